Context: an optimization exercise on an open-source flow, tuned for small area. The choices shown serve that exercise and are no tape-out recipe. Where RTL was checked, it was by simulation tests only, not by an equivalence proof against the original. Runs are listed by start time; runs that overlapped did not see each other's results, and the first one shown may already differ from the original design. Some runs may be left out. An edit can pass the tests and still lose a function that they never use. The RTL of runs 2 to 4 and 6 was laid out without a check of its function. The flow treats the clock pin as an ideal source, which a real chip does not have. Power figures rest on the tool's default switching activity, not on a simulated workload.

==> design/flow/design.v <==
module ProcessingElement #(
    parameter FORWARD = 1    
)(
    input wire clk,
    input wire rst,
    input wire enable,
    input wire read_weight,
    input wire read_data,
    input wire forwarding_enable,
    input wire [7:0] data_bus,
    input wire [7:0] weight_bus,
    input wire [7:0] forwarded_input,
    output wire [7:0] forwarded_data,
    output reg [15:0] product_output
);
    reg [7:0] data;
    reg [7:0] weight;
    reg [7:0] forwarded_q;
    always @(posedge clk or posedge rst) begin
        if (rst) begin
            data <= 8'd0;
            weight <= 8'd0;
            product_output <= 16'd0;
        end else if (enable) begin
            if (read_weight) weight <= weight_bus;
            if (read_data) data <= data_bus;
            if (forwarding_enable) data <= forwarded_input;
            product_output <= data * weight;
        end
    end
    generate
        if (FORWARD) begin : g_forward
            always @(posedge clk or posedge rst) begin
                if (rst) forwarded_q <= 8'd0;
                else if (enable) forwarded_q <= data;   
            end
            assign forwarded_data = forwarded_q;
        end else begin : g_no_forward
            assign forwarded_data = 8'd0;
        end
    endgenerate
    (* keep = "true" *) wire [15:0] debug_product_output = product_output;
    (* keep = "true" *) wire [7:0] debug_forwarded_data = forwarded_data;
endmodule
module AccumulatorTree(
    input clk,
    input rst,
    input [15:0] product0, product1, product2, product3, product4, product5, product6, product7, product8, product9, product10, product11,
    input [31:0] partial_sum,   
    output reg [31:0] accumulated_output
);
    reg [31:0] sum0, sum1, sum2, sum3, sum4, sum5;
    reg [31:0] sum6, sum7, sum8;
    always @(posedge clk or posedge rst) begin
        if (rst) begin
            sum0 <= 32'd0;
            sum1 <= 32'd0;
            sum2 <= 32'd0;
            sum3 <= 32'd0;
            sum4 <= 32'd0;
            sum5 <= 32'd0;
            sum6 <= 32'd0;
            sum7 <= 32'd0;
            sum8 <= 32'd0;
            accumulated_output <= 32'd0;
        end else begin
            sum0 <= product0 + product1;
            sum1 <= product2 + product3;
            sum2 <= product4 + product5;
            sum3 <= product6 + product7;
            sum4 <= product8 + product9;
            sum5 <= product10 + product11;
            sum6 <= sum0 + sum1;
            sum7 <= sum2 + sum3;
            sum8 <= sum4 + sum5;
            accumulated_output <= sum6 + sum7 + sum8 + partial_sum;   
        end
    end
endmodule
module PE_Array(
    input clk,
    input [11:0] rst,               
    input [11:0] enable,            
    input [11:0] read_weight,       
    input [11:0] read_data,         
    input [11:0] forwarding_enable, 
    input [7:0] data_bus0,          
    input [7:0] data_bus1,          
    input [7:0] data_bus2,          
    input [7:0] data_bus3,          
    input [7:0] weight_bus,         
    input [31:0] partial_sum,       
    output [31:0] accumulated_output  
);
    wire [15:0] product_outputs[11:0];
    wire [7:0] forwarded_data[11:0];
    genvar i;
    generate
        for (i = 0; i < 12; i = i + 1) begin : pe_block
            ProcessingElement #(.FORWARD(i < 11 ? 1 : 0)) pe(
                .clk(clk),
                .rst(rst[i]),
                .enable(enable[i]),
                .read_weight(read_weight[i]),
                .read_data(read_data[i]),
                .data_bus(data_bus0),  
                .weight_bus(weight_bus),
                .forwarded_input(i == 0 ? 8'd0 : forwarded_data[i-1]),  
                .forwarding_enable(forwarding_enable[i]),
                .forwarded_data(forwarded_data[i]),
                .product_output(product_outputs[i])
            );
        end
    endgenerate
    AccumulatorTree accum_tree(
        .clk(clk),
        .rst(rst[0]),  
        .product0(product_outputs[0]),
        .product1(product_outputs[1]),
        .product2(product_outputs[2]),
        .product3(product_outputs[3]),
        .product4(product_outputs[4]),
        .product5(product_outputs[5]),
        .product6(product_outputs[6]),
        .product7(product_outputs[7]),
        .product8(product_outputs[8]),
        .product9(product_outputs[9]),
        .product10(product_outputs[10]),
        .product11(product_outputs[11]),
        .partial_sum(partial_sum),   
        .accumulated_output(accumulated_output)
    );
endmodule
module PE_Matrix(
    input clk,
    input rst,                 
    input [47:0] enable,       
    input [11:0] read_weight,  
    input [11:0] read_data,    
    input [11:0] forwarding_enable,  
    input [31:0] data_bus,     
    input [31:0] weight_bus,   
    input [127:0] partial_sum,  
    output [127:0] accumulated_output  
);
    genvar i;
    generate
        for (i = 0; i < 4; i = i + 1) begin : pe_array_block
            PE_Array pe_array(
                .clk(clk),
                .rst({12{rst}}),           
                .enable(enable[i*12 +: 12]),
                .read_weight(read_weight),
                .read_data(read_data),
                .forwarding_enable(forwarding_enable),
                .data_bus0(data_bus[7:0]),       
                .data_bus1(data_bus[15:8]),
                .data_bus2(data_bus[23:16]),
                .data_bus3(data_bus[31:24]),
                .weight_bus(weight_bus[i*8+:8]),  
                .partial_sum(partial_sum[i*32+:32]),
                .accumulated_output(accumulated_output[i*32+:32])  
            );
        end
    endgenerate
endmodule
==> design/flow/run.sh <==
#!/bin/bash
# synth_recipe.tcl (not shown) runs the flow's synth.tcl, then flattens the netlist and writes it again
# the make line also repeats each setting of config.mk as NAME=value (left out here)
make -C /OpenROAD-flow-scripts/flow DESIGN_CONFIG=/design/flow/config.mk WORK_HOME=/design/flow/orfs CLKGATE_MAP_FILE= SYNTH_SCRIPT=/design/flow/synth_recipe.tcl finish
==> design/flow/config.mk <==
export PLATFORM = sky130hd
export DESIGN_NAME = PE_Matrix
export DESIGN_NICKNAME = PE_Matrix
export VERILOG_FILES = /design/flow/design.v
export SDC_FILE = /design/flow/constraint.sdc
export NUM_CORES = 4
export LEC_CHECK = 0
export CAP_MARGIN = 20
export CORE_MARGIN = 2
export CORE_UTILIZATION = 40
export PLACE_DENSITY = 0.6
export SLEW_MARGIN = 20
==> design/flow/constraint.sdc <==
create_clock -name core_clock -period 5.0 [get_ports {clk}]
set_input_delay 1.0000 -clock core_clock [delete_from_list [all_inputs] [get_ports {clk}]]
set_output_delay 1.0000 -clock core_clock [all_outputs]
set_load 0.01 [all_outputs]
==> results of run 1 <==
flip-flops by register name, indices dropped and copies added, names as in the netlist:
name                                                   cells
pe_array_block.pe_array.pe_block.pe.forwarded_q          352
pe_array_block.pe_array.accum_tree.sum6                   72
pe_array_block.pe_array.pe_block.pe.product_output       768
pe_array_block.pe_array.accum_tree.sum8                   72
pe_array_block.pe_array.accum_tree.sum4                   68
pe_array_block.pe_array.accum_tree.accumulated_output    128
pe_array_block.pe_array.accum_tree.sum0                   68
pe_array_block.pe_array.accum_tree.sum7                   72
pe_array_block.pe_array.accum_tree.sum5                   68
pe_array_block.pe_array.pe_block.pe.data                 384
pe_array_block.pe_array.accum_tree.sum1                   68
pe_array_block.pe_array.pe_block.pe.weight               384
pe_array_block.pe_array.accum_tree.sum3                   68
pe_array_block.pe_array.accum_tree.sum2                   68
per-stage QoR:
| step | power, mW | hold slack (ns) | instances | util, % |
|---|---|---|---|---|
| after floorplan | 103 | 0.443 | 21800 | - |
| after global placement | 129 | 0.468 | 29500 | 42.7 |
| after detailed placement | 130 | 0.453 | 29500 | 42.7 |
| after CTS | 155 | 0.425 | 30100 | 44.7 |
| after global routing | 168 | 0.491 | 30100 | 44.7 |
| final | 154 | 0.470 | 30100 | 44.7 |
cell type report:
| type | count | share of cell area (%) |
|---|---|---|
| antenna | 25 | 0.0252 |
| clock buffer | 419 | 3.59 |
| clock inverter | 141 | 0.743 |
| inverter | 3040 | 4.59 |
| multi-input combinational | 15600 | 57.8 |
| sequential | 2640 | 26.6 |
| tap | 7452 | 3.75 |
| timing repair buffer | 809 | 2.97 |
power by group through the flow:
stage          Clock [mW]  Combinational (mW)  Sequential (mW)
2_1_floorplan           0                70.1             33.4
4_1_cts              24.8                94.3             36.0
3_3_place_gp            0                92.4             36.2
5_1_grt              25.6                 106             36.7
3_5_place_dp            0                93.3             36.2
6_report             24.2                93.8             35.9
cells in the final DEF (no fill, tap or decap), types with 642 or more instances in the layout:
master / n
ha_1: 2400
a21oi_1: 833
xnor2_1: 778
fa_1: 1908
nand2_1: 1245
inv_1: 3039
nor2_1: 642
o21ai_0: 846
mux2_2: 1185
and2_1: 2449
dfrtp_1: 2635
routing by layer:
layer	wire [um]	up-vias
met4	23000	28
met3	28600	822
li1	-	73700
met1	267000	79600
met5	184	-
met2	283000	2974
worst max-delay path, delay by kind of cell (launching register included):
kind,cells,cell delay [ns]
AND/OR/NAND/NOR,1,0.13
flip-flops,1,0.58
buffers and inverters,3,0.15
AO/OA/AOI/OAI,6,1.57
adder cells (fa/ha/maj),5,2.24
path summary, 6_finish.rpt:
path | start | endpoint | slack, ns | cells past startpoint
worst max-delay path | flop | flop | 0.25 | 15
worst min-delay path | pe_array_block[1].pe_array.accum_tree.sum3[0] | pe_array_block[1].pe_array.accum_tree.sum7[0] | 0.47 | 1
worst max register to register | flop | flop | 0.25 | 15
worst min register to register | pe_array_block[1].pe_array.accum_tree.sum3[0] | pe_array_block[1].pe_array.accum_tree.sum7[0] | 0.47 | 1
max in group asynchronous | rst | pe_array_block[3].pe_array.accum_tree.sum0[16] | 2.95 | 5
min in group asynchronous | rst | asynchronous set/reset pin | 0.56 | 2
repair_timing:
item,4_1_cts,5_1_grt
gates resized for setup,0,12
setup endpoints to repair,0,8
hold buffers,0,0
==> out/metrics.yaml, run 1 <==
run_status:
  status: "no timing/DRC/antenna violations"
floorplanning:
  ios: 406
  die_h_um: 751
  die_area_um2: 564000
  start_util_pct: 40.1
  row_count: 274
  core_um2: 556000
  die_w_um: 751
critical_path:
  start_kind: "flop"
  cp.arrival_ns: 5.64
  crit_fanout: 10
  required_ns: 5.89
  crit_top_cell: "fa_1"
  worstSetupEndpointType: "flop"
  cpPeakStageDelay_ns: 0.58
  path_class: "reg2reg"
  slowest_stage: "dfrtp_1"
  crit_path_cell_trace: "nand2_1, fa_1, fa_1, inv_1, fa_1, inv_1, fa_1, inv_1, ha_1, o21ai_0, a21oi_1, o21ai_1, o21ai_0, a2111oi_0, o21bai_1"
place:
  hpwl_um: 467000
  place_area_um2: 238000
  gp_congestion: 0.885
  place_ws_ns: 0.0500
  io_buffers: 381
global_routing:
  grt_pass1_vias: 163000
  grt_use_total_pct: 21.4
  antenna_found_initial: 88
  busiest_layer: "met2"
  gr-total-overflow: 0
  grtUsageMet3_pct: 2.95
  met2_usage_pct: 35.4
  use_met1_pct: 28.9
  grt_max_degree: 139
  grt_pass1_wl_um: 950000
drt:
  drc_errors: 0
  viasPerCell: 5.22
  drtAntennaViolNets: 0
  drt-pass1-iter-count: 5
  drt-total-wl_um: 602000
  drt_iter0_markers: 8955
  via_count: 157000
  wire_per_inst_um: 20.0
cts:
  cts_made_buffers: 311
  clk_pin_slew_ns: 0.06
  clock_latency_ns: 0.99
  h-tree-depth: 5
  cts_setup_buffers: 0
  root_buffer: "clkbuf_16"
  cts.path.max_buffers: 4
  cts.sinks: 2640
  cts_tree: "yes"
final_layout:
  multi_input_area_um2: 144000
  design_area_um2: 249000
  fillers: 52500
  drive_gt1_share_pct: 10.0
  area_growth_pct: 11.4
  nets: 27000
  seqCellArea_um2: 66100
timing:
  rsz0062_at_grt: "no"
  fmaxAchievable_ghz: 0.210
  finalSetupViolations: 0
  period_share_pct: 95.1
  tns_ns: 0
  finClkSkew_ns: 0.0312
  timing.final.ws_setup_ns: 0.246
  worst_pin_slew_ns: 1.10
  relSlewSlack_pct: 26.6
  hold_viol: 0
  slew_viol_final: 0
  finalCriticalPeriod_ns: 4.75
power:
  p_comb_share_pct: 61.0
  p_clk_share_pct: 15.7
  swShare_pct: 44.7
  pwr-share-seq_pct: 23.3
  p_per_area_nw_per_um2: 619
  p_int_mw: 85.2
  leakage_nw: 124
  ir_drop_uv: 549
  p_switching_mw: 68.8
run:
  drv_cap: 0
synth:
  postSynthAreaPerCell_um2: 10.2
  synth_area_um2: 223000
  synthesis.instances: 21800
  yosys_warnings: 4
worst_hold_path:
  worstHoldPathType: "reg2reg"
--- run 2: outline of the changes from run 1 ---
design/flow/design.v: 166 -> 1814 lines; modules unchanged: 0
  ProcessingElement: edited, 44 -> 31 lines
  FullAdder: new, 4 lines
  AccumulatorTree: edited, 35 -> 1708 lines, shown in part
  PE_Array: edited, 54 -> 41 lines
  PE_Matrix: edited, 33 -> 30 lines
==> module ProcessingElement as of run 2 <==
module ProcessingElement(
    input wire clk,
    input wire rst,
    input wire enable,
    input wire read_weight,
    input wire read_data,
    input wire forwarding_enable,
    input wire [7:0] data_bus,
    input wire [7:0] weight_bus,
    input wire [7:0] forwarded_input,
    output reg [7:0] forwarded_data,
    output reg [7:0] product_weight
);
    reg [7:0] data;
    reg [7:0] weight;
    always @(posedge clk or posedge rst) begin
        if (rst) begin
            data <= 8'd0;
            weight <= 8'd0;
            forwarded_data <= 8'd0;
        end else if (enable) begin
            if (read_weight) weight <= weight_bus;
            if (forwarding_enable) data <= forwarded_input;
            else if (read_data) data <= data_bus;
            forwarded_data <= data;
        end
    end
    always @(posedge clk) begin
        if (enable) product_weight <= weight;
    end
endmodule
==> module FullAdder as of run 2 <==
module FullAdder(input a, input b, input c, output s, output co);
    assign s = a ^ b ^ c;
    assign co = (a & b) | (a & c) | (b & c);
endmodule
==> module AccumulatorTree, changes in run 2, first 24 of 1728 lines <==
@@ -3,31 +3,1704 @@
     input rst,
-    input [15:0] product0, product1, product2, product3, product4, product5, product6, product7, product8, product9, product10, product11,
-    input [31:0] partial_sum,   
+    input [95:0] fwd,    
+    input [95:0] wgt,    
+    input [31:0] partial_sum,
     output reg [31:0] accumulated_output
 );
-    reg [31:0] sum0, sum1, sum2, sum3, sum4, sum5;
-    reg [31:0] sum6, sum7, sum8;
+    reg [53:0] sum_a;
+    reg [19:0] sum_b;
+    wire pp1, pp2, pp3, pp4, pp5, pp6, pp7, pp8, pp9, pp10, pp11, pp12, pp13, pp14, pp15, pp16;
+    wire pp17, pp18, pp19, pp20, pp21, pp22, pp23, pp24, pp25, pp26, pp27, pp28, pp29, pp30, pp31, pp32;
+    wire pp33, pp34, pp35, pp36, pp37, pp38, pp39, pp40, pp41, pp42, pp43, pp44, pp45, pp46, pp47, pp48;
+    wire pp49, pp50, pp51, pp52, pp53, pp54, pp55, pp56, pp57, pp58, pp59, pp60, pp61, pp62, pp63, pp64;
+    wire pp65, pp66, pp67, pp68, pp69, pp70, pp71, pp72, pp73, pp74, pp75, pp76, pp77, pp78, pp79, pp80;
+    wire pp81, pp82, pp83, pp84, pp85, pp86, pp87, pp88, pp89, pp90, pp91, pp92, pp93, pp94, pp95, pp96;
+    wire pp97, pp98, pp99, pp100, pp101, pp102, pp103, pp104, pp105, pp106, pp107, pp108, pp109, pp110, pp111, pp112;
+    wire pp113, pp114, pp115, pp116, pp117, pp118, pp119, pp120, pp121, pp122, pp123, pp124, pp125, pp126, pp127, pp128;
+    wire pp129, pp130, pp131, pp132, pp133, pp134, pp135, pp136, pp137, pp138, pp139, pp140, pp141, pp142, pp143, pp144;
+    wire pp145, pp146, pp147, pp148, pp149, pp150, pp151, pp152, pp153, pp154, pp155, pp156, pp157, pp158, pp159, pp160;
+    wire pp161, pp162, pp163, pp164, pp165, pp166, pp167, pp168, pp169, pp170, pp171, pp172, pp173, pp174, pp175, pp176;
==> module PE_Array as of run 2 <==
module PE_Array(
    input clk,
    input rst,
    input [11:0] enable,
    input [11:0] read_weight,
    input [11:0] read_data,
    input [11:0] forwarding_enable,
    input [7:0] data_bus,
    input [7:0] weight_bus,
    input [31:0] partial_sum,
    output [31:0] accumulated_output
);
    wire [95:0] fwd;
    wire [95:0] wgt;
    genvar i;
    generate
        for (i = 0; i < 12; i = i + 1) begin : pe_block
            ProcessingElement pe(
                .clk(clk),
                .rst(rst),
                .enable(enable[i]),
                .read_weight(read_weight[i]),
                .read_data(read_data[i]),
                .forwarding_enable(forwarding_enable[i]),
                .data_bus(data_bus),
                .weight_bus(weight_bus),
                .forwarded_input(i == 0 ? 8'd0 : fwd[(i-1)*8 +: 8]),
                .forwarded_data(fwd[i*8 +: 8]),
                .product_weight(wgt[i*8 +: 8])
            );
        end
    endgenerate
    AccumulatorTree accum_tree(
        .clk(clk),
        .rst(rst),
        .fwd(fwd),
        .wgt(wgt),
        .partial_sum(partial_sum),
        .accumulated_output(accumulated_output)
    );
endmodule
==> module PE_Matrix as of run 2 <==
module PE_Matrix(
    input clk,
    input rst,                 
    input [47:0] enable,       
    input [11:0] read_weight,  
    input [11:0] read_data,    
    input [11:0] forwarding_enable,  
    input [31:0] data_bus,     
    input [31:0] weight_bus,   
    input [127:0] partial_sum,  
    output [127:0] accumulated_output  
);
    genvar i;
    generate
        for (i = 0; i < 4; i = i + 1) begin : pe_array_block
            PE_Array pe_array(
                .clk(clk),
                .rst(rst),
                .enable(enable[i*12 +: 12]),
                .read_weight(read_weight),
                .read_data(read_data),
                .forwarding_enable(forwarding_enable),
                .data_bus(data_bus[7:0]),
                .weight_bus(weight_bus[i*8 +: 8]),
                .partial_sum(partial_sum[i*32 +: 32]),
                .accumulated_output(accumulated_output[i*32 +: 32])
            );
        end
    endgenerate
endmodule
--- a/design/flow/config.mk
+++ b/design/flow/config.mk
@@ -12 +12,2 @@
 export SLEW_MARGIN = 20
+export SYNTH_HIERARCHICAL = 1
==> run 2 against run 1 <==
- the layout now fails its checks (negative setup slack)
- register-to-register slack got worse by 0.46 ns
- cell area fell by 24%
- core utilization rose by 3.3 points
- sequential cell count fell by 680
- synthesized cell count fell by 47%
- wire length fell by 5.1%
- via count fell by 34%
- fmax fell by 8.8%
- largest cell class unchanged
- global-route usage rose by 7.4 points
- cell count fell by 37%
- critical path depth fell by 5
==> out/metrics.yaml, run 2 <==
synth:
  synthTopCellsByArea: "fa_1, dfrtp_1, and2_1"
  synthesis.instances: 11700
  yosysMostFrequentCell: "and2_1"
  postSynthAreaPerCell_um2: 13.6
  ys_seq_area_share_pct: 32.2
  synth_ff_type: "dfrtp_1"
  ys_types: 49
  synth_top_area_cell: "fa_1"
  ys_seq_elements: 1960
  synth_top_area_share_pct: 37.1
  synth_area_um2: 158000
  synth_edf_count: 384
  yosys_warnings: 8
  ys_async_sr_fraction_pct: 80.4
  netlist_top_cells_count: "and2_1, fa_1, dfrtp_1"
global_routing:
  antenna_found_initial: 63
  grt_pass1_vias: 111000
  grt_use_total_pct: 28.8
  grt_pass1_wl_um: 813000
  gr-total-overflow: 0
  grt_max_degree: 83
critical_path:
  required_ns: 5.85
  path_class: "reg2reg"
  reg2regPathDepth: 10
  cpPeakStageDelay_ns: 0.60
  crit_top_cell: "fa_2"
  path_buf_inv: 0
  crit_fanout: 4
  cp.arrival_ns: 6.06
  critPathTopFamily: "adder cells"
  crit_path_cell_trace: "and2_1, fa_2, fa_1, fa_2, fa_1, fa_2, fa_1, fa_2, fa_2, fa_2"
  path_depth: 10
  worstSetupEndpointType: "flop"
  slowest_stage: "fa_2"
  start_kind: "flop"
cts:
  cts_made_buffers: 226
  cts_tree: "yes"
  cts_hold_buf: 0
  cts.sinks: 1960
  root_buffer: "clkbuf_16"
  clock_latency_ns: 0.96
  cts.path.max_buffers: 4
  h-tree-depth: 4
  clk_pin_slew_ns: 0.07
drt:
  drt-pass1-iter-count: 11
  wirelength_met1_um: 238000
  wl_met3_um: 43600
  via_count: 103000
  drt_iter0_markers: 11100
  viasPerCell: 5.40
  drtAntennaViolNets: 0
  wire_per_inst_um: 30.0
  dr_wl_met2_um: 262000
  drc_errors: 0
  top_layer: "met5"
  drt-total-wl_um: 571000
floorplanning:
  start_util_pct: 40.2
  die_area_um2: 400000
  die_w_um: 633
  ios: 406
  row_count: 230
  die_h_um: 633
  core_um2: 393000
final_layout:
  drive_gt1_share_pct: 27.8
  layout_commonest_cell: "and2_1"
  area_growth_pct: 19.3
  most-common-layout-cells: "and2_1, fa_1, dfrtp_1"
  fillers: 35300
  seqCellArea_um2: 51100
  nets: 17000
  multi_input_area_um2: 106000
timing:
  finalSetupViolations: 32
  period_share_pct: 104
  finalCriticalPeriod_ns: 5.21
  slew_viol_final: 0
  finClkSkew_ns: 0.0556
  fmaxAchievable_ghz: 0.192
  timing.final.ws_setup_ns: -0.214
  rsz0062_at_grt: "yes"
  worst_pin_slew_ns: 1.13
  hold_viol: 0
  tns_ns: -2.94
  relSlewSlack_pct: 24.6
run:
  drv_cap: 0
place:
  io_buffers: 381
  place_ws_ns: -0.406
  gp_congestion: 1.04
  hpwl_um: 462000
run_status:
  failed_checks: "negative setup slack"
  status: "complete, but fails checks"
worst_hold_path:
  worstHoldPathType: "in2async"
-- run 2: cell types whose count changed in the layout (fill, tap and decap cells not counted), moves of 417 or more --
cell and delta:
inv_1 -2256, ha_1 -2171, dfrtp_1 -1154, nand2_1 -1153, buf_4 +916, fa_2 +826
o21ai_0 -798, a21oi_1 -713, xnor2_1 -634, nor2_1 -598, and2_1 +559, mux2_2 -417
-- run 2: cell families after synthesis --
logic type	after synthesis	synth area share, %
compound gates	832	4.46
mux	768	5.47
other cells	4	0.00949
xor+xnor	180	0.997
buf+inv	892	2.46
flops	1960	32.2
simple gates	3856	15.4
fa+ha+maj	3168	39.0
-- run 2: stage by stage --
step                      hold WS (ns)  std cells  utilization [%]  instance area (um^2)
after global routing             0.406      19000             48.0                189000
after detailed placement         0.425      18400             45.0                177000
after CTS                        0.410      19000             47.6                187000
after floorplan                  0.419      11700                -                158000
after global placement           0.422      18400             45.0                177000
final                            0.398      19100             48.0                189000
-- run 2: layout make-up --
cell class	instances	share of cell area, %
Clock inverter	94	0.555
Antenna cell	51	0.0676
Clock buffer	330	3.47
Sequential cell	1960	27.1
Tap cell	5220	3.46
Timing Repair Buffer	1776	7.73
Multi-Input combinational cell	8836	56.0
Inverter	796	1.59
-- run 2: timing repair --
item	4_1_cts	5_1_grt
endpoints found under the setup margin	80	68
pin swaps	285	376
setup buffers	98	38
cloned	0	0
resized for setup	732	391
-- run 2: worst reg2reg max path, stage by stage, from the launching register on --
cell and delay, ns:
edfxtp_1 0.52, and2_1 0.23, fa_2 0.43, fa_1 0.51, fa_2 0.60, fa_1 0.45
fa_2 0.41, fa_1 0.60, fa_2 0.48, fa_2 0.36, fa_2 0.57
-- run 2: per-module statistics from Yosys, one instance, submodules excluded, a selection --
module / cell area (um^2) / cells inside
AccumulatorTree: 9590 / 1139
FullAdder: 20.0 / 1
PE_Array: 3.75 / 1
ProcessingElement: 1270 / 87
-- run 2: worst paths after layout --
check	end	slack (ns)	start
worst max register to register	pe_array_block[2].pe_array.accum_tree.sum_a[35]	-0.21	flop
max in group asynchronous	asynchronous set/reset pin	3.21	rst
min in group core_clock	flop	0.42	flop
worst min-delay path	asynchronous set/reset pin	0.40	rst
worst max-delay path	pe_array_block[2].pe_array.accum_tree.sum_a[35]	-0.21	flop
worst min register to register	flop	0.42	flop
-- run 2: metal layers --
metal / vias up / global-route usage, %
li1: 42300 / -
met1: 55600 / 39.9
met2: 4197 / 45.0
met3: 900 / 4.82
met4: 16 / 11.9
met5: - / 0
Power of run 2 is left out: the tool's default activity adds up to more than one toggle a clock period on the data nets, which glitch-free logic cannot reach.
==> run 3, diff against run 2 <==
--- a/design/flow/design.v
+++ b/design/flow/design.v
@@ -43,3 +43,3 @@
 );
-    reg [53:0] sum_a;
+    reg [69:0] sum_a;
     reg [19:0] sum_b;
@@ -1691,42 +1691,42 @@
     FullAdder fa698 (.a(c2132), .b(c2134), .c(c2136), .s(s2201), .co(c2202));
-    assign s2203 = s2045 ^ s1923;
-    assign c2204 = s2045 & s1923;
-    FullAdder fa699 (.a(c2138), .b(s2049), .c(s2139), .s(s2205), .co(c2206));
-    FullAdder fa700 (.a(c2140), .b(c2142), .c(s2143), .s(s2207), .co(c2208));
-    FullAdder fa701 (.a(c2144), .b(s2147), .c(c2146), .s(s2209), .co(c2210));
-    FullAdder fa702 (.a(c2148), .b(c2150), .c(s2151), .s(s2211), .co(c2212));
-    FullAdder fa703 (.a(c2152), .b(s2155), .c(c2154), .s(s2213), .co(c2214));
-    FullAdder fa704 (.a(c2156), .b(s2159), .c(c2158), .s(s2215), .co(c2216));
-    FullAdder fa705 (.a(c2160), .b(s2163), .c(c2162), .s(s2217), .co(c2218));
-    FullAdder fa706 (.a(c2164), .b(s2167), .c(c2166), .s(s2219), .co(c2220));
-    FullAdder fa707 (.a(c2168), .b(s2171), .c(c2170), .s(s2221), .co(c2222));
-    FullAdder fa708 (.a(c2172), .b(s2175), .c(c2174), .s(s2223), .co(c2224));
-    FullAdder fa709 (.a(c2176), .b(s2179), .c(c2178), .s(s2225), .co(c2226));
-    FullAdder fa710 (.a(c2180), .b(s2183), .c(c2182), .s(s2227), .co(c2228));
-    FullAdder fa711 (.a(s2187), .b(c2184), .c(c2186), .s(s2229), .co(c2230));
-    FullAdder fa712 (.a(s2191), .b(c2188), .c(c2190), .s(s2231), .co(c2232));
-    FullAdder fa713 (.a(s2195), .b(c2192), .c(s2197), .s(s2233), .co(c2234));
-    FullAdder fa714 (.a(s2199), .b(c2196), .c(s2201), .s(s2235), .co(c2236));
-    assign s2237 = sum_a[0] ^ sum_a[1];
-    assign c2238 = sum_a[0] & sum_a[1];
-    FullAdder fa715 (.a(sum_a[3]), .b(sum_a[4]), .c(sum_a[5]), .s(s2239), .co(c2240));
-    FullAdder fa716 (.a(sum_a[6]), .b(sum_a[7]), .c(sum_a[8]), .s(s2241), .co(c2242));
-    FullAdder fa717 (.a(sum_a[10]), .b(sum_a[11]), .c(sum_a[9]), .s(s2243), .co(c2244));
-    FullAdder fa718 (.a(sum_a[12]), .b(sum_a[13]), .c(sum_a[14]), .s(s2245), .co(c2246));
-    FullAdder fa719 (.a(sum_a[15]), .b(sum_a[16]), .c(sum_a[17]), .s(s2247), .co(c2248));
-    FullAdder fa720 (.a(sum_a[18]), .b(sum_a[19]), .c(sum_a[20]), .s(s2249), .co(c2250));
-    FullAdder fa721 (.a(sum_a[21]), .b(sum_a[22]), .c(sum_a[23]), .s(s2251), .co(c2252));
-    FullAdder fa722 (.a(sum_a[24]), .b(sum_a[25]), .c(sum_a[26]), .s(s2253), .co(c2254));
-    FullAdder fa723 (.a(sum_a[27]), .b(sum_a[28]), .c(sum_a[29]), .s(s2255), .co(c2256));
-    FullAdder fa724 (.a(sum_a[30]), .b(sum_a[31]), .c(sum_a[32]), .s(s2257), .co(c2258));
-    FullAdder fa725 (.a(sum_a[33]), .b(sum_a[34]), .c(sum_a[35]), .s(s2259), .co(c2260));
-    FullAdder fa726 (.a(sum_a[36]), .b(sum_a[37]), .c(sum_a[38]), .s(s2261), .co(c2262));
-    FullAdder fa727 (.a(sum_a[39]), .b(sum_a[40]), .c(sum_a[41]), .s(s2263), .co(c2264));
-    FullAdder fa728 (.a(sum_a[42]), .b(sum_a[43]), .c(sum_a[44]), .s(s2265), .co(c2266));
-    FullAdder fa729 (.a(sum_a[45]), .b(sum_a[46]), .c(sum_a[47]), .s(s2267), .co(c2268));
-    FullAdder fa730 (.a(sum_a[48]), .b(sum_a[49]), .c(sum_a[50]), .s(s2269), .co(c2270));
-    FullAdder fa731 (.a(sum_a[51]), .b(sum_a[52]), .c(sum_a[53]), .s(s2271), .co(c2272));
-    wire [53:0] sum_a_d = {c2236, c2202, c2200, c2234, s2235, c2198, c2232, s2233, c2194, s2231, c2230, s2193, s2229, c2228, s2189, s2227, c2226, s2185, s2225, c2224, s2181, s2223, c2222, s2177, s2221, s2173, c2220, s2219, s2169, c2218, s2217, s2165, c2216, s2215, s2161, c2214, s2213, s2157, c2212, s2153, s2211, c2210, s2149, s2209, c2208, s2145, s2207, c2206, s2205, s2141, c2204, s2203, s2137, s2043};
+    assign s2203 = sum_a[0] ^ sum_a[1];
+    assign c2204 = sum_a[0] & sum_a[1];
+    FullAdder fa699 (.a(sum_a[4]), .b(sum_a[5]), .c(sum_a[6]), .s(s2205), .co(c2206));
+    FullAdder fa700 (.a(sum_a[10]), .b(sum_a[11]), .c(sum_a[8]), .s(s2207), .co(c2208));
+    FullAdder fa701 (.a(sum_a[12]), .b(sum_a[13]), .c(sum_a[14]), .s(s2209), .co(c2210));
+    FullAdder fa702 (.a(sum_a[16]), .b(sum_a[17]), .c(sum_a[18]), .s(s2211), .co(c2212));
+    FullAdder fa703 (.a(sum_a[20]), .b(sum_a[21]), .c(sum_a[22]), .s(s2213), .co(c2214));
+    FullAdder fa704 (.a(sum_a[24]), .b(sum_a[25]), .c(sum_a[26]), .s(s2215), .co(c2216));
+    FullAdder fa705 (.a(sum_a[28]), .b(sum_a[29]), .c(sum_a[30]), .s(s2217), .co(c2218));
+    FullAdder fa706 (.a(sum_a[32]), .b(sum_a[33]), .c(sum_a[34]), .s(s2219), .co(c2220));
+    FullAdder fa707 (.a(sum_a[36]), .b(sum_a[37]), .c(sum_a[38]), .s(s2221), .co(c2222));
+    FullAdder fa708 (.a(sum_a[40]), .b(sum_a[41]), .c(sum_a[42]), .s(s2223), .co(c2224));
+    FullAdder fa709 (.a(sum_a[44]), .b(sum_a[45]), .c(sum_a[46]), .s(s2225), .co(c2226));
+    FullAdder fa710 (.a(sum_a[48]), .b(sum_a[49]), .c(sum_a[50]), .s(s2227), .co(c2228));
+    FullAdder fa711 (.a(sum_a[52]), .b(sum_a[53]), .c(sum_a[54]), .s(s2229), .co(c2230));
+    FullAdder fa712 (.a(sum_a[56]), .b(sum_a[57]), .c(sum_a[58]), .s(s2231), .co(c2232));
+    FullAdder fa713 (.a(sum_a[60]), .b(sum_a[61]), .c(sum_a[62]), .s(s2233), .co(c2234));
+    FullAdder fa714 (.a(sum_a[64]), .b(sum_a[65]), .c(sum_a[66]), .s(s2235), .co(c2236));
+    assign s2237 = sum_a[2] ^ sum_a[3];
+    assign c2238 = sum_a[2] & sum_a[3];
+    FullAdder fa715 (.a(sum_a[7]), .b(c2204), .c(s2205), .s(s2239), .co(c2240));
+    FullAdder fa716 (.a(sum_a[9]), .b(c2206), .c(s2207), .s(s2241), .co(c2242));
+    FullAdder fa717 (.a(sum_a[15]), .b(c2208), .c(s2209), .s(s2243), .co(c2244));
+    FullAdder fa718 (.a(sum_a[19]), .b(c2210), .c(s2211), .s(s2245), .co(c2246));
+    FullAdder fa719 (.a(sum_a[23]), .b(c2212), .c(s2213), .s(s2247), .co(c2248));
+    FullAdder fa720 (.a(sum_a[27]), .b(c2214), .c(s2215), .s(s2249), .co(c2250));
+    FullAdder fa721 (.a(sum_a[31]), .b(c2216), .c(s2217), .s(s2251), .co(c2252));
+    FullAdder fa722 (.a(sum_a[35]), .b(c2218), .c(s2219), .s(s2253), .co(c2254));
+    FullAdder fa723 (.a(sum_a[39]), .b(c2220), .c(s2221), .s(s2255), .co(c2256));
+    FullAdder fa724 (.a(sum_a[43]), .b(c2222), .c(s2223), .s(s2257), .co(c2258));
+    FullAdder fa725 (.a(sum_a[47]), .b(c2224), .c(s2225), .s(s2259), .co(c2260));
+    FullAdder fa726 (.a(sum_a[51]), .b(c2226), .c(s2227), .s(s2261), .co(c2262));
+    FullAdder fa727 (.a(sum_a[55]), .b(c2228), .c(s2229), .s(s2263), .co(c2264));
+    FullAdder fa728 (.a(sum_a[59]), .b(c2230), .c(s2231), .s(s2265), .co(c2266));
+    FullAdder fa729 (.a(sum_a[63]), .b(c2232), .c(s2233), .s(s2267), .co(c2268));
+    FullAdder fa730 (.a(sum_a[67]), .b(c2234), .c(s2235), .s(s2269), .co(c2270));
+    FullAdder fa731 (.a(sum_a[68]), .b(sum_a[69]), .c(c2236), .s(s2271), .co(c2272));
+    wire [69:0] sum_a_d = {c2202, c2200, c2198, s2201, c2196, s2199, c2194, s2197, c2192, s2195, s2193, c2190, c2188, s2191, s2189, c2186, c2184, s2187, s2185, c2182, s2183, c2180, s2181, c2178, s2179, c2176, s2177, c2174, s2175, c2172, s2173, c2170, s2171, c2168, s2169, c2166, s2167, c2164, s2165, c2162, s2163, c2160, s2161, c2158, s2159, c2156, s2157, c2154, s2155, c2152, s2153, s2151, c2150, c2148, s2149, c2146, s2147, c2144, s2145, s2143, c2142, c2140, s2141, s2139, s2049, c2138, s2137, s2043, s1923, s2045};
     wire [19:0] row_a = {1'b0, c2272, c2270, c2268, c2266, c2264, c2262, c2260, c2258, c2256, c2254, c2252, c2250, c2248, c2246, c2244, c2242, c2240, c2238, s2237};
-    wire [19:0] row_b = {1'b0, 1'b0, s2271, s2269, s2267, s2265, s2263, s2261, s2259, s2257, s2255, s2253, s2251, s2249, s2247, s2245, s2243, s2241, s2239, sum_a[2]};
+    wire [19:0] row_b = {1'b0, 1'b0, s2271, s2269, s2267, s2265, s2263, s2261, s2259, s2257, s2255, s2253, s2251, s2249, s2247, s2245, s2243, s2241, s2239, s2203};
     always @(posedge clk or posedge rst) begin
==> run 3 against run 2 <==
- still fails the layout checks on negative setup slack
- worst hold slack better by 0.030 ns
- first-iteration DRC count rose by 3.4%
- cell count fell by 0.59%
- sequential cell count is 64 higher
- core utilization is 1.5 points lower
- non-clock buffer count decreased by 407
- via count grew 0.54%
- critical endpoint is now pe_array_block[2].pe_array.accum_tree.sum_a[51]
- largest cell class unchanged
- highest routed layer unchanged
==> out/metrics.yaml, run 3 <==
global_routing:
  antenna_found_initial: 65
  grt_pass1_wl_um: 829000
  grt_pass1_vias: 111000
  grt_use_total_pct: 28.8
  gr-total-overflow: 0
  grt_max_degree: 114
critical_path:
  reg2regPathDepth: 10
  crit_top_cell: "fa_1"
  crit_path_cell_trace: "buf_4, and2_1, fa_1, fa_2, fa_1, fa_1, fa_1, fa_1, fa_1, fa_1"
  cpPeakStageDelay_ns: 0.61
  path_class: "reg2reg"
  crit_fanout: 7
  worstSetupEndpointType: "flop"
  rrSetupSlack_ns: -0.01
  r2r_end: "pe_array_block[2].pe_array.accum_tree.sum_a[51]"
  required_ns: 5.82
  critPathTopFamily: "adder cells"
  cp.arrival_ns: 5.83
  start_kind: "flop"
  slowest_stage: "fa_1"
  path_buf_inv: 1
drt:
  via_count: 104000
  viasPerCell: 5.46
  drt-pass1-iter-count: 10
  drtAntennaViolNets: 0
  wire_per_inst_um: 30.7
  drc_errors: 0
  drt-total-wl_um: 583000
  drt_iter0_markers: 11500
cts:
  cts_hold_buf: 0
  root_buffer: "clkbuf_16"
  clock_latency_ns: 0.97
  cts_made_buffers: 229
  cts_tree: "yes"
  cts.path.max_buffers: 4
  clk_pin_slew_ns: 0.06
  cts.sinks: 2024
  h-tree-depth: 4
final_layout:
  seqCellArea_um2: 52600
  most-common-layout-cells: "and2_1, fa_1, dfrtp_1"
  design_area_um2: 186000
  layout_commonest_cell: "and2_1"
  area_growth_pct: 15.7
  multi_input_area_um2: 104000
  drive_gt1_share_pct: 18.4
  nets: 16900
  fillers: 36200
synth:
  ys_seq_area_share_pct: 32.7
  synth_top_area_cell: "fa_1"
  ys_seq_elements: 2024
  synth_top_area_share_pct: 36.6
  synth_ff_type: "dfrtp_1"
  yosysMostFrequentCell: "and2_1"
  netlist_top_cells_count: "and2_1, fa_1, dfrtp_1"
  synth_edf_count: 384
  ys_types: 57
  postSynthAreaPerCell_um2: 13.4
  ys_async_sr_fraction_pct: 81.0
  synth_area_um2: 161000
  synthesis.instances: 11900
  yosys_warnings: 8
  synthTopCellsByArea: "fa_1, dfrtp_1, and2_1"
place:
  io_buffers: 381
  gp_congestion: 1.04
  place_area_um2: 177000
  hpwl_um: 469000
run:
  drv_cap: 0
floorplanning:
  ios: 406
  die_w_um: 638
  die_h_um: 638
  row_count: 232
  start_util_pct: 40.2
  core_um2: 399000
  die_area_um2: 407000
timing:
  period_share_pct: 100
  relSlewSlack_pct: 23.5
  finalSetupViolations: 4
  hold_viol: 0
  worst_pin_slew_ns: 1.15
  finClkSkew_ns: 0.0383
  timing.final.ws_setup_ns: -0.0103
  finalCriticalPeriod_ns: 5.01
  fmaxAchievable_ghz: 0.200
  tns_ns: -0.0234
  whs_ns: 0.429
  slew_viol_final: 0
worst_hold_path:
  worstHoldPathType: "reg2reg"
  worstHoldPathCells: 0
run_status:
  failed_checks: "negative setup slack"
  status: "complete, but fails checks"
==> run 3: worst max path at each step <==
stage | depth (start not counted) | endpoint
2_1_floorplan | 9 | pe_array_block[0].pe_array.accum_tree.sum_a[43]
3_3_place_gp | 9 | pe_array_block[3].pe_array.accum_tree.sum_a[47]
3_5_place_dp | 9 | pe_array_block[3].pe_array.accum_tree.sum_a[47]
4_1_cts | 9 | pe_array_block[0].pe_array.accum_tree.sum_a[51]
5_1_grt | 10 | pe_array_block[2].pe_array.accum_tree.sum_a[51]
6_report | 10 | pe_array_block[2].pe_array.accum_tree.sum_a[51]
==> run 3: Yosys stat by module (local to each module, per instance), a selection <==
module / area [um^2] / flip-flops and latches / cells inside / copies in the design
FullAdder: 20.0 / 0 / 1 / 2924
PE_Array: 3.75 / 0 / 1 / 4
AccumulatorTree: 10200 / 122 / 1210 / 4
ProcessingElement: 1270 / 32 / 87 / 48
==> run 3: cell type report <==
type / instances / share of cell area [%]
diodes: 24 / 0.0323
clock buffers: 317 / 3.50
clock inverters: 112 / 0.684
inverters: 816 / 1.66
multi-input cells: 9024 / 56.2
flip-flops and latches: 2024 / 28.3
well taps: 5265 / 3.55
repair buffers: 1369 / 6.09
==> run 3: what timing repair did <==
action,in CTS,in global routing
resized for setup,15,100
setup buffers,6,23
pin swaps,0,20
setup endpoints to repair,19,32
==> run 3: metal layers <==
layer  wire (um)  track usage [%]
met1      242000             39.7
met2      265000             44.7
met3       45100             5.27
met4       31000             12.7
met5         179                0
==> run 3: cells by family (layout without fill, tap and decap cells) <==
logic type	after synthesis	in the layout	share of synthesized area (%)
flops	2024	2024	32.7
buf+inv	924	2614	2.50
simple gates	4032	4032	15.5
other cells	4	56	0.00935
fa+ha+maj	3168	3168	38.4
xor+xnor	160	160	0.873
compound gates	864	864	4.58
mux	768	768	5.39
==> run 3: through the flow <==
stage	utilization, %	cells	worst slack [ns]
floorplan	-	12000	0.499
global placement	44.4	18500	-0.0704
detailed placement	44.4	18500	-0.0930
CTS	46.4	18900	0.000356
global route	46.5	18900	-0.0113
finish	46.5	19000	-0.0103
==> run 3: worst reg2reg max path, delay by kind of cell, from the launching register on <==
| family | cells | cell delay, ns |
|---|---|---|
| DFF | 1 | 0.47 |
| and+or+nand+nor | 1 | 0.19 |
| adders and majority gates | 8 | 3.99 |
| buffers and inverters | 1 | 0.23 |
Power of run 3 is left out for the same reason.
==> run 4, diff against run 3 <==
--- a/design/flow/design.v
+++ b/design/flow/design.v
@@ -43,4 +43,4 @@
 );
-    reg [69:0] sum_a;
-    reg [19:0] sum_b;
+    reg [53:0] sum_a;
+    reg [19:0] sum_b_n;
     wire pp1, pp2, pp3, pp4, pp5, pp6, pp7, pp8, pp9, pp10, pp11, pp12, pp13, pp14, pp15, pp16;
@@ -187,770 +187,770 @@
     wire s2257, c2258, s2259, c2260, s2261, c2262, s2263, c2264, s2265, c2266, s2267, c2268, s2269, c2270, s2271, c2272;
-    assign pp1 = fwd[0] & wgt[0];
-    assign pp2 = fwd[0] & wgt[1];
-    assign pp3 = fwd[0] & wgt[2];
-    assign pp4 = fwd[0] & wgt[3];
-    assign pp5 = fwd[0] & wgt[4];
-    assign pp6 = fwd[0] & wgt[5];
-    assign pp7 = fwd[0] & wgt[6];
-    assign pp8 = fwd[0] & wgt[7];
-    assign pp9 = fwd[1] & wgt[0];
-    assign pp10 = fwd[1] & wgt[1];
-    assign pp11 = fwd[1] & wgt[2];
-    assign pp12 = fwd[1] & wgt[3];
-    assign pp13 = fwd[1] & wgt[4];
-    assign pp14 = fwd[1] & wgt[5];
-    assign pp15 = fwd[1] & wgt[6];
-    assign pp16 = fwd[1] & wgt[7];
-    assign pp17 = fwd[2] & wgt[0];
-    assign pp18 = fwd[2] & wgt[1];
-    assign pp19 = fwd[2] & wgt[2];
-    assign pp20 = fwd[2] & wgt[3];
-    assign pp21 = fwd[2] & wgt[4];
-    assign pp22 = fwd[2] & wgt[5];
-    assign pp23 = fwd[2] & wgt[6];
-    assign pp24 = fwd[2] & wgt[7];
-    assign pp25 = fwd[3] & wgt[0];
-    assign pp26 = fwd[3] & wgt[1];
-    assign pp27 = fwd[3] & wgt[2];
-    assign pp28 = fwd[3] & wgt[3];
-    assign pp29 = fwd[3] & wgt[4];
-    assign pp30 = fwd[3] & wgt[5];
-    assign pp31 = fwd[3] & wgt[6];
-    assign pp32 = fwd[3] & wgt[7];
-    assign pp33 = fwd[4] & wgt[0];
-    assign pp34 = fwd[4] & wgt[1];
-    assign pp35 = fwd[4] & wgt[2];
-    assign pp36 = fwd[4] & wgt[3];
-    assign pp37 = fwd[4] & wgt[4];
-    assign pp38 = fwd[4] & wgt[5];
-    assign pp39 = fwd[4] & wgt[6];
-    assign pp40 = fwd[4] & wgt[7];
-    assign pp41 = fwd[5] & wgt[0];
-    assign pp42 = fwd[5] & wgt[1];
-    assign pp43 = fwd[5] & wgt[2];
-    assign pp44 = fwd[5] & wgt[3];
-    assign pp45 = fwd[5] & wgt[4];
-    assign pp46 = fwd[5] & wgt[5];
-    assign pp47 = fwd[5] & wgt[6];
-    assign pp48 = fwd[5] & wgt[7];
-    assign pp49 = fwd[6] & wgt[0];
-    assign pp50 = fwd[6] & wgt[1];
-    assign pp51 = fwd[6] & wgt[2];
-    assign pp52 = fwd[6] & wgt[3];
-    assign pp53 = fwd[6] & wgt[4];
-    assign pp54 = fwd[6] & wgt[5];
-    assign pp55 = fwd[6] & wgt[6];
-    assign pp56 = fwd[6] & wgt[7];
-    assign pp57 = fwd[7] & wgt[0];
-    assign pp58 = fwd[7] & wgt[1];
-    assign pp59 = fwd[7] & wgt[2];
-    assign pp60 = fwd[7] & wgt[3];
-    assign pp61 = fwd[7] & wgt[4];
-    assign pp62 = fwd[7] & wgt[5];
-    assign pp63 = fwd[7] & wgt[6];
-    assign pp64 = fwd[7] & wgt[7];
-    assign pp65 = fwd[8] & wgt[8];
-    assign pp66 = fwd[8] & wgt[9];
-    assign pp67 = fwd[8] & wgt[10];
-    assign pp68 = fwd[8] & wgt[11];
-    assign pp69 = fwd[8] & wgt[12];
-    assign pp70 = fwd[8] & wgt[13];
-    assign pp71 = fwd[8] & wgt[14];
-    assign pp72 = fwd[8] & wgt[15];
-    assign pp73 = fwd[9] & wgt[8];
-    assign pp74 = fwd[9] & wgt[9];
-    assign pp75 = fwd[9] & wgt[10];
-    assign pp76 = fwd[9] & wgt[11];
-    assign pp77 = fwd[9] & wgt[12];
-    assign pp78 = fwd[9] & wgt[13];
-    assign pp79 = fwd[9] & wgt[14];
-    assign pp80 = fwd[9] & wgt[15];
-    assign pp81 = fwd[10] & wgt[8];
-    assign pp82 = fwd[10] & wgt[9];
-    assign pp83 = fwd[10] & wgt[10];
-    assign pp84 = fwd[10] & wgt[11];
-    assign pp85 = fwd[10] & wgt[12];
-    assign pp86 = fwd[10] & wgt[13];
-    assign pp87 = fwd[10] & wgt[14];
-    assign pp88 = fwd[10] & wgt[15];
-    assign pp89 = fwd[11] & wgt[8];
-    assign pp90 = fwd[11] & wgt[9];
-    assign pp91 = fwd[11] & wgt[10];
-    assign pp92 = fwd[11] & wgt[11];
-    assign pp93 = fwd[11] & wgt[12];
-    assign pp94 = fwd[11] & wgt[13];
-    assign pp95 = fwd[11] & wgt[14];
-    assign pp96 = fwd[11] & wgt[15];
-    assign pp97 = fwd[12] & wgt[8];
-    assign pp98 = fwd[12] & wgt[9];
-    assign pp99 = fwd[12] & wgt[10];
-    assign pp100 = fwd[12] & wgt[11];
-    assign pp101 = fwd[12] & wgt[12];
-    assign pp102 = fwd[12] & wgt[13];
-    assign pp103 = fwd[12] & wgt[14];
-    assign pp104 = fwd[12] & wgt[15];
-    assign pp105 = fwd[13] & wgt[8];
-    assign pp106 = fwd[13] & wgt[9];
-    assign pp107 = fwd[13] & wgt[10];
-    assign pp108 = fwd[13] & wgt[11];
-    assign pp109 = fwd[13] & wgt[12];
-    assign pp110 = fwd[13] & wgt[13];
-    assign pp111 = fwd[13] & wgt[14];
-    assign pp112 = fwd[13] & wgt[15];
-    assign pp113 = fwd[14] & wgt[8];
-    assign pp114 = fwd[14] & wgt[9];
-    assign pp115 = fwd[14] & wgt[10];
-    assign pp116 = fwd[14] & wgt[11];
-    assign pp117 = fwd[14] & wgt[12];
-    assign pp118 = fwd[14] & wgt[13];
-    assign pp119 = fwd[14] & wgt[14];
-    assign pp120 = fwd[14] & wgt[15];
-    assign pp121 = fwd[15] & wgt[8];
-    assign pp122 = fwd[15] & wgt[9];
-    assign pp123 = fwd[15] & wgt[10];
-    assign pp124 = fwd[15] & wgt[11];
-    assign pp125 = fwd[15] & wgt[12];
-    assign pp126 = fwd[15] & wgt[13];
-    assign pp127 = fwd[15] & wgt[14];
-    assign pp128 = fwd[15] & wgt[15];
-    assign pp129 = fwd[16] & wgt[16];
-    assign pp130 = fwd[16] & wgt[17];
-    assign pp131 = fwd[16] & wgt[18];
-    assign pp132 = fwd[16] & wgt[19];
-    assign pp133 = fwd[16] & wgt[20];
-    assign pp134 = fwd[16] & wgt[21];
-    assign pp135 = fwd[16] & wgt[22];
-    assign pp136 = fwd[16] & wgt[23];
-    assign pp137 = fwd[17] & wgt[16];
-    assign pp138 = fwd[17] & wgt[17];
-    assign pp139 = fwd[17] & wgt[18];
-    assign pp140 = fwd[17] & wgt[19];
-    assign pp141 = fwd[17] & wgt[20];
-    assign pp142 = fwd[17] & wgt[21];
-    assign pp143 = fwd[17] & wgt[22];
-    assign pp144 = fwd[17] & wgt[23];
-    assign pp145 = fwd[18] & wgt[16];
-    assign pp146 = fwd[18] & wgt[17];
-    assign pp147 = fwd[18] & wgt[18];
-    assign pp148 = fwd[18] & wgt[19];
-    assign pp149 = fwd[18] & wgt[20];
-    assign pp150 = fwd[18] & wgt[21];
-    assign pp151 = fwd[18] & wgt[22];
-    assign pp152 = fwd[18] & wgt[23];
-    assign pp153 = fwd[19] & wgt[16];
-    assign pp154 = fwd[19] & wgt[17];
-    assign pp155 = fwd[19] & wgt[18];
-    assign pp156 = fwd[19] & wgt[19];
-    assign pp157 = fwd[19] & wgt[20];
-    assign pp158 = fwd[19] & wgt[21];
-    assign pp159 = fwd[19] & wgt[22];
-    assign pp160 = fwd[19] & wgt[23];
-    assign pp161 = fwd[20] & wgt[16];
-    assign pp162 = fwd[20] & wgt[17];
-    assign pp163 = fwd[20] & wgt[18];
-    assign pp164 = fwd[20] & wgt[19];
-    assign pp165 = fwd[20] & wgt[20];
-    assign pp166 = fwd[20] & wgt[21];
-    assign pp167 = fwd[20] & wgt[22];
-    assign pp168 = fwd[20] & wgt[23];
-    assign pp169 = fwd[21] & wgt[16];
-    assign pp170 = fwd[21] & wgt[17];
-    assign pp171 = fwd[21] & wgt[18];
-    assign pp172 = fwd[21] & wgt[19];
-    assign pp173 = fwd[21] & wgt[20];
-    assign pp174 = fwd[21] & wgt[21];
-    assign pp175 = fwd[21] & wgt[22];
-    assign pp176 = fwd[21] & wgt[23];
-    assign pp177 = fwd[22] & wgt[16];
-    assign pp178 = fwd[22] & wgt[17];
-    assign pp179 = fwd[22] & wgt[18];
-    assign pp180 = fwd[22] & wgt[19];
-    assign pp181 = fwd[22] & wgt[20];
-    assign pp182 = fwd[22] & wgt[21];
-    assign pp183 = fwd[22] & wgt[22];
-    assign pp184 = fwd[22] & wgt[23];
-    assign pp185 = fwd[23] & wgt[16];
-    assign pp186 = fwd[23] & wgt[17];
-    assign pp187 = fwd[23] & wgt[18];
-    assign pp188 = fwd[23] & wgt[19];
-    assign pp189 = fwd[23] & wgt[20];
-    assign pp190 = fwd[23] & wgt[21];
-    assign pp191 = fwd[23] & wgt[22];
-    assign pp192 = fwd[23] & wgt[23];
-    assign pp193 = fwd[24] & wgt[24];
-    assign pp194 = fwd[24] & wgt[25];
-    assign pp195 = fwd[24] & wgt[26];
-    assign pp196 = fwd[24] & wgt[27];
-    assign pp197 = fwd[24] & wgt[28];
-    assign pp198 = fwd[24] & wgt[29];
-    assign pp199 = fwd[24] & wgt[30];
-    assign pp200 = fwd[24] & wgt[31];
-    assign pp201 = fwd[25] & wgt[24];
-    assign pp202 = fwd[25] & wgt[25];
-    assign pp203 = fwd[25] & wgt[26];
-    assign pp204 = fwd[25] & wgt[27];
-    assign pp205 = fwd[25] & wgt[28];
-    assign pp206 = fwd[25] & wgt[29];
-    assign pp207 = fwd[25] & wgt[30];
-    assign pp208 = fwd[25] & wgt[31];
-    assign pp209 = fwd[26] & wgt[24];
-    assign pp210 = fwd[26] & wgt[25];
-    assign pp211 = fwd[26] & wgt[26];
-    assign pp212 = fwd[26] & wgt[27];
-    assign pp213 = fwd[26] & wgt[28];
-    assign pp214 = fwd[26] & wgt[29];
-    assign pp215 = fwd[26] & wgt[30];
-    assign pp216 = fwd[26] & wgt[31];
-    assign pp217 = fwd[27] & wgt[24];
-    assign pp218 = fwd[27] & wgt[25];
-    assign pp219 = fwd[27] & wgt[26];
-    assign pp220 = fwd[27] & wgt[27];
-    assign pp221 = fwd[27] & wgt[28];
-    assign pp222 = fwd[27] & wgt[29];
-    assign pp223 = fwd[27] & wgt[30];
-    assign pp224 = fwd[27] & wgt[31];
-    assign pp225 = fwd[28] & wgt[24];
-    assign pp226 = fwd[28] & wgt[25];
-    assign pp227 = fwd[28] & wgt[26];
-    assign pp228 = fwd[28] & wgt[27];
-    assign pp229 = fwd[28] & wgt[28];
-    assign pp230 = fwd[28] & wgt[29];
-    assign pp231 = fwd[28] & wgt[30];
-    assign pp232 = fwd[28] & wgt[31];
-    assign pp233 = fwd[29] & wgt[24];
-    assign pp234 = fwd[29] & wgt[25];
-    assign pp235 = fwd[29] & wgt[26];
-    assign pp236 = fwd[29] & wgt[27];
-    assign pp237 = fwd[29] & wgt[28];
-    assign pp238 = fwd[29] & wgt[29];
-    assign pp239 = fwd[29] & wgt[30];
-    assign pp240 = fwd[29] & wgt[31];
-    assign pp241 = fwd[30] & wgt[24];
-    assign pp242 = fwd[30] & wgt[25];
-    assign pp243 = fwd[30] & wgt[26];
-    assign pp244 = fwd[30] & wgt[27];
-    assign pp245 = fwd[30] & wgt[28];
-    assign pp246 = fwd[30] & wgt[29];
-    assign pp247 = fwd[30] & wgt[30];
-    assign pp248 = fwd[30] & wgt[31];
-    assign pp249 = fwd[31] & wgt[24];
-    assign pp250 = fwd[31] & wgt[25];
-    assign pp251 = fwd[31] & wgt[26];
-    assign pp252 = fwd[31] & wgt[27];
-    assign pp253 = fwd[31] & wgt[28];
-    assign pp254 = fwd[31] & wgt[29];
-    assign pp255 = fwd[31] & wgt[30];
-    assign pp256 = fwd[31] & wgt[31];
-    assign pp257 = fwd[32] & wgt[32];
-    assign pp258 = fwd[32] & wgt[33];
-    assign pp259 = fwd[32] & wgt[34];
-    assign pp260 = fwd[32] & wgt[35];
-    assign pp261 = fwd[32] & wgt[36];
-    assign pp262 = fwd[32] & wgt[37];
-    assign pp263 = fwd[32] & wgt[38];
-    assign pp264 = fwd[32] & wgt[39];
-    assign pp265 = fwd[33] & wgt[32];
-    assign pp266 = fwd[33] & wgt[33];
-    assign pp267 = fwd[33] & wgt[34];
-    assign pp268 = fwd[33] & wgt[35];
-    assign pp269 = fwd[33] & wgt[36];
-    assign pp270 = fwd[33] & wgt[37];
-    assign pp271 = fwd[33] & wgt[38];
-    assign pp272 = fwd[33] & wgt[39];
-    assign pp273 = fwd[34] & wgt[32];
-    assign pp274 = fwd[34] & wgt[33];
-    assign pp275 = fwd[34] & wgt[34];
-    assign pp276 = fwd[34] & wgt[35];
-    assign pp277 = fwd[34] & wgt[36];
-    assign pp278 = fwd[34] & wgt[37];
-    assign pp279 = fwd[34] & wgt[38];
-    assign pp280 = fwd[34] & wgt[39];
-    assign pp281 = fwd[35] & wgt[32];
-    assign pp282 = fwd[35] & wgt[33];
-    assign pp283 = fwd[35] & wgt[34];
-    assign pp284 = fwd[35] & wgt[35];
-    assign pp285 = fwd[35] & wgt[36];
-    assign pp286 = fwd[35] & wgt[37];
-    assign pp287 = fwd[35] & wgt[38];
-    assign pp288 = fwd[35] & wgt[39];
-    assign pp289 = fwd[36] & wgt[32];
-    assign pp290 = fwd[36] & wgt[33];
-    assign pp291 = fwd[36] & wgt[34];
-    assign pp292 = fwd[36] & wgt[35];
-    assign pp293 = fwd[36] & wgt[36];
-    assign pp294 = fwd[36] & wgt[37];
-    assign pp295 = fwd[36] & wgt[38];
-    assign pp296 = fwd[36] & wgt[39];
-    assign pp297 = fwd[37] & wgt[32];
-    assign pp298 = fwd[37] & wgt[33];
-    assign pp299 = fwd[37] & wgt[34];
-    assign pp300 = fwd[37] & wgt[35];
-    assign pp301 = fwd[37] & wgt[36];
-    assign pp302 = fwd[37] & wgt[37];
-    assign pp303 = fwd[37] & wgt[38];
-    assign pp304 = fwd[37] & wgt[39];
-    assign pp305 = fwd[38] & wgt[32];
-    assign pp306 = fwd[38] & wgt[33];
-    assign pp307 = fwd[38] & wgt[34];
-    assign pp308 = fwd[38] & wgt[35];
-    assign pp309 = fwd[38] & wgt[36];
-    assign pp310 = fwd[38] & wgt[37];
-    assign pp311 = fwd[38] & wgt[38];
-    assign pp312 = fwd[38] & wgt[39];
-    assign pp313 = fwd[39] & wgt[32];
-    assign pp314 = fwd[39] & wgt[33];
-    assign pp315 = fwd[39] & wgt[34];
-    assign pp316 = fwd[39] & wgt[35];
-    assign pp317 = fwd[39] & wgt[36];
-    assign pp318 = fwd[39] & wgt[37];
-    assign pp319 = fwd[39] & wgt[38];
-    assign pp320 = fwd[39] & wgt[39];
-    assign pp321 = fwd[40] & wgt[40];
-    assign pp322 = fwd[40] & wgt[41];
-    assign pp323 = fwd[40] & wgt[42];
-    assign pp324 = fwd[40] & wgt[43];
-    assign pp325 = fwd[40] & wgt[44];
-    assign pp326 = fwd[40] & wgt[45];
-    assign pp327 = fwd[40] & wgt[46];
-    assign pp328 = fwd[40] & wgt[47];
-    assign pp329 = fwd[41] & wgt[40];
-    assign pp330 = fwd[41] & wgt[41];
-    assign pp331 = fwd[41] & wgt[42];
-    assign pp332 = fwd[41] & wgt[43];
-    assign pp333 = fwd[41] & wgt[44];
-    assign pp334 = fwd[41] & wgt[45];
-    assign pp335 = fwd[41] & wgt[46];
-    assign pp336 = fwd[41] & wgt[47];
-    assign pp337 = fwd[42] & wgt[40];
-    assign pp338 = fwd[42] & wgt[41];
-    assign pp339 = fwd[42] & wgt[42];
-    assign pp340 = fwd[42] & wgt[43];
-    assign pp341 = fwd[42] & wgt[44];
-    assign pp342 = fwd[42] & wgt[45];
-    assign pp343 = fwd[42] & wgt[46];
-    assign pp344 = fwd[42] & wgt[47];
-    assign pp345 = fwd[43] & wgt[40];
-    assign pp346 = fwd[43] & wgt[41];
-    assign pp347 = fwd[43] & wgt[42];
-    assign pp348 = fwd[43] & wgt[43];
-    assign pp349 = fwd[43] & wgt[44];
-    assign pp350 = fwd[43] & wgt[45];
-    assign pp351 = fwd[43] & wgt[46];
-    assign pp352 = fwd[43] & wgt[47];
-    assign pp353 = fwd[44] & wgt[40];
-    assign pp354 = fwd[44] & wgt[41];
-    assign pp355 = fwd[44] & wgt[42];
-    assign pp356 = fwd[44] & wgt[43];
-    assign pp357 = fwd[44] & wgt[44];
-    assign pp358 = fwd[44] & wgt[45];
-    assign pp359 = fwd[44] & wgt[46];
-    assign pp360 = fwd[44] & wgt[47];
-    assign pp361 = fwd[45] & wgt[40];
-    assign pp362 = fwd[45] & wgt[41];
-    assign pp363 = fwd[45] & wgt[42];
-    assign pp364 = fwd[45] & wgt[43];
-    assign pp365 = fwd[45] & wgt[44];
-    assign pp366 = fwd[45] & wgt[45];
-    assign pp367 = fwd[45] & wgt[46];
-    assign pp368 = fwd[45] & wgt[47];
-    assign pp369 = fwd[46] & wgt[40];
-    assign pp370 = fwd[46] & wgt[41];
-    assign pp371 = fwd[46] & wgt[42];
-    assign pp372 = fwd[46] & wgt[43];
-    assign pp373 = fwd[46] & wgt[44];
-    assign pp374 = fwd[46] & wgt[45];
-    assign pp375 = fwd[46] & wgt[46];
-    assign pp376 = fwd[46] & wgt[47];
-    assign pp377 = fwd[47] & wgt[40];
-    assign pp378 = fwd[47] & wgt[41];
-    assign pp379 = fwd[47] & wgt[42];
-    assign pp380 = fwd[47] & wgt[43];
-    assign pp381 = fwd[47] & wgt[44];
-    assign pp382 = fwd[47] & wgt[45];
-    assign pp383 = fwd[47] & wgt[46];
-    assign pp384 = fwd[47] & wgt[47];
-    assign pp385 = fwd[48] & wgt[48];
-    assign pp386 = fwd[48] & wgt[49];
-    assign pp387 = fwd[48] & wgt[50];
-    assign pp388 = fwd[48] & wgt[51];
-    assign pp389 = fwd[48] & wgt[52];
-    assign pp390 = fwd[48] & wgt[53];
-    assign pp391 = fwd[48] & wgt[54];
-    assign pp392 = fwd[48] & wgt[55];
-    assign pp393 = fwd[49] & wgt[48];
-    assign pp394 = fwd[49] & wgt[49];
-    assign pp395 = fwd[49] & wgt[50];
-    assign pp396 = fwd[49] & wgt[51];
-    assign pp397 = fwd[49] & wgt[52];
-    assign pp398 = fwd[49] & wgt[53];
-    assign pp399 = fwd[49] & wgt[54];
-    assign pp400 = fwd[49] & wgt[55];
-    assign pp401 = fwd[50] & wgt[48];
-    assign pp402 = fwd[50] & wgt[49];
-    assign pp403 = fwd[50] & wgt[50];
-    assign pp404 = fwd[50] & wgt[51];
-    assign pp405 = fwd[50] & wgt[52];
-    assign pp406 = fwd[50] & wgt[53];
-    assign pp407 = fwd[50] & wgt[54];
-    assign pp408 = fwd[50] & wgt[55];
-    assign pp409 = fwd[51] & wgt[48];
-    assign pp410 = fwd[51] & wgt[49];
-    assign pp411 = fwd[51] & wgt[50];
-    assign pp412 = fwd[51] & wgt[51];
-    assign pp413 = fwd[51] & wgt[52];
-    assign pp414 = fwd[51] & wgt[53];
-    assign pp415 = fwd[51] & wgt[54];
-    assign pp416 = fwd[51] & wgt[55];
-    assign pp417 = fwd[52] & wgt[48];
-    assign pp418 = fwd[52] & wgt[49];
-    assign pp419 = fwd[52] & wgt[50];
-    assign pp420 = fwd[52] & wgt[51];
-    assign pp421 = fwd[52] & wgt[52];
-    assign pp422 = fwd[52] & wgt[53];
-    assign pp423 = fwd[52] & wgt[54];
-    assign pp424 = fwd[52] & wgt[55];
-    assign pp425 = fwd[53] & wgt[48];
-    assign pp426 = fwd[53] & wgt[49];
-    assign pp427 = fwd[53] & wgt[50];
-    assign pp428 = fwd[53] & wgt[51];
-    assign pp429 = fwd[53] & wgt[52];
-    assign pp430 = fwd[53] & wgt[53];
-    assign pp431 = fwd[53] & wgt[54];
-    assign pp432 = fwd[53] & wgt[55];
-    assign pp433 = fwd[54] & wgt[48];
-    assign pp434 = fwd[54] & wgt[49];
-    assign pp435 = fwd[54] & wgt[50];
-    assign pp436 = fwd[54] & wgt[51];
-    assign pp437 = fwd[54] & wgt[52];
-    assign pp438 = fwd[54] & wgt[53];
-    assign pp439 = fwd[54] & wgt[54];
-    assign pp440 = fwd[54] & wgt[55];
-    assign pp441 = fwd[55] & wgt[48];
-    assign pp442 = fwd[55] & wgt[49];
-    assign pp443 = fwd[55] & wgt[50];
-    assign pp444 = fwd[55] & wgt[51];
-    assign pp445 = fwd[55] & wgt[52];
-    assign pp446 = fwd[55] & wgt[53];
-    assign pp447 = fwd[55] & wgt[54];
-    assign pp448 = fwd[55] & wgt[55];
-    assign pp449 = fwd[56] & wgt[56];
-    assign pp450 = fwd[56] & wgt[57];
-    assign pp451 = fwd[56] & wgt[58];
-    assign pp452 = fwd[56] & wgt[59];
-    assign pp453 = fwd[56] & wgt[60];
-    assign pp454 = fwd[56] & wgt[61];
-    assign pp455 = fwd[56] & wgt[62];
-    assign pp456 = fwd[56] & wgt[63];
-    assign pp457 = fwd[57] & wgt[56];
-    assign pp458 = fwd[57] & wgt[57];
-    assign pp459 = fwd[57] & wgt[58];
-    assign pp460 = fwd[57] & wgt[59];
-    assign pp461 = fwd[57] & wgt[60];
-    assign pp462 = fwd[57] & wgt[61];
-    assign pp463 = fwd[57] & wgt[62];
-    assign pp464 = fwd[57] & wgt[63];
-    assign pp465 = fwd[58] & wgt[56];
-    assign pp466 = fwd[58] & wgt[57];
-    assign pp467 = fwd[58] & wgt[58];
-    assign pp468 = fwd[58] & wgt[59];
-    assign pp469 = fwd[58] & wgt[60];
-    assign pp470 = fwd[58] & wgt[61];
-    assign pp471 = fwd[58] & wgt[62];
-    assign pp472 = fwd[58] & wgt[63];
-    assign pp473 = fwd[59] & wgt[56];
-    assign pp474 = fwd[59] & wgt[57];
-    assign pp475 = fwd[59] & wgt[58];
-    assign pp476 = fwd[59] & wgt[59];
-    assign pp477 = fwd[59] & wgt[60];
-    assign pp478 = fwd[59] & wgt[61];
-    assign pp479 = fwd[59] & wgt[62];
-    assign pp480 = fwd[59] & wgt[63];
-    assign pp481 = fwd[60] & wgt[56];
-    assign pp482 = fwd[60] & wgt[57];
-    assign pp483 = fwd[60] & wgt[58];
-    assign pp484 = fwd[60] & wgt[59];
-    assign pp485 = fwd[60] & wgt[60];
-    assign pp486 = fwd[60] & wgt[61];
-    assign pp487 = fwd[60] & wgt[62];
-    assign pp488 = fwd[60] & wgt[63];
-    assign pp489 = fwd[61] & wgt[56];
-    assign pp490 = fwd[61] & wgt[57];
-    assign pp491 = fwd[61] & wgt[58];
-    assign pp492 = fwd[61] & wgt[59];
-    assign pp493 = fwd[61] & wgt[60];
-    assign pp494 = fwd[61] & wgt[61];
-    assign pp495 = fwd[61] & wgt[62];
-    assign pp496 = fwd[61] & wgt[63];
-    assign pp497 = fwd[62] & wgt[56];
-    assign pp498 = fwd[62] & wgt[57];
-    assign pp499 = fwd[62] & wgt[58];
-    assign pp500 = fwd[62] & wgt[59];
-    assign pp501 = fwd[62] & wgt[60];
-    assign pp502 = fwd[62] & wgt[61];
-    assign pp503 = fwd[62] & wgt[62];
-    assign pp504 = fwd[62] & wgt[63];
-    assign pp505 = fwd[63] & wgt[56];
-    assign pp506 = fwd[63] & wgt[57];
-    assign pp507 = fwd[63] & wgt[58];
-    assign pp508 = fwd[63] & wgt[59];
-    assign pp509 = fwd[63] & wgt[60];
-    assign pp510 = fwd[63] & wgt[61];
-    assign pp511 = fwd[63] & wgt[62];
-    assign pp512 = fwd[63] & wgt[63];
-    assign pp513 = fwd[64] & wgt[64];
-    assign pp514 = fwd[64] & wgt[65];
-    assign pp515 = fwd[64] & wgt[66];
-    assign pp516 = fwd[64] & wgt[67];
-    assign pp517 = fwd[64] & wgt[68];
-    assign pp518 = fwd[64] & wgt[69];
-    assign pp519 = fwd[64] & wgt[70];
-    assign pp520 = fwd[64] & wgt[71];
-    assign pp521 = fwd[65] & wgt[64];
-    assign pp522 = fwd[65] & wgt[65];
-    assign pp523 = fwd[65] & wgt[66];
-    assign pp524 = fwd[65] & wgt[67];
-    assign pp525 = fwd[65] & wgt[68];
-    assign pp526 = fwd[65] & wgt[69];
-    assign pp527 = fwd[65] & wgt[70];
-    assign pp528 = fwd[65] & wgt[71];
-    assign pp529 = fwd[66] & wgt[64];
-    assign pp530 = fwd[66] & wgt[65];
-    assign pp531 = fwd[66] & wgt[66];
-    assign pp532 = fwd[66] & wgt[67];
-    assign pp533 = fwd[66] & wgt[68];
-    assign pp534 = fwd[66] & wgt[69];
-    assign pp535 = fwd[66] & wgt[70];
-    assign pp536 = fwd[66] & wgt[71];
-    assign pp537 = fwd[67] & wgt[64];
-    assign pp538 = fwd[67] & wgt[65];
-    assign pp539 = fwd[67] & wgt[66];
-    assign pp540 = fwd[67] & wgt[67];
-    assign pp541 = fwd[67] & wgt[68];
-    assign pp542 = fwd[67] & wgt[69];
-    assign pp543 = fwd[67] & wgt[70];
-    assign pp544 = fwd[67] & wgt[71];
-    assign pp545 = fwd[68] & wgt[64];
-    assign pp546 = fwd[68] & wgt[65];
-    assign pp547 = fwd[68] & wgt[66];
-    assign pp548 = fwd[68] & wgt[67];
-    assign pp549 = fwd[68] & wgt[68];
-    assign pp550 = fwd[68] & wgt[69];
-    assign pp551 = fwd[68] & wgt[70];
-    assign pp552 = fwd[68] & wgt[71];
-    assign pp553 = fwd[69] & wgt[64];
-    assign pp554 = fwd[69] & wgt[65];
-    assign pp555 = fwd[69] & wgt[66];
-    assign pp556 = fwd[69] & wgt[67];
-    assign pp557 = fwd[69] & wgt[68];
-    assign pp558 = fwd[69] & wgt[69];
-    assign pp559 = fwd[69] & wgt[70];
-    assign pp560 = fwd[69] & wgt[71];
-    assign pp561 = fwd[70] & wgt[64];
-    assign pp562 = fwd[70] & wgt[65];
-    assign pp563 = fwd[70] & wgt[66];
-    assign pp564 = fwd[70] & wgt[67];
-    assign pp565 = fwd[70] & wgt[68];
-    assign pp566 = fwd[70] & wgt[69];
-    assign pp567 = fwd[70] & wgt[70];
-    assign pp568 = fwd[70] & wgt[71];
-    assign pp569 = fwd[71] & wgt[64];
-    assign pp570 = fwd[71] & wgt[65];
-    assign pp571 = fwd[71] & wgt[66];
-    assign pp572 = fwd[71] & wgt[67];
-    assign pp573 = fwd[71] & wgt[68];
-    assign pp574 = fwd[71] & wgt[69];
-    assign pp575 = fwd[71] & wgt[70];
-    assign pp576 = fwd[71] & wgt[71];
-    assign pp577 = fwd[72] & wgt[72];
-    assign pp578 = fwd[72] & wgt[73];
-    assign pp579 = fwd[72] & wgt[74];
-    assign pp580 = fwd[72] & wgt[75];
-    assign pp581 = fwd[72] & wgt[76];
-    assign pp582 = fwd[72] & wgt[77];
-    assign pp583 = fwd[72] & wgt[78];
-    assign pp584 = fwd[72] & wgt[79];
-    assign pp585 = fwd[73] & wgt[72];
-    assign pp586 = fwd[73] & wgt[73];
-    assign pp587 = fwd[73] & wgt[74];
-    assign pp588 = fwd[73] & wgt[75];
-    assign pp589 = fwd[73] & wgt[76];
-    assign pp590 = fwd[73] & wgt[77];
-    assign pp591 = fwd[73] & wgt[78];
-    assign pp592 = fwd[73] & wgt[79];
-    assign pp593 = fwd[74] & wgt[72];
-    assign pp594 = fwd[74] & wgt[73];
-    assign pp595 = fwd[74] & wgt[74];
-    assign pp596 = fwd[74] & wgt[75];
-    assign pp597 = fwd[74] & wgt[76];
-    assign pp598 = fwd[74] & wgt[77];
-    assign pp599 = fwd[74] & wgt[78];
-    assign pp600 = fwd[74] & wgt[79];
-    assign pp601 = fwd[75] & wgt[72];
-    assign pp602 = fwd[75] & wgt[73];
-    assign pp603 = fwd[75] & wgt[74];
-    assign pp604 = fwd[75] & wgt[75];
-    assign pp605 = fwd[75] & wgt[76];
-    assign pp606 = fwd[75] & wgt[77];
-    assign pp607 = fwd[75] & wgt[78];
-    assign pp608 = fwd[75] & wgt[79];
-    assign pp609 = fwd[76] & wgt[72];
-    assign pp610 = fwd[76] & wgt[73];
-    assign pp611 = fwd[76] & wgt[74];
-    assign pp612 = fwd[76] & wgt[75];
-    assign pp613 = fwd[76] & wgt[76];
-    assign pp614 = fwd[76] & wgt[77];
-    assign pp615 = fwd[76] & wgt[78];
-    assign pp616 = fwd[76] & wgt[79];
-    assign pp617 = fwd[77] & wgt[72];
-    assign pp618 = fwd[77] & wgt[73];
-    assign pp619 = fwd[77] & wgt[74];
-    assign pp620 = fwd[77] & wgt[75];
-    assign pp621 = fwd[77] & wgt[76];
-    assign pp622 = fwd[77] & wgt[77];
-    assign pp623 = fwd[77] & wgt[78];
-    assign pp624 = fwd[77] & wgt[79];
-    assign pp625 = fwd[78] & wgt[72];
-    assign pp626 = fwd[78] & wgt[73];
-    assign pp627 = fwd[78] & wgt[74];
-    assign pp628 = fwd[78] & wgt[75];
-    assign pp629 = fwd[78] & wgt[76];
-    assign pp630 = fwd[78] & wgt[77];
-    assign pp631 = fwd[78] & wgt[78];
-    assign pp632 = fwd[78] & wgt[79];
-    assign pp633 = fwd[79] & wgt[72];
-    assign pp634 = fwd[79] & wgt[73];
-    assign pp635 = fwd[79] & wgt[74];
-    assign pp636 = fwd[79] & wgt[75];
-    assign pp637 = fwd[79] & wgt[76];
-    assign pp638 = fwd[79] & wgt[77];
-    assign pp639 = fwd[79] & wgt[78];
-    assign pp640 = fwd[79] & wgt[79];
-    assign pp641 = fwd[80] & wgt[80];
-    assign pp642 = fwd[80] & wgt[81];
-    assign pp643 = fwd[80] & wgt[82];
-    assign pp644 = fwd[80] & wgt[83];
-    assign pp645 = fwd[80] & wgt[84];
-    assign pp646 = fwd[80] & wgt[85];
-    assign pp647 = fwd[80] & wgt[86];
-    assign pp648 = fwd[80] & wgt[87];
-    assign pp649 = fwd[81] & wgt[80];
-    assign pp650 = fwd[81] & wgt[81];
-    assign pp651 = fwd[81] & wgt[82];
-    assign pp652 = fwd[81] & wgt[83];
-    assign pp653 = fwd[81] & wgt[84];
-    assign pp654 = fwd[81] & wgt[85];
-    assign pp655 = fwd[81] & wgt[86];
-    assign pp656 = fwd[81] & wgt[87];
-    assign pp657 = fwd[82] & wgt[80];
-    assign pp658 = fwd[82] & wgt[81];
-    assign pp659 = fwd[82] & wgt[82];
-    assign pp660 = fwd[82] & wgt[83];
-    assign pp661 = fwd[82] & wgt[84];
-    assign pp662 = fwd[82] & wgt[85];
-    assign pp663 = fwd[82] & wgt[86];
-    assign pp664 = fwd[82] & wgt[87];
-    assign pp665 = fwd[83] & wgt[80];
-    assign pp666 = fwd[83] & wgt[81];
-    assign pp667 = fwd[83] & wgt[82];
-    assign pp668 = fwd[83] & wgt[83];
-    assign pp669 = fwd[83] & wgt[84];
-    assign pp670 = fwd[83] & wgt[85];
-    assign pp671 = fwd[83] & wgt[86];
-    assign pp672 = fwd[83] & wgt[87];
-    assign pp673 = fwd[84] & wgt[80];
-    assign pp674 = fwd[84] & wgt[81];
-    assign pp675 = fwd[84] & wgt[82];
-    assign pp676 = fwd[84] & wgt[83];
-    assign pp677 = fwd[84] & wgt[84];
-    assign pp678 = fwd[84] & wgt[85];
-    assign pp679 = fwd[84] & wgt[86];
-    assign pp680 = fwd[84] & wgt[87];
-    assign pp681 = fwd[85] & wgt[80];
-    assign pp682 = fwd[85] & wgt[81];
-    assign pp683 = fwd[85] & wgt[82];
-    assign pp684 = fwd[85] & wgt[83];
-    assign pp685 = fwd[85] & wgt[84];
-    assign pp686 = fwd[85] & wgt[85];
-    assign pp687 = fwd[85] & wgt[86];
-    assign pp688 = fwd[85] & wgt[87];
-    assign pp689 = fwd[86] & wgt[80];
-    assign pp690 = fwd[86] & wgt[81];
-    assign pp691 = fwd[86] & wgt[82];
-    assign pp692 = fwd[86] & wgt[83];
-    assign pp693 = fwd[86] & wgt[84];
-    assign pp694 = fwd[86] & wgt[85];
-    assign pp695 = fwd[86] & wgt[86];
-    assign pp696 = fwd[86] & wgt[87];
-    assign pp697 = fwd[87] & wgt[80];
-    assign pp698 = fwd[87] & wgt[81];
-    assign pp699 = fwd[87] & wgt[82];
-    assign pp700 = fwd[87] & wgt[83];
-    assign pp701 = fwd[87] & wgt[84];
-    assign pp702 = fwd[87] & wgt[85];
-    assign pp703 = fwd[87] & wgt[86];
-    assign pp704 = fwd[87] & wgt[87];
-    assign pp705 = fwd[88] & wgt[88];
-    assign pp706 = fwd[88] & wgt[89];
-    assign pp707 = fwd[88] & wgt[90];
-    assign pp708 = fwd[88] & wgt[91];
-    assign pp709 = fwd[88] & wgt[92];
-    assign pp710 = fwd[88] & wgt[93];
-    assign pp711 = fwd[88] & wgt[94];
-    assign pp712 = fwd[88] & wgt[95];
-    assign pp713 = fwd[89] & wgt[88];
-    assign pp714 = fwd[89] & wgt[89];
-    assign pp715 = fwd[89] & wgt[90];
-    assign pp716 = fwd[89] & wgt[91];
-    assign pp717 = fwd[89] & wgt[92];
-    assign pp718 = fwd[89] & wgt[93];
-    assign pp719 = fwd[89] & wgt[94];
-    assign pp720 = fwd[89] & wgt[95];
-    assign pp721 = fwd[90] & wgt[88];
-    assign pp722 = fwd[90] & wgt[89];
-    assign pp723 = fwd[90] & wgt[90];
-    assign pp724 = fwd[90] & wgt[91];
-    assign pp725 = fwd[90] & wgt[92];
-    assign pp726 = fwd[90] & wgt[93];
-    assign pp727 = fwd[90] & wgt[94];
-    assign pp728 = fwd[90] & wgt[95];
-    assign pp729 = fwd[91] & wgt[88];
-    assign pp730 = fwd[91] & wgt[89];
-    assign pp731 = fwd[91] & wgt[90];
-    assign pp732 = fwd[91] & wgt[91];
-    assign pp733 = fwd[91] & wgt[92];
-    assign pp734 = fwd[91] & wgt[93];
-    assign pp735 = fwd[91] & wgt[94];
-    assign pp736 = fwd[91] & wgt[95];
-    assign pp737 = fwd[92] & wgt[88];
-    assign pp738 = fwd[92] & wgt[89];
-    assign pp739 = fwd[92] & wgt[90];
-    assign pp740 = fwd[92] & wgt[91];
-    assign pp741 = fwd[92] & wgt[92];
-    assign pp742 = fwd[92] & wgt[93];
-    assign pp743 = fwd[92] & wgt[94];
-    assign pp744 = fwd[92] & wgt[95];
-    assign pp745 = fwd[93] & wgt[88];
-    assign pp746 = fwd[93] & wgt[89];
-    assign pp747 = fwd[93] & wgt[90];
-    assign pp748 = fwd[93] & wgt[91];
-    assign pp749 = fwd[93] & wgt[92];
-    assign pp750 = fwd[93] & wgt[93];
-    assign pp751 = fwd[93] & wgt[94];
-    assign pp752 = fwd[93] & wgt[95];
-    assign pp753 = fwd[94] & wgt[88];
-    assign pp754 = fwd[94] & wgt[89];
-    assign pp755 = fwd[94] & wgt[90];
-    assign pp756 = fwd[94] & wgt[91];
-    assign pp757 = fwd[94] & wgt[92];
-    assign pp758 = fwd[94] & wgt[93];
-    assign pp759 = fwd[94] & wgt[94];
-    assign pp760 = fwd[94] & wgt[95];
-    assign pp761 = fwd[95] & wgt[88];
-    assign pp762 = fwd[95] & wgt[89];
-    assign pp763 = fwd[95] & wgt[90];
-    assign pp764 = fwd[95] & wgt[91];
-    assign pp765 = fwd[95] & wgt[92];
-    assign pp766 = fwd[95] & wgt[93];
-    assign pp767 = fwd[95] & wgt[94];
-    assign pp768 = fwd[95] & wgt[95];
+    assign pp1 = ~(fwd[0] & wgt[0]);
+    assign pp2 = ~(fwd[0] & wgt[1]);
+    assign pp3 = ~(fwd[0] & wgt[2]);
+    assign pp4 = ~(fwd[0] & wgt[3]);
+    assign pp5 = ~(fwd[0] & wgt[4]);
+    assign pp6 = ~(fwd[0] & wgt[5]);
+    assign pp7 = ~(fwd[0] & wgt[6]);
+    assign pp8 = ~(fwd[0] & wgt[7]);
+    assign pp9 = ~(fwd[1] & wgt[0]);
+    assign pp10 = ~(fwd[1] & wgt[1]);
+    assign pp11 = ~(fwd[1] & wgt[2]);
+    assign pp12 = ~(fwd[1] & wgt[3]);
+    assign pp13 = ~(fwd[1] & wgt[4]);
+    assign pp14 = ~(fwd[1] & wgt[5]);
+    assign pp15 = ~(fwd[1] & wgt[6]);
+    assign pp16 = ~(fwd[1] & wgt[7]);
+    assign pp17 = ~(fwd[2] & wgt[0]);
+    assign pp18 = ~(fwd[2] & wgt[1]);
+    assign pp19 = ~(fwd[2] & wgt[2]);
+    assign pp20 = ~(fwd[2] & wgt[3]);
+    assign pp21 = ~(fwd[2] & wgt[4]);
+    assign pp22 = ~(fwd[2] & wgt[5]);
+    assign pp23 = ~(fwd[2] & wgt[6]);
+    assign pp24 = ~(fwd[2] & wgt[7]);
+    assign pp25 = ~(fwd[3] & wgt[0]);
+    assign pp26 = ~(fwd[3] & wgt[1]);
+    assign pp27 = ~(fwd[3] & wgt[2]);
+    assign pp28 = ~(fwd[3] & wgt[3]);
+    assign pp29 = ~(fwd[3] & wgt[4]);
+    assign pp30 = ~(fwd[3] & wgt[5]);
+    assign pp31 = ~(fwd[3] & wgt[6]);
+    assign pp32 = ~(fwd[3] & wgt[7]);
+    assign pp33 = ~(fwd[4] & wgt[0]);
+    assign pp34 = ~(fwd[4] & wgt[1]);
+    assign pp35 = ~(fwd[4] & wgt[2]);
+    assign pp36 = ~(fwd[4] & wgt[3]);
+    assign pp37 = ~(fwd[4] & wgt[4]);
+    assign pp38 = ~(fwd[4] & wgt[5]);
+    assign pp39 = ~(fwd[4] & wgt[6]);
+    assign pp40 = ~(fwd[4] & wgt[7]);
+    assign pp41 = ~(fwd[5] & wgt[0]);
+    assign pp42 = ~(fwd[5] & wgt[1]);
+    assign pp43 = ~(fwd[5] & wgt[2]);
+    assign pp44 = ~(fwd[5] & wgt[3]);
+    assign pp45 = ~(fwd[5] & wgt[4]);
+    assign pp46 = ~(fwd[5] & wgt[5]);
+    assign pp47 = ~(fwd[5] & wgt[6]);
+    assign pp48 = ~(fwd[5] & wgt[7]);
+    assign pp49 = ~(fwd[6] & wgt[0]);
+    assign pp50 = ~(fwd[6] & wgt[1]);
+    assign pp51 = ~(fwd[6] & wgt[2]);
+    assign pp52 = ~(fwd[6] & wgt[3]);
+    assign pp53 = ~(fwd[6] & wgt[4]);
+    assign pp54 = ~(fwd[6] & wgt[5]);
+    assign pp55 = ~(fwd[6] & wgt[6]);
+    assign pp56 = ~(fwd[6] & wgt[7]);
+    assign pp57 = ~(fwd[7] & wgt[0]);
+    assign pp58 = ~(fwd[7] & wgt[1]);
+    assign pp59 = ~(fwd[7] & wgt[2]);
+    assign pp60 = ~(fwd[7] & wgt[3]);
+    assign pp61 = ~(fwd[7] & wgt[4]);
+    assign pp62 = ~(fwd[7] & wgt[5]);
+    assign pp63 = ~(fwd[7] & wgt[6]);
+    assign pp64 = ~(fwd[7] & wgt[7]);
+    assign pp65 = ~(fwd[8] & wgt[8]);
+    assign pp66 = ~(fwd[8] & wgt[9]);
+    assign pp67 = ~(fwd[8] & wgt[10]);
+    assign pp68 = ~(fwd[8] & wgt[11]);
+    assign pp69 = ~(fwd[8] & wgt[12]);
+    assign pp70 = ~(fwd[8] & wgt[13]);
+    assign pp71 = ~(fwd[8] & wgt[14]);
+    assign pp72 = ~(fwd[8] & wgt[15]);
+    assign pp73 = ~(fwd[9] & wgt[8]);
+    assign pp74 = ~(fwd[9] & wgt[9]);
+    assign pp75 = ~(fwd[9] & wgt[10]);
+    assign pp76 = ~(fwd[9] & wgt[11]);
+    assign pp77 = ~(fwd[9] & wgt[12]);
+    assign pp78 = ~(fwd[9] & wgt[13]);
+    assign pp79 = ~(fwd[9] & wgt[14]);
+    assign pp80 = ~(fwd[9] & wgt[15]);
+    assign pp81 = ~(fwd[10] & wgt[8]);
+    assign pp82 = ~(fwd[10] & wgt[9]);
+    assign pp83 = ~(fwd[10] & wgt[10]);
+    assign pp84 = ~(fwd[10] & wgt[11]);
+    assign pp85 = ~(fwd[10] & wgt[12]);
+    assign pp86 = ~(fwd[10] & wgt[13]);
+    assign pp87 = ~(fwd[10] & wgt[14]);
+    assign pp88 = ~(fwd[10] & wgt[15]);
+    assign pp89 = ~(fwd[11] & wgt[8]);
+    assign pp90 = ~(fwd[11] & wgt[9]);
+    assign pp91 = ~(fwd[11] & wgt[10]);
+    assign pp92 = ~(fwd[11] & wgt[11]);
+    assign pp93 = ~(fwd[11] & wgt[12]);
+    assign pp94 = ~(fwd[11] & wgt[13]);
+    assign pp95 = ~(fwd[11] & wgt[14]);
+    assign pp96 = ~(fwd[11] & wgt[15]);
+    assign pp97 = ~(fwd[12] & wgt[8]);
+    assign pp98 = ~(fwd[12] & wgt[9]);
+    assign pp99 = ~(fwd[12] & wgt[10]);
+    assign pp100 = ~(fwd[12] & wgt[11]);
+    assign pp101 = ~(fwd[12] & wgt[12]);
+    assign pp102 = ~(fwd[12] & wgt[13]);
+    assign pp103 = ~(fwd[12] & wgt[14]);
+    assign pp104 = ~(fwd[12] & wgt[15]);
+    assign pp105 = ~(fwd[13] & wgt[8]);
+    assign pp106 = ~(fwd[13] & wgt[9]);
+    assign pp107 = ~(fwd[13] & wgt[10]);
+    assign pp108 = ~(fwd[13] & wgt[11]);
+    assign pp109 = ~(fwd[13] & wgt[12]);
+    assign pp110 = ~(fwd[13] & wgt[13]);
+    assign pp111 = ~(fwd[13] & wgt[14]);
+    assign pp112 = ~(fwd[13] & wgt[15]);
+    assign pp113 = ~(fwd[14] & wgt[8]);
+    assign pp114 = ~(fwd[14] & wgt[9]);
+    assign pp115 = ~(fwd[14] & wgt[10]);
+    assign pp116 = ~(fwd[14] & wgt[11]);
+    assign pp117 = ~(fwd[14] & wgt[12]);
+    assign pp118 = ~(fwd[14] & wgt[13]);
+    assign pp119 = ~(fwd[14] & wgt[14]);
+    assign pp120 = ~(fwd[14] & wgt[15]);
+    assign pp121 = ~(fwd[15] & wgt[8]);
+    assign pp122 = ~(fwd[15] & wgt[9]);
+    assign pp123 = ~(fwd[15] & wgt[10]);
+    assign pp124 = ~(fwd[15] & wgt[11]);
+    assign pp125 = ~(fwd[15] & wgt[12]);
+    assign pp126 = ~(fwd[15] & wgt[13]);
+    assign pp127 = ~(fwd[15] & wgt[14]);
+    assign pp128 = ~(fwd[15] & wgt[15]);
+    assign pp129 = ~(fwd[16] & wgt[16]);
+    assign pp130 = ~(fwd[16] & wgt[17]);
+    assign pp131 = ~(fwd[16] & wgt[18]);
+    assign pp132 = ~(fwd[16] & wgt[19]);
+    assign pp133 = ~(fwd[16] & wgt[20]);
+    assign pp134 = ~(fwd[16] & wgt[21]);
+    assign pp135 = ~(fwd[16] & wgt[22]);
+    assign pp136 = ~(fwd[16] & wgt[23]);
+    assign pp137 = ~(fwd[17] & wgt[16]);
+    assign pp138 = ~(fwd[17] & wgt[17]);
+    assign pp139 = ~(fwd[17] & wgt[18]);
+    assign pp140 = ~(fwd[17] & wgt[19]);
+    assign pp141 = ~(fwd[17] & wgt[20]);
+    assign pp142 = ~(fwd[17] & wgt[21]);
+    assign pp143 = ~(fwd[17] & wgt[22]);
+    assign pp144 = ~(fwd[17] & wgt[23]);
+    assign pp145 = ~(fwd[18] & wgt[16]);
+    assign pp146 = ~(fwd[18] & wgt[17]);
+    assign pp147 = ~(fwd[18] & wgt[18]);
+    assign pp148 = ~(fwd[18] & wgt[19]);
+    assign pp149 = ~(fwd[18] & wgt[20]);
+    assign pp150 = ~(fwd[18] & wgt[21]);
+    assign pp151 = ~(fwd[18] & wgt[22]);
+    assign pp152 = ~(fwd[18] & wgt[23]);
+    assign pp153 = ~(fwd[19] & wgt[16]);
+    assign pp154 = ~(fwd[19] & wgt[17]);
+    assign pp155 = ~(fwd[19] & wgt[18]);
+    assign pp156 = ~(fwd[19] & wgt[19]);
+    assign pp157 = ~(fwd[19] & wgt[20]);
+    assign pp158 = ~(fwd[19] & wgt[21]);
+    assign pp159 = ~(fwd[19] & wgt[22]);
+    assign pp160 = ~(fwd[19] & wgt[23]);
+    assign pp161 = ~(fwd[20] & wgt[16]);
+    assign pp162 = ~(fwd[20] & wgt[17]);
+    assign pp163 = ~(fwd[20] & wgt[18]);
+    assign pp164 = ~(fwd[20] & wgt[19]);
+    assign pp165 = ~(fwd[20] & wgt[20]);
+    assign pp166 = ~(fwd[20] & wgt[21]);
+    assign pp167 = ~(fwd[20] & wgt[22]);
+    assign pp168 = ~(fwd[20] & wgt[23]);
+    assign pp169 = ~(fwd[21] & wgt[16]);
+    assign pp170 = ~(fwd[21] & wgt[17]);
+    assign pp171 = ~(fwd[21] & wgt[18]);
+    assign pp172 = ~(fwd[21] & wgt[19]);
+    assign pp173 = ~(fwd[21] & wgt[20]);
+    assign pp174 = ~(fwd[21] & wgt[21]);
+    assign pp175 = ~(fwd[21] & wgt[22]);
+    assign pp176 = ~(fwd[21] & wgt[23]);
+    assign pp177 = ~(fwd[22] & wgt[16]);
+    assign pp178 = ~(fwd[22] & wgt[17]);
+    assign pp179 = ~(fwd[22] & wgt[18]);
+    assign pp180 = ~(fwd[22] & wgt[19]);
+    assign pp181 = ~(fwd[22] & wgt[20]);
+    assign pp182 = ~(fwd[22] & wgt[21]);
+    assign pp183 = ~(fwd[22] & wgt[22]);
+    assign pp184 = ~(fwd[22] & wgt[23]);
+    assign pp185 = ~(fwd[23] & wgt[16]);
+    assign pp186 = ~(fwd[23] & wgt[17]);
+    assign pp187 = ~(fwd[23] & wgt[18]);
+    assign pp188 = ~(fwd[23] & wgt[19]);
+    assign pp189 = ~(fwd[23] & wgt[20]);
+    assign pp190 = ~(fwd[23] & wgt[21]);
+    assign pp191 = ~(fwd[23] & wgt[22]);
+    assign pp192 = ~(fwd[23] & wgt[23]);
+    assign pp193 = ~(fwd[24] & wgt[24]);
+    assign pp194 = ~(fwd[24] & wgt[25]);
+    assign pp195 = ~(fwd[24] & wgt[26]);
+    assign pp196 = ~(fwd[24] & wgt[27]);
+    assign pp197 = ~(fwd[24] & wgt[28]);
+    assign pp198 = ~(fwd[24] & wgt[29]);
+    assign pp199 = ~(fwd[24] & wgt[30]);
+    assign pp200 = ~(fwd[24] & wgt[31]);
+    assign pp201 = ~(fwd[25] & wgt[24]);
+    assign pp202 = ~(fwd[25] & wgt[25]);
+    assign pp203 = ~(fwd[25] & wgt[26]);
+    assign pp204 = ~(fwd[25] & wgt[27]);
+    assign pp205 = ~(fwd[25] & wgt[28]);
+    assign pp206 = ~(fwd[25] & wgt[29]);
+    assign pp207 = ~(fwd[25] & wgt[30]);
+    assign pp208 = ~(fwd[25] & wgt[31]);
+    assign pp209 = ~(fwd[26] & wgt[24]);
+    assign pp210 = ~(fwd[26] & wgt[25]);
+    assign pp211 = ~(fwd[26] & wgt[26]);
+    assign pp212 = ~(fwd[26] & wgt[27]);
+    assign pp213 = ~(fwd[26] & wgt[28]);
+    assign pp214 = ~(fwd[26] & wgt[29]);
+    assign pp215 = ~(fwd[26] & wgt[30]);
+    assign pp216 = ~(fwd[26] & wgt[31]);
+    assign pp217 = ~(fwd[27] & wgt[24]);
+    assign pp218 = ~(fwd[27] & wgt[25]);
+    assign pp219 = ~(fwd[27] & wgt[26]);
+    assign pp220 = ~(fwd[27] & wgt[27]);
+    assign pp221 = ~(fwd[27] & wgt[28]);
+    assign pp222 = ~(fwd[27] & wgt[29]);
+    assign pp223 = ~(fwd[27] & wgt[30]);
+    assign pp224 = ~(fwd[27] & wgt[31]);
+    assign pp225 = ~(fwd[28] & wgt[24]);
+    assign pp226 = ~(fwd[28] & wgt[25]);
+    assign pp227 = ~(fwd[28] & wgt[26]);
+    assign pp228 = ~(fwd[28] & wgt[27]);
+    assign pp229 = ~(fwd[28] & wgt[28]);
+    assign pp230 = ~(fwd[28] & wgt[29]);
+    assign pp231 = ~(fwd[28] & wgt[30]);
+    assign pp232 = ~(fwd[28] & wgt[31]);
+    assign pp233 = ~(fwd[29] & wgt[24]);
+    assign pp234 = ~(fwd[29] & wgt[25]);
+    assign pp235 = ~(fwd[29] & wgt[26]);
+    assign pp236 = ~(fwd[29] & wgt[27]);
+    assign pp237 = ~(fwd[29] & wgt[28]);
+    assign pp238 = ~(fwd[29] & wgt[29]);
+    assign pp239 = ~(fwd[29] & wgt[30]);
+    assign pp240 = ~(fwd[29] & wgt[31]);
+    assign pp241 = ~(fwd[30] & wgt[24]);
+    assign pp242 = ~(fwd[30] & wgt[25]);
+    assign pp243 = ~(fwd[30] & wgt[26]);
+    assign pp244 = ~(fwd[30] & wgt[27]);
+    assign pp245 = ~(fwd[30] & wgt[28]);
+    assign pp246 = ~(fwd[30] & wgt[29]);
+    assign pp247 = ~(fwd[30] & wgt[30]);
+    assign pp248 = ~(fwd[30] & wgt[31]);
+    assign pp249 = ~(fwd[31] & wgt[24]);
+    assign pp250 = ~(fwd[31] & wgt[25]);
+    assign pp251 = ~(fwd[31] & wgt[26]);
+    assign pp252 = ~(fwd[31] & wgt[27]);
+    assign pp253 = ~(fwd[31] & wgt[28]);
+    assign pp254 = ~(fwd[31] & wgt[29]);
+    assign pp255 = ~(fwd[31] & wgt[30]);
+    assign pp256 = ~(fwd[31] & wgt[31]);
+    assign pp257 = ~(fwd[32] & wgt[32]);
+    assign pp258 = ~(fwd[32] & wgt[33]);
+    assign pp259 = ~(fwd[32] & wgt[34]);
+    assign pp260 = ~(fwd[32] & wgt[35]);
+    assign pp261 = ~(fwd[32] & wgt[36]);
+    assign pp262 = ~(fwd[32] & wgt[37]);
+    assign pp263 = ~(fwd[32] & wgt[38]);
+    assign pp264 = ~(fwd[32] & wgt[39]);
+    assign pp265 = ~(fwd[33] & wgt[32]);
+    assign pp266 = ~(fwd[33] & wgt[33]);
+    assign pp267 = ~(fwd[33] & wgt[34]);
+    assign pp268 = ~(fwd[33] & wgt[35]);
+    assign pp269 = ~(fwd[33] & wgt[36]);
+    assign pp270 = ~(fwd[33] & wgt[37]);
+    assign pp271 = ~(fwd[33] & wgt[38]);
+    assign pp272 = ~(fwd[33] & wgt[39]);
+    assign pp273 = ~(fwd[34] & wgt[32]);
+    assign pp274 = ~(fwd[34] & wgt[33]);
+    assign pp275 = ~(fwd[34] & wgt[34]);
+    assign pp276 = ~(fwd[34] & wgt[35]);
+    assign pp277 = ~(fwd[34] & wgt[36]);
+    assign pp278 = ~(fwd[34] & wgt[37]);
+    assign pp279 = ~(fwd[34] & wgt[38]);
+    assign pp280 = ~(fwd[34] & wgt[39]);
+    assign pp281 = ~(fwd[35] & wgt[32]);
+    assign pp282 = ~(fwd[35] & wgt[33]);
+    assign pp283 = ~(fwd[35] & wgt[34]);
+    assign pp284 = ~(fwd[35] & wgt[35]);
+    assign pp285 = ~(fwd[35] & wgt[36]);
+    assign pp286 = ~(fwd[35] & wgt[37]);
+    assign pp287 = ~(fwd[35] & wgt[38]);
+    assign pp288 = ~(fwd[35] & wgt[39]);
+    assign pp289 = ~(fwd[36] & wgt[32]);
+    assign pp290 = ~(fwd[36] & wgt[33]);
+    assign pp291 = ~(fwd[36] & wgt[34]);
+    assign pp292 = ~(fwd[36] & wgt[35]);
+    assign pp293 = ~(fwd[36] & wgt[36]);
+    assign pp294 = ~(fwd[36] & wgt[37]);
+    assign pp295 = ~(fwd[36] & wgt[38]);
+    assign pp296 = ~(fwd[36] & wgt[39]);
+    assign pp297 = ~(fwd[37] & wgt[32]);
+    assign pp298 = ~(fwd[37] & wgt[33]);
+    assign pp299 = ~(fwd[37] & wgt[34]);
+    assign pp300 = ~(fwd[37] & wgt[35]);
+    assign pp301 = ~(fwd[37] & wgt[36]);
+    assign pp302 = ~(fwd[37] & wgt[37]);
+    assign pp303 = ~(fwd[37] & wgt[38]);
+    assign pp304 = ~(fwd[37] & wgt[39]);
+    assign pp305 = ~(fwd[38] & wgt[32]);
+    assign pp306 = ~(fwd[38] & wgt[33]);
+    assign pp307 = ~(fwd[38] & wgt[34]);
+    assign pp308 = ~(fwd[38] & wgt[35]);
+    assign pp309 = ~(fwd[38] & wgt[36]);
+    assign pp310 = ~(fwd[38] & wgt[37]);
+    assign pp311 = ~(fwd[38] & wgt[38]);
+    assign pp312 = ~(fwd[38] & wgt[39]);
+    assign pp313 = ~(fwd[39] & wgt[32]);
+    assign pp314 = ~(fwd[39] & wgt[33]);
+    assign pp315 = ~(fwd[39] & wgt[34]);
+    assign pp316 = ~(fwd[39] & wgt[35]);
+    assign pp317 = ~(fwd[39] & wgt[36]);
+    assign pp318 = ~(fwd[39] & wgt[37]);
+    assign pp319 = ~(fwd[39] & wgt[38]);
+    assign pp320 = ~(fwd[39] & wgt[39]);
+    assign pp321 = ~(fwd[40] & wgt[40]);
+    assign pp322 = ~(fwd[40] & wgt[41]);
+    assign pp323 = ~(fwd[40] & wgt[42]);
+    assign pp324 = ~(fwd[40] & wgt[43]);
+    assign pp325 = ~(fwd[40] & wgt[44]);
+    assign pp326 = ~(fwd[40] & wgt[45]);
+    assign pp327 = ~(fwd[40] & wgt[46]);
+    assign pp328 = ~(fwd[40] & wgt[47]);
+    assign pp329 = ~(fwd[41] & wgt[40]);
+    assign pp330 = ~(fwd[41] & wgt[41]);
+    assign pp331 = ~(fwd[41] & wgt[42]);
+    assign pp332 = ~(fwd[41] & wgt[43]);
+    assign pp333 = ~(fwd[41] & wgt[44]);
+    assign pp334 = ~(fwd[41] & wgt[45]);
+    assign pp335 = ~(fwd[41] & wgt[46]);
+    assign pp336 = ~(fwd[41] & wgt[47]);
+    assign pp337 = ~(fwd[42] & wgt[40]);
+    assign pp338 = ~(fwd[42] & wgt[41]);
+    assign pp339 = ~(fwd[42] & wgt[42]);
+    assign pp340 = ~(fwd[42] & wgt[43]);
+    assign pp341 = ~(fwd[42] & wgt[44]);
+    assign pp342 = ~(fwd[42] & wgt[45]);
+    assign pp343 = ~(fwd[42] & wgt[46]);
+    assign pp344 = ~(fwd[42] & wgt[47]);
+    assign pp345 = ~(fwd[43] & wgt[40]);
+    assign pp346 = ~(fwd[43] & wgt[41]);
+    assign pp347 = ~(fwd[43] & wgt[42]);
+    assign pp348 = ~(fwd[43] & wgt[43]);
+    assign pp349 = ~(fwd[43] & wgt[44]);
+    assign pp350 = ~(fwd[43] & wgt[45]);
+    assign pp351 = ~(fwd[43] & wgt[46]);
+    assign pp352 = ~(fwd[43] & wgt[47]);
+    assign pp353 = ~(fwd[44] & wgt[40]);
+    assign pp354 = ~(fwd[44] & wgt[41]);
+    assign pp355 = ~(fwd[44] & wgt[42]);
+    assign pp356 = ~(fwd[44] & wgt[43]);
+    assign pp357 = ~(fwd[44] & wgt[44]);
+    assign pp358 = ~(fwd[44] & wgt[45]);
+    assign pp359 = ~(fwd[44] & wgt[46]);
+    assign pp360 = ~(fwd[44] & wgt[47]);
+    assign pp361 = ~(fwd[45] & wgt[40]);
+    assign pp362 = ~(fwd[45] & wgt[41]);
+    assign pp363 = ~(fwd[45] & wgt[42]);
+    assign pp364 = ~(fwd[45] & wgt[43]);
+    assign pp365 = ~(fwd[45] & wgt[44]);
+    assign pp366 = ~(fwd[45] & wgt[45]);
+    assign pp367 = ~(fwd[45] & wgt[46]);
+    assign pp368 = ~(fwd[45] & wgt[47]);
+    assign pp369 = ~(fwd[46] & wgt[40]);
+    assign pp370 = ~(fwd[46] & wgt[41]);
+    assign pp371 = ~(fwd[46] & wgt[42]);
+    assign pp372 = ~(fwd[46] & wgt[43]);
+    assign pp373 = ~(fwd[46] & wgt[44]);
+    assign pp374 = ~(fwd[46] & wgt[45]);
+    assign pp375 = ~(fwd[46] & wgt[46]);
+    assign pp376 = ~(fwd[46] & wgt[47]);
+    assign pp377 = ~(fwd[47] & wgt[40]);
+    assign pp378 = ~(fwd[47] & wgt[41]);
+    assign pp379 = ~(fwd[47] & wgt[42]);
+    assign pp380 = ~(fwd[47] & wgt[43]);
+    assign pp381 = ~(fwd[47] & wgt[44]);
+    assign pp382 = ~(fwd[47] & wgt[45]);
+    assign pp383 = ~(fwd[47] & wgt[46]);
+    assign pp384 = ~(fwd[47] & wgt[47]);
+    assign pp385 = ~(fwd[48] & wgt[48]);
+    assign pp386 = ~(fwd[48] & wgt[49]);
+    assign pp387 = ~(fwd[48] & wgt[50]);
+    assign pp388 = ~(fwd[48] & wgt[51]);
+    assign pp389 = ~(fwd[48] & wgt[52]);
+    assign pp390 = ~(fwd[48] & wgt[53]);
+    assign pp391 = ~(fwd[48] & wgt[54]);
+    assign pp392 = ~(fwd[48] & wgt[55]);
+    assign pp393 = ~(fwd[49] & wgt[48]);
+    assign pp394 = ~(fwd[49] & wgt[49]);
+    assign pp395 = ~(fwd[49] & wgt[50]);
+    assign pp396 = ~(fwd[49] & wgt[51]);
+    assign pp397 = ~(fwd[49] & wgt[52]);
+    assign pp398 = ~(fwd[49] & wgt[53]);
+    assign pp399 = ~(fwd[49] & wgt[54]);
+    assign pp400 = ~(fwd[49] & wgt[55]);
+    assign pp401 = ~(fwd[50] & wgt[48]);
+    assign pp402 = ~(fwd[50] & wgt[49]);
+    assign pp403 = ~(fwd[50] & wgt[50]);
+    assign pp404 = ~(fwd[50] & wgt[51]);
+    assign pp405 = ~(fwd[50] & wgt[52]);
+    assign pp406 = ~(fwd[50] & wgt[53]);
+    assign pp407 = ~(fwd[50] & wgt[54]);
+    assign pp408 = ~(fwd[50] & wgt[55]);
+    assign pp409 = ~(fwd[51] & wgt[48]);
+    assign pp410 = ~(fwd[51] & wgt[49]);
+    assign pp411 = ~(fwd[51] & wgt[50]);
+    assign pp412 = ~(fwd[51] & wgt[51]);
+    assign pp413 = ~(fwd[51] & wgt[52]);
+    assign pp414 = ~(fwd[51] & wgt[53]);
+    assign pp415 = ~(fwd[51] & wgt[54]);
+    assign pp416 = ~(fwd[51] & wgt[55]);
+    assign pp417 = ~(fwd[52] & wgt[48]);
+    assign pp418 = ~(fwd[52] & wgt[49]);
+    assign pp419 = ~(fwd[52] & wgt[50]);
+    assign pp420 = ~(fwd[52] & wgt[51]);
+    assign pp421 = ~(fwd[52] & wgt[52]);
+    assign pp422 = ~(fwd[52] & wgt[53]);
+    assign pp423 = ~(fwd[52] & wgt[54]);
+    assign pp424 = ~(fwd[52] & wgt[55]);
+    assign pp425 = ~(fwd[53] & wgt[48]);
+    assign pp426 = ~(fwd[53] & wgt[49]);
+    assign pp427 = ~(fwd[53] & wgt[50]);
+    assign pp428 = ~(fwd[53] & wgt[51]);
+    assign pp429 = ~(fwd[53] & wgt[52]);
+    assign pp430 = ~(fwd[53] & wgt[53]);
+    assign pp431 = ~(fwd[53] & wgt[54]);
+    assign pp432 = ~(fwd[53] & wgt[55]);
+    assign pp433 = ~(fwd[54] & wgt[48]);
+    assign pp434 = ~(fwd[54] & wgt[49]);
+    assign pp435 = ~(fwd[54] & wgt[50]);
+    assign pp436 = ~(fwd[54] & wgt[51]);
+    assign pp437 = ~(fwd[54] & wgt[52]);
+    assign pp438 = ~(fwd[54] & wgt[53]);
+    assign pp439 = ~(fwd[54] & wgt[54]);
+    assign pp440 = ~(fwd[54] & wgt[55]);
+    assign pp441 = ~(fwd[55] & wgt[48]);
+    assign pp442 = ~(fwd[55] & wgt[49]);
+    assign pp443 = ~(fwd[55] & wgt[50]);
+    assign pp444 = ~(fwd[55] & wgt[51]);
+    assign pp445 = ~(fwd[55] & wgt[52]);
+    assign pp446 = ~(fwd[55] & wgt[53]);
+    assign pp447 = ~(fwd[55] & wgt[54]);
+    assign pp448 = ~(fwd[55] & wgt[55]);
+    assign pp449 = ~(fwd[56] & wgt[56]);
+    assign pp450 = ~(fwd[56] & wgt[57]);
+    assign pp451 = ~(fwd[56] & wgt[58]);
+    assign pp452 = ~(fwd[56] & wgt[59]);
+    assign pp453 = ~(fwd[56] & wgt[60]);
+    assign pp454 = ~(fwd[56] & wgt[61]);
+    assign pp455 = ~(fwd[56] & wgt[62]);
+    assign pp456 = ~(fwd[56] & wgt[63]);
+    assign pp457 = ~(fwd[57] & wgt[56]);
+    assign pp458 = ~(fwd[57] & wgt[57]);
+    assign pp459 = ~(fwd[57] & wgt[58]);
+    assign pp460 = ~(fwd[57] & wgt[59]);
+    assign pp461 = ~(fwd[57] & wgt[60]);
+    assign pp462 = ~(fwd[57] & wgt[61]);
+    assign pp463 = ~(fwd[57] & wgt[62]);
+    assign pp464 = ~(fwd[57] & wgt[63]);
+    assign pp465 = ~(fwd[58] & wgt[56]);
+    assign pp466 = ~(fwd[58] & wgt[57]);
+    assign pp467 = ~(fwd[58] & wgt[58]);
+    assign pp468 = ~(fwd[58] & wgt[59]);
+    assign pp469 = ~(fwd[58] & wgt[60]);
+    assign pp470 = ~(fwd[58] & wgt[61]);
+    assign pp471 = ~(fwd[58] & wgt[62]);
+    assign pp472 = ~(fwd[58] & wgt[63]);
+    assign pp473 = ~(fwd[59] & wgt[56]);
+    assign pp474 = ~(fwd[59] & wgt[57]);
+    assign pp475 = ~(fwd[59] & wgt[58]);
+    assign pp476 = ~(fwd[59] & wgt[59]);
+    assign pp477 = ~(fwd[59] & wgt[60]);
+    assign pp478 = ~(fwd[59] & wgt[61]);
+    assign pp479 = ~(fwd[59] & wgt[62]);
+    assign pp480 = ~(fwd[59] & wgt[63]);
+    assign pp481 = ~(fwd[60] & wgt[56]);
+    assign pp482 = ~(fwd[60] & wgt[57]);
+    assign pp483 = ~(fwd[60] & wgt[58]);
+    assign pp484 = ~(fwd[60] & wgt[59]);
+    assign pp485 = ~(fwd[60] & wgt[60]);
+    assign pp486 = ~(fwd[60] & wgt[61]);
+    assign pp487 = ~(fwd[60] & wgt[62]);
+    assign pp488 = ~(fwd[60] & wgt[63]);
+    assign pp489 = ~(fwd[61] & wgt[56]);
+    assign pp490 = ~(fwd[61] & wgt[57]);
+    assign pp491 = ~(fwd[61] & wgt[58]);
+    assign pp492 = ~(fwd[61] & wgt[59]);
+    assign pp493 = ~(fwd[61] & wgt[60]);
+    assign pp494 = ~(fwd[61] & wgt[61]);
+    assign pp495 = ~(fwd[61] & wgt[62]);
+    assign pp496 = ~(fwd[61] & wgt[63]);
+    assign pp497 = ~(fwd[62] & wgt[56]);
+    assign pp498 = ~(fwd[62] & wgt[57]);
+    assign pp499 = ~(fwd[62] & wgt[58]);
+    assign pp500 = ~(fwd[62] & wgt[59]);
+    assign pp501 = ~(fwd[62] & wgt[60]);
+    assign pp502 = ~(fwd[62] & wgt[61]);
+    assign pp503 = ~(fwd[62] & wgt[62]);
+    assign pp504 = ~(fwd[62] & wgt[63]);
+    assign pp505 = ~(fwd[63] & wgt[56]);
+    assign pp506 = ~(fwd[63] & wgt[57]);
+    assign pp507 = ~(fwd[63] & wgt[58]);
+    assign pp508 = ~(fwd[63] & wgt[59]);
+    assign pp509 = ~(fwd[63] & wgt[60]);
+    assign pp510 = ~(fwd[63] & wgt[61]);
+    assign pp511 = ~(fwd[63] & wgt[62]);
+    assign pp512 = ~(fwd[63] & wgt[63]);
+    assign pp513 = ~(fwd[64] & wgt[64]);
+    assign pp514 = ~(fwd[64] & wgt[65]);
+    assign pp515 = ~(fwd[64] & wgt[66]);
+    assign pp516 = ~(fwd[64] & wgt[67]);
+    assign pp517 = ~(fwd[64] & wgt[68]);
+    assign pp518 = ~(fwd[64] & wgt[69]);
+    assign pp519 = ~(fwd[64] & wgt[70]);
+    assign pp520 = ~(fwd[64] & wgt[71]);
+    assign pp521 = ~(fwd[65] & wgt[64]);
+    assign pp522 = ~(fwd[65] & wgt[65]);
+    assign pp523 = ~(fwd[65] & wgt[66]);
+    assign pp524 = ~(fwd[65] & wgt[67]);
+    assign pp525 = ~(fwd[65] & wgt[68]);
+    assign pp526 = ~(fwd[65] & wgt[69]);
+    assign pp527 = ~(fwd[65] & wgt[70]);
+    assign pp528 = ~(fwd[65] & wgt[71]);
+    assign pp529 = ~(fwd[66] & wgt[64]);
+    assign pp530 = ~(fwd[66] & wgt[65]);
+    assign pp531 = ~(fwd[66] & wgt[66]);
+    assign pp532 = ~(fwd[66] & wgt[67]);
+    assign pp533 = ~(fwd[66] & wgt[68]);
+    assign pp534 = ~(fwd[66] & wgt[69]);
+    assign pp535 = ~(fwd[66] & wgt[70]);
+    assign pp536 = ~(fwd[66] & wgt[71]);
+    assign pp537 = ~(fwd[67] & wgt[64]);
+    assign pp538 = ~(fwd[67] & wgt[65]);
+    assign pp539 = ~(fwd[67] & wgt[66]);
+    assign pp540 = ~(fwd[67] & wgt[67]);
+    assign pp541 = ~(fwd[67] & wgt[68]);
+    assign pp542 = ~(fwd[67] & wgt[69]);
+    assign pp543 = ~(fwd[67] & wgt[70]);
+    assign pp544 = ~(fwd[67] & wgt[71]);
+    assign pp545 = ~(fwd[68] & wgt[64]);
+    assign pp546 = ~(fwd[68] & wgt[65]);
+    assign pp547 = ~(fwd[68] & wgt[66]);
+    assign pp548 = ~(fwd[68] & wgt[67]);
+    assign pp549 = ~(fwd[68] & wgt[68]);
+    assign pp550 = ~(fwd[68] & wgt[69]);
+    assign pp551 = ~(fwd[68] & wgt[70]);
+    assign pp552 = ~(fwd[68] & wgt[71]);
+    assign pp553 = ~(fwd[69] & wgt[64]);
+    assign pp554 = ~(fwd[69] & wgt[65]);
+    assign pp555 = ~(fwd[69] & wgt[66]);
+    assign pp556 = ~(fwd[69] & wgt[67]);
+    assign pp557 = ~(fwd[69] & wgt[68]);
+    assign pp558 = ~(fwd[69] & wgt[69]);
+    assign pp559 = ~(fwd[69] & wgt[70]);
+    assign pp560 = ~(fwd[69] & wgt[71]);
+    assign pp561 = ~(fwd[70] & wgt[64]);
+    assign pp562 = ~(fwd[70] & wgt[65]);
+    assign pp563 = ~(fwd[70] & wgt[66]);
+    assign pp564 = ~(fwd[70] & wgt[67]);
+    assign pp565 = ~(fwd[70] & wgt[68]);
+    assign pp566 = ~(fwd[70] & wgt[69]);
+    assign pp567 = ~(fwd[70] & wgt[70]);
+    assign pp568 = ~(fwd[70] & wgt[71]);
+    assign pp569 = ~(fwd[71] & wgt[64]);
+    assign pp570 = ~(fwd[71] & wgt[65]);
+    assign pp571 = ~(fwd[71] & wgt[66]);
+    assign pp572 = ~(fwd[71] & wgt[67]);
+    assign pp573 = ~(fwd[71] & wgt[68]);
+    assign pp574 = ~(fwd[71] & wgt[69]);
+    assign pp575 = ~(fwd[71] & wgt[70]);
+    assign pp576 = ~(fwd[71] & wgt[71]);
+    assign pp577 = ~(fwd[72] & wgt[72]);
+    assign pp578 = ~(fwd[72] & wgt[73]);
+    assign pp579 = ~(fwd[72] & wgt[74]);
+    assign pp580 = ~(fwd[72] & wgt[75]);
+    assign pp581 = ~(fwd[72] & wgt[76]);
+    assign pp582 = ~(fwd[72] & wgt[77]);
+    assign pp583 = ~(fwd[72] & wgt[78]);
+    assign pp584 = ~(fwd[72] & wgt[79]);
+    assign pp585 = ~(fwd[73] & wgt[72]);
+    assign pp586 = ~(fwd[73] & wgt[73]);
+    assign pp587 = ~(fwd[73] & wgt[74]);
+    assign pp588 = ~(fwd[73] & wgt[75]);
+    assign pp589 = ~(fwd[73] & wgt[76]);
+    assign pp590 = ~(fwd[73] & wgt[77]);
+    assign pp591 = ~(fwd[73] & wgt[78]);
+    assign pp592 = ~(fwd[73] & wgt[79]);
+    assign pp593 = ~(fwd[74] & wgt[72]);
+    assign pp594 = ~(fwd[74] & wgt[73]);
+    assign pp595 = ~(fwd[74] & wgt[74]);
+    assign pp596 = ~(fwd[74] & wgt[75]);
+    assign pp597 = ~(fwd[74] & wgt[76]);
+    assign pp598 = ~(fwd[74] & wgt[77]);
+    assign pp599 = ~(fwd[74] & wgt[78]);
+    assign pp600 = ~(fwd[74] & wgt[79]);
+    assign pp601 = ~(fwd[75] & wgt[72]);
+    assign pp602 = ~(fwd[75] & wgt[73]);
+    assign pp603 = ~(fwd[75] & wgt[74]);
+    assign pp604 = ~(fwd[75] & wgt[75]);
+    assign pp605 = ~(fwd[75] & wgt[76]);
+    assign pp606 = ~(fwd[75] & wgt[77]);
+    assign pp607 = ~(fwd[75] & wgt[78]);
+    assign pp608 = ~(fwd[75] & wgt[79]);
+    assign pp609 = ~(fwd[76] & wgt[72]);
+    assign pp610 = ~(fwd[76] & wgt[73]);
+    assign pp611 = ~(fwd[76] & wgt[74]);
+    assign pp612 = ~(fwd[76] & wgt[75]);
+    assign pp613 = ~(fwd[76] & wgt[76]);
+    assign pp614 = ~(fwd[76] & wgt[77]);
+    assign pp615 = ~(fwd[76] & wgt[78]);
+    assign pp616 = ~(fwd[76] & wgt[79]);
+    assign pp617 = ~(fwd[77] & wgt[72]);
+    assign pp618 = ~(fwd[77] & wgt[73]);
+    assign pp619 = ~(fwd[77] & wgt[74]);
+    assign pp620 = ~(fwd[77] & wgt[75]);
+    assign pp621 = ~(fwd[77] & wgt[76]);
+    assign pp622 = ~(fwd[77] & wgt[77]);
+    assign pp623 = ~(fwd[77] & wgt[78]);
+    assign pp624 = ~(fwd[77] & wgt[79]);
+    assign pp625 = ~(fwd[78] & wgt[72]);
+    assign pp626 = ~(fwd[78] & wgt[73]);
+    assign pp627 = ~(fwd[78] & wgt[74]);
+    assign pp628 = ~(fwd[78] & wgt[75]);
+    assign pp629 = ~(fwd[78] & wgt[76]);
+    assign pp630 = ~(fwd[78] & wgt[77]);
+    assign pp631 = ~(fwd[78] & wgt[78]);
+    assign pp632 = ~(fwd[78] & wgt[79]);
+    assign pp633 = ~(fwd[79] & wgt[72]);
+    assign pp634 = ~(fwd[79] & wgt[73]);
+    assign pp635 = ~(fwd[79] & wgt[74]);
+    assign pp636 = ~(fwd[79] & wgt[75]);
+    assign pp637 = ~(fwd[79] & wgt[76]);
+    assign pp638 = ~(fwd[79] & wgt[77]);
+    assign pp639 = ~(fwd[79] & wgt[78]);
+    assign pp640 = ~(fwd[79] & wgt[79]);
+    assign pp641 = ~(fwd[80] & wgt[80]);
+    assign pp642 = ~(fwd[80] & wgt[81]);
+    assign pp643 = ~(fwd[80] & wgt[82]);
+    assign pp644 = ~(fwd[80] & wgt[83]);
+    assign pp645 = ~(fwd[80] & wgt[84]);
+    assign pp646 = ~(fwd[80] & wgt[85]);
+    assign pp647 = ~(fwd[80] & wgt[86]);
+    assign pp648 = ~(fwd[80] & wgt[87]);
+    assign pp649 = ~(fwd[81] & wgt[80]);
+    assign pp650 = ~(fwd[81] & wgt[81]);
+    assign pp651 = ~(fwd[81] & wgt[82]);
+    assign pp652 = ~(fwd[81] & wgt[83]);
+    assign pp653 = ~(fwd[81] & wgt[84]);
+    assign pp654 = ~(fwd[81] & wgt[85]);
+    assign pp655 = ~(fwd[81] & wgt[86]);
+    assign pp656 = ~(fwd[81] & wgt[87]);
+    assign pp657 = ~(fwd[82] & wgt[80]);
+    assign pp658 = ~(fwd[82] & wgt[81]);
+    assign pp659 = ~(fwd[82] & wgt[82]);
+    assign pp660 = ~(fwd[82] & wgt[83]);
+    assign pp661 = ~(fwd[82] & wgt[84]);
+    assign pp662 = ~(fwd[82] & wgt[85]);
+    assign pp663 = ~(fwd[82] & wgt[86]);
+    assign pp664 = ~(fwd[82] & wgt[87]);
+    assign pp665 = ~(fwd[83] & wgt[80]);
+    assign pp666 = ~(fwd[83] & wgt[81]);
+    assign pp667 = ~(fwd[83] & wgt[82]);
+    assign pp668 = ~(fwd[83] & wgt[83]);
+    assign pp669 = ~(fwd[83] & wgt[84]);
+    assign pp670 = ~(fwd[83] & wgt[85]);
+    assign pp671 = ~(fwd[83] & wgt[86]);
+    assign pp672 = ~(fwd[83] & wgt[87]);
+    assign pp673 = ~(fwd[84] & wgt[80]);
+    assign pp674 = ~(fwd[84] & wgt[81]);
+    assign pp675 = ~(fwd[84] & wgt[82]);
+    assign pp676 = ~(fwd[84] & wgt[83]);
+    assign pp677 = ~(fwd[84] & wgt[84]);
+    assign pp678 = ~(fwd[84] & wgt[85]);
+    assign pp679 = ~(fwd[84] & wgt[86]);
+    assign pp680 = ~(fwd[84] & wgt[87]);
+    assign pp681 = ~(fwd[85] & wgt[80]);
+    assign pp682 = ~(fwd[85] & wgt[81]);
+    assign pp683 = ~(fwd[85] & wgt[82]);
+    assign pp684 = ~(fwd[85] & wgt[83]);
+    assign pp685 = ~(fwd[85] & wgt[84]);
+    assign pp686 = ~(fwd[85] & wgt[85]);
+    assign pp687 = ~(fwd[85] & wgt[86]);
+    assign pp688 = ~(fwd[85] & wgt[87]);
+    assign pp689 = ~(fwd[86] & wgt[80]);
+    assign pp690 = ~(fwd[86] & wgt[81]);
+    assign pp691 = ~(fwd[86] & wgt[82]);
+    assign pp692 = ~(fwd[86] & wgt[83]);
+    assign pp693 = ~(fwd[86] & wgt[84]);
+    assign pp694 = ~(fwd[86] & wgt[85]);
+    assign pp695 = ~(fwd[86] & wgt[86]);
+    assign pp696 = ~(fwd[86] & wgt[87]);
+    assign pp697 = ~(fwd[87] & wgt[80]);
+    assign pp698 = ~(fwd[87] & wgt[81]);
+    assign pp699 = ~(fwd[87] & wgt[82]);
+    assign pp700 = ~(fwd[87] & wgt[83]);
+    assign pp701 = ~(fwd[87] & wgt[84]);
+    assign pp702 = ~(fwd[87] & wgt[85]);
+    assign pp703 = ~(fwd[87] & wgt[86]);
+    assign pp704 = ~(fwd[87] & wgt[87]);
+    assign pp705 = ~(fwd[88] & wgt[88]);
+    assign pp706 = ~(fwd[88] & wgt[89]);
+    assign pp707 = ~(fwd[88] & wgt[90]);
+    assign pp708 = ~(fwd[88] & wgt[91]);
+    assign pp709 = ~(fwd[88] & wgt[92]);
+    assign pp710 = ~(fwd[88] & wgt[93]);
+    assign pp711 = ~(fwd[88] & wgt[94]);
+    assign pp712 = ~(fwd[88] & wgt[95]);
+    assign pp713 = ~(fwd[89] & wgt[88]);
+    assign pp714 = ~(fwd[89] & wgt[89]);
+    assign pp715 = ~(fwd[89] & wgt[90]);
+    assign pp716 = ~(fwd[89] & wgt[91]);
+    assign pp717 = ~(fwd[89] & wgt[92]);
+    assign pp718 = ~(fwd[89] & wgt[93]);
+    assign pp719 = ~(fwd[89] & wgt[94]);
+    assign pp720 = ~(fwd[89] & wgt[95]);
+    assign pp721 = ~(fwd[90] & wgt[88]);
+    assign pp722 = ~(fwd[90] & wgt[89]);
+    assign pp723 = ~(fwd[90] & wgt[90]);
+    assign pp724 = ~(fwd[90] & wgt[91]);
+    assign pp725 = ~(fwd[90] & wgt[92]);
+    assign pp726 = ~(fwd[90] & wgt[93]);
+    assign pp727 = ~(fwd[90] & wgt[94]);
+    assign pp728 = ~(fwd[90] & wgt[95]);
+    assign pp729 = ~(fwd[91] & wgt[88]);
+    assign pp730 = ~(fwd[91] & wgt[89]);
+    assign pp731 = ~(fwd[91] & wgt[90]);
+    assign pp732 = ~(fwd[91] & wgt[91]);
+    assign pp733 = ~(fwd[91] & wgt[92]);
+    assign pp734 = ~(fwd[91] & wgt[93]);
+    assign pp735 = ~(fwd[91] & wgt[94]);
+    assign pp736 = ~(fwd[91] & wgt[95]);
+    assign pp737 = ~(fwd[92] & wgt[88]);
+    assign pp738 = ~(fwd[92] & wgt[89]);
+    assign pp739 = ~(fwd[92] & wgt[90]);
+    assign pp740 = ~(fwd[92] & wgt[91]);
+    assign pp741 = ~(fwd[92] & wgt[92]);
+    assign pp742 = ~(fwd[92] & wgt[93]);
+    assign pp743 = ~(fwd[92] & wgt[94]);
+    assign pp744 = ~(fwd[92] & wgt[95]);
+    assign pp745 = ~(fwd[93] & wgt[88]);
+    assign pp746 = ~(fwd[93] & wgt[89]);
+    assign pp747 = ~(fwd[93] & wgt[90]);
+    assign pp748 = ~(fwd[93] & wgt[91]);
+    assign pp749 = ~(fwd[93] & wgt[92]);
+    assign pp750 = ~(fwd[93] & wgt[93]);
+    assign pp751 = ~(fwd[93] & wgt[94]);
+    assign pp752 = ~(fwd[93] & wgt[95]);
+    assign pp753 = ~(fwd[94] & wgt[88]);
+    assign pp754 = ~(fwd[94] & wgt[89]);
+    assign pp755 = ~(fwd[94] & wgt[90]);
+    assign pp756 = ~(fwd[94] & wgt[91]);
+    assign pp757 = ~(fwd[94] & wgt[92]);
+    assign pp758 = ~(fwd[94] & wgt[93]);
+    assign pp759 = ~(fwd[94] & wgt[94]);
+    assign pp760 = ~(fwd[94] & wgt[95]);
+    assign pp761 = ~(fwd[95] & wgt[88]);
+    assign pp762 = ~(fwd[95] & wgt[89]);
+    assign pp763 = ~(fwd[95] & wgt[90]);
+    assign pp764 = ~(fwd[95] & wgt[91]);
+    assign pp765 = ~(fwd[95] & wgt[92]);
+    assign pp766 = ~(fwd[95] & wgt[93]);
+    assign pp767 = ~(fwd[95] & wgt[94]);
+    assign pp768 = ~(fwd[95] & wgt[95]);
     FullAdder fa1 (.a(pp100), .b(pp107), .c(pp114), .s(s769), .co(c770));
@@ -960,4 +960,4 @@
     FullAdder fa5 (.a(pp20), .b(pp205), .c(pp212), .s(s777), .co(c778));
-    assign s779 = pp219 ^ pp226;
-    assign c780 = pp219 & pp226;
+    assign s779 = ~(pp219 ^ pp226);
+    assign c780 = pp219 | pp226;
     FullAdder fa6 (.a(pp106), .b(pp113), .c(pp135), .s(s781), .co(c782));
@@ -1034,4 +1034,4 @@
     FullAdder fa77 (.a(pp500), .b(pp507), .c(pp52), .s(s923), .co(c924));
-    assign s925 = pp536 ^ pp543;
-    assign c926 = pp536 & pp543;
+    assign s925 = ~(pp536 ^ pp543);
+    assign c926 = pp536 | pp543;
     FullAdder fa78 (.a(pp103), .b(pp110), .c(pp117), .s(s927), .co(c928));
@@ -1042,4 +1042,4 @@
     FullAdder fa83 (.a(pp295), .b(pp302), .c(pp309), .s(s937), .co(c938));
-    assign s939 = pp316 ^ pp32;
-    assign c940 = pp316 & pp32;
+    assign s939 = ~(pp316 ^ pp32);
+    assign c940 = pp316 | pp32;
     FullAdder fa84 (.a(pp11), .b(pp132), .c(pp139), .s(s941), .co(c942));
@@ -1057,4 +1057,4 @@
     FullAdder fa96 (.a(pp410), .b(pp417), .c(pp453), .s(s965), .co(c966));
-    assign s967 = pp460 ^ pp467;
-    assign c968 = pp460 & pp467;
+    assign s967 = ~(pp460 ^ pp467);
+    assign c968 = pp460 | pp467;
     FullAdder fa97 (.a(pp233), .b(pp262), .c(pp269), .s(s969), .co(c970));
@@ -1093,4 +1093,4 @@
     FullAdder fa130 (.a(s783), .b(s785), .c(s787), .s(s1035), .co(c1036));
-    assign s1037 = s789 ^ s791;
-    assign c1038 = s789 & s791;
+    assign s1037 = ~(s789 ^ s791);
+    assign c1038 = s789 | s791;
     FullAdder fa131 (.a(pp598), .b(pp605), .c(pp612), .s(s1039), .co(c1040));
@@ -1135,4 +1135,4 @@
     FullAdder fa170 (.a(s883), .b(s885), .c(s887), .s(s1117), .co(c1118));
-    assign s1119 = s889 ^ s891;
-    assign c1120 = s889 & s891;
+    assign s1119 = ~(s889 ^ s891);
+    assign c1120 = s889 | s891;
     FullAdder fa171 (.a(pp550), .b(pp557), .c(pp564), .s(s1121), .co(c1122));
@@ -1201,4 +1201,4 @@
     FullAdder fa234 (.a(pp368), .b(pp375), .c(pp382), .s(s1247), .co(c1248));
-    assign s1249 = pp432 ^ pp439;
-    assign c1250 = pp432 & pp439;
+    assign s1249 = ~(pp432 ^ pp439);
+    assign c1250 = pp432 | pp439;
     FullAdder fa235 (.a(pp10), .b(pp131), .c(pp138), .s(s1251), .co(c1252));
@@ -1227,4 +1227,4 @@
     FullAdder fa258 (.a(c944), .b(c946), .c(s947), .s(s1297), .co(c1298));
-    assign s1299 = s949 ^ s951;
-    assign c1300 = s949 & s951;
+    assign s1299 = ~(s949 ^ s951);
+    assign c1300 = s949 | s951;
     FullAdder fa259 (.a(pp710), .b(pp717), .c(pp724), .s(s1301), .co(c1302));
@@ -1255,4 +1255,4 @@
     FullAdder fa284 (.a(s803), .b(s805), .c(s1037), .s(s1351), .co(c1352));
-    assign s1353 = s1031 ^ s1033;
-    assign c1354 = s1031 & s1033;
+    assign s1353 = ~(s1031 ^ s1033);
+    assign c1354 = s1031 | s1033;
     FullAdder fa285 (.a(c1002), .b(c1004), .c(c1006), .s(s1355), .co(c1356));
@@ -1351,4 +1351,4 @@
     FullAdder fa378 (.a(pp2), .b(pp201), .c(pp258), .s(s1541), .co(c1542));
-    assign s1543 = pp265 ^ pp322;
-    assign c1544 = pp265 & pp322;
+    assign s1543 = ~(pp265 ^ pp322);
+    assign c1544 = pp265 | pp322;
     FullAdder fa379 (.a(pp323), .b(pp330), .c(pp337), .s(s1545), .co(c1546));
@@ -1366,4 +1366,4 @@
     FullAdder fa391 (.a(s1263), .b(s1265), .c(s1267), .s(s1569), .co(c1570));
-    assign s1571 = s1269 ^ s1271;
-    assign c1572 = s1269 & s1271;
+    assign s1571 = ~(s1269 ^ s1271);
+    assign c1572 = s1269 | s1271;
     FullAdder fa392 (.a(c1260), .b(c1262), .c(c1264), .s(s1573), .co(c1574));
@@ -1376,4 +1376,4 @@
     FullAdder fa399 (.a(s959), .b(s961), .c(s963), .s(s1587), .co(c1588));
-    assign s1589 = s965 ^ s1299;
-    assign c1590 = s965 & s1299;
+    assign s1589 = ~(s965 ^ s1299);
+    assign c1590 = s965 | s1299;
     FullAdder fa400 (.a(c1278), .b(c1280), .c(c1282), .s(s1591), .co(c1592));
@@ -1471,4 +1471,4 @@
     FullAdder fa492 (.a(s1251), .b(s1253), .c(s1255), .s(s1775), .co(c1776));
-    assign s1777 = s1257 ^ s1545;
-    assign c1778 = s1257 & s1545;
+    assign s1777 = ~(s1257 ^ s1545);
+    assign c1778 = s1257 | s1545;
     FullAdder fa493 (.a(c1546), .b(c1548), .c(c1550), .s(s1779), .co(c1780));
@@ -1478,4 +1478,4 @@
     FullAdder fa497 (.a(s941), .b(s943), .c(s945), .s(s1787), .co(c1788));
-    assign s1789 = s1571 ^ s1565;
-    assign c1790 = s1571 & s1565;
+    assign s1789 = ~(s1571 ^ s1565);
+    assign c1790 = s1571 | s1565;
     FullAdder fa498 (.a(c1558), .b(c1560), .c(c1562), .s(s1791), .co(c1792));
@@ -1547,4 +1547,4 @@
     FullAdder fa564 (.a(pp1), .b(pp129), .c(pp193), .s(s1923), .co(c1924));
-    assign s1925 = pp257 ^ pp321;
-    assign c1926 = pp257 & pp321;
+    assign s1925 = ~(pp257 ^ pp321);
+    assign c1926 = pp257 | pp321;
     FullAdder fa565 (.a(pp642), .b(pp649), .c(pp66), .s(s1927), .co(c1928));
@@ -1555,4 +1555,4 @@
     FullAdder fa570 (.a(s1553), .b(s1555), .c(s1769), .s(s1937), .co(c1938));
-    assign s1939 = s1771 ^ s1777;
-    assign c1940 = s1771 & s1777;
+    assign s1939 = ~(s1771 ^ s1777);
+    assign c1940 = s1771 | s1777;
     FullAdder fa571 (.a(c1770), .b(c1772), .c(c1774), .s(s1941), .co(c1942));
@@ -1609,8 +1609,8 @@
     FullAdder fa622 (.a(pp385), .b(pp449), .c(pp513), .s(s2043), .co(c2044));
-    assign s2045 = pp577 ^ pp641;
-    assign c2046 = pp577 & pp641;
+    assign s2045 = ~(pp577 ^ pp641);
+    assign c2046 = pp577 | pp641;
     FullAdder fa623 (.a(c1926), .b(c1924), .c(s1541), .s(s2047), .co(c2048));
     FullAdder fa624 (.a(s1763), .b(s1765), .c(s1767), .s(s2049), .co(c2050));
-    assign s2051 = s1927 ^ s1929;
-    assign c2052 = s1927 & s1929;
+    assign s2051 = ~(s1927 ^ s1929);
+    assign c2052 = s1927 | s1929;
     FullAdder fa625 (.a(c1928), .b(c1930), .c(c1932), .s(s2053), .co(c2054));
@@ -1659,4 +1659,4 @@
     FullAdder fa668 (.a(c2046), .b(c2044), .c(s2051), .s(s2139), .co(c2140));
-    assign s2141 = s1931 ^ s2047;
-    assign c2142 = s1931 & s2047;
+    assign s2141 = ~(s1931 ^ s2047);
+    assign c2142 = s1931 | s2047;
     FullAdder fa669 (.a(c2052), .b(c2048), .c(c2050), .s(s2143), .co(c2144));
@@ -1691,46 +1691,46 @@
     FullAdder fa698 (.a(c2132), .b(c2134), .c(c2136), .s(s2201), .co(c2202));
-    assign s2203 = sum_a[0] ^ sum_a[1];
-    assign c2204 = sum_a[0] & sum_a[1];
-    FullAdder fa699 (.a(sum_a[4]), .b(sum_a[5]), .c(sum_a[6]), .s(s2205), .co(c2206));
-    FullAdder fa700 (.a(sum_a[10]), .b(sum_a[11]), .c(sum_a[8]), .s(s2207), .co(c2208));
-    FullAdder fa701 (.a(sum_a[12]), .b(sum_a[13]), .c(sum_a[14]), .s(s2209), .co(c2210));
-    FullAdder fa702 (.a(sum_a[16]), .b(sum_a[17]), .c(sum_a[18]), .s(s2211), .co(c2212));
-    FullAdder fa703 (.a(sum_a[20]), .b(sum_a[21]), .c(sum_a[22]), .s(s2213), .co(c2214));
-    FullAdder fa704 (.a(sum_a[24]), .b(sum_a[25]), .c(sum_a[26]), .s(s2215), .co(c2216));
-    FullAdder fa705 (.a(sum_a[28]), .b(sum_a[29]), .c(sum_a[30]), .s(s2217), .co(c2218));
-    FullAdder fa706 (.a(sum_a[32]), .b(sum_a[33]), .c(sum_a[34]), .s(s2219), .co(c2220));
-    FullAdder fa707 (.a(sum_a[36]), .b(sum_a[37]), .c(sum_a[38]), .s(s2221), .co(c2222));
-    FullAdder fa708 (.a(sum_a[40]), .b(sum_a[41]), .c(sum_a[42]), .s(s2223), .co(c2224));
-    FullAdder fa709 (.a(sum_a[44]), .b(sum_a[45]), .c(sum_a[46]), .s(s2225), .co(c2226));
-    FullAdder fa710 (.a(sum_a[48]), .b(sum_a[49]), .c(sum_a[50]), .s(s2227), .co(c2228));
-    FullAdder fa711 (.a(sum_a[52]), .b(sum_a[53]), .c(sum_a[54]), .s(s2229), .co(c2230));
-    FullAdder fa712 (.a(sum_a[56]), .b(sum_a[57]), .c(sum_a[58]), .s(s2231), .co(c2232));
-    FullAdder fa713 (.a(sum_a[60]), .b(sum_a[61]), .c(sum_a[62]), .s(s2233), .co(c2234));
-    FullAdder fa714 (.a(sum_a[64]), .b(sum_a[65]), .c(sum_a[66]), .s(s2235), .co(c2236));
-    assign s2237 = sum_a[2] ^ sum_a[3];
-    assign c2238 = sum_a[2] & sum_a[3];
-    FullAdder fa715 (.a(sum_a[7]), .b(c2204), .c(s2205), .s(s2239), .co(c2240));
-    FullAdder fa716 (.a(sum_a[9]), .b(c2206), .c(s2207), .s(s2241), .co(c2242));
-    FullAdder fa717 (.a(sum_a[15]), .b(c2208), .c(s2209), .s(s2243), .co(c2244));
-    FullAdder fa718 (.a(sum_a[19]), .b(c2210), .c(s2211), .s(s2245), .co(c2246));
-    FullAdder fa719 (.a(sum_a[23]), .b(c2212), .c(s2213), .s(s2247), .co(c2248));
-    FullAdder fa720 (.a(sum_a[27]), .b(c2214), .c(s2215), .s(s2249), .co(c2250));
-    FullAdder fa721 (.a(sum_a[31]), .b(c2216), .c(s2217), .s(s2251), .co(c2252));
-    FullAdder fa722 (.a(sum_a[35]), .b(c2218), .c(s2219), .s(s2253), .co(c2254));
-    FullAdder fa723 (.a(sum_a[39]), .b(c2220), .c(s2221), .s(s2255), .co(c2256));
-    FullAdder fa724 (.a(sum_a[43]), .b(c2222), .c(s2223), .s(s2257), .co(c2258));
-    FullAdder fa725 (.a(sum_a[47]), .b(c2224), .c(s2225), .s(s2259), .co(c2260));
-    FullAdder fa726 (.a(sum_a[51]), .b(c2226), .c(s2227), .s(s2261), .co(c2262));
-    FullAdder fa727 (.a(sum_a[55]), .b(c2228), .c(s2229), .s(s2263), .co(c2264));
-    FullAdder fa728 (.a(sum_a[59]), .b(c2230), .c(s2231), .s(s2265), .co(c2266));
-    FullAdder fa729 (.a(sum_a[63]), .b(c2232), .c(s2233), .s(s2267), .co(c2268));
-    FullAdder fa730 (.a(sum_a[67]), .b(c2234), .c(s2235), .s(s2269), .co(c2270));
-    FullAdder fa731 (.a(sum_a[68]), .b(sum_a[69]), .c(c2236), .s(s2271), .co(c2272));
-    wire [69:0] sum_a_d = {c2202, c2200, c2198, s2201, c2196, s2199, c2194, s2197, c2192, s2195, s2193, c2190, c2188, s2191, s2189, c2186, c2184, s2187, s2185, c2182, s2183, c2180, s2181, c2178, s2179, c2176, s2177, c2174, s2175, c2172, s2173, c2170, s2171, c2168, s2169, c2166, s2167, c2164, s2165, c2162, s2163, c2160, s2161, c2158, s2159, c2156, s2157, c2154, s2155, c2152, s2153, s2151, c2150, c2148, s2149, c2146, s2147, c2144, s2145, s2143, c2142, c2140, s2141, s2139, s2049, c2138, s2137, s2043, s1923, s2045};
-    wire [19:0] row_a = {1'b0, c2272, c2270, c2268, c2266, c2264, c2262, c2260, c2258, c2256, c2254, c2252, c2250, c2248, c2246, c2244, c2242, c2240, c2238, s2237};
-    wire [19:0] row_b = {1'b0, 1'b0, s2271, s2269, s2267, s2265, s2263, s2261, s2259, s2257, s2255, s2253, s2251, s2249, s2247, s2245, s2243, s2241, s2239, s2203};
+    assign s2203 = ~(s2045 ^ s1923);
+    assign c2204 = s2045 | s1923;
+    FullAdder fa699 (.a(c2138), .b(s2049), .c(s2139), .s(s2205), .co(c2206));
+    FullAdder fa700 (.a(c2140), .b(c2142), .c(s2143), .s(s2207), .co(c2208));
+    FullAdder fa701 (.a(c2144), .b(s2147), .c(c2146), .s(s2209), .co(c2210));
+    FullAdder fa702 (.a(c2148), .b(c2150), .c(s2151), .s(s2211), .co(c2212));
+    FullAdder fa703 (.a(c2152), .b(s2155), .c(c2154), .s(s2213), .co(c2214));
+    FullAdder fa704 (.a(c2156), .b(s2159), .c(c2158), .s(s2215), .co(c2216));
+    FullAdder fa705 (.a(c2160), .b(s2163), .c(c2162), .s(s2217), .co(c2218));
+    FullAdder fa706 (.a(c2164), .b(s2167), .c(c2166), .s(s2219), .co(c2220));
+    FullAdder fa707 (.a(c2168), .b(s2171), .c(c2170), .s(s2221), .co(c2222));
+    FullAdder fa708 (.a(c2172), .b(s2175), .c(c2174), .s(s2223), .co(c2224));
+    FullAdder fa709 (.a(c2176), .b(s2179), .c(c2178), .s(s2225), .co(c2226));
+    FullAdder fa710 (.a(c2180), .b(s2183), .c(c2182), .s(s2227), .co(c2228));
+    FullAdder fa711 (.a(s2187), .b(c2184), .c(c2186), .s(s2229), .co(c2230));
+    FullAdder fa712 (.a(s2191), .b(c2188), .c(c2190), .s(s2231), .co(c2232));
+    FullAdder fa713 (.a(s2195), .b(c2192), .c(s2197), .s(s2233), .co(c2234));
+    FullAdder fa714 (.a(s2199), .b(c2196), .c(s2201), .s(s2235), .co(c2236));
+    assign s2237 = ~(sum_a[0] ^ sum_a[1]);
+    assign c2238 = sum_a[0] | sum_a[1];
+    FullAdder fa715 (.a(sum_a[3]), .b(sum_a[4]), .c(sum_a[5]), .s(s2239), .co(c2240));
+    FullAdder fa716 (.a(sum_a[6]), .b(sum_a[7]), .c(sum_a[8]), .s(s2241), .co(c2242));
+    FullAdder fa717 (.a(sum_a[10]), .b(sum_a[11]), .c(sum_a[9]), .s(s2243), .co(c2244));
+    FullAdder fa718 (.a(sum_a[12]), .b(sum_a[13]), .c(sum_a[14]), .s(s2245), .co(c2246));
+    FullAdder fa719 (.a(sum_a[15]), .b(sum_a[16]), .c(sum_a[17]), .s(s2247), .co(c2248));
+    FullAdder fa720 (.a(sum_a[18]), .b(sum_a[19]), .c(sum_a[20]), .s(s2249), .co(c2250));
+    FullAdder fa721 (.a(sum_a[21]), .b(sum_a[22]), .c(sum_a[23]), .s(s2251), .co(c2252));
+    FullAdder fa722 (.a(sum_a[24]), .b(sum_a[25]), .c(sum_a[26]), .s(s2253), .co(c2254));
+    FullAdder fa723 (.a(sum_a[27]), .b(sum_a[28]), .c(sum_a[29]), .s(s2255), .co(c2256));
+    FullAdder fa724 (.a(sum_a[30]), .b(sum_a[31]), .c(sum_a[32]), .s(s2257), .co(c2258));
+    FullAdder fa725 (.a(sum_a[33]), .b(sum_a[34]), .c(sum_a[35]), .s(s2259), .co(c2260));
+    FullAdder fa726 (.a(sum_a[36]), .b(sum_a[37]), .c(sum_a[38]), .s(s2261), .co(c2262));
+    FullAdder fa727 (.a(sum_a[39]), .b(sum_a[40]), .c(sum_a[41]), .s(s2263), .co(c2264));
+    FullAdder fa728 (.a(sum_a[42]), .b(sum_a[43]), .c(sum_a[44]), .s(s2265), .co(c2266));
+    FullAdder fa729 (.a(sum_a[45]), .b(sum_a[46]), .c(sum_a[47]), .s(s2267), .co(c2268));
+    FullAdder fa730 (.a(sum_a[48]), .b(sum_a[49]), .c(sum_a[50]), .s(s2269), .co(c2270));
+    FullAdder fa731 (.a(sum_a[51]), .b(sum_a[52]), .c(sum_a[53]), .s(s2271), .co(c2272));
+    wire [53:0] sum_a_d = {c2236, c2202, c2200, c2234, s2235, c2198, c2232, s2233, c2194, s2231, c2230, s2193, s2229, c2228, s2189, s2227, c2226, s2185, s2225, c2224, s2181, s2223, c2222, s2177, s2221, s2173, c2220, s2219, s2169, c2218, s2217, s2165, c2216, s2215, s2161, c2214, s2213, s2157, c2212, s2153, s2211, c2210, s2149, s2209, c2208, s2145, s2207, c2206, s2205, s2141, c2204, s2203, s2137, s2043};
+    wire [19:0] row_a = {1'b1, c2272, c2270, c2268, c2266, c2264, c2262, c2260, c2258, c2256, c2254, c2252, c2250, c2248, c2246, c2244, c2242, c2240, c2238, s2237};
+    wire [19:0] row_b = {1'b1, 1'b1, s2271, s2269, s2267, s2265, s2263, s2261, s2259, s2257, s2255, s2253, s2251, s2249, s2247, s2245, s2243, s2241, s2239, sum_a[2]};
     always @(posedge clk or posedge rst) begin
         if (rst) begin
-            sum_a <= 0;
-            sum_b <= 0;
+            sum_a <= {54{1'b1}};
+            sum_b_n <= {20{1'b1}};
             accumulated_output <= 32'd0;
@@ -1738,4 +1738,4 @@
             sum_a <= sum_a_d;
-            sum_b <= row_a + row_b;
-            accumulated_output <= {12'd0, sum_b} + partial_sum;
+            sum_b_n <= row_a + row_b + 1'b1;
+            accumulated_output <= {12'd0, ~sum_b_n} + partial_sum;
         end
--- a/design/flow/config.mk
+++ b/design/flow/config.mk
@@ -10,2 +10,3 @@
 export CORE_UTILIZATION = 40
+export GPL_TIMING_DRIVEN = 0
 export PLACE_DENSITY = 0.6
==> run 4 against run 3 <==
- still fails the layout checks on negative setup slack
- synthesized cell count increased by 7.3%
- non-clock buffer count up 480
- wire length fell by 1.6%
- die area down 3.0%
==> out/metrics.yaml, run 4 <==
run_status:
  status: "complete, but fails checks"
  failed_checks: "negative setup slack"
timing:
  fmaxAchievable_ghz: 0.190
  period_share_pct: 105
  hold_viol: 0
  finalSetupViolations: 25
  rsz0062_at_grt: "yes"
  finClkSkew_ns: 0.0529
  whs_ns: 0.317
  tns_ns: -2.76
  finalCriticalPeriod_ns: 5.27
  worst_pin_slew_ns: 1.28
  relSlewSlack_pct: 14.3
  slew_viol_final: 0
  timing.final.ws_setup_ns: -0.272
drt:
  drt-total-wl_um: 573000
  drc_errors: 0
  drtAntennaViolNets: 0
  viasPerCell: 5.58
  drt-pass1-iter-count: 10
  via_count: 109000
  drt_iter0_markers: 13400
  wire_per_inst_um: 29.3
floorplanning:
  die_h_um: 628
  core_um2: 388000
  start_util_pct: 40.1
  die_area_um2: 394000
  row_count: 229
  die_w_um: 628
  ios: 406
synth:
  yosysMostFrequentCell: "nand2_1"
  netlist_top_cells_count: "nand2_1, fa_1, dfrtp_1"
  synth_ff_type: "dfrtp_1"
  postSynthAreaPerCell_um2: 12.2
  ys_async_sr_fraction_pct: 80.4
  ys_seq_area_share_pct: 33.0
  synthTopCellsByArea: "fa_1, dfrtp_1, nand2_1"
  ys_types: 66
  synth_top_area_cell: "fa_1"
  yosys_warnings: 8
  synth_area_um2: 156000
  synth_top_area_share_pct: 37.7
  ys_seq_elements: 1960
  synth_edf_count: 384
  synthesis.instances: 12800
cts:
  cts.sinks: 1960
  cts_tree: "yes"
  root_buffer: "clkbuf_16"
  cts.path.max_buffers: 4
  cts_hold_buf: 0
  cts_made_buffers: 226
  clk_pin_slew_ns: 0.06
  clock_latency_ns: 0.95
  h-tree-depth: 4
critical_path:
  start_kind: "flop"
  path_class: "reg2reg"
  crit_path_cell_trace: "buf_8, buf_6, nand2_2, fa_2, fa_2, fa_2, fa_2, fa_1, fa_1, fa_1, fa_2, fa_2"
  reg2regPathDepth: 12
  r2r_end: "pe_array_block[3].pe_array.accum_tree.sum_a[35]"
  cp.arrival_ns: 6.11
  worstSetupEndpointType: "flop"
  crit_top_cell: "fa_2"
  slowest_stage: "fa_2"
  cpPeakStageDelay_ns: 0.63
  crit_fanout: 4
  required_ns: 5.83
  rrSetupSlack_ns: -0.27
place:
  place_ws_ns: -1.02
  dp_cells: 18500
  io_buffers: 381
  gp_congestion: 1.05
  hpwl_um: 435000
final_layout:
  layout_commonest_cell: "nand2_1"
  nets: 17600
  final_cell_count_no_fill: 19600
  most-common-layout-cells: "nand2_1, fa_1, buf_4"
  area_growth_pct: 19.3
  drive_gt1_share_pct: 29.5
global_routing:
  use_met1_pct: 38.6
  antenna_found_initial: 58
  gr-total-overflow: 0
  met2_usage_pct: 44.4
  grt_pass1_wl_um: 822000
  grt_use_total_pct: 29.0
  grt_max_degree: 72
  grtUsageMet3_pct: 6.58
  busiest_layer: "met2"
  grt_pass1_vias: 115000
run:
  drv_cap: 0
worst_hold_path:
  worstHoldPathType: "in2async"
-- run 4: timing repair --
action                                  4_1_cts  5_1_grt
setup buffers                              1044      218
pin swaps                                   203      260
resized for setup                           913      348
endpoints found under the setup margin      124       61
-- run 4: per-stage QoR --
step                      util [%]  cell area (um^2)
final                         47.9            186000
after global routing          47.8            186000
after CTS                     47.1            183000
after detailed placement      43.0            167000
after global placement        42.8            166000
after floorplan                  -            156000
-- run 4: critical path, delay by kind of cell, from the launching register on --
kind / cells / cell delay (ns)
buf+inv: 2 / 0.28
simple gates: 1 / 0.05
fa+ha+maj: 9 / 4.36
flops: 1 / 0.43
-- run 4: cell type report --
cell class | count | area (um^2)
Clock inverter | 130 | 1360
Fill cell | 34800 | 202000
Tap cell | 5197 | 6500
Sequential cell | 1960 | 51800
Clock buffer | 293 | 6170
Antenna cell | 22 | 55.1
Buffer | 153 | 1550
Timing Repair Buffer | 1696 | 15400
Multi-Input combinational cell | 8976 | 98600
Inverter | 1140 | 4300
-- run 4: logic make-up after synthesis --
| kind of cell | after synthesis | share of synthesized area, % |
|---|---|---|
| AO/OA/AOI/OAI | 824 | 4.65 |
| XOR/XNOR | 152 | 0.855 |
| adder cells (fa/ha/maj) | 3168 | 39.6 |
| buffers and inverters | 1908 | 4.97 |
| flip-flops | 1960 | 33.0 |
| multiplexers | 776 | 5.60 |
| other | 4 | 0.00964 |
| AND/OR/NAND/NOR | 4024 | 11.4 |
-- run 4: worst max-delay path by stage --
stage               start                                         endpoint  slack, ns  cells after the start
floorplan            flop  pe_array_block[0].pe_array.accum_tree.sum_a[32]       0.06                     11
global route         flop  pe_array_block[3].pe_array.accum_tree.sum_a[35]      -0.27                     11
finish               flop  pe_array_block[3].pe_array.accum_tree.sum_a[35]      -0.27                     12
global placement      rst                       asynchronous set/reset pin      -5.03                      2
detailed placement   flop  pe_array_block[3].pe_array.accum_tree.sum_a[41]      -1.02                     11
CTS                  flop  pe_array_block[0].pe_array.accum_tree.sum_a[32]      -0.25                     11
-- run 4: metal layers --
layer  vias up  wire (um)
met1     58100     221000
li1      43600          -
met4        26      37800
met5         -        160
met2      6177     258000
met3      1418      56500
-- run 4: Yosys stat by module (local to each module, per instance), excerpt --
| module | cells inside | times used | flops+latches |
|---|---|---|---|
| PE_Array | 1 | 4 | 0 |
| FullAdder | 1 | 2924 | 0 |
| AccumulatorTree | 1428 | 4 | 106 |
| ProcessingElement | 87 | 48 | 32 |
Power of run 4 is left out for the same reason.
==> run 5, diff against run 4 <==
--- a/design/flow/design.v
+++ b/design/flow/design.v
@@ -15,2 +15,12 @@
     reg [7:0] weight;
+    wire sel_fwd = enable & forwarding_enable;
+    wire sel_bus = enable & ~forwarding_enable & read_data;
+    wire sel_hold = ~(enable & (forwarding_enable | read_data));
+    wire [7:0] data_next;
+    Select3 data_sel(
+        .s0(sel_fwd), .d0(forwarded_input),
+        .s1(sel_bus), .d1(data_bus),
+        .s2(sel_hold), .d2(data),
+        .y(data_next)
+    );
     always @(posedge clk or posedge rst) begin
@@ -20,7 +30,6 @@
             forwarded_data <= 8'd0;
-        end else if (enable) begin
-            if (read_weight) weight <= weight_bus;
-            if (forwarding_enable) data <= forwarded_input;
-            else if (read_data) data <= data_bus;
-            forwarded_data <= data;
+        end else begin
+            data <= data_next;
+            if (enable & read_weight) weight <= weight_bus;
+            if (enable) forwarded_data <= data;
         end
@@ -31,2 +40,10 @@
 endmodule
+module Select3(
+    input wire s0, input wire [7:0] d0,
+    input wire s1, input wire [7:0] d1,
+    input wire s2, input wire [7:0] d2,
+    output wire [7:0] y
+);
+    assign y = ({8{s0}} & d0) | ({8{s1}} & d1) | ({8{s2}} & d2);
+endmodule
 module FullAdder(input a, input b, input c, output s, output co);
@@ -43,3 +60,3 @@
 );
-    reg [53:0] sum_a;
+    reg [101:0] sum_a;
     reg [19:0] sum_b_n;
@@ -1657,79 +1674,79 @@
     FullAdder fa666 (.a(s2041), .b(c2034), .c(c2036), .s(s2135), .co(c2136));
-    FullAdder fa667 (.a(pp65), .b(pp705), .c(s1925), .s(s2137), .co(c2138));
-    FullAdder fa668 (.a(c2046), .b(c2044), .c(s2051), .s(s2139), .co(c2140));
-    assign s2141 = ~(s1931 ^ s2047);
-    assign c2142 = s1931 | s2047;
-    FullAdder fa669 (.a(c2052), .b(c2048), .c(c2050), .s(s2143), .co(c2144));
-    FullAdder fa670 (.a(s2053), .b(s2055), .c(s2057), .s(s2145), .co(c2146));
-    FullAdder fa671 (.a(c2054), .b(c2056), .c(s2059), .s(s2147), .co(c2148));
-    FullAdder fa672 (.a(c2058), .b(s2061), .c(s2063), .s(s2149), .co(c2150));
-    FullAdder fa673 (.a(c2060), .b(c2062), .c(c2064), .s(s2151), .co(c2152));
-    FullAdder fa674 (.a(s2065), .b(s2067), .c(s2069), .s(s2153), .co(c2154));
-    FullAdder fa675 (.a(c2066), .b(c2068), .c(s2071), .s(s2155), .co(c2156));
-    FullAdder fa676 (.a(c2070), .b(s2073), .c(s2075), .s(s2157), .co(c2158));
-    FullAdder fa677 (.a(c2072), .b(c2074), .c(s2077), .s(s2159), .co(c2160));
-    FullAdder fa678 (.a(c2076), .b(s2079), .c(s2081), .s(s2161), .co(c2162));
-    FullAdder fa679 (.a(c2078), .b(c2080), .c(s2083), .s(s2163), .co(c2164));
-    FullAdder fa680 (.a(c2082), .b(s2085), .c(s2087), .s(s2165), .co(c2166));
-    FullAdder fa681 (.a(c2084), .b(c2086), .c(s2089), .s(s2167), .co(c2168));
-    FullAdder fa682 (.a(c2088), .b(s2091), .c(s2093), .s(s2169), .co(c2170));
-    FullAdder fa683 (.a(c2090), .b(c2092), .c(s2095), .s(s2171), .co(c2172));
-    FullAdder fa684 (.a(s2097), .b(c2094), .c(s2099), .s(s2173), .co(c2174));
-    FullAdder fa685 (.a(c2096), .b(c2098), .c(s2101), .s(s2175), .co(c2176));
-    FullAdder fa686 (.a(s2103), .b(c2100), .c(s2105), .s(s2177), .co(c2178));
-    FullAdder fa687 (.a(c2102), .b(s2107), .c(c2104), .s(s2179), .co(c2180));
-    FullAdder fa688 (.a(s2109), .b(c2106), .c(s2111), .s(s2181), .co(c2182));
-    FullAdder fa689 (.a(c2108), .b(s2113), .c(c2110), .s(s2183), .co(c2184));
-    FullAdder fa690 (.a(s2115), .b(c2112), .c(s2117), .s(s2185), .co(c2186));
-    FullAdder fa691 (.a(c2114), .b(s2119), .c(s2121), .s(s2187), .co(c2188));
-    FullAdder fa692 (.a(c2116), .b(c2118), .c(s2123), .s(s2189), .co(c2190));
-    FullAdder fa693 (.a(s2125), .b(c2120), .c(s2127), .s(s2191), .co(c2192));
-    FullAdder fa694 (.a(c2122), .b(s2129), .c(c2124), .s(s2193), .co(c2194));
-    FullAdder fa695 (.a(s2131), .b(c2126), .c(s2133), .s(s2195), .co(c2196));
-    FullAdder fa696 (.a(c2128), .b(s2135), .c(c2130), .s(s2197), .co(c2198));
-    FullAdder fa697 (.a(c2038), .b(c2040), .c(c2042), .s(s2199), .co(c2200));
-    FullAdder fa698 (.a(c2132), .b(c2134), .c(c2136), .s(s2201), .co(c2202));
-    assign s2203 = ~(s2045 ^ s1923);
-    assign c2204 = s2045 | s1923;
-    FullAdder fa699 (.a(c2138), .b(s2049), .c(s2139), .s(s2205), .co(c2206));
-    FullAdder fa700 (.a(c2140), .b(c2142), .c(s2143), .s(s2207), .co(c2208));
-    FullAdder fa701 (.a(c2144), .b(s2147), .c(c2146), .s(s2209), .co(c2210));
+    FullAdder fa667 (.a(sum_a[0]), .b(sum_a[1]), .c(sum_a[2]), .s(s2137), .co(c2138));
+    FullAdder fa668 (.a(sum_a[10]), .b(sum_a[11]), .c(sum_a[6]), .s(s2139), .co(c2140));
+    assign s2141 = ~(sum_a[7] ^ sum_a[8]);
+    assign c2142 = sum_a[7] | sum_a[8];
+    FullAdder fa669 (.a(sum_a[12]), .b(sum_a[13]), .c(sum_a[14]), .s(s2143), .co(c2144));
+    FullAdder fa670 (.a(sum_a[15]), .b(sum_a[16]), .c(sum_a[17]), .s(s2145), .co(c2146));
+    FullAdder fa671 (.a(sum_a[18]), .b(sum_a[19]), .c(sum_a[20]), .s(s2147), .co(c2148));
+    FullAdder fa672 (.a(sum_a[21]), .b(sum_a[22]), .c(sum_a[23]), .s(s2149), .co(c2150));
+    FullAdder fa673 (.a(sum_a[24]), .b(sum_a[25]), .c(sum_a[26]), .s(s2151), .co(c2152));
+    FullAdder fa674 (.a(sum_a[27]), .b(sum_a[28]), .c(sum_a[29]), .s(s2153), .co(c2154));
+    FullAdder fa675 (.a(sum_a[30]), .b(sum_a[31]), .c(sum_a[32]), .s(s2155), .co(c2156));
+    FullAdder fa676 (.a(sum_a[33]), .b(sum_a[34]), .c(sum_a[35]), .s(s2157), .co(c2158));
+    FullAdder fa677 (.a(sum_a[36]), .b(sum_a[37]), .c(sum_a[38]), .s(s2159), .co(c2160));
+    FullAdder fa678 (.a(sum_a[39]), .b(sum_a[40]), .c(sum_a[41]), .s(s2161), .co(c2162));
+    FullAdder fa679 (.a(sum_a[42]), .b(sum_a[43]), .c(sum_a[44]), .s(s2163), .co(c2164));
+    FullAdder fa680 (.a(sum_a[45]), .b(sum_a[46]), .c(sum_a[47]), .s(s2165), .co(c2166));
+    FullAdder fa681 (.a(sum_a[48]), .b(sum_a[49]), .c(sum_a[50]), .s(s2167), .co(c2168));
+    FullAdder fa682 (.a(sum_a[51]), .b(sum_a[52]), .c(sum_a[53]), .s(s2169), .co(c2170));
+    FullAdder fa683 (.a(sum_a[54]), .b(sum_a[55]), .c(sum_a[56]), .s(s2171), .co(c2172));
+    FullAdder fa684 (.a(sum_a[57]), .b(sum_a[58]), .c(sum_a[59]), .s(s2173), .co(c2174));
+    FullAdder fa685 (.a(sum_a[60]), .b(sum_a[61]), .c(sum_a[62]), .s(s2175), .co(c2176));
+    FullAdder fa686 (.a(sum_a[63]), .b(sum_a[64]), .c(sum_a[65]), .s(s2177), .co(c2178));
+    FullAdder fa687 (.a(sum_a[66]), .b(sum_a[67]), .c(sum_a[68]), .s(s2179), .co(c2180));
+    FullAdder fa688 (.a(sum_a[69]), .b(sum_a[70]), .c(sum_a[71]), .s(s2181), .co(c2182));
+    FullAdder fa689 (.a(sum_a[72]), .b(sum_a[73]), .c(sum_a[74]), .s(s2183), .co(c2184));
+    FullAdder fa690 (.a(sum_a[75]), .b(sum_a[76]), .c(sum_a[77]), .s(s2185), .co(c2186));
+    FullAdder fa691 (.a(sum_a[78]), .b(sum_a[79]), .c(sum_a[80]), .s(s2187), .co(c2188));
+    FullAdder fa692 (.a(sum_a[81]), .b(sum_a[82]), .c(sum_a[83]), .s(s2189), .co(c2190));
+    FullAdder fa693 (.a(sum_a[84]), .b(sum_a[85]), .c(sum_a[86]), .s(s2191), .co(c2192));
+    FullAdder fa694 (.a(sum_a[87]), .b(sum_a[88]), .c(sum_a[89]), .s(s2193), .co(c2194));
+    FullAdder fa695 (.a(sum_a[90]), .b(sum_a[91]), .c(sum_a[92]), .s(s2195), .co(c2196));
+    FullAdder fa696 (.a(sum_a[93]), .b(sum_a[94]), .c(sum_a[95]), .s(s2197), .co(c2198));
+    FullAdder fa697 (.a(sum_a[100]), .b(sum_a[101]), .c(sum_a[96]), .s(s2199), .co(c2200));
+    FullAdder fa698 (.a(sum_a[97]), .b(sum_a[98]), .c(sum_a[99]), .s(s2201), .co(c2202));
+    assign s2203 = ~(sum_a[3] ^ sum_a[4]);
+    assign c2204 = sum_a[3] | sum_a[4];
+    FullAdder fa699 (.a(sum_a[9]), .b(s2141), .c(c2138), .s(s2205), .co(c2206));
+    FullAdder fa700 (.a(c2142), .b(c2140), .c(s2143), .s(s2207), .co(c2208));
+    FullAdder fa701 (.a(c2144), .b(c2146), .c(s2147), .s(s2209), .co(c2210));
     FullAdder fa702 (.a(c2148), .b(c2150), .c(s2151), .s(s2211), .co(c2212));
-    FullAdder fa703 (.a(c2152), .b(s2155), .c(c2154), .s(s2213), .co(c2214));
-    FullAdder fa704 (.a(c2156), .b(s2159), .c(c2158), .s(s2215), .co(c2216));
-    FullAdder fa705 (.a(c2160), .b(s2163), .c(c2162), .s(s2217), .co(c2218));
-    FullAdder fa706 (.a(c2164), .b(s2167), .c(c2166), .s(s2219), .co(c2220));
-    FullAdder fa707 (.a(c2168), .b(s2171), .c(c2170), .s(s2221), .co(c2222));
-    FullAdder fa708 (.a(c2172), .b(s2175), .c(c2174), .s(s2223), .co(c2224));
-    FullAdder fa709 (.a(c2176), .b(s2179), .c(c2178), .s(s2225), .co(c2226));
-    FullAdder fa710 (.a(c2180), .b(s2183), .c(c2182), .s(s2227), .co(c2228));
-    FullAdder fa711 (.a(s2187), .b(c2184), .c(c2186), .s(s2229), .co(c2230));
-    FullAdder fa712 (.a(s2191), .b(c2188), .c(c2190), .s(s2231), .co(c2232));
-    FullAdder fa713 (.a(s2195), .b(c2192), .c(s2197), .s(s2233), .co(c2234));
-    FullAdder fa714 (.a(s2199), .b(c2196), .c(s2201), .s(s2235), .co(c2236));
-    assign s2237 = ~(sum_a[0] ^ sum_a[1]);
-    assign c2238 = sum_a[0] | sum_a[1];
-    FullAdder fa715 (.a(sum_a[3]), .b(sum_a[4]), .c(sum_a[5]), .s(s2239), .co(c2240));
-    FullAdder fa716 (.a(sum_a[6]), .b(sum_a[7]), .c(sum_a[8]), .s(s2241), .co(c2242));
-    FullAdder fa717 (.a(sum_a[10]), .b(sum_a[11]), .c(sum_a[9]), .s(s2243), .co(c2244));
-    FullAdder fa718 (.a(sum_a[12]), .b(sum_a[13]), .c(sum_a[14]), .s(s2245), .co(c2246));
-    FullAdder fa719 (.a(sum_a[15]), .b(sum_a[16]), .c(sum_a[17]), .s(s2247), .co(c2248));
-    FullAdder fa720 (.a(sum_a[18]), .b(sum_a[19]), .c(sum_a[20]), .s(s2249), .co(c2250));
-    FullAdder fa721 (.a(sum_a[21]), .b(sum_a[22]), .c(sum_a[23]), .s(s2251), .co(c2252));
-    FullAdder fa722 (.a(sum_a[24]), .b(sum_a[25]), .c(sum_a[26]), .s(s2253), .co(c2254));
-    FullAdder fa723 (.a(sum_a[27]), .b(sum_a[28]), .c(sum_a[29]), .s(s2255), .co(c2256));
-    FullAdder fa724 (.a(sum_a[30]), .b(sum_a[31]), .c(sum_a[32]), .s(s2257), .co(c2258));
-    FullAdder fa725 (.a(sum_a[33]), .b(sum_a[34]), .c(sum_a[35]), .s(s2259), .co(c2260));
-    FullAdder fa726 (.a(sum_a[36]), .b(sum_a[37]), .c(sum_a[38]), .s(s2261), .co(c2262));
-    FullAdder fa727 (.a(sum_a[39]), .b(sum_a[40]), .c(sum_a[41]), .s(s2263), .co(c2264));
-    FullAdder fa728 (.a(sum_a[42]), .b(sum_a[43]), .c(sum_a[44]), .s(s2265), .co(c2266));
-    FullAdder fa729 (.a(sum_a[45]), .b(sum_a[46]), .c(sum_a[47]), .s(s2267), .co(c2268));
-    FullAdder fa730 (.a(sum_a[48]), .b(sum_a[49]), .c(sum_a[50]), .s(s2269), .co(c2270));
-    FullAdder fa731 (.a(sum_a[51]), .b(sum_a[52]), .c(sum_a[53]), .s(s2271), .co(c2272));
-    wire [53:0] sum_a_d = {c2236, c2202, c2200, c2234, s2235, c2198, c2232, s2233, c2194, s2231, c2230, s2193, s2229, c2228, s2189, s2227, c2226, s2185, s2225, c2224, s2181, s2223, c2222, s2177, s2221, s2173, c2220, s2219, s2169, c2218, s2217, s2165, c2216, s2215, s2161, c2214, s2213, s2157, c2212, s2153, s2211, c2210, s2149, s2209, c2208, s2145, s2207, c2206, s2205, s2141, c2204, s2203, s2137, s2043};
+    FullAdder fa703 (.a(c2152), .b(c2154), .c(s2155), .s(s2213), .co(c2214));
+    FullAdder fa704 (.a(c2156), .b(c2158), .c(s2159), .s(s2215), .co(c2216));
+    FullAdder fa705 (.a(c2160), .b(c2162), .c(s2163), .s(s2217), .co(c2218));
+    FullAdder fa706 (.a(c2164), .b(c2166), .c(s2167), .s(s2219), .co(c2220));
+    FullAdder fa707 (.a(c2168), .b(c2170), .c(s2171), .s(s2221), .co(c2222));
+    FullAdder fa708 (.a(c2172), .b(c2174), .c(s2175), .s(s2223), .co(c2224));
+    FullAdder fa709 (.a(c2176), .b(c2178), .c(s2179), .s(s2225), .co(c2226));
+    FullAdder fa710 (.a(c2180), .b(c2182), .c(s2183), .s(s2227), .co(c2228));
+    FullAdder fa711 (.a(c2184), .b(c2186), .c(s2187), .s(s2229), .co(c2230));
+    FullAdder fa712 (.a(c2188), .b(c2190), .c(s2191), .s(s2231), .co(c2232));
+    FullAdder fa713 (.a(c2192), .b(c2194), .c(s2195), .s(s2233), .co(c2234));
+    FullAdder fa714 (.a(c2196), .b(c2198), .c(s2199), .s(s2235), .co(c2236));
+    assign s2237 = ~(sum_a[5] ^ s2203);
+    assign c2238 = sum_a[5] | s2203;
+    FullAdder fa715 (.a(c2204), .b(s2139), .c(s2205), .s(s2239), .co(c2240));
+    FullAdder fa716 (.a(s2145), .b(c2206), .c(s2207), .s(s2241), .co(c2242));
+    FullAdder fa717 (.a(s2149), .b(c2208), .c(s2209), .s(s2243), .co(c2244));
+    FullAdder fa718 (.a(s2153), .b(c2210), .c(s2211), .s(s2245), .co(c2246));
+    FullAdder fa719 (.a(s2157), .b(c2212), .c(s2213), .s(s2247), .co(c2248));
+    FullAdder fa720 (.a(s2161), .b(c2214), .c(s2215), .s(s2249), .co(c2250));
+    FullAdder fa721 (.a(s2165), .b(c2216), .c(s2217), .s(s2251), .co(c2252));
+    FullAdder fa722 (.a(s2169), .b(c2218), .c(s2219), .s(s2253), .co(c2254));
+    FullAdder fa723 (.a(s2173), .b(c2220), .c(s2221), .s(s2255), .co(c2256));
+    FullAdder fa724 (.a(s2177), .b(c2222), .c(s2223), .s(s2257), .co(c2258));
+    FullAdder fa725 (.a(s2181), .b(c2224), .c(s2225), .s(s2259), .co(c2260));
+    FullAdder fa726 (.a(s2185), .b(c2226), .c(s2227), .s(s2261), .co(c2262));
+    FullAdder fa727 (.a(s2189), .b(c2228), .c(s2229), .s(s2263), .co(c2264));
+    FullAdder fa728 (.a(s2193), .b(c2230), .c(s2231), .s(s2265), .co(c2266));
+    FullAdder fa729 (.a(s2197), .b(c2232), .c(s2233), .s(s2267), .co(c2268));
+    FullAdder fa730 (.a(s2201), .b(c2234), .c(s2235), .s(s2269), .co(c2270));
+    FullAdder fa731 (.a(c2200), .b(c2202), .c(c2236), .s(s2271), .co(c2272));
+    wire [101:0] sum_a_d = {c2136, c2134, c2132, c2042, c2040, c2038, c2130, s2135, c2128, s2133, c2126, s2131, c2124, s2129, c2122, s2127, c2120, s2125, s2123, c2118, c2116, s2121, s2119, c2114, s2117, c2112, s2115, c2110, s2113, c2108, s2111, c2106, s2109, c2104, s2107, c2102, s2105, c2100, s2103, s2101, c2098, c2096, s2099, c2094, s2097, s2095, c2092, c2090, s2093, s2091, c2088, s2089, c2086, c2084, s2087, s2085, c2082, s2083, c2080, c2078, s2081, s2079, c2076, s2077, c2074, c2072, s2075, s2073, c2070, s2071, c2068, c2066, s2069, s2067, s2065, c2064, c2062, c2060, s2063, s2061, c2058, s2059, c2056, c2054, s2057, s2055, s2053, c2050, c2048, c2052, s2049, s2047, s1931, s2051, c2044, c2046, s2043, s1923, s2045, s1925, pp705, pp65};
     wire [19:0] row_a = {1'b1, c2272, c2270, c2268, c2266, c2264, c2262, c2260, c2258, c2256, c2254, c2252, c2250, c2248, c2246, c2244, c2242, c2240, c2238, s2237};
-    wire [19:0] row_b = {1'b1, 1'b1, s2271, s2269, s2267, s2265, s2263, s2261, s2259, s2257, s2255, s2253, s2251, s2249, s2247, s2245, s2243, s2241, s2239, sum_a[2]};
+    wire [19:0] row_b = {1'b1, 1'b1, s2271, s2269, s2267, s2265, s2263, s2261, s2259, s2257, s2255, s2253, s2251, s2249, s2247, s2245, s2243, s2241, s2239, s2137};
     always @(posedge clk or posedge rst) begin
         if (rst) begin
-            sum_a <= {54{1'b1}};
+            sum_a <= {102{1'b1}};
             sum_b_n <= {20{1'b1}};
--- a/design/flow/config.mk
+++ b/design/flow/config.mk
@@ -10,3 +10,2 @@
 export CORE_UTILIZATION = 40
-export GPL_TIMING_DRIVEN = 0
 export PLACE_DENSITY = 0.6
==> run 5 against run 4 <==
- the run now finishes clean
- cell count is 7.9% lower
- clock skew is 0.0086 ns higher
- fmax is 12% higher
- synthesized cell count is 4.0% lower
- non-clock buffer count is 1009 lower
- die area hardly changed
- register-to-register slack better by 0.55 ns
- via count is 6.6% lower
- critical endpoint is now pe_array_block[1].pe_array.accum_tree.sum_a[53]
- worst setup slack better by 0.55 ns
- sequential cell count is 192 higher
- clock-buffer cell count is 26 higher
- core utilization is 2.9 points lower
==> out/metrics.yaml, run 5 <==
cts:
  cts_made_buffers: 240
  cts_tree: "yes"
  h-tree-depth: 4
  cts.path.max_buffers: 4
  cts.sinks: 2152
  clock_latency_ns: 1.01
  cts_setup_buffers: 0
  clk_pin_slew_ns: 0.06
  cts_hold_buf: 0
  ctsResizeCount: 0
  root_buffer: "clkbuf_16"
critical_path:
  cp-endpoint: "pe_array_block[1].pe_array.accum_tree.sum_a[53]"
  crit_path_cell_trace: "nand2_1, fa_1, inv_1, ha_1, inv_1, fa_1, fa_1, fa_1, fa_1, fa_1"
  path_class: "reg2reg"
  critPathTopFamily: "adder cells"
  worstSetupEndpointType: "flop"
  cp.arrival_ns: 5.64
  crit_top_cell: "fa_1"
  cpPeakStageDelay_ns: 0.64
  slowest_stage: "dfrtp_1"
  r2r_end: "pe_array_block[1].pe_array.accum_tree.sum_a[53]"
  crit_fanout: 6
  required_ns: 5.92
  path_depth: 10
  start_kind: "flop"
  path_buf_inv: 2
  reg2regPathDepth: 10
  rrSetupSlack_ns: 0.28
timing:
  relSlewSlack_pct: 28.3
  tns_ns: 0
  slew_viol_final: 0
  rsz0062_at_grt: "no"
  fmaxAchievable_ghz: 0.212
  whs_ns: 0.407
  finalCriticalPeriod_ns: 4.72
  finClkSkew_ns: 0.0615
  hold_viol: 0
  finalSetupViolations: 0
  worst_pin_slew_ns: 1.07
  period_share_pct: 94.4
synth:
  postSynthAreaPerCell_um2: 12.7
  ys_async_sr_fraction_pct: 82.2
  ys_seq_elements: 2152
  synth_area_um2: 156000
  synthTopCellsByArea: "fa_1, dfrtp_1, dfstp_2"
  synth_top_area_cell: "fa_1"
  yosysMostFrequentCell: "nand2_1"
  yosys_warnings: 8
  ys_types: 58
  ys_seq_area_share_pct: 36.2
  synth_ff_type: "dfrtp_1"
  synth_top_area_share_pct: 37.7
  netlist_top_cells_count: "nand2_1, fa_1, dfrtp_1"
  synthesis.instances: 12300
  synth_edf_count: 384
place:
  dp_cells: 17500
  gp_congestion: 1.04
  io_buffers: 381
  hpwl_um: 446000
global_routing:
  grt_use_total_pct: 28.8
  met2_usage_pct: 43.1
  grtUsageMet3_pct: 7.38
  gr-total-overflow: 0
  use_met1_pct: 39.4
  grt_max_degree: 112
  antenna_found_initial: 48
  busiest_layer: "met2"
  grt_pass1_vias: 108000
  grt_pass1_wl_um: 800000
final_layout:
  largest_reg_flops: 408
  fillers: 35500
  regMostFlops: "pe_array_block.pe_array.accum_tree.sum_a"
  seqCellArea_um2: 56400
  layout_commonest_cell: "nand2_1"
  drive_gt1_share_pct: 17.4
  multi_input_area_um2: 93000
  fin_util_pct: 45.0
  area_growth_pct: 12.1
  most-common-layout-cells: "nand2_1, fa_1, dfrtp_1"
  final_cell_count_no_fill: 18000
  nets: 16000
drt:
  via_count: 102000
  wire_per_inst_um: 31.2
  drtAntennaViolNets: 0
  drc_errors: 0
  drt-total-wl_um: 563000
  drt-pass1-iter-count: 13
  drt_iter0_markers: 14300
  viasPerCell: 5.66
floorplanning:
  start_util_pct: 40.1
  row_count: 229
  die_area_um2: 394000
  ios: 406
  die_w_um: 628
  core_um2: 388000
  die_h_um: 628
worst_hold_path:
  worstHoldPathType: "reg2reg"
  worstHoldPathCells: 0
run_status:
  status: "no timing/DRC/antenna violations"
run:
  drv_cap: 0
==> run 5: cell count changes in the layout (fill, tap and decap cells not counted), moves of 65 or more <==
cell and change:
buf_4 -715, fa_1 +642, inv_1 -327, buf_12 -105, dfrtp_2 -312, buf_6 -118, nand2_1 +65, fa_2 -642
nor2b_1 -352, dfstp_2 +192, dfrtp_1 +327
==> run 5: cells by family after synthesis <==
logic type	Yosys count	synth area share, %
AOI/OAI and AO/OA	824	4.33
xor gates and xnor gates	176	0.990
adders and majority gates	3168	39.6
buffers and inverters	1624	4.11
DFF	2152	36.2
muxes	768	5.56
other	4	0.00964
and+or+nand+nor	3584	9.17
==> run 5: cell type report <==
type | count | share of cell area [%]
well taps | 5197 | 3.73
inverters | 808 | 1.75
multi-input cells | 8552 | 53.3
clock inverters | 132 | 0.968
repair buffers | 840 | 4.13
diodes | 28 | 0.0401
clock buffers | 319 | 3.82
flip-flops and latches | 2152 | 32.3
==> run 5: per-stage QoR <==
step,setup WS [ns],instance area (um^2)
2_1_floorplan,0.0521,156000
3_3_place_gp,0.422,166000
3_5_place_dp,0.382,166000
4_1_cts,0.371,174000
5_1_grt,0.276,175000
6_report,0.279,175000
==> run 5: worst register-to-register path, delay by kind of cell, from the launching register on <==
family | cells | cell delay, ns
AND/OR/NAND/NOR | 1 | 0.22
adder cells (fa/ha/maj) | 7 | 3.63
buffers and inverters | 2 | 0.15
flip-flops | 1 | 0.64
==> run 5: per-module statistics from Yosys (local to each module, per instance), excerpt <==
module             copies in the design  cell area [um^2]  flops+latches
AccumulatorTree                       4             10100            154
PE_Array                              4              3.75              0
ProcessingElement                    48              1060             32
FullAdder                          2924              20.0              0
Select3                              48               120              0
==> run 5: worst min path at each step <==
| stage | startpoint | to | slack (ns) |
|---|---|---|---|
| 2_1_floorplan | flop | flop | 0.42 |
| 3_3_place_gp | flop | flop | 0.42 |
| 3_5_place_dp | flop | flop | 0.43 |
| 4_1_cts | flop | flop | 0.41 |
| 5_1_grt | flop | flop | 0.44 |
| 6_report | flop | flop | 0.41 |
==> run 5: per-layer routing <==
metal / up-vias / share of wire [%] / wire length (um)
met1: 54600 / 39 / 219000
met2: 6208 / 44 / 248000
met3: 1132 / 11 / 62800
met4: 18 / 5.8 / 32500
met5: - / 0.019 / 108
li1: 40100 / - / -
Power of run 5 is not shown: the default activity estimate is doubtful for this run.
--- run 6: outline of the changes from run 5 ---
design/flow/design.v: 1831 -> 1821 lines; modules unchanged: 5
  AccumulatorTree: edited, 1708 -> 1698 lines, shown in part
==> module AccumulatorTree as of run 6, first 23 of 1698 lines <==
module AccumulatorTree(
    input clk,
    input rst,
    input [95:0] fwd,    
    input [95:0] wgt,    
    input [31:0] partial_sum,
    output reg [31:0] accumulated_output
);
    reg [131:0] sum_a;
    reg [19:0] sum_b_n;
    wire pp1, pp2, pp3, pp4, pp5, pp6, pp7, pp8, pp9, pp10, pp11, pp12, pp13, pp14, pp15, pp16;
    wire pp17, pp18, pp19, pp20, pp21, pp22, pp23, pp24, pp25, pp26, pp27, pp28, pp29, pp30, pp31, pp32;
    wire pp33, pp34, pp35, pp36, pp37, pp38, pp39, pp40, pp41, pp42, pp43, pp44, pp45, pp46, pp47, pp48;
    wire pp49, pp50, pp51, pp52, pp53, pp54, pp55, pp56, pp57, pp58, pp59, pp60, pp61, pp62, pp63, pp64;
    wire pp65, pp66, pp67, pp68, pp69, pp70, pp71, pp72, pp73, pp74, pp75, pp76, pp77, pp78, pp79, pp80;
    wire pp81, pp82, pp83, pp84, pp85, pp86, pp87, pp88, pp89, pp90, pp91, pp92, pp93, pp94, pp95, pp96;
    wire pp97, pp98, pp99, pp100, pp101, pp102, pp103, pp104, pp105, pp106, pp107, pp108, pp109, pp110, pp111, pp112;
    wire pp113, pp114, pp115, pp116, pp117, pp118, pp119, pp120, pp121, pp122, pp123, pp124, pp125, pp126, pp127, pp128;
    wire pp129, pp130, pp131, pp132, pp133, pp134, pp135, pp136, pp137, pp138, pp139, pp140, pp141, pp142, pp143, pp144;
    wire pp145, pp146, pp147, pp148, pp149, pp150, pp151, pp152, pp153, pp154, pp155, pp156, pp157, pp158, pp159, pp160;
    wire pp161, pp162, pp163, pp164, pp165, pp166, pp167, pp168, pp169, pp170, pp171, pp172, pp173, pp174, pp175, pp176;
    wire pp177, pp178, pp179, pp180, pp181, pp182, pp183, pp184, pp185, pp186, pp187, pp188, pp189, pp190, pp191, pp192;
    wire pp193, pp194, pp195, pp196, pp197, pp198, pp199, pp200, pp201, pp202, pp203, pp204, pp205, pp206, pp207, pp208;
==> run 6 against run 5 <==
- largest cell class unchanged
- synthesized cell count grew 1.2%
- worst setup slack gained 0.24 ns
- sequential cell count grew 120
- highest routed layer unchanged
- critical endpoint is now pe_array_block[1].pe_array.accum_tree.sum_a[63]
- clock skew shrank 0.015 ns
==> out/metrics.yaml, run 6 <==
run_status:
  status: "no timing/DRC/antenna violations"
synth:
  postSynthAreaPerCell_um2: 12.7
  synth_top_area_cell: "fa_1"
  yosysMostFrequentCell: "nand2_1"
  ys_seq_elements: 2272
  synth_area_um2: 159000
  synthesis.instances: 12400
  yosys_warnings: 8
  ys_async_sr_fraction_pct: 83.1
  ys_types: 56
  synth_edf_count: 384
  synthTopCellsByArea: "fa_1, dfrtp_1, dfstp_2"
  netlist_top_cells_count: "nand2_1, fa_1, dfrtp_1"
  synth_top_area_share_pct: 37.0
  synth_ff_type: "dfrtp_1"
  ys_seq_area_share_pct: 37.6
timing:
  slew_viol_final: 0
  hold_viol: 0
  rsz0062_at_grt: "no"
  worst_pin_slew_ns: 1.16
  period_share_pct: 89.7
  relSlewSlack_pct: 22.1
  fmaxAchievable_ghz: 0.223
  finalCriticalPeriod_ns: 4.48
  finClkSkew_ns: 0.0461
  tns_ns: 0
  finalSetupViolations: 0
place:
  hpwl_um: 445000
  gp_congestion: 1.05
  io_buffers: 381
critical_path:
  start_kind: "flop"
  cp.arrival_ns: 5.36
  crit_top_cell: "fa_1"
  path_class: "reg2reg"
  cpPeakStageDelay_ns: 0.89
  worstSetupEndpointType: "flop"
  crit_path_cell_trace: "nand2_1, fa_1, fa_1, fa_1, fa_1, fa_1, fa_1"
  slowest_stage: "dfrtp_1"
  rrSetupSlack_ns: 0.52
  required_ns: 5.88
  crit_fanout: 10
final_layout:
  fillers: 35900
  regMostFlops: "pe_array_block.pe_array.accum_tree.sum_a"
  largest_reg_flops: 528
  most-common-layout-cells: "nand2_1, fa_1, dfrtp_1"
  multi_input_area_um2: 92400
  seqCellArea_um2: 59500
  area_growth_pct: 11.5
  drive_gt1_share_pct: 17.4
  layout_commonest_cell: "nand2_1"
  nets: 16000
floorplanning:
  die_w_um: 634
  row_count: 231
  die_area_um2: 401000
  die_h_um: 634
  start_util_pct: 40.1
  ios: 406
  core_um2: 395000
cts:
  cts_made_buffers: 269
  cts.path.max_buffers: 4
  root_buffer: "clkbuf_16"
  ctsResizeCount: 0
  cts_setup_buffers: 0
  clk_pin_slew_ns: 0.06
  h-tree-depth: 5
  cts_tree: "yes"
  cts_hold_buf: 0
  clock_latency_ns: 0.95
  cts.sinks: 2272
drt:
  drtAntennaViolNets: 0
  drc_errors: 0
  via_count: 102000
  drt-total-wl_um: 569000
  drt_iter0_markers: 14300
  wire_per_inst_um: 31.6
  drt-pass1-iter-count: 12
  viasPerCell: 5.68
run:
  drv_cap: 0
global_routing:
  grt_use_total_pct: 28.7
  grt_pass1_wl_um: 810000
  antenna_found_initial: 43
  grt_max_degree: 110
  grt_pass1_vias: 108000
  gr-total-overflow: 0
worst_hold_path:
  worstHoldPathType: "reg2reg"
[run 6: area by class of cell]
type	count	area share, %
Inverter	768	1.64
Tap cell	5242	3.71
Clock inverter	110	0.619
Timing Repair Buffer	718	3.63
Antenna cell	32	0.0453
Multi-Input combinational cell	8512	52.3
Sequential cell	2272	33.7
Clock buffer	379	4.38
[run 6: path summary, 6_finish.rpt]
path                       start                                         endpoint  depth (start not counted)
max                         flop  pe_array_block[1].pe_array.accum_tree.sum_a[63]                          7
min                         flop                                             flop                          0
max reg2reg                 flop  pe_array_block[1].pe_array.accum_tree.sum_a[63]                          7
min reg2reg                 flop                                             flop                          0
max in group asynchronous    rst  pe_array_block[3].pe_array.accum_tree.sum_a[73]                          4
min in group asynchronous    rst                       asynchronous set/reset pin                          2
[run 6: cells by family (layout without fill, tap and decap cells)]
| family | count (synthesis) | in the layout | synth area share (%) |
|---|---|---|---|
| AOI/OAI and AO/OA | 832 | 832 | 4.26 |
| xor gates and xnor gates | 156 | 156 | 0.862 |
| adders and majority gates | 3148 | 3148 | 38.7 |
| buffers and inverters | 1688 | 1975 | 4.21 |
| DFF | 2272 | 2272 | 37.6 |
| muxes | 772 | 772 | 5.48 |
| other | 4 | 64 | 0.00947 |
| and+or+nand+nor | 3572 | 3572 | 8.89 |
[run 6: metrics by stage]
| stage | utilization, % | setup slack [ns] | instance area (um^2) | instances | hold slack (ns) |
|---|---|---|---|---|---|
| after floorplan | - | 0.993 | 159000 | 12500 | 0.419 |
| after global placement | 42.5 | 0.623 | 168000 | 17500 | 0.422 |
| after detailed placement | 42.5 | 0.597 | 168000 | 17500 | 0.425 |
| after CTS | 44.7 | 0.604 | 177000 | 18000 | 0.433 |
| after global routing | 44.7 | 0.376 | 177000 | 18000 | 0.438 |
| final | 44.7 | 0.516 | 177000 | 18000 | 0.435 |
[run 6: per-layer routing]
layer  GRT usage (%)  part of all wire (%)  vias up
met1            38.0                    38    54700
met3            7.54                    11     1360
li1                -                     -    40100
met2            43.0                    44     6268
met4            15.9                   6.8       18
met5               0                 0.023        -
[run 6: Yosys stat by module (local to each module, per instance), excerpt]
module | cells | times used
PE_Array | 1 | 4
Select3 | 18 | 48
ProcessingElement | 55 | 48
FullAdder | 1 | 2924
AccumulatorTree | 1503 | 4
[run 6: critical path, delay by kind of cell, from the launching register on]
kind / cells / cell delay (ns)
AND/OR/NAND/NOR: 1 / 0.18
adder cells (fa/ha/maj): 6 / 3.32
flip-flops: 1 / 0.89
Power of run 6 is left out: the tool's default activity adds up to more than one toggle a clock period on the data nets, which glitch-free logic cannot reach.
==> run 7, diff against run 6 <==
==> design/flow/design.v: back to that of run 5 <==
--- a/design/flow/config.mk
+++ b/design/flow/config.mk
@@ -10,2 +10,5 @@
 export CORE_UTILIZATION = 40
+export CTS_BUF_LIST = sky130_fd_sc_hd__clkbuf_16
+export CTS_CLUSTER_DIAMETER = 100
+export CTS_CLUSTER_SIZE = 24
 export PLACE_DENSITY = 0.6
==> run 7 against run 6 <==
- still clean
- global-route usage hardly changed
- fmax is 5.1% lower
- worst setup slack worse by 0.24 ns
- wire length is 1.9% lower
- sequential cell count is 120 lower
- die area is 1.8% lower
- register-to-register slack worse by 0.24 ns
- critical path type unchanged
- critical endpoint is now pe_array_block[1].pe_array.accum_tree.sum_a[53]
==> out/metrics.yaml, run 7 <==
run_status:
  status: "no timing/DRC/antenna violations"
place:
  io_buffers: 381
  gp_congestion: 1.04
  hpwl_um: 446000
drt:
  drt_iter0_markers: 14700
  top_layer: "met5"
  drt-pass1-iter-count: 9
  via_count: 101000
  drc_errors: 0
  wire_per_inst_um: 31.4
  wl_met3_um: 61800
  dr_wl_met2_um: 248000
  drtAntennaViolNets: 0
  drt-total-wl_um: 559000
  wirelength_met1_um: 219000
  viasPerCell: 5.68
run:
  drv_cap: 0
timing:
  finClkSkew_ns: 0.0637
  rsz0062_at_grt: "no"
  period_share_pct: 94.5
  finalSetupViolations: 0
  relSlewSlack_pct: 26.6
  worst_pin_slew_ns: 1.10
  fmaxAchievable_ghz: 0.212
  hold_viol: 0
  slew_viol_final: 0
  finalCriticalPeriod_ns: 4.72
  tns_ns: 0
synth:
  yosys_warnings: 8
  ys_seq_elements: 2152
  yosysMostFrequentCell: "nand2_1"
  ys_seq_area_share_pct: 36.2
  netlist_top_cells_count: "nand2_1, fa_1, dfrtp_1"
  ys_async_sr_fraction_pct: 82.2
  synth_area_um2: 156000
  ys_types: 58
  synthTopCellsByArea: "fa_1, dfrtp_1, dfstp_2"
  synth_edf_count: 384
  synth_top_area_share_pct: 37.7
  synthesis.instances: 12300
  synth_top_area_cell: "fa_1"
  postSynthAreaPerCell_um2: 12.7
  synth_ff_type: "dfrtp_1"
final_layout:
  area_growth_pct: 9.30
  regMostFlops: "pe_array_block.pe_array.accum_tree.sum_a"
  nets: 15900
  most-common-layout-cells: "nand2_1, fa_1, dfrtp_1"
  drive_gt1_share_pct: 15.9
  seqCellArea_um2: 56400
  largest_reg_flops: 408
  fillers: 35900
  layout_commonest_cell: "nand2_1"
  multi_input_area_um2: 93000
cts:
  ctsResizeCount: 0
  clock_latency_ns: 0.97
  cts_setup_buffers: 0
  clk_pin_slew_ns: 0.10
  cts_made_buffers: 122
  cts_tree: "yes"
  root_buffer: "clkbuf_16"
  cts.path.max_buffers: 4
  cts.sinks: 2152
  h-tree-depth: 3
  cts_hold_buf: 0
global_routing:
  grt_use_total_pct: 28.6
  gr-total-overflow: 0
  antenna_found_initial: 51
  grt_max_degree: 112
  grt_pass1_wl_um: 794000
  grt_pass1_vias: 106000
critical_path:
  crit_top_cell: "fa_1"
  critPathTopFamily: "adder cells"
  crit_fanout: 6
  worstSetupEndpointType: "flop"
  cp.arrival_ns: 5.59
  required_ns: 5.86
  path_buf_inv: 2
  path_class: "reg2reg"
  start_kind: "flop"
  crit_path_cell_trace: "nand2_1, fa_1, inv_1, ha_1, inv_1, fa_1, fa_1, fa_1, fa_1, fa_1"
  slowest_stage: "dfrtp_1"
  cpPeakStageDelay_ns: 0.66
floorplanning:
  ios: 406
  start_util_pct: 40.1
  die_w_um: 628
  core_um2: 388000
  die_h_um: 628
  row_count: 229
  die_area_um2: 394000
worst_hold_path:
  worstHoldPathType: "reg2reg"
## run 7: cell families (layout without fill, tap and decap cells)
group | after synthesis | after routing | synth area share (%)
other | 4 | 53 | 0.00964
muxes | 768 | 768 | 5.56
buffers and inverters | 1624 | 1869 | 4.11
DFF | 2152 | 2152 | 36.2
adders and majority gates | 3168 | 3168 | 39.6
xor gates and xnor gates | 176 | 176 | 0.990
and+or+nand+nor | 3584 | 3584 | 9.17
AOI/OAI and AO/OA | 824 | 824 | 4.33
## run 7: worst register-to-register path, cell delays in order, from the launching register on
cell and delay, ns:
dfrtp_1 0.66, nand2_1 0.22, fa_1 0.58, inv_1 0.06
ha_1 0.40, inv_1 0.08, fa_1 0.47, fa_1 0.64
fa_1 0.48, fa_1 0.46, fa_1 0.58
## run 7: per-stage QoR
stage | worst slack [ns] | hold WS [ns] | instances | utilization [%] | instance area [um^2]
after floorplan | 0.0521 | 0.419 | 12300 | - | 156000
after global placement | 0.422 | 0.422 | 17500 | 42.8 | 166000
after detailed placement | 0.382 | 0.425 | 17500 | 42.8 | 166000
after CTS | 0.329 | 0.426 | 17800 | 43.8 | 170000
after global routing | 0.242 | 0.418 | 17800 | 43.8 | 170000
final | 0.275 | 0.426 | 17800 | 43.8 | 170000
## run 7: path summary, 6_finish.rpt
path | end | slack [ns] | depth (start not counted)
max | pe_array_block[1].pe_array.accum_tree.sum_a[53] | 0.28 | 10
min | flop | 0.43 | 0
max reg2reg | pe_array_block[1].pe_array.accum_tree.sum_a[53] | 0.28 | 10
min reg2reg | flop | 0.43 | 0
max in group asynchronous | pe_array_block[1].pe_array.accum_tree.sum_a[9] | 3.09 | 4
min in group asynchronous | asynchronous set/reset pin | 0.45 | 2
## run 7: per-module statistics from Yosys (local to each module, per instance), a selection
module	flip-flops and latches	area, um^2
FullAdder	0	20.0
AccumulatorTree	154	10100
Select3	0	120
PE_Array	0	3.75
ProcessingElement	32	1060
## run 7: routing by layer
metal,global-route usage (%),up-vias
li1,-,39600
met1,39.4,54200
met2,42.9,6071
met3,7.09,1079
met4,12.9,20
met5,0,-
## run 7: final cells by class
class                           instances  share of cell area, %
Antenna cell                           21                 0.0309
Multi-Input combinational cell       8552                   54.6
Tap cell                             5197                   3.82
Clock buffer                          125                   1.84
Sequential cell                      2152                   33.1
Inverter                              808                   1.79
Clock inverter                         97                  0.479
Timing Repair Buffer                  839                   4.24
Power of run 7 is not shown: the default activity estimate is doubtful for this run.
==> run 8, diff against run 7 <==
--- a/design/flow/design.v
+++ b/design/flow/design.v
@@ -60,3 +60,3 @@
 );
-    reg [101:0] sum_a;
+    reg [53:0] sum_a;
     reg [19:0] sum_b_n;
@@ -1674,79 +1674,79 @@
     FullAdder fa666 (.a(s2041), .b(c2034), .c(c2036), .s(s2135), .co(c2136));
-    FullAdder fa667 (.a(sum_a[0]), .b(sum_a[1]), .c(sum_a[2]), .s(s2137), .co(c2138));
-    FullAdder fa668 (.a(sum_a[10]), .b(sum_a[11]), .c(sum_a[6]), .s(s2139), .co(c2140));
-    assign s2141 = ~(sum_a[7] ^ sum_a[8]);
-    assign c2142 = sum_a[7] | sum_a[8];
-    FullAdder fa669 (.a(sum_a[12]), .b(sum_a[13]), .c(sum_a[14]), .s(s2143), .co(c2144));
-    FullAdder fa670 (.a(sum_a[15]), .b(sum_a[16]), .c(sum_a[17]), .s(s2145), .co(c2146));
-    FullAdder fa671 (.a(sum_a[18]), .b(sum_a[19]), .c(sum_a[20]), .s(s2147), .co(c2148));
-    FullAdder fa672 (.a(sum_a[21]), .b(sum_a[22]), .c(sum_a[23]), .s(s2149), .co(c2150));
-    FullAdder fa673 (.a(sum_a[24]), .b(sum_a[25]), .c(sum_a[26]), .s(s2151), .co(c2152));
-    FullAdder fa674 (.a(sum_a[27]), .b(sum_a[28]), .c(sum_a[29]), .s(s2153), .co(c2154));
-    FullAdder fa675 (.a(sum_a[30]), .b(sum_a[31]), .c(sum_a[32]), .s(s2155), .co(c2156));
-    FullAdder fa676 (.a(sum_a[33]), .b(sum_a[34]), .c(sum_a[35]), .s(s2157), .co(c2158));
-    FullAdder fa677 (.a(sum_a[36]), .b(sum_a[37]), .c(sum_a[38]), .s(s2159), .co(c2160));
-    FullAdder fa678 (.a(sum_a[39]), .b(sum_a[40]), .c(sum_a[41]), .s(s2161), .co(c2162));
-    FullAdder fa679 (.a(sum_a[42]), .b(sum_a[43]), .c(sum_a[44]), .s(s2163), .co(c2164));
-    FullAdder fa680 (.a(sum_a[45]), .b(sum_a[46]), .c(sum_a[47]), .s(s2165), .co(c2166));
-    FullAdder fa681 (.a(sum_a[48]), .b(sum_a[49]), .c(sum_a[50]), .s(s2167), .co(c2168));
-    FullAdder fa682 (.a(sum_a[51]), .b(sum_a[52]), .c(sum_a[53]), .s(s2169), .co(c2170));
-    FullAdder fa683 (.a(sum_a[54]), .b(sum_a[55]), .c(sum_a[56]), .s(s2171), .co(c2172));
-    FullAdder fa684 (.a(sum_a[57]), .b(sum_a[58]), .c(sum_a[59]), .s(s2173), .co(c2174));
-    FullAdder fa685 (.a(sum_a[60]), .b(sum_a[61]), .c(sum_a[62]), .s(s2175), .co(c2176));
-    FullAdder fa686 (.a(sum_a[63]), .b(sum_a[64]), .c(sum_a[65]), .s(s2177), .co(c2178));
-    FullAdder fa687 (.a(sum_a[66]), .b(sum_a[67]), .c(sum_a[68]), .s(s2179), .co(c2180));
-    FullAdder fa688 (.a(sum_a[69]), .b(sum_a[70]), .c(sum_a[71]), .s(s2181), .co(c2182));
-    FullAdder fa689 (.a(sum_a[72]), .b(sum_a[73]), .c(sum_a[74]), .s(s2183), .co(c2184));
-    FullAdder fa690 (.a(sum_a[75]), .b(sum_a[76]), .c(sum_a[77]), .s(s2185), .co(c2186));
-    FullAdder fa691 (.a(sum_a[78]), .b(sum_a[79]), .c(sum_a[80]), .s(s2187), .co(c2188));
-    FullAdder fa692 (.a(sum_a[81]), .b(sum_a[82]), .c(sum_a[83]), .s(s2189), .co(c2190));
-    FullAdder fa693 (.a(sum_a[84]), .b(sum_a[85]), .c(sum_a[86]), .s(s2191), .co(c2192));
-    FullAdder fa694 (.a(sum_a[87]), .b(sum_a[88]), .c(sum_a[89]), .s(s2193), .co(c2194));
-    FullAdder fa695 (.a(sum_a[90]), .b(sum_a[91]), .c(sum_a[92]), .s(s2195), .co(c2196));
-    FullAdder fa696 (.a(sum_a[93]), .b(sum_a[94]), .c(sum_a[95]), .s(s2197), .co(c2198));
-    FullAdder fa697 (.a(sum_a[100]), .b(sum_a[101]), .c(sum_a[96]), .s(s2199), .co(c2200));
-    FullAdder fa698 (.a(sum_a[97]), .b(sum_a[98]), .c(sum_a[99]), .s(s2201), .co(c2202));
-    assign s2203 = ~(sum_a[3] ^ sum_a[4]);
-    assign c2204 = sum_a[3] | sum_a[4];
-    FullAdder fa699 (.a(sum_a[9]), .b(s2141), .c(c2138), .s(s2205), .co(c2206));
-    FullAdder fa700 (.a(c2142), .b(c2140), .c(s2143), .s(s2207), .co(c2208));
-    FullAdder fa701 (.a(c2144), .b(c2146), .c(s2147), .s(s2209), .co(c2210));
+    FullAdder fa667 (.a(pp65), .b(pp705), .c(s1925), .s(s2137), .co(c2138));
+    FullAdder fa668 (.a(c2046), .b(c2044), .c(s2051), .s(s2139), .co(c2140));
+    assign s2141 = ~(s1931 ^ s2047);
+    assign c2142 = s1931 | s2047;
+    FullAdder fa669 (.a(c2052), .b(c2048), .c(c2050), .s(s2143), .co(c2144));
+    FullAdder fa670 (.a(s2053), .b(s2055), .c(s2057), .s(s2145), .co(c2146));
+    FullAdder fa671 (.a(c2054), .b(c2056), .c(s2059), .s(s2147), .co(c2148));
+    FullAdder fa672 (.a(c2058), .b(s2061), .c(s2063), .s(s2149), .co(c2150));
+    FullAdder fa673 (.a(c2060), .b(c2062), .c(c2064), .s(s2151), .co(c2152));
+    FullAdder fa674 (.a(s2065), .b(s2067), .c(s2069), .s(s2153), .co(c2154));
+    FullAdder fa675 (.a(c2066), .b(c2068), .c(s2071), .s(s2155), .co(c2156));
+    FullAdder fa676 (.a(c2070), .b(s2073), .c(s2075), .s(s2157), .co(c2158));
+    FullAdder fa677 (.a(c2072), .b(c2074), .c(s2077), .s(s2159), .co(c2160));
+    FullAdder fa678 (.a(c2076), .b(s2079), .c(s2081), .s(s2161), .co(c2162));
+    FullAdder fa679 (.a(c2078), .b(c2080), .c(s2083), .s(s2163), .co(c2164));
+    FullAdder fa680 (.a(c2082), .b(s2085), .c(s2087), .s(s2165), .co(c2166));
+    FullAdder fa681 (.a(c2084), .b(c2086), .c(s2089), .s(s2167), .co(c2168));
+    FullAdder fa682 (.a(c2088), .b(s2091), .c(s2093), .s(s2169), .co(c2170));
+    FullAdder fa683 (.a(c2090), .b(c2092), .c(s2095), .s(s2171), .co(c2172));
+    FullAdder fa684 (.a(s2097), .b(c2094), .c(s2099), .s(s2173), .co(c2174));
+    FullAdder fa685 (.a(c2096), .b(c2098), .c(s2101), .s(s2175), .co(c2176));
+    FullAdder fa686 (.a(s2103), .b(c2100), .c(s2105), .s(s2177), .co(c2178));
+    FullAdder fa687 (.a(c2102), .b(s2107), .c(c2104), .s(s2179), .co(c2180));
+    FullAdder fa688 (.a(s2109), .b(c2106), .c(s2111), .s(s2181), .co(c2182));
+    FullAdder fa689 (.a(c2108), .b(s2113), .c(c2110), .s(s2183), .co(c2184));
+    FullAdder fa690 (.a(s2115), .b(c2112), .c(s2117), .s(s2185), .co(c2186));
+    FullAdder fa691 (.a(c2114), .b(s2119), .c(s2121), .s(s2187), .co(c2188));
+    FullAdder fa692 (.a(c2116), .b(c2118), .c(s2123), .s(s2189), .co(c2190));
+    FullAdder fa693 (.a(s2125), .b(c2120), .c(s2127), .s(s2191), .co(c2192));
+    FullAdder fa694 (.a(c2122), .b(s2129), .c(c2124), .s(s2193), .co(c2194));
+    FullAdder fa695 (.a(s2131), .b(c2126), .c(s2133), .s(s2195), .co(c2196));
+    FullAdder fa696 (.a(c2128), .b(s2135), .c(c2130), .s(s2197), .co(c2198));
+    FullAdder fa697 (.a(c2038), .b(c2040), .c(c2042), .s(s2199), .co(c2200));
+    FullAdder fa698 (.a(c2132), .b(c2134), .c(c2136), .s(s2201), .co(c2202));
+    assign s2203 = ~(s2045 ^ s1923);
+    assign c2204 = s2045 | s1923;
+    FullAdder fa699 (.a(c2138), .b(s2049), .c(s2139), .s(s2205), .co(c2206));
+    FullAdder fa700 (.a(c2140), .b(c2142), .c(s2143), .s(s2207), .co(c2208));
+    FullAdder fa701 (.a(c2144), .b(s2147), .c(c2146), .s(s2209), .co(c2210));
     FullAdder fa702 (.a(c2148), .b(c2150), .c(s2151), .s(s2211), .co(c2212));
-    FullAdder fa703 (.a(c2152), .b(c2154), .c(s2155), .s(s2213), .co(c2214));
-    FullAdder fa704 (.a(c2156), .b(c2158), .c(s2159), .s(s2215), .co(c2216));
-    FullAdder fa705 (.a(c2160), .b(c2162), .c(s2163), .s(s2217), .co(c2218));
-    FullAdder fa706 (.a(c2164), .b(c2166), .c(s2167), .s(s2219), .co(c2220));
-    FullAdder fa707 (.a(c2168), .b(c2170), .c(s2171), .s(s2221), .co(c2222));
-    FullAdder fa708 (.a(c2172), .b(c2174), .c(s2175), .s(s2223), .co(c2224));
-    FullAdder fa709 (.a(c2176), .b(c2178), .c(s2179), .s(s2225), .co(c2226));
-    FullAdder fa710 (.a(c2180), .b(c2182), .c(s2183), .s(s2227), .co(c2228));
-    FullAdder fa711 (.a(c2184), .b(c2186), .c(s2187), .s(s2229), .co(c2230));
-    FullAdder fa712 (.a(c2188), .b(c2190), .c(s2191), .s(s2231), .co(c2232));
-    FullAdder fa713 (.a(c2192), .b(c2194), .c(s2195), .s(s2233), .co(c2234));
-    FullAdder fa714 (.a(c2196), .b(c2198), .c(s2199), .s(s2235), .co(c2236));
-    assign s2237 = ~(sum_a[5] ^ s2203);
-    assign c2238 = sum_a[5] | s2203;
-    FullAdder fa715 (.a(c2204), .b(s2139), .c(s2205), .s(s2239), .co(c2240));
-    FullAdder fa716 (.a(s2145), .b(c2206), .c(s2207), .s(s2241), .co(c2242));
-    FullAdder fa717 (.a(s2149), .b(c2208), .c(s2209), .s(s2243), .co(c2244));
-    FullAdder fa718 (.a(s2153), .b(c2210), .c(s2211), .s(s2245), .co(c2246));
-    FullAdder fa719 (.a(s2157), .b(c2212), .c(s2213), .s(s2247), .co(c2248));
-    FullAdder fa720 (.a(s2161), .b(c2214), .c(s2215), .s(s2249), .co(c2250));
-    FullAdder fa721 (.a(s2165), .b(c2216), .c(s2217), .s(s2251), .co(c2252));
-    FullAdder fa722 (.a(s2169), .b(c2218), .c(s2219), .s(s2253), .co(c2254));
-    FullAdder fa723 (.a(s2173), .b(c2220), .c(s2221), .s(s2255), .co(c2256));
-    FullAdder fa724 (.a(s2177), .b(c2222), .c(s2223), .s(s2257), .co(c2258));
-    FullAdder fa725 (.a(s2181), .b(c2224), .c(s2225), .s(s2259), .co(c2260));
-    FullAdder fa726 (.a(s2185), .b(c2226), .c(s2227), .s(s2261), .co(c2262));
-    FullAdder fa727 (.a(s2189), .b(c2228), .c(s2229), .s(s2263), .co(c2264));
-    FullAdder fa728 (.a(s2193), .b(c2230), .c(s2231), .s(s2265), .co(c2266));
-    FullAdder fa729 (.a(s2197), .b(c2232), .c(s2233), .s(s2267), .co(c2268));
-    FullAdder fa730 (.a(s2201), .b(c2234), .c(s2235), .s(s2269), .co(c2270));
-    FullAdder fa731 (.a(c2200), .b(c2202), .c(c2236), .s(s2271), .co(c2272));
-    wire [101:0] sum_a_d = {c2136, c2134, c2132, c2042, c2040, c2038, c2130, s2135, c2128, s2133, c2126, s2131, c2124, s2129, c2122, s2127, c2120, s2125, s2123, c2118, c2116, s2121, s2119, c2114, s2117, c2112, s2115, c2110, s2113, c2108, s2111, c2106, s2109, c2104, s2107, c2102, s2105, c2100, s2103, s2101, c2098, c2096, s2099, c2094, s2097, s2095, c2092, c2090, s2093, s2091, c2088, s2089, c2086, c2084, s2087, s2085, c2082, s2083, c2080, c2078, s2081, s2079, c2076, s2077, c2074, c2072, s2075, s2073, c2070, s2071, c2068, c2066, s2069, s2067, s2065, c2064, c2062, c2060, s2063, s2061, c2058, s2059, c2056, c2054, s2057, s2055, s2053, c2050, c2048, c2052, s2049, s2047, s1931, s2051, c2044, c2046, s2043, s1923, s2045, s1925, pp705, pp65};
+    FullAdder fa703 (.a(c2152), .b(s2155), .c(c2154), .s(s2213), .co(c2214));
+    FullAdder fa704 (.a(c2156), .b(s2159), .c(c2158), .s(s2215), .co(c2216));
+    FullAdder fa705 (.a(c2160), .b(s2163), .c(c2162), .s(s2217), .co(c2218));
+    FullAdder fa706 (.a(c2164), .b(s2167), .c(c2166), .s(s2219), .co(c2220));
+    FullAdder fa707 (.a(c2168), .b(s2171), .c(c2170), .s(s2221), .co(c2222));
+    FullAdder fa708 (.a(c2172), .b(s2175), .c(c2174), .s(s2223), .co(c2224));
+    FullAdder fa709 (.a(c2176), .b(s2179), .c(c2178), .s(s2225), .co(c2226));
+    FullAdder fa710 (.a(c2180), .b(s2183), .c(c2182), .s(s2227), .co(c2228));
+    FullAdder fa711 (.a(s2187), .b(c2184), .c(c2186), .s(s2229), .co(c2230));
+    FullAdder fa712 (.a(s2191), .b(c2188), .c(c2190), .s(s2231), .co(c2232));
+    FullAdder fa713 (.a(s2195), .b(c2192), .c(s2197), .s(s2233), .co(c2234));
+    FullAdder fa714 (.a(s2199), .b(c2196), .c(s2201), .s(s2235), .co(c2236));
+    assign s2237 = ~(sum_a[0] ^ sum_a[1]);
+    assign c2238 = sum_a[0] | sum_a[1];
+    FullAdder fa715 (.a(sum_a[3]), .b(sum_a[4]), .c(sum_a[5]), .s(s2239), .co(c2240));
+    FullAdder fa716 (.a(sum_a[6]), .b(sum_a[7]), .c(sum_a[8]), .s(s2241), .co(c2242));
+    FullAdder fa717 (.a(sum_a[10]), .b(sum_a[11]), .c(sum_a[9]), .s(s2243), .co(c2244));
+    FullAdder fa718 (.a(sum_a[12]), .b(sum_a[13]), .c(sum_a[14]), .s(s2245), .co(c2246));
+    FullAdder fa719 (.a(sum_a[15]), .b(sum_a[16]), .c(sum_a[17]), .s(s2247), .co(c2248));
+    FullAdder fa720 (.a(sum_a[18]), .b(sum_a[19]), .c(sum_a[20]), .s(s2249), .co(c2250));
+    FullAdder fa721 (.a(sum_a[21]), .b(sum_a[22]), .c(sum_a[23]), .s(s2251), .co(c2252));
+    FullAdder fa722 (.a(sum_a[24]), .b(sum_a[25]), .c(sum_a[26]), .s(s2253), .co(c2254));
+    FullAdder fa723 (.a(sum_a[27]), .b(sum_a[28]), .c(sum_a[29]), .s(s2255), .co(c2256));
+    FullAdder fa724 (.a(sum_a[30]), .b(sum_a[31]), .c(sum_a[32]), .s(s2257), .co(c2258));
+    FullAdder fa725 (.a(sum_a[33]), .b(sum_a[34]), .c(sum_a[35]), .s(s2259), .co(c2260));
+    FullAdder fa726 (.a(sum_a[36]), .b(sum_a[37]), .c(sum_a[38]), .s(s2261), .co(c2262));
+    FullAdder fa727 (.a(sum_a[39]), .b(sum_a[40]), .c(sum_a[41]), .s(s2263), .co(c2264));
+    FullAdder fa728 (.a(sum_a[42]), .b(sum_a[43]), .c(sum_a[44]), .s(s2265), .co(c2266));
+    FullAdder fa729 (.a(sum_a[45]), .b(sum_a[46]), .c(sum_a[47]), .s(s2267), .co(c2268));
+    FullAdder fa730 (.a(sum_a[48]), .b(sum_a[49]), .c(sum_a[50]), .s(s2269), .co(c2270));
+    FullAdder fa731 (.a(sum_a[51]), .b(sum_a[52]), .c(sum_a[53]), .s(s2271), .co(c2272));
+    wire [53:0] sum_a_d = {c2236, c2202, c2200, c2234, s2235, c2198, c2232, s2233, c2194, s2231, c2230, s2193, s2229, c2228, s2189, s2227, c2226, s2185, s2225, c2224, s2181, s2223, c2222, s2177, s2221, s2173, c2220, s2219, s2169, c2218, s2217, s2165, c2216, s2215, s2161, c2214, s2213, s2157, c2212, s2153, s2211, c2210, s2149, s2209, c2208, s2145, s2207, c2206, s2205, s2141, c2204, s2203, s2137, s2043};
     wire [19:0] row_a = {1'b1, c2272, c2270, c2268, c2266, c2264, c2262, c2260, c2258, c2256, c2254, c2252, c2250, c2248, c2246, c2244, c2242, c2240, c2238, s2237};
-    wire [19:0] row_b = {1'b1, 1'b1, s2271, s2269, s2267, s2265, s2263, s2261, s2259, s2257, s2255, s2253, s2251, s2249, s2247, s2245, s2243, s2241, s2239, s2137};
+    wire [19:0] row_b = {1'b1, 1'b1, s2271, s2269, s2267, s2265, s2263, s2261, s2259, s2257, s2255, s2253, s2251, s2249, s2247, s2245, s2243, s2241, s2239, sum_a[2]};
     always @(posedge clk or posedge rst) begin
         if (rst) begin
-            sum_a <= {102{1'b1}};
+            sum_a <= {54{1'b1}};
             sum_b_n <= {20{1'b1}};
==> design/flow/flow/run.sh (new file) <==
#!/bin/bash
set -euo pipefail
bash standard.sh synth > synth.log 2>&1
sdc=orfs/results/$FLOW_PLATFORM/PE_Matrix/base/1_synth.sdc
test -f "$sdc"
# placement-time hint of the later clock; flow/skew.tcl removes it after CTS
echo 'set_clock_latency 1.0 [get_pins *accum_tree.sum_a*/CLK]' >> "$sdc"
SKIP_CTS_REPAIR_TIMING=1 POST_CTS_TCL="$PWD/flow/skew.tcl" bash standard.sh finish > layout.log 2>&1
==> design/flow/flow/skew.tcl (new file) <==
set dly_cell sky130_fd_sc_hd__clkdlybuf4s50_1
set n_dly 1
set pins_all [get_pins *accum_tree.sum_a*/CLK]
unset_clock_latency $pins_all

proc driver_of { pin } {
  set net [get_nets -of_objects $pin]
  return [get_cells -of_objects [get_pins -of_objects $net -filter "direction == output"]]
}

set groups [dict create]
foreach pin $pins_all {
  dict lappend groups [get_full_name [get_nets -of_objects $pin]] $pin
}
set arrays [dict create]
set i 0
dict for {net pins} $groups {
  set n [llength $pins]
  set cell [expr {$n <= 6 ? "sky130_fd_sc_hd__clkbuf_4" : ($n <= 12 ? "sky130_fd_sc_hd__clkbuf_8" : "sky130_fd_sc_hd__clkbuf_16")}]
  insert_buffer -buffer_cell $cell -net [get_nets $net] -load_pins $pins \
    -buffer_name skewbuf_$i -net_name skewnet_$i
  set b [driver_of [lindex $pins 0]]
  regexp {pe_array_block\[(\d+)\]} [get_full_name [lindex $pins 0]] -> a
  dict lappend arrays $a [sta::find_pin "[get_full_name $b]/A"]
  incr i
}
dict for {a bpins} $arrays {
  if { [llength $bpins] > 1 } {
    insert_buffer -buffer_cell sky130_fd_sc_hd__clkbuf_8 -load_pins $bpins -load_pins_on_diff_nets \
      -buffer_name skewroot_$a -net_name skewrootnet_$a
    set load [sta::find_pin "[get_full_name [driver_of [lindex $bpins 0]]]/A"]
  } else {
    set load [lindex $bpins 0]
  }
  for {set k 0} {$k < $n_dly} {incr k} {
    insert_buffer -buffer_cell $dly_cell -load_pins [list $load] \
      -buffer_name skewdly_${a}_$k -net_name skewdlynet_${a}_$k
    set load [sta::find_pin "[get_full_name [driver_of $load]]/A"]
  }
}
puts "skew: [llength $pins_all] sum_a clock pins in [dict size $groups] groups, [dict size $arrays] branches"
detailed_placement
estimate_parasitics -placement
report_clock_skew

# what the standard CTS step does after clock tree synthesis
repair_timing_helper
detailed_placement
check_placement -verbose
==> design/flow/standard.sh (new file) <==
#!/bin/bash
# synth_recipe.tcl (not shown) runs the flow's synth.tcl, then flattens the netlist and writes it again
# the make line also repeats each setting of config.mk as NAME=value (left out here)
make -C /OpenROAD-flow-scripts/flow DESIGN_CONFIG=/design/flow/config.mk WORK_HOME=/design/flow/orfs CLKGATE_MAP_FILE= SYNTH_SCRIPT=/design/flow/synth_recipe.tcl "${@:-finish}"
removed: design/flow/run.sh
==> run 8 against run 7 <==
- sequential cell count fell by 192
- cell area shrank 2.6%
- register-to-register slack got worse by 0.19 ns
- fmax shrank 4.0%
- largest cell class unchanged
==> out/metrics.yaml, run 8 <==
floorplanning:
  die_w_um: 619
  ios: 406
  die_area_um2: 383000
  die_h_um: 619
  start_util_pct: 40.2
  core_um2: 376000
  row_count: 225
worst_hold_path:
  worstHoldPathType: "reg2reg"
cts:
  clock_latency_ns: 1.88
  cts.sinks: 1960
  cts_tree: "yes"
  clk_pin_slew_ns: 0.10
final_layout:
  seqCellArea_um2: 51300
  nets: 15800
  layout_commonest_cell: "nand2_1"
  most-common-layout-cells: "nand2_1, fa_1, dfrtp_1"
  area_growth_pct: 9.65
  drive_gt1_share_pct: 15.2
  multi_input_area_um2: 93400
  fillers: 34700
synth:
  yosysMostFrequentCell: "nand2_1"
  synthesis.instances: 12100
  ys_async_sr_fraction_pct: 80.4
  ys_types: 63
  ys_seq_elements: 1960
  yosys_warnings: 8
  synth_ff_type: "dfrtp_1"
  synthTopCellsByArea: "fa_1, dfrtp_1, nand2_1"
  synth_top_area_cell: "fa_1"
  synth_edf_count: 384
  ys_seq_area_share_pct: 34.0
  postSynthAreaPerCell_um2: 12.4
  synth_top_area_share_pct: 38.8
  netlist_top_cells_count: "nand2_1, fa_1, dfrtp_1"
  synth_area_um2: 151000
timing:
  fmaxAchievable_ghz: 0.203
  finClkSkew_ns: 1.01
  relSlewSlack_pct: 22.5
  worst_pin_slew_ns: 1.16
  tns_ns: 0
  finalCriticalPeriod_ns: 4.92
  period_share_pct: 98.4
  slew_viol_final: 0
  rsz0062_at_grt: "no"
  hold_viol: 0
  finalSetupViolations: 0
place:
  hpwl_um: 452000
  gp_congestion: 1.06
  io_buffers: 381
drt:
  viasPerCell: 5.72
  drc_errors: 0
  wire_per_inst_um: 32.2
  via_count: 100000
  drt-pass1-iter-count: 11
  drtAntennaViolNets: 0
  drt_iter0_markers: 13000
  drt-total-wl_um: 563000
critical_path:
  start_kind: "flop"
  crit_fanout: 6
  worstSetupEndpointType: "flop"
  path_class: "reg2reg"
  cp.arrival_ns: 6.63
  required_ns: 6.71
global_routing:
  grt_pass1_vias: 105000
  grt_pass1_wl_um: 797000
  antenna_found_initial: 51
  gr-total-overflow: 0
  grt_use_total_pct: 29.6
  grt_max_degree: 78
run:
  drv_cap: 0
run_status:
  status: "no timing/DRC/antenna violations"
run 8: layout make-up, without the clock buffers:
| class | count | area share [%] |
|---|---|---|
| Antenna cell | 30 | 0.0453 |
| Inverter | 804 | 1.83 |
| Timing Repair Buffer | 907 | 4.66 |
| Tap cell | 4994 | 3.77 |
| Multi-Input combinational cell | 8592 | 56.4 |
| Clock inverter | 88 | 0.408 |
| Sequential cell | 1960 | 31.0 |
run 8: worst paths after layout:
check / start / endpoint / slack (ns) / depth (start not counted)
min in group asynchronous: rst / pe_array_block[0].pe_array.accum_tree.sum_a[2] / 0.37 / 2
setup / recovery: flop / pe_array_block[0].pe_array.accum_tree.sum_a[32] / 0.08 / 10
max in group asynchronous: rst / pe_array_block[1].pe_array.pe_block[10].pe.data[0] / 3.04 / 3
hold reg to reg: flop / pe_array_block[2].pe_array.accum_tree.sum_a[1] / 0.05 / 3
setup reg to reg: flop / pe_array_block[0].pe_array.accum_tree.sum_a[32] / 0.08 / 10
hold / removal: flop / pe_array_block[2].pe_array.accum_tree.sum_a[1] / 0.05 / 3
run 8: cells by family after synthesis:
family / synth area share (%)
AOI/OAI and AO/OA: 4.59
other: 0.00993
muxes: 5.78
buffers and inverters: 4.25
and+or+nand+nor: 9.70
DFF: 34.0
xor gates and xnor gates: 0.881
adders and majority gates: 40.8
run 8: modules after synthesis, one instance, submodules excluded, a selection:
module / copies in the design / flip-flops and latches / area (um^2) / cells inside
PE_Array: 4 / 0 / 3.75 / 1
ProcessingElement: 48 / 32 / 1060 / 55
FullAdder: 2924 / 0 / 20.0 / 1
Select3: 48 / 0 / 120 / 18
AccumulatorTree: 4 / 106 / 9000 / 1428
run 8: worst max-delay path: stages, from the launching register on:
cell and delay [ns]:
dfrtp_1 0.86, nand2_1 0.16, fa_1 0.54, fa_1 0.53
fa_1 0.59, fa_1 0.44, fa_1 0.42, fa_1 0.71
fa_1 0.48, fa_1 0.45, fa_1 0.51
run 8: layer usage:
layer,vias to the layer above,part of all wire (%),GRT usage [%]
met1,53500,37,37.9
met5,-,0.030,0
met2,5882,45,45.3
met3,1318,10,7.36
li1,39500,-,-
met4,26,7.6,18.6
run 8: per-stage QoR:
stage	util [%]	setup slack [ns]	cells	hold slack, ns	instance area [um^2]
floorplan	-	1.06	12200	-0.232	151000
global placement	43.0	0.456	17300	-0.182	162000
detailed placement	43.0	0.425	17300	-0.163	162000
global route	44.1	0.140	17500	0.0465	166000
finish	44.1	0.0805	17500	0.0546	166000
Power of run 8 is not shown: default switching activity piles up to over one toggle a cycle in this logic, so the estimate is an artifact.
==> run 9, diff against run 8 <==
--- a/design/flow/config.mk
+++ b/design/flow/config.mk
@@ -13,2 +13,3 @@
 export CTS_CLUSTER_SIZE = 24
+export GPL_TIMING_DRIVEN = 0
 export PLACE_DENSITY = 0.6
==> run 9 against run 8 <==
- via count rose by 0.48%
- global-route usage decreased by 0.49 points
- critical path type unchanged
- worst hold slack improved by 0.021 ns
- critical endpoint unchanged
- now fails the layout checks on negative setup slack
- sequential cell count unchanged
==> out/metrics.yaml, run 9 <==
run_status:
  status: "complete, but fails checks"
  failed_checks: "negative setup slack"
drt:
  drt_iter0_markers: 12500
  drtAntennaViolNets: 0
  drt-pass1-iter-count: 12
  drc_errors: 0
  wire_per_inst_um: 31.1
  drt-total-wl_um: 554000
  viasPerCell: 5.66
  via_count: 101000
timing:
  finClkSkew_ns: 1.05
  rsz0062_at_grt: "yes"
  fmaxAchievable_ghz: 0.196
  period_share_pct: 102
  worst_pin_slew_ns: 1.34
  finalCriticalPeriod_ns: 5.11
  tns_ns: -0.238
  hold_viol: 0
  whs_ns: 0.0756
  relSlewSlack_pct: 10.4
  slew_viol_final: 0
  finalSetupViolations: 4
  timing.final.ws_setup_ns: -0.114
final_layout:
  nets: 16100
  layout_commonest_cell: "nand2_1"
  design_area_um2: 166000
  area_growth_pct: 9.78
  most-common-layout-cells: "nand2_1, fa_1, dfrtp_1"
  drive_gt1_share_pct: 12.8
  fillers: 34900
  fin_util_pct: 44.1
synth:
  yosys_warnings: 8
  yosysMostFrequentCell: "nand2_1"
  synth_top_area_cell: "fa_1"
  ys_types: 63
  postSynthAreaPerCell_um2: 12.4
  ys_async_sr_fraction_pct: 80.4
  synthesis.instances: 12100
  ys_seq_area_share_pct: 34.0
  synthTopCellsByArea: "fa_1, dfrtp_1, nand2_1"
  synth_area_um2: 151000
  synth_ff_type: "dfrtp_1"
  synth_edf_count: 384
  synth_top_area_share_pct: 38.8
  netlist_top_cells_count: "nand2_1, fa_1, dfrtp_1"
  ys_seq_elements: 1960
worst_hold_path:
  worstHoldPathType: "reg2reg"
  worstHoldPathCells: 3
  min_to: "pe_array_block[1].pe_array.accum_tree.sum_a[0]"
floorplanning:
  row_count: 225
  die_w_um: 619
  core_um2: 376000
  ios: 406
  die_h_um: 619
  die_area_um2: 383000
  start_util_pct: 40.2
global_routing:
  grt_max_degree: 76
  antenna_found_initial: 59
  grt_use_total_pct: 29.1
  grt_pass1_wl_um: 788000
  grt_pass1_vias: 107000
  gr-total-overflow: 0
critical_path:
  rrSetupSlack_ns: -0.11
  path_class: "reg2reg"
  worstSetupEndpointType: "flop"
  crit_fanout: 8
  start_kind: "flop"
  cp.arrival_ns: 6.81
  r2r_end: "pe_array_block[0].pe_array.accum_tree.sum_a[32]"
  required_ns: 6.70
  reg2regPathDepth: 11
place:
  hpwl_um: 445000
  place_area_um2: 162000
  io_buffers: 381
  gp_congestion: 1.03
cts:
  clk_pin_slew_ns: 0.10
  cts.sinks: 1960
  cts_tree: "yes"
  clock_latency_ns: 1.92
run:
  drv_cap: 0
[run 9: cell counts after synthesis]
No cell type changed its count.
[run 9: final cells by class, without the clock buffers]
type	instances	area, um^2	area share (%)
clock inverter	91	758	0.457
timing repair buffer	421	4410	2.66
sequential	1960	51300	31.0
multi-input combinational	8592	93400	56.3
inverter	804	3040	1.83
tap	4994	6250	3.77
antenna	39	97.6	0.0588
buffer	752	3180	1.92
[run 9: modules after synthesis, one instance, submodules excluded, a selection]
module | area (um^2) | flip-flops and latches | times used
AccumulatorTree | 9000 | 106 | 4
Select3 | 120 | 0 | 48
ProcessingElement | 1060 | 32 | 48
FullAdder | 20.0 | 0 | 2924
PE_Array | 3.75 | 0 | 4
[run 9: logic make-up (layout without fill, tap and decap cells)]
| logic type | count (synthesis) | count (layout) | synth area share [%] |
|---|---|---|---|
| other | 4 | 71 | 0.00993 |
| multiplexers | 776 | 776 | 5.78 |
| AND/OR/NAND/NOR | 3640 | 3640 | 9.70 |
| AO/OA/AOI/OAI | 824 | 824 | 4.59 |
| buffers and inverters | 1620 | 2219 | 4.25 |
| adder cells (fa/ha/maj) | 3168 | 3168 | 40.8 |
| XOR/XNOR | 152 | 152 | 0.881 |
| flip-flops | 1960 | 1960 | 34.0 |
[run 9: how the worst max path moves through the flow]
stage,startpoint,end,slack (ns),cells after the start
final,flop,pe_array_block[0].pe_array.accum_tree.sum_a[32],-0.11,11
after global placement,rst,asynchronous set/reset pin,-4.90,2
after detailed placement,flop,pe_array_block[0].pe_array.accum_tree.sum_a[32],-0.1,11
after global routing,flop,pe_array_block[0].pe_array.accum_tree.sum_a[32],-0.03,11
after floorplan,flop,pe_array_block[0].pe_array.accum_tree.sum_a[32],1.06,11
[run 9: worst max-delay path, cell delays in order, from the launching register on]
cell and delay [ns]:
dfrtp_1 0.40, clkbuf_1 0.62, nand2_1 0.16, fa_1 0.43, fa_1 0.51, fa_1 0.55
fa_1 0.58, fa_1 0.45, fa_1 0.67, fa_1 0.50, fa_1 0.40, fa_1 0.53
[run 9: metal layers]
layer,GRT usage [%],routed length [um],vias to the layer above,part of all wire [%]
met3,6.89,54100,1139,9.8
li1,-,-,40100,-
met5,0,160,-,0.029
met2,45.0,250000,5420,45
met1,37.8,212000,54100,38
met4,16.5,37400,24,6.8
[run 9: per-stage QoR]
step	std cells	worst slack, ns
global route	17800	-0.0301
detailed placement	17600	-0.0953
global placement	17500	-4.90
finish	17800	-0.114
floorplan	12200	1.06
Power of run 9 is left out for the same reason.
==> run 10, diff against run 9 <==
--- a/design/flow/config.mk
+++ b/design/flow/config.mk
@@ -13,4 +13,3 @@
 export CTS_CLUSTER_SIZE = 24
-export GPL_TIMING_DRIVEN = 0
-export PLACE_DENSITY = 0.6
+export PLACE_DENSITY = 0.75
 export SLEW_MARGIN = 20
==> run 10 against run 9 <==
- fmax rose by 5.4%
- now clean on timing, DRC and antenna
- die area did not move
- cell area fell by 0.30%
- global-route usage fell by 1.2 points
- area after synthesis did not move
- register-to-register slack improved by 0.26 ns
- worst setup slack improved by 0.26 ns
- cell count fell by 2.0%
- via count rose by 0.90%
- critical path type unchanged
==> out/metrics.yaml, run 10 <==
run_status:
  status: "no timing/DRC/antenna violations"
worst_hold_path:
  worstHoldPathType: "reg2reg"
  worstHoldPathCells: 2
  min_to: "pe_array_block[1].pe_array.accum_tree.sum_a[1]"
place:
  io_buffers: 381
  place_ws_ns: 0.458
  place_area_um2: 161000
  gp_congestion: 1.09
  hpwl_um: 421000
final_layout:
  area_growth_pct: 9.45
  fin_util_pct: 44.0
  fillers: 34000
  nets: 15800
  layout_commonest_cell: "nand2_1"
  most-common-layout-cells: "nand2_1, fa_1, dfrtp_1"
  drive_gt1_share_pct: 14.7
  design_area_um2: 165000
drt:
  wire_per_inst_um: 30.4
  drt-pass1-iter-count: 14
  drc_errors: 0
  drt_iter0_markers: 16000
  viasPerCell: 5.82
  drtAntennaViolNets: 0
  via_count: 102000
  drt-total-wl_um: 531000
cts:
  clock_latency_ns: 1.83
  cts_tree: "yes"
  cts.sinks: 1960
  clk_pin_slew_ns: 0.09
critical_path:
  r2r_end: "pe_array_block[3].pe_array.accum_tree.sum_a[32]"
  crit_fanout: 10
  path_buf_inv: 0
  crit_top_cell: "fa_1"
  cp.arrival_ns: 6.48
  start_kind: "flop"
  path_class: "reg2reg"
  cpPeakStageDelay_ns: 0.68
  reg2regPathDepth: 10
  critPathTopFamily: "adder cells"
  rrSetupSlack_ns: 0.15
  slowest_stage: "dfrtp_1"
  crit_path_cell_trace: "nand2_1, fa_1, fa_1, fa_1, fa_1, fa_1, fa_1, fa_1, fa_1, fa_1"
  worstSetupEndpointType: "flop"
  required_ns: 6.63
synth:
  synth_edf_count: 384
  synth_top_area_cell: "fa_1"
  synth_area_um2: 151000
  netlist_top_cells_count: "nand2_1, fa_1, dfrtp_1"
  yosys_warnings: 8
  ys_async_sr_fraction_pct: 80.4
  postSynthAreaPerCell_um2: 12.4
  ys_seq_area_share_pct: 34.0
  yosysMostFrequentCell: "nand2_1"
  ys_types: 63
  synthesis.instances: 12100
  synth_top_area_share_pct: 38.8
  synthTopCellsByArea: "fa_1, dfrtp_1, nand2_1"
  synth_ff_type: "dfrtp_1"
  ys_seq_elements: 1960
floorplanning:
  ios: 406
  die_area_um2: 383000
  core_um2: 376000
  die_h_um: 619
  row_count: 225
  die_w_um: 619
  start_util_pct: 40.2
global_routing:
  grt_pass1_vias: 107000
  gr-total-overflow: 0
  grt_pass1_wl_um: 761000
  grt_use_total_pct: 27.9
  antenna_found_initial: 49
  grt_max_degree: 65
timing:
  worst_pin_slew_ns: 1.15
  finalCriticalPeriod_ns: 4.85
  hold_viol: 0
  finClkSkew_ns: 0.934
  fmaxAchievable_ghz: 0.206
  timing.final.ws_setup_ns: 0.149
  relSlewSlack_pct: 23.4
  slew_viol_final: 0
  rsz0062_at_grt: "no"
  period_share_pct: 97.0
  finalSetupViolations: 0
  tns_ns: 0
run:
  drv_cap: 0
## run 10: final cells by class, without the clock buffers
cell class	count	area (um^2)	area share [%]
Multi-Input combinational cell	8592	93400	56.5
Tap cell	4994	6250	3.78
Timing Repair Buffer	845	7270	4.40
Inverter	804	3030	1.83
Antenna cell	24	60.1	0.0363
Clock inverter	87	677	0.409
Sequential cell	1960	51300	31.0
## run 10: kinds of logic (layout without fill, tap and decap cells)
group | after synthesis | in the layout | share of synthesized area [%]
and+or+nand+nor | 3640 | 3640 | 9.70
adders and majority gates | 3168 | 3168 | 40.8
DFF | 1960 | 1960 | 34.0
buffers and inverters | 1620 | 1881 | 4.25
AOI/OAI and AO/OA | 824 | 824 | 4.59
muxes | 776 | 776 | 5.78
xor gates and xnor gates | 152 | 152 | 0.881
other | 4 | 56 | 0.00993
## run 10: stage by stage
stage,instances,hold WS [ns]
detailed placement,17200,-0.130
global placement,17200,-0.139
global route,17400,0.0364
floorplan,12200,-0.232
finish,17500,0.0413
## run 10: worst max path at each step
stage | cells after the start | end | startpoint | slack, ns
finish | 10 | pe_array_block[3].pe_array.accum_tree.sum_a[32] | flop | 0.15
global route | 10 | pe_array_block[3].pe_array.accum_tree.sum_a[32] | flop | 0.15
detailed placement | 10 | pe_array_block[3].pe_array.accum_tree.sum_a[32] | flop | 0.46
global placement | 10 | pe_array_block[3].pe_array.accum_tree.sum_a[32] | flop | 0.47
floorplan | 11 | pe_array_block[0].pe_array.accum_tree.sum_a[32] | flop | 1.06
## run 10: per-module statistics from Yosys (local to each module, per instance), a selection
module / cells inside / copies in the design / cell area, um^2
PE_Array: 1 / 4 / 3.75
Select3: 18 / 48 / 120
FullAdder: 1 / 2924 / 20.0
AccumulatorTree: 1428 / 4 / 9000
ProcessingElement: 55 / 48 / 1060
## run 10: metal layers
metal  vias to the layer above  global-route usage (%)  routed length (um)
li1                      39300                       -                   -
met1                     53300                    35.4              189000
met2                      7431                    41.2              230000
met3                      1511                    10.1               73900
met4                        34                    15.9               37700
met5                         -                   0.429                 438
## run 10: tightest hold or removal path, delay by kind of cell (launching register included)
kind	cells	cell delay (ns)
fa+ha+maj	1	0.18
simple gates	1	0.14
flops	1	0.54
Power of run 10 is left out for the same reason.
==> run 11, diff against run 10 <==
==> design/flow/flow/run.sh (replaced) <==
#!/bin/bash
set -euo pipefail
bash standard.sh synth > synth.log 2>&1
sdc=orfs/results/$FLOW_PLATFORM/PE_Matrix/base/1_synth.sdc
test -f "$sdc"
# placement-time hint of the later clock; flow/skew.tcl removes it after CTS
echo 'set_clock_latency 1.5 [get_pins *accum_tree.sum_a*/CLK]' >> "$sdc"
# clock tree synthesis as the standard flow runs it, without dummy loads
cts_args="-sink_clustering_enable -repair_clock_nets -sink_clustering_size 24"
cts_args="$cts_args -sink_clustering_max_diameter 100 -buf_list sky130_fd_sc_hd__clkbuf_16 -dont_use_dummy_load"
CTS_ARGS="$cts_args" SKIP_CTS_REPAIR_TIMING=1 POST_CTS_TCL="$PWD/flow/skew.tcl" \
  bash standard.sh finish > layout.log 2>&1
--- a/design/flow/flow/skew.tcl
+++ b/design/flow/flow/skew.tcl
@@ -1,3 +1,3 @@
 set dly_cell sky130_fd_sc_hd__clkdlybuf4s50_1
-set n_dly 1
+set n_dly 2
 set pins_all [get_pins *accum_tree.sum_a*/CLK]
@@ -40,2 +40,21 @@
 }
+# The later clock leaves less time between a clock edge and the release of the
+# reset at the sum_a registers' asynchronous set pins (removal check): give
+# each array's sum_a set pins a delay cell and a buffer of their own, which
+# delay the reset to them a little (its recovery check has ample slack).
+foreach a {0 1 2 3} {
+  set rpins {}
+  foreach pin $pins_all {
+    if { [string match "pe_array_block?$a?.*" [get_full_name $pin]] } {
+      lappend rpins [sta::find_pin "[get_full_name [get_cells -of_objects $pin]]/SET_B"]
+    }
+  }
+  if { [llength $rpins] > 0 } {
+    insert_buffer -buffer_cell sky130_fd_sc_hd__buf_8 -load_pins $rpins -load_pins_on_diff_nets \
+      -buffer_name skewrst_$a -net_name skewrstnet_$a
+    set load [sta::find_pin "[get_full_name [driver_of [lindex $rpins 0]]]/A"]
+    insert_buffer -buffer_cell $dly_cell -load_pins [list $load] \
+      -buffer_name skewrstdly_$a -net_name skewrstdlynet_$a
+  }
+}
 puts "skew: [llength $pins_all] sum_a clock pins in [dict size $groups] groups, [dict size $arrays] branches"
--- a/design/flow/config.mk
+++ b/design/flow/config.mk
@@ -13,3 +13,3 @@
 export CTS_CLUSTER_SIZE = 24
-export PLACE_DENSITY = 0.75
+export PLACE_DENSITY = 0.6
 export SLEW_MARGIN = 20
==> run 11 against run 10 <==
- via count shrank 1.4%
- sequential cell count did not move
- cell count fell by 1.1%
- clock skew grew 0.57 ns
- sequential share of layout area is 0.26 points higher
- synthesized cell count unchanged
- cell area shrank 0.83%
- wire length up 6.3%
- area after synthesis is the same
- critical endpoint unchanged
- largest cell class unchanged
- highest routed layer unchanged
==> out/metrics.yaml, run 11 <==
run_status:
  status: "no timing/DRC/antenna violations"
synth:
  synth_top_area_share_pct: 38.8
  yosys_warnings: 8
  ys_seq_area_share_pct: 34.0
  ys_seq_elements: 1960
  synth_top_area_cell: "fa_1"
  yosysMostFrequentCell: "nand2_1"
  ys_types: 63
  synthTopCellsByArea: "fa_1, dfrtp_1, nand2_1"
  netlist_top_cells_count: "nand2_1, fa_1, dfrtp_1"
  synth_edf_count: 384
  postSynthAreaPerCell_um2: 12.4
  ys_async_sr_fraction_pct: 80.4
  synth_area_um2: 151000
  synth_ff_type: "dfrtp_1"
  synthesis.instances: 12100
floorplanning:
  ios: 406
  die_w_um: 619
  die_area_um2: 383000
  core_um2: 376000
  start_util_pct: 40.2
  row_count: 225
  die_h_um: 619
timing:
  finalCriticalPeriod_ns: 4.79
  worst_pin_slew_ns: 1.17
  period_share_pct: 95.8
  relSlewSlack_pct: 21.7
  fmaxAchievable_ghz: 0.209
  finalSetupViolations: 0
  hold_viol: 0
  slew_viol_final: 0
  tns_ns: 0
  timing.final.ws_setup_ns: 0.211
  rsz0062_at_grt: "no"
  finClkSkew_ns: 1.50
worst_hold_path:
  worstHoldPathType: "reg2reg"
  worstHoldPathCells: 4
  min_to: "pe_array_block[3].pe_array.accum_tree.sum_a[51]"
global_routing:
  antenna_found_initial: 55
  use_met1_pct: 38.5
  met2_usage_pct: 45.0
  grt_max_degree: 55
  gr-total-overflow: 0
  busiest_layer: "met2"
  grtUsageMet3_pct: 7.14
  grt_pass1_vias: 104000
  grt_use_total_pct: 29.7
  grt_pass1_wl_um: 797000
cts:
  clk_pin_slew_ns: 0.10
  cts_tree: "yes"
  cts.sinks: 1960
  clock_latency_ns: 2.32
place:
  place_area_um2: 160000
  io_buffers: 381
  dp_cells: 17000
  gp_congestion: 1.07
  hpwl_um: 446000
  place_ws_ns: 0.259
final_layout:
  nets: 15700
  final_cell_count_no_fill: 17300
  area_growth_pct: 8.54
  multi_input_area_um2: 93400
  design_area_um2: 164000
  layout_commonest_cell: "nand2_1"
  drive_gt1_share_pct: 13.3
  seqCellArea_um2: 51300
  fillers: 34700
  most-common-layout-cells: "nand2_1, fa_1, dfrtp_1"
drt:
  drt_iter0_markers: 13700
  drt-pass1-iter-count: 12
  wire_per_inst_um: 32.7
  via_count: 100000
  viasPerCell: 5.81
  drt-total-wl_um: 565000
  drc_errors: 0
  drtAntennaViolNets: 0
critical_path:
  start_kind: "flop"
  reg2regPathDepth: 12
  worstSetupEndpointType: "flop"
  path_class: "reg2reg"
  r2r_end: "pe_array_block[3].pe_array.accum_tree.sum_a[32]"
  crit_fanout: 8
  cp.arrival_ns: 6.96
  required_ns: 7.17
  rrSetupSlack_ns: 0.21
run:
  drv_cap: 0
-- run 11: cell counts after synthesis --
No cell type changed its count.
-- run 11: area by class of cell, without the clock buffers --
class / instances / share of cell area, %
diodes: 34 / 0.0519
flip-flops and latches: 1960 / 31.3
well taps: 4994 / 3.81
inverters: 804 / 1.85
multi-input cells: 8592 / 57.0
repair buffers: 719 / 3.96
-- run 11: layer usage --
metal  vias to the layer above  wire [um]
met1                     53800     210000
met3                      1305      58800
met4                        22      43200
li1                      39000          -
met2                      6063     252000
met5                         -        149
-- run 11: Yosys stat by module, one instance, submodules excluded, a selection --
module / area (um^2) / flops+latches
ProcessingElement: 1060 / 32
AccumulatorTree: 9000 / 106
PE_Array: 3.75 / 0
Select3: 120 / 0
FullAdder: 20.0 / 0
-- run 11: through the flow --
stage | util [%] | hold slack (ns)
detailed placement | 42.5 | -0.681
floorplan | - | -0.732
finish | 43.6 | 0.0186
global placement | 42.5 | -0.674
global route | 43.6 | 0.0124
-- run 11: worst max path at each step --
stage,startpoint,end,slack (ns),cells past startpoint
3_3_place_gp,pe_array_block[1].pe_array.accum_tree.sum_a[7],pe_array_block[1].pe_array.accum_tree.sum_b_n[18],0.25,9
5_1_grt,pe_array_block[1].pe_array.accum_tree.sum_a[7],pe_array_block[1].pe_array.accum_tree.sum_b_n[18],0.23,9
6_report,flop,pe_array_block[3].pe_array.accum_tree.sum_a[32],0.21,12
2_1_floorplan,pe_array_block[0].pe_array.accum_tree.sum_a[7],pe_array_block[0].pe_array.accum_tree.sum_b_n[18],0.75,9
3_5_place_dp,pe_array_block[1].pe_array.accum_tree.sum_a[7],pe_array_block[1].pe_array.accum_tree.sum_b_n[18],0.26,9
-- run 11: cell families after synthesis --
| family | after synthesis | synth area share (%) |
|---|---|---|
| adders and majority gates | 3168 | 40.8 |
| DFF | 1960 | 34.0 |
| other | 4 | 0.00993 |
| xor gates and xnor gates | 152 | 0.881 |
| and+or+nand+nor | 3640 | 9.70 |
| muxes | 776 | 5.78 |
| AOI/OAI and AO/OA | 824 | 4.59 |
| buffers and inverters | 1620 | 4.25 |
-- run 11: critical path, cell delays in order (launching register included) --
cell           delay (ns)
edfxtp_1             0.33
dlygate4sd3_1        0.55
buf_4                0.22
nand2_1              0.11
fa_1                 0.45
fa_1                 0.52
fa_1                 0.57
fa_1                 0.66
fa_1                 0.45
fa_1                 0.66
fa_1                 0.49
fa_1                 0.40
fa_1                 0.60
Power of run 11 is left out for the same reason.
==> run 12, diff against run 11 <==
==> design/flow/flow/run.sh (replaced) <==
#!/bin/bash
set -euo pipefail
bash standard.sh synth > synth.log 2>&1
sdc=orfs/results/$FLOW_PLATFORM/PE_Matrix/base/1_synth.sdc
test -f "$sdc"
# placement-time hint of the later clock; flow/skew.tcl removes it after CTS
echo 'set_clock_latency 1.0 [get_pins *accum_tree.sum_a*/CLK]' >> "$sdc"
SKIP_CTS_REPAIR_TIMING=1 POST_CTS_TCL="$PWD/flow/skew.tcl" \
  BUFFER_PORTS_ARGS="-buffer_cell sky130_fd_sc_hd__buf_1" bash standard.sh finish > layout.log 2>&1
--- a/design/flow/flow/skew.tcl
+++ b/design/flow/flow/skew.tcl
@@ -1,3 +1,3 @@
 set dly_cell sky130_fd_sc_hd__clkdlybuf4s50_1
-set n_dly 2
+set n_dly 1
 set pins_all [get_pins *accum_tree.sum_a*/CLK]
@@ -40,21 +40,2 @@
 }
-# The later clock leaves less time between a clock edge and the release of the
-# reset at the sum_a registers' asynchronous set pins (removal check): give
-# each array's sum_a set pins a delay cell and a buffer of their own, which
-# delay the reset to them a little (its recovery check has ample slack).
-foreach a {0 1 2 3} {
-  set rpins {}
-  foreach pin $pins_all {
-    if { [string match "pe_array_block?$a?.*" [get_full_name $pin]] } {
-      lappend rpins [sta::find_pin "[get_full_name [get_cells -of_objects $pin]]/SET_B"]
-    }
-  }
-  if { [llength $rpins] > 0 } {
-    insert_buffer -buffer_cell sky130_fd_sc_hd__buf_8 -load_pins $rpins -load_pins_on_diff_nets \
-      -buffer_name skewrst_$a -net_name skewrstnet_$a
-    set load [sta::find_pin "[get_full_name [driver_of [lindex $rpins 0]]]/A"]
-    insert_buffer -buffer_cell $dly_cell -load_pins [list $load] \
-      -buffer_name skewrstdly_$a -net_name skewrstdlynet_$a
-  }
-}
 puts "skew: [llength $pins_all] sum_a clock pins in [dict size $groups] groups, [dict size $arrays] branches"
==> run 12 against run 11 <==
- worst hold slack improved by 0.027 ns
- wire length is 0.17% higher
- clock skew is 0.49 ns lower
- synthesized cell count did not move
- fmax shrank 2.4%
- area after synthesis unchanged
- first-iteration DRC count fell by 7.1%
- global-route usage up 0.074 points
- worst setup slack worse by 0.12 ns
- sequential share of layout area grew 0.11 points
- register-to-register slack got worse by 0.12 ns
- critical path depth down 2
- critical path type unchanged
==> out/metrics.yaml, run 12 <==
worst_hold_path:
  worstHoldPathCells: 3
  worstHoldPathType: "reg2reg"
floorplanning:
  die_area_um2: 383000
  start_util_pct: 40.2
  die_h_um: 619
  row_count: 225
  die_w_um: 619
  core_um2: 376000
  ios: 406
final_layout:
  multi_input_area_um2: 93400
  fillers: 34900
  final_cell_count_no_fill: 17500
  area_growth_pct: 8.16
  nets: 15800
  seqCellArea_um2: 51300
  most-common-layout-cells: "nand2_1, fa_1, dfrtp_1"
  layout_commonest_cell: "nand2_1"
  drive_gt1_share_pct: 15.2
synth:
  synth_ff_type: "dfrtp_1"
  netlist_top_cells_count: "nand2_1, fa_1, dfrtp_1"
  ys_seq_elements: 1960
  synth_edf_count: 384
  ys_async_sr_fraction_pct: 80.4
  synthTopCellsByArea: "fa_1, dfrtp_1, nand2_1"
  synth_area_um2: 151000
  ys_seq_area_share_pct: 34.0
  synth_top_area_cell: "fa_1"
  synthesis.instances: 12100
  synth_top_area_share_pct: 38.8
  yosys_warnings: 8
  ys_types: 63
  postSynthAreaPerCell_um2: 12.4
  yosysMostFrequentCell: "nand2_1"
place:
  gp_congestion: 1.05
  io_buffers: 381
  hpwl_um: 455000
  place_ws_ns: 0.417
  dp_cells: 17200
timing:
  fmaxAchievable_ghz: 0.204
  finalCriticalPeriod_ns: 4.91
  period_share_pct: 98.2
  tns_ns: 0
  rsz0062_at_grt: "no"
  timing.final.ws_setup_ns: 0.0913
  relSlewSlack_pct: 19.2
  finClkSkew_ns: 1.01
  finalSetupViolations: 0
  slew_viol_final: 0
  hold_viol: 0
  worst_pin_slew_ns: 1.21
critical_path:
  required_ns: 6.66
  worstSetupEndpointType: "flop"
  start_kind: "flop"
  crit_fanout: 9
  path_class: "reg2reg"
  reg2regPathDepth: 10
  cp.arrival_ns: 6.57
run_status:
  status: "no timing/DRC/antenna violations"
cts:
  clock_latency_ns: 1.86
  cts_tree: "yes"
  cts.sinks: 1960
  clk_pin_slew_ns: 0.10
drt:
  drtAntennaViolNets: 0
  drc_errors: 0
  viasPerCell: 5.72
  wire_per_inst_um: 32.3
  drt-pass1-iter-count: 10
  via_count: 100000
  drt_iter0_markers: 12700
  drt-total-wl_um: 566000
global_routing:
  grt_pass1_vias: 106000
  grt_pass1_wl_um: 799000
  grt_use_total_pct: 29.8
  grt_max_degree: 78
  gr-total-overflow: 0
  antenna_found_initial: 50
run:
  drv_cap: 0
==> run 12: cell count changes in the layout (fill, tap and decap cells not counted), moves of 4 or more <==
cell	previous run	this run
clkdlybuf4s50_1	359	4
buf_1	0	329
buf_4	280	486
inv_1	796	849
dlygate4sd3_1	53	3
clkbuf_2	0	42
buf_2	25	1
inv_16	0	9
buf_16	5	1
clkinv_4	0	4
inv_12	0	4
inv_6	0	4
==> run 12: cell families after synthesis <==
| group | Yosys count | synth area share [%] |
|---|---|---|
| and+or+nand+nor | 3640 | 9.70 |
| adders and majority gates | 3168 | 40.8 |
| DFF | 1960 | 34.0 |
| buffers and inverters | 1620 | 4.25 |
| AOI/OAI and AO/OA | 824 | 4.59 |
| muxes | 776 | 5.78 |
| xor gates and xnor gates | 152 | 0.881 |
| other | 4 | 0.00993 |
==> run 12: layout make-up, without the clock buffers <==
class                           instances  area share [%]
Inverter                              804            1.85
Tap cell                             4994            3.82
Antenna cell                           36          0.0551
Timing Repair Buffer                  879            3.28
Sequential cell                      1960            31.4
Clock inverter                         87           0.415
Multi-Input combinational cell       8592            57.2
==> run 12: metal layers <==
| layer | vias up | track usage, % | share of wire (%) |
|---|---|---|---|
| met3 | 1304 | 7.93 | 10 |
| met5 | - | 0 | 0.035 |
| met4 | 30 | 17.9 | 7.5 |
| li1 | 39400 | - | - |
| met1 | 53500 | 37.9 | 37 |
| met2 | 5831 | 45.7 | 45 |
==> run 12: path summary, 6_finish.rpt <==
| kind | startpoint | end | slack, ns |
|---|---|---|---|
| worst max-delay path | flop | pe_array_block[0].pe_array.accum_tree.sum_a[32] | 0.09 |
| worst min-delay path | flop | pe_array_block[3].pe_array.accum_tree.sum_a[1] | 0.05 |
| worst max register to register | flop | pe_array_block[0].pe_array.accum_tree.sum_a[32] | 0.09 |
| worst min register to register | flop | pe_array_block[3].pe_array.accum_tree.sum_a[1] | 0.05 |
| max in group asynchronous | rst | asynchronous set/reset pin | 3.01 |
| min in group asynchronous | rst | asynchronous set/reset pin | 0.58 |
==> run 12: through the flow <==
| stage | cell area, um^2 | hold slack [ns] | util [%] |
|---|---|---|---|
| after global placement | 159000 | -0.184 | 42.4 |
| after detailed placement | 159000 | -0.183 | 42.4 |
| after global routing | 163000 | 0.0610 | 43.5 |
| after floorplan | 151000 | -0.232 | - |
| final | 163000 | 0.0460 | 43.5 |
==> run 12: worst max-delay path, cell delays in order (launching register included) <==
cell and delay (ns):
dfrtp_1 0.86, nand2_1 0.16, fa_1 0.50, fa_1 0.56, fa_1 0.59, fa_1 0.43, fa_1 0.41, fa_1 0.69
fa_1 0.47, fa_1 0.44, fa_1 0.51
==> run 12: modules after synthesis, one instance, submodules excluded, a selection <==
module	flops+latches	area (um^2)
FullAdder	0	20.0
Select3	0	120
PE_Array	0	3.75
AccumulatorTree	106	9000
ProcessingElement	32	1060
Power of run 12 is left out for the same reason.
==> run 13, diff against run 12 <==
==> design/flow/flow/run.sh (replaced) <==
#!/bin/bash
set -euo pipefail
bash standard.sh synth > synth.log 2>&1
sdc=orfs/results/$FLOW_PLATFORM/PE_Matrix/base/1_synth.sdc
test -f "$sdc"
# placement-time hint of the later clock; flow/skew.tcl removes it after CTS
echo 'set_clock_latency 1.5 [get_pins *accum_tree.sum_a*/CLK]' >> "$sdc"
# clock tree synthesis as the standard flow runs it, without dummy loads
cts_args="-sink_clustering_enable -repair_clock_nets -sink_clustering_size 24"
cts_args="$cts_args -sink_clustering_max_diameter 100 -buf_list sky130_fd_sc_hd__clkbuf_16 -dont_use_dummy_load"
# ports buffered with the smallest buffer
CTS_ARGS="$cts_args" SKIP_CTS_REPAIR_TIMING=1 POST_CTS_TCL="$PWD/flow/skew.tcl" \
  BUFFER_PORTS_ARGS="-buffer_cell sky130_fd_sc_hd__buf_1" bash standard.sh finish > layout.log 2>&1
--- a/design/flow/flow/skew.tcl
+++ b/design/flow/flow/skew.tcl
@@ -1,3 +1,3 @@
 set dly_cell sky130_fd_sc_hd__clkdlybuf4s50_1
-set n_dly 1
+set n_dly 2
 set pins_all [get_pins *accum_tree.sum_a*/CLK]
@@ -40,2 +40,21 @@
 }
+# The later clock leaves less time between a clock edge and the release of the
+# reset at the sum_a registers' asynchronous set pins (removal check): give
+# each array's sum_a set pins a delay cell and a buffer of their own, which
+# delay the reset to them a little (its recovery check has ample slack).
+foreach a {0 1 2 3} {
+  set rpins {}
+  foreach pin $pins_all {
+    if { [string match "pe_array_block?$a?.*" [get_full_name $pin]] } {
+      lappend rpins [sta::find_pin "[get_full_name [get_cells -of_objects $pin]]/SET_B"]
+    }
+  }
+  if { [llength $rpins] > 0 } {
+    insert_buffer -buffer_cell sky130_fd_sc_hd__buf_8 -load_pins $rpins -load_pins_on_diff_nets \
+      -buffer_name skewrst_$a -net_name skewrstnet_$a
+    set load [sta::find_pin "[get_full_name [driver_of [lindex $rpins 0]]]/A"]
+    insert_buffer -buffer_cell $dly_cell -load_pins [list $load] \
+      -buffer_name skewrstdly_$a -net_name skewrstdlynet_$a
+  }
+}
 puts "skew: [llength $pins_all] sum_a clock pins in [dict size $groups] groups, [dict size $arrays] branches"
==> run 13 against run 12 <==
- still clean
- via count decreased by 0.59%
- critical path depth unchanged
- die area unchanged
- worst setup slack improved by 0.083 ns
==> out/metrics.yaml, run 13 <==
run_status:
  status: "no timing/DRC/antenna violations"
synth:
  ys_seq_elements: 1960
  synthTopCellsByArea: "fa_1, dfrtp_1, nand2_1"
  synth_edf_count: 384
  ys_seq_area_share_pct: 34.0
  synth_ff_type: "dfrtp_1"
  synth_area_um2: 151000
  postSynthAreaPerCell_um2: 12.4
  synth_top_area_share_pct: 38.8
  synthesis.instances: 12100
  ys_async_sr_fraction_pct: 80.4
  ys_types: 63
  yosysMostFrequentCell: "nand2_1"
  netlist_top_cells_count: "nand2_1, fa_1, dfrtp_1"
  yosys_warnings: 8
  synth_top_area_cell: "fa_1"
critical_path:
  rrSetupSlack_ns: 0.17
  path_buf_inv: 1
  cp.arrival_ns: 5.68
  required_ns: 5.86
  critPathTopFamily: "compound AO/OA/AOI/OAI gates"
  cpPeakStageDelay_ns: 0.74
  r2r_end: "pe_array_block[1].pe_array.accum_tree.sum_b_n[19]"
  crit_fanout: 4
  start_kind: "flop"
  cp-startpoint: "pe_array_block[1].pe_array.accum_tree.sum_a[7]"
  reg2regPathDepth: 10
  crit_path_cell_trace: "fa_1, ha_1, o21a_1, o31a_1, o21ai_1, o41ai_1, buf_4, nor2_1, o311ai_2, a211o_1"
  slowest_stage: "o41ai_1"
  worstSetupEndpointType: "flop"
  path_class: "reg2reg"
  regToRegStartpoint: "pe_array_block[1].pe_array.accum_tree.sum_a[7]"
worst_hold_path:
  worstHoldPathType: "reg2reg"
  worstHoldPathCells: 4
  min_to: "pe_array_block[3].pe_array.accum_tree.sum_a[51]"
place:
  place_area_um2: 158000
  dp_cells: 17000
  hpwl_um: 459000
  gp_congestion: 1.05
  io_buffers: 381
timing:
  finalSetupViolations: 0
  finClkSkew_ns: 1.45
  whs_ns: 0.0374
  fmaxAchievable_ghz: 0.207
  slew_viol_final: 0
  rsz0062_at_grt: "no"
  relSlewSlack_pct: 21.8
  hold_viol: 0
  period_share_pct: 96.5
  worst_pin_slew_ns: 1.17
  finalCriticalPeriod_ns: 4.83
  tns_ns: 0
global_routing:
  grt_max_degree: 55
  gr-total-overflow: 0
  grt_pass1_wl_um: 811000
  antenna_found_initial: 51
  grt_use_total_pct: 30.4
  grt_pass1_vias: 105000
final_layout:
  most-common-layout-cells: "nand2_1, fa_1, dfrtp_1"
  drive_gt1_share_pct: 13.3
  fillers: 35000
  layout_commonest_cell: "nand2_1"
  design_area_um2: 161000
  final_cell_count_no_fill: 17200
  area_growth_pct: 6.88
  nets: 15600
floorplanning:
  die_h_um: 619
  ios: 406
  die_area_um2: 383000
  row_count: 225
  start_util_pct: 40.2
  core_um2: 376000
  die_w_um: 619
drt:
  via_count: 99500
  viasPerCell: 5.78
  drt_iter0_markers: 13700
  drt-total-wl_um: 577000
  drc_errors: 0
  drtAntennaViolNets: 0
  drt-pass1-iter-count: 10
  wire_per_inst_um: 33.5
cts:
  cts.sinks: 1960
  clk_pin_slew_ns: 0.09
  clock_latency_ns: 2.30
  cts_tree: "yes"
run:
  drv_cap: 0
## run 13: cell counts after synthesis
Identical to the previous run, type by type.
## run 13: area by class of cell, without the clock buffers
| class | count | area, um^2 | share of cell area (%) |
|---|---|---|---|
| Inverter | 804 | 3030 | 1.88 |
| Sequential cell | 1960 | 51300 | 31.8 |
| Multi-Input combinational cell | 8592 | 93400 | 57.9 |
| Timing Repair Buffer | 702 | 4200 | 2.60 |
| Tap cell | 4994 | 6250 | 3.87 |
| Antenna cell | 30 | 75.1 | 0.0465 |
## run 13: stage by stage
step	utilization, %	setup WS (ns)
global placement	41.9	0.0730
detailed placement	41.9	0.0763
global route	43.0	0.0728
finish	43.0	0.174
floorplan	-	0.747
## run 13: how the worst max path moves through the flow
| stage | end | slack [ns] | cells after the start |
|---|---|---|---|
| finish | pe_array_block[1].pe_array.accum_tree.sum_b_n[19] | 0.17 | 10 |
| global route | pe_array_block[1].pe_array.accum_tree.sum_b_n[17] | 0.07 | 10 |
| detailed placement | pe_array_block[1].pe_array.accum_tree.sum_b_n[19] | 0.08 | 10 |
| global placement | pe_array_block[1].pe_array.accum_tree.sum_b_n[17] | 0.07 | 10 |
| floorplan | pe_array_block[0].pe_array.accum_tree.sum_b_n[18] | 0.75 | 9 |
## run 13: Yosys stat by module, one instance, submodules excluded, excerpt
module / cells inside / area, um^2 / times used
ProcessingElement: 55 / 1060 / 48
Select3: 18 / 120 / 48
PE_Array: 1 / 3.75 / 4
FullAdder: 1 / 20.0 / 2924
AccumulatorTree: 1428 / 9000 / 4
## run 13: logic make-up (layout without fill, tap and decap cells)
| logic type | Yosys count | after routing | share of synthesized area [%] |
|---|---|---|---|
| compound gates | 824 | 824 | 4.59 |
| mux | 776 | 776 | 5.78 |
| buf+inv | 1620 | 1649 | 4.25 |
| xor+xnor | 152 | 152 | 0.881 |
| flops | 1960 | 1960 | 34.0 |
| fa+ha+maj | 3168 | 3168 | 40.8 |
| simple gates | 3640 | 3640 | 9.70 |
| other cells | 4 | 62 | 0.00993 |
## run 13: routing by layer
layer / up-vias / global-route usage, % / part of all wire (%)
met1: 53800 / 39.6 / 38
met3: 1201 / 6.76 / 9.6
met5: - / 0 / 0.024
li1: 39000 / - / -
met4: 22 / 17.0 / 6.9
met2: 5523 / 47.1 / 45
## run 13: tightest hold or removal path: stages, from the launching register on
cell	delay, ns
edfxtp_1	0.58
nand2_1	0.17
fa_1	0.22
fa_1	0.21
fa_1	0.19
Power of run 13 is left out for the same reason.
==> run 14, diff against run 13 <==
--- a/design/flow/config.mk
+++ b/design/flow/config.mk
@@ -9,3 +9,3 @@
 export CORE_MARGIN = 2
-export CORE_UTILIZATION = 40
+export CORE_UTILIZATION = 55
 export CTS_BUF_LIST = sky130_fd_sc_hd__clkbuf_16
==> run 14 against run 13 <==
- wire length is 2.3% lower
- highest routed layer unchanged
- cell count is 8.4% lower
- largest cell class unchanged
- critical path type unchanged
- critical endpoint is now pe_array_block[0].pe_array.accum_tree.sum_b_n[17]
- synthesized cell count stayed put
==> out/metrics.yaml, run 14 <==
drt:
  drc_errors: 0
  via_count: 101000
  drt_iter0_markers: 14500
  drt-pass1-iter-count: 14
  drtAntennaViolNets: 0
  viasPerCell: 6.41
  drt-total-wl_um: 564000
  wire_per_inst_um: 35.8
critical_path:
  start_kind: "flop"
  crit_fanout: 4
  worstSetupEndpointType: "flop"
  cp-startpoint: "pe_array_block[0].pe_array.accum_tree.sum_a[4]"
  regToRegStartpoint: "pe_array_block[0].pe_array.accum_tree.sum_a[4]"
  required_ns: 5.77
  cp.arrival_ns: 5.52
  path_class: "reg2reg"
synth:
  synth_edf_count: 384
  synth_top_area_share_pct: 38.8
  synthTopCellsByArea: "fa_1, dfrtp_1, nand2_1"
  yosys_warnings: 8
  postSynthAreaPerCell_um2: 12.4
  synth_area_um2: 151000
  synthesis.instances: 12100
  ys_async_sr_fraction_pct: 80.4
  ys_types: 63
  ys_seq_area_share_pct: 34.0
  ys_seq_elements: 1960
  synth_top_area_cell: "fa_1"
  netlist_top_cells_count: "nand2_1, fa_1, dfrtp_1"
  yosysMostFrequentCell: "nand2_1"
  synth_ff_type: "dfrtp_1"
floorplanning:
  die_area_um2: 279000
  start_util_pct: 55.3
  core_um2: 273000
  row_count: 192
  die_h_um: 528
  die_w_um: 528
  ios: 406
final_layout:
  fillers: 22300
  fin_util_pct: 58.2
  area_growth_pct: 5.32
  drive_gt1_share_pct: 12.8
  final_cell_count_no_fill: 15800
  multi_input_area_um2: 93400
  most-common-layout-cells: "nand2_1, fa_1, dfrtp_1"
  seqCellArea_um2: 51300
  layout_commonest_cell: "nand2_1"
  nets: 15600
  design_area_um2: 159000
global_routing:
  grt_pass1_wl_um: 798000
  grt_pass1_vias: 107000
  grt_use_total_pct: 41.2
  grt_max_degree: 55
  antenna_found_initial: 49
  gr-total-overflow: 0
place:
  dp_cells: 15500
  hpwl_um: 445000
  place_area_um2: 155000
  io_buffers: 381
  gp_congestion: 1.05
timing:
  hold_viol: 0
  finalCriticalPeriod_ns: 4.75
  relSlewSlack_pct: 15.0
  worst_pin_slew_ns: 1.27
  tns_ns: 0
  period_share_pct: 95.0
  rsz0062_at_grt: "no"
  finalSetupViolations: 0
  fmaxAchievable_ghz: 0.211
  slew_viol_final: 0
  finClkSkew_ns: 1.45
run:
  drv_cap: 0
cts:
  cts.sinks: 1960
  clock_latency_ns: 2.30
  cts_tree: "yes"
  clk_pin_slew_ns: 0.09
worst_hold_path:
  worstHoldPathType: "reg2reg"
run_status:
  status: "no timing/DRC/antenna violations"
-- run 14: cell counts after synthesis --
Identical to the previous run, type by type.
-- run 14: cell families after synthesis --
| group | after synthesis | synth area share [%] |
|---|---|---|
| adders and majority gates | 3168 | 40.8 |
| DFF | 1960 | 34.0 |
| muxes | 776 | 5.78 |
| AOI/OAI and AO/OA | 824 | 4.59 |
| xor gates and xnor gates | 152 | 0.881 |
| other | 4 | 0.00993 |
| and+or+nand+nor | 3640 | 9.70 |
| buffers and inverters | 1620 | 4.25 |
-- run 14: final timing paths --
check                                                                     to  slack [ns]  cells past startpoint
setup / recovery           pe_array_block[0].pe_array.accum_tree.sum_b_n[17]        0.25                      9
hold / removal                pe_array_block[1].pe_array.accum_tree.sum_a[8]        0.02                      4
setup reg to reg           pe_array_block[0].pe_array.accum_tree.sum_b_n[17]        0.25                      9
hold reg to reg               pe_array_block[1].pe_array.accum_tree.sum_a[8]        0.02                      4
max in group asynchronous  pe_array_block[3].pe_array.pe_block[9].pe.data[0]        3.38                      3
min in group asynchronous                         asynchronous set/reset pin        0.48                      3
-- run 14: final cells by class, without the clock buffers --
class / instances / area share [%]
diodes: 49 / 0.0771
multi-input cells: 8592 / 58.7
flip-flops and latches: 1960 / 32.3
inverters: 804 / 1.90
repair buffers: 644 / 2.37
well taps: 3589 / 2.82
-- run 14: critical path, cell delays in order, from the launching register on --
cell,delay (ns)
dfstp_2,0.54
fa_1,0.44
ha_1,0.29
nor2b_1,0.17
o31a_1,0.18
o21ai_1,0.15
o41ai_1,0.72
nor2_1,0.23
o311ai_2,0.41
xor2_1,0.18
-- run 14: per-stage QoR --
stage	hold slack, ns	worst slack [ns]
final	0.0230	0.251
after global placement	-0.640	0.342
after floorplan	-0.732	0.747
after detailed placement	-0.617	0.214
after global routing	0.0162	0.0461
-- run 14: routing by layer --
layer | GRT usage [%] | wire [um]
met5 | 0 | 142
met3 | 10.3 | 60200
met2 | 61.6 | 253000
met1 | 54.6 | 208000
met4 | 25.3 | 42400
-- run 14: modules after synthesis, one instance, submodules excluded, excerpt --
module             flip-flops and latches  cells  times used  cell area, um^2
PE_Array                                0      1           4             3.75
Select3                                 0     18          48              120
AccumulatorTree                       106   1428           4             9000
FullAdder                               0      1        2924             20.0
ProcessingElement                      32     55          48             1060
Power of run 14 is left out for the same reason.
==> run 15, diff against run 14 <==
--- a/design/flow/design.v
+++ b/design/flow/design.v
@@ -60,3 +60,3 @@
 );
-    reg [53:0] sum_a;
+    reg [36:0] sum_a;
     reg [19:0] sum_b_n;
@@ -1726,27 +1726,27 @@
     FullAdder fa714 (.a(s2199), .b(c2196), .c(s2201), .s(s2235), .co(c2236));
-    assign s2237 = ~(sum_a[0] ^ sum_a[1]);
-    assign c2238 = sum_a[0] | sum_a[1];
-    FullAdder fa715 (.a(sum_a[3]), .b(sum_a[4]), .c(sum_a[5]), .s(s2239), .co(c2240));
-    FullAdder fa716 (.a(sum_a[6]), .b(sum_a[7]), .c(sum_a[8]), .s(s2241), .co(c2242));
-    FullAdder fa717 (.a(sum_a[10]), .b(sum_a[11]), .c(sum_a[9]), .s(s2243), .co(c2244));
-    FullAdder fa718 (.a(sum_a[12]), .b(sum_a[13]), .c(sum_a[14]), .s(s2245), .co(c2246));
-    FullAdder fa719 (.a(sum_a[15]), .b(sum_a[16]), .c(sum_a[17]), .s(s2247), .co(c2248));
-    FullAdder fa720 (.a(sum_a[18]), .b(sum_a[19]), .c(sum_a[20]), .s(s2249), .co(c2250));
-    FullAdder fa721 (.a(sum_a[21]), .b(sum_a[22]), .c(sum_a[23]), .s(s2251), .co(c2252));
-    FullAdder fa722 (.a(sum_a[24]), .b(sum_a[25]), .c(sum_a[26]), .s(s2253), .co(c2254));
-    FullAdder fa723 (.a(sum_a[27]), .b(sum_a[28]), .c(sum_a[29]), .s(s2255), .co(c2256));
-    FullAdder fa724 (.a(sum_a[30]), .b(sum_a[31]), .c(sum_a[32]), .s(s2257), .co(c2258));
-    FullAdder fa725 (.a(sum_a[33]), .b(sum_a[34]), .c(sum_a[35]), .s(s2259), .co(c2260));
-    FullAdder fa726 (.a(sum_a[36]), .b(sum_a[37]), .c(sum_a[38]), .s(s2261), .co(c2262));
-    FullAdder fa727 (.a(sum_a[39]), .b(sum_a[40]), .c(sum_a[41]), .s(s2263), .co(c2264));
-    FullAdder fa728 (.a(sum_a[42]), .b(sum_a[43]), .c(sum_a[44]), .s(s2265), .co(c2266));
-    FullAdder fa729 (.a(sum_a[45]), .b(sum_a[46]), .c(sum_a[47]), .s(s2267), .co(c2268));
-    FullAdder fa730 (.a(sum_a[48]), .b(sum_a[49]), .c(sum_a[50]), .s(s2269), .co(c2270));
-    FullAdder fa731 (.a(sum_a[51]), .b(sum_a[52]), .c(sum_a[53]), .s(s2271), .co(c2272));
-    wire [53:0] sum_a_d = {c2236, c2202, c2200, c2234, s2235, c2198, c2232, s2233, c2194, s2231, c2230, s2193, s2229, c2228, s2189, s2227, c2226, s2185, s2225, c2224, s2181, s2223, c2222, s2177, s2221, s2173, c2220, s2219, s2169, c2218, s2217, s2165, c2216, s2215, s2161, c2214, s2213, s2157, c2212, s2153, s2211, c2210, s2149, s2209, c2208, s2145, s2207, c2206, s2205, s2141, c2204, s2203, s2137, s2043};
-    wire [19:0] row_a = {1'b1, c2272, c2270, c2268, c2266, c2264, c2262, c2260, c2258, c2256, c2254, c2252, c2250, c2248, c2246, c2244, c2242, c2240, c2238, s2237};
-    wire [19:0] row_b = {1'b1, 1'b1, s2271, s2269, s2267, s2265, s2263, s2261, s2259, s2257, s2255, s2253, s2251, s2249, s2247, s2245, s2243, s2241, s2239, sum_a[2]};
+    assign s2237 = ~(s2043 ^ s2137);
+    assign c2238 = s2043 | s2137;
+    FullAdder fa715 (.a(c2204), .b(s2141), .c(s2205), .s(s2239), .co(c2240));
+    FullAdder fa716 (.a(c2206), .b(s2207), .c(s2145), .s(s2241), .co(c2242));
+    FullAdder fa717 (.a(c2208), .b(s2209), .c(s2149), .s(s2243), .co(c2244));
+    FullAdder fa718 (.a(c2210), .b(s2211), .c(s2153), .s(s2245), .co(c2246));
+    FullAdder fa719 (.a(c2212), .b(s2157), .c(s2213), .s(s2247), .co(c2248));
+    FullAdder fa720 (.a(c2214), .b(s2161), .c(s2215), .s(s2249), .co(c2250));
+    FullAdder fa721 (.a(c2216), .b(s2165), .c(s2217), .s(s2251), .co(c2252));
+    FullAdder fa722 (.a(c2218), .b(s2169), .c(s2219), .s(s2253), .co(c2254));
+    FullAdder fa723 (.a(c2220), .b(s2173), .c(s2221), .s(s2255), .co(c2256));
+    FullAdder fa724 (.a(s2177), .b(c2222), .c(s2223), .s(s2257), .co(c2258));
+    FullAdder fa725 (.a(s2181), .b(c2224), .c(s2225), .s(s2259), .co(c2260));
+    FullAdder fa726 (.a(s2185), .b(c2226), .c(s2227), .s(s2261), .co(c2262));
+    FullAdder fa727 (.a(s2189), .b(c2228), .c(s2229), .s(s2263), .co(c2264));
+    FullAdder fa728 (.a(s2193), .b(c2230), .c(s2231), .s(s2265), .co(c2266));
+    FullAdder fa729 (.a(c2194), .b(s2233), .c(c2232), .s(s2267), .co(c2268));
+    FullAdder fa730 (.a(c2198), .b(s2235), .c(c2234), .s(s2269), .co(c2270));
+    FullAdder fa731 (.a(c2200), .b(c2202), .c(c2236), .s(s2271), .co(c2272));
+    wire [36:0] sum_a_d = {c2272, c2270, s2271, c2268, s2269, s2267, c2266, s2265, c2264, s2263, c2262, s2261, c2260, s2259, c2258, s2257, c2256, s2255, c2254, s2253, c2252, s2251, c2250, s2249, c2248, s2247, c2246, s2245, c2244, s2243, c2242, s2241, c2240, s2239, c2238, s2237, s2203};
+    wire [19:0] row_a = {1'b1, sum_a[36], sum_a[34], sum_a[32], sum_a[30], sum_a[28], sum_a[26], sum_a[24], sum_a[22], sum_a[20], sum_a[18], sum_a[16], sum_a[14], sum_a[12], sum_a[10], sum_a[8], sum_a[6], sum_a[4], sum_a[2], sum_a[0]};
+    wire [19:0] row_b = {1'b1, 1'b1, sum_a[35], sum_a[33], sum_a[31], sum_a[29], sum_a[27], sum_a[25], sum_a[23], sum_a[21], sum_a[19], sum_a[17], sum_a[15], sum_a[13], sum_a[11], sum_a[9], sum_a[7], sum_a[5], sum_a[3], sum_a[1]};
     always @(posedge clk or posedge rst) begin
         if (rst) begin
-            sum_a <= {54{1'b1}};
+            sum_a <= {37{1'b1}};
             sum_b_n <= {20{1'b1}};
--- a/design/flow/flow/run.sh
+++ b/design/flow/flow/run.sh
@@ -6,3 +6,3 @@
 # placement-time hint of the later clock; flow/skew.tcl removes it after CTS
-echo 'set_clock_latency 1.5 [get_pins *accum_tree.sum_a*/CLK]' >> "$sdc"
+echo 'set_clock_latency 2.0 [get_pins *accum_tree.sum_a*/CLK]' >> "$sdc"
 # clock tree synthesis as the standard flow runs it, without dummy loads
--- a/design/flow/flow/skew.tcl
+++ b/design/flow/flow/skew.tcl
@@ -1,3 +1,3 @@
 set dly_cell sky130_fd_sc_hd__clkdlybuf4s50_1
-set n_dly 2
+set n_dly 3
 set pins_all [get_pins *accum_tree.sum_a*/CLK]
@@ -55,4 +55,7 @@
     set load [sta::find_pin "[get_full_name [driver_of [lindex $rpins 0]]]/A"]
-    insert_buffer -buffer_cell $dly_cell -load_pins [list $load] \
-      -buffer_name skewrstdly_$a -net_name skewrstdlynet_$a
+    for {set k 1} {$k < $n_dly} {incr k} {
+      insert_buffer -buffer_cell $dly_cell -load_pins [list $load] \
+        -buffer_name skewrstdly_${a}_$k -net_name skewrstdlynet_${a}_$k
+      set load [sta::find_pin "[get_full_name [driver_of $load]]/A"]
+    }
   }
==> run 15 against run 14 <==
- cell area shrank 0.66%
- via count fell by 0.58%
- cell count increased by 0.11%
- wire length shrank 2.9%
- highest routed layer unchanged
- first-iteration DRC count down 2.1%
==> out/metrics.yaml, run 15 <==
drt:
  viasPerCell: 6.36
  via_count: 100000
  drt_iter0_markers: 14200
  drtAntennaViolNets: 0
  drt-total-wl_um: 548000
  drt-pass1-iter-count: 9
  wire_per_inst_um: 34.7
  drc_errors: 0
synth:
  yosysMostFrequentCell: "nand2_1"
  synthTopCellsByArea: "fa_1, dfrtp_1, nand2_1"
  ys_seq_elements: 1892
  ys_seq_area_share_pct: 33.3
  synth_ff_type: "dfrtp_1"
  synth_top_area_share_pct: 39.5
  synth_top_area_cell: "fa_1"
  postSynthAreaPerCell_um2: 12.3
  netlist_top_cells_count: "nand2_1, fa_1, dfrtp_1"
  synthesis.instances: 12000
  synth_edf_count: 384
  yosys_warnings: 8
  synth_area_um2: 149000
  ys_types: 55
  ys_async_sr_fraction_pct: 79.7
critical_path:
  crit_top_cell: "dlygate4sd3_1"
  cp.arrival_ns: 7.33
  crit_path_cell_trace: "dlygate4sd3_1, nand2_1, dlygate4sd3_1, fa_1, dlygate4sd3_1, fa_1, dlygate4sd3_1, fa_1, fa_1, dlygate4sd3_1, fa_1, dlygate4sd3_1"
  crit_fanout: 9
  critPathTopFamily: "buffers and inverters"
  worstSetupEndpointType: "flop"
  path_buf_inv: 6
  start_kind: "flop"
  required_ns: 7.53
  slowest_stage: "dlygate4sd3_1"
  cpPeakStageDelay_ns: 0.65
  path_class: "reg2reg"
final_layout:
  nets: 15600
  most-common-layout-cells: "nand2_1, fa_1, dfrtp_1"
  area_growth_pct: 6.30
  fillers: 21800
  final_cell_count_no_fill: 15800
  drive_gt1_share_pct: 12.0
  layout_commonest_cell: "nand2_1"
floorplanning:
  die_w_um: 524
  core_um2: 268000
  die_h_um: 524
  start_util_pct: 55.4
  die_area_um2: 275000
  ios: 406
  row_count: 190
run_status:
  status: "no timing/DRC/antenna violations"
cts:
  clock_latency_ns: 2.68
  cts_tree: "yes"
  clk_pin_slew_ns: 0.09
  cts.sinks: 1892
timing:
  slew_viol_final: 0
  period_share_pct: 96.1
  finalCriticalPeriod_ns: 4.81
  fmaxAchievable_ghz: 0.208
  timing.final.ws_setup_ns: 0.193
  hold_viol: 0
  finalSetupViolations: 0
  rsz0062_at_grt: "no"
  worst_pin_slew_ns: 1.17
  finClkSkew_ns: 1.92
  tns_ns: 0
  whs_ns: 0.0209
  relSlewSlack_pct: 22.0
place:
  gp_congestion: 1.07
  io_buffers: 381
  dp_cells: 15400
  hpwl_um: 426000
  place_ws_ns: 0.448
run:
  drv_cap: 0
global_routing:
  gr-total-overflow: 0
  grt_max_degree: 54
  grt_pass1_vias: 106000
  grt_pass1_wl_um: 780000
  antenna_found_initial: 35
  grt_use_total_pct: 40.8
worst_hold_path:
  worstHoldPathType: "reg2reg"
-- run 15: cell types whose count changed after synthesis, moves of 24 or more --
cell and change:
nand2_1 +40, a21oi_1 +28, xnor2_1 +28, dfstp_2 -68, o21ai_0 -24
-- run 15: area by class of cell, without the clock buffers --
| type | count | area, um^2 | area share [%] |
|---|---|---|---|
| diodes | 39 | 97.6 | 0.0617 |
| repair buffers | 803 | 5360 | 3.39 |
| multi-input cells | 8572 | 92900 | 58.8 |
| well taps | 3552 | 4440 | 2.81 |
| flip-flops and latches | 1892 | 49600 | 31.3 |
| inverters | 808 | 3040 | 1.92 |
-- run 15: layer usage --
layer | GRT usage (%) | vias to the layer above | part of all wire, %
li1 | - | 38700 | -
met1 | 55.8 | 53700 | 38
met2 | 59.8 | 6610 | 44
met3 | 9.93 | 1375 | 11
met4 | 24.4 | 12 | 7.3
met5 | 0 | - | 0.014
-- run 15: cells by family after synthesis --
| logic type | count (synthesis) | share of synthesized area [%] |
|---|---|---|
| buf+inv | 1612 | 4.27 |
| fa+ha+maj | 3168 | 41.5 |
| xor+xnor | 180 | 1.06 |
| mux | 768 | 5.82 |
| compound gates | 796 | 4.45 |
| other cells | 4 | 0.0101 |
| flops | 1892 | 33.3 |
| simple gates | 3628 | 9.62 |
-- run 15: path summary, 6_finish.rpt --
| path | from | cells after the start | slack (ns) | end |
|---|---|---|---|---|
| min in group asynchronous | rst | 2 | 0.99 | asynchronous set/reset pin |
| worst max register to register | flop | 12 | 0.19 | pe_array_block[3].pe_array.accum_tree.sum_a[7] |
| worst max-delay path | flop | 12 | 0.19 | pe_array_block[3].pe_array.accum_tree.sum_a[7] |
| max in group asynchronous | rst | 3 | 2.89 | asynchronous set/reset pin |
| worst min register to register | flop | 8 | 0.02 | pe_array_block[2].pe_array.accum_tree.sum_a[10] |
| worst min-delay path | flop | 8 | 0.02 | pe_array_block[2].pe_array.accum_tree.sum_a[10] |
-- run 15: Yosys stat by module (local to each module, per instance), excerpt --
module	copies in the design	cells inside
FullAdder	2924	1
AccumulatorTree	4	1404
PE_Array	4	1
Select3	48	18
ProcessingElement	48	55
-- run 15: worst register-to-register path: stages, from the launching register on --
cell	delay (ns)
dfrtp_1	0.57
dlygate4sd3_1	0.65
nand2_1	0.06
dlygate4sd3_1	0.61
fa_1	0.42
dlygate4sd3_1	0.59
fa_1	0.52
dlygate4sd3_1	0.57
fa_1	0.44
fa_1	0.54
dlygate4sd3_1	0.60
fa_1	0.42
dlygate4sd3_1	0.57
-- run 15: per-stage QoR --
| step | cell area (um^2) | util (%) |
|---|---|---|
| finish | 158000 | 58.9 |
| global route | 158000 | 58.9 |
| detailed placement | 153000 | 57.0 |
| global placement | 153000 | 57.0 |
| floorplan | 149000 | - |
Power of run 15 is left out for the same reason.
==> run 16, diff against run 15 <==
--- a/design/flow/config.mk
+++ b/design/flow/config.mk
@@ -9,3 +9,3 @@
 export CORE_MARGIN = 2
-export CORE_UTILIZATION = 55
+export CORE_UTILIZATION = 40
 export CTS_BUF_LIST = sky130_fd_sc_hd__clkbuf_16
==> run 16 against run 15 <==
- clock skew is 0.022 ns lower
- sequential cell count stayed put
- wire length is 0.91% lower
- register-to-register slack hardly changed
- worst setup slack worse by 0.0086 ns
- critical endpoint is now pe_array_block[1].pe_array.accum_tree.sum_a[5]
- sequential share of layout area is 0.45 points lower
- still clean
- core utilization is 15 points lower
- cell count is 9.1% higher
- area after synthesis stayed put
- fmax is 0.18% lower
==> out/metrics.yaml, run 16 <==
timing:
  finalSetupViolations: 0
  finalCriticalPeriod_ns: 4.82
  finClkSkew_ns: 1.90
  worst_pin_slew_ns: 1.12
  hold_viol: 0
  period_share_pct: 96.3
  fmaxAchievable_ghz: 0.208
  slew_viol_final: 0
  rsz0062_at_grt: "no"
  relSlewSlack_pct: 25.6
  tns_ns: 0
  timing.final.ws_setup_ns: 0.184
synth:
  synthesis.instances: 12000
  ys_seq_elements: 1892
  synth_area_um2: 149000
  synth_top_area_cell: "fa_1"
  synth_edf_count: 384
  yosys_warnings: 8
  ys_async_sr_fraction_pct: 79.7
  synth_top_area_share_pct: 39.5
  ys_types: 55
  netlist_top_cells_count: "nand2_1, fa_1, dfrtp_1"
  yosysMostFrequentCell: "nand2_1"
  postSynthAreaPerCell_um2: 12.3
  synthTopCellsByArea: "fa_1, dfrtp_1, nand2_1"
  ys_seq_area_share_pct: 33.3
  synth_ff_type: "dfrtp_1"
place:
  hpwl_um: 425000
  place_area_um2: 155000
  io_buffers: 381
  place_ws_ns: 0.492
  gp_congestion: 1.02
global_routing:
  gr-total-overflow: 0
  grt_pass1_wl_um: 774000
  antenna_found_initial: 38
  grt_max_degree: 55
  grt_pass1_vias: 104000
  grt_use_total_pct: 29.2
drt:
  via_count: 98300
  viasPerCell: 5.71
  drtAntennaViolNets: 0
  drt-pass1-iter-count: 10
  wire_per_inst_um: 31.5
  drc_errors: 0
  drt_iter0_markers: 13100
  drt-total-wl_um: 543000
cts:
  cts_tree: "yes"
  clock_latency_ns: 2.74
  cts.sinks: 1892
  clk_pin_slew_ns: 0.09
critical_path:
  path_class: "reg2reg"
  slowest_stage: "dlygate4sd3_1"
  rrSetupSlack_ns: 0.18
  critPathTopFamily: "buffers and inverters"
  path_buf_inv: 6
  crit_fanout: 9
  worstSetupEndpointType: "flop"
  crit_top_cell: "dlygate4sd3_1"
  cpPeakStageDelay_ns: 0.67
  crit_path_cell_trace: "dlygate4sd3_1, nand2_1, dlygate4sd3_1, fa_1, dlygate4sd3_1, fa_1, dlygate4sd3_1, fa_1, fa_1, dlygate4sd3_1, fa_1, dlygate4sd3_1"
  cp.arrival_ns: 7.46
  r2r_end: "pe_array_block[1].pe_array.accum_tree.sum_a[5]"
  reg2regPathDepth: 12
  start_kind: "flop"
  required_ns: 7.64
final_layout:
  nets: 15700
  seqCellArea_um2: 49600
  layout_commonest_cell: "nand2_1"
  multi_input_area_um2: 92900
  most-common-layout-cells: "nand2_1, fa_1, dfrtp_1"
  drive_gt1_share_pct: 12.2
  area_growth_pct: 7.84
  fillers: 34400
  design_area_um2: 160000
floorplanning:
  core_um2: 369000
  die_h_um: 614
  start_util_pct: 40.3
  row_count: 223
  die_area_um2: 377000
  ios: 406
  die_w_um: 614
worst_hold_path:
  worstHoldPathType: "reg2reg"
  worstHoldPathCells: 6
  min_to: "pe_array_block[3].pe_array.accum_tree.sum_a[34]"
run:
  drv_cap: 0
run_status:
  status: "no timing/DRC/antenna violations"
==> run 16: cell counts after synthesis <==
Identical to the previous run, type by type.
==> run 16: Yosys stat by module (local to each module, per instance), a selection <==
module / times used / cells / flip-flops and latches
Select3: 48 / 18 / 0
FullAdder: 2924 / 1 / 0
PE_Array: 4 / 1 / 0
ProcessingElement: 48 / 55 / 32
AccumulatorTree: 4 / 1404 / 89
==> run 16: how the worst max path moves through the flow <==
stage	to	cells past startpoint	slack [ns]	start
2_1_floorplan	pe_array_block[0].pe_array.accum_tree.sum_b_n[18]	11	0.70	pe_array_block[0].pe_array.accum_tree.sum_a[0]
3_3_place_gp	pe_array_block[1].pe_array.accum_tree.sum_b_n[18]	11	0.49	pe_array_block[1].pe_array.accum_tree.sum_a[0]
3_5_place_dp	pe_array_block[1].pe_array.accum_tree.sum_b_n[18]	11	0.49	pe_array_block[1].pe_array.accum_tree.sum_a[0]
5_1_grt	pe_array_block[1].pe_array.accum_tree.sum_a[5]	12	0.07	flop
6_report	pe_array_block[1].pe_array.accum_tree.sum_a[5]	12	0.18	flop
==> run 16: layer usage <==
layer	GRT usage, %	vias to the layer above	share of wire [%]
met1	39.6	52800	39
met5	0	-	0.053
li1	-	38800	-
met3	7.16	1040	11
met2	44.0	5560	45
met4	14.0	42	5.8
==> run 16: per-stage QoR <==
stage,std cells,hold slack [ns],utilization [%]
after global routing,17200,0.0381,43.4
final,17200,0.0384,43.4
after detailed placement,16800,-0.961,41.9
after floorplan,12100,-1.19,-
after global placement,16800,-0.954,41.9
==> run 16: kinds of logic after synthesis <==
group / after synthesis / share of synthesized area, %
AND/OR/NAND/NOR: 3628 / 9.62
XOR/XNOR: 180 / 1.06
flip-flops: 1892 / 33.3
AO/OA/AOI/OAI: 796 / 4.45
buffers and inverters: 1612 / 4.27
adder cells (fa/ha/maj): 3168 / 41.5
other: 4 / 0.0101
multiplexers: 768 / 5.82
==> run 16: cell type report, without the clock buffers <==
cell class	instances	area share [%]
multi-input cells	8572	57.9
flip-flops and latches	1892	30.9
well taps	4950	3.86
repair buffers	835	3.50
inverters	808	1.90
diodes	24	0.0375
==> run 16: worst reg2reg max path: stages (launching register included) <==
cell           delay (ns)
dfrtp_1              0.61
dlygate4sd3_1        0.67
nand2_1              0.07
dlygate4sd3_1        0.59
fa_1                 0.50
dlygate4sd3_1        0.56
fa_1                 0.41
dlygate4sd3_1        0.60
fa_1                 0.54
fa_1                 0.40
dlygate4sd3_1        0.58
fa_1                 0.49
dlygate4sd3_1        0.56
Power of run 16 is left out for the same reason.

[re-timing with driven ports]
Ports are ideal in the flow. The routed layouts listed here were re-timed in OpenROAD. Step 1: set_driving_cell puts a clkbuf_16 on clk and a buf_2 on each other input, an assumption about the parent block. Step 2, shift: input delay + t, output delay - t, t = (earliest + latest rising clock arrival at the registers) / 2. This alone moves slack from input paths to output paths. Slacks: ideal ports / drivers / drivers and shift; pairs: ideal ports / drivers.
run	shift t [ns]	setup slack, ns	worst setup path after step 2	latest minus earliest clock arrival (ns)
run 1	1.087	0.246 / 0.246 / -0.056	input to register	0.047 / 0.048
run 2	1.048	-0.214 / -0.214 / -0.214	register to register	0.086 / 0.087
run 3	1.073	-0.010 / -0.010 / -0.010	register to register	0.049 / 0.050
run 4	1.038	-0.272 / -0.272 / -0.272	register to register	0.067 / 0.067
run 5	1.063	0.279 / 0.279 / 0.279	register to register	0.070 / 0.069
run 6	1.027	0.516 / 0.516 / 0.516	register to register	0.050 / 0.050
run 7	1.063	0.275 / 0.275 / 0.275	register to register	0.067 / 0.068
run 8	1.478	0.081 / 0.081 / 0.075	input to register	1.025 / 1.025
run 9	1.486	-0.114 / -0.114 / -0.239	input to register	1.094 / 1.093
run 10	1.426	0.149 / 0.149 / 0.149	register to register	1.027 / 1.027
run 11	1.681	0.211 / 0.211 / -0.194	input to register	1.501 / 1.502
run 12	1.480	0.091 / 0.091 / 0.091	register to register	1.034 / 1.034
run 13	1.672	0.174 / 0.174 / -0.010	input to register	1.479 / 1.479
run 14	1.659	0.251 / 0.251 / 0.251	register to register	1.508 / 1.508
run 15	1.801	0.193 / 0.193 / 0.193	register to register	1.966 / 1.966
run 16	1.900	0.184 / 0.184 / 0.184	register to register	1.902 / 1.902
In 9 of these runs the clock reaches the registers at very different times; t lies between them, and the last value is a rough guide only. For run 11, which loses most, drivers alone change the setup slack by 0.000 ns; drivers and shift together by -0.405 ns.
